This design comes from an exercise in tuning for small area, a short achievable clock period and few clock cycles per item on the open sky130 flow, not from production work. RTL that was checked went through simulation tests only; none was proved equivalent to the original. The runs stand in the order in which they began. Some may have run side by side, so a run need not build on the results above it, and the first need not be the original design. The series may have gaps, and a smaller design here may also do less where the tests do not look. For runs 1 to 5, 8, 11 to 15, 18, 27 to 30 and 33 to 35, only the layout was checked, not whether the RTL still works. The clock port is modelled as an ideal driver; clocking choices that lean on that would not hold on a real chip.

$ cat flow/design.v
`timescale 1ns/1ps
module booth_fsm
# (parameter DATAWIDTH = 32)
(
  input                        clk,
  input                        rstn,
  input                        en,
  input        [DATAWIDTH-1:0] multiplier,
  input        [DATAWIDTH-1:0] multiplicand,
  output reg                   done,
  output reg [2*DATAWIDTH-1:0] product
);
always @(posedge clk or negedge rstn)
  if (!rstn) done <= 1'b0;
  else       done <= en;
always @(posedge clk)
  product <= $signed(multiplier) * $signed(multiplicand);
endmodule
$ cat flow/config.mk
export PLATFORM = sky130hd
export DESIGN_NAME = booth_fsm
export DESIGN_NICKNAME = booth_fsm
export VERILOG_FILES = /design/flow/design.v
export SDC_FILE = /design/flow/constraint.sdc
export NUM_CORES = 4
export LEC_CHECK = 0
export CAP_MARGIN = 20
export CORE_MARGIN = 2
export CORE_UTILIZATION = 40
export SLEW_MARGIN = 20
$ cat flow/constraint.sdc
create_clock -name core_clock -period 6.0 [get_ports {clk}]
set_input_delay 1.2000 -clock core_clock [delete_from_list [all_inputs] [get_ports {clk}]]
set_output_delay 1.2000 -clock core_clock [all_outputs]
set_load 0.01 [all_outputs]
$ cat flow/run.sh
#!/bin/bash
# synth_recipe.tcl (not shown) runs the flow's synth.tcl, then flattens the netlist and writes it again
# the make line also repeats each setting of config.mk as NAME=value (left out here)
make -C /OpenROAD-flow-scripts/flow DESIGN_CONFIG=/design/flow/config.mk WORK_HOME=/design/flow/orfs CLKGATE_MAP_FILE= SYNTH_SCRIPT=/design/flow/synth_recipe.tcl finish
==> impl_metrics.env, run 1 <==
export IMPL_status="complete, but fails checks"
export IMPL_so_violations="negative setup slack"
export IMPL_finalWirelength_mm=119
export IMPL_ys_top_cells_by_count="1082 x fa_1, 952 x inv_1, 516 x and2_1, 511 x nand2_1, 195 x clkbuf_1"
export IMPL_synthFlopType="dfxtp_1"
export IMPL_start_util_pct=40.5
export IMPL_dp_slack_ps=-3040
export IMPL_setup_ws_ps=-2060
export IMPL_core_um2=91900
export IMPL_async_flop_share_pct=1.54
export IMPL_place_inst=5568
export IMPL_fill_cells=7970
export IMPL_nNetsFinal=5920
export IMPL_avgSynthCellArea_um2=9.59
export IMPL_grt_first_pass_wirelength_mm=184
export IMPL_vias=28807
export IMPL_grt_use_total_pct=25.7
export IMPL_grt_pass1_vias=32185
export IMPL_dr_pass1_iters=7
export IMPL_clock_sinks=65
export IMPL_yosys_warnings=1
export IMPL_grt_overflow=0
export IMPL_multi_input_area_um2=34200
export IMPL_wl_per_cell_um=20.4
export IMPL_dpl_hpwl_mm=91.2
export IMPL_hold_ws_ps=1000
export IMPL_slew_violations=0
export IMPL_path_clk_slew_ps=60
export IMPL_rsz0062_at_grt="yes"
export IMPL_startpoint_type="input port"
export IMPL_area_growth_pct=36.2
export IMPL_ctsHoldBuffers=0
export IMPL_vias_per_cell=4.94
export IMPL_slew_limit_headroom_pct=73.3
export IMPL_critPathRequiredTime_ps=6280
export IMPL_yosysTopAreaCell="fa_1"
export IMPL_pin_count=132
export IMPL_setup_violations=53
export IMPL_fmax_ghz=0.124
export IMPL_stdcell_count=5835
export IMPL_end_kind="register"
export IMPL_antenna_left=0
export IMPL_worst_pin_slew_ps=398
export IMPL_ys_seq_area_share_pct=3.51
export IMPL_die_h_um=309
export IMPL_route_detailed_drc=0
export IMPL_root_buffer="clkbuf_16"
export IMPL_yosysMostFrequentCell="fa_1"
export IMPL_cts_buffers=9
export IMPL_crit_type="input port to register"
export IMPL_synth_edff_count=0
export IMPL_cts_buffer_depth=2
export IMPL_synth_area_top_cells="fa_1 58%, inv_1 9.6%, and2_1 8.7%, ha_1 6.2%, nand2_1 5.1%"
export IMPL_synth_top_area_share_pct=58.1
export IMPL_first_iter_violations=1612
export IMPL_critPathArrivalTime_ps=8340
export IMPL_syn_inst=3885
export IMPL_core_rowCount=111
export IMPL_cts_tree="built"
export IMPL_die_w_um=309
export IMPL_ctsHtreeMaxLevel=3
export IMPL_fp_dieArea_um2=95600
export IMPL_drv_cap=0
export IMPL_register_area_um2=1310
export IMPL_worstHoldPathType="input port to asynchronous set/reset pin"
export IMPL_fin_crit_sh_pct=134
export IMPL_port_buffers=131
export IMPL_crit_fanout=7
export IMPL_synth_cell_type_count=64
export IMPL_syn_area_um2=37300
export IMPL_gp_congestion=0.889
export IMPL_grt_max_degree=23
export IMPL_finalHoldViolCount=0
export IMPL_tns_ps=-75910
export IMPL_synth_seq_cells=65
export IMPL_drive_gt1_share_pct=29.6
export IMPL_antenna_found_initial=3
export IMPL_final_min_clock_period_ps=8060
## area by class of cell
type	count	share of cell area, %
diodes	1	0.00493
repair buffers	891	19.4
inverters	952	7.07
clock buffers	11	0.478
multi-input cells	2668	67.4
flip-flops and latches	65	2.57
clock inverters	4	0.0394
well taps	1243	3.06
## routing by layer
metal	GRT usage, %	share of wire (%)
met1	31.1	37
met2	46.5	53
met3	3.20	5.0
met4	10.3	5.0
met5	0	0.023
## flip-flops by register name, summed over array words and instances, names as in the netlist
| signal | cells |
|---|---|
| done | 1 |
| product | 64 |
## worst max-delay path by stage
stage | from | depth (start not counted) | slack, ps | endpoint
after floorplan | multiplier[31] | 25 | -2180 | product[62]$_DFF_P_
after global placement | multiplicand[11] | 26 | -2910 | product[60]$_DFF_P_
after detailed placement | multiplicand[5] | 25 | -3040 | product[62]$_DFF_P_
after CTS | multiplier[15] | 27 | -2050 | product[62]$_DFF_P_
after global routing | multiplier[15] | 26 | -2200 | product[60]$_DFF_P_
final | multiplicand[18] | 26 | -2060 | product[61]$_DFF_P_
## repair_timing
item                       CTS  global route
buffers inserted           172            63
gates cloned                45             4
pin swaps                  310           313
resized for setup          698           348
setup endpoints to repair   55            54
## logic make-up after synthesis
group	after synthesis	synth area share, %
XOR/XNOR	75	1.76
adder cells (fa/ha/maj)	1266	64.3
buffers and inverters	1152	11.6
flip-flops	65	3.51
AO/OA/AOI/OAI	193	3.46
AND/OR/NAND/NOR	1134	15.4
## worst max-delay path, cell delays in order
cell and delay (ps):
clkdlybuf4s15_1 200, buf_12 160, buf_12 130, buf_4 150, and2_1 150, fa_2 340, fa_1 510, inv_1 50
fa_2 530, fa_1 430, fa_2 540, inv_1 50, fa_2 530, fa_2 500, fa_1 560, ha_4 220
a21oi_1 240, o21ai_4 80, a211oi_2 230, nor2_2 70, buf_4 140, a211oi_4 370, o21ai_4 100, a221o_1 430
a31oi_4 240, xnor2_1 130
## stage by stage
stage	cell area [um^2]	utilization (%)
3_3_place_gp	44900	48.9
6_report	50800	55.2
4_1_cts	49400	53.7
3_5_place_dp	44900	48.9
2_1_floorplan	38500	-
5_1_grt	50800	55.2
## layout by cell type, fill, tap and decap left out, types with 67 or more instances in the layout
master	netlist	final
buf_4	0	503
and2_4	0	80
and2_1	516	436
fa_2	0	118
buf_6	0	123
clkdlybuf4s50_1	0	67
ha_1	184	141
fa_1	1082	964
inv_1	952	883
nand2_1	511	475
buf_12	0	93
Power of run 1 is not shown: default switching activity piles up to over one toggle a cycle in this logic, so the estimate is an artifact.
--- run 2: outline of the changes from run 1 ---
flow/design.v: 18 -> 3128 lines; modules unchanged: 0
  booth_fsm: edited, 17 -> 3119 lines, shown in part
  lookahead_adder_64: new, 7 lines
  code outside the modules changed too, not shown
==> module booth_fsm, changes in run 2, first 128 of 3113 lines <==
@@ -9,9 +9,3111 @@
   output reg                   done,
   output reg [2*DATAWIDTH-1:0] product
 );
+wire [31:0] A = multiplicand;
+wire [31:0] B = multiplier;
+wire neg0;
+wire one0;
+wire two0;
+wire pp0_0;
+wire pp0_1;
+wire pp0_2;
+wire pp0_3;
+wire pp0_4;
+wire pp0_5;
+wire pp0_6;
+wire pp0_7;
+wire pp0_8;
+wire pp0_9;
+wire pp0_10;
+wire pp0_11;
+wire pp0_12;
+wire pp0_13;
+wire pp0_14;
+wire pp0_15;
+wire pp0_16;
+wire pp0_17;
+wire pp0_18;
+wire pp0_19;
+wire pp0_20;
+wire pp0_21;
+wire pp0_22;
+wire pp0_23;
+wire pp0_24;
+wire pp0_25;
+wire pp0_26;
+wire pp0_27;
+wire pp0_28;
+wire pp0_29;
+wire pp0_30;
+wire pp0_31;
+wire pp0_32;
+wire ns0;
+wire neg1;
+wire one1;
+wire two1;
+wire pp1_0;
+wire pp1_1;
+wire pp1_2;
+wire pp1_3;
+wire pp1_4;
+wire pp1_5;
+wire pp1_6;
+wire pp1_7;
+wire pp1_8;
+wire pp1_9;
+wire pp1_10;
+wire pp1_11;
+wire pp1_12;
+wire pp1_13;
+wire pp1_14;
+wire pp1_15;
+wire pp1_16;
+wire pp1_17;
+wire pp1_18;
+wire pp1_19;
+wire pp1_20;
+wire pp1_21;
+wire pp1_22;
+wire pp1_23;
+wire pp1_24;
+wire pp1_25;
+wire pp1_26;
+wire pp1_27;
+wire pp1_28;
+wire pp1_29;
+wire pp1_30;
+wire pp1_31;
+wire pp1_32;
+wire ns1;
+wire neg2;
+wire one2;
+wire two2;
+wire pp2_0;
+wire pp2_1;
+wire pp2_2;
+wire pp2_3;
+wire pp2_4;
+wire pp2_5;
+wire pp2_6;
+wire pp2_7;
+wire pp2_8;
+wire pp2_9;
+wire pp2_10;
+wire pp2_11;
+wire pp2_12;
+wire pp2_13;
+wire pp2_14;
+wire pp2_15;
+wire pp2_16;
+wire pp2_17;
+wire pp2_18;
+wire pp2_19;
+wire pp2_20;
+wire pp2_21;
+wire pp2_22;
+wire pp2_23;
+wire pp2_24;
+wire pp2_25;
+wire pp2_26;
+wire pp2_27;
+wire pp2_28;
+wire pp2_29;
+wire pp2_30;
+wire pp2_31;
+wire pp2_32;
+wire ns2;
+wire neg3;
+wire one3;
+wire two3;
+wire pp3_0;
+wire pp3_1;
+wire pp3_2;
+wire pp3_3;
+wire pp3_4;
+wire pp3_5;
+wire pp3_6;
+wire pp3_7;
==> module lookahead_adder_64 as of run 2 <==
module lookahead_adder_64 (
  input  [63:0] a,
  input  [63:0] b,
  output [63:0] s
);
assign s = a + b;
endmodule
==> impl_metrics.env, run 2 <==
export IMPL_status="complete, but fails checks"
export IMPL_so_violations="negative setup slack"
export IMPL_slowest_delay_ps=540
export IMPL_finalHoldViolCount=0
export IMPL_slew_limit_headroom_pct=49.0
export IMPL_crit_fanout=4
export IMPL_nNetsFinal=4150
export IMPL_syn_inst=2998
export IMPL_critPathBufInv=11
export IMPL_drive_gt1_share_pct=35.5
export IMPL_root_buffer="clkbuf_16"
export IMPL_grt_overflow=0
export IMPL_ctsHoldBuffers=0
export IMPL_grt_max_degree=25
export IMPL_grt_use_total_pct=30.6
export IMPL_met1_usage_pct=43.1
export IMPL_cp_top_family="adder cells"
export IMPL_finalWirelength_mm=104
export IMPL_grt_first_pass_wirelength_mm=158
export IMPL_largestRegisters="product: 64 flops, done: 1 flops"
export IMPL_fp_dieArea_um2=67700
export IMPL_ys_top_cells_by_count="516 x xnor2_1, 498 x inv_1, 466 x a22oi_1, 427 x fa_1, 259 x clkbuf_1"
export IMPL_regMostFlops="product"
export IMPL_syn_area_um2=26200
export IMPL_die_h_um=260
export IMPL_rsz0062_at_grt="yes"
export IMPL_synth_seq_cells=65
export IMPL_synth_top_area_share_pct=32.6
export IMPL_use_met2_pct=46.4
export IMPL_route_detailed_drc=0
export IMPL_grt_use_met3_pct=6.64
export IMPL_fin_crit_sh_pct=120
export IMPL_crit_cells=29
export IMPL_yosysMostFrequentCell="xnor2_1"
export IMPL_area_growth_pct=39.9
export IMPL_crit_type="input port to register"
export IMPL_setup_ws_ps=-1230
export IMPL_dpl_hpwl_mm=81.7
export IMPL_synth_area_top_cells="fa_1 33%, xnor2_1 17%, a22oi_1 13%, inv_1 7.1%, ha_1 6.7%"
export IMPL_die_w_um=260
export IMPL_port_buffers=131
export IMPL_cts_buffer_depth=2
export IMPL_clock_sinks=65
export IMPL_antenna_left=0
export IMPL_fill_cells=5692
export IMPL_startpoint_type="input port"
export IMPL_avgSynthCellArea_um2=8.75
export IMPL_grt_pass1_vias=25722
export IMPL_pin_count=132
export IMPL_setup_violations=45
export IMPL_critPathArrivalTime_ps=7460
export IMPL_worst_pin_slew_ps=758
export IMPL_largest_reg_flops=64
export IMPL_final_common_cell="buf_4"
export IMPL_path_clk_slew_ps=60
export IMPL_end_kind="register"
export IMPL_final_min_clock_period_ps=7230
export IMPL_diodes=0
export IMPL_synth_cell_type_count=70
export IMPL_cts_tree="built"
export IMPL_yosysTopAreaCell="fa_1"
export IMPL_worst_path_max_delay_cell="fa_2"
export IMPL_drv_cap=0
export IMPL_first_iter_violations=2488
export IMPL_start_util_pct=40.6
export IMPL_cts_buffers=9
export IMPL_busiest_layer="met2"
export IMPL_vias=24766
export IMPL_async_flop_share_pct=1.54
export IMPL_hold_ws_ps=991
export IMPL_ctsHtreeMaxLevel=3
export IMPL_yosys_warnings=1
export IMPL_ys_seq_area_share_pct=4.98
export IMPL_wl_per_cell_um=23.8
export IMPL_dr_pass1_iters=6
export IMPL_synth_edff_count=0
export IMPL_fmax_ghz=0.138
export IMPL_core_rowCount=93
export IMPL_vias_per_cell=5.66
export IMPL_core_um2=64700
export IMPL_critPathRequiredTime_ps=6230
export IMPL_slew_violations=0
export IMPL_synthFlopType="dfxtp_1"
export IMPL_worstHoldPathType="input port to asynchronous set/reset pin"
export IMPL_gp_congestion=0.953
export IMPL_antenna_found_initial=0
export IMPL_final_cell_mix="522 x buf_4, 481 x xnor2_1, 419 x inv_1"
[run 2: changes by cell type after synthesis, sizes merged, moves of 43 or more]
| cell | before | now |
|---|---|---|
| xor2 | 22 | 70 |
| ha | 184 | 141 |
| nand2 | 511 | 89 |
| a22oi | 0 | 466 |
| fa | 1082 | 427 |
| clkbuf | 195 | 259 |
| inv | 952 | 506 |
| xnor2 | 53 | 516 |
| and2 | 516 | 6 |
[run 2: per-layer routing]
metal  part of all wire [%]  vias to the layer above
met5                      0                        -
met3                     11                      231
met1                     43                    12327
met4                    3.7                        0
met2                     43                     1399
li1                       -                    10809
[run 2: layout make-up]
class / count / area (um^2) / area share (%)
Clock inverter: 2 / 60.1 / 0.164
Inverter: 512 / 2050 / 5.57
Timing Repair Buffer: 796 / 7390 / 20.1
Sequential cell: 65 / 1310 / 3.56
Tap cell: 855 / 1070 / 2.91
Clock buffer: 13 / 270 / 0.736
Multi-Input combinational cell: 2131 / 24600 / 66.9
[run 2: kinds of logic after synthesis]
| family | share of synthesized area [%] |
|---|---|
| simple gates | 3.81 |
| xor+xnor | 19.6 |
| mux | 0.725 |
| fa+ha+maj | 39.3 |
| flops | 4.98 |
| compound gates | 20.1 |
| buf+inv | 11.6 |
[run 2: what timing repair did]
item,in CTS,in global routing
endpoints found under the setup margin,50,48
resized for setup,506,138
pin swaps,297,110
cloned,8,0
buffers inserted,81,24
[run 2: final timing paths]
kind	from	slack, ps	to
min in group core_clock	en	1290	done$_DFF_PN0_
setup / recovery	multiplier[7]	-1230	product[60]$_DFF_P_
max in group asynchronous	rstn	4910	done$_DFF_PN0_
hold / removal	rstn	990	done$_DFF_PN0_
[run 2: stage by stage]
stage | instances | worst slack, ps | utilization, % | setup TNS (ps) | cell area (um^2)
detailed placement | 4260 | -2140 | 51.3 | -80000 | 33200
floorplan | 2998 | -1210 | - | -31390 | 28100
CTS | 4357 | -1190 | 55.7 | -32990 | 36100
global placement | 4260 | -2050 | 51.3 | -76920 | 33200
global route | 4374 | -1390 | 56.8 | -42310 | 36700
finish | 4374 | -1230 | 56.8 | -34330 | 36700
Power of run 2 is left out for the same reason.
--- run 3: outline of the changes from run 2 ---
flow/design.v: 3128 -> 3175 lines; modules unchanged: 1
  booth_fsm: edited, 3119 -> 3105 lines, shown in part
  mul_fa: new, 10 lines
  mul_ha: new, 9 lines
  mul_cfa: new, 9 lines
  mul_xor: new, 7 lines
  mul_maj: new, 8 lines
  mul_sel: new, 10 lines
  mul_sel0: new, 8 lines
==> module booth_fsm as of run 3, first 61 of 3105 lines <==
module booth_fsm
# (parameter DATAWIDTH = 32)
(
  input                        clk,
  input                        rstn,
  input                        en,
  input        [DATAWIDTH-1:0] multiplier,
  input        [DATAWIDTH-1:0] multiplicand,
  output reg                   done,
  output reg [2*DATAWIDTH-1:0] product
);
wire [31:0] A = multiplicand;
wire [31:0] B = multiplier;
wire pp0_0;
wire pp0_1;
wire pp0_2;
wire pp0_3;
wire pp0_4;
wire pp0_5;
wire pp0_6;
wire pp0_7;
wire pp0_8;
wire pp0_9;
wire pp0_10;
wire pp0_11;
wire pp0_12;
wire pp0_13;
wire pp0_14;
wire pp0_15;
wire pp0_16;
wire pp0_17;
wire pp0_18;
wire pp0_19;
wire pp0_20;
wire pp0_21;
wire pp0_22;
wire pp0_23;
wire pp0_24;
wire pp0_25;
wire pp0_26;
wire pp0_27;
wire pp0_28;
wire pp0_29;
wire pp0_30;
wire pp0_31;
wire pp0_32;
wire pp1_0;
wire pp1_1;
wire pp1_2;
wire pp1_3;
wire pp1_4;
wire pp1_5;
wire pp1_6;
wire pp1_7;
wire pp1_8;
wire pp1_9;
wire pp1_10;
wire pp1_11;
wire pp1_12;
wire pp1_13;
wire pp1_14;
==> module mul_fa as of run 3 <==
module mul_fa (
  input  a,
  input  b,
  input  ci,
  output s,
  output co
);
assign s  = a ^ b ^ ci;
assign co = (a & b) | (ci & (a ^ b));
endmodule
==> module mul_ha as of run 3 <==
module mul_ha (
  input  a,
  input  b,
  output s,
  output co
);
assign s  = a ^ b;
assign co = a & b;
endmodule
==> module mul_cfa as of run 3 <==
module mul_cfa (
  input  a,
  input  b,
  output s,
  output co
);
assign s  = ~(a ^ b);
assign co = a | b;
endmodule
==> module mul_xor as of run 3 <==
module mul_xor (
  input  a,
  input  b,
  output y
);
assign y = a ^ b;
endmodule
==> module mul_maj as of run 3 <==
module mul_maj (
  input  a,
  input  b,
  input  c,
  output y
);
assign y = (a & b) | (c & (a | b));
endmodule
==> module mul_sel as of run 3 <==
module mul_sel (
  input  one,
  input  two,
  input  neg,
  input  x1,
  input  x0,
  output pp
);
assign pp = neg ^ ((one & x1) | (two & x0));
endmodule
==> module mul_sel0 as of run 3 <==
module mul_sel0 (
  input  one,
  input  neg,
  input  x1,
  output pp
);
assign pp = neg ^ (one & x1);
endmodule
--- a/flow/config.mk
+++ b/flow/config.mk
@@ -9,3 +9,4 @@
 export CORE_MARGIN = 2
 export CORE_UTILIZATION = 40
 export SLEW_MARGIN = 20
+export SYNTH_HIERARCHICAL = 1
==> impl_metrics.env, run 3 <==
export IMPL_grt_overflow=0
export IMPL_critPathRequiredTime_ps=6280
export IMPL_cts_buffer_depth=2
export IMPL_synth_top_area_share_pct=23.2
export IMPL_fin_crit_sh_pct=110
export IMPL_antenna_found_initial=1
export IMPL_ys_seq_area_share_pct=4.72
export IMPL_yosysTopAreaCell="a22oi_2"
export IMPL_synth_top_family_by_area="adder cells"
export IMPL_synth_xor_area_share_pct=29.7
export IMPL_setup_ws_ps=-580
export IMPL_dpl_hpwl_mm=85.8
export IMPL_area_growth_pct=48.1
export IMPL_slew_limit_headroom_pct=45.8
export IMPL_drive_gt1_share_pct=57.4
export IMPL_synthFlopType="dfxtp_1"
export IMPL_synth_area_mux_share_pct=0.815
export IMPL_vias=26074
export IMPL_port_buffers=131
export IMPL_worstHoldPathType="input port to asynchronous set/reset pin"
export IMPL_final_cell_mix="741 x buf_4, 512 x a22oi_2, 493 x xnor2_1"
export IMPL_yosysMostFrequentCell="xnor2_1"
export IMPL_route_detailed_drc=0
export IMPL_yosys_area_share_adder_pct=31.8
export IMPL_rsz0062_at_grt="yes"
export IMPL_ys_top_cells_by_count="566 x xnor2_1, 512 x a22oi_2, 372 x xor2_1, 253 x fa_1, 175 x maj3_2"
export IMPL_grt_max_degree=35
export IMPL_drv_cap=0
export IMPL_avgSynthCellArea_um2=10.6
export IMPL_end_kind="register"
export IMPL_syn_area_um2=27600
export IMPL_crit_fanout=8
export IMPL_cts_tree="built"
export IMPL_regMostFlops="product"
export IMPL_finalHoldViolCount=0
export IMPL_ctsHoldBuffers=0
export IMPL_fmax_ghz=0.152
export IMPL_grt_first_pass_wirelength_mm=166
export IMPL_core_um2=68500
export IMPL_grt_use_total_pct=30.6
export IMPL_yosys_warnings=7
export IMPL_path_clk_slew_ps=60
export IMPL_start_util_pct=40.4
export IMPL_die_h_um=267
export IMPL_nNetsFinal=4087
export IMPL_fill_cells=5548
export IMPL_ctsHtreeMaxLevel=3
export IMPL_clock_sinks=65
export IMPL_final_common_cell="buf_4"
export IMPL_grt_pass1_vias=26972
export IMPL_stdcell_count=4513
export IMPL_cts_buffers=9
export IMPL_vias_per_cell=5.78
export IMPL_core_rowCount=96
export IMPL_status="complete, but fails checks"
export IMPL_fp_dieArea_um2=71200
export IMPL_synth_area_top_cells="a22oi_2 23%, fa_1 18%, xnor2_1 18%, xor2_1 12%, maj3_2 7.1%"
export IMPL_hold_ws_ps=981
export IMPL_diodes=0
export IMPL_antenna_left=0
export IMPL_largest_reg_flops=64
export IMPL_setup_violations=31
export IMPL_place_inst=4357
export IMPL_slew_violations=0
export IMPL_critPathArrivalTime_ps=6860
export IMPL_final_min_clock_period_ps=6580
export IMPL_startpoint_type="input port"
export IMPL_finalWirelength_mm=111
export IMPL_wl_per_cell_um=24.6
export IMPL_async_flop_share_pct=1.54
export IMPL_so_violations="negative setup slack"
export IMPL_synth_edff_count=0
export IMPL_crit_type="input port to register"
export IMPL_largestRegisters="product: 64 flops, done: 1 flops"
export IMPL_synth_seq_cells=65
export IMPL_dr_pass1_iters=5
export IMPL_die_w_um=267
export IMPL_pin_count=132
export IMPL_yosys_area_share_simple_pct=3.11
export IMPL_synth_cell_type_count=57
export IMPL_synth_compound_area_share_pct=28.1
export IMPL_root_buffer="clkbuf_16"
export IMPL_syn_inst=2615
export IMPL_worst_pin_slew_ps=813
export IMPL_gp_congestion=0.941
export IMPL_first_iter_violations=1955
==> run 3: cell families after synthesis <==
logic type	after synthesis
flip-flops	65
AND/OR/NAND/NOR	179
multiplexers	15
other	2
buffers and inverters	120
XOR/XNOR	938
AO/OA/AOI/OAI	727
adder cells (fa/ha/maj)	569
==> run 3: repair_timing <==
item | in CTS | in global routing
setup buffers | 89 | 54
gates resized for setup | 424 | 190
pin swaps | 293 | 227
endpoints found under the setup margin | 46 | 35
cloned | 9 | 0
==> run 3: path summary, 6_finish.rpt <==
kind | startpoint | to | slack [ps] | cells after the start
max in group asynchronous | rstn | done$_DFF_PN0_ | 4920 | 1
min | rstn | done$_DFF_PN0_ | 980 | 1
max | multiplier[30] | product[57]$_DFF_P_ | -580 | 27
min in group core_clock | en | done$_DFF_PN0_ | 1290 | 1
==> run 3: modules after synthesis, one instance, submodules excluded <==
| module | flops+latches | times used |
|---|---|---|
| mul_cfa | 0 | 8 |
| lookahead_adder_64 | 0 | 1 |
| mul_ha | 0 | 40 |
| mul_sel | 0 | 512 |
| booth_fsm | 65 | 1 |
| mul_xor | 0 | 350 |
| mul_sel0 | 0 | 16 |
| mul_maj | 0 | 175 |
| mul_fa | 0 | 252 |
==> run 3: metrics by stage <==
| stage | instance area [um^2] | worst slack, ps | TNS, ps | utilization (%) |
|---|---|---|---|---|
| after floorplan | 28100 | -353 | -3580 | - |
| after global placement | 36700 | -1330 | -47770 | 53.6 |
| after detailed placement | 36700 | -1370 | -49970 | 53.6 |
| after CTS | 39500 | -361 | -5170 | 57.6 |
| after global routing | 40900 | -646 | -13480 | 59.8 |
| final | 40900 | -580 | -10710 | 59.8 |
==> run 3: layout make-up <==
type	count	area [um^2]	area share, %
clock buffers	11	243	0.593
inverters	96	378	0.923
well taps	882	1100	2.70
flip-flops and latches	65	1310	3.19
clock inverters	5	31.3	0.0764
multi-input cells	2440	28800	70.3
repair buffers	1014	9080	22.2
==> run 3: per-layer routing <==
metal  up-vias  wire (um)  share of wire (%)  track usage, %
met3       276       7430                6.7            3.59
met1     13221      47300                 43            41.4
met4         0       5780                5.2            13.2
met5         -          0                  0               0
met2      1129      50700                 46            49.0
li1      11448          -                  -               -
==> run 3: worst max-delay path, cell delays in order <==
cell             delay (ps)
clkdlybuf4s50_1         480
inv_1                    50
ha_2                    150
mux2_4                  290
buf_12                  160
a22oi_2                 160
xnor2_2                 150
fa_1                    460
fa_1                    590
buf_4                   140
buf_4                   100
xor2_2                  180
xor2_2                  230
buf_4                   170
xor2_1                  180
xor2_1                  190
ha_1                    320
buf_4                   190
nand2_1                 120
nor2_2                   60
a21oi_1                 160
o21ai_1                 100
a31oi_1                 320
o31ai_2                 150
or2_4                   270
a31oi_4                 160
xnor2_1                 130
Power of run 3 is left out for the same reason.
==> run 4, diff against run 3 <==
--- a/flow/design.v
+++ b/flow/design.v
@@ -12,6 +12,8 @@
 );
 wire [31:0] A = multiplicand;
 wire [31:0] B = multiplier;
+wire one0;
+wire two0;
 wire pp0_0;
 wire pp0_1;
 wire pp0_2;
@@ -45,6 +47,8 @@
 wire pp0_30;
 wire pp0_31;
 wire pp0_32;
+wire one1;
+wire two1;
 wire pp1_0;
 wire pp1_1;
 wire pp1_2;
@@ -78,6 +82,8 @@
 wire pp1_30;
 wire pp1_31;
 wire pp1_32;
+wire one2;
+wire two2;
 wire pp2_0;
 wire pp2_1;
 wire pp2_2;
@@ -111,6 +117,8 @@
 wire pp2_30;
 wire pp2_31;
 wire pp2_32;
+wire one3;
+wire two3;
 wire pp3_0;
 wire pp3_1;
 wire pp3_2;
@@ -144,6 +152,8 @@
 wire pp3_30;
 wire pp3_31;
 wire pp3_32;
+wire one4;
+wire two4;
 wire pp4_0;
 wire pp4_1;
 wire pp4_2;
@@ -177,6 +187,8 @@
 wire pp4_30;
 wire pp4_31;
 wire pp4_32;
+wire one5;
+wire two5;
 wire pp5_0;
 wire pp5_1;
 wire pp5_2;
@@ -210,6 +222,8 @@
 wire pp5_30;
 wire pp5_31;
 wire pp5_32;
+wire one6;
+wire two6;
 wire pp6_0;
 wire pp6_1;
 wire pp6_2;
@@ -243,6 +257,8 @@
 wire pp6_30;
 wire pp6_31;
 wire pp6_32;
+wire one7;
+wire two7;
 wire pp7_0;
 wire pp7_1;
 wire pp7_2;
@@ -276,6 +292,8 @@
 wire pp7_30;
 wire pp7_31;
 wire pp7_32;
+wire one8;
+wire two8;
 wire pp8_0;
 wire pp8_1;
 wire pp8_2;
@@ -309,6 +327,8 @@
 wire pp8_30;
 wire pp8_31;
 wire pp8_32;
+wire one9;
+wire two9;
 wire pp9_0;
 wire pp9_1;
 wire pp9_2;
@@ -342,6 +362,8 @@
 wire pp9_30;
 wire pp9_31;
 wire pp9_32;
+wire one10;
+wire two10;
 wire pp10_0;
 wire pp10_1;
 wire pp10_2;
@@ -375,6 +397,8 @@
 wire pp10_30;
 wire pp10_31;
 wire pp10_32;
+wire one11;
+wire two11;
 wire pp11_0;
 wire pp11_1;
 wire pp11_2;
@@ -408,6 +432,8 @@
 wire pp11_30;
 wire pp11_31;
 wire pp11_32;
+wire one12;
+wire two12;
 wire pp12_0;
 wire pp12_1;
 wire pp12_2;
@@ -441,6 +467,8 @@
 wire pp12_30;
 wire pp12_31;
 wire pp12_32;
+wire one13;
+wire two13;
 wire pp13_0;
 wire pp13_1;
 wire pp13_2;
@@ -474,6 +502,8 @@
 wire pp13_30;
 wire pp13_31;
 wire pp13_32;
+wire one14;
+wire two14;
 wire pp14_0;
 wire pp14_1;
 wire pp14_2;
@@ -507,6 +537,8 @@
 wire pp14_30;
 wire pp14_31;
 wire pp14_32;
+wire one15;
+wire two15;
 wire pp15_0;
 wire pp15_1;
 wire pp15_2;
@@ -1671,8 +1703,7 @@
 wire add465_t;
 wire add466_t;
 wire add468_t;
-wire one0 = B[0];
-wire two0 = B[1] & ~B[0];
+mul_enc u_enc0 (.b2(B[1]), .b1(B[0]), .b0(1'b0), .one(one0), .two(two0));
 wire neg0 = B[1];
 mul_sel0 u_pp0_0 (.one(one0), .neg(neg0), .x1(A[0]), .pp(pp0_0));
 mul_sel u_pp0_1 (.one(one0), .two(two0), .neg(neg0), .x1(A[1]), .x0(A[0]), .pp(pp0_1));
@@ -1708,8 +1739,7 @@
 mul_sel u_pp0_31 (.one(one0), .two(two0), .neg(neg0), .x1(A[31]), .x0(A[30]), .pp(pp0_31));
 mul_sel u_pp0_32 (.one(one0), .two(two0), .neg(neg0), .x1(A[31]), .x0(A[31]), .pp(pp0_32));
 wire ns0 = ~pp0_32;
-wire one1 = B[2] ^ B[1];
-wire two1 = B[3] ? (~B[2] & ~B[1]) : (B[2] & B[1]);
+mul_enc u_enc1 (.b2(B[3]), .b1(B[2]), .b0(B[1]), .one(one1), .two(two1));
 wire neg1 = B[3];
 mul_sel0 u_pp1_0 (.one(one1), .neg(neg1), .x1(A[0]), .pp(pp1_0));
 mul_sel u_pp1_1 (.one(one1), .two(two1), .neg(neg1), .x1(A[1]), .x0(A[0]), .pp(pp1_1));
@@ -1745,8 +1775,7 @@
 mul_sel u_pp1_31 (.one(one1), .two(two1), .neg(neg1), .x1(A[31]), .x0(A[30]), .pp(pp1_31));
 mul_sel u_pp1_32 (.one(one1), .two(two1), .neg(neg1), .x1(A[31]), .x0(A[31]), .pp(pp1_32));
 wire ns1 = ~pp1_32;
-wire one2 = B[4] ^ B[3];
-wire two2 = B[5] ? (~B[4] & ~B[3]) : (B[4] & B[3]);
+mul_enc u_enc2 (.b2(B[5]), .b1(B[4]), .b0(B[3]), .one(one2), .two(two2));
 wire neg2 = B[5];
 mul_sel0 u_pp2_0 (.one(one2), .neg(neg2), .x1(A[0]), .pp(pp2_0));
 mul_sel u_pp2_1 (.one(one2), .two(two2), .neg(neg2), .x1(A[1]), .x0(A[0]), .pp(pp2_1));
@@ -1782,8 +1811,7 @@
 mul_sel u_pp2_31 (.one(one2), .two(two2), .neg(neg2), .x1(A[31]), .x0(A[30]), .pp(pp2_31));
 mul_sel u_pp2_32 (.one(one2), .two(two2), .neg(neg2), .x1(A[31]), .x0(A[31]), .pp(pp2_32));
 wire ns2 = ~pp2_32;
-wire one3 = B[6] ^ B[5];
-wire two3 = B[7] ? (~B[6] & ~B[5]) : (B[6] & B[5]);
+mul_enc u_enc3 (.b2(B[7]), .b1(B[6]), .b0(B[5]), .one(one3), .two(two3));
 wire neg3 = B[7];
 mul_sel0 u_pp3_0 (.one(one3), .neg(neg3), .x1(A[0]), .pp(pp3_0));
 mul_sel u_pp3_1 (.one(one3), .two(two3), .neg(neg3), .x1(A[1]), .x0(A[0]), .pp(pp3_1));
@@ -1819,8 +1847,7 @@
 mul_sel u_pp3_31 (.one(one3), .two(two3), .neg(neg3), .x1(A[31]), .x0(A[30]), .pp(pp3_31));
 mul_sel u_pp3_32 (.one(one3), .two(two3), .neg(neg3), .x1(A[31]), .x0(A[31]), .pp(pp3_32));
 wire ns3 = ~pp3_32;
-wire one4 = B[8] ^ B[7];
-wire two4 = B[9] ? (~B[8] & ~B[7]) : (B[8] & B[7]);
+mul_enc u_enc4 (.b2(B[9]), .b1(B[8]), .b0(B[7]), .one(one4), .two(two4));
 wire neg4 = B[9];
 mul_sel0 u_pp4_0 (.one(one4), .neg(neg4), .x1(A[0]), .pp(pp4_0));
 mul_sel u_pp4_1 (.one(one4), .two(two4), .neg(neg4), .x1(A[1]), .x0(A[0]), .pp(pp4_1));
@@ -1856,8 +1883,7 @@
 mul_sel u_pp4_31 (.one(one4), .two(two4), .neg(neg4), .x1(A[31]), .x0(A[30]), .pp(pp4_31));
 mul_sel u_pp4_32 (.one(one4), .two(two4), .neg(neg4), .x1(A[31]), .x0(A[31]), .pp(pp4_32));
 wire ns4 = ~pp4_32;
-wire one5 = B[10] ^ B[9];
-wire two5 = B[11] ? (~B[10] & ~B[9]) : (B[10] & B[9]);
+mul_enc u_enc5 (.b2(B[11]), .b1(B[10]), .b0(B[9]), .one(one5), .two(two5));
 wire neg5 = B[11];
 mul_sel0 u_pp5_0 (.one(one5), .neg(neg5), .x1(A[0]), .pp(pp5_0));
 mul_sel u_pp5_1 (.one(one5), .two(two5), .neg(neg5), .x1(A[1]), .x0(A[0]), .pp(pp5_1));
@@ -1893,8 +1919,7 @@
 mul_sel u_pp5_31 (.one(one5), .two(two5), .neg(neg5), .x1(A[31]), .x0(A[30]), .pp(pp5_31));
 mul_sel u_pp5_32 (.one(one5), .two(two5), .neg(neg5), .x1(A[31]), .x0(A[31]), .pp(pp5_32));
 wire ns5 = ~pp5_32;
-wire one6 = B[12] ^ B[11];
-wire two6 = B[13] ? (~B[12] & ~B[11]) : (B[12] & B[11]);
+mul_enc u_enc6 (.b2(B[13]), .b1(B[12]), .b0(B[11]), .one(one6), .two(two6));
 wire neg6 = B[13];
 mul_sel0 u_pp6_0 (.one(one6), .neg(neg6), .x1(A[0]), .pp(pp6_0));
 mul_sel u_pp6_1 (.one(one6), .two(two6), .neg(neg6), .x1(A[1]), .x0(A[0]), .pp(pp6_1));
@@ -1930,8 +1955,7 @@
 mul_sel u_pp6_31 (.one(one6), .two(two6), .neg(neg6), .x1(A[31]), .x0(A[30]), .pp(pp6_31));
 mul_sel u_pp6_32 (.one(one6), .two(two6), .neg(neg6), .x1(A[31]), .x0(A[31]), .pp(pp6_32));
 wire ns6 = ~pp6_32;
-wire one7 = B[14] ^ B[13];
-wire two7 = B[15] ? (~B[14] & ~B[13]) : (B[14] & B[13]);
+mul_enc u_enc7 (.b2(B[15]), .b1(B[14]), .b0(B[13]), .one(one7), .two(two7));
 wire neg7 = B[15];
 mul_sel0 u_pp7_0 (.one(one7), .neg(neg7), .x1(A[0]), .pp(pp7_0));
 mul_sel u_pp7_1 (.one(one7), .two(two7), .neg(neg7), .x1(A[1]), .x0(A[0]), .pp(pp7_1));
@@ -1967,8 +1991,7 @@
 mul_sel u_pp7_31 (.one(one7), .two(two7), .neg(neg7), .x1(A[31]), .x0(A[30]), .pp(pp7_31));
 mul_sel u_pp7_32 (.one(one7), .two(two7), .neg(neg7), .x1(A[31]), .x0(A[31]), .pp(pp7_32));
 wire ns7 = ~pp7_32;
-wire one8 = B[16] ^ B[15];
-wire two8 = B[17] ? (~B[16] & ~B[15]) : (B[16] & B[15]);
+mul_enc u_enc8 (.b2(B[17]), .b1(B[16]), .b0(B[15]), .one(one8), .two(two8));
 wire neg8 = B[17];
 mul_sel0 u_pp8_0 (.one(one8), .neg(neg8), .x1(A[0]), .pp(pp8_0));
 mul_sel u_pp8_1 (.one(one8), .two(two8), .neg(neg8), .x1(A[1]), .x0(A[0]), .pp(pp8_1));
@@ -2004,8 +2027,7 @@
 mul_sel u_pp8_31 (.one(one8), .two(two8), .neg(neg8), .x1(A[31]), .x0(A[30]), .pp(pp8_31));
 mul_sel u_pp8_32 (.one(one8), .two(two8), .neg(neg8), .x1(A[31]), .x0(A[31]), .pp(pp8_32));
 wire ns8 = ~pp8_32;
-wire one9 = B[18] ^ B[17];
-wire two9 = B[19] ? (~B[18] & ~B[17]) : (B[18] & B[17]);
+mul_enc u_enc9 (.b2(B[19]), .b1(B[18]), .b0(B[17]), .one(one9), .two(two9));
 wire neg9 = B[19];
 mul_sel0 u_pp9_0 (.one(one9), .neg(neg9), .x1(A[0]), .pp(pp9_0));
 mul_sel u_pp9_1 (.one(one9), .two(two9), .neg(neg9), .x1(A[1]), .x0(A[0]), .pp(pp9_1));
@@ -2041,8 +2063,7 @@
 mul_sel u_pp9_31 (.one(one9), .two(two9), .neg(neg9), .x1(A[31]), .x0(A[30]), .pp(pp9_31));
 mul_sel u_pp9_32 (.one(one9), .two(two9), .neg(neg9), .x1(A[31]), .x0(A[31]), .pp(pp9_32));
 wire ns9 = ~pp9_32;
-wire one10 = B[20] ^ B[19];
-wire two10 = B[21] ? (~B[20] & ~B[19]) : (B[20] & B[19]);
+mul_enc u_enc10 (.b2(B[21]), .b1(B[20]), .b0(B[19]), .one(one10), .two(two10));
 wire neg10 = B[21];
 mul_sel0 u_pp10_0 (.one(one10), .neg(neg10), .x1(A[0]), .pp(pp10_0));
 mul_sel u_pp10_1 (.one(one10), .two(two10), .neg(neg10), .x1(A[1]), .x0(A[0]), .pp(pp10_1));
@@ -2078,8 +2099,7 @@
 mul_sel u_pp10_31 (.one(one10), .two(two10), .neg(neg10), .x1(A[31]), .x0(A[30]), .pp(pp10_31));
 mul_sel u_pp10_32 (.one(one10), .two(two10), .neg(neg10), .x1(A[31]), .x0(A[31]), .pp(pp10_32));
 wire ns10 = ~pp10_32;
-wire one11 = B[22] ^ B[21];
-wire two11 = B[23] ? (~B[22] & ~B[21]) : (B[22] & B[21]);
+mul_enc u_enc11 (.b2(B[23]), .b1(B[22]), .b0(B[21]), .one(one11), .two(two11));
 wire neg11 = B[23];
 mul_sel0 u_pp11_0 (.one(one11), .neg(neg11), .x1(A[0]), .pp(pp11_0));
 mul_sel u_pp11_1 (.one(one11), .two(two11), .neg(neg11), .x1(A[1]), .x0(A[0]), .pp(pp11_1));
@@ -2115,8 +2135,7 @@
 mul_sel u_pp11_31 (.one(one11), .two(two11), .neg(neg11), .x1(A[31]), .x0(A[30]), .pp(pp11_31));
 mul_sel u_pp11_32 (.one(one11), .two(two11), .neg(neg11), .x1(A[31]), .x0(A[31]), .pp(pp11_32));
 wire ns11 = ~pp11_32;
-wire one12 = B[24] ^ B[23];
-wire two12 = B[25] ? (~B[24] & ~B[23]) : (B[24] & B[23]);
+mul_enc u_enc12 (.b2(B[25]), .b1(B[24]), .b0(B[23]), .one(one12), .two(two12));
 wire neg12 = B[25];
 mul_sel0 u_pp12_0 (.one(one12), .neg(neg12), .x1(A[0]), .pp(pp12_0));
 mul_sel u_pp12_1 (.one(one12), .two(two12), .neg(neg12), .x1(A[1]), .x0(A[0]), .pp(pp12_1));
@@ -2152,8 +2171,7 @@
 mul_sel u_pp12_31 (.one(one12), .two(two12), .neg(neg12), .x1(A[31]), .x0(A[30]), .pp(pp12_31));
 mul_sel u_pp12_32 (.one(one12), .two(two12), .neg(neg12), .x1(A[31]), .x0(A[31]), .pp(pp12_32));
 wire ns12 = ~pp12_32;
-wire one13 = B[26] ^ B[25];
-wire two13 = B[27] ? (~B[26] & ~B[25]) : (B[26] & B[25]);
+mul_enc u_enc13 (.b2(B[27]), .b1(B[26]), .b0(B[25]), .one(one13), .two(two13));
 wire neg13 = B[27];
 mul_sel0 u_pp13_0 (.one(one13), .neg(neg13), .x1(A[0]), .pp(pp13_0));
 mul_sel u_pp13_1 (.one(one13), .two(two13), .neg(neg13), .x1(A[1]), .x0(A[0]), .pp(pp13_1));
@@ -2189,8 +2207,7 @@
 mul_sel u_pp13_31 (.one(one13), .two(two13), .neg(neg13), .x1(A[31]), .x0(A[30]), .pp(pp13_31));
 mul_sel u_pp13_32 (.one(one13), .two(two13), .neg(neg13), .x1(A[31]), .x0(A[31]), .pp(pp13_32));
 wire ns13 = ~pp13_32;
-wire one14 = B[28] ^ B[27];
-wire two14 = B[29] ? (~B[28] & ~B[27]) : (B[28] & B[27]);
+mul_enc u_enc14 (.b2(B[29]), .b1(B[28]), .b0(B[27]), .one(one14), .two(two14));
 wire neg14 = B[29];
 mul_sel0 u_pp14_0 (.one(one14), .neg(neg14), .x1(A[0]), .pp(pp14_0));
 mul_sel u_pp14_1 (.one(one14), .two(two14), .neg(neg14), .x1(A[1]), .x0(A[0]), .pp(pp14_1));
@@ -2226,8 +2243,7 @@
 mul_sel u_pp14_31 (.one(one14), .two(two14), .neg(neg14), .x1(A[31]), .x0(A[30]), .pp(pp14_31));
 mul_sel u_pp14_32 (.one(one14), .two(two14), .neg(neg14), .x1(A[31]), .x0(A[31]), .pp(pp14_32));
 wire ns14 = ~pp14_32;
-wire one15 = B[30] ^ B[29];
-wire two15 = B[31] ? (~B[30] & ~B[29]) : (B[30] & B[29]);
+mul_enc u_enc15 (.b2(B[31]), .b1(B[30]), .b0(B[29]), .one(one15), .two(two15));
 wire neg15 = B[31];
 mul_sel0 u_pp15_0 (.one(one15), .neg(neg15), .x1(A[0]), .pp(pp15_0));
 mul_sel u_pp15_1 (.one(one15), .two(two15), .neg(neg15), .x1(A[1]), .x0(A[0]), .pp(pp15_1));
@@ -3155,6 +3171,16 @@
 );
 assign y = (a & b) | (c & (a | b));
 endmodule
+module mul_enc (
+  input  b2,
+  input  b1,
+  input  b0,
+  output one,
+  output two
+);
+assign one = b1 ^ b0;
+assign two = (b2 ^ b1) & ~(b1 ^ b0);
+endmodule
 module mul_sel (
   input  one,
   input  two,
==> impl_metrics.env, run 4 <==
export IMPL_placed_cell_area_um2=37700
export IMPL_crit_type="input port to register"
export IMPL_yosys_warnings=7
export IMPL_root_buffer="clkbuf_16"
export IMPL_final_min_clock_period_ps=6440
export IMPL_clock_sinks=65
export IMPL_core_um2=68500
export IMPL_register_area_um2=1310
export IMPL_slew_violations=0
export IMPL_fin_area_um2=42200
export IMPL_fill_cells=5467
export IMPL_yosys_area_share_adder_pct=30.5
export IMPL_ctsHoldBuffers=0
export IMPL_critPathRequiredTime_ps=6230
export IMPL_synth_seq_cells=65
export IMPL_ctsHtreeMaxLevel=3
export IMPL_nNetsFinal=4145
export IMPL_die_h_um=267
export IMPL_synth_edff_count=0
export IMPL_dpl_hpwl_mm=84.6
export IMPL_worst_path_max_delay_cell="maj3_2"
export IMPL_crit_top_cell="maj3_2"
export IMPL_yosysTopAreaCell="a22oi_2"
export IMPL_worstHoldPathType="input port to asynchronous set/reset pin"
export IMPL_place_inst=4431
export IMPL_synth_cell_type_count=70
export IMPL_multi_input_area_um2=29000
export IMPL_critPathArrivalTime_ps=6670
export IMPL_vias=26354
export IMPL_first_iter_violations=2042
export IMPL_fin_crit_sh_pct=107
export IMPL_avgSynthCellArea_um2=10.5
export IMPL_stdcell_count=4601
export IMPL_gp_congestion=0.943
export IMPL_port_buffers=131
export IMPL_synth_top_area_share_pct=23.2
export IMPL_cts_buffer_depth=2
export IMPL_finalHoldViolCount=0
export IMPL_yosysMostFrequentCell="xnor2_1"
export IMPL_regMostFlops="product"
export IMPL_antenna_found_initial=1
export IMPL_final_cell_mix="777 x buf_4, 512 x a22oi_2, 482 x xnor2_1"
export IMPL_area_growth_pct=52.8
export IMPL_final_common_cell="buf_4"
export IMPL_grt_first_pass_wirelength_mm=165
export IMPL_grt_use_total_pct=30.3
export IMPL_dr_pass1_iters=5
export IMPL_end_kind="register"
export IMPL_synth_xor_area_share_pct=30.3
export IMPL_start_util_pct=40.3
export IMPL_synth_area_mux_share_pct=0
export IMPL_async_flop_share_pct=1.54
export IMPL_yosys_area_share_simple_pct=4.28
export IMPL_drive_gt1_share_pct=57.8
export IMPL_ys_seq_area_share_pct=4.73
export IMPL_die_w_um=267
export IMPL_vias_per_cell=5.73
export IMPL_antenna_left=0
export IMPL_worst_pin_slew_ps=792
export IMPL_synthFlopType="dfxtp_1"
export IMPL_route_detailed_drc=0
export IMPL_syn_inst=2621
export IMPL_dp_slack_ps=-1410
export IMPL_pin_count=132
export IMPL_core_rowCount=96
export IMPL_grt_max_degree=36
export IMPL_synth_top_family_by_area="adder cells"
export IMPL_slew_limit_headroom_pct=47.2
export IMPL_wl_per_cell_um=23.8
export IMPL_status="complete, but fails checks"
export IMPL_finalWirelength_mm=109
export IMPL_setup_violations=31
export IMPL_largest_reg_flops=64
export IMPL_syn_area_um2=27600
export IMPL_synth_compound_area_share_pct=28.9
export IMPL_synth_area_top_cells="a22oi_2 23%, fa_1 18%, xnor2_1 18%, xor2_1 12%, maj3_2 7.1%"
export IMPL_fp_dieArea_um2=71100
export IMPL_path_clk_slew_ps=60
export IMPL_startpoint_type="input port"
export IMPL_drv_cap=0
export IMPL_diodes=0
export IMPL_cts_buffers=9
export IMPL_ys_top_cells_by_count="565 x xnor2_1, 512 x a22oi_2, 389 x xor2_1, 253 x fa_1, 175 x maj3_2"
export IMPL_rsz0062_at_grt="yes"
export IMPL_so_violations="negative setup slack"
export IMPL_setup_ws_ps=-442
export IMPL_utilization_pct=61.6
export IMPL_largestRegisters="product: 64 flops, done: 1 flops"
export IMPL_crit_fanout=6
export IMPL_slowest_delay_ps=370
export IMPL_grt_pass1_vias=27712
export IMPL_grt_overflow=0
export IMPL_cts_tree="built"
export IMPL_fmax_ghz=0.155
run 4: changes by cell type in the layout (fill, tap and decap cells not counted), moves of 10 or more:
| cell | previous run | this run |
|---|---|---|
| ha_4 | 56 | 28 |
| buf_4 | 741 | 777 |
| xnor2_1 | 493 | 482 |
| nand2b_4 | 1 | 12 |
| inv_2 | 17 | 3 |
| xor2_4 | 8 | 21 |
| mux2_4 | 21 | 0 |
| xnor2_2 | 71 | 82 |
| o21ai_4 | 3 | 18 |
| nand3b_1 | 0 | 20 |
| nor2_1 | 22 | 32 |
| buf_12 | 85 | 116 |
run 4: critical path: cells and delay by family:
| kind | cells | cell delay (ps) |
|---|---|---|
| simple gates | 2 | 250 |
| buf+inv | 12 | 1440 |
| fa+ha+maj | 7 | 2340 |
| xor+xnor | 2 | 310 |
| compound gates | 8 | 1160 |
run 4: through the flow:
step	hold WS, ps	setup TNS, ps
after global placement	1350	-44400
final	998	-7170
after floorplan	904	-5520
after detailed placement	1360	-47760
after CTS	989	-5470
after global routing	986	-13520
run 4: final cells by class:
class	instances	share of cell area, %
multi-input cells	2472	68.6
repair buffers	1098	24.3
flip-flops and latches	65	3.10
well taps	882	2.62
inverters	68	0.605
clock buffers	11	0.575
clock inverters	5	0.131
run 4: worst max path at each step:
stage	start	endpoint	slack (ps)	cells past startpoint
final	multiplier[9]	product[56]$_DFF_P_	-440	31
after global routing	multiplier[3]	product[60]$_DFF_P_	-650	27
after CTS	multiplier[9]	product[62]$_DFF_P_	-350	26
after detailed placement	multiplier[18]	product[61]$_DFF_P_	-1410	25
after global placement	multiplier[18]	product[61]$_DFF_P_	-1350	25
after floorplan	multiplier[15]	product[62]$_DFF_P_	-450	20
run 4: modules after synthesis, one instance, submodules excluded, a selection:
| module | flops+latches | cells | cell area [um^2] |
|---|---|---|---|
| booth_fsm | 65 | 89 | 1400 |
| lookahead_adder_64 | 0 | 555 | 3820 |
| mul_cfa | 0 | 5 | 27.5 |
| mul_fa | 0 | 1 | 20.0 |
| mul_ha | 0 | 1 | 12.5 |
| mul_maj | 0 | 1 | 11.3 |
| mul_sel | 0 | 2 | 21.3 |
| mul_sel0 | 0 | 2 | 12.5 |
run 4: per-layer routing:
metal	vias to the layer above	global-route usage, %	routed length [um]
met5	-	0	0
met4	0	13.0	5180
met3	274	4.48	7590
met2	1110	49.0	50300
met1	13300	40.3	46300
li1	11670	-	-
run 4: logic make-up after synthesis:
kind of cell	count (synthesis)
other	2
buffers and inverters	89
adders and majority gates	539
xor gates and xnor gates	954
DFF	65
AOI/OAI and AO/OA	745
and+or+nand+nor	227
run 4: timing repair:
| item | in CTS | in global routing |
|---|---|---|
| pin swaps | 280 | 163 |
| setup buffers | 125 | 37 |
| endpoints found under the setup margin | 51 | 44 |
| gates cloned | 8 | 0 |
| gates resized for setup | 396 | 122 |
Power of run 4 is left out for the same reason.
==> run 5, diff against run 4 <==
--- a/flow/design.v
+++ b/flow/design.v
@@ -3126,7 +3126,13 @@
   input  [63:0] b,
   output [63:0] s
 );
-assign s = a + b;
+wire [63:0] p, g;
+genvar i;
+generate for (i = 0; i < 64; i = i + 1) begin : pg
+  mul_xor u_p (.a(a[i]), .b(b[i]), .y(p[i]));
+  mul_and u_g (.a(a[i]), .b(b[i]), .y(g[i]));
+end endgenerate
+mul_prefix u_prefix (.p(p), .g(g), .s(s));
 endmodule
 module mul_fa (
   input  a,
@@ -3199,3 +3205,659 @@
 );
 assign pp = neg ^ (one & x1);
 endmodule
+module mul_prefix (
+  input  [63:0] p,
+  input  [63:0] g,
+  output [63:0] s
+);
+wire g0_1 = g[1] | (p[1] & g[0]);
+wire g0_2 = g[2] | (p[2] & g[1]);
+wire p0_2 = p[2] & p[1];
+wire g0_3 = g[3] | (p[3] & g[2]);
+wire p0_3 = p[3] & p[2];
+wire g0_4 = g[4] | (p[4] & g[3]);
+wire p0_4 = p[4] & p[3];
+wire g0_5 = g[5] | (p[5] & g[4]);
+wire p0_5 = p[5] & p[4];
+wire g0_6 = g[6] | (p[6] & g[5]);
+wire p0_6 = p[6] & p[5];
+wire g0_7 = g[7] | (p[7] & g[6]);
+wire p0_7 = p[7] & p[6];
+wire g0_8 = g[8] | (p[8] & g[7]);
+wire p0_8 = p[8] & p[7];
+wire g0_9 = g[9] | (p[9] & g[8]);
+wire p0_9 = p[9] & p[8];
+wire g0_10 = g[10] | (p[10] & g[9]);
+wire p0_10 = p[10] & p[9];
+wire g0_11 = g[11] | (p[11] & g[10]);
+wire p0_11 = p[11] & p[10];
+wire g0_12 = g[12] | (p[12] & g[11]);
+wire p0_12 = p[12] & p[11];
+wire g0_13 = g[13] | (p[13] & g[12]);
+wire p0_13 = p[13] & p[12];
+wire g0_14 = g[14] | (p[14] & g[13]);
+wire p0_14 = p[14] & p[13];
+wire g0_15 = g[15] | (p[15] & g[14]);
+wire p0_15 = p[15] & p[14];
+wire g0_16 = g[16] | (p[16] & g[15]);
+wire p0_16 = p[16] & p[15];
+wire g0_17 = g[17] | (p[17] & g[16]);
+wire p0_17 = p[17] & p[16];
+wire g0_18 = g[18] | (p[18] & g[17]);
+wire p0_18 = p[18] & p[17];
+wire g0_19 = g[19] | (p[19] & g[18]);
+wire p0_19 = p[19] & p[18];
+wire g0_20 = g[20] | (p[20] & g[19]);
+wire p0_20 = p[20] & p[19];
+wire g0_21 = g[21] | (p[21] & g[20]);
+wire p0_21 = p[21] & p[20];
+wire g0_22 = g[22] | (p[22] & g[21]);
+wire p0_22 = p[22] & p[21];
+wire g0_23 = g[23] | (p[23] & g[22]);
+wire p0_23 = p[23] & p[22];
+wire g0_24 = g[24] | (p[24] & g[23]);
+wire p0_24 = p[24] & p[23];
+wire g0_25 = g[25] | (p[25] & g[24]);
+wire p0_25 = p[25] & p[24];
+wire g0_26 = g[26] | (p[26] & g[25]);
+wire p0_26 = p[26] & p[25];
+wire g0_27 = g[27] | (p[27] & g[26]);
+wire p0_27 = p[27] & p[26];
+wire g0_28 = g[28] | (p[28] & g[27]);
+wire p0_28 = p[28] & p[27];
+wire g0_29 = g[29] | (p[29] & g[28]);
+wire p0_29 = p[29] & p[28];
+wire g0_30 = g[30] | (p[30] & g[29]);
+wire p0_30 = p[30] & p[29];
+wire g0_31 = g[31] | (p[31] & g[30]);
+wire p0_31 = p[31] & p[30];
+wire g0_32 = g[32] | (p[32] & g[31]);
+wire p0_32 = p[32] & p[31];
+wire g0_33 = g[33] | (p[33] & g[32]);
+wire p0_33 = p[33] & p[32];
+wire g0_34 = g[34] | (p[34] & g[33]);
+wire p0_34 = p[34] & p[33];
+wire g0_35 = g[35] | (p[35] & g[34]);
+wire p0_35 = p[35] & p[34];
+wire g0_36 = g[36] | (p[36] & g[35]);
+wire p0_36 = p[36] & p[35];
+wire g0_37 = g[37] | (p[37] & g[36]);
+wire p0_37 = p[37] & p[36];
+wire g0_38 = g[38] | (p[38] & g[37]);
+wire p0_38 = p[38] & p[37];
+wire g0_39 = g[39] | (p[39] & g[38]);
+wire p0_39 = p[39] & p[38];
+wire g0_40 = g[40] | (p[40] & g[39]);
+wire p0_40 = p[40] & p[39];
+wire g0_41 = g[41] | (p[41] & g[40]);
+wire p0_41 = p[41] & p[40];
+wire g0_42 = g[42] | (p[42] & g[41]);
+wire p0_42 = p[42] & p[41];
+wire g0_43 = g[43] | (p[43] & g[42]);
+wire p0_43 = p[43] & p[42];
+wire g0_44 = g[44] | (p[44] & g[43]);
+wire p0_44 = p[44] & p[43];
+wire g0_45 = g[45] | (p[45] & g[44]);
+wire p0_45 = p[45] & p[44];
+wire g0_46 = g[46] | (p[46] & g[45]);
+wire p0_46 = p[46] & p[45];
+wire g0_47 = g[47] | (p[47] & g[46]);
+wire p0_47 = p[47] & p[46];
+wire g0_48 = g[48] | (p[48] & g[47]);
+wire p0_48 = p[48] & p[47];
+wire g0_49 = g[49] | (p[49] & g[48]);
+wire p0_49 = p[49] & p[48];
+wire g0_50 = g[50] | (p[50] & g[49]);
+wire p0_50 = p[50] & p[49];
+wire g0_51 = g[51] | (p[51] & g[50]);
+wire p0_51 = p[51] & p[50];
+wire g0_52 = g[52] | (p[52] & g[51]);
+wire p0_52 = p[52] & p[51];
+wire g0_53 = g[53] | (p[53] & g[52]);
+wire p0_53 = p[53] & p[52];
+wire g0_54 = g[54] | (p[54] & g[53]);
+wire p0_54 = p[54] & p[53];
+wire g0_55 = g[55] | (p[55] & g[54]);
+wire p0_55 = p[55] & p[54];
+wire g0_56 = g[56] | (p[56] & g[55]);
+wire p0_56 = p[56] & p[55];
+wire g0_57 = g[57] | (p[57] & g[56]);
+wire p0_57 = p[57] & p[56];
+wire g0_58 = g[58] | (p[58] & g[57]);
+wire p0_58 = p[58] & p[57];
+wire g0_59 = g[59] | (p[59] & g[58]);
+wire p0_59 = p[59] & p[58];
+wire g0_60 = g[60] | (p[60] & g[59]);
+wire p0_60 = p[60] & p[59];
+wire g0_61 = g[61] | (p[61] & g[60]);
+wire p0_61 = p[61] & p[60];
+wire g0_62 = g[62] | (p[62] & g[61]);
+wire p0_62 = p[62] & p[61];
+wire g0_63 = g[63] | (p[63] & g[62]);
+wire p0_63 = p[63] & p[62];
+wire g1_2 = g0_2 | (p0_2 & g[0]);
+wire g1_3 = g0_3 | (p0_3 & g0_1);
+wire g1_4 = g0_4 | (p0_4 & g0_2);
+wire p1_4 = p0_4 & p0_2;
+wire g1_5 = g0_5 | (p0_5 & g0_3);
+wire p1_5 = p0_5 & p0_3;
+wire g1_6 = g0_6 | (p0_6 & g0_4);
+wire p1_6 = p0_6 & p0_4;
+wire g1_7 = g0_7 | (p0_7 & g0_5);
+wire p1_7 = p0_7 & p0_5;
+wire g1_8 = g0_8 | (p0_8 & g0_6);
+wire p1_8 = p0_8 & p0_6;
+wire g1_9 = g0_9 | (p0_9 & g0_7);
+wire p1_9 = p0_9 & p0_7;
+wire g1_10 = g0_10 | (p0_10 & g0_8);
+wire p1_10 = p0_10 & p0_8;
+wire g1_11 = g0_11 | (p0_11 & g0_9);
+wire p1_11 = p0_11 & p0_9;
+wire g1_12 = g0_12 | (p0_12 & g0_10);
+wire p1_12 = p0_12 & p0_10;
+wire g1_13 = g0_13 | (p0_13 & g0_11);
+wire p1_13 = p0_13 & p0_11;
+wire g1_14 = g0_14 | (p0_14 & g0_12);
+wire p1_14 = p0_14 & p0_12;
+wire g1_15 = g0_15 | (p0_15 & g0_13);
+wire p1_15 = p0_15 & p0_13;
+wire g1_16 = g0_16 | (p0_16 & g0_14);
+wire p1_16 = p0_16 & p0_14;
+wire g1_17 = g0_17 | (p0_17 & g0_15);
+wire p1_17 = p0_17 & p0_15;
+wire g1_18 = g0_18 | (p0_18 & g0_16);
+wire p1_18 = p0_18 & p0_16;
+wire g1_19 = g0_19 | (p0_19 & g0_17);
+wire p1_19 = p0_19 & p0_17;
+wire g1_20 = g0_20 | (p0_20 & g0_18);
+wire p1_20 = p0_20 & p0_18;
+wire g1_21 = g0_21 | (p0_21 & g0_19);
+wire p1_21 = p0_21 & p0_19;
+wire g1_22 = g0_22 | (p0_22 & g0_20);
+wire p1_22 = p0_22 & p0_20;
+wire g1_23 = g0_23 | (p0_23 & g0_21);
+wire p1_23 = p0_23 & p0_21;
+wire g1_24 = g0_24 | (p0_24 & g0_22);
+wire p1_24 = p0_24 & p0_22;
+wire g1_25 = g0_25 | (p0_25 & g0_23);
+wire p1_25 = p0_25 & p0_23;
+wire g1_26 = g0_26 | (p0_26 & g0_24);
+wire p1_26 = p0_26 & p0_24;
+wire g1_27 = g0_27 | (p0_27 & g0_25);
+wire p1_27 = p0_27 & p0_25;
+wire g1_28 = g0_28 | (p0_28 & g0_26);
+wire p1_28 = p0_28 & p0_26;
+wire g1_29 = g0_29 | (p0_29 & g0_27);
+wire p1_29 = p0_29 & p0_27;
+wire g1_30 = g0_30 | (p0_30 & g0_28);
+wire p1_30 = p0_30 & p0_28;
+wire g1_31 = g0_31 | (p0_31 & g0_29);
+wire p1_31 = p0_31 & p0_29;
+wire g1_32 = g0_32 | (p0_32 & g0_30);
+wire p1_32 = p0_32 & p0_30;
+wire g1_33 = g0_33 | (p0_33 & g0_31);
+wire p1_33 = p0_33 & p0_31;
+wire g1_34 = g0_34 | (p0_34 & g0_32);
+wire p1_34 = p0_34 & p0_32;
+wire g1_35 = g0_35 | (p0_35 & g0_33);
+wire p1_35 = p0_35 & p0_33;
+wire g1_36 = g0_36 | (p0_36 & g0_34);
+wire p1_36 = p0_36 & p0_34;
+wire g1_37 = g0_37 | (p0_37 & g0_35);
+wire p1_37 = p0_37 & p0_35;
+wire g1_38 = g0_38 | (p0_38 & g0_36);
+wire p1_38 = p0_38 & p0_36;
+wire g1_39 = g0_39 | (p0_39 & g0_37);
+wire p1_39 = p0_39 & p0_37;
+wire g1_40 = g0_40 | (p0_40 & g0_38);
+wire p1_40 = p0_40 & p0_38;
+wire g1_41 = g0_41 | (p0_41 & g0_39);
+wire p1_41 = p0_41 & p0_39;
+wire g1_42 = g0_42 | (p0_42 & g0_40);
+wire p1_42 = p0_42 & p0_40;
+wire g1_43 = g0_43 | (p0_43 & g0_41);
+wire p1_43 = p0_43 & p0_41;
+wire g1_44 = g0_44 | (p0_44 & g0_42);
+wire p1_44 = p0_44 & p0_42;
+wire g1_45 = g0_45 | (p0_45 & g0_43);
+wire p1_45 = p0_45 & p0_43;
+wire g1_46 = g0_46 | (p0_46 & g0_44);
+wire p1_46 = p0_46 & p0_44;
+wire g1_47 = g0_47 | (p0_47 & g0_45);
+wire p1_47 = p0_47 & p0_45;
+wire g1_48 = g0_48 | (p0_48 & g0_46);
+wire p1_48 = p0_48 & p0_46;
+wire g1_49 = g0_49 | (p0_49 & g0_47);
+wire p1_49 = p0_49 & p0_47;
+wire g1_50 = g0_50 | (p0_50 & g0_48);
+wire p1_50 = p0_50 & p0_48;
+wire g1_51 = g0_51 | (p0_51 & g0_49);
+wire p1_51 = p0_51 & p0_49;
+wire g1_52 = g0_52 | (p0_52 & g0_50);
+wire p1_52 = p0_52 & p0_50;
+wire g1_53 = g0_53 | (p0_53 & g0_51);
+wire p1_53 = p0_53 & p0_51;
+wire g1_54 = g0_54 | (p0_54 & g0_52);
+wire p1_54 = p0_54 & p0_52;
+wire g1_55 = g0_55 | (p0_55 & g0_53);
+wire p1_55 = p0_55 & p0_53;
+wire g1_56 = g0_56 | (p0_56 & g0_54);
+wire p1_56 = p0_56 & p0_54;
+wire g1_57 = g0_57 | (p0_57 & g0_55);
+wire p1_57 = p0_57 & p0_55;
+wire g1_58 = g0_58 | (p0_58 & g0_56);
+wire p1_58 = p0_58 & p0_56;
+wire g1_59 = g0_59 | (p0_59 & g0_57);
+wire p1_59 = p0_59 & p0_57;
+wire g1_60 = g0_60 | (p0_60 & g0_58);
+wire p1_60 = p0_60 & p0_58;
+wire g1_61 = g0_61 | (p0_61 & g0_59);
+wire p1_61 = p0_61 & p0_59;
+wire g1_62 = g0_62 | (p0_62 & g0_60);
+wire p1_62 = p0_62 & p0_60;
+wire g1_63 = g0_63 | (p0_63 & g0_61);
+wire p1_63 = p0_63 & p0_61;
+wire g2_4 = g1_4 | (p1_4 & g[0]);
+wire g2_5 = g1_5 | (p1_5 & g0_1);
+wire g2_6 = g1_6 | (p1_6 & g1_2);
+wire g2_7 = g1_7 | (p1_7 & g1_3);
+wire g2_8 = g1_8 | (p1_8 & g1_4);
+wire p2_8 = p1_8 & p1_4;
+wire g2_9 = g1_9 | (p1_9 & g1_5);
+wire p2_9 = p1_9 & p1_5;
+wire g2_10 = g1_10 | (p1_10 & g1_6);
+wire p2_10 = p1_10 & p1_6;
+wire g2_11 = g1_11 | (p1_11 & g1_7);
+wire p2_11 = p1_11 & p1_7;
+wire g2_12 = g1_12 | (p1_12 & g1_8);
+wire p2_12 = p1_12 & p1_8;
+wire g2_13 = g1_13 | (p1_13 & g1_9);
+wire p2_13 = p1_13 & p1_9;
+wire g2_14 = g1_14 | (p1_14 & g1_10);
+wire p2_14 = p1_14 & p1_10;
+wire g2_15 = g1_15 | (p1_15 & g1_11);
+wire p2_15 = p1_15 & p1_11;
+wire g2_16 = g1_16 | (p1_16 & g1_12);
+wire p2_16 = p1_16 & p1_12;
+wire g2_17 = g1_17 | (p1_17 & g1_13);
+wire p2_17 = p1_17 & p1_13;
+wire g2_18 = g1_18 | (p1_18 & g1_14);
+wire p2_18 = p1_18 & p1_14;
+wire g2_19 = g1_19 | (p1_19 & g1_15);
+wire p2_19 = p1_19 & p1_15;
+wire g2_20 = g1_20 | (p1_20 & g1_16);
+wire p2_20 = p1_20 & p1_16;
+wire g2_21 = g1_21 | (p1_21 & g1_17);
+wire p2_21 = p1_21 & p1_17;
+wire g2_22 = g1_22 | (p1_22 & g1_18);
+wire p2_22 = p1_22 & p1_18;
+wire g2_23 = g1_23 | (p1_23 & g1_19);
+wire p2_23 = p1_23 & p1_19;
+wire g2_24 = g1_24 | (p1_24 & g1_20);
+wire p2_24 = p1_24 & p1_20;
+wire g2_25 = g1_25 | (p1_25 & g1_21);
+wire p2_25 = p1_25 & p1_21;
+wire g2_26 = g1_26 | (p1_26 & g1_22);
+wire p2_26 = p1_26 & p1_22;
+wire g2_27 = g1_27 | (p1_27 & g1_23);
+wire p2_27 = p1_27 & p1_23;
+wire g2_28 = g1_28 | (p1_28 & g1_24);
+wire p2_28 = p1_28 & p1_24;
+wire g2_29 = g1_29 | (p1_29 & g1_25);
+wire p2_29 = p1_29 & p1_25;
+wire g2_30 = g1_30 | (p1_30 & g1_26);
+wire p2_30 = p1_30 & p1_26;
+wire g2_31 = g1_31 | (p1_31 & g1_27);
+wire p2_31 = p1_31 & p1_27;
+wire g2_32 = g1_32 | (p1_32 & g1_28);
+wire p2_32 = p1_32 & p1_28;
+wire g2_33 = g1_33 | (p1_33 & g1_29);
+wire p2_33 = p1_33 & p1_29;
+wire g2_34 = g1_34 | (p1_34 & g1_30);
+wire p2_34 = p1_34 & p1_30;
+wire g2_35 = g1_35 | (p1_35 & g1_31);
+wire p2_35 = p1_35 & p1_31;
+wire g2_36 = g1_36 | (p1_36 & g1_32);
+wire p2_36 = p1_36 & p1_32;
+wire g2_37 = g1_37 | (p1_37 & g1_33);
+wire p2_37 = p1_37 & p1_33;
+wire g2_38 = g1_38 | (p1_38 & g1_34);
+wire p2_38 = p1_38 & p1_34;
+wire g2_39 = g1_39 | (p1_39 & g1_35);
+wire p2_39 = p1_39 & p1_35;
+wire g2_40 = g1_40 | (p1_40 & g1_36);
+wire p2_40 = p1_40 & p1_36;
+wire g2_41 = g1_41 | (p1_41 & g1_37);
+wire p2_41 = p1_41 & p1_37;
+wire g2_42 = g1_42 | (p1_42 & g1_38);
+wire p2_42 = p1_42 & p1_38;
+wire g2_43 = g1_43 | (p1_43 & g1_39);
+wire p2_43 = p1_43 & p1_39;
+wire g2_44 = g1_44 | (p1_44 & g1_40);
+wire p2_44 = p1_44 & p1_40;
+wire g2_45 = g1_45 | (p1_45 & g1_41);
+wire p2_45 = p1_45 & p1_41;
+wire g2_46 = g1_46 | (p1_46 & g1_42);
+wire p2_46 = p1_46 & p1_42;
+wire g2_47 = g1_47 | (p1_47 & g1_43);
+wire p2_47 = p1_47 & p1_43;
+wire g2_48 = g1_48 | (p1_48 & g1_44);
+wire p2_48 = p1_48 & p1_44;
+wire g2_49 = g1_49 | (p1_49 & g1_45);
+wire p2_49 = p1_49 & p1_45;
+wire g2_50 = g1_50 | (p1_50 & g1_46);
+wire p2_50 = p1_50 & p1_46;
+wire g2_51 = g1_51 | (p1_51 & g1_47);
+wire p2_51 = p1_51 & p1_47;
+wire g2_52 = g1_52 | (p1_52 & g1_48);
+wire p2_52 = p1_52 & p1_48;
+wire g2_53 = g1_53 | (p1_53 & g1_49);
+wire p2_53 = p1_53 & p1_49;
+wire g2_54 = g1_54 | (p1_54 & g1_50);
+wire p2_54 = p1_54 & p1_50;
+wire g2_55 = g1_55 | (p1_55 & g1_51);
+wire p2_55 = p1_55 & p1_51;
+wire g2_56 = g1_56 | (p1_56 & g1_52);
+wire p2_56 = p1_56 & p1_52;
+wire g2_57 = g1_57 | (p1_57 & g1_53);
+wire p2_57 = p1_57 & p1_53;
+wire g2_58 = g1_58 | (p1_58 & g1_54);
+wire p2_58 = p1_58 & p1_54;
+wire g2_59 = g1_59 | (p1_59 & g1_55);
+wire p2_59 = p1_59 & p1_55;
+wire g2_60 = g1_60 | (p1_60 & g1_56);
+wire p2_60 = p1_60 & p1_56;
+wire g2_61 = g1_61 | (p1_61 & g1_57);
+wire p2_61 = p1_61 & p1_57;
+wire g2_62 = g1_62 | (p1_62 & g1_58);
+wire p2_62 = p1_62 & p1_58;
+wire g2_63 = g1_63 | (p1_63 & g1_59);
+wire p2_63 = p1_63 & p1_59;
+wire g3_8 = g2_8 | (p2_8 & g[0]);
+wire g3_9 = g2_9 | (p2_9 & g0_1);
+wire g3_10 = g2_10 | (p2_10 & g1_2);
+wire g3_11 = g2_11 | (p2_11 & g1_3);
+wire g3_12 = g2_12 | (p2_12 & g2_4);
+wire g3_13 = g2_13 | (p2_13 & g2_5);
+wire g3_14 = g2_14 | (p2_14 & g2_6);
+wire g3_15 = g2_15 | (p2_15 & g2_7);
+wire g3_16 = g2_16 | (p2_16 & g2_8);
+wire p3_16 = p2_16 & p2_8;
+wire g3_17 = g2_17 | (p2_17 & g2_9);
+wire p3_17 = p2_17 & p2_9;
+wire g3_18 = g2_18 | (p2_18 & g2_10);
+wire p3_18 = p2_18 & p2_10;
+wire g3_19 = g2_19 | (p2_19 & g2_11);
+wire p3_19 = p2_19 & p2_11;
+wire g3_20 = g2_20 | (p2_20 & g2_12);
+wire p3_20 = p2_20 & p2_12;
+wire g3_21 = g2_21 | (p2_21 & g2_13);
+wire p3_21 = p2_21 & p2_13;
+wire g3_22 = g2_22 | (p2_22 & g2_14);
+wire p3_22 = p2_22 & p2_14;
+wire g3_23 = g2_23 | (p2_23 & g2_15);
+wire p3_23 = p2_23 & p2_15;
+wire g3_24 = g2_24 | (p2_24 & g2_16);
+wire p3_24 = p2_24 & p2_16;
+wire g3_25 = g2_25 | (p2_25 & g2_17);
+wire p3_25 = p2_25 & p2_17;
+wire g3_26 = g2_26 | (p2_26 & g2_18);
+wire p3_26 = p2_26 & p2_18;
+wire g3_27 = g2_27 | (p2_27 & g2_19);
+wire p3_27 = p2_27 & p2_19;
+wire g3_28 = g2_28 | (p2_28 & g2_20);
+wire p3_28 = p2_28 & p2_20;
+wire g3_29 = g2_29 | (p2_29 & g2_21);
+wire p3_29 = p2_29 & p2_21;
+wire g3_30 = g2_30 | (p2_30 & g2_22);
+wire p3_30 = p2_30 & p2_22;
+wire g3_31 = g2_31 | (p2_31 & g2_23);
+wire p3_31 = p2_31 & p2_23;
+wire g3_32 = g2_32 | (p2_32 & g2_24);
+wire p3_32 = p2_32 & p2_24;
+wire g3_33 = g2_33 | (p2_33 & g2_25);
+wire p3_33 = p2_33 & p2_25;
+wire g3_34 = g2_34 | (p2_34 & g2_26);
+wire p3_34 = p2_34 & p2_26;
+wire g3_35 = g2_35 | (p2_35 & g2_27);
+wire p3_35 = p2_35 & p2_27;
+wire g3_36 = g2_36 | (p2_36 & g2_28);
+wire p3_36 = p2_36 & p2_28;
+wire g3_37 = g2_37 | (p2_37 & g2_29);
+wire p3_37 = p2_37 & p2_29;
+wire g3_38 = g2_38 | (p2_38 & g2_30);
+wire p3_38 = p2_38 & p2_30;
+wire g3_39 = g2_39 | (p2_39 & g2_31);
+wire p3_39 = p2_39 & p2_31;
+wire g3_40 = g2_40 | (p2_40 & g2_32);
+wire p3_40 = p2_40 & p2_32;
+wire g3_41 = g2_41 | (p2_41 & g2_33);
+wire p3_41 = p2_41 & p2_33;
+wire g3_42 = g2_42 | (p2_42 & g2_34);
+wire p3_42 = p2_42 & p2_34;
+wire g3_43 = g2_43 | (p2_43 & g2_35);
+wire p3_43 = p2_43 & p2_35;
+wire g3_44 = g2_44 | (p2_44 & g2_36);
+wire p3_44 = p2_44 & p2_36;
+wire g3_45 = g2_45 | (p2_45 & g2_37);
+wire p3_45 = p2_45 & p2_37;
+wire g3_46 = g2_46 | (p2_46 & g2_38);
+wire p3_46 = p2_46 & p2_38;
+wire g3_47 = g2_47 | (p2_47 & g2_39);
+wire p3_47 = p2_47 & p2_39;
+wire g3_48 = g2_48 | (p2_48 & g2_40);
+wire p3_48 = p2_48 & p2_40;
+wire g3_49 = g2_49 | (p2_49 & g2_41);
+wire p3_49 = p2_49 & p2_41;
+wire g3_50 = g2_50 | (p2_50 & g2_42);
+wire p3_50 = p2_50 & p2_42;
+wire g3_51 = g2_51 | (p2_51 & g2_43);
+wire p3_51 = p2_51 & p2_43;
+wire g3_52 = g2_52 | (p2_52 & g2_44);
+wire p3_52 = p2_52 & p2_44;
+wire g3_53 = g2_53 | (p2_53 & g2_45);
+wire p3_53 = p2_53 & p2_45;
+wire g3_54 = g2_54 | (p2_54 & g2_46);
+wire p3_54 = p2_54 & p2_46;
+wire g3_55 = g2_55 | (p2_55 & g2_47);
+wire p3_55 = p2_55 & p2_47;
+wire g3_56 = g2_56 | (p2_56 & g2_48);
+wire p3_56 = p2_56 & p2_48;
+wire g3_57 = g2_57 | (p2_57 & g2_49);
+wire p3_57 = p2_57 & p2_49;
+wire g3_58 = g2_58 | (p2_58 & g2_50);
+wire p3_58 = p2_58 & p2_50;
+wire g3_59 = g2_59 | (p2_59 & g2_51);
+wire p3_59 = p2_59 & p2_51;
+wire g3_60 = g2_60 | (p2_60 & g2_52);
+wire p3_60 = p2_60 & p2_52;
+wire g3_61 = g2_61 | (p2_61 & g2_53);
+wire p3_61 = p2_61 & p2_53;
+wire g3_62 = g2_62 | (p2_62 & g2_54);
+wire p3_62 = p2_62 & p2_54;
+wire g3_63 = g2_63 | (p2_63 & g2_55);
+wire p3_63 = p2_63 & p2_55;
+wire g4_16 = g3_16 | (p3_16 & g[0]);
+wire g4_17 = g3_17 | (p3_17 & g0_1);
+wire g4_18 = g3_18 | (p3_18 & g1_2);
+wire g4_19 = g3_19 | (p3_19 & g1_3);
+wire g4_20 = g3_20 | (p3_20 & g2_4);
+wire g4_21 = g3_21 | (p3_21 & g2_5);
+wire g4_22 = g3_22 | (p3_22 & g2_6);
+wire g4_23 = g3_23 | (p3_23 & g2_7);
+wire g4_24 = g3_24 | (p3_24 & g3_8);
+wire g4_25 = g3_25 | (p3_25 & g3_9);
+wire g4_26 = g3_26 | (p3_26 & g3_10);
+wire g4_27 = g3_27 | (p3_27 & g3_11);
+wire g4_28 = g3_28 | (p3_28 & g3_12);
+wire g4_29 = g3_29 | (p3_29 & g3_13);
+wire g4_30 = g3_30 | (p3_30 & g3_14);
+wire g4_31 = g3_31 | (p3_31 & g3_15);
+wire g4_32 = g3_32 | (p3_32 & g3_16);
+wire p4_32 = p3_32 & p3_16;
+wire g4_33 = g3_33 | (p3_33 & g3_17);
+wire p4_33 = p3_33 & p3_17;
+wire g4_34 = g3_34 | (p3_34 & g3_18);
+wire p4_34 = p3_34 & p3_18;
+wire g4_35 = g3_35 | (p3_35 & g3_19);
+wire p4_35 = p3_35 & p3_19;
+wire g4_36 = g3_36 | (p3_36 & g3_20);
+wire p4_36 = p3_36 & p3_20;
+wire g4_37 = g3_37 | (p3_37 & g3_21);
+wire p4_37 = p3_37 & p3_21;
+wire g4_38 = g3_38 | (p3_38 & g3_22);
+wire p4_38 = p3_38 & p3_22;
+wire g4_39 = g3_39 | (p3_39 & g3_23);
+wire p4_39 = p3_39 & p3_23;
+wire g4_40 = g3_40 | (p3_40 & g3_24);
+wire p4_40 = p3_40 & p3_24;
+wire g4_41 = g3_41 | (p3_41 & g3_25);
+wire p4_41 = p3_41 & p3_25;
+wire g4_42 = g3_42 | (p3_42 & g3_26);
+wire p4_42 = p3_42 & p3_26;
+wire g4_43 = g3_43 | (p3_43 & g3_27);
+wire p4_43 = p3_43 & p3_27;
+wire g4_44 = g3_44 | (p3_44 & g3_28);
+wire p4_44 = p3_44 & p3_28;
+wire g4_45 = g3_45 | (p3_45 & g3_29);
+wire p4_45 = p3_45 & p3_29;
+wire g4_46 = g3_46 | (p3_46 & g3_30);
+wire p4_46 = p3_46 & p3_30;
+wire g4_47 = g3_47 | (p3_47 & g3_31);
+wire p4_47 = p3_47 & p3_31;
+wire g4_48 = g3_48 | (p3_48 & g3_32);
+wire p4_48 = p3_48 & p3_32;
+wire g4_49 = g3_49 | (p3_49 & g3_33);
+wire p4_49 = p3_49 & p3_33;
+wire g4_50 = g3_50 | (p3_50 & g3_34);
+wire p4_50 = p3_50 & p3_34;
+wire g4_51 = g3_51 | (p3_51 & g3_35);
+wire p4_51 = p3_51 & p3_35;
+wire g4_52 = g3_52 | (p3_52 & g3_36);
+wire p4_52 = p3_52 & p3_36;
+wire g4_53 = g3_53 | (p3_53 & g3_37);
+wire p4_53 = p3_53 & p3_37;
+wire g4_54 = g3_54 | (p3_54 & g3_38);
+wire p4_54 = p3_54 & p3_38;
+wire g4_55 = g3_55 | (p3_55 & g3_39);
+wire p4_55 = p3_55 & p3_39;
+wire g4_56 = g3_56 | (p3_56 & g3_40);
+wire p4_56 = p3_56 & p3_40;
+wire g4_57 = g3_57 | (p3_57 & g3_41);
+wire p4_57 = p3_57 & p3_41;
+wire g4_58 = g3_58 | (p3_58 & g3_42);
+wire p4_58 = p3_58 & p3_42;
+wire g4_59 = g3_59 | (p3_59 & g3_43);
+wire p4_59 = p3_59 & p3_43;
+wire g4_60 = g3_60 | (p3_60 & g3_44);
+wire p4_60 = p3_60 & p3_44;
+wire g4_61 = g3_61 | (p3_61 & g3_45);
+wire p4_61 = p3_61 & p3_45;
+wire g4_62 = g3_62 | (p3_62 & g3_46);
+wire p4_62 = p3_62 & p3_46;
+wire g4_63 = g3_63 | (p3_63 & g3_47);
+wire p4_63 = p3_63 & p3_47;
+wire g5_32 = g4_32 | (p4_32 & g[0]);
+wire g5_33 = g4_33 | (p4_33 & g0_1);
+wire g5_34 = g4_34 | (p4_34 & g1_2);
+wire g5_35 = g4_35 | (p4_35 & g1_3);
+wire g5_36 = g4_36 | (p4_36 & g2_4);
+wire g5_37 = g4_37 | (p4_37 & g2_5);
+wire g5_38 = g4_38 | (p4_38 & g2_6);
+wire g5_39 = g4_39 | (p4_39 & g2_7);
+wire g5_40 = g4_40 | (p4_40 & g3_8);
+wire g5_41 = g4_41 | (p4_41 & g3_9);
+wire g5_42 = g4_42 | (p4_42 & g3_10);
+wire g5_43 = g4_43 | (p4_43 & g3_11);
+wire g5_44 = g4_44 | (p4_44 & g3_12);
+wire g5_45 = g4_45 | (p4_45 & g3_13);
+wire g5_46 = g4_46 | (p4_46 & g3_14);
+wire g5_47 = g4_47 | (p4_47 & g3_15);
+wire g5_48 = g4_48 | (p4_48 & g4_16);
+wire g5_49 = g4_49 | (p4_49 & g4_17);
+wire g5_50 = g4_50 | (p4_50 & g4_18);
+wire g5_51 = g4_51 | (p4_51 & g4_19);
+wire g5_52 = g4_52 | (p4_52 & g4_20);
+wire g5_53 = g4_53 | (p4_53 & g4_21);
+wire g5_54 = g4_54 | (p4_54 & g4_22);
+wire g5_55 = g4_55 | (p4_55 & g4_23);
+wire g5_56 = g4_56 | (p4_56 & g4_24);
+wire g5_57 = g4_57 | (p4_57 & g4_25);
+wire g5_58 = g4_58 | (p4_58 & g4_26);
+wire g5_59 = g4_59 | (p4_59 & g4_27);
+wire g5_60 = g4_60 | (p4_60 & g4_28);
+wire g5_61 = g4_61 | (p4_61 & g4_29);
+wire g5_62 = g4_62 | (p4_62 & g4_30);
+wire g5_63 = g4_63 | (p4_63 & g4_31);
+assign s[0] = p[0];
+assign s[1] = p[1] ^ g[0];
+assign s[2] = p[2] ^ g0_1;
+assign s[3] = p[3] ^ g1_2;
+assign s[4] = p[4] ^ g1_3;
+assign s[5] = p[5] ^ g2_4;
+assign s[6] = p[6] ^ g2_5;
+assign s[7] = p[7] ^ g2_6;
+assign s[8] = p[8] ^ g2_7;
+assign s[9] = p[9] ^ g3_8;
+assign s[10] = p[10] ^ g3_9;
+assign s[11] = p[11] ^ g3_10;
+assign s[12] = p[12] ^ g3_11;
+assign s[13] = p[13] ^ g3_12;
+assign s[14] = p[14] ^ g3_13;
+assign s[15] = p[15] ^ g3_14;
+assign s[16] = p[16] ^ g3_15;
+assign s[17] = p[17] ^ g4_16;
+assign s[18] = p[18] ^ g4_17;
+assign s[19] = p[19] ^ g4_18;
+assign s[20] = p[20] ^ g4_19;
+assign s[21] = p[21] ^ g4_20;
+assign s[22] = p[22] ^ g4_21;
+assign s[23] = p[23] ^ g4_22;
+assign s[24] = p[24] ^ g4_23;
+assign s[25] = p[25] ^ g4_24;
+assign s[26] = p[26] ^ g4_25;
+assign s[27] = p[27] ^ g4_26;
+assign s[28] = p[28] ^ g4_27;
+assign s[29] = p[29] ^ g4_28;
+assign s[30] = p[30] ^ g4_29;
+assign s[31] = p[31] ^ g4_30;
+assign s[32] = p[32] ^ g4_31;
+assign s[33] = p[33] ^ g5_32;
+assign s[34] = p[34] ^ g5_33;
+assign s[35] = p[35] ^ g5_34;
+assign s[36] = p[36] ^ g5_35;
+assign s[37] = p[37] ^ g5_36;
+assign s[38] = p[38] ^ g5_37;
+assign s[39] = p[39] ^ g5_38;
+assign s[40] = p[40] ^ g5_39;
+assign s[41] = p[41] ^ g5_40;
+assign s[42] = p[42] ^ g5_41;
+assign s[43] = p[43] ^ g5_42;
+assign s[44] = p[44] ^ g5_43;
+assign s[45] = p[45] ^ g5_44;
+assign s[46] = p[46] ^ g5_45;
+assign s[47] = p[47] ^ g5_46;
+assign s[48] = p[48] ^ g5_47;
+assign s[49] = p[49] ^ g5_48;
+assign s[50] = p[50] ^ g5_49;
+assign s[51] = p[51] ^ g5_50;
+assign s[52] = p[52] ^ g5_51;
+assign s[53] = p[53] ^ g5_52;
+assign s[54] = p[54] ^ g5_53;
+assign s[55] = p[55] ^ g5_54;
+assign s[56] = p[56] ^ g5_55;
+assign s[57] = p[57] ^ g5_56;
+assign s[58] = p[58] ^ g5_57;
+assign s[59] = p[59] ^ g5_58;
+assign s[60] = p[60] ^ g5_59;
+assign s[61] = p[61] ^ g5_60;
+assign s[62] = p[62] ^ g5_61;
+assign s[63] = p[63] ^ g5_62;
+endmodule
+module mul_and (
+  input  a,
+  input  b,
+  output y
+);
+assign y = a & b;
+endmodule
==> impl_metrics.env, run 5 <==
export IMPL_status="complete, but fails checks"
export IMPL_so_violations="negative setup slack"
export IMPL_fp_dieArea_um2=70900
export IMPL_rsz0062_at_grt="yes"
export IMPL_largestRegisters="product: 64 flops, done: 1 flops"
export IMPL_wl_per_cell_um=23.9
export IMPL_core_um2=68300
export IMPL_avgSynthCellArea_um2=10.4
export IMPL_stdcell_count=4611
export IMPL_worst_pin_slew_ps=623
export IMPL_path_clk_slew_ps=60
export IMPL_final_cell_mix="774 x buf_4, 513 x a22oi_2, 469 x xnor2_1"
export IMPL_grt_max_degree=35
export IMPL_setup_violations=34
export IMPL_fin_area_um2=41200
export IMPL_root_buffer="clkbuf_16"
export IMPL_core_rowCount=96
export IMPL_route_detailed_drc=0
export IMPL_ctsHtreeMaxLevel=3
export IMPL_critPathArrivalTime_ps=7000
export IMPL_placed_cell_area_um2=37200
export IMPL_crit_fanout=8
export IMPL_regMostFlops="product"
export IMPL_setup_ws_ps=-727
export IMPL_critPathRequiredTime_ps=6270
export IMPL_syn_area_um2=27500
export IMPL_fmax_ghz=0.149
export IMPL_vias_per_cell=5.67
export IMPL_antenna_found_initial=1
export IMPL_fill_cells=5554
export IMPL_worstHoldPathType="input port to asynchronous set/reset pin"
export IMPL_end_kind="register"
export IMPL_fin_crit_sh_pct=112
export IMPL_drv_cap=0
export IMPL_vias=26156
export IMPL_antenna_left=0
export IMPL_finalHoldViolCount=0
export IMPL_cts_buffer_depth=2
export IMPL_final_common_cell="buf_4"
export IMPL_dr_pass1_iters=5
export IMPL_nNetsFinal=4091
export IMPL_grt_use_total_pct=30.1
export IMPL_startpoint_type="input port"
export IMPL_syn_inst=2655
export IMPL_die_w_um=266
export IMPL_crit_type="input port to register"
export IMPL_drive_gt1_share_pct=56.4
export IMPL_first_iter_violations=1806
export IMPL_port_buffers=131
export IMPL_finalWirelength_mm=110
export IMPL_final_min_clock_period_ps=6730
export IMPL_gp_congestion=0.977
export IMPL_cts_buffers=9
export IMPL_yosys_warnings=7
export IMPL_dpl_hpwl_mm=89.7
export IMPL_grt_overflow=0
export IMPL_die_h_um=266
export IMPL_dp_slack_ps=-1710
export IMPL_grt_first_pass_wirelength_mm=165
export IMPL_start_util_pct=40.3
export IMPL_grt_pass1_vias=27197
export IMPL_place_inst=4462
export IMPL_hold_ws_ps=988
export IMPL_slew_limit_headroom_pct=58.5
export IMPL_largest_reg_flops=64
export IMPL_slew_violations=0
export IMPL_pin_count=132
export IMPL_area_growth_pct=49.5
export IMPL_clock_sinks=65
export IMPL_cts_tree="built"
run 5: what timing repair did:
action	in CTS	in global routing
cloned	0	2
hold buffers	0	0
buffers inserted	69	74
pin swaps	150	257
resized for setup	278	250
setup endpoints to repair	44	39
run 5: cell type report:
class	count	area, um^2	share of cell area (%)
Multi-Input combinational cell	2497	28600	69.4
Clock buffer	11	233	0.565
Timing Repair Buffer	1080	9620	23.4
Inverter	70	263	0.638
Antenna cell	1	2.50	0.00608
Sequential cell	65	1310	3.17
Tap cell	882	1100	2.68
Clock inverter	5	56.3	0.137
run 5: final timing paths:
path,from,to,depth (start not counted)
max in group asynchronous,rstn,done$_DFF_PN0_,1
min in group core_clock,en,done$_DFF_PN0_,1
setup / recovery,multiplier[13],product[60]$_DFF_P_,26
hold / removal,rstn,done$_DFF_PN0_,1
run 5: routing by layer:
layer	GRT usage (%)	share of wire (%)	vias up	wire [um]
li1	-	-	11615	-
met5	0	0	-	0
met2	48.9	46	991	51300
met4	12.9	4.9	0	5390
met1	41.3	43	13310	47600
met3	2.14	5.6	240	6190
run 5: worst max-delay path, stage by stage:
cell	delay [ps]
buf_2	130
buf_6	140
xor2_4	300
buf_4	210
buf_6	160
a22oi_2	100
xnor2_1	400
ha_4	210
xor2_1	190
xor2_1	230
xor2_1	200
xor2_1	300
maj3_2	300
xor2_1	190
xor2_1	280
xor2_1	290
and2_1	270
a21oi_2	70
o21bai_1	280
a21oi_2	140
o221a_1	280
o31a_1	150
o31a_4	310
o41a_1	370
o21ai_2	140
xor2_1	150
run 5: through the flow:
step,setup TNS (ps),utilization [%]
final,-15880,60.2
after global routing,-22020,60.2
after CTS,-12370,57.6
after detailed placement,-53030,54.5
after global placement,-48570,54.5
after floorplan,-10040,-
Power of run 5 is left out for the same reason.
## Run 6: large edit since run 5, in outline
flow/design.v: 3863 -> 3964 lines; modules unchanged: 9
  lookahead_adder_64: edited, 13 -> 716 lines, not shown
  mul_pg0: new, 9 lines
  mul_gpn: new, 11 lines
  mul_gpp: new, 11 lines
  mul_aoi21: new, 8 lines
  mul_oai21: new, 8 lines
  mul_xnor: new, 7 lines
  removed: mul_prefix, mul_and
==> module mul_pg0 as of run 6 <==
module mul_pg0 (
  input  a,
  input  b,
  output gn,
  output pn
);
assign gn = ~(a & b);
assign pn = ~(a | b);
endmodule
==> module mul_gpn as of run 6 <==
module mul_gpn (
  input  gh,
  input  ph,
  input  gl,
  input  pl,
  output g,
  output p
);
assign g = ~(gh | (ph & gl));
assign p = ~(ph & pl);
endmodule
==> module mul_gpp as of run 6 <==
module mul_gpp (
  input  gh,
  input  ph,
  input  gl,
  input  pl,
  output g,
  output p
);
assign g = ~(gh & (ph | gl));
assign p = ~(ph | pl);
endmodule
==> module mul_aoi21 as of run 6 <==
module mul_aoi21 (
  input  gh,
  input  ph,
  input  gl,
  output g
);
assign g = ~(gh | (ph & gl));
endmodule
==> module mul_oai21 as of run 6 <==
module mul_oai21 (
  input  gh,
  input  ph,
  input  gl,
  output g
);
assign g = ~(gh & (ph | gl));
endmodule
==> module mul_xnor as of run 6 <==
module mul_xnor (
  input  a,
  input  b,
  output y
);
assign y = ~(a ^ b);
endmodule
==> impl_metrics.env, run 6 <==
export IMPL_cts_buffer_depth=2
export IMPL_path_clk_slew_ps=70
export IMPL_largestRegisters="product: 64 flops, done: 1 flops"
export IMPL_drv_cap=0
export IMPL_stdcell_count=4584
export IMPL_first_iter_violations=1631
export IMPL_crit_fanout=10
export IMPL_final_min_clock_period_ps=5900
export IMPL_vias_per_cell=5.51
export IMPL_fin_area_um2=40000
export IMPL_setup_violations=0
export IMPL_dpl_hpwl_mm=79.0
export IMPL_wl_per_cell_um=22.2
export IMPL_critPathRequiredTime_ps=6290
export IMPL_critPathBufInv=7
export IMPL_finalWirelength_mm=102
export IMPL_slew_limit_headroom_pct=51.7
export IMPL_area_growth_pct=45.1
export IMPL_crit_top_cell="xor2_1"
export IMPL_core_um2=68500
export IMPL_start_util_pct=40.3
export IMPL_vias=25242
export IMPL_startpoint_type="input port"
export IMPL_fp_dieArea_um2=71000
export IMPL_cts_tree="built"
export IMPL_finalHoldViolCount=0
export IMPL_yosys_warnings=7
export IMPL_fmax_ghz=0.169
export IMPL_cp_top_family="XOR/XNOR gates"
export IMPL_port_buffers=131
export IMPL_diodes=0
export IMPL_avgSynthCellArea_um2=10.3
export IMPL_cts_buffers=9
export IMPL_syn_area_um2=27600
export IMPL_die_w_um=267
export IMPL_final_cell_mix="720 x buf_4, 512 x a22oi_2, 484 x xnor2_1"
export IMPL_core_rowCount=96
export IMPL_antenna_left=0
export IMPL_gp_congestion=0.932
export IMPL_root_buffer="clkbuf_16"
export IMPL_worst_pin_slew_ps=725
export IMPL_grt_use_total_pct=28.1
export IMPL_syn_inst=2686
export IMPL_end_kind="register"
export IMPL_drive_gt1_share_pct=55.1
export IMPL_setup_ws_ps=98.5
export IMPL_clock_sinks=65
export IMPL_place_inst=4440
export IMPL_slowest_delay_ps=500
export IMPL_status="timing/DRC/antenna clean"
export IMPL_grt_first_pass_wirelength_mm=153
export IMPL_fin_crit_sh_pct=98.4
export IMPL_slew_violations=0
export IMPL_crit_type="input port to register"
export IMPL_dp_slack_ps=-755
export IMPL_nNetsFinal=4064
export IMPL_worst_path_max_delay_cell="fa_2"
export IMPL_route_detailed_drc=0
export IMPL_die_h_um=267
export IMPL_hold_ws_ps=929
export IMPL_final_common_cell="buf_4"
export IMPL_grt_overflow=0
export IMPL_rsz0062_at_grt="yes"
export IMPL_dr_pass1_iters=5
export IMPL_ctsHtreeMaxLevel=3
export IMPL_regMostFlops="product"
export IMPL_antenna_found_initial=1
export IMPL_critPathArrivalTime_ps=6190
export IMPL_placed_cell_area_um2=37000
export IMPL_worstHoldPathType="input port to asynchronous set/reset pin"
export IMPL_largest_reg_flops=64
export IMPL_pin_count=132
export IMPL_grt_pass1_vias=26527
export IMPL_grt_max_degree=35
## run 6: through the flow
stage               TNS, ps  util, %
floorplan             -7320        -
global placement     -21760     54.0
detailed placement   -25160     54.0
CTS                   -1130     55.4
global route          -2430     58.4
finish                    0     58.4
## run 6: layout make-up
type / instances / area, um^2
well taps: 882 / 1100
inverters: 111 / 430
repair buffers: 995 / 9150
clock buffers: 9 / 225
fillers: 5766 / 28500
multi-input cells: 2515 / 27700
clock inverters: 7 / 76.3
flip-flops and latches: 65 / 1310
## run 6: layer usage
layer | share of wire [%] | GRT usage (%)
met5 | 0 | 0
met1 | 43 | 37.1
met3 | 5.4 | 3.32
met2 | 48 | 46.9
met4 | 3.9 | 11.1
## run 6: worst paths after layout
path                                        to  slack [ps]            from  cells after the start
max                        product[60]$_DFF_P_         100  multiplier[10]                     26
max in group asynchronous       done$_DFF_PN0_        4970            rstn                      1
min in group core_clock         done$_DFF_PN0_        1240              en                      1
min                             done$_DFF_PN0_         930            rstn                      1
## run 6: what timing repair did
| item | CTS | global route |
|---|---|---|
| resized for setup | 64 | 228 |
| cloned | 2 | 7 |
| endpoints found under the hold margin | 0 | 0 |
| pin swaps | 37 | 209 |
| endpoints found under the setup margin | 32 | 37 |
| buffers inserted | 33 | 90 |
| hold buffers | 0 | 0 |
Testbench counts for the RTL of run 6, summed over its fixed seeds: cycles 2,048, items 2,048.
Power of run 6 is left out for the same reason.
## Run 7: large edit since run 6, in outline
flow/design.v: 3964 -> 4117 lines; modules unchanged: 15
  lookahead_adder_64: edited, 716 -> 869 lines, not shown
removed: flow/run.sh
==> flow/flow/run.sh (new file) <==
#!/bin/bash
# Own layout flow: the standard ORFS flow with two changes.
#  - ports are buffered with a plain buffer (buf_2) instead of the delay
#    buffer buffer_ports picks by default; every port still gets a buffer;
#  - before floorplanning, combinational cells that synthesis upsized are set
#    back to their smallest drive strength (registers are left alone); the
#    resizer then upsizes only what timing needs.
set -euo pipefail
here=$(pwd)
export BUFFER_PORTS_ARGS="-buffer_cell sky130_fd_sc_hd__buf_2"
export PRE_FLOORPLAN_TCL="$here/flow/downsize.tcl"
bash standard.sh > "$here/standard.log" 2>&1
==> flow/flow/downsize.tcl (new file) <==
# Set every combinational cell to the smallest-area cell of the library with
# the same function and pins (registers, clock, tap and tie cells unchanged).
set lib_cells [get_lib_cells */sky130_fd_sc_hd__*]
proc base_name {name} {
  if {[regexp {^(sky130_fd_sc_hd__[a-z0-9]+)_[0-9]+$} $name -> b]} { return $b }
  return ""
}
set area_of [dict create]
set group [dict create]
foreach c $lib_cells {
  set n [get_name $c]
  set b [base_name $n]
  if {$b eq ""} { continue }
  if {[get_property $c dont_use]} { continue }
  dict set area_of $n [get_property $c area]
  dict lappend group $b $n
}
set n_changed 0
foreach inst [get_cells *] {
  set m [get_name [get_lib_cells -of_objects $inst]]
  set b [base_name $m]
  if {$b eq "" || ![dict exists $group $b]} { continue }
  if {[regexp {(df|dl|sdf|edf|clk|conb|tap|fill|decap|buf|inv|probe|lpflow)} $b]} { continue }
  set best $m
  set best_area [dict get $area_of $m]
  foreach cand [dict get $group $b] {
    set a [dict get $area_of $cand]
    if {$a < $best_area || ($a == $best_area && [string match *_1 $cand])} {
      set best $cand
      set best_area $a
    }
  }
  if {$best ne $m} {
    replace_cell $inst $best
    incr n_changed
  }
}
puts "downsize: $n_changed cells set to their smallest drive strength"
==> flow/standard.sh (new file) <==
#!/bin/bash
# synth_recipe.tcl (not shown) runs the flow's synth.tcl, then flattens the netlist and writes it again
# the make line also repeats each setting of config.mk as NAME=value (left out here)
make -C /OpenROAD-flow-scripts/flow DESIGN_CONFIG=/design/flow/config.mk WORK_HOME=/design/flow/orfs CLKGATE_MAP_FILE= SYNTH_SCRIPT=/design/flow/synth_recipe.tcl "${@:-finish}"
--- a/flow/config.mk
+++ b/flow/config.mk
@@ -8,5 +8,6 @@
 export CAP_MARGIN = 20
 export CORE_MARGIN = 2
 export CORE_UTILIZATION = 40
+export GPL_TIMING_DRIVEN = 0
 export SLEW_MARGIN = 20
 export SYNTH_HIERARCHICAL = 1
==> impl_metrics.env, run 7 <==
export IMPL_status="complete, but fails checks"
export IMPL_so_violations="negative setup slack"
export IMPL_utilization_pct=55.1
export IMPL_path_clk_slew_ps=60
export IMPL_vias_per_cell=6.32
export IMPL_ctsHoldBuffers=0
export IMPL_die_w_um=255
export IMPL_rsz0062_at_grt="yes"
export IMPL_drv_cap=0
export IMPL_critPathRequiredTime_ps=6220
export IMPL_wl_per_cell_um=28.2
export IMPL_final_cell_mix="551 x xnor2_1, 503 x a22oi_1, 344 x xor2_1"
export IMPL_port_buffers=131
export IMPL_largestRegisters="product: 64 flops, done: 1 flops"
export IMPL_route_detailed_drc=0
export IMPL_slew_violations=0
export IMPL_cts_buffers=9
export IMPL_fmax_ghz=0.166
export IMPL_drive_gt1_share_pct=29.1
export IMPL_largest_reg_flops=64
export IMPL_avgSynthCellArea_um2=8.65
export IMPL_regMostFlops="product"
export IMPL_final_min_clock_period_ps=6010
export IMPL_cts_buffer_depth=2
export IMPL_finalWirelength_mm=117
export IMPL_fp_dieArea_um2=64800
export IMPL_diodes=0
export IMPL_grt_max_degree=49
export IMPL_worst_pin_slew_ps=1050
export IMPL_first_iter_violations=3206
export IMPL_start_util_pct=40.6
export IMPL_core_um2=61900
export IMPL_ctsHtreeMaxLevel=3
export IMPL_area_growth_pct=35.8
export IMPL_antenna_left=0
export IMPL_finalHoldViolCount=0
export IMPL_clock_sinks=65
export IMPL_grt_pass1_vias=25500
export IMPL_die_h_um=255
export IMPL_crit_type="input port to register"
export IMPL_nNetsFinal=3656
export IMPL_antenna_found_initial=0
export IMPL_grt_overflow=0
export IMPL_final_common_cell="xnor2_1"
export IMPL_worstHoldPathType="input port to asynchronous set/reset pin"
export IMPL_yosys_warnings=7
export IMPL_cts_tree="built"
export IMPL_setup_ws_ps=-13.3
export IMPL_root_buffer="clkbuf_16"
export IMPL_fin_crit_sh_pct=100
export IMPL_grt_use_total_pct=33.1
export IMPL_end_kind="register"
export IMPL_slew_limit_headroom_pct=30.3
export IMPL_grt_first_pass_wirelength_mm=161
export IMPL_crit_fanout=11
export IMPL_dpl_hpwl_mm=73.5
export IMPL_dr_pass1_iters=6
export IMPL_startpoint_type="input port"
export IMPL_vias=26127
export IMPL_setup_violations=1
export IMPL_syn_inst=2903
export IMPL_syn_area_um2=25100
export IMPL_critPathArrivalTime_ps=6230
export IMPL_gp_congestion=1.02
export IMPL_pin_count=132
export IMPL_core_rowCount=91
## run 7: how the worst max path moves through the flow
stage / from / endpoint / slack (ps) / cells after the start
2_1_floorplan: multiplier[0] / product[38]$_DFF_P_ / 150 / 20
6_report: multiplier[0] / product[40]$_DFF_P_ / -10 / 25
3_5_place_dp: multiplier[1] / product[40]$_DFF_P_ / -1880 / 23
3_3_place_gp: multiplier[13] / product[42]$_DFF_P_ / -3290 / 19
4_1_cts: multiplier[9] / product[40]$_DFF_P_ / -130 / 21
5_1_grt: multiplier[0] / product[38]$_DFF_P_ / -140 / 25
## run 7: final cells by class
class                      count  area (um^2)
multi-input combinational   2773        26900
clock buffer                  14          264
inverter                      70          263
timing repair buffer         369         4300
sequential                    65         1310
fill                        5572        27800
tap                          837         1050
clock inverter                 2         60.1
buffer                         1         7.51
## run 7: critical path, cell delays in order
cell       delay, ps
buf_2            180
xor2_4           250
clkbuf_16        230
a22oi_1          130
xnor2_2          330
buf_4            200
xor2_1           180
xor2_1           220
xor2_1           200
xor2_1           110
maj3_2           360
xor2_2           170
xor2_2           190
maj3_2           350
xor2_2           200
xor2_2           230
buf_4            170
nor2_4           180
o21ai_4          100
a21oi_4          180
o21ai_2          100
a21oi_2          180
o21ai_1          110
a21oi_2          290
xnor2_2          170
## run 7: what timing repair did
action | CTS | global route
endpoints found under the hold margin | 0 | 0
pin swaps | 73 | 212
resized for setup | 306 | 464
setup endpoints to repair | 51 | 47
buffers inserted | 103 | 70
gates cloned | 6 | 19
## run 7: per-stage QoR
stage	setup TNS [ps]	setup WS, ps	hold WS [ps]	instance area, um^2	std cells
finish	-13.3	-13.3	614	34100	4131
global route	-2540	-144	607	34100	4131
CTS	-848	-127	598	31200	4043
detailed placement	-70280	-1880	976	28400	3918
global placement	-150690	-3290	974	27000	3877
floorplan	0	146	904	25300	2909
## run 7: layer usage
| metal | vias up | wire length, um | track usage (%) |
|---|---|---|---|
| met5 | - | 42 | 0 |
| met4 | 2 | 5950 | 12.0 |
| met3 | 412 | 13900 | 7.13 |
| met2 | 1835 | 51700 | 53.8 |
| met1 | 12846 | 45000 | 43.3 |
| li1 | 11032 | - | - |
Testbench counts for the RTL of run 7, summed over its fixed seeds: cycles 2,048, items 2,048.
Power of run 7 is left out for the same reason.
## Run 8: large edit since run 7, in outline
flow/design.v: 4117 -> 3928 lines; modules unchanged: 14
  booth_fsm: edited, 3121 -> 3085 lines, not shown
  lookahead_adder_64: edited, 869 -> 716 lines, not shown
--- a/flow/config.mk
+++ b/flow/config.mk
@@ -8,6 +8,5 @@
 export CAP_MARGIN = 20
 export CORE_MARGIN = 2
 export CORE_UTILIZATION = 40
-export GPL_TIMING_DRIVEN = 0
 export SLEW_MARGIN = 20
 export SYNTH_HIERARCHICAL = 1
==> impl_metrics.env, run 8 <==
export IMPL_drive_gt1_share_pct=32.1
export IMPL_end_kind="register"
export IMPL_gp_congestion=0.919
export IMPL_die_h_um=249
export IMPL_syn_inst=2662
export IMPL_start_util_pct=40.6
export IMPL_placed_cell_area_um2=31400
export IMPL_vias_per_cell=5.78
export IMPL_worst_pin_slew_ps=818
export IMPL_final_common_cell="buf_4"
export IMPL_utilization_pct=56.6
export IMPL_grt_first_pass_wirelength_mm=141
export IMPL_fp_dieArea_um2=62100
export IMPL_tns_ps=-47.4
export IMPL_cts_tree="built"
export IMPL_avgSynthCellArea_um2=9.04
export IMPL_critPathRequiredTime_ps=6270
export IMPL_cts_buffers=9
export IMPL_path_clk_slew_ps=70
export IMPL_dr_pass1_iters=7
export IMPL_ctsHoldBuffers=0
export IMPL_setup_violations=3
export IMPL_cts_buffer_depth=2
export IMPL_core_um2=59200
export IMPL_startpoint_type="input port"
export IMPL_route_detailed_drc=0
export IMPL_finalHoldViolCount=0
export IMPL_syn_area_um2=24100
export IMPL_so_violations="negative setup slack"
export IMPL_largest_reg_flops=64
export IMPL_grt_pass1_vias=24370
export IMPL_area_growth_pct=39.3
export IMPL_core_rowCount=89
export IMPL_final_min_clock_period_ps=6040
export IMPL_setup_ws_ps=-36.3
export IMPL_vias=24480
export IMPL_fin_area_um2=33500
export IMPL_antenna_left=0
export IMPL_grt_use_total_pct=29.2
export IMPL_regMostFlops="product"
export IMPL_port_buffers=131
export IMPL_root_buffer="clkbuf_16"
export IMPL_drv_cap=0
export IMPL_slew_limit_headroom_pct=45.5
export IMPL_grt_overflow=0
export IMPL_fin_crit_sh_pct=101
export IMPL_clock_sinks=65
export IMPL_dpl_hpwl_mm=69.5
export IMPL_crit_fanout=8
export IMPL_worstHoldPathType="input port to asynchronous set/reset pin"
export IMPL_rsz0062_at_grt="yes"
export IMPL_critPathArrivalTime_ps=6310
export IMPL_ctsHtreeMaxLevel=3
export IMPL_diodes=0
export IMPL_crit_type="input port to register"
export IMPL_final_cell_mix="566 x buf_4, 552 x xnor2_1, 472 x a22oi_1"
export IMPL_wl_per_cell_um=22.5
export IMPL_nNetsFinal=3834
export IMPL_status="complete, but fails checks"
export IMPL_finalWirelength_mm=95.4
export IMPL_first_iter_violations=2604
export IMPL_pin_count=132
export IMPL_largestRegisters="product: 64 flops, done: 1 flops"
export IMPL_die_w_um=249
export IMPL_antenna_found_initial=1
export IMPL_fmax_ghz=0.166
export IMPL_yosys_warnings=7
export IMPL_grt_max_degree=36
export IMPL_slew_violations=0
run 8: metal layers:
metal	GRT usage (%)	up-vias	part of all wire, %
met5	0	-	0
met1	39.3	12048	42
met4	11.2	0	4.1
met2	46.6	1268	46
li1	-	10930	-
met3	5.04	234	8.6
run 8: critical path: stages:
cell and delay, ps:
buf_12 120, nand2b_4 140, o21ai_4 230, buf_12 160
clkbuf_16 150, a22oi_2 60, xnor2_1 270, xor2_1 220
xor2_1 260, xor2_1 280, xor2_2 260, buf_4 170
xor2_2 60, maj3_2 340, xor2_2 150, xor2_1 220
xor2_1 280, xor2_2 150, buf_4 160, nand2_2 50
o21ai_2 70, a21oi_2 180, o21ai_4 120, a21oi_4 220
clkinvlp_4 290, a21oi_2 240, o21ai_2 70, xor2_1 150
run 8: area by class of cell:
type,count,area [um^2]
tap,773,967
inverter,111,424
sequential,65,1310
clock inverter,7,78.8
timing repair buffer,777,6600
multi-input combinational,2491,23900
fill,5285,25700
clock buffer,9,225
run 8: metrics by stage:
stage / hold slack (ps) / setup slack (ps) / std cells
2_1_floorplan: 904 / -10.4 / 2668
3_3_place_gp: 974 / -548 / 4140
3_5_place_dp: 977 / -525 / 4140
4_1_cts: 533 / 10.6 / 4158
5_1_grt: 551 / -212 / 4233
6_report: 559 / -36.3 / 4233
run 8: worst max-delay path by stage:
stage | cells after the start | endpoint | start
after global placement | 23 | product[51]$_DFF_P_ | multiplier[1]
after detailed placement | 24 | product[51]$_DFF_P_ | multiplier[1]
after CTS | 23 | product[47]$_DFF_P_ | multiplier[1]
final | 28 | product[51]$_DFF_P_ | multiplier[7]
after global routing | 28 | product[51]$_DFF_P_ | multiplier[7]
after floorplan | 20 | product[48]$_DFF_P_ | multiplier[1]
run 8: what timing repair did:
action / in CTS / in global routing
cloned: 0 / 10
resized for setup: 3 / 274
endpoints found under the setup margin: 24 / 32
buffers inserted: 2 / 65
pin swaps: 1 / 204
Power of run 8 is left out for the same reason.
==> run 9, diff against run 8 <==
==> flow/design.v: back to that of run 7 <==
==> impl_metrics.env, run 9 <==
export IMPL_cts_tree="built"
export IMPL_wl_met2_mm=44.0
export IMPL_area_growth_pct=35.6
export IMPL_drv_cap=0
export IMPL_syn_inst=2903
export IMPL_largest_reg_flops=64
export IMPL_final_cell_mix="594 x buf_4, 565 x xnor2_1, 512 x a22oi_1"
export IMPL_regMostFlops="product"
export IMPL_wl_per_cell_um=21.6
export IMPL_ctsHoldBuffers=0
export IMPL_first_iter_violations=2589
export IMPL_antenna_found_initial=6
export IMPL_vias=25780
export IMPL_nNetsFinal=4067
export IMPL_port_buffers=131
export IMPL_rsz0062_at_grt="yes"
export IMPL_pin_count=132
export IMPL_core_rowCount=91
export IMPL_status="timing/DRC/antenna clean"
export IMPL_slew_violations=0
export IMPL_drive_gt1_share_pct=29.1
export IMPL_worstHoldPathType="input port to asynchronous set/reset pin"
export IMPL_grt_max_degree=36
export IMPL_ctsHtreeMaxLevel=3
export IMPL_critPathRequiredTime_ps=6280
export IMPL_cts_buffer_depth=2
export IMPL_grt_use_total_pct=29.9
export IMPL_die_h_um=255
export IMPL_gp_congestion=1.00
export IMPL_crit_fanout=9
export IMPL_cts_buffers=9
export IMPL_die_w_um=255
export IMPL_dr_pass1_iters=6
export IMPL_avgSynthCellArea_um2=8.65
export IMPL_syn_area_um2=25100
export IMPL_largestRegisters="product: 64 flops, done: 1 flops"
export IMPL_stdcell_count=4542
export IMPL_hold_ws_ps=614
export IMPL_utilization_pct=55.0
export IMPL_fmax_ghz=0.169
export IMPL_start_util_pct=40.6
export IMPL_core_um2=61900
export IMPL_dpl_hpwl_mm=82.5
export IMPL_fill_cells=5926
export IMPL_top_layer="met5"
export IMPL_startpoint_type="input port"
export IMPL_finalWirelength_mm=97.9
export IMPL_grt_overflow=0
export IMPL_wl_met3_mm=7.95
export IMPL_antenna_left=0
export IMPL_final_min_clock_period_ps=5900
export IMPL_clock_sinks=65
export IMPL_wl_met1_mm=43.4
export IMPL_vias_per_cell=5.68
export IMPL_route_detailed_drc=0
export IMPL_final_common_cell="buf_4"
export IMPL_root_buffer="clkbuf_16"
export IMPL_grt_pass1_vias=25093
export IMPL_worst_pin_slew_ps=699
export IMPL_diodes=0
export IMPL_grt_first_pass_wirelength_mm=149
export IMPL_slew_limit_headroom_pct=53.4
export IMPL_setup_violations=0
export IMPL_end_kind="register"
export IMPL_critPathArrivalTime_ps=6180
export IMPL_yosys_warnings=7
export IMPL_setup_ws_ps=99.3
export IMPL_crit_type="input port to register"
export IMPL_dp_slack_ps=-526
export IMPL_finalHoldViolCount=0
export IMPL_fp_dieArea_um2=64800
export IMPL_path_clk_slew_ps=60
export IMPL_place_inst=4518
export IMPL_fin_crit_sh_pct=98.3
[run 9: repair_timing]
action	in CTS	in global routing
endpoints found under the setup margin	9	47
setup buffers	1	7
pin swaps	2	62
gates resized for setup	11	283
[run 9: final cells by class]
class / count / area, um^2 / share of cell area, %
clock inverters: 6 / 67.6 / 0.198
clock buffers: 10 / 229 / 0.672
repair buffers: 781 / 6240 / 18.3
well taps: 837 / 1050 / 3.07
flip-flops and latches: 65 / 1310 / 3.83
multi-input cells: 2773 / 24900 / 73.1
inverters: 70 / 263 / 0.771
[run 9: path summary, 6_finish.rpt]
| path | start | endpoint | slack [ps] | depth (start not counted) |
|---|---|---|---|---|
| max in group asynchronous | rstn | done$_DFF_PN0_ | 5300 | 1 |
| min in group core_clock | en | done$_DFF_PN0_ | 960 | 1 |
| min | rstn | done$_DFF_PN0_ | 610 | 1 |
| max | multiplier[18] | product[60]$_DFF_P_ | 100 | 21 |
[run 9: metrics by stage]
step,cell area (um^2),TNS (ps)
after detailed placement,32500,-14610
after global placement,32500,-12160
after floorplan,25300,0
after CTS,32900,0
after global routing,34100,-2670
final,34100,0
[run 9: worst max-delay path, stage by stage]
cell and delay [ps]:
buf_2 260, nand3b_1 170, o21ai_4 140, buf_4 210
buf_4 170, a22oi_1 100, xnor2_1 150, fa_1 440
fa_1 440, fa_1 490, fa_1 480, fa_1 460
nor2_1 200, nor2_1 110, a21oi_1 250, buf_4 150
o21ai_1 120, a21oi_1 200, o21ai_1 80, a21oi_1 170
xnor2_1 160
[run 9: per-layer routing]
layer  global-route usage [%]  vias to the layer above
met5                        0                        -
met1                     42.8                    12616
met2                     47.3                     1173
met3                     3.79                      148
met4                     7.84                        2
li1                         -                    11841
Testbench counts for the RTL of run 9, summed over its fixed seeds: cycles 2,048, items 2,048.
Power of run 9 is left out for the same reason.
==> run 10, diff against run 9 <==
--- a/flow/config.mk
+++ b/flow/config.mk
@@ -5,8 +5,8 @@
 export SDC_FILE = /design/flow/constraint.sdc
 export NUM_CORES = 4
 export LEC_CHECK = 0
-export CAP_MARGIN = 20
+export CAP_MARGIN = 0
 export CORE_MARGIN = 2
 export CORE_UTILIZATION = 40
-export SLEW_MARGIN = 20
+export SLEW_MARGIN = 0
 export SYNTH_HIERARCHICAL = 1
==> impl_metrics.env, run 10 <==
export IMPL_setup_violations=0
export IMPL_cts_buffers=9
export IMPL_wl_met1_mm=43.4
export IMPL_utilization_pct=55.0
export IMPL_cts_tree="built"
export IMPL_worstHoldPathType="input port to asynchronous set/reset pin"
export IMPL_critPathArrivalTime_ps=6180
export IMPL_final_cell_mix="594 x buf_4, 565 x xnor2_1, 512 x a22oi_1"
export IMPL_vias=25780
export IMPL_wl_per_cell_um=21.6
export IMPL_grt_overflow=0
export IMPL_die_h_um=255
export IMPL_first_iter_violations=2589
export IMPL_start_util_pct=40.6
export IMPL_yosys_warnings=7
export IMPL_ctsHtreeMaxLevel=3
export IMPL_tns_ps=0
export IMPL_area_growth_pct=35.6
export IMPL_gp_congestion=1.00
export IMPL_antenna_left=0
export IMPL_rsz0062_at_grt="yes"
export IMPL_slew_limit_headroom_pct=53.4
export IMPL_route_detailed_drc=0
export IMPL_largest_reg_flops=64
export IMPL_antenna_found_initial=6
export IMPL_pin_count=132
export IMPL_fmax_ghz=0.169
export IMPL_critPathRequiredTime_ps=6280
export IMPL_final_common_cell="buf_4"
export IMPL_top_layer="met5"
export IMPL_avgSynthCellArea_um2=8.65
export IMPL_syn_area_um2=25100
export IMPL_port_buffers=131
export IMPL_clock_sinks=65
export IMPL_drive_gt1_share_pct=29.1
export IMPL_core_um2=61900
export IMPL_wl_met3_mm=7.95
export IMPL_crit_type="input port to register"
export IMPL_regMostFlops="product"
export IMPL_slew_violations=0
export IMPL_drv_cap=0
export IMPL_final_min_clock_period_ps=5900
export IMPL_cts_buffer_depth=2
export IMPL_core_rowCount=91
export IMPL_grt_pass1_vias=25093
export IMPL_dpl_hpwl_mm=82.5
export IMPL_largestRegisters="product: 64 flops, done: 1 flops"
export IMPL_crit_fanout=9
export IMPL_status="timing/DRC/antenna clean"
export IMPL_nNetsFinal=4067
export IMPL_die_w_um=255
export IMPL_root_buffer="clkbuf_16"
export IMPL_grt_first_pass_wirelength_mm=149
export IMPL_grt_use_total_pct=29.9
export IMPL_fp_dieArea_um2=64800
export IMPL_wl_met2_mm=44.0
export IMPL_grt_max_degree=36
export IMPL_vias_per_cell=5.68
export IMPL_end_kind="register"
export IMPL_syn_inst=2903
export IMPL_dr_pass1_iters=6
export IMPL_path_clk_slew_ps=60
export IMPL_finalWirelength_mm=97.9
export IMPL_diodes=0
export IMPL_fin_crit_sh_pct=98.3
export IMPL_worst_pin_slew_ps=699
export IMPL_finalHoldViolCount=0
export IMPL_startpoint_type="input port"
-- run 10: through the flow --
step                hold WS, ps  setup WS, ps  area (um^2)  std cells
CTS                         593          1.15        32900       4535
detailed placement          976          -526        32500       4518
floorplan                   904           146        25300       2909
finish                      614          99.3        34100       4542
global placement            974          -463        32500       4518
global route                609          -148        34100       4542
-- run 10: routing by layer --
| layer | vias to the layer above | GRT usage [%] |
|---|---|---|
| met5 | - | 0 |
| met2 | 1173 | 47.3 |
| met4 | 2 | 7.84 |
| li1 | 11841 | - |
| met1 | 12616 | 42.8 |
| met3 | 148 | 3.79 |
-- run 10: worst max-delay path by stage --
stage	from	end	slack (ps)	depth (start not counted)
floorplan	multiplier[0]	product[38]$_DFF_P_	150	20
global placement	multiplier[3]	product[40]$_DFF_P_	-460	23
detailed placement	multiplier[5]	product[40]$_DFF_P_	-530	25
CTS	multiplier[5]	product[40]$_DFF_P_	1	25
global route	multiplier[1]	product[40]$_DFF_P_	-150	26
finish	multiplier[18]	product[60]$_DFF_P_	100	21
-- run 10: area by class of cell --
cell class / instances / area (um^2)
fillers: 5926 / 27900
multi-input cells: 2773 / 24900
repair buffers: 781 / 6240
flip-flops and latches: 65 / 1310
well taps: 837 / 1050
inverters: 70 / 263
clock buffers: 10 / 229
clock inverters: 6 / 67.6
-- run 10: worst max-delay path, stage by stage --
cell and delay [ps]:
buf_2 260, nand3b_1 170, o21ai_4 140, buf_4 210, buf_4 170, a22oi_1 100, xnor2_1 150, fa_1 440
fa_1 440, fa_1 490, fa_1 480, fa_1 460, nor2_1 200, nor2_1 110, a21oi_1 250, buf_4 150
o21ai_1 120, a21oi_1 200, o21ai_1 80, a21oi_1 170, xnor2_1 160
-- run 10: timing repair --
item,in CTS,in global routing
resized for setup,11,283
endpoints found under the hold margin,0,0
hold buffers,0,0
setup buffers,1,7
gates cloned,0,0
setup endpoints to repair,9,47
pin swaps,2,62
Power of run 10 is left out for the same reason.
==> run 11: too many edits to list; what changed since run 10 <==
flow/design.v: 4117 -> 4051 lines; modules unchanged: 14
  booth_fsm: edited, 3121 -> 3208 lines, shown in part
  lookahead_adder_64: edited, 869 -> 716 lines, not shown
==> module booth_fsm, changes in run 11, first 127 of 1788 lines <==
@@ -11,8 +11,10 @@
 );
 wire [31:0] A = multiplicand;
 wire [31:0] B = multiplier;
-wire one0;
-wire two0;
+wire one0_0;
+wire two0_0;
+wire one0_1;
+wire two0_1;
 wire pp0_0;
 wire pp0_1;
 wire pp0_2;
@@ -46,8 +48,10 @@
 wire pp0_30;
 wire pp0_31;
 wire pp0_32;
-wire one1;
-wire two1;
+wire one1_0;
+wire two1_0;
+wire one1_1;
+wire two1_1;
 wire pp1_0;
 wire pp1_1;
 wire pp1_2;
@@ -81,8 +85,10 @@
 wire pp1_30;
 wire pp1_31;
 wire pp1_32;
-wire one2;
-wire two2;
+wire one2_0;
+wire two2_0;
+wire one2_1;
+wire two2_1;
 wire pp2_0;
 wire pp2_1;
 wire pp2_2;
@@ -116,8 +122,10 @@
 wire pp2_30;
 wire pp2_31;
 wire pp2_32;
-wire one3;
-wire two3;
+wire one3_0;
+wire two3_0;
+wire one3_1;
+wire two3_1;
 wire pp3_0;
 wire pp3_1;
 wire pp3_2;
@@ -151,8 +159,10 @@
 wire pp3_30;
 wire pp3_31;
 wire pp3_32;
-wire one4;
-wire two4;
+wire one4_0;
+wire two4_0;
+wire one4_1;
+wire two4_1;
 wire pp4_0;
 wire pp4_1;
 wire pp4_2;
@@ -186,8 +196,10 @@
 wire pp4_30;
 wire pp4_31;
 wire pp4_32;
-wire one5;
-wire two5;
+wire one5_0;
+wire two5_0;
+wire one5_1;
+wire two5_1;
 wire pp5_0;
 wire pp5_1;
 wire pp5_2;
@@ -221,8 +233,10 @@
 wire pp5_30;
 wire pp5_31;
 wire pp5_32;
-wire one6;
-wire two6;
+wire one6_0;
+wire two6_0;
+wire one6_1;
+wire two6_1;
 wire pp6_0;
 wire pp6_1;
 wire pp6_2;
@@ -256,8 +270,10 @@
 wire pp6_30;
 wire pp6_31;
 wire pp6_32;
-wire one7;
-wire two7;
+wire one7_0;
+wire two7_0;
+wire one7_1;
+wire two7_1;
 wire pp7_0;
 wire pp7_1;
 wire pp7_2;
@@ -291,8 +307,10 @@
 wire pp7_30;
 wire pp7_31;
 wire pp7_32;
-wire one8;
-wire two8;
+wire one8_0;
+wire two8_0;
+wire one8_1;
+wire two8_1;
 wire pp8_0;
 wire pp8_1;
 wire pp8_2;
@@ -326,8 +344,10 @@
 wire pp8_30;
 wire pp8_31;
 wire pp8_32;
-wire one9;
-wire two9;
+wire one9_0;
+wire two9_0;
+wire one9_1;
+wire two9_1;
--- a/flow/config.mk
+++ b/flow/config.mk
@@ -5,8 +5,8 @@
 export SDC_FILE = /design/flow/constraint.sdc
 export NUM_CORES = 4
 export LEC_CHECK = 0
-export CAP_MARGIN = 0
+export CAP_MARGIN = 20
 export CORE_MARGIN = 2
 export CORE_UTILIZATION = 40
-export SLEW_MARGIN = 0
+export SLEW_MARGIN = 20
 export SYNTH_HIERARCHICAL = 1
==> impl_metrics.env, run 11 <==
export IMPL_status="timing/DRC/antenna clean"
export IMPL_crit_fanout=16
export IMPL_ctsHtreeMaxLevel=3
export IMPL_worstHoldPathType="input port to asynchronous set/reset pin"
export IMPL_pin_count=132
export IMPL_cts_buffers=9
export IMPL_root_buffer="clkbuf_16"
export IMPL_port_buffers=131
export IMPL_end_kind="register"
export IMPL_clock_sinks=65
export IMPL_startpoint_type="input port"
export IMPL_drv_cap=0
export IMPL_nNetsFinal=3994
export IMPL_finalWirelength_mm=93.9
export IMPL_slew_violations=0
export IMPL_busiest_layer="met2"
export IMPL_finalHoldViolCount=0
export IMPL_wl_per_cell_um=21.2
export IMPL_tns_ps=0
export IMPL_multi_input_area_um2=24200
export IMPL_grt_max_degree=33
export IMPL_first_iter_violations=2147
export IMPL_grt_use_met3_pct=4.98
export IMPL_dpl_hpwl_mm=75.8
export IMPL_gp_congestion=0.951
export IMPL_area_growth_pct=38.4
export IMPL_antenna_left=0
export IMPL_largest_reg_flops=64
export IMPL_setup_ws_ps=120
export IMPL_slew_limit_headroom_pct=37.9
export IMPL_core_um2=61400
export IMPL_setup_violations=0
export IMPL_core_rowCount=91
export IMPL_fmax_ghz=0.170
export IMPL_fill_cells=5464
export IMPL_critPathRequiredTime_ps=6270
export IMPL_register_area_um2=1310
export IMPL_cts_buffer_depth=2
export IMPL_worst_pin_slew_ps=932
export IMPL_fp_dieArea_um2=63700
export IMPL_final_cell_mix="639 x buf_4, 552 x xnor2_1, 509 x a22oi_1"
export IMPL_vias_per_cell=5.69
export IMPL_die_h_um=252
export IMPL_fin_crit_sh_pct=98.0
export IMPL_grt_pass1_vias=25754
export IMPL_rsz0062_at_grt="yes"
export IMPL_antenna_found_initial=7
export IMPL_vias=25242
export IMPL_dr_pass1_iters=6
export IMPL_dp_slack_ps=-621
export IMPL_met1_usage_pct=36.8
export IMPL_final_min_clock_period_ps=5880
export IMPL_drive_gt1_share_pct=30.5
export IMPL_grt_use_total_pct=28.9
export IMPL_critPathArrivalTime_ps=6150
export IMPL_ctsHoldBuffers=0
export IMPL_final_common_cell="buf_4"
export IMPL_cts_tree="built"
export IMPL_syn_area_um2=24700
export IMPL_utilization_pct=55.7
export IMPL_path_clk_slew_ps=70
export IMPL_largestRegisters="product: 64 flops, done: 1 flops"
export IMPL_regMostFlops="product"
export IMPL_route_detailed_drc=0
export IMPL_grt_overflow=0
export IMPL_crit_type="input port to register"
export IMPL_syn_inst=2776
export IMPL_yosys_warnings=7
export IMPL_avgSynthCellArea_um2=8.89
export IMPL_use_met2_pct=48.4
export IMPL_start_util_pct=40.2
export IMPL_die_w_um=252
export IMPL_grt_first_pass_wirelength_mm=144
## run 11: worst paths after layout
path,from,endpoint,slack (ps),cells past startpoint
worst max-delay path,multiplier[11],product[53]$_DFF_P_,120,23
max in group asynchronous,rstn,done$_DFF_PN0_,5350,1
min in group core_clock,en,done$_DFF_PN0_,910,1
worst min-delay path,rstn,done$_DFF_PN0_,560,1
## run 11: timing repair
| action | 4_1_cts | 5_1_grt |
|---|---|---|
| resized for setup | 21 | 254 |
| pin swaps | 8 | 154 |
| setup buffers | 4 | 40 |
| cloned | 0 | 2 |
| setup endpoints to repair | 31 | 41 |
## run 11: worst max-delay path, cell delays in order
cell and delay [ps]:
clkbuf_4 190, buf_4 180, nand2b_1 150, o21ai_2 240, buf_8 170, buf_12 140, a22oi_1 90, xnor2_1 320
fa_1 480, fa_1 440, fa_1 540, fa_1 460, nor2_2 180, o21ai_2 90, a21oi_2 160, buf_4 150
o21ai_2 80, a21oi_2 180, o21ai_4 110, inv_2 80, buf_12 160, o21ai_1 120, xor2_1 170
## run 11: final cells by class
type                            count  area share, %
Multi-Input combinational cell   2608           70.9
Timing Repair Buffer              845           20.1
Sequential cell                    65           3.82
Tap cell                          790           2.89
Inverter                          111           1.26
Clock buffer                       12          0.780
Clock inverter                      4          0.286
Antenna cell                        2         0.0146
## run 11: metal layers
| metal | routed length (um) | vias up | part of all wire (%) |
|---|---|---|---|
| met3 | 7390 | 237 | 7.9 |
| met1 | 37600 | 12432 | 40 |
| met4 | 3650 | 10 | 3.9 |
| met5 | 68 | - | 0.072 |
| met2 | 45200 | 1108 | 48 |
| li1 | - | 11455 | - |
## run 11: stage by stage
step | area [um^2] | hold WS, ps | cells
final | 34200 | 565 | 4437
after global routing | 34200 | 559 | 4436
after CTS | 32700 | 541 | 4393
after detailed placement | 32300 | 976 | 4373
after global placement | 32300 | 974 | 4373
after floorplan | 25000 | 904 | 2785
Power of run 11 is left out for the same reason.
==> run 12: too many edits to list; what changed since run 11 <==
flow/design.v: 4051 -> 4321 lines; modules unchanged: 14
  booth_fsm: edited, 3208 -> 3325 lines, shown in part
  lookahead_adder_64: edited, 716 -> 869 lines, not shown
==> module booth_fsm, changes in run 12, first 127 of 1861 lines <==
@@ -11,10 +11,8 @@
 );
 wire [31:0] A = multiplicand;
 wire [31:0] B = multiplier;
-wire one0_0;
-wire two0_0;
-wire one0_1;
-wire two0_1;
+wire one0;
+wire two0;
 wire pp0_0;
 wire pp0_1;
 wire pp0_2;
@@ -48,10 +46,8 @@
 wire pp0_30;
 wire pp0_31;
 wire pp0_32;
-wire one1_0;
-wire two1_0;
-wire one1_1;
-wire two1_1;
+wire one1;
+wire two1;
 wire pp1_0;
 wire pp1_1;
 wire pp1_2;
@@ -85,10 +81,8 @@
 wire pp1_30;
 wire pp1_31;
 wire pp1_32;
-wire one2_0;
-wire two2_0;
-wire one2_1;
-wire two2_1;
+wire one2;
+wire two2;
 wire pp2_0;
 wire pp2_1;
 wire pp2_2;
@@ -122,10 +116,8 @@
 wire pp2_30;
 wire pp2_31;
 wire pp2_32;
-wire one3_0;
-wire two3_0;
-wire one3_1;
-wire two3_1;
+wire one3;
+wire two3;
 wire pp3_0;
 wire pp3_1;
 wire pp3_2;
@@ -159,10 +151,8 @@
 wire pp3_30;
 wire pp3_31;
 wire pp3_32;
-wire one4_0;
-wire two4_0;
-wire one4_1;
-wire two4_1;
+wire one4;
+wire two4;
 wire pp4_0;
 wire pp4_1;
 wire pp4_2;
@@ -196,10 +186,8 @@
 wire pp4_30;
 wire pp4_31;
 wire pp4_32;
-wire one5_0;
-wire two5_0;
-wire one5_1;
-wire two5_1;
+wire one5;
+wire two5;
 wire pp5_0;
 wire pp5_1;
 wire pp5_2;
@@ -233,10 +221,8 @@
 wire pp5_30;
 wire pp5_31;
 wire pp5_32;
-wire one6_0;
-wire two6_0;
-wire one6_1;
-wire two6_1;
+wire one6;
+wire two6;
 wire pp6_0;
 wire pp6_1;
 wire pp6_2;
@@ -270,10 +256,8 @@
 wire pp6_30;
 wire pp6_31;
 wire pp6_32;
-wire one7_0;
-wire two7_0;
-wire one7_1;
-wire two7_1;
+wire one7;
+wire two7;
 wire pp7_0;
 wire pp7_1;
 wire pp7_2;
@@ -307,10 +291,8 @@
 wire pp7_30;
 wire pp7_31;
 wire pp7_32;
-wire one8_0;
-wire two8_0;
-wire one8_1;
-wire two8_1;
+wire one8;
+wire two8;
 wire pp8_0;
 wire pp8_1;
 wire pp8_2;
@@ -344,10 +326,8 @@
 wire pp8_30;
 wire pp8_31;
 wire pp8_32;
-wire one9_0;
-wire two9_0;
-wire one9_1;
-wire two9_1;
+wire one9;
+wire two9;
==> impl_metrics.env, run 12 <==
export IMPL_status="timing/DRC/antenna clean"
export IMPL_port_buffers=131
export IMPL_setup_violations=0
export IMPL_cts_buffers=9
export IMPL_worst_pin_slew_ps=710
export IMPL_worst_path_max_delay_cell="maj3_1"
export IMPL_startpoint_type="input port"
export IMPL_crit_type="input port to register"
export IMPL_wl_met1_mm=43.2
export IMPL_top_layer="met4"
export IMPL_wl_per_cell_um=20.8
export IMPL_root_buffer="clkbuf_16"
export IMPL_path_clk_slew_ps=70
export IMPL_core_um2=63200
export IMPL_worstHoldPathType="input port to asynchronous set/reset pin"
export IMPL_avgSynthCellArea_um2=8.43
export IMPL_fin_crit_sh_pct=98.2
export IMPL_slowest_delay_ps=410
export IMPL_ctsHoldBuffers=0
export IMPL_regMostFlops="product"
export IMPL_end_kind="register"
export IMPL_vias_per_cell=5.61
export IMPL_fmax_ghz=0.170
export IMPL_grt_overflow=0
export IMPL_utilization_pct=55.6
export IMPL_crit_fanout=5
export IMPL_fp_dieArea_um2=66100
export IMPL_rsz0062_at_grt="yes"
export IMPL_cts_tree="built"
export IMPL_critPathRequiredTime_ps=6300
export IMPL_start_util_pct=40.6
export IMPL_wl_met2_mm=46.0
export IMPL_syn_inst=3039
export IMPL_area_growth_pct=37.0
export IMPL_slew_limit_headroom_pct=52.6
export IMPL_die_w_um=257
export IMPL_final_min_clock_period_ps=5890
export IMPL_clock_sinks=65
export IMPL_largestRegisters="product: 64 flops, done: 1 flops"
export IMPL_grt_use_total_pct=29.4
export IMPL_diodes=0
export IMPL_pin_count=132
export IMPL_fill_cells=5929
export IMPL_largest_reg_flops=64
export IMPL_syn_area_um2=25600
export IMPL_yosys_warnings=7
export IMPL_drv_cap=0
export IMPL_nNetsFinal=4224
export IMPL_die_h_um=257
export IMPL_slew_violations=0
export IMPL_finalHoldViolCount=0
export IMPL_grt_max_degree=35
export IMPL_route_detailed_drc=0
export IMPL_final_common_cell="buf_4"
export IMPL_drive_gt1_share_pct=29.0
export IMPL_antenna_left=0
export IMPL_critPathArrivalTime_ps=6200
export IMPL_antenna_found_initial=0
export IMPL_finalWirelength_mm=99.5
export IMPL_vias=26793
export IMPL_gp_congestion=0.976
export IMPL_cts_buffer_depth=2
export IMPL_final_cell_mix="674 x buf_4, 566 x xnor2_1, 548 x xor2_1"
export IMPL_ctsHtreeMaxLevel=3
export IMPL_first_iter_violations=2528
export IMPL_core_rowCount=92
export IMPL_dpl_hpwl_mm=84.2
export IMPL_dr_pass1_iters=6
export IMPL_grt_first_pass_wirelength_mm=152
export IMPL_grt_pass1_vias=25910
export IMPL_wl_met3_mm=7.37
## run 12: worst max-delay path by stage
stage / to / slack [ps] / startpoint / cells after the start
2_1_floorplan: product[61]$_DFF_P_ / 20 / multiplier[27] / 17
3_3_place_gp: product[40]$_DFF_P_ / -530 / multiplier[0] / 21
3_5_place_dp: product[40]$_DFF_P_ / -620 / multiplier[0] / 21
4_1_cts: product[40]$_DFF_P_ / 20 / multiplier[5] / 26
5_1_grt: product[53]$_DFF_P_ / -150 / multiplier[1] / 27
6_report: product[40]$_DFF_P_ / 110 / multiplier[0] / 25
## run 12: area by class of cell
type | instances | area, um^2 | share of cell area, %
Clock buffer | 9 | 225 | 0.641
Clock inverter | 7 | 78.8 | 0.225
Inverter | 70 | 263 | 0.748
Multi-Input combinational cell | 2909 | 25200 | 71.7
Sequential cell | 65 | 1310 | 3.72
Tap cell | 846 | 1060 | 3.01
Timing Repair Buffer | 870 | 7010 | 20.0
## run 12: per-layer routing
metal	up-vias	GRT usage, %
met4	0	8.04
met5	-	0
met1	12866	40.7
met2	1238	48.5
met3	169	2.90
li1	12520	-
## run 12: critical path: cells and delay by family
family	cells	cell delay, ps
AND/OR/NAND/NOR	1	90
adder cells (fa/ha/maj)	4	1570
AO/OA/AOI/OAI	7	1190
buffers and inverters	6	850
XOR/XNOR	7	1260
## run 12: timing repair
item                                    CTS  global route
setup buffers                             0             9
pin swaps                                 0            52
resized for setup                        11           237
cloned                                    0             1
endpoints found under the setup margin    8            45
## run 12: metrics by stage
stage | setup slack, ps | hold WS (ps) | cells | area [um^2] | setup TNS (ps)
detailed placement | -620 | 975 | 4750 | 33800 | -12880
finish | 106 | 605 | 4776 | 35100 | 0
global route | -154 | 596 | 4776 | 35100 | -1850
floorplan | 23.3 | 904 | 3045 | 25800 | 0
global placement | -532 | 974 | 4750 | 33800 | -11370
CTS | 19.6 | 597 | 4766 | 34100 | 0
Power of run 12 is left out for the same reason.
==> run 13: too many edits to list; what changed since run 12 <==
flow/design.v: 4321 -> 4204 lines; modules unchanged: 15
  booth_fsm: edited, 3325 -> 3208 lines, shown in part
==> module booth_fsm, changes in run 13, first 127 of 1861 lines <==
@@ -11,8 +11,10 @@
 );
 wire [31:0] A = multiplicand;
 wire [31:0] B = multiplier;
-wire one0;
-wire two0;
+wire one0_0;
+wire two0_0;
+wire one0_1;
+wire two0_1;
 wire pp0_0;
 wire pp0_1;
 wire pp0_2;
@@ -46,8 +48,10 @@
 wire pp0_30;
 wire pp0_31;
 wire pp0_32;
-wire one1;
-wire two1;
+wire one1_0;
+wire two1_0;
+wire one1_1;
+wire two1_1;
 wire pp1_0;
 wire pp1_1;
 wire pp1_2;
@@ -81,8 +85,10 @@
 wire pp1_30;
 wire pp1_31;
 wire pp1_32;
-wire one2;
-wire two2;
+wire one2_0;
+wire two2_0;
+wire one2_1;
+wire two2_1;
 wire pp2_0;
 wire pp2_1;
 wire pp2_2;
@@ -116,8 +122,10 @@
 wire pp2_30;
 wire pp2_31;
 wire pp2_32;
-wire one3;
-wire two3;
+wire one3_0;
+wire two3_0;
+wire one3_1;
+wire two3_1;
 wire pp3_0;
 wire pp3_1;
 wire pp3_2;
@@ -151,8 +159,10 @@
 wire pp3_30;
 wire pp3_31;
 wire pp3_32;
-wire one4;
-wire two4;
+wire one4_0;
+wire two4_0;
+wire one4_1;
+wire two4_1;
 wire pp4_0;
 wire pp4_1;
 wire pp4_2;
@@ -186,8 +196,10 @@
 wire pp4_30;
 wire pp4_31;
 wire pp4_32;
-wire one5;
-wire two5;
+wire one5_0;
+wire two5_0;
+wire one5_1;
+wire two5_1;
 wire pp5_0;
 wire pp5_1;
 wire pp5_2;
@@ -221,8 +233,10 @@
 wire pp5_30;
 wire pp5_31;
 wire pp5_32;
-wire one6;
-wire two6;
+wire one6_0;
+wire two6_0;
+wire one6_1;
+wire two6_1;
 wire pp6_0;
 wire pp6_1;
 wire pp6_2;
@@ -256,8 +270,10 @@
 wire pp6_30;
 wire pp6_31;
 wire pp6_32;
-wire one7;
-wire two7;
+wire one7_0;
+wire two7_0;
+wire one7_1;
+wire two7_1;
 wire pp7_0;
 wire pp7_1;
 wire pp7_2;
@@ -291,8 +307,10 @@
 wire pp7_30;
 wire pp7_31;
 wire pp7_32;
-wire one8;
-wire two8;
+wire one8_0;
+wire two8_0;
+wire one8_1;
+wire two8_1;
 wire pp8_0;
 wire pp8_1;
 wire pp8_2;
@@ -326,8 +344,10 @@
 wire pp8_30;
 wire pp8_31;
 wire pp8_32;
-wire one9;
-wire two9;
+wire one9_0;
+wire two9_0;
+wire one9_1;
+wire two9_1;
==> impl_metrics.env, run 13 <==
export IMPL_avgSynthCellArea_um2=8.57
export IMPL_drv_cap=0
export IMPL_place_inst=4691
export IMPL_stdcell_count=4739
export IMPL_fin_crit_sh_pct=97.8
export IMPL_first_iter_violations=2372
export IMPL_port_buffers=131
export IMPL_dpl_hpwl_mm=82.8
export IMPL_cts_buffer_depth=2
export IMPL_worstHoldPathType="input port to asynchronous set/reset pin"
export IMPL_route_detailed_drc=0
export IMPL_cts_tree="built"
export IMPL_vias=26718
export IMPL_largestRegisters="product: 64 flops, done: 1 flops"
export IMPL_setup_violations=0
export IMPL_gp_congestion=0.969
export IMPL_die_h_um=257
export IMPL_clock_sinks=65
export IMPL_ctsHtreeMaxLevel=3
export IMPL_drive_gt1_share_pct=33.0
export IMPL_start_util_pct=40.6
export IMPL_grt_first_pass_wirelength_mm=150
export IMPL_status="timing/DRC/antenna clean"
export IMPL_wl_per_cell_um=21.0
export IMPL_crit_fanout=8
export IMPL_top_layer="met4"
export IMPL_wl_met3_mm=7.33
export IMPL_slew_violations=0
export IMPL_fp_dieArea_um2=66200
export IMPL_ctsHoldBuffers=0
export IMPL_final_cell_mix="692 x buf_4, 563 x xnor2_1, 509 x a22oi_1"
export IMPL_core_rowCount=92
export IMPL_critPathArrivalTime_ps=6110
export IMPL_cts_buffers=9
export IMPL_root_buffer="clkbuf_16"
export IMPL_antenna_left=0
export IMPL_end_kind="register"
export IMPL_slew_limit_headroom_pct=58.9
export IMPL_rsz0062_at_grt="yes"
export IMPL_finalHoldViolCount=0
export IMPL_path_clk_slew_ps=60
export IMPL_die_w_um=257
export IMPL_core_um2=63200
export IMPL_syn_inst=2993
export IMPL_fill_cells=5861
export IMPL_worst_pin_slew_ps=616
export IMPL_syn_area_um2=25700
export IMPL_fmax_ghz=0.170
export IMPL_vias_per_cell=5.64
export IMPL_grt_overflow=0
export IMPL_largest_reg_flops=64
export IMPL_antenna_found_initial=2
export IMPL_final_common_cell="buf_4"
export IMPL_yosys_warnings=7
export IMPL_area_growth_pct=38.9
export IMPL_nNetsFinal=4241
export IMPL_pin_count=132
export IMPL_grt_pass1_vias=26145
export IMPL_grt_use_total_pct=28.8
export IMPL_dr_pass1_iters=5
export IMPL_wl_met2_mm=46.5
export IMPL_grt_max_degree=38
export IMPL_crit_type="input port to register"
export IMPL_final_min_clock_period_ps=5870
export IMPL_finalWirelength_mm=99.3
export IMPL_wl_met1_mm=42.7
export IMPL_startpoint_type="input port"
export IMPL_regMostFlops="product"
export IMPL_critPathRequiredTime_ps=6240
run 13: through the flow:
stage | area (um^2) | TNS, ps | setup slack (ps) | utilization, % | hold WS, ps
floorplan | 25700 | 0 | 266 | - | 904
global placement | 33200 | -26220 | -877 | 52.6 | 975
detailed placement | 33200 | -29380 | -914 | 52.6 | 976
CTS | 33600 | 0 | 0.929 | 53.2 | 600
global route | 35700 | -1520 | -139 | 56.4 | 603
finish | 35700 | 0 | 132 | 56.4 | 612
run 13: layer usage:
metal / track usage, % / vias to the layer above
li1: - / 12372
met1: 39.4 / 13050
met2: 47.3 / 1127
met3: 3.93 / 169
met4: 7.99 / 0
met5: 0 / -
run 13: worst max-delay path, stage by stage:
cell,delay [ps]
buf_2,150
xor2_4,380
buf_4,210
a22oi_1,90
xnor2_1,190
buf_4,150
maj3_1,400
xor2_2,200
xor2_2,240
xor2_1,200
xor2_1,310
buf_4,170
xor2_1,150
xor2_1,260
xor2_1,200
xor2_1,290
buf_4,180
nand2_1,80
o21ai_2,190
a21oi_2,100
o21ai_2,80
buf_4,130
a21oi_1,60
o21ai_1,130
a21oi_1,60
buf_4,170
xnor2_2,120
run 13: layout make-up:
type | count | area [um^2] | share of cell area, %
Antenna cell | 1 | 2.50 | 0.00702
Timing Repair Buffer | 875 | 6810 | 19.1
Sequential cell | 65 | 1310 | 3.66
Tap cell | 846 | 1060 | 2.97
Clock buffer | 10 | 229 | 0.642
Clock inverter | 6 | 67.6 | 0.190
Inverter | 70 | 263 | 0.737
Multi-Input combinational cell | 2866 | 25900 | 72.7
run 13: how the worst max path moves through the flow:
stage,start,end,slack (ps),depth (start not counted)
after floorplan,multiplier[0],product[38]$_DFF_P_,270,20
after global placement,multiplier[0],product[40]$_DFF_P_,-880,22
after detailed placement,multiplier[0],product[40]$_DFF_P_,-910,22
after CTS,multiplier[0],product[54]$_DFF_P_,0.9,25
after global routing,multiplier[5],product[60]$_DFF_P_,-140,27
final,multiplier[0],product[60]$_DFF_P_,130,27
run 13: timing repair:
item,in CTS,in global routing
gates cloned,0,2
setup endpoints to repair,44,48
pin swaps,2,178
resized for setup,19,455
buffers inserted,0,29
Power of run 13 is left out for the same reason.
==> run 14, diff against run 13 <==
==> flow/design.v: back to that of run 11 <==
--- a/flow/config.mk
+++ b/flow/config.mk
@@ -8,5 +8,6 @@
 export CAP_MARGIN = 20
 export CORE_MARGIN = 2
 export CORE_UTILIZATION = 40
+export PLACE_DENSITY = 0.75
 export SLEW_MARGIN = 20
 export SYNTH_HIERARCHICAL = 1
==> impl_metrics.env, run 14 <==
export IMPL_status="complete, but fails checks"
export IMPL_so_violations="negative setup slack"
export IMPL_hold_ws_ps=551
export IMPL_syn_area_um2=24700
export IMPL_dr_pass1_iters=7
export IMPL_drv_cap=0
export IMPL_cts_buffers=9
export IMPL_root_buffer="clkbuf_16"
export IMPL_pin_count=132
export IMPL_clock_sinks=65
export IMPL_crit_type="input port to register"
export IMPL_avgSynthCellArea_um2=8.89
export IMPL_grt_overflow=0
export IMPL_gp_congestion=0.969
export IMPL_finalHoldViolCount=0
export IMPL_yosys_warnings=7
export IMPL_wl_per_cell_um=20.2
export IMPL_startpoint_type="input port"
export IMPL_worst_pin_slew_ps=762
export IMPL_grt_max_degree=30
export IMPL_antenna_found_initial=8
export IMPL_fp_dieArea_um2=63700
export IMPL_drive_gt1_share_pct=31.2
export IMPL_finalWirelength_mm=90.2
export IMPL_core_um2=61400
export IMPL_setup_violations=1
export IMPL_dpl_hpwl_mm=69.9
export IMPL_fin_crit_sh_pct=100
export IMPL_grt_first_pass_wirelength_mm=134
export IMPL_critPathRequiredTime_ps=6290
export IMPL_path_clk_slew_ps=70
export IMPL_grt_use_total_pct=26.4
export IMPL_slew_violations=0
export IMPL_dp_slack_ps=-621
export IMPL_fill_cells=5010
export IMPL_final_min_clock_period_ps=6010
export IMPL_regMostFlops="product"
export IMPL_first_iter_violations=2552
export IMPL_grt_pass1_vias=25137
export IMPL_die_h_um=252
export IMPL_crit_fanout=8
export IMPL_final_cell_mix="675 x buf_4, 549 x xnor2_1, 497 x a22oi_1"
export IMPL_start_util_pct=40.2
export IMPL_vias=25770
export IMPL_route_detailed_drc=0
export IMPL_syn_inst=2776
export IMPL_port_buffers=131
export IMPL_utilization_pct=55.8
export IMPL_antenna_left=0
export IMPL_vias_per_cell=5.78
export IMPL_fmax_ghz=0.166
export IMPL_setup_ws_ps=-7.08
export IMPL_die_w_um=252
export IMPL_end_kind="register"
export IMPL_tns_ps=-7.08
export IMPL_slew_limit_headroom_pct=49.2
export IMPL_area_growth_pct=38.7
export IMPL_ctsHtreeMaxLevel=3
export IMPL_critPathArrivalTime_ps=6290
export IMPL_final_common_cell="buf_4"
export IMPL_largestRegisters="product: 64 flops, done: 1 flops"
export IMPL_largest_reg_flops=64
export IMPL_worstHoldPathType="input port to asynchronous set/reset pin"
export IMPL_cts_tree="built"
export IMPL_rsz0062_at_grt="yes"
export IMPL_core_rowCount=91
export IMPL_cts_buffer_depth=2
export IMPL_nNetsFinal=4014
[run 14: final cells by class]
class	count	area [um^2]	share of cell area, %
multi-input combinational	2608	24300	71.0
timing repair buffer	865	6880	20.1
sequential	65	1310	3.82
tap	790	988	2.89
inverter	111	424	1.24
clock buffer	13	260	0.760
clock inverter	3	40.0	0.117
antenna	6	15.0	0.0439
[run 14: what timing repair did]
| action | CTS | global route |
|---|---|---|
| endpoints found under the setup margin | 23 | 40 |
| setup buffers | 6 | 39 |
| pin swaps | 7 | 179 |
| gates cloned | 0 | 2 |
| hold buffers | 0 | 0 |
| resized for setup | 30 | 259 |
[run 14: per-layer routing]
layer	vias up	wire, um	track usage, %
met5	-	37	0
met4	6	5820	14.6
met3	366	7840	4.77
met2	1358	42400	43.3
met1	12533	34200	32.9
li1	11507	-	-
[run 14: critical path, cell delays in order]
cell        delay (ps)
buf_4              160
buf_12             140
nand3b_1           120
o21ai_4            110
buf_12             160
a22oi_2            210
xnor2_2            140
buf_4              150
maj3_2             340
maj3_1             450
maj3_2             380
xor2_1             180
xor2_1             200
maj3_2             340
buf_4              140
maj3_2             320
nand2_1            100
o21ai_1            120
a21oi_2            200
o21ai_4             90
a21oi_2            150
buf_6              160
clkinvlp_4         230
a21oi_4            220
o21ai_4             80
xor2_1             170
[run 14: worst max path at each step]
stage	startpoint	end	slack [ps]	cells past startpoint
2_1_floorplan	multiplier[7]	product[56]$_DFF_P_	50	19
3_3_place_gp	multiplier[3]	product[53]$_DFF_P_	-470	24
3_5_place_dp	multiplier[3]	product[53]$_DFF_P_	-620	24
4_1_cts	multiplier[3]	product[53]$_DFF_P_	-30	24
5_1_grt	multiplier[5]	product[53]$_DFF_P_	-170	27
6_report	multiplier[1]	product[53]$_DFF_P_	-7	26
[run 14: per-stage QoR]
stage / instances / area (um^2)
after CTS: 4414 / 32800
after detailed placement: 4392 / 32300
after global placement: 4392 / 32300
after floorplan: 2785 / 25000
after global routing: 4460 / 34200
final: 4461 / 34200
Power of run 14 is left out for the same reason.
## Run 15: large edit since run 14, in outline
flow/design.v: 4051 -> 4534 lines; modules unchanged: 14
  booth_fsm: edited, 3208 -> 3550 lines, shown in part
  lookahead_adder_64: edited, 716 -> 857 lines, not shown
==> module booth_fsm, changes in run 15, first 127 of 2434 lines <==
@@ -11,10 +11,8 @@
 );
 wire [31:0] A = multiplicand;
 wire [31:0] B = multiplier;
-wire one0_0;
-wire two0_0;
-wire one0_1;
-wire two0_1;
+wire one0;
+wire two0;
 wire pp0_0;
 wire pp0_1;
 wire pp0_2;
@@ -48,10 +46,8 @@
 wire pp0_30;
 wire pp0_31;
 wire pp0_32;
-wire one1_0;
-wire two1_0;
-wire one1_1;
-wire two1_1;
+wire one1;
+wire two1;
 wire pp1_0;
 wire pp1_1;
 wire pp1_2;
@@ -85,10 +81,8 @@
 wire pp1_30;
 wire pp1_31;
 wire pp1_32;
-wire one2_0;
-wire two2_0;
-wire one2_1;
-wire two2_1;
+wire one2;
+wire two2;
 wire pp2_0;
 wire pp2_1;
 wire pp2_2;
@@ -122,10 +116,8 @@
 wire pp2_30;
 wire pp2_31;
 wire pp2_32;
-wire one3_0;
-wire two3_0;
-wire one3_1;
-wire two3_1;
+wire one3;
+wire two3;
 wire pp3_0;
 wire pp3_1;
 wire pp3_2;
@@ -159,10 +151,8 @@
 wire pp3_30;
 wire pp3_31;
 wire pp3_32;
-wire one4_0;
-wire two4_0;
-wire one4_1;
-wire two4_1;
+wire one4;
+wire two4;
 wire pp4_0;
 wire pp4_1;
 wire pp4_2;
@@ -196,10 +186,8 @@
 wire pp4_30;
 wire pp4_31;
 wire pp4_32;
-wire one5_0;
-wire two5_0;
-wire one5_1;
-wire two5_1;
+wire one5;
+wire two5;
 wire pp5_0;
 wire pp5_1;
 wire pp5_2;
@@ -233,10 +221,8 @@
 wire pp5_30;
 wire pp5_31;
 wire pp5_32;
-wire one6_0;
-wire two6_0;
-wire one6_1;
-wire two6_1;
+wire one6;
+wire two6;
 wire pp6_0;
 wire pp6_1;
 wire pp6_2;
@@ -270,10 +256,8 @@
 wire pp6_30;
 wire pp6_31;
 wire pp6_32;
-wire one7_0;
-wire two7_0;
-wire one7_1;
-wire two7_1;
+wire one7;
+wire two7;
 wire pp7_0;
 wire pp7_1;
 wire pp7_2;
@@ -307,10 +291,8 @@
 wire pp7_30;
 wire pp7_31;
 wire pp7_32;
-wire one8_0;
-wire two8_0;
-wire one8_1;
-wire two8_1;
+wire one8;
+wire two8;
 wire pp8_0;
 wire pp8_1;
 wire pp8_2;
@@ -344,10 +326,8 @@
 wire pp8_30;
 wire pp8_31;
 wire pp8_32;
-wire one9_0;
-wire two9_0;
-wire one9_1;
-wire two9_1;
+wire one9;
+wire two9;
--- a/flow/config.mk
+++ b/flow/config.mk
@@ -8,6 +8,5 @@
 export CAP_MARGIN = 20
 export CORE_MARGIN = 2
 export CORE_UTILIZATION = 40
-export PLACE_DENSITY = 0.75
 export SLEW_MARGIN = 20
 export SYNTH_HIERARCHICAL = 1
==> impl_metrics.env, run 15 <==
export IMPL_status="timing/DRC/antenna clean"
export IMPL_crit_type="input port to register"
export IMPL_wl_met2_mm=47.4
export IMPL_path_clk_slew_ps=60
export IMPL_slowest_delay_ps=440
export IMPL_die_h_um=260
export IMPL_pin_count=132
export IMPL_port_buffers=131
export IMPL_cp_top_family="adder cells"
export IMPL_top_layer="met5"
export IMPL_wl_met3_mm=6.50
export IMPL_final_cell_mix="694 x xor2_1, 650 x buf_4, 569 x xnor2_1"
export IMPL_start_util_pct=40.6
export IMPL_vias=27483
export IMPL_dr_pass1_iters=7
export IMPL_worst_path_max_delay_cell="maj3_1"
export IMPL_grt_max_degree=36
export IMPL_cts_buffers=9
export IMPL_syn_inst=3189
export IMPL_fp_dieArea_um2=67600
export IMPL_die_w_um=260
export IMPL_crit_top_cell="maj3_1"
export IMPL_first_iter_violations=2507
export IMPL_area_growth_pct=34.1
export IMPL_finalHoldViolCount=0
export IMPL_vias_per_cell=5.61
export IMPL_rsz0062_at_grt="yes"
export IMPL_finalWirelength_mm=101
export IMPL_fin_area_um2=35100
export IMPL_slew_limit_headroom_pct=59.9
export IMPL_diodes=0
export IMPL_ctsHoldBuffers=0
export IMPL_ctsHtreeMaxLevel=3
export IMPL_syn_area_um2=26200
export IMPL_gp_congestion=0.950
export IMPL_wl_met1_mm=44.3
export IMPL_root_buffer="clkbuf_16"
export IMPL_avgSynthCellArea_um2=8.21
export IMPL_cts_tree="built"
export IMPL_nNetsFinal=4263
export IMPL_setup_violations=0
export IMPL_route_detailed_drc=0
export IMPL_fmax_ghz=0.169
export IMPL_antenna_found_initial=7
export IMPL_yosys_warnings=7
export IMPL_final_min_clock_period_ps=5910
export IMPL_crit_fanout=8
export IMPL_drv_cap=0
export IMPL_core_rowCount=93
export IMPL_largest_reg_flops=64
export IMPL_slew_violations=0
export IMPL_largestRegisters="product: 64 flops, done: 1 flops"
export IMPL_core_um2=64600
export IMPL_dpl_hpwl_mm=84.5
export IMPL_critPathBufInv=5
export IMPL_worst_pin_slew_ps=597
export IMPL_grt_pass1_vias=26706
export IMPL_critPathRequiredTime_ps=6260
export IMPL_grt_first_pass_wirelength_mm=155
export IMPL_worstHoldPathType="input port to asynchronous set/reset pin"
export IMPL_setup_ws_ps=87.7
export IMPL_antenna_left=0
export IMPL_regMostFlops="product"
export IMPL_path_cells="buf_4 -> nand3b_1 -> o21ai_4 -> buf_4 -> clkbuf_16 -> a22oi_1 -> xnor2_1 -> maj3_1 -> maj3_1 -> maj3_1 -> maj3_1 -> maj3_1 -> xor2_1 -> xor2_1 -> buf_4 -> nor2_2 -> nor2_1 -> buf_4 -> nand2_1 -> nor2_1 -> a21oi_1 -> o21ai_1 -> a21oi_1 -> xnor2_1"
export IMPL_drive_gt1_share_pct=26.3
export IMPL_grt_overflow=0
export IMPL_cts_buffer_depth=2
export IMPL_startpoint_type="input port"
export IMPL_end_kind="register"
export IMPL_final_common_cell="xor2_1"
export IMPL_grt_use_total_pct=29.2
export IMPL_placed_cell_area_um2=33900
export IMPL_dp_slack_ps=-462
export IMPL_critPathArrivalTime_ps=6180
export IMPL_utilization_pct=54.4
export IMPL_fin_crit_sh_pct=98.5
export IMPL_wl_per_cell_um=20.7
export IMPL_clock_sinks=65
## run 15: final cells by class
cell class | count | area (um^2)
timing repair buffer | 834 | 6580
tap | 855 | 1070
sequential | 65 | 1310
fill | 6177 | 29500
clock buffer | 9 | 225
clock inverter | 7 | 100
multi-input combinational | 3059 | 25600
inverter | 70 | 263
## run 15: timing repair
action,in CTS,in global routing
resized for setup,3,202
endpoints found under the setup margin,4,45
gates cloned,0,1
setup buffers,0,17
pin swaps,0,68
## run 15: worst max-delay path by stage
stage | depth (start not counted) | endpoint | start
final | 24 | product[39]$_DFF_P_ | multiplier[5]
after global routing | 26 | product[51]$_DFF_P_ | multiplier[13]
after CTS | 24 | product[44]$_DFF_P_ | multiplier[5]
after detailed placement | 20 | product[50]$_DFF_P_ | multiplier[5]
after global placement | 20 | product[50]$_DFF_P_ | multiplier[5]
after floorplan | 19 | product[61]$_DFF_P_ | multiplier[30]
## run 15: routing by layer
layer | global-route usage, % | vias up
met5 | 0 | -
li1 | - | 12962
met4 | 8.14 | 2
met3 | 2.78 | 203
met1 | 40.1 | 13211
met2 | 48.7 | 1105
## run 15: stage by stage
stage          setup TNS [ps]  instances  hold WS (ps)
4_1_cts                     0       4881           592
3_3_place_gp            -8990       4865           974
3_5_place_dp           -10490       4865           976
6_report                    0       4899           611
5_1_grt                 -2090       4899           604
2_1_floorplan               0       3195           904
Power of run 15 is left out for the same reason.
==> run 16, diff against run 15 <==
==> flow/design.v: back to that of run 7 <==
--- a/flow/config.mk
+++ b/flow/config.mk
@@ -8,5 +8,6 @@
 export CAP_MARGIN = 20
 export CORE_MARGIN = 2
 export CORE_UTILIZATION = 40
+export PLACE_DENSITY = 0.65
 export SLEW_MARGIN = 20
 export SYNTH_HIERARCHICAL = 1
==> impl_metrics.env, run 16 <==
export IMPL_wl_per_cell_um=21.9
export IMPL_cts_buffer_depth=2
export IMPL_crit_fanout=11
export IMPL_so_violations="negative setup slack"
export IMPL_worstHoldPathType="input port to asynchronous set/reset pin"
export IMPL_placed_cell_area_um2=32600
export IMPL_utilization_pct=54.7
export IMPL_first_iter_violations=3190
export IMPL_final_cell_mix="567 x xnor2_1, 562 x buf_4, 511 x a22oi_1"
export IMPL_fin_crit_sh_pct=100
export IMPL_slew_violations=0
export IMPL_drive_gt1_share_pct=27.6
export IMPL_finalWirelength_mm=98.9
export IMPL_rsz0062_at_grt="yes"
export IMPL_status="complete, but fails checks"
export IMPL_grt_first_pass_wirelength_mm=150
export IMPL_end_kind="register"
export IMPL_grt_pass1_vias=25702
export IMPL_port_buffers=131
export IMPL_nNetsFinal=4052
export IMPL_largestRegisters="product: 64 flops, done: 1 flops"
export IMPL_pin_count=132
export IMPL_final_min_clock_period_ps=6010
export IMPL_final_common_cell="xnor2_1"
export IMPL_syn_area_um2=25100
export IMPL_tns_ps=-7.13
export IMPL_worst_pin_slew_ps=668
export IMPL_grt_max_degree=36
export IMPL_grt_use_total_pct=29.8
export IMPL_vias_per_cell=5.80
export IMPL_die_w_um=255
export IMPL_core_rowCount=91
export IMPL_diodes=0
export IMPL_fill_cells=5775
export IMPL_startpoint_type="input port"
export IMPL_fp_dieArea_um2=64800
export IMPL_setup_violations=1
export IMPL_cts_tree="built"
export IMPL_antenna_left=0
export IMPL_setup_ws_ps=-7.13
export IMPL_largest_reg_flops=64
export IMPL_slew_limit_headroom_pct=55.5
export IMPL_start_util_pct=40.6
export IMPL_multi_input_area_um2=24600
export IMPL_register_area_um2=1310
export IMPL_crit_type="input port to register"
export IMPL_fmax_ghz=0.166
export IMPL_drv_cap=0
export IMPL_grt_overflow=0
export IMPL_area_growth_pct=35.0
export IMPL_path_clk_slew_ps=70
export IMPL_regMostFlops="product"
export IMPL_avgSynthCellArea_um2=8.65
export IMPL_core_um2=61900
export IMPL_antenna_found_initial=3
export IMPL_ctsHtreeMaxLevel=3
export IMPL_yosys_warnings=7
export IMPL_critPathArrivalTime_ps=6250
export IMPL_syn_inst=2903
export IMPL_fin_area_um2=33900
export IMPL_dpl_hpwl_mm=80.1
export IMPL_finalHoldViolCount=0
export IMPL_dr_pass1_iters=8
export IMPL_die_h_um=255
export IMPL_cts_buffers=9
export IMPL_clock_sinks=65
export IMPL_vias=26236
export IMPL_route_detailed_drc=0
export IMPL_gp_congestion=1.00
export IMPL_ctsHoldBuffers=0
export IMPL_critPathRequiredTime_ps=6250
export IMPL_root_buffer="clkbuf_16"
-- run 16: cell type report --
cell class / count / area share (%)
multi-input combinational: 2773 / 72.7
tap: 837 / 3.09
clock buffer: 9 / 0.664
sequential: 65 / 3.85
timing repair buffer: 766 / 18.7
clock inverter: 7 / 0.210
inverter: 70 / 0.775
-- run 16: routing by layer --
layer / part of all wire [%] / up-vias / track usage (%) / wire length, um
li1: - / 11828 / - / -
met1: 42 / 12650 / 42.1 / 42000
met2: 45 / 1548 / 46.9 / 44100
met3: 10 / 210 / 4.78 / 9920
met4: 3.0 / 0 / 8.65 / 2940
met5: 0 / - / 0 / 0
-- run 16: through the flow --
| step | setup slack, ps | std cells | hold WS, ps |
|---|---|---|---|
| CTS | 20.2 | 4512 | 600 |
| global route | -184 | 4527 | 608 |
| detailed placement | -550 | 4496 | 976 |
| finish | -7.13 | 4527 | 618 |
| global placement | -490 | 4496 | 974 |
| floorplan | 146 | 2909 | 904 |
-- run 16: what timing repair did --
action	4_1_cts	5_1_grt
endpoints found under the setup margin	1	43
buffers inserted	0	12
gates cloned	0	3
pin swaps	0	23
gates resized for setup	3	226
-- run 16: worst max-delay path, cell delays in order --
cell and delay, ps:
buf_2 140, nand2b_4 150, o21ai_4 300, clkbuf_16 260, a22oi_1 90, xnor2_1 160, fa_1 480, fa_1 440
fa_1 470, fa_1 480, fa_1 490, buf_4 160, nand2_1 70, o21ai_1 80, buf_4 130, a21oi_1 190
o21ai_1 130, buf_4 150, a21oi_1 230, o21ai_1 130, a21oi_2 200, xnor2_1 100
-- run 16: path summary, 6_finish.rpt --
check / startpoint / to / slack [ps] / cells after the start
worst min-delay path: rstn / done$_DFF_PN0_ / 620 / 1
min in group core_clock: en / done$_DFF_PN0_ / 960 / 1
worst max-delay path: multiplier[13] / product[50]$_DFF_P_ / -7 / 22
max in group asynchronous: rstn / done$_DFF_PN0_ / 5300 / 1
Testbench counts for the RTL of run 16, summed over its fixed seeds: cycles 2,048, items 2,048.
Power of run 16 is left out for the same reason.
==> run 17, diff against run 16 <==
--- a/flow/config.mk
+++ b/flow/config.mk
@@ -8,6 +8,6 @@
 export CAP_MARGIN = 20
 export CORE_MARGIN = 2
 export CORE_UTILIZATION = 40
-export PLACE_DENSITY = 0.65
+export PLACE_DENSITY = 0.7
 export SLEW_MARGIN = 20
 export SYNTH_HIERARCHICAL = 1
==> impl_metrics.env, run 17 <==
export IMPL_nNetsFinal=4040
export IMPL_fin_crit_sh_pct=100
export IMPL_grt_first_pass_wirelength_mm=147
export IMPL_clock_sinks=65
export IMPL_status="complete, but fails checks"
export IMPL_final_min_clock_period_ps=6020
export IMPL_critPathRequiredTime_ps=6230
export IMPL_start_util_pct=40.6
export IMPL_setup_ws_ps=-23.1
export IMPL_final_cell_mix="568 x xnor2_1, 554 x buf_4, 511 x a22oi_1"
export IMPL_dr_pass1_iters=6
export IMPL_cts_tree="built"
export IMPL_area_growth_pct=34.4
export IMPL_grt_max_degree=29
export IMPL_stdcell_count=4515
export IMPL_path_clk_slew_ps=60
export IMPL_port_buffers=131
export IMPL_first_iter_violations=3049
export IMPL_setup_violations=1
export IMPL_syn_inst=2903
export IMPL_slew_limit_headroom_pct=61.1
export IMPL_critPathArrivalTime_ps=6250
export IMPL_fill_cells=5745
export IMPL_largest_reg_flops=64
export IMPL_route_detailed_drc=0
export IMPL_finalWirelength_mm=96.7
export IMPL_core_rowCount=91
export IMPL_crit_type="input port to register"
export IMPL_drv_cap=0
export IMPL_avgSynthCellArea_um2=8.65
export IMPL_gp_congestion=0.987
export IMPL_so_violations="negative setup slack"
export IMPL_place_inst=4478
export IMPL_cts_buffer_depth=2
export IMPL_largestRegisters="product: 64 flops, done: 1 flops"
export IMPL_antenna_left=0
export IMPL_rsz0062_at_grt="yes"
export IMPL_vias_per_cell=5.81
export IMPL_wl_per_cell_um=21.4
export IMPL_vias=26218
export IMPL_cts_buffers=9
export IMPL_drive_gt1_share_pct=27.8
export IMPL_yosys_warnings=7
export IMPL_diodes=0
export IMPL_startpoint_type="input port"
export IMPL_dpl_hpwl_mm=80.4
export IMPL_grt_use_total_pct=29.2
export IMPL_grt_pass1_vias=25294
export IMPL_fmax_ghz=0.166
export IMPL_regMostFlops="product"
export IMPL_worst_pin_slew_ps=583
export IMPL_root_buffer="clkbuf_16"
export IMPL_hold_ws_ps=627
export IMPL_ctsHtreeMaxLevel=3
export IMPL_die_h_um=255
export IMPL_die_w_um=255
export IMPL_crit_fanout=16
export IMPL_end_kind="register"
export IMPL_antenna_found_initial=6
export IMPL_fp_dieArea_um2=64800
export IMPL_core_um2=61900
export IMPL_worstHoldPathType="input port to asynchronous set/reset pin"
export IMPL_final_common_cell="xnor2_1"
export IMPL_grt_overflow=0
export IMPL_pin_count=132
export IMPL_finalHoldViolCount=0
export IMPL_slew_violations=0
export IMPL_syn_area_um2=25100
[run 17: per-layer routing]
metal	track usage [%]	part of all wire, %	up-vias
met3	5.91	11	253
met4	7.70	3.0	2
li1	-	-	11816
met5	0	0.013	-
met2	45.7	44	1537
met1	40.7	42	12610
[run 17: worst max-delay path, stage by stage]
cell and delay [ps]:
clkbuf_4 200, nand2b_1 180, o21ai_2 160, buf_12 180, buf_4 140, a22oi_1 70, xnor2_1 150, fa_1 430
fa_1 500, fa_1 440, fa_1 510, buf_4 160, xor2_1 160, buf_4 160, buf_4 130, nand2_1 70
buf_4 110, o21ai_1 70, a21oi_1 220, o21ai_1 180, a21oi_2 240, buf_4 150, o21ai_1 70, a21oi_2 240
xnor2_1 130
[run 17: final cells by class]
class / instances / area (um^2) / share of cell area [%]
sequential: 65 / 1310 / 3.87
multi-input combinational: 2773 / 24600 / 73.0
tap: 837 / 1050 / 3.10
inverter: 70 / 263 / 0.778
clock buffer: 10 / 239 / 0.708
clock inverter: 6 / 90.1 / 0.267
timing repair buffer: 754 / 6190 / 18.3
[run 17: per-stage QoR]
stage	setup slack (ps)	utilization, %	area (um^2)	TNS, ps
final	-23.1	54.5	33800	-23.1
after global routing	-163	54.5	33800	-3100
after CTS	-1.45	52.9	32700	-1.45
after detailed placement	-526	52.3	32400	-10420
after global placement	-528	52.3	32400	-8120
after floorplan	146	-	25300	0
[run 17: what timing repair did]
action	in CTS	in global routing
buffers inserted	0	21
endpoints found under the setup margin	6	44
pin swaps	0	62
gates resized for setup	8	238
hold buffers	0	0
[run 17: final timing paths]
| path | startpoint | endpoint | slack, ps | cells past startpoint |
|---|---|---|---|---|
| worst max-delay path | multiplier[3] | product[42]$_DFF_P_ | -20 | 25 |
| worst min-delay path | rstn | done$_DFF_PN0_ | 630 | 1 |
| max in group asynchronous | rstn | done$_DFF_PN0_ | 5290 | 1 |
| min in group core_clock | en | done$_DFF_PN0_ | 970 | 1 |
Power of run 17 is left out for the same reason.
## Run 18: large edit since run 17, in outline
flow/design.v: 4117 -> 4315 lines; modules unchanged: 14
  booth_fsm: edited, 3121 -> 3288 lines, not shown
  lookahead_adder_64: edited, 869 -> 857 lines, not shown
  mul_mux2i: new, 8 lines
  mul_nor: new, 7 lines
  mul_nand: new, 7 lines
  mul_or: new, 7 lines
  mul_andn: new, 7 lines
  mul_orn: new, 7 lines
==> module mul_mux2i as of run 18 <==
module mul_mux2i (
  input  s,
  input  d0,
  input  d1,
  output y
);
assign y = ~(s ? d1 : d0);
endmodule
==> module mul_nor as of run 18 <==
module mul_nor (
  input  a,
  input  b,
  output y
);
assign y = ~(a | b);
endmodule
==> module mul_nand as of run 18 <==
module mul_nand (
  input  a,
  input  b,
  output y
);
assign y = ~(a & b);
endmodule
==> module mul_or as of run 18 <==
module mul_or (
  input  a,
  input  b,
  output y
);
assign y = a | b;
endmodule
==> module mul_andn as of run 18 <==
module mul_andn (
  input  an,
  input  b,
  output y
);
assign y = ~an & b;
endmodule
==> module mul_orn as of run 18 <==
module mul_orn (
  input  an,
  input  b,
  output y
);
assign y = ~an | b;
endmodule
--- a/flow/config.mk
+++ b/flow/config.mk
@@ -8,6 +8,5 @@
 export CAP_MARGIN = 20
 export CORE_MARGIN = 2
 export CORE_UTILIZATION = 40
-export PLACE_DENSITY = 0.7
 export SLEW_MARGIN = 20
 export SYNTH_HIERARCHICAL = 1
==> impl_metrics.env, run 18 <==
export IMPL_vias_per_cell=5.69
export IMPL_final_common_cell="buf_4"
export IMPL_nNetsFinal=4228
export IMPL_fmax_ghz=0.170
export IMPL_worst_pin_slew_ps=681
export IMPL_fp_dieArea_um2=66400
export IMPL_drv_cap=0
export IMPL_dpl_hpwl_mm=84.5
export IMPL_rsz0062_at_grt="yes"
export IMPL_path_clk_slew_ps=60
export IMPL_avgSynthCellArea_um2=8.54
export IMPL_worst_path_max_delay_cell="fa_1"
export IMPL_gp_congestion=0.995
export IMPL_port_buffers=131
export IMPL_cts_tree="built"
export IMPL_cts_buffers=9
export IMPL_crit_type="input port to register"
export IMPL_antenna_left=0
export IMPL_largest_reg_flops=64
export IMPL_antenna_found_initial=2
export IMPL_critPathArrivalTime_ps=6120
export IMPL_final_cell_mix="678 x buf_4, 569 x xnor2_1, 510 x a22oi_1"
export IMPL_grt_pass1_vias=26439
export IMPL_root_buffer="clkbuf_16"
export IMPL_status="timing/DRC/antenna clean"
export IMPL_ctsHoldBuffers=0
export IMPL_tns_ps=0
export IMPL_clock_sinks=65
export IMPL_stdcell_count=4757
export IMPL_core_um2=63300
export IMPL_pin_count=132
export IMPL_utilization_pct=55.5
export IMPL_ctsHtreeMaxLevel=3
export IMPL_regMostFlops="product"
export IMPL_slowest_delay_ps=520
export IMPL_place_inst=4712
export IMPL_path_cells="clkbuf_4 -> nand2b_1 -> o21ai_1 -> buf_6 -> buf_4 -> a22oi_1 -> xnor2_1 -> buf_4 -> maj3_1 -> fa_1 -> fa_1 -> maj3_1 -> xor2_1 -> xor2_2 -> nor2_4 -> nor2_2 -> nand2_2 -> nor2_2 -> nand2_1 -> o21ai_1 -> a21oi_1 -> xnor2_1"
export IMPL_slew_limit_headroom_pct=54.5
export IMPL_setup_violations=0
export IMPL_startpoint="multiplier[15]"
export IMPL_core_rowCount=92
export IMPL_grt_use_total_pct=29.9
export IMPL_wl_per_cell_um=21.6
export IMPL_finalWirelength_mm=103
export IMPL_largestRegisters="product: 64 flops, done: 1 flops"
export IMPL_slew_violations=0
export IMPL_drive_gt1_share_pct=29.2
export IMPL_finalHoldViolCount=0
export IMPL_start_util_pct=40.6
export IMPL_worstHoldPathType="input port to asynchronous set/reset pin"
export IMPL_crit_fanout=13
export IMPL_yosys_warnings=7
export IMPL_end_kind="register"
export IMPL_final_min_clock_period_ps=5870
export IMPL_dr_pass1_iters=6
export IMPL_die_h_um=258
export IMPL_critPathRequiredTime_ps=6250
export IMPL_cts_buffer_depth=2
export IMPL_grt_overflow=0
export IMPL_syn_inst=3013
export IMPL_route_detailed_drc=0
export IMPL_first_iter_violations=2707
export IMPL_area_growth_pct=36.6
export IMPL_fin_area_um2=35100
export IMPL_grt_first_pass_wirelength_mm=155
export IMPL_vias=27076
export IMPL_syn_area_um2=25700
export IMPL_grt_max_degree=36
export IMPL_fin_crit_sh_pct=97.9
export IMPL_critPathBufInv=4
export IMPL_die_w_um=258
export IMPL_startpoint_type="input port"
export IMPL_placed_cell_area_um2=33500
export IMPL_cp_top_family="adder cells"
==> run 18: repair_timing <==
| action | CTS | global route |
|---|---|---|
| setup buffers | 0 | 25 |
| setup endpoints to repair | 31 | 46 |
| gates resized for setup | 7 | 285 |
| cloned | 0 | 2 |
| pin swaps | 0 | 97 |
==> run 18: path summary, 6_finish.rpt <==
check,slack [ps],cells past startpoint,to
max,130,22,product[63]$_DFF_P_
min in group core_clock,950,1,done$_DFF_PN0_
max in group asynchronous,5310,1,done$_DFF_PN0_
min,610,1,done$_DFF_PN0_
==> run 18: through the flow <==
stage / worst slack, ps / hold WS, ps
after floorplan: 238 / 904
after global placement: -648 / 974
after detailed placement: -678 / 980
after CTS: 13.4 / 598
after global routing: -86.6 / 598
final: 125 / 607
==> run 18: final cells by class <==
cell class,instances,area (um^2)
fillers,6026,28200
multi-input cells,2918,25400
repair buffers,872,6900
flip-flops and latches,65,1310
well taps,846,1060
clock buffers,9,225
inverters,38,143
clock inverters,7,61.3
diodes,2,5.00
==> run 18: per-layer routing <==
metal,share of wire (%),vias up,global-route usage (%)
li1,-,12468,-
met1,42,13104,40.3
met2,46,1261,49.3
met3,7.7,243,3.26
met4,4.3,0,11.1
met5,0,-,0
Power of run 18 is left out for the same reason.
==> run 19, diff against run 18 <==
==> flow/design.v: back to that of run 7 <==
--- a/flow/config.mk
+++ b/flow/config.mk
@@ -8,5 +8,6 @@
 export CAP_MARGIN = 20
 export CORE_MARGIN = 2
 export CORE_UTILIZATION = 40
+export SETUP_SLACK_MARGIN = 0.3
 export SLEW_MARGIN = 20
 export SYNTH_HIERARCHICAL = 1
==> impl_metrics.env, run 19 <==
export IMPL_wl_per_cell_um=22.5
export IMPL_tns_ps=0
export IMPL_finalWirelength_mm=103
export IMPL_vias_per_cell=5.86
export IMPL_area_growth_pct=40.9
export IMPL_slew_limit_headroom_pct=47.9
export IMPL_vias=26790
export IMPL_setup_violations=0
export IMPL_final_cell_mix="617 x buf_4, 563 x xnor2_1, 509 x a22oi_1"
export IMPL_cts_buffer_depth=2
export IMPL_final_min_clock_period_ps=5910
export IMPL_final_common_cell="buf_4"
export IMPL_setup_ws_ps=92.8
export IMPL_largest_reg_flops=64
export IMPL_dpl_hpwl_mm=83.7
export IMPL_pin_count=132
export IMPL_utilization_pct=57.2
export IMPL_critPathArrivalTime_ps=6180
export IMPL_slowest_delay_ps=400
export IMPL_fp_dieArea_um2=64800
export IMPL_crit_top_cell="xor2_1"
export IMPL_startpoint_type="input port"
export IMPL_syn_inst=2903
export IMPL_root_buffer="clkbuf_16"
export IMPL_fmax_ghz=0.169
export IMPL_clock_sinks=65
export IMPL_drive_gt1_share_pct=33.9
export IMPL_worst_pin_slew_ps=782
export IMPL_antenna_found_initial=3
export IMPL_gp_congestion=1.02
export IMPL_worst_path_max_delay_cell="maj3_1"
export IMPL_core_rowCount=91
export IMPL_path_clk_slew_ps=60
export IMPL_start_util_pct=40.6
export IMPL_worstHoldPathType="input port to asynchronous set/reset pin"
export IMPL_slew_violations=0
export IMPL_crit_type="input port to register"
export IMPL_finalHoldViolCount=0
export IMPL_grt_use_total_pct=30.8
export IMPL_rsz0062_at_grt="yes"
export IMPL_largestRegisters="product: 64 flops, done: 1 flops"
export IMPL_grt_first_pass_wirelength_mm=156
export IMPL_cts_tree="built"
export IMPL_dr_pass1_iters=8
export IMPL_nNetsFinal=4092
export IMPL_cts_buffers=9
export IMPL_cp_top_family="XOR/XNOR gates"
export IMPL_drv_cap=0
export IMPL_critPathRequiredTime_ps=6270
export IMPL_grt_overflow=0
export IMPL_ctsHtreeMaxLevel=3
export IMPL_crit_fanout=20
export IMPL_fin_crit_sh_pct=98.5
export IMPL_port_buffers=131
export IMPL_core_um2=61900
export IMPL_critPathBufInv=5
export IMPL_first_iter_violations=3002
export IMPL_die_h_um=255
export IMPL_antenna_left=0
export IMPL_yosys_warnings=7
export IMPL_syn_area_um2=25100
export IMPL_dp_slack_ps=-839
export IMPL_die_w_um=255
export IMPL_status="timing/DRC/antenna clean"
export IMPL_route_detailed_drc=0
export IMPL_grt_pass1_vias=27343
export IMPL_regMostFlops="product"
export IMPL_avgSynthCellArea_um2=8.65
export IMPL_grt_max_degree=36
export IMPL_end_kind="register"
-- run 19: final cells by class --
cell class / instances / area [um^2]
diodes: 3 / 7.51
clock buffers: 9 / 225
clock inverters: 7 / 100
fillers: 5640 / 26500
inverters: 70 / 263
multi-input cells: 2773 / 25900
flip-flops and latches: 65 / 1310
well taps: 837 / 1050
repair buffers: 806 / 6530
-- run 19: how the worst max path moves through the flow --
stage,from,endpoint,slack [ps],depth (start not counted)
2_1_floorplan,multiplier[24],product[63]$_DFF_P_,320,17
3_3_place_gp,multiplier[5],product[40]$_DFF_P_,-790,26
3_5_place_dp,multiplier[14],product[40]$_DFF_P_,-840,22
4_1_cts,multiplier[15],product[40]$_DFF_P_,70,24
5_1_grt,multiplier[5],product[49]$_DFF_P_,-150,28
6_report,multiplier[5],product[56]$_DFF_P_,90,26
-- run 19: metrics by stage --
stage               cells  hold WS (ps)  cell area, um^2
floorplan            2909           904            25600
global placement     4520           975            32800
detailed placement   4520           975            32800
CTS                  4554           598            34000
global route         4567           605            35400
finish               4570           610            35400
-- run 19: metal layers --
metal  global-route usage, %  share of wire (%)  vias to the layer above
li1                        -                  -                    11887
met2                    51.6                 47                     1486
met5                       0                  0                        -
met1                    41.0                 41                    13184
met3                    4.16                8.4                      233
met4                    10.1                3.3                        0
-- run 19: what timing repair did --
action | CTS | global route
endpoints found under the setup margin | 47 | 50
setup buffers | 17 | 12
hold buffers | 0 | 0
gates resized for setup | 210 | 296
pin swaps | 51 | 69
cloned | 1 | 1
Testbench counts for the RTL of run 19, summed over its fixed seeds: cycles 2,048, items 2,048.
Power of run 19 is left out for the same reason.
==> run 20, diff against run 19 <==
--- a/flow/config.mk
+++ b/flow/config.mk
@@ -7,7 +7,6 @@
 export LEC_CHECK = 0
 export CAP_MARGIN = 20
 export CORE_MARGIN = 2
-export CORE_UTILIZATION = 40
-export SETUP_SLACK_MARGIN = 0.3
+export CORE_UTILIZATION = 55
 export SLEW_MARGIN = 20
 export SYNTH_HIERARCHICAL = 1
==> impl_metrics.env, run 20 <==
export IMPL_status="complete, but fails checks"
export IMPL_so_violations="negative setup slack"
export IMPL_ctsHtreeMaxLevel=3
export IMPL_dpl_hpwl_mm=82.4
export IMPL_route_detailed_drc=0
export IMPL_cts_tree="built"
export IMPL_die_w_um=218
export IMPL_grt_overflow=0
export IMPL_gp_congestion=1.05
export IMPL_final_cell_mix="581 x buf_4, 555 x xnor2_1, 510 x a22oi_1"
export IMPL_final_common_cell="buf_4"
export IMPL_finalWirelength_mm=107
export IMPL_start_util_pct=55.6
export IMPL_vias_per_cell=6.45
export IMPL_hold_ws_ps=610
export IMPL_first_iter_violations=3446
export IMPL_critPathRequiredTime_ps=6260
export IMPL_largestRegisters="product: 64 flops, done: 1 flops"
export IMPL_register_area_um2=1310
export IMPL_final_min_clock_period_ps=6050
export IMPL_critPathArrivalTime_ps=6300
export IMPL_pin_count=132
export IMPL_fmax_ghz=0.165
export IMPL_dr_pass1_iters=6
export IMPL_cts_buffers=9
export IMPL_antenna_found_initial=4
export IMPL_worstHoldPathType="input port to asynchronous set/reset pin"
export IMPL_drive_gt1_share_pct=32.2
export IMPL_largest_reg_flops=64
export IMPL_nNetsFinal=4061
export IMPL_syn_inst=2903
export IMPL_root_buffer="clkbuf_16"
export IMPL_rsz0062_at_grt="yes"
export IMPL_grt_pass1_vias=27098
export IMPL_fp_dieArea_um2=47400
export IMPL_yosys_warnings=7
export IMPL_die_h_um=218
export IMPL_antenna_left=0
export IMPL_multi_input_area_um2=25500
export IMPL_grt_max_degree=36
export IMPL_grt_first_pass_wirelength_mm=153
export IMPL_slew_violations=0
export IMPL_grt_use_total_pct=41.8
export IMPL_worst_pin_slew_ps=757
export IMPL_syn_area_um2=25100
export IMPL_core_rowCount=78
export IMPL_ctsHoldBuffers=0
export IMPL_drv_cap=0
export IMPL_slew_limit_headroom_pct=49.5
export IMPL_port_buffers=131
export IMPL_wl_per_cell_um=24.8
export IMPL_setup_violations=6
export IMPL_regMostFlops="product"
export IMPL_avgSynthCellArea_um2=8.65
export IMPL_crit_type="input port to register"
export IMPL_clock_sinks=65
export IMPL_startpoint_type="input port"
export IMPL_fin_crit_sh_pct=101
export IMPL_core_um2=45200
export IMPL_vias=27768
export IMPL_cts_buffer_depth=2
export IMPL_fill_cells=3245
export IMPL_dp_slack_ps=-789
export IMPL_setup_ws_ps=-47.1
export IMPL_path_clk_slew_ps=60
export IMPL_crit_fanout=10
export IMPL_end_kind="register"
export IMPL_area_growth_pct=36.8
export IMPL_finalHoldViolCount=0
run 20: cell count changes in the layout (fill, tap and decap cells not counted), sizes merged:
| cell | before | now |
|---|---|---|
| clkbuf | 11 | 17 |
| clkinv | 2 | 3 |
| clkinvlp | 0 | 1 |
| buf | 804 | 769 |
| inv | 73 | 70 |
| bufinv | 2 | 1 |
run 20: per-layer routing:
layer	up-vias	routed length, um	track usage [%]
met4	2	7030	20.1
met5	-	16	0
met1	13409	39700	54.2
li1	11820	-	-
met2	2023	47400	66.5
met3	514	12600	8.59
run 20: per-stage QoR:
stage / cell area, um^2 / setup TNS [ps] / utilization, % / instances
6_report: 34400 / -146 / 76.1 / 4302
5_1_grt: 34400 / -3460 / 76.1 / 4301
4_1_cts: 32300 / 0 / 71.5 / 4258
3_5_place_dp: 31900 / -15770 / 70.6 / 4240
3_3_place_gp: 31900 / -10200 / 70.6 / 4240
2_1_floorplan: 25300 / 0 / - / 2909
run 20: timing repair:
item / CTS / global route
pin swaps: 10 / 169
gates cloned: 0 / 5
setup buffers: 2 / 36
endpoints found under the setup margin: 21 / 42
gates resized for setup: 28 / 401
hold endpoints to repair: 0 / 0
run 20: path summary, 6_finish.rpt:
path / start / to / slack [ps] / cells after the start
setup / recovery: multiplier[5] / product[45]$_DFF_P_ / -50 / 25
hold / removal: rstn / done$_DFF_PN0_ / 610 / 1
max in group asynchronous: rstn / done$_DFF_PN0_ / 5310 / 1
min in group core_clock: en / done$_DFF_PN0_ / 950 / 1
run 20: final cells by class:
cell class / instances / share of cell area, %
Clock inverter: 5 / 0.164
Inverter: 70 / 0.764
Clock buffer: 11 / 0.677
Antenna cell: 3 / 0.0218
Multi-Input combinational cell: 2773 / 74.1
Timing Repair Buffer: 775 / 18.3
Tap cell: 600 / 2.18
Sequential cell: 65 / 3.80
run 20: critical path: stages:
cell and delay [ps]:
buf_2 150, nand2b_4 160, o21ai_4 190, buf_12 170, a22oi_1 110, xnor2_2 490, xor2_1 220, xor2_1 260
xor2_1 280, xor2_2 300, buf_4 190, xor2_2 80, maj3_2 360, maj3_2 360, xor2_2 160, xor2_1 330
nor2_4 100, nor2_1 130, buf_4 150, nand2_2 110, nor2_2 190, nand2_1 140, nor2_1 150, a21oi_2 100
xnor2_1 210
Power of run 20 is left out for the same reason.
==> run 21, diff against run 20 <==
--- a/flow/flow/run.sh
+++ b/flow/flow/run.sh
@@ -4,9 +4,12 @@
 #    buffer buffer_ports picks by default; every port still gets a buffer;
 #  - before floorplanning, combinational cells that synthesis upsized are set
 #    back to their smallest drive strength (registers are left alone); the
-#    resizer then upsizes only what timing needs.
+#    resizer then upsizes only what timing needs;
+#  - before clock tree synthesis the buffers that timing-driven placement
+#    added are taken out again (flow/rebuffer.tcl).
 set -euo pipefail
 here=$(pwd)
 export BUFFER_PORTS_ARGS="-buffer_cell sky130_fd_sc_hd__buf_2"
 export PRE_FLOORPLAN_TCL="$here/flow/downsize.tcl"
+export PRE_CTS_TCL="$here/flow/rebuffer.tcl"
 bash standard.sh > "$here/standard.log" 2>&1
==> flow/flow/rebuffer.tcl (new file) <==
# Before clock tree synthesis: take out the buffers that timing-driven global
# placement inserted, fix only slew, capacitance and fanout again, and
# legalize; the repair after clock tree synthesis then buffers or sizes only
# the paths that need it.
set bufs [get_cells -quiet place*]
puts "rebuffer: removing [llength $bufs] placement buffers"
if {[llength $bufs] > 0} {
  remove_buffers $bufs
}
estimate_parasitics -placement
repair_design -cap_margin $::env(CAP_MARGIN) -slew_margin $::env(SLEW_MARGIN)
detailed_placement
--- a/flow/config.mk
+++ b/flow/config.mk
@@ -7,6 +7,6 @@
 export LEC_CHECK = 0
 export CAP_MARGIN = 20
 export CORE_MARGIN = 2
-export CORE_UTILIZATION = 55
+export CORE_UTILIZATION = 40
 export SLEW_MARGIN = 20
 export SYNTH_HIERARCHICAL = 1
==> impl_metrics.env, run 21 <==
export IMPL_multi_input_area_um2=24700
export IMPL_grt_first_pass_wirelength_mm=145
export IMPL_die_w_um=255
export IMPL_start_util_pct=40.6
export IMPL_critPathRequiredTime_ps=6230
export IMPL_fin_crit_sh_pct=98.3
export IMPL_cts_buffers=9
export IMPL_dr_pass1_iters=6
export IMPL_final_cell_mix="562 x xnor2_1, 512 x a22oi_1, 408 x xor2_1"
export IMPL_finalWirelength_mm=95.4
export IMPL_largest_reg_flops=64
export IMPL_fmax_ghz=0.170
export IMPL_grt_overflow=0
export IMPL_syn_area_um2=25100
export IMPL_wl_per_cell_um=24.8
export IMPL_setup_violations=0
export IMPL_fin_area_um2=29000
export IMPL_vias_per_cell=6.05
export IMPL_pin_count=132
export IMPL_fill_cells=6246
export IMPL_grt_use_total_pct=29.1
export IMPL_port_buffers=131
export IMPL_grt_pass1_vias=23023
export IMPL_final_common_cell="xnor2_1"
export IMPL_slew_violations=0
export IMPL_route_detailed_drc=0
export IMPL_slew_limit_headroom_pct=37.0
export IMPL_setup_ws_ps=103
export IMPL_syn_inst=2903
export IMPL_core_rowCount=91
export IMPL_worst_pin_slew_ps=945
export IMPL_antenna_found_initial=0
export IMPL_startpoint_type="input port"
export IMPL_dpl_hpwl_mm=82.5
export IMPL_register_area_um2=1310
export IMPL_end_kind="register"
export IMPL_finalHoldViolCount=0
export IMPL_critPathArrivalTime_ps=6120
export IMPL_yosys_warnings=7
export IMPL_die_h_um=255
export IMPL_diodes=0
export IMPL_area_growth_pct=15.3
export IMPL_clock_sinks=65
export IMPL_largestRegisters="product: 64 flops, done: 1 flops"
export IMPL_drive_gt1_share_pct=9.18
export IMPL_regMostFlops="product"
export IMPL_status="timing/DRC/antenna clean"
export IMPL_rsz0062_at_grt="yes"
export IMPL_dp_slack_ps=-526
export IMPL_core_um2=61900
export IMPL_placed_cell_area_um2=32500
export IMPL_crit_type="input port to register"
export IMPL_first_iter_violations=2458
export IMPL_crit_fanout=39
export IMPL_vias=23323
export IMPL_avgSynthCellArea_um2=8.65
export IMPL_final_min_clock_period_ps=5900
export IMPL_drv_cap=0
export IMPL_hold_ws_ps=548
export IMPL_nNetsFinal=3378
export IMPL_cts_tree="built"
export IMPL_worstHoldPathType="input port to asynchronous set/reset pin"
export IMPL_path_clk_slew_ps=50
export IMPL_antenna_left=0
export IMPL_gp_congestion=1.00
export IMPL_fp_dieArea_um2=64800
export IMPL_grt_max_degree=49
## run 21: final cells by class
class | count | area share (%)
Clock inverter | 6 | 0.233
Multi-Input combinational cell | 2775 | 85.2
Inverter | 70 | 0.907
Timing Repair Buffer | 90 | 4.71
Tap cell | 837 | 3.61
Clock buffer | 10 | 0.790
Sequential cell | 65 | 4.51
## run 21: worst max-delay path: stages
cell      delay (ps)
nand2b_1         170
o21ai_4          160
buf_4            140
buf_16           160
a22oi_1          100
xnor2_1          150
fa_1             480
fa_1             460
fa_1             480
fa_1             600
maj3_1           450
nor2_2           210
o21ai_1          190
a21oi_1          230
o21ai_1          190
a21oi_2          210
o21ai_2          130
a21oi_1          250
xnor2_1          130
## run 21: path summary, 6_finish.rpt
| check | cells past startpoint | end | from |
|---|---|---|---|
| max | 19 | product[59]$_DFF_P_ | multiplier[3] |
| min | 0 | done$_DFF_PN0_ | rstn |
| min in group core_clock | 0 | done$_DFF_PN0_ | en |
| max in group asynchronous | 0 | done$_DFF_PN0_ | rstn |
## run 21: per-layer routing
metal	vias to the layer above	GRT usage, %	wire length (um)
li1	10472	-	-
met1	11648	41.4	42000
met2	1110	46.3	43100
met3	93	5.07	8410
met4	0	6.17	1860
met5	-	0	0
## run 21: what timing repair did
item                                    4_1_cts  5_1_grt
endpoints found under the setup margin       32       43
pin swaps                                    12       34
gates resized for setup                      10      136
gates cloned                                  2        0
buffers inserted                             21       39
hold buffers                                  0        0
## run 21: stage by stage
step / util (%) / instances / setup TNS [ps]
floorplan: - / 2909 / 0
CTS: 45.3 / 3814 / -4.01
finish: 46.8 / 3853 / 0
detailed placement: 52.5 / 4518 / -14610
global route: 46.8 / 3853 / -377
global placement: 52.5 / 4518 / -12160
Power of run 21 is left out for the same reason.
==> run 22, diff against run 21 <==
==> flow/flow/rebuffer.tcl (replaced) <==
# Before clock tree synthesis: take out the buffers that timing-driven global
# placement inserted (keeping a buffer on every port), fix only slew, capacitance and fanout again, and
# legalize; the repair after clock tree synthesis then buffers or sizes only
# the paths that need it.
# remove_buffers takes out every buffer, the port buffers too, so the ports
# are buffered again right after, as global placement did.
puts "rebuffer: removing [llength [get_cells -quiet place*]] placement buffers"
remove_buffers
buffer_ports -buffer_cell sky130_fd_sc_hd__buf_2
estimate_parasitics -placement
repair_design -cap_margin $::env(CAP_MARGIN) -slew_margin $::env(SLEW_MARGIN)
detailed_placement
==> impl_metrics.env, run 22 <==
export IMPL_fill_cells=5887
export IMPL_pin_count=132
export IMPL_final_common_cell="xnor2_1"
export IMPL_vias=24571
export IMPL_largest_reg_flops=64
export IMPL_port_buffers=131
export IMPL_grt_max_degree=49
export IMPL_wl_per_cell_um=25.5
export IMPL_vias_per_cell=6.07
export IMPL_final_cell_mix="559 x xnor2_1, 508 x a22oi_1, 347 x xor2_1"
export IMPL_first_iter_violations=2570
export IMPL_fmax_ghz=0.169
export IMPL_worst_pin_slew_ps=907
export IMPL_fp_dieArea_um2=64800
export IMPL_path_clk_slew_ps=50
export IMPL_final_min_clock_period_ps=5910
export IMPL_startpoint_type="input port"
export IMPL_regMostFlops="product"
export IMPL_placed_cell_area_um2=32500
export IMPL_finalWirelength_mm=103
export IMPL_grt_first_pass_wirelength_mm=147
export IMPL_start_util_pct=40.6
export IMPL_clock_sinks=65
export IMPL_fin_crit_sh_pct=98.5
export IMPL_route_detailed_drc=0
export IMPL_antenna_found_initial=1
export IMPL_place_inst=4518
export IMPL_die_w_um=255
export IMPL_antenna_left=0
export IMPL_cts_tree="built"
export IMPL_ctsHoldBuffers=0
export IMPL_gp_congestion=1.00
export IMPL_slew_limit_headroom_pct=39.5
export IMPL_nNetsFinal=3573
export IMPL_slew_violations=0
export IMPL_syn_area_um2=25100
export IMPL_fin_area_um2=32300
export IMPL_cts_buffers=9
export IMPL_setup_violations=0
export IMPL_syn_inst=2903
export IMPL_dr_pass1_iters=7
export IMPL_status="timing/DRC/antenna clean"
export IMPL_area_growth_pct=28.6
export IMPL_drv_cap=0
export IMPL_stdcell_count=4049
export IMPL_core_rowCount=91
export IMPL_critPathRequiredTime_ps=6260
export IMPL_avgSynthCellArea_um2=8.65
export IMPL_crit_type="input port to register"
export IMPL_die_h_um=255
export IMPL_end_kind="register"
export IMPL_drive_gt1_share_pct=23.2
export IMPL_rsz0062_at_grt="yes"
export IMPL_grt_pass1_vias=23683
export IMPL_critPathArrivalTime_ps=6180
export IMPL_yosys_warnings=7
export IMPL_largestRegisters="product: 64 flops, done: 1 flops"
export IMPL_grt_overflow=0
export IMPL_grt_use_total_pct=29.7
export IMPL_dpl_hpwl_mm=82.5
export IMPL_worstHoldPathType="input port to asynchronous set/reset pin"
export IMPL_finalHoldViolCount=0
export IMPL_crit_fanout=20
export IMPL_core_um2=61900
==> run 22: what timing repair did <==
action | CTS | global route
resized for setup | 190 | 395
buffers inserted | 63 | 43
pin swaps | 48 | 140
setup endpoints to repair | 51 | 47
cloned | 4 | 16
hold endpoints to repair | 0 | 0
==> run 22: routing by layer <==
metal | up-vias | part of all wire (%) | track usage, %
li1 | 10846 | - | -
met5 | - | 0 | 0
met1 | 12234 | 43 | 42.7
met3 | 191 | 8.5 | 3.80
met2 | 1300 | 45 | 47.1
met4 | 0 | 3.5 | 6.77
==> run 22: area by class of cell <==
class                           count  area (um^2)  area share, %
Antenna cell                        1         2.50        0.00775
Multi-Input combinational cell   2775        26200           81.1
Clock buffer                       10          229          0.709
Sequential cell                    65         1310           4.04
Inverter                           70          263          0.814
Tap cell                          837         1050           3.24
Clock inverter                      6         67.6          0.209
Timing Repair Buffer              285         3190           9.88
==> run 22: path summary, 6_finish.rpt <==
| path | from | endpoint | slack, ps | depth (start not counted) |
|---|---|---|---|---|
| min in group core_clock | en | done$_DFF_PN0_ | 960 | 1 |
| max in group asynchronous | rstn | done$_DFF_PN0_ | 5300 | 1 |
| setup / recovery | multiplier[5] | product[24]$_DFF_P_ | 90 | 21 |
| hold / removal | rstn | done$_DFF_PN0_ | 620 | 1 |
==> run 22: stage by stage <==
stage / TNS, ps / utilization [%] / hold WS (ps) / setup WS [ps]
global route: -729 / 52.1 / 611 / -80.2
global placement: -12160 / 52.5 / 974 / -463
floorplan: 0 / - / 904 / 146
CTS: -417 / 48.3 / 601 / -53.8
detailed placement: -14610 / 52.5 / 976 / -526
finish: 0 / 52.1 / 616 / 87.7
==> run 22: critical path, stage by stage <==
cell	delay (ps)
buf_16	160
nand2b_1	190
o21ai_4	190
buf_12	160
buf_16	150
a22oi_1	90
xnor2_1	290
fa_2	540
fa_1	400
fa_1	500
maj3_1	440
xor2_2	220
xor2_2	280
nor2_4	110
nor2_4	140
nand2_2	110
nor2_2	210
nand2_1	150
o21ai_4	300
buf_12	150
xor2_2	190
Power of run 22 is left out for the same reason.
==> run 23, diff against run 22 <==
--- a/flow/flow/rebuffer.tcl
+++ b/flow/flow/rebuffer.tcl
@@ -4,9 +4,12 @@
 # the paths that need it.
 # remove_buffers takes out every buffer, the port buffers too, so the ports
 # are buffered again right after, as global placement did.
+set_dont_use $::env(DONT_USE_CELLS)
 puts "rebuffer: removing [llength [get_cells -quiet place*]] placement buffers"
 remove_buffers
 buffer_ports -buffer_cell sky130_fd_sc_hd__buf_2
+# and set the cells placement upsized back to their smallest size
+source [file join [file dirname [info script]] downsize.tcl]
 estimate_parasitics -placement
 repair_design -cap_margin $::env(CAP_MARGIN) -slew_margin $::env(SLEW_MARGIN)
 detailed_placement
==> impl_metrics.env, run 23 <==
export IMPL_start_util_pct=40.6
export IMPL_dpl_hpwl_mm=82.5
export IMPL_avgSynthCellArea_um2=8.65
export IMPL_yosys_warnings=7
export IMPL_core_rowCount=91
export IMPL_stop_error="[ERROR STA-2204] get_property NULL is not an object."
export IMPL_pin_count=132
export IMPL_port_buffers=131
export IMPL_die_h_um=255
export IMPL_haltStage="clock tree synthesis (4_1_cts)"
export IMPL_syn_inst=2903
export IMPL_status="stopped before the end"
export IMPL_die_w_um=255
export IMPL_gp_congestion=1.00
export IMPL_syn_area_um2=25100
-- run 23: worst max-delay path by stage --
stage,to,slack [ps],cells after the start
after floorplan,product[38]$_DFF_P_,150,20
after detailed placement,product[40]$_DFF_P_,-530,25
after global placement,product[40]$_DFF_P_,-460,23
-- run 23: stage by stage --
step	instances	instance area (um^2)	util [%]	setup slack [ps]
2_1_floorplan	2909	25300	-	146
3_3_place_gp	4518	32500	52.5	-463
3_5_place_dp	4518	32500	52.5	-526
==> run 24, diff against run 23 <==
--- a/flow/flow/rebuffer.tcl
+++ b/flow/flow/rebuffer.tcl
@@ -8,8 +8,6 @@
 puts "rebuffer: removing [llength [get_cells -quiet place*]] placement buffers"
 remove_buffers
 buffer_ports -buffer_cell sky130_fd_sc_hd__buf_2
-# and set the cells placement upsized back to their smallest size
-source [file join [file dirname [info script]] downsize.tcl]
 estimate_parasitics -placement
 repair_design -cap_margin $::env(CAP_MARGIN) -slew_margin $::env(SLEW_MARGIN)
 detailed_placement
--- a/flow/config.mk
+++ b/flow/config.mk
@@ -8,5 +8,6 @@
 export CAP_MARGIN = 20
 export CORE_MARGIN = 2
 export CORE_UTILIZATION = 40
+export GPL_TIMING_DRIVEN = 0
 export SLEW_MARGIN = 20
 export SYNTH_HIERARCHICAL = 1
==> impl_metrics.env, run 24 <==
export IMPL_worst_pin_slew_ps=1020
export IMPL_crit_top_cell="xor2_1"
export IMPL_final_cell_mix="545 x xnor2_1, 500 x a22oi_1, 338 x xor2_1"
export IMPL_vias_per_cell=6.33
export IMPL_final_min_clock_period_ps=6090
export IMPL_so_violations="negative setup slack"
export IMPL_setup_violations=5
export IMPL_grt_pass1_vias=25796
export IMPL_status="complete, but fails checks"
export IMPL_die_w_um=255
export IMPL_grt_max_degree=49
export IMPL_syn_inst=2903
export IMPL_antenna_found_initial=3
export IMPL_regMostFlops="product"
export IMPL_cp_endpoint="product[40]$_DFF_P_"
export IMPL_largestRegisters="product: 64 flops, done: 1 flops"
export IMPL_crit_type="input port to register"
export IMPL_tns_ps=-218
export IMPL_startpoint_type="input port"
export IMPL_grt_use_total_pct=34.7
export IMPL_antenna_left=0
export IMPL_syn_area_um2=25100
export IMPL_nNetsFinal=3709
export IMPL_end_kind="register"
export IMPL_port_buffers=131
export IMPL_place_inst=3918
export IMPL_die_h_um=255
export IMPL_stdcell_count=4185
export IMPL_dpl_hpwl_mm=73.5
export IMPL_slowest_delay_ps=390
export IMPL_fp_dieArea_um2=64800
export IMPL_clock_sinks=65
export IMPL_fin_crit_sh_pct=101
export IMPL_critPathArrivalTime_ps=6310
export IMPL_cts_buffers=9
export IMPL_largest_reg_flops=64
export IMPL_first_iter_violations=3037
export IMPL_rsz0062_at_grt="yes"
export IMPL_vias=26489
export IMPL_critPathRequiredTime_ps=6220
export IMPL_pin_count=132
export IMPL_setup_ws_ps=-87.8
export IMPL_avgSynthCellArea_um2=8.65
export IMPL_dp_slack_ps=-1880
export IMPL_startpoint="multiplier[0]"
export IMPL_core_um2=61900
export IMPL_finalWirelength_mm=120
export IMPL_route_detailed_drc=0
export IMPL_start_util_pct=40.6
export IMPL_finalHoldViolCount=0
export IMPL_grt_first_pass_wirelength_mm=167
export IMPL_cts_tree="built"
export IMPL_yosys_warnings=7
export IMPL_gp_congestion=1.02
export IMPL_worstHoldPathType="input port to asynchronous set/reset pin"
export IMPL_ctsHoldBuffers=0
export IMPL_dr_pass1_iters=6
export IMPL_final_common_cell="xnor2_1"
export IMPL_wl_per_cell_um=28.6
export IMPL_path_clk_slew_ps=60
export IMPL_path_cells="buf_2 -> xor2_4 -> buf_16 -> a22oi_2 -> xnor2_2 -> buf_4 -> xor2_1 -> xor2_1 -> xor2_1 -> xor2_1 -> maj3_2 -> maj3_2 -> maj3_2 -> buf_6 -> maj3_4 -> nor2_4 -> o21ai_4 -> a21oi_4 -> o21ai_4 -> a21oi_2 -> o21ai_1 -> a21oi_2 -> xnor2_2"
export IMPL_crit_fanout=21
export IMPL_worst_path_max_delay_cell="maj3_2"
export IMPL_area_growth_pct=39.5
export IMPL_slew_violations=0
export IMPL_drive_gt1_share_pct=32.2
export IMPL_core_rowCount=91
export IMPL_drv_cap=0
export IMPL_fmax_ghz=0.164
export IMPL_grt_overflow=0
export IMPL_slew_limit_headroom_pct=31.8
[run 24: layout make-up]
class	instances	area, um^2
clock buffer	11	253
tap	837	1050
clock inverter	5	30.0
sequential	65	1310
timing repair buffer	420	4880
antenna	1	2.50
inverter	70	263
fill	5440	26900
multi-input combinational	2776	27300
[run 24: repair_timing]
action	CTS	global route
gates cloned	19	12
resized for setup	337	526
pin swaps	125	301
setup endpoints to repair	52	48
buffers inserted	125	102
[run 24: worst max-delay path, delay by kind of cell]
kind,cells,cell delay (ps)
fa+ha+maj,4,1470
simple gates,1,220
compound gates,7,1130
buf+inv,4,710
xor+xnor,7,1540
[run 24: worst min path at each step]
stage / slack (ps) / to / start / depth (start not counted)
after global routing: 610 / done$_DFF_PN0_ / rstn / 1
after floorplan: 900 / done$_DFF_PN0_ / rstn / 0
after detailed placement: 980 / done$_DFF_PN0_ / rstn / 1
after CTS: 600 / done$_DFF_PN0_ / rstn / 1
final: 620 / done$_DFF_PN0_ / rstn / 1
after global placement: 970 / done$_DFF_PN0_ / rstn / 1
[run 24: routing by layer]
metal	up-vias	share of wire (%)	GRT usage, %
li1	11121	-	-
met4	4	6.2	14.1
met3	485	12	8.25
met5	-	0.021	0
met2	1842	44	55.7
met1	13037	38	44.7
[run 24: per-stage QoR]
| stage | cell area (um^2) | util (%) | hold slack (ps) |
|---|---|---|---|
| 5_1_grt | 35000 | 56.6 | 606 |
| 3_3_place_gp | 27000 | 43.6 | 974 |
| 4_1_cts | 31700 | 51.1 | 597 |
| 6_report | 35000 | 56.6 | 619 |
| 3_5_place_dp | 28400 | 45.9 | 976 |
| 2_1_floorplan | 25300 | - | 904 |
Power of run 24 is left out for the same reason.
==> run 25, diff against run 24 <==
==> flow/flow/rebuffer.tcl (replaced) <==
# Before clock tree synthesis: take out the buffers that timing-driven global
# placement inserted inside the design (port buffers stay), fix slew,
# capacitance and fanout again, and legalize; the repair after clock tree
# synthesis then buffers or sizes only the paths that need it.
set_dont_use $::env(DONT_USE_CELLS)
set n 0
set block [ord::get_db_block]
foreach inst [$block getInsts] {
  if {![string match place* [$inst getName]]} { continue }
  set in_it [$inst findITerm A]
  set out_it [$inst findITerm X]
  if {$in_it eq "NULL" || $out_it eq "NULL"} { continue }
  set in_net [$in_it getNet]
  set out_net [$out_it getNet]
  if {[llength [$out_net getBTerms]] > 0} { continue }
  foreach it [$out_net getITerms] {
    if {[$it getInst] eq $inst} { continue }
    $it disconnect
    $it connect $in_net
  }
  $in_it disconnect
  $out_it disconnect
  odb::dbInst_destroy $inst
  odb::dbNet_destroy $out_net
  incr n
}
puts "rebuffer: removed $n placement buffers"
estimate_parasitics -placement
repair_design -cap_margin $::env(CAP_MARGIN) -slew_margin $::env(SLEW_MARGIN)
detailed_placement
--- a/flow/config.mk
+++ b/flow/config.mk
@@ -8,6 +8,5 @@
 export CAP_MARGIN = 20
 export CORE_MARGIN = 2
 export CORE_UTILIZATION = 40
-export GPL_TIMING_DRIVEN = 0
 export SLEW_MARGIN = 20
 export SYNTH_HIERARCHICAL = 1
==> impl_metrics.env, run 25 <==
export IMPL_critPathBufInv=4
export IMPL_critPathRequiredTime_ps=6250
export IMPL_pin_count=132
export IMPL_cts_tree="built"
export IMPL_setup_violations=0
export IMPL_slowest_delay_ps=580
export IMPL_crit_top_cell="fa_1"
export IMPL_stdcell_count=4043
export IMPL_path_clk_slew_ps=60
export IMPL_dpl_hpwl_mm=82.5
export IMPL_grt_overflow=0
export IMPL_worstHoldPathType="input port to asynchronous set/reset pin"
export IMPL_vias=24522
export IMPL_grt_max_degree=49
export IMPL_final_cell_mix="561 x xnor2_1, 512 x a22oi_1, 364 x xor2_1"
export IMPL_cp_top_family="adder cells"
export IMPL_clock_sinks=65
export IMPL_worst_path_max_delay_cell="fa_1"
export IMPL_finalWirelength_mm=102
export IMPL_final_common_cell="xnor2_1"
export IMPL_rsz0062_at_grt="yes"
export IMPL_placed_cell_area_um2=32500
export IMPL_place_inst=4518
export IMPL_fill_cells=5901
export IMPL_fin_area_um2=32200
export IMPL_critPathArrivalTime_ps=6160
export IMPL_path_cells="buf_16 -> nand2b_1 -> o21ai_4 -> buf_4 -> buf_12 -> bufbuf_16 -> a22oi_1 -> xnor2_1 -> fa_1 -> fa_1 -> fa_1 -> fa_1 -> nor2_2 -> nor2_1 -> nand2_1 -> nor2_2 -> nand2_1 -> o21ai_4 -> a21oi_4 -> xnor2_1"
export IMPL_nNetsFinal=3568
export IMPL_syn_area_um2=25100
export IMPL_utilization_pct=52.0
export IMPL_diodes=0
export IMPL_grt_pass1_vias=23649
export IMPL_fmax_ghz=0.169
export IMPL_route_detailed_drc=0
export IMPL_dr_pass1_iters=6
export IMPL_die_w_um=255
export IMPL_yosys_warnings=7
export IMPL_slew_limit_headroom_pct=46.2
export IMPL_area_growth_pct=28.1
export IMPL_finalHoldViolCount=0
export IMPL_crit_fanout=20
export IMPL_first_iter_violations=2756
export IMPL_syn_inst=2903
export IMPL_antenna_left=0
export IMPL_largest_reg_flops=64
export IMPL_regMostFlops="product"
export IMPL_largestRegisters="product: 64 flops, done: 1 flops"
export IMPL_port_buffers=131
export IMPL_tns_ps=0
export IMPL_die_h_um=255
export IMPL_slew_violations=0
export IMPL_worst_pin_slew_ps=807
export IMPL_grt_use_total_pct=29.7
export IMPL_end_kind="register"
export IMPL_startpoint_type="input port"
export IMPL_status="timing/DRC/antenna clean"
export IMPL_ctsHoldBuffers=0
export IMPL_start_util_pct=40.6
export IMPL_fin_crit_sh_pct=98.5
export IMPL_core_rowCount=91
export IMPL_crit_type="input port to register"
export IMPL_grt_first_pass_wirelength_mm=147
export IMPL_wl_per_cell_um=25.3
export IMPL_gp_congestion=1.00
export IMPL_avgSynthCellArea_um2=8.65
export IMPL_drv_cap=0
export IMPL_vias_per_cell=6.07
export IMPL_cts_buffers=9
export IMPL_drive_gt1_share_pct=23.0
export IMPL_fp_dieArea_um2=64800
export IMPL_antenna_found_initial=5
export IMPL_final_min_clock_period_ps=5910
export IMPL_core_um2=61900
## run 25: worst max path at each step
stage / from / endpoint / slack [ps] / cells after the start
finish: multiplier[5] / product[58]$_DFF_P_ / 90 / 20
global route: multiplier[19] / product[35]$_DFF_P_ / -50 / 19
CTS: multiplier[5] / product[56]$_DFF_P_ / -20 / 19
detailed placement: multiplier[5] / product[40]$_DFF_P_ / -530 / 25
global placement: multiplier[3] / product[40]$_DFF_P_ / -460 / 23
floorplan: multiplier[0] / product[38]$_DFF_P_ / 150 / 20
## run 25: repair_timing
| item | CTS | global route |
|---|---|---|
| setup endpoints to repair | 51 | 47 |
| resized for setup | 166 | 422 |
| buffers inserted | 67 | 36 |
| gates cloned | 5 | 13 |
| pin swaps | 49 | 120 |
## run 25: cell type report
class                      instances  area, um^2  share of cell area, %
inverter                          70         263                  0.816
timing repair buffer             280        3120                   9.70
clock inverter                     6        67.6                  0.210
sequential                        65        1310                   4.06
multi-input combinational       2775       26200                   81.3
clock buffer                      10         229                  0.711
tap                              837        1050                   3.25
## run 25: per-layer routing
metal	global-route usage, %	up-vias	share of wire (%)
met1	42.8	12184	43
li1	-	10839	-
met3	4.12	186	9.3
met2	47.1	1313	45
met5	0	-	0
met4	6.47	0	3.5
## run 25: through the flow
stage	setup WS, ps	hold WS, ps
2_1_floorplan	146	904
4_1_cts	-16.7	595
6_report	91.4	616
3_5_place_dp	-526	976
5_1_grt	-54.6	612
3_3_place_gp	-463	974
Power of run 25 is left out for the same reason.
==> run 26, diff against run 25 <==
--- a/flow/flow/rebuffer.tcl
+++ b/flow/flow/rebuffer.tcl
@@ -3,6 +3,9 @@
 # capacitance and fanout again, and legalize; the repair after clock tree
 # synthesis then buffers or sizes only the paths that need it.
 set_dont_use $::env(DONT_USE_CELLS)
+# the repair after clock tree synthesis aims for some slack, as routed
+# wires come out slower than their placement estimates
+set ::env(SETUP_SLACK_MARGIN) 0.3
 set n 0
 set block [ord::get_db_block]
 foreach inst [$block getInsts] {
==> impl_metrics.env, run 26 <==
export IMPL_slowest_delay_ps=610
export IMPL_drive_gt1_share_pct=24.0
export IMPL_worst_path_max_delay_cell="fa_2"
export IMPL_rsz0062_at_grt="yes"
export IMPL_critPathBufInv=4
export IMPL_final_common_cell="xnor2_1"
export IMPL_vias_per_cell=6.08
export IMPL_setup_violations=0
export IMPL_grt_first_pass_wirelength_mm=155
export IMPL_end_kind="register"
export IMPL_vias=24770
export IMPL_wl_per_cell_um=25.4
export IMPL_cp_top_family="adder cells"
export IMPL_yosys_warnings=7
export IMPL_ctsHoldBuffers=0
export IMPL_path_cells="buf_16 -> nand2b_4 -> o21ai_4 -> buf_4 -> buf_6 -> bufbuf_16 -> a22oi_1 -> xnor2_1 -> ha_1 -> xor2_1 -> xor2_1 -> fa_1 -> fa_1 -> fa_2 -> nor2_4 -> nor2_2 -> nand2_1 -> nor2_4 -> nand2_1 -> o21ai_4 -> a21oi_4 -> xnor2_1"
export IMPL_finalHoldViolCount=0
export IMPL_die_h_um=255
export IMPL_fp_dieArea_um2=64800
export IMPL_met1_usage_pct=43.7
export IMPL_pin_count=132
export IMPL_fill_cells=5916
export IMPL_nNetsFinal=3597
export IMPL_final_cell_mix="559 x xnor2_1, 509 x a22oi_1, 371 x xor2_1"
export IMPL_dp_slack_ps=-526
export IMPL_gp_congestion=1.00
export IMPL_grt_pass1_vias=24694
export IMPL_start_util_pct=40.6
export IMPL_fin_crit_sh_pct=97.6
export IMPL_crit_fanout=20
export IMPL_drv_cap=0
export IMPL_antenna_left=0
export IMPL_worst_pin_slew_ps=924
export IMPL_first_iter_violations=2751
export IMPL_startpoint_type="input port"
export IMPL_use_met2_pct=50.1
export IMPL_grt_use_total_pct=31.7
export IMPL_clock_sinks=65
export IMPL_antenna_found_initial=5
export IMPL_status="timing/DRC/antenna clean"
export IMPL_crit_type="input port to register"
export IMPL_slew_limit_headroom_pct=38.4
export IMPL_slew_violations=0
export IMPL_port_buffers=131
export IMPL_core_um2=61900
export IMPL_syn_inst=2903
export IMPL_cts_buffers=9
export IMPL_area_growth_pct=29.2
export IMPL_final_min_clock_period_ps=5850
export IMPL_dpl_hpwl_mm=82.5
export IMPL_busiest_layer="met2"
export IMPL_core_rowCount=91
export IMPL_grt_use_met3_pct=5.55
export IMPL_critPathRequiredTime_ps=6230
export IMPL_fmax_ghz=0.171
export IMPL_die_w_um=255
export IMPL_path_clk_slew_ps=50
export IMPL_largestRegisters="product: 64 flops, done: 1 flops"
export IMPL_grt_overflow=0
export IMPL_cts_tree="built"
export IMPL_avgSynthCellArea_um2=8.65
export IMPL_finalWirelength_mm=103
export IMPL_worstHoldPathType="input port to asynchronous set/reset pin"
export IMPL_dr_pass1_iters=6
export IMPL_largest_reg_flops=64
export IMPL_setup_ws_ps=146
export IMPL_route_detailed_drc=0
export IMPL_critPathArrivalTime_ps=6090
export IMPL_syn_area_um2=25100
export IMPL_regMostFlops="product"
export IMPL_grt_max_degree=49
run 26: changes by cell type in the layout (fill, tap and decap cells not counted), sizes merged:
cell    delta
bufbuf    +15
diode      +1
clkbuf    -29
buf       +43
run 26: what timing repair did:
action / 4_1_cts / 5_1_grt
buffers inserted: 121 / 9
gates cloned: 20 / 0
pin swaps: 167 / 45
resized for setup: 511 / 57
endpoints found under the setup margin: 53 / 32
run 26: through the flow:
stage          hold WS, ps  utilization [%]  setup TNS, ps  area, um^2  instances
2_1_floorplan          904                -              0       25300       2909
5_1_grt                612             52.4           -122       32500       4072
3_5_place_dp           976             52.5         -14610       32500       4518
3_3_place_gp           974             52.5         -12160       32500       4518
4_1_cts                595             51.8              0       32100       4063
6_report               617             52.4              0       32500       4073
run 26: final timing paths:
path                                from  depth (start not counted)  slack, ps                   to
worst min-delay path                rstn                          1        620       done$_DFF_PN0_
worst max-delay path       multiplier[5]                         22        150  product[56]$_DFF_P_
min in group core_clock               en                          1        960       done$_DFF_PN0_
max in group asynchronous           rstn                          1       5300       done$_DFF_PN0_
run 26: area by class of cell:
class | instances | area [um^2] | area share [%]
diodes | 1 | 2.50 | 0.00771
clock buffers | 10 | 229 | 0.705
clock inverters | 6 | 67.6 | 0.208
inverters | 70 | 263 | 0.809
multi-input cells | 2775 | 26000 | 80.1
flip-flops and latches | 65 | 1310 | 4.02
well taps | 837 | 1050 | 3.23
repair buffers | 309 | 3560 | 11.0
run 26: routing by layer:
metal,up-vias,part of all wire [%],routed length [um]
li1,10932,-,-
met1,12331,43,44300
met2,1314,45,46200
met3,193,8.8,9100
met4,0,3.6,3770
met5,-,0,0
Power of run 26 is left out for the same reason.
--- run 27: outline of the changes from run 26 ---
flow/design.v: 4117 -> 4077 lines; modules unchanged: 14
  booth_fsm: edited, 3121 -> 3040 lines, not shown
  lookahead_adder_64: edited, 869 -> 857 lines, not shown
  mul_mux2i: new, 8 lines
  mul_nor: new, 7 lines
  mul_nand: new, 7 lines
  mul_or: new, 7 lines
  mul_andn: new, 7 lines
  mul_orn: new, 7 lines
  mul_seln: new, 10 lines
==> module mul_mux2i as of run 27 <==
module mul_mux2i (
  input  s,
  input  d0,
  input  d1,
  output y
);
assign y = ~(s ? d1 : d0);
endmodule
==> module mul_nor as of run 27 <==
module mul_nor (
  input  a,
  input  b,
  output y
);
assign y = ~(a | b);
endmodule
==> module mul_nand as of run 27 <==
module mul_nand (
  input  a,
  input  b,
  output y
);
assign y = ~(a & b);
endmodule
==> module mul_or as of run 27 <==
module mul_or (
  input  a,
  input  b,
  output y
);
assign y = a | b;
endmodule
==> module mul_andn as of run 27 <==
module mul_andn (
  input  an,
  input  b,
  output y
);
assign y = ~an & b;
endmodule
==> module mul_orn as of run 27 <==
module mul_orn (
  input  an,
  input  b,
  output y
);
assign y = ~an | b;
endmodule
==> module mul_seln as of run 27 <==
module mul_seln (
  input  one,
  input  two,
  input  neg,
  input  x1,
  input  x0,
  output ppn
);
assign ppn = ~(neg ^ ((one & x1) | (two & x0)));
endmodule
==> impl_metrics.env, run 27 <==
export IMPL_fin_crit_sh_pct=98.4
export IMPL_grt_overflow=0
export IMPL_vias_per_cell=6.38
export IMPL_nNetsFinal=3585
export IMPL_regMostFlops="product"
export IMPL_fmax_ghz=0.169
export IMPL_worstHoldPathType="input port to asynchronous set/reset pin"
export IMPL_final_min_clock_period_ps=5900
export IMPL_utilization_pct=53.3
export IMPL_fill_cells=5645
export IMPL_grt_first_pass_wirelength_mm=168
export IMPL_port_buffers=131
export IMPL_placed_cell_area_um2=32200
export IMPL_dr_pass1_iters=8
export IMPL_syn_inst=2811
export IMPL_antenna_left=0
export IMPL_final_cell_mix="553 x xnor2_1, 511 x a22oi_1, 348 x xor2_1"
export IMPL_cts_tree="built"
export IMPL_start_util_pct=40.3
export IMPL_finalHoldViolCount=0
export IMPL_path_cells="buf_16 -> nand2b_1 -> o21ai_4 -> clkbuf_16 -> buf_12 -> a22oi_1 -> xnor2_1 -> fa_1 -> fa_1 -> fa_2 -> xor2_2 -> xor2_2 -> maj3_2 -> nor2_4 -> nor2_4 -> nand2_2 -> o21ai_2 -> a21oi_1 -> o21ai_1 -> a21oi_2 -> xnor2_1"
export IMPL_dpl_hpwl_mm=90.4
export IMPL_path_clk_slew_ps=60
export IMPL_slew_limit_headroom_pct=39.1
export IMPL_grt_use_total_pct=35.1
export IMPL_critPathRequiredTime_ps=6250
export IMPL_slowest_delay_ps=580
export IMPL_cts_buffers=9
export IMPL_tns_ps=0
export IMPL_yosys_warnings=7
export IMPL_largest_reg_flops=64
export IMPL_startpoint_type="input port"
export IMPL_setup_violations=0
export IMPL_register_area_um2=1310
export IMPL_die_w_um=253
export IMPL_largestRegisters="product: 64 flops, done: 1 flops"
export IMPL_syn_area_um2=24800
export IMPL_drive_gt1_share_pct=25.4
export IMPL_critPathArrivalTime_ps=6150
export IMPL_worst_pin_slew_ps=914
export IMPL_core_um2=61500
export IMPL_clock_sinks=65
export IMPL_area_growth_pct=32.4
export IMPL_antenna_found_initial=6
export IMPL_wl_per_cell_um=28.4
export IMPL_avgSynthCellArea_um2=8.81
export IMPL_fp_dieArea_um2=63900
export IMPL_stdcell_count=3996
export IMPL_first_iter_violations=2892
export IMPL_slew_violations=0
export IMPL_end_kind="register"
export IMPL_route_detailed_drc=0
export IMPL_fin_area_um2=32800
export IMPL_final_common_cell="xnor2_1"
export IMPL_core_rowCount=91
export IMPL_place_inst=4375
export IMPL_crit_fanout=20
export IMPL_grt_pass1_vias=26460
export IMPL_drv_cap=0
export IMPL_finalWirelength_mm=113
export IMPL_worst_path_max_delay_cell="fa_2"
export IMPL_rsz0062_at_grt="yes"
export IMPL_pin_count=132
export IMPL_gp_congestion=1.04
export IMPL_multi_input_area_um2=25900
export IMPL_status="timing/DRC/antenna clean"
export IMPL_vias=25500
export IMPL_crit_type="input port to register"
export IMPL_grt_max_degree=51
export IMPL_die_h_um=253
run 27: critical path, delay by kind of cell:
kind / cells / cell delay (ps)
fa+ha+maj: 4 / 1860
compound gates: 6 / 980
buf+inv: 3 / 500
simple gates: 4 / 620
xor+xnor: 4 / 950
run 27: final timing paths:
kind | from | to | slack [ps] | depth (start not counted)
min | rstn | done$_DFF_PN0_ | 610 | 1
min in group core_clock | en | done$_DFF_PN0_ | 950 | 1
max in group asynchronous | rstn | done$_DFF_PN0_ | 5310 | 1
max | multiplier[17] | product[54]$_DFF_P_ | 100 | 21
run 27: cell type report:
cell class / instances / area share (%)
multi-input combinational: 2733 / 78.9
timing repair buffer: 368 / 12.8
sequential: 65 / 3.98
tap: 790 / 3.01
clock buffer: 9 / 0.687
clock inverter: 7 / 0.313
inverter: 22 / 0.252
antenna: 2 / 0.0153
run 27: what timing repair did:
item	4_1_cts	5_1_grt
resized for setup	501	85
buffers inserted	173	14
cloned	25	0
hold buffers	0	0
pin swaps	260	90
endpoints found under the setup margin	52	36
run 27: layer usage:
metal | vias to the layer above | global-route usage [%] | routed length (um)
met3 | 337 | 6.34 | 10600
li1 | 10794 | - | -
met5 | - | 0 | 12
met4 | 2 | 15.9 | 5550
met1 | 12775 | 45.3 | 45200
met2 | 1592 | 57.1 | 52100
run 27: metrics by stage:
stage / hold slack [ps] / worst slack (ps)
5_1_grt: 591 / -73.8
6_report: 606 / 98.9
3_5_place_dp: 975 / -622
4_1_cts: 587 / 267
3_3_place_gp: 975 / -635
2_1_floorplan: 904 / 24.0
Power of run 27 is left out for the same reason.
==> run 28, diff against run 27 <==
--- a/flow/design.v
+++ b/flow/design.v
@@ -1530,11 +1530,6 @@
 wire add480_co;
 wire inv481_y;
 wire add5_t;
-wire add14_t;
-wire add18_t;
-wire add22_t;
-wire add26_t;
-wire add30_t;
 wire add44_t;
 wire add48_t;
 wire add49_t;
@@ -1548,25 +1543,7 @@
 wire add77_t;
 wire add80_t;
 wire add81_t;
-wire add84_t;
-wire add85_t;
-wire add88_t;
-wire add89_t;
-wire add91_t;
-wire add92_t;
-wire add93_t;
-wire add95_t;
-wire add96_t;
-wire add97_t;
-wire add99_t;
-wire add100_t;
-wire add101_t;
-wire add103_t;
-wire add104_t;
-wire add105_t;
-wire add108_t;
-wire add109_t;
-wire add113_t;
+wire add117_t;
 wire add121_t;
 wire pinv1;
 wire add126_t;
@@ -1575,12 +1552,7 @@
 wire add129_t;
 wire add131_t;
 wire add132_t;
-wire add134_t;
 wire add144_t;
-wire add160_t;
-wire add163_t;
-wire add166_t;
-wire add168_t;
 wire add169_t;
 wire add175_t;
 wire add187_t;
@@ -1589,7 +1561,6 @@
 wire add193_t;
 wire add196_t;
 wire add199_t;
-wire add201_t;
 wire add202_t;
 wire add204_t;
 wire add205_t;
@@ -1601,21 +1572,14 @@
 wire add214_t;
 wire add216_t;
 wire add217_t;
-wire add219_t;
 wire add220_t;
 wire add223_t;
 wire add226_t;
-wire add228_t;
-wire add237_t;
 wire add238_t;
-wire add241_t;
 wire pinv2;
-wire add253_t;
 wire add310_t;
-wire add311_t;
 wire add312_t;
 wire add313_t;
-wire add314_t;
 wire add315_t;
 wire add316_t;
 wire add317_t;
@@ -1628,15 +1592,10 @@
 wire add324_t;
 wire add325_t;
 wire add326_t;
-wire add328_t;
 wire add329_t;
-wire add331_t;
-wire add337_t;
 wire pinv3;
 wire add383_t;
 wire add385_t;
-wire add386_t;
-wire add387_t;
 wire add389_t;
 wire add390_t;
 wire add391_t;
@@ -1650,21 +1609,11 @@
 wire add399_t;
 wire add400_t;
 wire add401_t;
-wire add402_t;
-wire add403_t;
 wire add406_t;
 wire add407_t;
-wire add408_t;
 wire pinv4;
-wire add442_t;
-wire add443_t;
 wire add444_t;
 wire add445_t;
-wire add446_t;
-wire add447_t;
-wire add448_t;
-wire add449_t;
-wire add450_t;
 wire add451_t;
 wire add452_t;
 wire add453_t;
@@ -1673,14 +1622,10 @@
 wire add456_t;
 wire add457_t;
 wire add458_t;
-wire add459_t;
 wire add460_t;
 wire add461_t;
-wire add462_t;
-wire add463_t;
 wire add466_t;
 wire add467_t;
-wire add468_t;
 wire pinv5;
 wire pinv6;
 wire neg0 = B[1];
@@ -2259,33 +2204,23 @@
 mul_fa u_add11 (.a(pp3_23), .b(pp4_21), .ci(pp5_19), .s(add11_s), .co(add11_co));
 mul_ha u_ha12 (.a(pp6_17), .b(pp7_15), .s(ha12_s), .co(ha12_co));
 mul_fa u_add13 (.a(neg15), .b(pp0_30), .ci(pp1_28), .s(add13_s), .co(add13_co));
-mul_xor u_add14_x0 (.a(pp2_26), .b(pp3_24), .y(add14_t));
-mul_xor u_add14_x1 (.a(add14_t), .b(pp4_22), .y(add14_s));
-mul_maj u_add14_m (.a(pp2_26), .b(pp3_24), .c(pp4_22), .y(add14_co));
+mul_fa u_add14 (.a(pp2_26), .b(pp3_24), .ci(pp4_22), .s(add14_s), .co(add14_co));
 mul_fa u_add15 (.a(pp5_20), .b(pp6_18), .ci(pp7_16), .s(add15_s), .co(add15_co));
 mul_ha u_ha16 (.a(pp8_14), .b(pp9_12), .s(ha16_s), .co(ha16_co));
 mul_fa u_add17 (.a(pp0_31), .b(pp1_29), .ci(pp2_27), .s(add17_s), .co(add17_co));
-mul_xor u_add18_x0 (.a(pp3_25), .b(pp4_23), .y(add18_t));
-mul_xor u_add18_x1 (.a(add18_t), .b(pp5_21), .y(add18_s));
-mul_maj u_add18_m (.a(pp3_25), .b(pp4_23), .c(pp5_21), .y(add18_co));
+mul_fa u_add18 (.a(pp3_25), .b(pp4_23), .ci(pp5_21), .s(add18_s), .co(add18_co));
 mul_fa u_add19 (.a(pp6_19), .b(pp7_17), .ci(pp8_15), .s(add19_s), .co(add19_co));
 mul_ha u_ha20 (.a(pp9_13), .b(pp10_11), .s(ha20_s), .co(ha20_co));
 mul_fa u_add21 (.a(pp0_32), .b(pp1_30), .ci(pp2_28), .s(add21_s), .co(add21_co));
-mul_xor u_add22_x0 (.a(pp3_26), .b(pp4_24), .y(add22_t));
-mul_xor u_add22_x1 (.a(add22_t), .b(pp5_22), .y(add22_s));
-mul_maj u_add22_m (.a(pp3_26), .b(pp4_24), .c(pp5_22), .y(add22_co));
+mul_fa u_add22 (.a(pp3_26), .b(pp4_24), .ci(pp5_22), .s(add22_s), .co(add22_co));
 mul_fa u_add23 (.a(pp6_20), .b(pp7_18), .ci(pp8_16), .s(add23_s), .co(add23_co));
 mul_ha u_ha24 (.a(pp9_14), .b(pp10_12), .s(ha24_s), .co(ha24_co));
 mul_fa u_add25 (.a(pp0_32), .b(pp1_31), .ci(pp2_29), .s(add25_s), .co(add25_co));
-mul_xor u_add26_x0 (.a(pp3_27), .b(pp4_25), .y(add26_t));
-mul_xor u_add26_x1 (.a(add26_t), .b(pp5_23), .y(add26_s));
-mul_maj u_add26_m (.a(pp3_27), .b(pp4_25), .c(pp5_23), .y(add26_co));
+mul_fa u_add26 (.a(pp3_27), .b(pp4_25), .ci(pp5_23), .s(add26_s), .co(add26_co));
 mul_fa u_add27 (.a(pp6_21), .b(pp7_19), .ci(pp8_17), .s(add27_s), .co(add27_co));
 mul_ha u_ha28 (.a(pp9_15), .b(pp10_13), .s(ha28_s), .co(ha28_co));
 mul_fa u_add29 (.a(ns0), .b(ns1), .ci(pp2_30), .s(add29_s), .co(add29_co));
-mul_xor u_add30_x0 (.a(pp3_28), .b(pp4_26), .y(add30_t));
-mul_xor u_add30_x1 (.a(add30_t), .b(pp5_24), .y(add30_s));
-mul_maj u_add30_m (.a(pp3_28), .b(pp4_26), .c(pp5_24), .y(add30_co));
+mul_fa u_add30 (.a(pp3_28), .b(pp4_26), .ci(pp5_24), .s(add30_s), .co(add30_co));
 mul_fa u_add31 (.a(pp6_22), .b(pp7_20), .ci(pp8_18), .s(add31_s), .co(add31_co));
 mul_ha u_ha32 (.a(pp9_16), .b(pp10_14), .s(ha32_s), .co(ha32_co));
 mul_xnor u_cfa33_x (.a(pp2_31), .b(pp3_29), .y(cfa33_s));
@@ -2366,78 +2301,42 @@
 mul_maj u_add81_m (.a(ha9_s), .b(add5_co), .c(add7_s), .y(add81_co));
 mul_fa u_add82 (.a(pp8_13), .b(pp9_11), .ci(pp10_9), .s(add82_s), .co(add82_co));
 mul_fa u_add83 (.a(pp11_7), .b(pp12_5), .ci(pp13_3), .s(add83_s), .co(add83_co));
-mul_xor u_add84_x0 (.a(pp14_1), .b(ha9_co), .y(add84_t));
-mul_xor u_add84_x1 (.a(add84_t), .b(ha12_s), .y(add84_s));
-mul_maj u_add84_m (.a(pp14_1), .b(ha9_co), .c(ha12_s), .y(add84_co));
-mul_xor u_add85_x0 (.a(add7_co), .b(add8_co), .y(add85_t));
-mul_xor u_add85_x1 (.a(add85_t), .b(add10_s), .y(add85_s));
-mul_maj u_add85_m (.a(add7_co), .b(add8_co), .c(add10_s), .y(add85_co));
+mul_fa u_add84 (.a(pp14_1), .b(ha9_co), .ci(ha12_s), .s(add84_s), .co(add84_co));
+mul_fa u_add85 (.a(add7_co), .b(add8_co), .ci(add10_s), .s(add85_s), .co(add85_co));
 mul_fa u_add86 (.a(pp10_10), .b(pp11_8), .ci(pp12_6), .s(add86_s), .co(add86_co));
 mul_fa u_add87 (.a(pp13_4), .b(pp14_2), .ci(pp15_0), .s(add87_s), .co(add87_co));
-mul_xor u_add88_x0 (.a(ha12_co), .b(ha16_s), .y(add88_t));
-mul_xor u_add88_x1 (.a(add88_t), .b(add10_co), .y(add88_s));
-mul_maj u_add88_m (.a(ha12_co), .b(ha16_s), .c(add10_co), .y(add88_co));
-mul_xor u_add89_x0 (.a(add14_s), .b(add11_co), .y(add89_t));
-mul_xor u_add89_x1 (.a(add89_t), .b(add13_s), .y(add89_s));
-mul_maj u_add89_m (.a(add14_s), .b(add11_co), .c(add13_s), .y(add89_co));
+mul_fa u_add88 (.a(ha12_co), .b(ha16_s), .ci(add10_co), .s(add88_s), .co(add88_co));
+mul_fa u_add89 (.a(add11_co), .b(add13_s), .ci(add14_s), .s(add89_s), .co(add89_co));
 mul_fa u_add90 (.a(pp11_9), .b(pp12_7), .ci(pp13_5), .s(add90_s), .co(add90_co));
-mul_xor u_add91_x0 (.a(pp14_3), .b(pp15_1), .y(add91_t));
-mul_xor u_add91_x1 (.a(add91_t), .b(ha16_co), .y(add91_s));
-mul_maj u_add91_m (.a(pp14_3), .b(pp15_1), .c(ha16_co), .y(add91_co));
-mul_xor u_add92_x0 (.a(ha20_s), .b(add14_co), .y(add92_t));
-mul_xor u_add92_x1 (.a(add92_t), .b(add13_co), .y(add92_s));
-mul_maj u_add92_m (.a(ha20_s), .b(add14_co), .c(add13_co), .y(add92_co));
-mul_xor u_add93_x0 (.a(add18_s), .b(add15_co), .y(add93_t));
-mul_xor u_add93_x1 (.a(add93_t), .b(add17_s), .y(add93_s));
-mul_maj u_add93_m (.a(add18_s), .b(add15_co), .c(add17_s), .y(add93_co));
+mul_fa u_add91 (.a(pp14_3), .b(pp15_1), .ci(ha16_co), .s(add91_s), .co(add91_co));
+mul_fa u_add92 (.a(ha20_s), .b(add13_co), .ci(add14_co), .s(add92_s), .co(add92_co));
+mul_fa u_add93 (.a(add15_co), .b(add17_s), .ci(add18_s), .s(add93_s), .co(add93_co));
 mul_fa u_add94 (.a(pp11_10), .b(pp12_8), .ci(pp13_6), .s(add94_s), .co(add94_co));
-mul_xor u_add95_x0 (.a(pp14_4), .b(pp15_2), .y(add95_t));
-mul_xor u_add95_x1 (.a(add95_t), .b(ha20_co), .y(add95_s));
-mul_maj u_add95_m (.a(pp14_4), .b(pp15_2), .c(ha20_co), .y(add95_co));
-mul_xor u_add96_x0 (.a(ha24_s), .b(add18_co), .y(add96_t));
-mul_xor u_add96_x1 (.a(add96_t), .b(add17_co), .y(add96_s));
-mul_maj u_add96_m (.a(ha24_s), .b(add18_co), .c(add17_co), .y(add96_co));
-mul_xor u_add97_x0 (.a(add22_s), .b(add19_co), .y(add97_t));
-mul_xor u_add97_x1 (.a(add97_t), .b(add21_s), .y(add97_s));
-mul_maj u_add97_m (.a(add22_s), .b(add19_co), .c(add21_s), .y(add97_co));
+mul_fa u_add95 (.a(pp14_4), .b(pp15_2), .ci(ha20_co), .s(add95_s), .co(add95_co));
+mul_fa u_add96 (.a(ha24_s), .b(add17_co), .ci(add18_co), .s(add96_s), .co(add96_co));
+mul_fa u_add97 (.a(add19_co), .b(add21_s), .ci(add22_s), .s(add97_s), .co(add97_co));
 mul_fa u_add98 (.a(pp11_11), .b(pp12_9), .ci(pp13_7), .s(add98_s), .co(add98_co));
-mul_xor u_add99_x0 (.a(pp14_5), .b(pp15_3), .y(add99_t));
-mul_xor u_add99_x1 (.a(add99_t), .b(ha24_co), .y(add99_s));
-mul_maj u_add99_m (.a(pp14_5), .b(pp15_3), .c(ha24_co), .y(add99_co));
-mul_xor u_add100_x0 (.a(ha28_s), .b(add22_co), .y(add100_t));
-mul_xor u_add100_x1 (.a(add100_t), .b(add21_co), .y(add100_s));
-mul_maj u_add100_m (.a(ha28_s), .b(add22_co), .c(add21_co), .y(add100_co));
-mul_xor u_add101_x0 (.a(add26_s), .b(add23_co), .y(add101_t));
-mul_xor u_add101_x1 (.a(add101_t), .b(add25_s), .y(add101_s));
-mul_maj u_add101_m (.a(add26_s), .b(add23_co), .c(add25_s), .y(add101_co));
+mul_fa u_add99 (.a(pp14_5), .b(pp15_3), .ci(ha24_co), .s(add99_s), .co(add99_co));
+mul_fa u_add100 (.a(ha28_s), .b(add21_co), .ci(add22_co), .s(add100_s), .co(add100_co));
+mul_fa u_add101 (.a(add23_co), .b(add25_s), .ci(add26_s), .s(add101_s), .co(add101_co));
 mul_fa u_add102 (.a(pp11_12), .b(pp12_10), .ci(pp13_8), .s(add102_s), .co(add102_co));
-mul_xor u_add103_x0 (.a(pp14_6), .b(pp15_4), .y(add103_t));
-mul_xor u_add103_x1 (.a(add103_t), .b(ha28_co), .y(add103_s));
-mul_maj u_add103_m (.a(pp14_6), .b(pp15_4), .c(ha28_co), .y(add103_co));
-mul_xor u_add104_x0 (.a(ha32_s), .b(add26_co), .y(add104_t));
-mul_xor u_add104_x1 (.a(add104_t), .b(add25_co), .y(add104_s));
-mul_maj u_add104_m (.a(ha32_s), .b(add26_co), .c(add25_co), .y(add104_co));
-mul_xor u_add105_x0 (.a(add30_s), .b(add27_co), .y(add105_t));
-mul_xor u_add105_x1 (.a(add105_t), .b(add29_s), .y(add105_s));
-mul_maj u_add105_m (.a(add30_s), .b(add27_co), .c(add29_s), .y(add105_co));
+mul_fa u_add103 (.a(pp14_6), .b(pp15_4), .ci(ha28_co), .s(add103_s), .co(add103_co));
+mul_fa u_add104 (.a(ha32_s), .b(add25_co), .ci(add26_co), .s(add104_s), .co(add104_co));
+mul_fa u_add105 (.a(add27_co), .b(add29_s), .ci(add30_s), .s(add105_s), .co(add105_co));
 mul_fa u_add106 (.a(pp10_15), .b(pp11_13), .ci(pp12_11), .s(add106_s), .co(add106_co));
 mul_fa u_add107 (.a(pp13_9), .b(pp14_7), .ci(pp15_5), .s(add107_s), .co(add107_co));
-mul_xor u_add108_x0 (.a(ha32_co), .b(cfa33_s), .y(add108_t));
-mul_xor u_add108_x1 (.a(add108_t), .b(add29_co), .y(add108_s));
-mul_maj u_add108_m (.a(ha32_co), .b(cfa33_s), .c(add29_co), .y(add108_co));
-mul_xor u_add109_x0 (.a(add30_co), .b(add31_co), .y(add109_t));
-mul_xor u_add109_x1 (.a(add109_t), .b(add34_s), .y(add109_s));
-mul_maj u_add109_m (.a(add30_co), .b(add31_co), .c(add34_s), .y(add109_co));
+mul_fa u_add108 (.a(ha32_co), .b(cfa33_s), .ci(add29_co), .s(add108_s), .co(add108_co));
+mul_fa u_add109 (.a(add30_co), .b(add31_co), .ci(add34_s), .s(add109_s), .co(add109_co));
 mul_fa u_add110 (.a(pp8_20), .b(pp9_18), .ci(pp10_16), .s(add110_s), .co(add110_co));
 mul_fa u_add111 (.a(pp11_14), .b(pp12_12), .ci(pp13_10), .s(add111_s), .co(add111_co));
 mul_fa u_add112 (.a(pp14_8), .b(pp15_6), .ci(cfa33_co), .s(add112_s), .co(add112_co));
-mul_xor u_add113_x0 (.a(add34_co), .b(add35_co), .y(add113_t));
-mul_xor u_add113_x1 (.a(add113_t), .b(add36_s), .y(add113_s));
-mul_maj u_add113_m (.a(add34_co), .b(add35_co), .c(add36_s), .y(add113_co));
+mul_fa u_add113 (.a(add34_co), .b(add35_co), .ci(add36_s), .s(add113_s), .co(add113_co));
 mul_fa u_add114 (.a(pp7_23), .b(pp8_21), .ci(pp9_19), .s(add114_s), .co(add114_co));
 mul_fa u_add115 (.a(pp10_17), .b(pp11_15), .ci(pp12_13), .s(add115_s), .co(add115_co));
 mul_fa u_add116 (.a(pp13_11), .b(pp14_9), .ci(pp15_7), .s(add116_s), .co(add116_co));
-mul_fa u_add117 (.a(cfa38_s), .b(ha39_s), .ci(add36_co), .s(add117_s), .co(add117_co));
+mul_xor u_add117_x0 (.a(cfa38_s), .b(ha39_s), .y(add117_t));
+mul_xor u_add117_x1 (.a(add117_t), .b(add36_co), .y(add117_s));
+mul_maj u_add117_m (.a(cfa38_s), .b(ha39_s), .c(add36_co), .y(add117_co));
 mul_fa u_add118 (.a(pp6_26), .b(pp7_24), .ci(pp8_22), .s(add118_s), .co(add118_co));
 mul_fa u_add119 (.a(pp9_20), .b(pp10_18), .ci(pp11_16), .s(add119_s), .co(add119_co));
 mul_fa u_add120 (.a(pp12_14), .b(pp13_12), .ci(pp14_10), .s(add120_s), .co(add120_co));
@@ -2470,9 +2369,7 @@
 mul_xor u_add132_x1 (.a(add132_t), .b(pp12_17), .y(add132_s));
 mul_maj u_add132_m (.a(pp10_21), .b(pp11_19), .c(pp12_17), .y(add132_co));
 mul_ha u_ha133 (.a(pp13_15), .b(pp14_13), .s(ha133_s), .co(ha133_co));
-mul_xor u_add134_x0 (.a(ns5), .b(pp6_30), .y(add134_t));
-mul_xor u_add134_x1 (.a(add134_t), .b(pp7_28), .y(add134_s));
-mul_maj u_add134_m (.a(ns5), .b(pp6_30), .c(pp7_28), .y(add134_co));
+mul_fa u_add134 (.a(ns5), .b(pp6_30), .ci(pp7_28), .s(add134_s), .co(add134_co));
 mul_fa u_add135 (.a(pp8_26), .b(pp9_24), .ci(pp10_22), .s(add135_s), .co(add135_co));
 mul_fa u_add136 (.a(pp11_20), .b(pp12_18), .ci(pp13_16), .s(add136_s), .co(add136_co));
 mul_xnor u_cfa137_x (.a(pp6_31), .b(pp7_29), .y(cfa137_s));
@@ -2501,23 +2398,15 @@
 mul_ha u_ha157 (.a(pp6_3), .b(pp7_1), .s(ha157_s), .co(ha157_co));
 mul_fa u_add158 (.a(pp1_14), .b(pp2_12), .ci(pp3_10), .s(add158_s), .co(add158_co));
 mul_fa u_add159 (.a(pp4_8), .b(pp5_6), .ci(pp6_4), .s(add159_s), .co(add159_co));
-mul_xor u_add160_x0 (.a(pp7_2), .b(pp8_0), .y(add160_t));
-mul_xor u_add160_x1 (.a(add160_t), .b(ha42_s), .y(add160_s));
-mul_maj u_add160_m (.a(pp7_2), .b(pp8_0), .c(ha42_s), .y(add160_co));
+mul_fa u_add160 (.a(pp7_2), .b(pp8_0), .ci(ha42_s), .s(add160_s), .co(add160_co));
 mul_fa u_add161 (.a(pp2_13), .b(pp3_11), .ci(pp4_9), .s(add161_s), .co(add161_co));
 mul_fa u_add162 (.a(pp5_7), .b(pp6_5), .ci(pp7_3), .s(add162_s), .co(add162_co));
-mul_xor u_add163_x0 (.a(pp8_1), .b(ha42_co), .y(add163_t));
-mul_xor u_add163_x1 (.a(add163_t), .b(ha43_s), .y(add163_s));
-mul_maj u_add163_m (.a(pp8_1), .b(ha42_co), .c(ha43_s), .y(add163_co));
+mul_fa u_add163 (.a(pp8_1), .b(ha42_co), .ci(ha43_s), .s(add163_s), .co(add163_co));
 mul_fa u_add164 (.a(pp4_10), .b(pp5_8), .ci(pp6_6), .s(add164_s), .co(add164_co));
 mul_fa u_add165 (.a(pp7_4), .b(pp8_2), .ci(pp9_0), .s(add165_s), .co(add165_co));
-mul_xor u_add166_x0 (.a(ha43_co), .b(ha45_s), .y(add166_t));
-mul_xor u_add166_x1 (.a(add166_t), .b(add44_s), .y(add166_s));
-mul_maj u_add166_m (.a(ha43_co), .b(ha45_s), .c(add44_s), .y(add166_co));
+mul_fa u_add166 (.a(ha43_co), .b(ha45_s), .ci(add44_s), .s(add166_s), .co(add166_co));
 mul_fa u_add167 (.a(pp5_9), .b(pp6_7), .ci(pp7_5), .s(add167_s), .co(add167_co));
-mul_xor u_add168_x0 (.a(pp8_3), .b(pp9_1), .y(add168_t));
-mul_xor u_add168_x1 (.a(add168_t), .b(ha45_co), .y(add168_s));
-mul_maj u_add168_m (.a(pp8_3), .b(pp9_1), .c(ha45_co), .y(add168_co));
+mul_fa u_add168 (.a(pp8_3), .b(pp9_1), .ci(ha45_co), .s(add168_s), .co(add168_co));
 mul_xor u_add169_x0 (.a(ha47_s), .b(add44_co), .y(add169_t));
 mul_xor u_add169_x1 (.a(add169_t), .b(add46_s), .y(add169_s));
 mul_maj u_add169_m (.a(ha47_s), .b(add44_co), .c(add46_s), .y(add169_co));
@@ -2562,72 +2451,66 @@
 mul_maj u_add196_m (.a(add80_s), .b(add81_s), .c(add77_co), .y(add196_co));
 mul_fa u_add197 (.a(add78_co), .b(add79_co), .ci(add82_s), .s(add197_s), .co(add197_co));
 mul_fa u_add198 (.a(add83_s), .b(add11_s), .ci(add80_co), .s(add198_s), .co(add198_co));
-mul_xor u_add199_x0 (.a(add84_s), .b(add85_s), .y(add199_t));
-mul_xor u_add199_x1 (.a(add199_t), .b(add81_co), .y(add199_s));
-mul_maj u_add199_m (.a(add84_s), .b(add85_s), .c(add81_co), .y(add199_co));
+mul_xor u_add199_x0 (.a(add84_s), .b(add81_co), .y(add199_t));
+mul_xor u_add199_x1 (.a(add199_t), .b(add85_s), .y(add199_s));
+mul_maj u_add199_m (.a(add84_s), .b(add81_co), .c(add85_s), .y(add199_co));
 mul_fa u_add200 (.a(add82_co), .b(add83_co), .ci(add86_s), .s(add200_s), .co(add200_co));
-mul_xor u_add201_x0 (.a(add87_s), .b(add15_s), .y(add201_t));
-mul_xor u_add201_x1 (.a(add201_t), .b(add84_co), .y(add201_s));
-mul_maj u_add201_m (.a(add87_s), .b(add15_s), .c(add84_co), .y(add201_co));
-mul_xor u_add202_x0 (.a(add88_s), .b(add89_s), .y(add202_t));
-mul_xor u_add202_x1 (.a(add202_t), .b(add85_co), .y(add202_s));
-mul_maj u_add202_m (.a(add88_s), .b(add89_s), .c(add85_co), .y(add202_co));
+mul_fa u_add201 (.a(add87_s), .b(add15_s), .ci(add84_co), .s(add201_s), .co(add201_co));
+mul_xor u_add202_x0 (.a(add88_s), .b(add85_co), .y(add202_t));
+mul_xor u_add202_x1 (.a(add202_t), .b(add89_s), .y(add202_s));
+mul_maj u_add202_m (.a(add88_s), .b(add85_co), .c(add89_s), .y(add202_co));
 mul_fa u_add203 (.a(add86_co), .b(add87_co), .ci(add90_s), .s(add203_s), .co(add203_co));
-mul_xor u_add204_x0 (.a(add91_s), .b(add19_s), .y(add204_t));
+mul_xor u_add204_x0 (.a(add19_s), .b(add91_s), .y(add204_t));
 mul_xor u_add204_x1 (.a(add204_t), .b(add88_co), .y(add204_s));
-mul_maj u_add204_m (.a(add91_s), .b(add19_s), .c(add88_co), .y(add204_co));
-mul_xor u_add205_x0 (.a(add92_s), .b(add93_s), .y(add205_t));
-mul_xor u_add205_x1 (.a(add205_t), .b(add89_co), .y(add205_s));
-mul_maj u_add205_m (.a(add92_s), .b(add93_s), .c(add89_co), .y(add205_co));
+mul_maj u_add204_m (.a(add19_s), .b(add91_s), .c(add88_co), .y(add204_co));
+mul_xor u_add205_x0 (.a(add89_co), .b(add92_s), .y(add205_t));
+mul_xor u_add205_x1 (.a(add205_t), .b(add93_s), .y(add205_s));
+mul_maj u_add205_m (.a(add89_co), .b(add92_s), .c(add93_s), .y(add205_co));
 mul_fa u_add206 (.a(add90_co), .b(add94_s), .ci(add23_s), .s(add206_s), .co(add206_co));
-mul_xor u_add207_x0 (.a(add95_s), .b(add91_co), .y(add207_t));
+mul_xor u_add207_x0 (.a(add91_co), .b(add95_s), .y(add207_t));
 mul_xor u_add207_x1 (.a(add207_t), .b(add92_co), .y(add207_s));
-mul_maj u_add207_m (.a(add95_s), .b(add91_co), .c(add92_co), .y(add207_co));
-mul_xor u_add208_x0 (.a(add96_s), .b(add97_s), .y(add208_t));
-mul_xor u_add208_x1 (.a(add208_t), .b(add93_co), .y(add208_s));
-mul_maj u_add208_m (.a(add96_s), .b(add97_s), .c(add93_co), .y(add208_co));
+mul_maj u_add207_m (.a(add91_co), .b(add95_s), .c(add92_co), .y(add207_co));
+mul_xor u_add208_x0 (.a(add93_co), .b(add96_s), .y(add208_t));
+mul_xor u_add208_x1 (.a(add208_t), .b(add97_s), .y(add208_s));
+mul_maj u_add208_m (.a(add93_co), .b(add96_s), .c(add97_s), .y(add208_co));
 mul_fa u_add209 (.a(add94_co), .b(add98_s), .ci(add27_s), .s(add209_s), .co(add209_co));
-mul_xor u_add210_x0 (.a(add99_s), .b(add95_co), .y(add210_t));
+mul_xor u_add210_x0 (.a(add95_co), .b(add99_s), .y(add210_t));
 mul_xor u_add210_x1 (.a(add210_t), .b(add96_co), .y(add210_s));
-mul_maj u_add210_m (.a(add99_s), .b(add95_co), .c(add96_co), .y(add210_co));
-mul_xor u_add211_x0 (.a(add100_s), .b(add101_s), .y(add211_t));
-mul_xor u_add211_x1 (.a(add211_t), .b(add97_co), .y(add211_s));
-mul_maj u_add211_m (.a(add100_s), .b(add101_s), .c(add97_co), .y(add211_co));
+mul_maj u_add210_m (.a(add95_co), .b(add99_s), .c(add96_co), .y(add210_co));
+mul_xor u_add211_x0 (.a(add97_co), .b(add100_s), .y(add211_t));
+mul_xor u_add211_x1 (.a(add211_t), .b(add101_s), .y(add211_s));
+mul_maj u_add211_m (.a(add97_co), .b(add100_s), .c(add101_s), .y(add211_co));
 mul_fa u_add212 (.a(add98_co), .b(add102_s), .ci(add31_s), .s(add212_s), .co(add212_co));
-mul_xor u_add213_x0 (.a(add103_s), .b(add99_co), .y(add213_t));
+mul_xor u_add213_x0 (.a(add99_co), .b(add103_s), .y(add213_t));
 mul_xor u_add213_x1 (.a(add213_t), .b(add100_co), .y(add213_s));
-mul_maj u_add213_m (.a(add103_s), .b(add99_co), .c(add100_co), .y(add213_co));
-mul_xor u_add214_x0 (.a(add104_s), .b(add105_s), .y(add214_t));
-mul_xor u_add214_x1 (.a(add214_t), .b(add101_co), .y(add214_s));
-mul_maj u_add214_m (.a(add104_s), .b(add105_s), .c(add101_co), .y(add214_co));
+mul_maj u_add213_m (.a(add99_co), .b(add103_s), .c(add100_co), .y(add213_co));
+mul_xor u_add214_x0 (.a(add101_co), .b(add104_s), .y(add214_t));
+mul_xor u_add214_x1 (.a(add214_t), .b(add105_s), .y(add214_s));
+mul_maj u_add214_m (.a(add101_co), .b(add104_s), .c(add105_s), .y(add214_co));
 mul_fa u_add215 (.a(add102_co), .b(add106_s), .ci(add107_s), .s(add215_s), .co(add215_co));
 mul_xor u_add216_x0 (.a(add35_s), .b(add103_co), .y(add216_t));
 mul_xor u_add216_x1 (.a(add216_t), .b(add108_s), .y(add216_s));
 mul_maj u_add216_m (.a(add35_s), .b(add103_co), .c(add108_s), .y(add216_co));
-mul_xor u_add217_x0 (.a(add104_co), .b(add109_s), .y(add217_t));
-mul_xor u_add217_x1 (.a(add217_t), .b(add105_co), .y(add217_s));
-mul_maj u_add217_m (.a(add104_co), .b(add109_s), .c(add105_co), .y(add217_co));
+mul_xor u_add217_x0 (.a(add104_co), .b(add105_co), .y(add217_t));
+mul_xor u_add217_x1 (.a(add217_t), .b(add109_s), .y(add217_s));
+mul_maj u_add217_m (.a(add104_co), .b(add105_co), .c(add109_s), .y(add217_co));
 mul_fa u_add218 (.a(add106_co), .b(add107_co), .ci(add110_s), .s(add218_s), .co(add218_co));
-mul_xor u_add219_x0 (.a(add111_s), .b(add37_s), .y(add219_t));
-mul_xor u_add219_x1 (.a(add219_t), .b(add112_s), .y(add219_s));
-mul_maj u_add219_m (.a(add111_s), .b(add37_s), .c(add112_s), .y(add219_co));
-mul_xor u_add220_x0 (.a(add108_co), .b(add113_s), .y(add220_t));
-mul_xor u_add220_x1 (.a(add220_t), .b(add109_co), .y(add220_s));
-mul_maj u_add220_m (.a(add108_co), .b(add113_s), .c(add109_co), .y(add220_co));
+mul_fa u_add219 (.a(add111_s), .b(add37_s), .ci(add112_s), .s(add219_s), .co(add219_co));
+mul_xor u_add220_x0 (.a(add108_co), .b(add109_co), .y(add220_t));
+mul_xor u_add220_x1 (.a(add220_t), .b(add113_s), .y(add220_s));
+mul_maj u_add220_m (.a(add108_co), .b(add109_co), .c(add113_s), .y(add220_co));
 mul_fa u_add221 (.a(add110_co), .b(add111_co), .ci(add37_co), .s(add221_s), .co(add221_co));
 mul_fa u_add222 (.a(add114_s), .b(add115_s), .ci(add116_s), .s(add222_s), .co(add222_co));
-mul_xor u_add223_x0 (.a(add112_co), .b(add113_co), .y(add223_t));
-mul_xor u_add223_x1 (.a(add223_t), .b(add117_s), .y(add223_s));
-mul_maj u_add223_m (.a(add112_co), .b(add113_co), .c(add117_s), .y(add223_co));
+mul_xor u_add223_x0 (.a(add112_co), .b(add117_s), .y(add223_t));
+mul_xor u_add223_x1 (.a(add223_t), .b(add113_co), .y(add223_s));
+mul_maj u_add223_m (.a(add112_co), .b(add117_s), .c(add113_co), .y(add223_co));
 mul_fa u_add224 (.a(add114_co), .b(add115_co), .ci(add116_co), .s(add224_s), .co(add224_co));
 mul_fa u_add225 (.a(add118_s), .b(add119_s), .ci(add120_s), .s(add225_s), .co(add225_co));
 mul_xor u_add226_x0 (.a(add40_s), .b(add121_s), .y(add226_t));
 mul_xor u_add226_x1 (.a(add226_t), .b(add117_co), .y(add226_s));
 mul_maj u_add226_m (.a(add40_s), .b(add121_s), .c(add117_co), .y(add226_co));
 mul_fa u_add227 (.a(add118_co), .b(add119_co), .ci(add120_co), .s(add227_s), .co(add227_co));
-mul_xor u_add228_x0 (.a(add40_co), .b(add123_s), .y(add228_t));
-mul_xor u_add228_x1 (.a(add228_t), .b(add122_s), .y(add228_s));
-mul_maj u_add228_m (.a(add40_co), .b(add123_s), .c(add122_s), .y(add228_co));
+mul_fa u_add228 (.a(add40_co), .b(add123_s), .ci(add122_s), .s(add228_s), .co(add228_co));
 mul_fa u_add229 (.a(add124_s), .b(add125_s), .ci(add121_co), .s(add229_s), .co(add229_co));
 mul_fa u_add230 (.a(pp15_10), .b(add123_co), .ci(add124_co), .s(add230_s), .co(add230_co));
 mul_fa u_add231 (.a(add126_s), .b(add127_s), .ci(add125_co), .s(add231_s), .co(add231_co));
@@ -2636,17 +2519,13 @@
 mul_fa u_add234 (.a(add126_co), .b(add127_co), .ci(add128_co), .s(add234_s), .co(add234_co));
 mul_fa u_add235 (.a(add129_co), .b(add131_s), .ci(add132_s), .s(add235_s), .co(add235_co));
 mul_fa u_add236 (.a(pp14_14), .b(pp15_12), .ci(ha133_co), .s(add236_s), .co(add236_co));
-mul_xor u_add237_x0 (.a(cfa130_co), .b(add131_co), .y(add237_t));
-mul_xor u_add237_x1 (.a(add237_t), .b(add132_co), .y(add237_s));
-mul_maj u_add237_m (.a(cfa130_co), .b(add131_co), .c(add132_co), .y(add237_co));
+mul_fa u_add237 (.a(cfa130_co), .b(add131_co), .ci(add132_co), .s(add237_s), .co(add237_co));
 mul_xor u_add238_x0 (.a(add134_s), .b(add135_s), .y(add238_t));
 mul_xor u_add238_x1 (.a(add238_t), .b(add136_s), .y(add238_s));
 mul_maj u_add238_m (.a(add134_s), .b(add135_s), .c(add136_s), .y(add238_co));
 mul_fa u_add239 (.a(pp13_17), .b(pp14_15), .ci(pp15_13), .s(add239_s), .co(add239_co));
 mul_fa u_add240 (.a(cfa137_s), .b(ha139_s), .ci(add134_co), .s(add240_s), .co(add240_co));
-mul_xor u_add241_x0 (.a(add135_co), .b(add136_co), .y(add241_t));
-mul_xor u_add241_x1 (.a(add241_t), .b(add138_s), .y(add241_s));
-mul_maj u_add241_m (.a(add135_co), .b(add136_co), .c(add138_s), .y(add241_co));
+mul_fa u_add241 (.a(add135_co), .b(add136_co), .ci(add138_s), .s(add241_s), .co(add241_co));
 mul_fa u_add242 (.a(pp12_20), .b(pp13_18), .ci(pp14_16), .s(add242_s), .co(add242_co));
 mul_fa u_add243 (.a(pp15_14), .b(ha139_co), .ci(cfa137_co), .s(add243_s), .co(add243_co));
 mul_fa u_add244 (.a(add138_co), .b(add140_s), .ci(add141_s), .s(add244_s), .co(add244_co));
@@ -2659,9 +2538,7 @@
 assign pinv2 = ~pp8_31;
 mul_fa u_add251 (.a(pp9_29), .b(pp10_27), .ci(pinv2), .s(add251_s), .co(add251_co));
 mul_fa u_add252 (.a(pp11_25), .b(pp12_23), .ci(pp13_21), .s(add252_s), .co(add252_co));
-mul_xor u_add253_x0 (.a(pp14_19), .b(pp15_17), .y(add253_t));
-mul_xor u_add253_x1 (.a(add253_t), .b(add144_co), .y(add253_s));
-mul_maj u_add253_m (.a(pp14_19), .b(pp15_17), .c(add144_co), .y(add253_co));
+mul_fa u_add253 (.a(pp14_19), .b(pp15_17), .ci(add144_co), .s(add253_s), .co(add253_co));
 mul_fa u_add254 (.a(pp8_31), .b(ns8), .ci(pp9_30), .s(add254_s), .co(add254_co));
 mul_fa u_add255 (.a(pp10_28), .b(pp11_26), .ci(pp12_24), .s(add255_s), .co(add255_co));
 mul_fa u_add256 (.a(pp13_22), .b(pp14_20), .ci(pp15_18), .s(add256_s), .co(add256_co));
@@ -2694,13 +2571,13 @@
 mul_fa u_add282 (.a(ha154_co), .b(ha157_s), .ci(add152_co), .s(add282_s), .co(add282_co));
 mul_fa u_add283 (.a(add153_co), .b(add155_s), .ci(add156_s), .s(add283_s), .co(add283_co));
 mul_fa u_add284 (.a(ha157_co), .b(add155_co), .ci(add156_co), .s(add284_s), .co(add284_co));
-mul_fa u_add285 (.a(add160_s), .b(add158_s), .ci(add159_s), .s(add285_s), .co(add285_co));
+mul_fa u_add285 (.a(add158_s), .b(add159_s), .ci(add160_s), .s(add285_s), .co(add285_co));
 mul_fa u_add286 (.a(add158_co), .b(add159_co), .ci(add161_s), .s(add286_s), .co(add286_co));
-mul_fa u_add287 (.a(add162_s), .b(add163_s), .ci(add160_co), .s(add287_s), .co(add287_co));
+mul_fa u_add287 (.a(add162_s), .b(add160_co), .ci(add163_s), .s(add287_s), .co(add287_co));
 mul_fa u_add288 (.a(add161_co), .b(add162_co), .ci(add164_s), .s(add288_s), .co(add288_co));
 mul_fa u_add289 (.a(add165_s), .b(add163_co), .ci(add166_s), .s(add289_s), .co(add289_co));
 mul_fa u_add290 (.a(add164_co), .b(add165_co), .ci(add167_s), .s(add290_s), .co(add290_co));
-mul_fa u_add291 (.a(add168_s), .b(add166_co), .ci(add169_s), .s(add291_s), .co(add291_co));
+mul_fa u_add291 (.a(add169_s), .b(add168_s), .ci(add166_co), .s(add291_s), .co(add291_co));
 mul_fa u_add292 (.a(add167_co), .b(add170_s), .ci(add168_co), .s(add292_s), .co(add292_co));
 mul_fa u_add293 (.a(add171_s), .b(add169_co), .ci(add172_s), .s(add293_s), .co(add293_co));
 mul_fa u_add294 (.a(add170_co), .b(add173_s), .ci(add171_co), .s(add294_s), .co(add294_co));
@@ -2722,75 +2599,65 @@
 mul_xor u_add310_x0 (.a(add194_co), .b(add195_co), .y(add310_t));
 mul_xor u_add310_x1 (.a(add310_t), .b(add197_s), .y(add310_s));
 mul_maj u_add310_m (.a(add194_co), .b(add195_co), .c(add197_s), .y(add310_co));
-mul_xor u_add311_x0 (.a(add198_s), .b(add196_co), .y(add311_t));
-mul_xor u_add311_x1 (.a(add311_t), .b(add199_s), .y(add311_s));
-mul_maj u_add311_m (.a(add198_s), .b(add196_co), .c(add199_s), .y(add311_co));
-mul_xor u_add312_x0 (.a(add201_s), .b(add197_co), .y(add312_t));
-mul_xor u_add312_x1 (.a(add312_t), .b(add200_s), .y(add312_s));
-mul_maj u_add312_m (.a(add201_s), .b(add197_co), .c(add200_s), .y(add312_co));
+mul_fa u_add311 (.a(add198_s), .b(add196_co), .ci(add199_s), .s(add311_s), .co(add311_co));
+mul_xor u_add312_x0 (.a(add197_co), .b(add200_s), .y(add312_t));
+mul_xor u_add312_x1 (.a(add312_t), .b(add201_s), .y(add312_s));
+mul_maj u_add312_m (.a(add197_co), .b(add200_s), .c(add201_s), .y(add312_co));
 mul_xor u_add313_x0 (.a(add198_co), .b(add202_s), .y(add313_t));
 mul_xor u_add313_x1 (.a(add313_t), .b(add199_co), .y(add313_s));
 mul_maj u_add313_m (.a(add198_co), .b(add202_s), .c(add199_co), .y(add313_co));
-mul_xor u_add314_x0 (.a(add200_co), .b(add204_s), .y(add314_t));
-mul_xor u_add314_x1 (.a(add314_t), .b(add203_s), .y(add314_s));
-mul_maj u_add314_m (.a(add200_co), .b(add204_s), .c(add203_s), .y(add314_co));
+mul_fa u_add314 (.a(add200_co), .b(add203_s), .ci(add204_s), .s(add314_s), .co(add314_co));
 mul_xor u_add315_x0 (.a(add201_co), .b(add205_s), .y(add315_t));
 mul_xor u_add315_x1 (.a(add315_t), .b(add202_co), .y(add315_s));
 mul_maj u_add315_m (.a(add201_co), .b(add205_s), .c(add202_co), .y(add315_co));
-mul_xor u_add316_x0 (.a(add203_co), .b(add207_s), .y(add316_t));
-mul_xor u_add316_x1 (.a(add316_t), .b(add206_s), .y(add316_s));
-mul_maj u_add316_m (.a(add203_co), .b(add207_s), .c(add206_s), .y(add316_co));
+mul_xor u_add316_x0 (.a(add203_co), .b(add206_s), .y(add316_t));
+mul_xor u_add316_x1 (.a(add316_t), .b(add207_s), .y(add316_s));
+mul_maj u_add316_m (.a(add203_co), .b(add206_s), .c(add207_s), .y(add316_co));
 mul_xor u_add317_x0 (.a(add204_co), .b(add208_s), .y(add317_t));
 mul_xor u_add317_x1 (.a(add317_t), .b(add205_co), .y(add317_s));
 mul_maj u_add317_m (.a(add204_co), .b(add208_s), .c(add205_co), .y(add317_co));
-mul_xor u_add318_x0 (.a(add206_co), .b(add210_s), .y(add318_t));
-mul_xor u_add318_x1 (.a(add318_t), .b(add209_s), .y(add318_s));
-mul_maj u_add318_m (.a(add206_co), .b(add210_s), .c(add209_s), .y(add318_co));
+mul_xor u_add318_x0 (.a(add206_co), .b(add209_s), .y(add318_t));
+mul_xor u_add318_x1 (.a(add318_t), .b(add210_s), .y(add318_s));
+mul_maj u_add318_m (.a(add206_co), .b(add209_s), .c(add210_s), .y(add318_co));
 mul_xor u_add319_x0 (.a(add207_co), .b(add211_s), .y(add319_t));
 mul_xor u_add319_x1 (.a(add319_t), .b(add208_co), .y(add319_s));
 mul_maj u_add319_m (.a(add207_co), .b(add211_s), .c(add208_co), .y(add319_co));
-mul_xor u_add320_x0 (.a(add209_co), .b(add213_s), .y(add320_t));
-mul_xor u_add320_x1 (.a(add320_t), .b(add212_s), .y(add320_s));
-mul_maj u_add320_m (.a(add209_co), .b(add213_s), .c(add212_s), .y(add320_co));
+mul_xor u_add320_x0 (.a(add209_co), .b(add212_s), .y(add320_t));
+mul_xor u_add320_x1 (.a(add320_t), .b(add213_s), .y(add320_s));
+mul_maj u_add320_m (.a(add209_co), .b(add212_s), .c(add213_s), .y(add320_co));
 mul_xor u_add321_x0 (.a(add210_co), .b(add214_s), .y(add321_t));
 mul_xor u_add321_x1 (.a(add321_t), .b(add211_co), .y(add321_s));
 mul_maj u_add321_m (.a(add210_co), .b(add214_s), .c(add211_co), .y(add321_co));
-mul_xor u_add322_x0 (.a(add216_s), .b(add212_co), .y(add322_t));
-mul_xor u_add322_x1 (.a(add322_t), .b(add215_s), .y(add322_s));
-mul_maj u_add322_m (.a(add216_s), .b(add212_co), .c(add215_s), .y(add322_co));
+mul_xor u_add322_x0 (.a(add212_co), .b(add215_s), .y(add322_t));
+mul_xor u_add322_x1 (.a(add322_t), .b(add216_s), .y(add322_s));
+mul_maj u_add322_m (.a(add212_co), .b(add215_s), .c(add216_s), .y(add322_co));
 mul_xor u_add323_x0 (.a(add213_co), .b(add217_s), .y(add323_t));
 mul_xor u_add323_x1 (.a(add323_t), .b(add214_co), .y(add323_s));
 mul_maj u_add323_m (.a(add213_co), .b(add217_s), .c(add214_co), .y(add323_co));
-mul_xor u_add324_x0 (.a(add215_co), .b(add219_s), .y(add324_t));
-mul_xor u_add324_x1 (.a(add324_t), .b(add218_s), .y(add324_s));
-mul_maj u_add324_m (.a(add215_co), .b(add219_s), .c(add218_s), .y(add324_co));
+mul_xor u_add324_x0 (.a(add215_co), .b(add218_s), .y(add324_t));
+mul_xor u_add324_x1 (.a(add324_t), .b(add219_s), .y(add324_s));
+mul_maj u_add324_m (.a(add215_co), .b(add218_s), .c(add219_s), .y(add324_co));
 mul_xor u_add325_x0 (.a(add216_co), .b(add220_s), .y(add325_t));
 mul_xor u_add325_x1 (.a(add325_t), .b(add217_co), .y(add325_s));
 mul_maj u_add325_m (.a(add216_co), .b(add220_s), .c(add217_co), .y(add325_co));
 mul_xor u_add326_x0 (.a(add218_co), .b(add221_s), .y(add326_t));
 mul_xor u_add326_x1 (.a(add326_t), .b(add219_co), .y(add326_s));
 mul_maj u_add326_m (.a(add218_co), .b(add221_s), .c(add219_co), .y(add326_co));
-mul_fa u_add327 (.a(add222_s), .b(add220_co), .ci(add223_s), .s(add327_s), .co(add327_co));
-mul_xor u_add328_x0 (.a(add221_co), .b(add222_co), .y(add328_t));
-mul_xor u_add328_x1 (.a(add328_t), .b(add224_s), .y(add328_s));
-mul_maj u_add328_m (.a(add221_co), .b(add222_co), .c(add224_s), .y(add328_co));
+mul_fa u_add327 (.a(add222_s), .b(add223_s), .ci(add220_co), .s(add327_s), .co(add327_co));
+mul_fa u_add328 (.a(add221_co), .b(add222_co), .ci(add224_s), .s(add328_s), .co(add328_co));
 mul_xor u_add329_x0 (.a(add226_s), .b(add225_s), .y(add329_t));
 mul_xor u_add329_x1 (.a(add329_t), .b(add223_co), .y(add329_s));
 mul_maj u_add329_m (.a(add226_s), .b(add225_s), .c(add223_co), .y(add329_co));
 mul_fa u_add330 (.a(add224_co), .b(add225_co), .ci(add227_s), .s(add330_s), .co(add330_co));
-mul_xor u_add331_x0 (.a(add228_s), .b(add229_s), .y(add331_t));
-mul_xor u_add331_x1 (.a(add331_t), .b(add226_co), .y(add331_s));
-mul_maj u_add331_m (.a(add228_s), .b(add229_s), .c(add226_co), .y(add331_co));
-mul_fa u_add332 (.a(add227_co), .b(add228_co), .ci(add230_s), .s(add332_s), .co(add332_co));
+mul_fa u_add331 (.a(add226_co), .b(add229_s), .ci(add228_s), .s(add331_s), .co(add331_co));
+mul_fa u_add332 (.a(add227_co), .b(add230_s), .ci(add228_co), .s(add332_s), .co(add332_co));
 mul_fa u_add333 (.a(add231_s), .b(add229_co), .ci(add232_s), .s(add333_s), .co(add333_co));
 mul_fa u_add334 (.a(add233_s), .b(add230_co), .ci(add231_co), .s(add334_s), .co(add334_co));
 mul_fa u_add335 (.a(add234_s), .b(add232_co), .ci(add235_s), .s(add335_s), .co(add335_co));
 mul_fa u_add336 (.a(add233_co), .b(add236_s), .ci(add234_co), .s(add336_s), .co(add336_co));
-mul_xor u_add337_x0 (.a(add237_s), .b(add235_co), .y(add337_t));
-mul_xor u_add337_x1 (.a(add337_t), .b(add238_s), .y(add337_s));
-mul_maj u_add337_m (.a(add237_s), .b(add235_co), .c(add238_s), .y(add337_co));
+mul_fa u_add337 (.a(add235_co), .b(add237_s), .ci(add238_s), .s(add337_s), .co(add337_co));
 mul_fa u_add338 (.a(add239_s), .b(add236_co), .ci(add237_co), .s(add338_s), .co(add338_co));
-mul_fa u_add339 (.a(add241_s), .b(add240_s), .ci(add238_co), .s(add339_s), .co(add339_co));
+mul_fa u_add339 (.a(add238_co), .b(add240_s), .ci(add241_s), .s(add339_s), .co(add339_co));
 mul_fa u_add340 (.a(add239_co), .b(add242_s), .ci(add243_s), .s(add340_s), .co(add340_co));
 mul_fa u_add341 (.a(add240_co), .b(add241_co), .ci(add244_s), .s(add341_s), .co(add341_co));
 mul_fa u_add342 (.a(add242_co), .b(add245_s), .ci(add246_s), .s(add342_s), .co(add342_co));
@@ -2798,7 +2665,7 @@
 mul_fa u_add344 (.a(add245_co), .b(add248_s), .ci(add249_s), .s(add344_s), .co(add344_co));
 mul_fa u_add345 (.a(add246_co), .b(add247_co), .ci(add250_s), .s(add345_s), .co(add345_co));
 mul_fa u_add346 (.a(add248_co), .b(add249_co), .ci(add251_s), .s(add346_s), .co(add346_co));
-mul_fa u_add347 (.a(add252_s), .b(add253_s), .ci(add250_co), .s(add347_s), .co(add347_co));
+mul_fa u_add347 (.a(add252_s), .b(add250_co), .ci(add253_s), .s(add347_s), .co(add347_co));
 mul_fa u_add348 (.a(add252_co), .b(add254_s), .ci(add255_s), .s(add348_s), .co(add348_co));
 mul_fa u_add349 (.a(add251_co), .b(add256_s), .ci(add253_co), .s(add349_s), .co(add349_co));
 mul_fa u_add350 (.a(cfa257_s), .b(ha259_s), .ci(add254_co), .s(add350_s), .co(add350_co));
@@ -2831,8 +2698,8 @@
 mul_fa u_add376 (.a(add278_co), .b(add280_s), .ci(add279_co), .s(add376_s), .co(add376_co));
 mul_fa u_add377 (.a(add280_co), .b(add282_s), .ci(add281_co), .s(add377_s), .co(add377_co));
 mul_fa u_add378 (.a(add282_co), .b(add283_co), .ci(add284_s), .s(add378_s), .co(add378_co));
-mul_fa u_add379 (.a(add284_co), .b(add285_co), .ci(add286_s), .s(add379_s), .co(add379_co));
-mul_fa u_add380 (.a(add286_co), .b(add287_co), .ci(add288_s), .s(add380_s), .co(add380_co));
+mul_fa u_add379 (.a(add284_co), .b(add286_s), .ci(add285_co), .s(add379_s), .co(add379_co));
+mul_fa u_add380 (.a(add286_co), .b(add288_s), .ci(add287_co), .s(add380_s), .co(add380_co));
 mul_fa u_add381 (.a(add288_co), .b(add290_s), .ci(add289_co), .s(add381_s), .co(add381_co));
 mul_fa u_add382 (.a(add290_co), .b(add292_s), .ci(add291_co), .s(add382_s), .co(add382_co));
 mul_xor u_add383_x0 (.a(add292_co), .b(add294_s), .y(add383_t));
@@ -2842,12 +2709,8 @@
 mul_xor u_add385_x0 (.a(add296_co), .b(add298_s), .y(add385_t));
 mul_xor u_add385_x1 (.a(add385_t), .b(add297_co), .y(add385_s));
 mul_maj u_add385_m (.a(add296_co), .b(add298_s), .c(add297_co), .y(add385_co));
-mul_xor u_add386_x0 (.a(add298_co), .b(add300_s), .y(add386_t));
-mul_xor u_add386_x1 (.a(add386_t), .b(add299_co), .y(add386_s));
-mul_maj u_add386_m (.a(add298_co), .b(add300_s), .c(add299_co), .y(add386_co));
-mul_xor u_add387_x0 (.a(add300_co), .b(add301_co), .y(add387_t));
-mul_xor u_add387_x1 (.a(add387_t), .b(add302_s), .y(add387_s));
-mul_maj u_add387_m (.a(add300_co), .b(add301_co), .c(add302_s), .y(add387_co));
+mul_fa u_add386 (.a(add298_co), .b(add300_s), .ci(add299_co), .s(add386_s), .co(add386_co));
+mul_fa u_add387 (.a(add300_co), .b(add301_co), .ci(add302_s), .s(add387_s), .co(add387_co));
 mul_fa u_add388 (.a(add302_co), .b(add303_co), .ci(add304_s), .s(add388_s), .co(add388_co));
 mul_xor u_add389_x0 (.a(add304_co), .b(add306_s), .y(add389_t));
 mul_xor u_add389_x1 (.a(add389_t), .b(add305_co), .y(add389_s));
@@ -2858,12 +2721,12 @@
 mul_xor u_add391_x0 (.a(add310_s), .b(add308_co), .y(add391_t));
 mul_xor u_add391_x1 (.a(add391_t), .b(add309_co), .y(add391_s));
 mul_maj u_add391_m (.a(add310_s), .b(add308_co), .c(add309_co), .y(add391_co));
-mul_xor u_add392_x0 (.a(add312_s), .b(add310_co), .y(add392_t));
+mul_xor u_add392_x0 (.a(add310_co), .b(add312_s), .y(add392_t));
 mul_xor u_add392_x1 (.a(add392_t), .b(add311_co), .y(add392_s));
-mul_maj u_add392_m (.a(add312_s), .b(add310_co), .c(add311_co), .y(add392_co));
-mul_xor u_add393_x0 (.a(add314_s), .b(add312_co), .y(add393_t));
+mul_maj u_add392_m (.a(add310_co), .b(add312_s), .c(add311_co), .y(add392_co));
+mul_xor u_add393_x0 (.a(add312_co), .b(add314_s), .y(add393_t));
 mul_xor u_add393_x1 (.a(add393_t), .b(add313_co), .y(add393_s));
-mul_maj u_add393_m (.a(add314_s), .b(add312_co), .c(add313_co), .y(add393_co));
+mul_maj u_add393_m (.a(add312_co), .b(add314_s), .c(add313_co), .y(add393_co));
 mul_xor u_add394_x0 (.a(add316_s), .b(add314_co), .y(add394_t));
 mul_xor u_add394_x1 (.a(add394_t), .b(add315_co), .y(add394_s));
 mul_maj u_add394_m (.a(add316_s), .b(add314_co), .c(add315_co), .y(add394_co));
@@ -2876,35 +2739,29 @@
 mul_xor u_add397_x0 (.a(add322_s), .b(add320_co), .y(add397_t));
 mul_xor u_add397_x1 (.a(add397_t), .b(add321_co), .y(add397_s));
 mul_maj u_add397_m (.a(add322_s), .b(add320_co), .c(add321_co), .y(add397_co));
-mul_xor u_add398_x0 (.a(add324_s), .b(add322_co), .y(add398_t));
+mul_xor u_add398_x0 (.a(add322_co), .b(add324_s), .y(add398_t));
 mul_xor u_add398_x1 (.a(add398_t), .b(add323_co), .y(add398_s));
-mul_maj u_add398_m (.a(add324_s), .b(add322_co), .c(add323_co), .y(add398_co));
+mul_maj u_add398_m (.a(add322_co), .b(add324_s), .c(add323_co), .y(add398_co));
 mul_xor u_add399_x0 (.a(add326_s), .b(add324_co), .y(add399_t));
 mul_xor u_add399_x1 (.a(add399_t), .b(add325_co), .y(add399_s));
 mul_maj u_add399_m (.a(add326_s), .b(add324_co), .c(add325_co), .y(add399_co));
-mul_xor u_add400_x0 (.a(add328_s), .b(add326_co), .y(add400_t));
-mul_xor u_add400_x1 (.a(add400_t), .b(add329_s), .y(add400_s));
-mul_maj u_add400_m (.a(add328_s), .b(add326_co), .c(add329_s), .y(add400_co));
+mul_xor u_add400_x0 (.a(add329_s), .b(add328_s), .y(add400_t));
+mul_xor u_add400_x1 (.a(add400_t), .b(add326_co), .y(add400_s));
+mul_maj u_add400_m (.a(add329_s), .b(add328_s), .c(add326_co), .y(add400_co));
 mul_xor u_add401_x0 (.a(add328_co), .b(add330_s), .y(add401_t));
 mul_xor u_add401_x1 (.a(add401_t), .b(add331_s), .y(add401_s));
 mul_maj u_add401_m (.a(add328_co), .b(add330_s), .c(add331_s), .y(add401_co));
-mul_xor u_add402_x0 (.a(add330_co), .b(add332_s), .y(add402_t));
-mul_xor u_add402_x1 (.a(add402_t), .b(add333_s), .y(add402_s));
-mul_maj u_add402_m (.a(add330_co), .b(add332_s), .c(add333_s), .y(add402_co));
-mul_xor u_add403_x0 (.a(add332_co), .b(add334_s), .y(add403_t));
-mul_xor u_add403_x1 (.a(add403_t), .b(add335_s), .y(add403_s));
-mul_maj u_add403_m (.a(add332_co), .b(add334_s), .c(add335_s), .y(add403_co));
+mul_fa u_add402 (.a(add330_co), .b(add332_s), .ci(add333_s), .s(add402_s), .co(add402_co));
+mul_fa u_add403 (.a(add334_s), .b(add332_co), .ci(add335_s), .s(add403_s), .co(add403_co));
 mul_fa u_add404 (.a(add334_co), .b(add336_s), .ci(add335_co), .s(add404_s), .co(add404_co));
 mul_fa u_add405 (.a(add336_co), .b(add338_s), .ci(add337_co), .s(add405_s), .co(add405_co));
-mul_xor u_add406_x0 (.a(add338_co), .b(add339_co), .y(add406_t));
-mul_xor u_add406_x1 (.a(add406_t), .b(add340_s), .y(add406_s));
-mul_maj u_add406_m (.a(add338_co), .b(add339_co), .c(add340_s), .y(add406_co));
+mul_xor u_add406_x0 (.a(add338_co), .b(add340_s), .y(add406_t));
+mul_xor u_add406_x1 (.a(add406_t), .b(add339_co), .y(add406_s));
+mul_maj u_add406_m (.a(add338_co), .b(add340_s), .c(add339_co), .y(add406_co));
 mul_xor u_add407_x0 (.a(add340_co), .b(add342_s), .y(add407_t));
 mul_xor u_add407_x1 (.a(add407_t), .b(add341_co), .y(add407_s));
 mul_maj u_add407_m (.a(add340_co), .b(add342_s), .c(add341_co), .y(add407_co));
-mul_xor u_add408_x0 (.a(add344_s), .b(add342_co), .y(add408_t));
-mul_xor u_add408_x1 (.a(add408_t), .b(add345_s), .y(add408_s));
-mul_maj u_add408_m (.a(add344_s), .b(add342_co), .c(add345_s), .y(add408_co));
+mul_fa u_add408 (.a(add344_s), .b(add342_co), .ci(add345_s), .s(add408_s), .co(add408_co));
 mul_fa u_add409 (.a(add344_co), .b(add346_s), .ci(add347_s), .s(add409_s), .co(add409_co));
 mul_fa u_add410 (.a(add346_co), .b(add348_s), .ci(add349_s), .s(add410_s), .co(add410_co));
 mul_fa u_add411 (.a(add350_s), .b(add348_co), .ci(add351_s), .s(add411_s), .co(add411_co));
@@ -2936,38 +2793,24 @@
 mul_fa u_add437 (.a(add287_s), .b(add378_co), .ci(add379_s), .s(add437_s), .co(add437_co));
 mul_fa u_add438 (.a(add289_s), .b(add379_co), .ci(add380_s), .s(add438_s), .co(add438_co));
 mul_fa u_add439 (.a(add291_s), .b(add380_co), .ci(add381_s), .s(add439_s), .co(add439_co));
-mul_fa u_add440 (.a(add293_s), .b(add381_co), .ci(add382_s), .s(add440_s), .co(add440_co));
-mul_fa u_add441 (.a(add295_s), .b(add382_co), .ci(add383_s), .s(add441_s), .co(add441_co));
-mul_xor u_add442_x0 (.a(add297_s), .b(add383_co), .y(add442_t));
-mul_xor u_add442_x1 (.a(add442_t), .b(add384_s), .y(add442_s));
-mul_maj u_add442_m (.a(add297_s), .b(add383_co), .c(add384_s), .y(add442_co));
-mul_xor u_add443_x0 (.a(add299_s), .b(add385_s), .y(add443_t));
-mul_xor u_add443_x1 (.a(add443_t), .b(add384_co), .y(add443_s));
-mul_maj u_add443_m (.a(add299_s), .b(add385_s), .c(add384_co), .y(add443_co));
+mul_fa u_add440 (.a(add293_s), .b(add382_s), .ci(add381_co), .s(add440_s), .co(add440_co));
+mul_fa u_add441 (.a(add295_s), .b(add383_s), .ci(add382_co), .s(add441_s), .co(add441_co));
+mul_fa u_add442 (.a(add297_s), .b(add383_co), .ci(add384_s), .s(add442_s), .co(add442_co));
+mul_fa u_add443 (.a(add299_s), .b(add385_s), .ci(add384_co), .s(add443_s), .co(add443_co));
 mul_xor u_add444_x0 (.a(add301_s), .b(add385_co), .y(add444_t));
 mul_xor u_add444_x1 (.a(add444_t), .b(add386_s), .y(add444_s));
 mul_maj u_add444_m (.a(add301_s), .b(add385_co), .c(add386_s), .y(add444_co));
-mul_xor u_add445_x0 (.a(add303_s), .b(add387_s), .y(add445_t));
-mul_xor u_add445_x1 (.a(add445_t), .b(add386_co), .y(add445_s));
-mul_maj u_add445_m (.a(add303_s), .b(add387_s), .c(add386_co), .y(add445_co));
-mul_xor u_add446_x0 (.a(add305_s), .b(add387_co), .y(add446_t));
-mul_xor u_add446_x1 (.a(add446_t), .b(add388_s), .y(add446_s));
-mul_maj u_add446_m (.a(add305_s), .b(add387_co), .c(add388_s), .y(add446_co));
-mul_xor u_add447_x0 (.a(add307_s), .b(add388_co), .y(add447_t));
-mul_xor u_add447_x1 (.a(add447_t), .b(add389_s), .y(add447_s));
-mul_maj u_add447_m (.a(add307_s), .b(add388_co), .c(add389_s), .y(add447_co));
-mul_xor u_add448_x0 (.a(add309_s), .b(add389_co), .y(add448_t));
-mul_xor u_add448_x1 (.a(add448_t), .b(add390_s), .y(add448_s));
-mul_maj u_add448_m (.a(add309_s), .b(add389_co), .c(add390_s), .y(add448_co));
-mul_xor u_add449_x0 (.a(add311_s), .b(add391_s), .y(add449_t));
-mul_xor u_add449_x1 (.a(add449_t), .b(add390_co), .y(add449_s));
-mul_maj u_add449_m (.a(add311_s), .b(add391_s), .c(add390_co), .y(add449_co));
-mul_xor u_add450_x0 (.a(add313_s), .b(add392_s), .y(add450_t));
-mul_xor u_add450_x1 (.a(add450_t), .b(add391_co), .y(add450_s));
-mul_maj u_add450_m (.a(add313_s), .b(add392_s), .c(add391_co), .y(add450_co));
-mul_xor u_add451_x0 (.a(add315_s), .b(add393_s), .y(add451_t));
-mul_xor u_add451_x1 (.a(add451_t), .b(add392_co), .y(add451_s));
-mul_maj u_add451_m (.a(add315_s), .b(add393_s), .c(add392_co), .y(add451_co));
+mul_xor u_add445_x0 (.a(add303_s), .b(add386_co), .y(add445_t));
+mul_xor u_add445_x1 (.a(add445_t), .b(add387_s), .y(add445_s));
+mul_maj u_add445_m (.a(add303_s), .b(add386_co), .c(add387_s), .y(add445_co));
+mul_fa u_add446 (.a(add305_s), .b(add387_co), .ci(add388_s), .s(add446_s), .co(add446_co));
+mul_fa u_add447 (.a(add307_s), .b(add388_co), .ci(add389_s), .s(add447_s), .co(add447_co));
+mul_fa u_add448 (.a(add309_s), .b(add389_co), .ci(add390_s), .s(add448_s), .co(add448_co));
+mul_fa u_add449 (.a(add391_s), .b(add311_s), .ci(add390_co), .s(add449_s), .co(add449_co));
+mul_fa u_add450 (.a(add313_s), .b(add392_s), .ci(add391_co), .s(add450_s), .co(add450_co));
+mul_xor u_add451_x0 (.a(add315_s), .b(add392_co), .y(add451_t));
+mul_xor u_add451_x1 (.a(add451_t), .b(add393_s), .y(add451_s));
+mul_maj u_add451_m (.a(add315_s), .b(add392_co), .c(add393_s), .y(add451_co));
 mul_xor u_add452_x0 (.a(add317_s), .b(add394_s), .y(add452_t));
 mul_xor u_add452_x1 (.a(add452_t), .b(add393_co), .y(add452_s));
 mul_maj u_add452_m (.a(add317_s), .b(add394_s), .c(add393_co), .y(add452_co));
@@ -2989,32 +2832,24 @@
 mul_xor u_add458_x0 (.a(add327_co), .b(add400_s), .y(add458_t));
 mul_xor u_add458_x1 (.a(add458_t), .b(add399_co), .y(add458_s));
 mul_maj u_add458_m (.a(add327_co), .b(add400_s), .c(add399_co), .y(add458_co));
-mul_xor u_add459_x0 (.a(add329_co), .b(add400_co), .y(add459_t));
-mul_xor u_add459_x1 (.a(add459_t), .b(add401_s), .y(add459_s));
-mul_maj u_add459_m (.a(add329_co), .b(add400_co), .c(add401_s), .y(add459_co));
+mul_fa u_add459 (.a(add329_co), .b(add401_s), .ci(add400_co), .s(add459_s), .co(add459_co));
 mul_xor u_add460_x0 (.a(add331_co), .b(add401_co), .y(add460_t));
 mul_xor u_add460_x1 (.a(add460_t), .b(add402_s), .y(add460_s));
 mul_maj u_add460_m (.a(add331_co), .b(add401_co), .c(add402_s), .y(add460_co));
-mul_xor u_add461_x0 (.a(add333_co), .b(add403_s), .y(add461_t));
-mul_xor u_add461_x1 (.a(add461_t), .b(add402_co), .y(add461_s));
-mul_maj u_add461_m (.a(add333_co), .b(add403_s), .c(add402_co), .y(add461_co));
-mul_xor u_add462_x0 (.a(add337_s), .b(add403_co), .y(add462_t));
-mul_xor u_add462_x1 (.a(add462_t), .b(add404_s), .y(add462_s));
-mul_maj u_add462_m (.a(add337_s), .b(add403_co), .c(add404_s), .y(add462_co));
-mul_xor u_add463_x0 (.a(add339_s), .b(add404_co), .y(add463_t));
-mul_xor u_add463_x1 (.a(add463_t), .b(add405_s), .y(add463_s));
-mul_maj u_add463_m (.a(add339_s), .b(add404_co), .c(add405_s), .y(add463_co));
-mul_fa u_add464 (.a(add341_s), .b(add405_co), .ci(add406_s), .s(add464_s), .co(add464_co));
-mul_fa u_add465 (.a(add343_s), .b(add406_co), .ci(add407_s), .s(add465_s), .co(add465_co));
-mul_xor u_add466_x0 (.a(add343_co), .b(add408_s), .y(add466_t));
-mul_xor u_add466_x1 (.a(add466_t), .b(add407_co), .y(add466_s));
-mul_maj u_add466_m (.a(add343_co), .b(add408_s), .c(add407_co), .y(add466_co));
+mul_xor u_add461_x0 (.a(add333_co), .b(add402_co), .y(add461_t));
+mul_xor u_add461_x1 (.a(add461_t), .b(add403_s), .y(add461_s));
+mul_maj u_add461_m (.a(add333_co), .b(add402_co), .c(add403_s), .y(add461_co));
+mul_fa u_add462 (.a(add337_s), .b(add403_co), .ci(add404_s), .s(add462_s), .co(add462_co));
+mul_fa u_add463 (.a(add339_s), .b(add404_co), .ci(add405_s), .s(add463_s), .co(add463_co));
+mul_fa u_add464 (.a(add341_s), .b(add406_s), .ci(add405_co), .s(add464_s), .co(add464_co));
+mul_fa u_add465 (.a(add343_s), .b(add407_s), .ci(add406_co), .s(add465_s), .co(add465_co));
+mul_xor u_add466_x0 (.a(add343_co), .b(add407_co), .y(add466_t));
+mul_xor u_add466_x1 (.a(add466_t), .b(add408_s), .y(add466_s));
+mul_maj u_add466_m (.a(add343_co), .b(add407_co), .c(add408_s), .y(add466_co));
 mul_xor u_add467_x0 (.a(add345_co), .b(add408_co), .y(add467_t));
 mul_xor u_add467_x1 (.a(add467_t), .b(add409_s), .y(add467_s));
 mul_maj u_add467_m (.a(add345_co), .b(add408_co), .c(add409_s), .y(add467_co));
-mul_xor u_add468_x0 (.a(add347_co), .b(add410_s), .y(add468_t));
-mul_xor u_add468_x1 (.a(add468_t), .b(add409_co), .y(add468_s));
-mul_maj u_add468_m (.a(add347_co), .b(add410_s), .c(add409_co), .y(add468_co));
+mul_fa u_add468 (.a(add347_co), .b(add410_s), .ci(add409_co), .s(add468_s), .co(add468_co));
 mul_fa u_add469 (.a(add349_co), .b(add411_s), .ci(add410_co), .s(add469_s), .co(add469_co));
 mul_fa u_add470 (.a(add353_s), .b(add411_co), .ci(add412_s), .s(add470_s), .co(add470_co));
 mul_fa u_add471 (.a(add355_s), .b(add412_co), .ci(add413_s), .s(add471_s), .co(add471_co));
==> impl_metrics.env, run 28 <==
export IMPL_drive_gt1_share_pct=30.3
export IMPL_core_um2=60200
export IMPL_fin_area_um2=33800
export IMPL_crit_fanout=20
export IMPL_regMostFlops="product"
export IMPL_path_clk_slew_ps=70
export IMPL_worst_path_max_delay_cell="fa_1"
export IMPL_cp_top_family="adder cells"
export IMPL_dpl_hpwl_mm=86.5
export IMPL_ctsHoldBuffers=0
export IMPL_crit_top_cell="a21oi_2"
export IMPL_grt_use_total_pct=36.6
export IMPL_cts_buffers=9
export IMPL_fin_crit_sh_pct=98.6
export IMPL_placed_cell_area_um2=31400
export IMPL_path_cells="buf_16 -> nand2b_4 -> o21ai_4 -> buf_12 -> buf_6 -> a22oi_1 -> xnor2_1 -> fa_1 -> fa_2 -> maj3_1 -> maj3_2 -> xor2_2 -> buf_4 -> maj3_2 -> nor2_4 -> nor2_4 -> a21oi_2 -> o21ai_2 -> a21oi_2 -> o21ai_1 -> a21oi_2 -> xnor2_2"
export IMPL_slew_violations=0
export IMPL_startpoint_type="input port"
export IMPL_die_h_um=251
export IMPL_route_detailed_drc=0
export IMPL_start_util_pct=40.4
export IMPL_yosys_warnings=7
export IMPL_crit_cells=22
export IMPL_antenna_found_initial=5
export IMPL_core_rowCount=90
export IMPL_tns_ps=0
export IMPL_multi_input_area_um2=26100
export IMPL_status="timing/DRC/antenna clean"
export IMPL_fp_dieArea_um2=62900
export IMPL_critPathArrivalTime_ps=6200
export IMPL_fmax_ghz=0.169
export IMPL_avgSynthCellArea_um2=9.02
export IMPL_worst_pin_slew_ps=746
export IMPL_slowest_delay_ps=520
export IMPL_slew_limit_headroom_pct=50.1
export IMPL_grt_max_degree=51
export IMPL_wl_per_cell_um=29.7
export IMPL_grt_first_pass_wirelength_mm=171
export IMPL_critPathBufInv=4
export IMPL_gp_congestion=0.980
export IMPL_finalWirelength_mm=117
export IMPL_clock_sinks=65
export IMPL_port_buffers=131
export IMPL_setup_ws_ps=83.3
export IMPL_largestRegisters="product: 64 flops, done: 1 flops"
export IMPL_syn_area_um2=24400
export IMPL_finalHoldViolCount=0
export IMPL_cts_tree="built"
export IMPL_grt_pass1_vias=25826
export IMPL_antenna_left=0
export IMPL_rsz0062_at_grt="yes"
export IMPL_area_growth_pct=38.8
export IMPL_place_inst=4196
export IMPL_stdcell_count=3945
export IMPL_syn_inst=2701
export IMPL_largest_reg_flops=64
export IMPL_crit_type="input port to register"
export IMPL_dp_slack_ps=-940
export IMPL_register_area_um2=1310
export IMPL_die_w_um=251
export IMPL_pin_count=132
export IMPL_nNetsFinal=3596
export IMPL_worstHoldPathType="input port to asynchronous set/reset pin"
export IMPL_setup_violations=0
export IMPL_grt_overflow=0
export IMPL_drv_cap=0
export IMPL_final_common_cell="xnor2_1"
export IMPL_final_cell_mix="548 x xnor2_1, 500 x a22oi_1, 276 x fa_1"
export IMPL_fill_cells=5358
export IMPL_vias=25147
export IMPL_vias_per_cell=6.37
export IMPL_dr_pass1_iters=6
export IMPL_end_kind="register"
export IMPL_critPathRequiredTime_ps=6280
export IMPL_first_iter_violations=2925
export IMPL_final_min_clock_period_ps=5920
==> run 28: final cells by class <==
type	count	share of cell area, %
Antenna cell	3	0.0222
Inverter	22	0.244
Sequential cell	65	3.86
Tap cell	782	2.89
Clock inverter	7	0.248
Timing Repair Buffer	428	14.9
Multi-Input combinational cell	2629	77.2
Clock buffer	9	0.666
==> run 28: metrics by stage <==
step	utilization [%]	hold WS, ps
after floorplan	-	904
after global placement	52.0	975
after detailed placement	52.0	975
after CTS	54.5	587
after global routing	56.1	590
final	56.1	601
==> run 28: routing by layer <==
layer | track usage (%) | routed length, um | up-vias
met1 | 47.6 | 45500 | 12697
li1 | - | - | 10554
met3 | 8.02 | 12300 | 314
met2 | 59.0 | 53300 | 1578
met4 | 15.0 | 5910 | 4
met5 | 0 | 23 | -
==> run 28: repair_timing <==
item,in CTS,in global routing
pin swaps,248,148
gates resized for setup,576,162
setup endpoints to repair,53,39
cloned,41,3
buffers inserted,215,27
==> run 28: worst paths after layout <==
kind	start	endpoint	slack [ps]
max in group asynchronous	rstn	done$_DFF_PN0_	5320
min	rstn	done$_DFF_PN0_	600
max	multiplier[7]	product[40]$_DFF_P_	80
min in group core_clock	en	done$_DFF_PN0_	950
Power of run 28 is left out for the same reason.
==> run 29, diff against run 28 <==
==> flow/design.v: back to that of run 11 <==
==> impl_metrics.env, run 29 <==
export IMPL_fp_dieArea_um2=63700
export IMPL_placed_cell_area_um2=32300
export IMPL_pin_count=132
export IMPL_crit_type="input port to register"
export IMPL_worstHoldPathType="input port to asynchronous set/reset pin"
export IMPL_fmax_ghz=0.171
export IMPL_multi_input_area_um2=25000
export IMPL_core_rowCount=91
export IMPL_gp_congestion=0.951
export IMPL_slew_violations=0
export IMPL_vias_per_cell=6.01
export IMPL_register_area_um2=1310
export IMPL_fin_area_um2=32600
export IMPL_clock_sinks=65
export IMPL_fill_cells=5534
export IMPL_rsz0062_at_grt="yes"
export IMPL_critPathRequiredTime_ps=6290
export IMPL_syn_inst=2776
export IMPL_drv_cap=0
export IMPL_end_kind="register"
export IMPL_final_common_cell="xnor2_1"
export IMPL_regMostFlops="product"
export IMPL_fin_crit_sh_pct=97.3
export IMPL_area_growth_pct=32.1
export IMPL_largestRegisters="product: 64 flops, done: 1 flops"
export IMPL_cp_endpoint="product[62]$_DFF_P_"
export IMPL_grt_overflow=0
export IMPL_antenna_left=0
export IMPL_busiest_layer="met2"
export IMPL_die_w_um=252
export IMPL_start_util_pct=40.2
export IMPL_setup_violations=0
export IMPL_route_detailed_drc=0
export IMPL_finalHoldViolCount=0
export IMPL_cts_tree="built"
export IMPL_dpl_hpwl_mm=75.8
export IMPL_final_cell_mix="544 x xnor2_1, 499 x a22oi_1, 428 x xor2_1"
export IMPL_largest_reg_flops=64
export IMPL_syn_area_um2=24700
export IMPL_cts_buffers=9
export IMPL_finalWirelength_mm=96.8
export IMPL_crit_fanout=22
export IMPL_grt_use_total_pct=30.2
export IMPL_worst_pin_slew_ps=841
export IMPL_final_min_clock_period_ps=5840
export IMPL_startpoint="multiplier[5]"
export IMPL_antenna_found_initial=4
export IMPL_die_h_um=252
export IMPL_grt_use_met3_pct=6.35
export IMPL_grt_pass1_vias=25415
export IMPL_path_clk_slew_ps=70
export IMPL_vias=24213
export IMPL_wl_per_cell_um=24.0
export IMPL_avgSynthCellArea_um2=8.89
export IMPL_yosys_warnings=7
export IMPL_met1_usage_pct=36.4
export IMPL_first_iter_violations=2065
export IMPL_core_um2=61400
export IMPL_drive_gt1_share_pct=24.6
export IMPL_nNetsFinal=3588
export IMPL_dr_pass1_iters=6
export IMPL_port_buffers=131
export IMPL_grt_max_degree=49
export IMPL_critPathArrivalTime_ps=6130
export IMPL_startpoint_type="input port"
export IMPL_grt_first_pass_wirelength_mm=148
export IMPL_slew_limit_headroom_pct=44.0
export IMPL_status="timing/DRC/antenna clean"
export IMPL_utilization_pct=53.1
export IMPL_use_met2_pct=50.2
## run 29: changes by cell type in the layout (fill, tap and decap cells not counted), moves of 39 or more
cell / before / now
xor2_1: 243 / 428
inv_1: 22 / 108
maj3_1: 44 / 105
fa_1: 276 / 224
nor2_4: 57 / 11
fa_2: 58 / 15
a21oi_2: 55 / 14
buf_4: 225 / 264
## run 29: repair_timing
item	CTS	global route
pin swaps	216	92
hold buffers	0	0
cloned	19	6
gates resized for setup	369	110
endpoints found under the setup margin	48	29
endpoints found under the hold margin	0	0
setup buffers	249	32
## run 29: worst min-delay path by stage
| stage | end | depth (start not counted) |
|---|---|---|
| 2_1_floorplan | done$_DFF_PN0_ | 0 |
| 3_3_place_gp | done$_DFF_PN0_ | 1 |
| 3_5_place_dp | done$_DFF_PN0_ | 1 |
| 4_1_cts | done$_DFF_PN0_ | 1 |
| 5_1_grt | done$_DFF_PN0_ | 1 |
| 6_report | done$_DFF_PN0_ | 1 |
## run 29: area by class of cell
cell class	count	share of cell area, %
diodes	1	0.00767
clock inverters	4	0.299
inverters	111	1.32
multi-input cells	2608	76.7
repair buffers	439	13.8
flip-flops and latches	65	4.00
clock buffers	12	0.817
well taps	790	3.03
## run 29: per-stage QoR
step | cells | hold slack, ps | worst slack [ps] | TNS (ps)
after floorplan | 2785 | 904 | 45.1 | 0
after global placement | 4373 | 974 | -582 | -15850
after detailed placement | 4373 | 976 | -621 | -20310
after CTS | 3993 | 535 | 300 | 0
after global routing | 4029 | 557 | -63.5 | -631
final | 4030 | 555 | 161 | 0
## run 29: worst max-delay path, stage by stage
cell and delay, ps:
buf_16 160, nand2b_4 170, o21ai_4 230, buf_6 170, a22oi_1 90, xnor2_1 290
xor2_1 230, xor2_1 90, buf_4 160, maj3_2 330, maj3_2 370, xor2_2 170
xor2_2 160, buf_4 140, maj3_2 320, xor2_1 170, xor2_1 160, buf_4 150
nor2_4 120, nor2_4 60, a21oi_4 210, o21ai_4 130, a21oi_4 250, clkinv_4 150
a21oi_1 160, o21ai_1 110, xor2_1 170
## run 29: layer usage
| metal | share of wire [%] | routed length, um |
|---|---|---|
| met1 | 38 | 37200 |
| met2 | 47 | 45900 |
| met4 | 5.6 | 5380 |
| met5 | 0.056 | 54 |
| met3 | 8.5 | 8230 |
Power of run 29 is left out for the same reason.
==> run 30, diff against run 29 <==
==> flow/design.v: back to that of run 13 <==
==> impl_metrics.env, run 30 <==
export IMPL_avgSynthCellArea_um2=8.57
export IMPL_end_kind="register"
export IMPL_register_area_um2=1310
export IMPL_fp_dieArea_um2=66200
export IMPL_crit_fanout=22
export IMPL_yosys_warnings=7
export IMPL_slowest_delay_ps=420
export IMPL_route_detailed_drc=0
export IMPL_crit_top_cell="xor2_2"
export IMPL_start_util_pct=40.6
export IMPL_dr_pass1_iters=7
export IMPL_multi_input_area_um2=26400
export IMPL_final_cell_mix="565 x xnor2_1, 512 x a22oi_1, 415 x xor2_1"
export IMPL_grt_pass1_vias=25168
export IMPL_critPathArrivalTime_ps=6130
export IMPL_grt_overflow=0
export IMPL_setup_violations=0
export IMPL_nNetsFinal=3697
export IMPL_critPathRequiredTime_ps=6240
export IMPL_pin_count=132
export IMPL_rsz0062_at_grt="yes"
export IMPL_first_iter_violations=2565
export IMPL_worst_path_max_delay_cell="maj3_1"
export IMPL_die_w_um=257
export IMPL_status="timing/DRC/antenna clean"
export IMPL_antenna_found_initial=3
export IMPL_grt_use_total_pct=30.1
export IMPL_drv_cap=0
export IMPL_fin_area_um2=32600
export IMPL_slew_violations=0
export IMPL_syn_area_um2=25700
export IMPL_cts_tree="built"
export IMPL_fmax_ghz=0.170
export IMPL_utilization_pct=51.6
export IMPL_antenna_left=0
export IMPL_core_um2=63200
export IMPL_final_common_cell="xnor2_1"
export IMPL_area_growth_pct=27.1
export IMPL_wl_per_cell_um=24.3
export IMPL_port_buffers=131
export IMPL_fin_crit_sh_pct=98.2
export IMPL_vias_per_cell=6.01
export IMPL_vias=25217
export IMPL_slew_limit_headroom_pct=42.6
export IMPL_startpoint_type="input port"
export IMPL_regMostFlops="product"
export IMPL_fill_cells=6018
export IMPL_worst_pin_slew_ps=860
export IMPL_die_h_um=257
export IMPL_final_min_clock_period_ps=5890
export IMPL_placed_cell_area_um2=33200
export IMPL_clock_sinks=65
export IMPL_crit_type="input port to register"
export IMPL_finalWirelength_mm=102
export IMPL_dpl_hpwl_mm=82.8
export IMPL_worstHoldPathType="input port to asynchronous set/reset pin"
export IMPL_grt_first_pass_wirelength_mm=154
export IMPL_largest_reg_flops=64
export IMPL_core_rowCount=92
export IMPL_cts_buffers=9
export IMPL_path_clk_slew_ps=70
export IMPL_ctsHoldBuffers=0
export IMPL_syn_inst=2993
export IMPL_finalHoldViolCount=0
export IMPL_largestRegisters="product: 64 flops, done: 1 flops"
export IMPL_grt_max_degree=49
export IMPL_gp_congestion=0.969
export IMPL_drive_gt1_share_pct=22.0
## run 30: layout make-up
type                    instances  share of cell area, %
diodes                          3                 0.0230
clock buffers                  10                  0.702
clock inverters                 6                  0.207
inverters                      70                  0.806
multi-input cells            2866                   81.0
flip-flops and latches         65                   4.01
well taps                     846                   3.25
repair buffers                331                   9.98
## run 30: per-layer routing
metal / global-route usage, % / up-vias / share of wire [%]
met3: 3.81 / 170 / 7.7
met1: 40.8 / 12550 / 42
met5: 0 / - / 0
met4: 8.49 / 0 / 2.7
met2: 50.2 / 1218 / 47
li1: - / 11279 / -
## run 30: worst max-delay path by stage
stage | start | to | cells after the start
finish | multiplier[9] | product[40]$_DFF_P_ | 25
global route | multiplier[9] | product[60]$_DFF_P_ | 25
CTS | multiplier[3] | product[38]$_DFF_P_ | 23
detailed placement | multiplier[0] | product[40]$_DFF_P_ | 22
global placement | multiplier[0] | product[40]$_DFF_P_ | 22
floorplan | multiplier[0] | product[38]$_DFF_P_ | 20
## run 30: metrics by stage
step	setup WS, ps	setup TNS (ps)	instances	hold slack, ps
4_1_cts	268	0	4181	599
6_report	110	0	4197	611
2_1_floorplan	266	0	3002	904
3_5_place_dp	-914	-29380	4691	976
5_1_grt	-75.0	-602	4194	604
3_3_place_gp	-877	-26220	4691	975
## run 30: timing repair
action / CTS / global route
pin swaps: 129 / 51
resized for setup: 444 / 86
gates cloned: 15 / 1
setup endpoints to repair: 52 / 39
setup buffers: 154 / 12
## run 30: critical path: cells and delay by family
| kind | cells | cell delay (ps) |
|---|---|---|
| adders and majority gates | 3 | 1170 |
| and+or+nand+nor | 3 | 450 |
| xor gates and xnor gates | 8 | 1540 |
| AOI/OAI and AO/OA | 7 | 1130 |
| buffers and inverters | 4 | 580 |
Power of run 30 is left out for the same reason.
==> run 31, diff against run 30 <==
==> flow/design.v: back to that of run 7 <==
==> flow/flow/run.sh (replaced) <==
#!/bin/bash
# Own layout flow: the standard ORFS flow with three changes.
#  - ports are buffered with a plain buffer (buf_2) instead of the delay
#    buffer buffer_ports picks by default; every port still gets a buffer;
#  - before floorplanning, combinational cells that synthesis upsized are set
#    back to their smallest drive strength (registers are left alone); the
#    resizer then upsizes only what timing needs;
#  - before clock tree synthesis the buffers that timing-driven placement
#    added inside the design are taken out again and only slew, capacitance
#    and fanout are repaired (flow/rebuffer.tcl); the usual timing repair
#    after clock tree synthesis and global routing then does the rest.
# Each ORFS step writes its full log under orfs/logs/; make's output goes to
# standard.log here.
set -euo pipefail
here=$(pwd)
export BUFFER_PORTS_ARGS="-buffer_cell sky130_fd_sc_hd__buf_2"
export PRE_FLOORPLAN_TCL="$here/flow/downsize.tcl"
export PRE_CTS_TCL="$here/flow/rebuffer.tcl"
bash standard.sh > "$here/standard.log" 2>&1
--- a/flow/flow/rebuffer.tcl
+++ b/flow/flow/rebuffer.tcl
@@ -3,9 +3,6 @@
 # capacitance and fanout again, and legalize; the repair after clock tree
 # synthesis then buffers or sizes only the paths that need it.
 set_dont_use $::env(DONT_USE_CELLS)
-# the repair after clock tree synthesis aims for some slack, as routed
-# wires come out slower than their placement estimates
-set ::env(SETUP_SLACK_MARGIN) 0.3
 set n 0
 set block [ord::get_db_block]
 foreach inst [$block getInsts] {
==> impl_metrics.env, run 31 <==
export IMPL_final_common_cell="xnor2_1"
export IMPL_first_iter_violations=2756
export IMPL_crit_type="input port to register"
export IMPL_vias=24522
export IMPL_clock_sinks=65
export IMPL_core_um2=61900
export IMPL_dp_slack_ps=-526
export IMPL_setup_ws_ps=91.4
export IMPL_fp_dieArea_um2=64800
export IMPL_rsz0062_at_grt="yes"
export IMPL_largestRegisters="product: 64 flops, done: 1 flops"
export IMPL_yosys_warnings=7
export IMPL_grt_pass1_vias=23649
export IMPL_finalWirelength_mm=102
export IMPL_fill_cells=5901
export IMPL_end_kind="register"
export IMPL_slew_limit_headroom_pct=46.2
export IMPL_antenna_found_initial=5
export IMPL_core_rowCount=91
export IMPL_pin_count=132
export IMPL_cts_tree="built"
export IMPL_syn_inst=2903
export IMPL_syn_area_um2=25100
export IMPL_cts_buffers=9
export IMPL_diodes=0
export IMPL_gp_congestion=1.00
export IMPL_grt_use_total_pct=29.7
export IMPL_dr_pass1_iters=6
export IMPL_port_buffers=131
export IMPL_drv_cap=0
export IMPL_register_area_um2=1310
export IMPL_die_h_um=255
export IMPL_worst_pin_slew_ps=807
export IMPL_slew_violations=0
export IMPL_regMostFlops="product"
export IMPL_crit_fanout=20
export IMPL_antenna_left=0
export IMPL_route_detailed_drc=0
export IMPL_grt_overflow=0
export IMPL_nNetsFinal=3568
export IMPL_die_w_um=255
export IMPL_final_cell_mix="561 x xnor2_1, 512 x a22oi_1, 364 x xor2_1"
export IMPL_grt_first_pass_wirelength_mm=147
export IMPL_area_growth_pct=28.1
export IMPL_path_clk_slew_ps=60
export IMPL_fin_crit_sh_pct=98.5
export IMPL_grt_max_degree=49
export IMPL_critPathRequiredTime_ps=6250
export IMPL_dpl_hpwl_mm=82.5
export IMPL_wl_per_cell_um=25.3
export IMPL_multi_input_area_um2=26200
export IMPL_avgSynthCellArea_um2=8.65
export IMPL_critPathArrivalTime_ps=6160
export IMPL_status="timing/DRC/antenna clean"
export IMPL_setup_violations=0
export IMPL_drive_gt1_share_pct=23.0
export IMPL_start_util_pct=40.6
export IMPL_vias_per_cell=6.07
export IMPL_largest_reg_flops=64
export IMPL_final_min_clock_period_ps=5910
export IMPL_fmax_ghz=0.169
export IMPL_tns_ps=0
export IMPL_startpoint="multiplier[5]"
export IMPL_worstHoldPathType="input port to asynchronous set/reset pin"
export IMPL_finalHoldViolCount=0
export IMPL_startpoint_type="input port"
## run 31: critical path, cell delays in order
cell       delay [ps]
buf_16            160
nand2b_1          190
o21ai_4           250
buf_4             180
buf_12            110
bufbuf_16         270
a22oi_1            80
xnor2_1           210
fa_1              460
fa_1              510
fa_1              440
fa_1              580
nor2_2             90
nor2_1            250
nand2_1           160
nor2_2            230
nand2_1           190
o21ai_4           320
a21oi_4           120
xnor2_1           130
## run 31: path summary, 6_finish.rpt
kind / end / slack [ps]
max in group asynchronous: done$_DFF_PN0_ / 5300
min in group core_clock: done$_DFF_PN0_ / 960
min: done$_DFF_PN0_ / 620
max: product[58]$_DFF_P_ / 90
## run 31: layout make-up
class | count | area share (%)
clock buffer | 10 | 0.711
clock inverter | 6 | 0.210
inverter | 70 | 0.816
multi-input combinational | 2775 | 81.3
sequential | 65 | 4.06
tap | 837 | 3.25
timing repair buffer | 280 | 9.70
## run 31: timing repair
action                     4_1_cts  5_1_grt
cloned                           5       13
resized for setup              166      422
pin swaps                       49      120
hold buffers                     0        0
setup endpoints to repair       51       47
buffers inserted                67       36
## run 31: through the flow
step / util, % / area [um^2] / hold slack (ps) / instances
final: 52.0 / 32200 / 616 / 4043
after global routing: 52.0 / 32200 / 612 / 4043
after floorplan: - / 25300 / 904 / 2909
after detailed placement: 52.5 / 32500 / 976 / 4518
after global placement: 52.5 / 32500 / 974 / 4518
after CTS: 48.2 / 29900 / 595 / 3994
## run 31: metal layers
| layer | track usage, % | wire (um) |
|---|---|---|
| met1 | 42.8 | 43600 |
| met2 | 47.1 | 45600 |
| met3 | 4.12 | 9500 |
| met4 | 6.47 | 3580 |
| met5 | 0 | 0 |
Testbench counts for the RTL of run 31, summed over its fixed seeds: cycles 2,048, items 2,048.
Power of run 31 is left out for the same reason.
==> run 32, diff against run 31 <==
==> flow/flow/run.sh (replaced) <==
#!/bin/bash
# Own layout flow: the standard ORFS flow with two changes.
#  - ports are buffered with a plain buffer (buf_2) instead of the delay
#    buffer buffer_ports picks by default; every port still gets a buffer;
#  - before floorplanning, combinational cells that synthesis upsized are set
#    back to their smallest drive strength (registers are left alone); the
#    resizer then upsizes only what timing needs;
#  - before clock tree synthesis the buffers that timing-driven placement
#    added are taken out again (flow/rebuffer.tcl).
set -euo pipefail
here=$(pwd)
export BUFFER_PORTS_ARGS="-buffer_cell sky130_fd_sc_hd__buf_2"
export PRE_FLOORPLAN_TCL="$here/flow/downsize.tcl"
export PRE_CTS_TCL="$here/flow/rebuffer.tcl"
bash standard.sh > "$here/standard.log" 2>&1
--- a/flow/flow/rebuffer.tcl
+++ b/flow/flow/rebuffer.tcl
@@ -3,6 +3,9 @@
 # capacitance and fanout again, and legalize; the repair after clock tree
 # synthesis then buffers or sizes only the paths that need it.
 set_dont_use $::env(DONT_USE_CELLS)
+# the repair after clock tree synthesis aims for some slack, as routed
+# wires come out slower than their placement estimates
+set ::env(SETUP_SLACK_MARGIN) 0.45
 set n 0
 set block [ord::get_db_block]
 foreach inst [$block getInsts] {
==> impl_metrics.env, run 32 <==
export IMPL_critPathArrivalTime_ps=6010
export IMPL_finalHoldViolCount=0
export IMPL_start_util_pct=40.6
export IMPL_use_met2_pct=51.6
export IMPL_slew_violations=0
export IMPL_final_min_clock_period_ps=5770
export IMPL_die_w_um=255
export IMPL_end_kind="register"
export IMPL_yosys_warnings=7
export IMPL_ctsHoldBuffers=0
export IMPL_critPathRequiredTime_ps=6240
export IMPL_grt_max_degree=49
export IMPL_regMostFlops="product"
export IMPL_place_inst=4518
export IMPL_slowest_delay_ps=610
export IMPL_fp_dieArea_um2=64800
export IMPL_grt_overflow=0
export IMPL_drive_gt1_share_pct=27.0
export IMPL_busiest_layer="met2"
export IMPL_path_cells="buf_16 -> nand2b_1 -> o21ai_4 -> buf_12 -> buf_16 -> a22oi_1 -> xnor2_1 -> ha_1 -> fa_1 -> fa_1 -> fa_1 -> fa_2 -> nor2_4 -> nor2_2 -> nand2_2 -> nor2_4 -> nand2_2 -> o21ai_4 -> a21oi_2 -> xnor2_1"
export IMPL_avgSynthCellArea_um2=8.65
export IMPL_grt_pass1_vias=25198
export IMPL_fin_crit_sh_pct=96.1
export IMPL_cts_tree="built"
export IMPL_status="timing/DRC/antenna clean"
export IMPL_worst_pin_slew_ps=833
export IMPL_port_buffers=131
export IMPL_largestRegisters="product: 64 flops, done: 1 flops"
export IMPL_crit_type="input port to register"
export IMPL_final_cell_mix="560 x xnor2_1, 508 x a22oi_1, 362 x xor2_1"
export IMPL_wl_per_cell_um=25.8
export IMPL_setup_violations=0
export IMPL_rsz0062_at_grt="no"
export IMPL_syn_area_um2=25100
export IMPL_vias=25049
export IMPL_fmax_ghz=0.173
export IMPL_route_detailed_drc=0
export IMPL_core_rowCount=91
export IMPL_syn_inst=2903
export IMPL_vias_per_cell=6.09
export IMPL_startpoint_type="input port"
export IMPL_crit_top_cell="fa_1"
export IMPL_drv_cap=0
export IMPL_met1_usage_pct=44.3
export IMPL_nNetsFinal=3638
export IMPL_cts_buffers=9
export IMPL_grt_use_met3_pct=5.71
export IMPL_antenna_left=0
export IMPL_grt_first_pass_wirelength_mm=159
export IMPL_dpl_hpwl_mm=82.5
export IMPL_gp_congestion=1.00
export IMPL_grt_use_total_pct=32.5
export IMPL_slew_limit_headroom_pct=44.4
export IMPL_final_common_cell="xnor2_1"
export IMPL_worst_path_max_delay_cell="fa_2"
export IMPL_crit_fanout=20
export IMPL_largest_reg_flops=64
export IMPL_stdcell_count=4116
export IMPL_dr_pass1_iters=7
export IMPL_first_iter_violations=2807
export IMPL_die_h_um=255
export IMPL_worstHoldPathType="input port to asynchronous set/reset pin"
export IMPL_clock_sinks=65
export IMPL_core_um2=61900
export IMPL_pin_count=132
export IMPL_antenna_found_initial=6
export IMPL_path_clk_slew_ps=60
export IMPL_area_growth_pct=33.0
export IMPL_finalWirelength_mm=106
-- run 32: worst paths after layout --
check,from,to,slack (ps)
max in group asynchronous,rstn,done$_DFF_PN0_,5300
hold / removal,rstn,done$_DFF_PN0_,620
min in group core_clock,en,done$_DFF_PN0_,960
setup / recovery,multiplier[1],product[58]$_DFF_P_,230
-- run 32: area by class of cell --
type | count | area [um^2]
Clock buffer | 10 | 229
Tap cell | 837 | 1050
Clock inverter | 6 | 67.6
Inverter | 70 | 263
Multi-Input combinational cell | 2775 | 26300
Sequential cell | 65 | 1310
Timing Repair Buffer | 350 | 4170
Antenna cell | 3 | 7.51
Fill cell | 5806 | 28500
-- run 32: stage by stage --
stage | setup TNS (ps) | cell area [um^2] | setup slack, ps | utilization (%) | hold slack [ps]
3_3_place_gp | -12160 | 32500 | -463 | 52.5 | 974
4_1_cts | 0 | 33300 | 367 | 53.8 | 595
5_1_grt | 0 | 33400 | 3.29 | 53.9 | 612
6_report | 0 | 33400 | 234 | 53.9 | 617
2_1_floorplan | 0 | 25300 | 146 | - | 904
3_5_place_dp | -14610 | 32500 | -526 | 52.5 | 976
-- run 32: routing by layer --
layer	routed length [um]	vias to the layer above
met4	4450	2
met2	47200	1376
met1	44600	12424
li1	-	11016
met5	8	-
met3	9820	231
-- run 32: critical path: cells and delay by family --
kind,cells,cell delay (ps)
buffers and inverters,3,450
AO/OA/AOI/OAI,4,730
adder cells (fa/ha/maj),5,2330
AND/OR/NAND/NOR,6,850
XOR/XNOR,2,430
-- run 32: what timing repair did --
item                                    CTS  global route
pin swaps                               252             6
gates cloned                             31             0
resized for setup                       661             9
endpoints found under the setup margin   55             6
setup buffers                           157             3
Power of run 32 is left out for the same reason.
--- run 33: outline of the changes from run 32 ---
flow/design.v: 4117 -> 3816 lines; modules unchanged: 15
  lookahead_adder_64: edited, 869 -> 568 lines, not shown
==> flow/flow/run.sh (replaced) <==
#!/bin/bash
# Own layout flow: the standard ORFS flow with three changes.
#  - ports are buffered with a plain buffer (buf_2) instead of the delay
#    buffer buffer_ports picks by default; every port still gets a buffer;
#  - before floorplanning, combinational cells that synthesis upsized are set
#    back to their smallest drive strength (registers are left alone); the
#    resizer then upsizes only what timing needs;
#  - before clock tree synthesis the buffers that timing-driven placement
#    added inside the design are taken out again and only slew, capacitance
#    and fanout are repaired (flow/rebuffer.tcl); the usual timing repair
#    after clock tree synthesis and global routing then does the rest.
# Each ORFS step writes its full log under orfs/logs/; make's output goes to
# standard.log here.
set -euo pipefail
here=$(pwd)
export BUFFER_PORTS_ARGS="-buffer_cell sky130_fd_sc_hd__buf_2"
export PRE_FLOORPLAN_TCL="$here/flow/downsize.tcl"
export PRE_CTS_TCL="$here/flow/rebuffer.tcl"
bash standard.sh > "$here/standard.log" 2>&1
--- a/flow/flow/rebuffer.tcl
+++ b/flow/flow/rebuffer.tcl
@@ -3,9 +3,6 @@
 # capacitance and fanout again, and legalize; the repair after clock tree
 # synthesis then buffers or sizes only the paths that need it.
 set_dont_use $::env(DONT_USE_CELLS)
-# the repair after clock tree synthesis aims for some slack, as routed
-# wires come out slower than their placement estimates
-set ::env(SETUP_SLACK_MARGIN) 0.45
 set n 0
 set block [ord::get_db_block]
 foreach inst [$block getInsts] {
==> impl_metrics.env, run 33 <==
export IMPL_path_clk_slew_ps=60
export IMPL_so_violations="negative setup slack"
export IMPL_antenna_found_initial=2
export IMPL_final_cell_mix="551 x xnor2_1, 481 x a22oi_1, 365 x xor2_1"
export IMPL_final_min_clock_period_ps=6040
export IMPL_end_kind="register"
export IMPL_slew_limit_headroom_pct=35.9
export IMPL_grt_first_pass_wirelength_mm=157
export IMPL_syn_area_um2=23800
export IMPL_worst_path_max_delay_cell="fa_1"
export IMPL_largestRegisters="product: 64 flops, done: 1 flops"
export IMPL_fp_dieArea_um2=61500
export IMPL_yosys_warnings=7
export IMPL_utilization_pct=56.4
export IMPL_area_growth_pct=39.5
export IMPL_status="complete, but fails checks"
export IMPL_rsz0062_at_grt="yes"
export IMPL_drv_cap=0
export IMPL_cts_tree="built"
export IMPL_startpoint="multiplier[13]"
export IMPL_setup_violations=6
export IMPL_core_rowCount=89
export IMPL_core_um2=58900
export IMPL_slew_violations=0
export IMPL_finalHoldViolCount=0
export IMPL_gp_congestion=1.01
export IMPL_grt_use_total_pct=34.8
export IMPL_path_cells="buf_16 -> nand2b_4 -> o21ai_4 -> buf_4 -> buf_4 -> a22oi_1 -> xnor2_1 -> fa_1 -> maj3_1 -> fa_1 -> xor2_2 -> xor2_2 -> maj3_2 -> nor2_4 -> o21ai_2 -> a21oi_4 -> buf_12 -> buf_4 -> o21ai_4 -> a21oi_2 -> o21ai_1 -> a21oi_2 -> o21ai_2 -> xor2_2"
export IMPL_port_buffers=131
export IMPL_critPathArrivalTime_ps=6330
export IMPL_cts_buffers=9
export IMPL_drive_gt1_share_pct=31.7
export IMPL_dpl_hpwl_mm=79.4
export IMPL_wl_per_cell_um=28.6
export IMPL_start_util_pct=40.4
export IMPL_crit_fanout=10
export IMPL_fin_area_um2=33200
export IMPL_dp_slack_ps=-1120
export IMPL_stdcell_count=3892
export IMPL_route_detailed_drc=0
export IMPL_crit_type="input port to register"
export IMPL_syn_inst=2607
export IMPL_vias_per_cell=6.27
export IMPL_placed_cell_area_um2=31800
export IMPL_largest_reg_flops=64
export IMPL_multi_input_area_um2=25100
export IMPL_avgSynthCellArea_um2=9.13
export IMPL_worstHoldPathType="input port to asynchronous set/reset pin"
export IMPL_fmax_ghz=0.166
export IMPL_fin_crit_sh_pct=101
export IMPL_slowest_delay_ps=500
export IMPL_worst_pin_slew_ps=961
export IMPL_pin_count=132
export IMPL_final_common_cell="xnor2_1"
export IMPL_grt_pass1_vias=24268
export IMPL_vias=24384
export IMPL_clock_sinks=65
export IMPL_first_iter_violations=2896
export IMPL_antenna_left=0
export IMPL_grt_overflow=0
export IMPL_nNetsFinal=3480
export IMPL_dr_pass1_iters=9
export IMPL_grt_max_degree=49
export IMPL_startpoint_type="input port"
export IMPL_critPathRequiredTime_ps=6290
export IMPL_regMostFlops="product"
export IMPL_fill_cells=5105
export IMPL_setup_ws_ps=-38.5
export IMPL_die_w_um=248
export IMPL_register_area_um2=1310
export IMPL_place_inst=4210
export IMPL_die_h_um=248
export IMPL_finalWirelength_mm=111
run 33: final timing paths:
check	end	slack, ps	cells past startpoint
min	done$_DFF_PN0_	580	1
min in group core_clock	done$_DFF_PN0_	920	1
max	product[41]$_DFF_P_	-40	24
max in group asynchronous	done$_DFF_PN0_	5340	1
run 33: final cells by class:
class	instances	share of cell area, %
diodes	1	0.00754
inverters	100	1.14
clock inverters	6	0.203
repair buffers	473	15.6
well taps	773	2.91
flip-flops and latches	65	3.93
multi-input cells	2464	75.4
clock buffers	10	0.720
run 33: stage by stage:
step           hold slack [ps]  TNS [ps]
4_1_cts                    563         0
3_5_place_dp               977    -35730
5_1_grt                    565     -2030
2_1_floorplan              904         0
3_3_place_gp               975    -36190
6_report                   578      -105
run 33: critical path: cells and delay by family:
family / cells / cell delay (ps)
xor gates and xnor gates: 4 / 1150
buffers and inverters: 5 / 690
AOI/OAI and AO/OA: 9 / 1310
adders and majority gates: 4 / 1720
and+or+nand+nor: 2 / 240
run 33: metal layers:
layer  vias up  part of all wire (%)  track usage, %
li1      10204                     -               -
met1     12139                    38            44.9
met2      1631                    44            54.4
met3       408                    12            9.26
met4         2                   5.8            16.0
met5         -                 0.012               0
run 33: repair_timing:
| action | 4_1_cts | 5_1_grt |
|---|---|---|
| buffers inserted | 214 | 86 |
| setup endpoints to repair | 52 | 42 |
| cloned | 33 | 10 |
| hold buffers | 0 | 0 |
| pin swaps | 125 | 245 |
| gates resized for setup | 299 | 393 |
Power of run 33 is left out for the same reason.
==> run 34, diff against run 33 <==
--- a/flow/design.v
+++ b/flow/design.v
@@ -3323,371 +3323,399 @@
 mul_gpp u_g1_61 (.gh(gn0_61), .ph(pn0_61), .gl(gn0_60), .pl(pn0_60), .g(g1_61), .p(p1_61));
 wire g2_3;
 mul_aoi21 u_g2_3 (.gh(g1_3), .ph(p1_3), .gl(g1_1), .g(g2_3));
+wire g2_5, p2_5;
+mul_gpn u_g2_5 (.gh(g1_5), .ph(p1_5), .gl(g1_3), .pl(p1_3), .g(g2_5), .p(p2_5));
 wire g2_7, p2_7;
 mul_gpn u_g2_7 (.gh(g1_7), .ph(p1_7), .gl(g1_5), .pl(p1_5), .g(g2_7), .p(p2_7));
+wire g2_9, p2_9;
+mul_gpn u_g2_9 (.gh(g1_9), .ph(p1_9), .gl(g1_7), .pl(p1_7), .g(g2_9), .p(p2_9));
 wire g2_11, p2_11;
 mul_gpn u_g2_11 (.gh(g1_11), .ph(p1_11), .gl(g1_9), .pl(p1_9), .g(g2_11), .p(p2_11));
+wire g2_13, p2_13;
+mul_gpn u_g2_13 (.gh(g1_13), .ph(p1_13), .gl(g1_11), .pl(p1_11), .g(g2_13), .p(p2_13));
 wire g2_15, p2_15;
 mul_gpn u_g2_15 (.gh(g1_15), .ph(p1_15), .gl(g1_13), .pl(p1_13), .g(g2_15), .p(p2_15));
+wire g2_17, p2_17;
+mul_gpn u_g2_17 (.gh(g1_17), .ph(p1_17), .gl(g1_15), .pl(p1_15), .g(g2_17), .p(p2_17));
 wire g2_19, p2_19;
 mul_gpn u_g2_19 (.gh(g1_19), .ph(p1_19), .gl(g1_17), .pl(p1_17), .g(g2_19), .p(p2_19));
+wire g2_21, p2_21;
+mul_gpn u_g2_21 (.gh(g1_21), .ph(p1_21), .gl(g1_19), .pl(p1_19), .g(g2_21), .p(p2_21));
 wire g2_23, p2_23;
 mul_gpn u_g2_23 (.gh(g1_23), .ph(p1_23), .gl(g1_21), .pl(p1_21), .g(g2_23), .p(p2_23));
+wire g2_25, p2_25;
+mul_gpn u_g2_25 (.gh(g1_25), .ph(p1_25), .gl(g1_23), .pl(p1_23), .g(g2_25), .p(p2_25));
 wire g2_27, p2_27;
 mul_gpn u_g2_27 (.gh(g1_27), .ph(p1_27), .gl(g1_25), .pl(p1_25), .g(g2_27), .p(p2_27));
+wire g2_29, p2_29;
+mul_gpn u_g2_29 (.gh(g1_29), .ph(p1_29), .gl(g1_27), .pl(p1_27), .g(g2_29), .p(p2_29));
 wire g2_31, p2_31;
 mul_gpn u_g2_31 (.gh(g1_31), .ph(p1_31), .gl(g1_29), .pl(p1_29), .g(g2_31), .p(p2_31));
+wire g2_33, p2_33;
+mul_gpn u_g2_33 (.gh(g1_33), .ph(p1_33), .gl(g1_31), .pl(p1_31), .g(g2_33), .p(p2_33));
 wire g2_35, p2_35;
 mul_gpn u_g2_35 (.gh(g1_35), .ph(p1_35), .gl(g1_33), .pl(p1_33), .g(g2_35), .p(p2_35));
+wire g2_37, p2_37;
+mul_gpn u_g2_37 (.gh(g1_37), .ph(p1_37), .gl(g1_35), .pl(p1_35), .g(g2_37), .p(p2_37));
 wire g2_39, p2_39;
 mul_gpn u_g2_39 (.gh(g1_39), .ph(p1_39), .gl(g1_37), .pl(p1_37), .g(g2_39), .p(p2_39));
+wire g2_41, p2_41;
+mul_gpn u_g2_41 (.gh(g1_41), .ph(p1_41), .gl(g1_39), .pl(p1_39), .g(g2_41), .p(p2_41));
 wire g2_43, p2_43;
 mul_gpn u_g2_43 (.gh(g1_43), .ph(p1_43), .gl(g1_41), .pl(p1_41), .g(g2_43), .p(p2_43));
+wire g2_45, p2_45;
+mul_gpn u_g2_45 (.gh(g1_45), .ph(p1_45), .gl(g1_43), .pl(p1_43), .g(g2_45), .p(p2_45));
 wire g2_47, p2_47;
 mul_gpn u_g2_47 (.gh(g1_47), .ph(p1_47), .gl(g1_45), .pl(p1_45), .g(g2_47), .p(p2_47));
+wire g2_49, p2_49;
+mul_gpn u_g2_49 (.gh(g1_49), .ph(p1_49), .gl(g1_47), .pl(p1_47), .g(g2_49), .p(p2_49));
 wire g2_51, p2_51;
 mul_gpn u_g2_51 (.gh(g1_51), .ph(p1_51), .gl(g1_49), .pl(p1_49), .g(g2_51), .p(p2_51));
+wire g2_53, p2_53;
+mul_gpn u_g2_53 (.gh(g1_53), .ph(p1_53), .gl(g1_51), .pl(p1_51), .g(g2_53), .p(p2_53));
 wire g2_55, p2_55;
 mul_gpn u_g2_55 (.gh(g1_55), .ph(p1_55), .gl(g1_53), .pl(p1_53), .g(g2_55), .p(p2_55));
+wire g2_57, p2_57;
+mul_gpn u_g2_57 (.gh(g1_57), .ph(p1_57), .gl(g1_55), .pl(p1_55), .g(g2_57), .p(p2_57));
 wire g2_59, p2_59;
 mul_gpn u_g2_59 (.gh(g1_59), .ph(p1_59), .gl(g1_57), .pl(p1_57), .g(g2_59), .p(p2_59));
+wire g2_61, p2_61;
+mul_gpn u_g2_61 (.gh(g1_61), .ph(p1_61), .gl(g1_59), .pl(p1_59), .g(g2_61), .p(p2_61));
 wire ig1 = ~g1_1;
-wire g2_2;
-mul_oai21 u_g2_2 (.gh(gn0_2), .ph(pn0_2), .gl(ig1), .g(g2_2));
-wire ig2 = ~g1_5;
-wire ip2 = ~p1_5;
-wire g2_6, p2_6;
-mul_gpp u_g2_6 (.gh(gn0_6), .ph(pn0_6), .gl(ig2), .pl(ip2), .g(g2_6), .p(p2_6));
-wire ig3 = ~g1_9;
-wire ip3 = ~p1_9;
-wire g2_10, p2_10;
-mul_gpp u_g2_10 (.gh(gn0_10), .ph(pn0_10), .gl(ig3), .pl(ip3), .g(g2_10), .p(p2_10));
-wire ig4 = ~g1_13;
-wire ip4 = ~p1_13;
-wire g2_14, p2_14;
-mul_gpp u_g2_14 (.gh(gn0_14), .ph(pn0_14), .gl(ig4), .pl(ip4), .g(g2_14), .p(p2_14));
-wire ig5 = ~g1_17;
-wire ip5 = ~p1_17;
-wire g2_18, p2_18;
-mul_gpp u_g2_18 (.gh(gn0_18), .ph(pn0_18), .gl(ig5), .pl(ip5), .g(g2_18), .p(p2_18));
-wire ig6 = ~g1_21;
-wire ip6 = ~p1_21;
-wire g2_22, p2_22;
-mul_gpp u_g2_22 (.gh(gn0_22), .ph(pn0_22), .gl(ig6), .pl(ip6), .g(g2_22), .p(p2_22));
-wire ig7 = ~g1_25;
-wire ip7 = ~p1_25;
-wire g2_26, p2_26;
-mul_gpp u_g2_26 (.gh(gn0_26), .ph(pn0_26), .gl(ig7), .pl(ip7), .g(g2_26), .p(p2_26));
-wire ig8 = ~g1_29;
-wire ip8 = ~p1_29;
-wire g2_30, p2_30;
-mul_gpp u_g2_30 (.gh(gn0_30), .ph(pn0_30), .gl(ig8), .pl(ip8), .g(g2_30), .p(p2_30));
-wire ig9 = ~g1_33;
-wire ip9 = ~p1_33;
-wire g2_34, p2_34;
-mul_gpp u_g2_34 (.gh(gn0_34), .ph(pn0_34), .gl(ig9), .pl(ip9), .g(g2_34), .p(p2_34));
-wire ig10 = ~g1_37;
-wire ip10 = ~p1_37;
-wire g2_38, p2_38;
-mul_gpp u_g2_38 (.gh(gn0_38), .ph(pn0_38), .gl(ig10), .pl(ip10), .g(g2_38), .p(p2_38));
-wire ig11 = ~g1_41;
-wire ip11 = ~p1_41;
-wire g2_42, p2_42;
-mul_gpp u_g2_42 (.gh(gn0_42), .ph(pn0_42), .gl(ig11), .pl(ip11), .g(g2_42), .p(p2_42));
-wire ig12 = ~g1_45;
-wire ip12 = ~p1_45;
-wire g2_46, p2_46;
-mul_gpp u_g2_46 (.gh(gn0_46), .ph(pn0_46), .gl(ig12), .pl(ip12), .g(g2_46), .p(p2_46));
-wire ig13 = ~g1_49;
-wire ip13 = ~p1_49;
-wire g2_50, p2_50;
-mul_gpp u_g2_50 (.gh(gn0_50), .ph(pn0_50), .gl(ig13), .pl(ip13), .g(g2_50), .p(p2_50));
-wire ig14 = ~g1_53;
-wire ip14 = ~p1_53;
-wire g2_54, p2_54;
-mul_gpp u_g2_54 (.gh(gn0_54), .ph(pn0_54), .gl(ig14), .pl(ip14), .g(g2_54), .p(p2_54));
-wire ig15 = ~g1_57;
-wire ip15 = ~p1_57;
-wire g2_58, p2_58;
-mul_gpp u_g2_58 (.gh(gn0_58), .ph(pn0_58), .gl(ig15), .pl(ip15), .g(g2_58), .p(p2_58));
-wire ig16 = ~g1_61;
-wire ip16 = ~p1_61;
-wire g2_62, p2_62;
-mul_gpp u_g2_62 (.gh(gn0_62), .ph(pn0_62), .gl(ig16), .pl(ip16), .g(g2_62), .p(p2_62));
+wire g3_5;
+mul_oai21 u_g3_5 (.gh(g2_5), .ph(p2_5), .gl(ig1), .g(g3_5));
 wire g3_7;
 mul_oai21 u_g3_7 (.gh(g2_7), .ph(p2_7), .gl(g2_3), .g(g3_7));
+wire g3_9, p3_9;
+mul_gpp u_g3_9 (.gh(g2_9), .ph(p2_9), .gl(g2_5), .pl(p2_5), .g(g3_9), .p(p3_9));
 wire g3_11, p3_11;
 mul_gpp u_g3_11 (.gh(g2_11), .ph(p2_11), .gl(g2_7), .pl(p2_7), .g(g3_11), .p(p3_11));
+wire g3_13, p3_13;
+mul_gpp u_g3_13 (.gh(g2_13), .ph(p2_13), .gl(g2_9), .pl(p2_9), .g(g3_13), .p(p3_13));
 wire g3_15, p3_15;
 mul_gpp u_g3_15 (.gh(g2_15), .ph(p2_15), .gl(g2_11), .pl(p2_11), .g(g3_15), .p(p3_15));
+wire g3_17, p3_17;
+mul_gpp u_g3_17 (.gh(g2_17), .ph(p2_17), .gl(g2_13), .pl(p2_13), .g(g3_17), .p(p3_17));
 wire g3_19, p3_19;
 mul_gpp u_g3_19 (.gh(g2_19), .ph(p2_19), .gl(g2_15), .pl(p2_15), .g(g3_19), .p(p3_19));
+wire g3_21, p3_21;
+mul_gpp u_g3_21 (.gh(g2_21), .ph(p2_21), .gl(g2_17), .pl(p2_17), .g(g3_21), .p(p3_21));
 wire g3_23, p3_23;
 mul_gpp u_g3_23 (.gh(g2_23), .ph(p2_23), .gl(g2_19), .pl(p2_19), .g(g3_23), .p(p3_23));
+wire g3_25, p3_25;
+mul_gpp u_g3_25 (.gh(g2_25), .ph(p2_25), .gl(g2_21), .pl(p2_21), .g(g3_25), .p(p3_25));
 wire g3_27, p3_27;
 mul_gpp u_g3_27 (.gh(g2_27), .ph(p2_27), .gl(g2_23), .pl(p2_23), .g(g3_27), .p(p3_27));
+wire g3_29, p3_29;
+mul_gpp u_g3_29 (.gh(g2_29), .ph(p2_29), .gl(g2_25), .pl(p2_25), .g(g3_29), .p(p3_29));
 wire g3_31, p3_31;
 mul_gpp u_g3_31 (.gh(g2_31), .ph(p2_31), .gl(g2_27), .pl(p2_27), .g(g3_31), .p(p3_31));
+wire g3_33, p3_33;
+mul_gpp u_g3_33 (.gh(g2_33), .ph(p2_33), .gl(g2_29), .pl(p2_29), .g(g3_33), .p(p3_33));
 wire g3_35, p3_35;
 mul_gpp u_g3_35 (.gh(g2_35), .ph(p2_35), .gl(g2_31), .pl(p2_31), .g(g3_35), .p(p3_35));
+wire g3_37, p3_37;
+mul_gpp u_g3_37 (.gh(g2_37), .ph(p2_37), .gl(g2_33), .pl(p2_33), .g(g3_37), .p(p3_37));
 wire g3_39, p3_39;
 mul_gpp u_g3_39 (.gh(g2_39), .ph(p2_39), .gl(g2_35), .pl(p2_35), .g(g3_39), .p(p3_39));
+wire g3_41, p3_41;
+mul_gpp u_g3_41 (.gh(g2_41), .ph(p2_41), .gl(g2_37), .pl(p2_37), .g(g3_41), .p(p3_41));
 wire g3_43, p3_43;
 mul_gpp u_g3_43 (.gh(g2_43), .ph(p2_43), .gl(g2_39), .pl(p2_39), .g(g3_43), .p(p3_43));
+wire g3_45, p3_45;
+mul_gpp u_g3_45 (.gh(g2_45), .ph(p2_45), .gl(g2_41), .pl(p2_41), .g(g3_45), .p(p3_45));
 wire g3_47, p3_47;
 mul_gpp u_g3_47 (.gh(g2_47), .ph(p2_47), .gl(g2_43), .pl(p2_43), .g(g3_47), .p(p3_47));
+wire g3_49, p3_49;
+mul_gpp u_g3_49 (.gh(g2_49), .ph(p2_49), .gl(g2_45), .pl(p2_45), .g(g3_49), .p(p3_49));
 wire g3_51, p3_51;
 mul_gpp u_g3_51 (.gh(g2_51), .ph(p2_51), .gl(g2_47), .pl(p2_47), .g(g3_51), .p(p3_51));
+wire g3_53, p3_53;
+mul_gpp u_g3_53 (.gh(g2_53), .ph(p2_53), .gl(g2_49), .pl(p2_49), .g(g3_53), .p(p3_53));
 wire g3_55, p3_55;
 mul_gpp u_g3_55 (.gh(g2_55), .ph(p2_55), .gl(g2_51), .pl(p2_51), .g(g3_55), .p(p3_55));
+wire g3_57, p3_57;
+mul_gpp u_g3_57 (.gh(g2_57), .ph(p2_57), .gl(g2_53), .pl(p2_53), .g(g3_57), .p(p3_57));
 wire g3_59, p3_59;
 mul_gpp u_g3_59 (.gh(g2_59), .ph(p2_59), .gl(g2_55), .pl(p2_55), .g(g3_59), .p(p3_59));
-wire ig17 = ~g2_3;
+wire g3_61, p3_61;
+mul_gpp u_g3_61 (.gh(g2_61), .ph(p2_61), .gl(g2_57), .pl(p2_57), .g(g3_61), .p(p3_61));
+wire g4_9;
+mul_aoi21 u_g4_9 (.gh(g3_9), .ph(p3_9), .gl(g1_1), .g(g4_9));
+wire ig2 = ~g2_3;
 wire g4_11;
-mul_aoi21 u_g4_11 (.gh(g3_11), .ph(p3_11), .gl(ig17), .g(g4_11));
+mul_aoi21 u_g4_11 (.gh(g3_11), .ph(p3_11), .gl(ig2), .g(g4_11));
+wire g4_13;
+mul_aoi21 u_g4_13 (.gh(g3_13), .ph(p3_13), .gl(g3_5), .g(g4_13));
 wire g4_15;
 mul_aoi21 u_g4_15 (.gh(g3_15), .ph(p3_15), .gl(g3_7), .g(g4_15));
+wire g4_17, p4_17;
+mul_gpn u_g4_17 (.gh(g3_17), .ph(p3_17), .gl(g3_9), .pl(p3_9), .g(g4_17), .p(p4_17));
 wire g4_19, p4_19;
 mul_gpn u_g4_19 (.gh(g3_19), .ph(p3_19), .gl(g3_11), .pl(p3_11), .g(g4_19), .p(p4_19));
+wire g4_21, p4_21;
+mul_gpn u_g4_21 (.gh(g3_21), .ph(p3_21), .gl(g3_13), .pl(p3_13), .g(g4_21), .p(p4_21));
 wire g4_23, p4_23;
 mul_gpn u_g4_23 (.gh(g3_23), .ph(p3_23), .gl(g3_15), .pl(p3_15), .g(g4_23), .p(p4_23));
+wire g4_25, p4_25;
+mul_gpn u_g4_25 (.gh(g3_25), .ph(p3_25), .gl(g3_17), .pl(p3_17), .g(g4_25), .p(p4_25));
 wire g4_27, p4_27;
 mul_gpn u_g4_27 (.gh(g3_27), .ph(p3_27), .gl(g3_19), .pl(p3_19), .g(g4_27), .p(p4_27));
+wire g4_29, p4_29;
+mul_gpn u_g4_29 (.gh(g3_29), .ph(p3_29), .gl(g3_21), .pl(p3_21), .g(g4_29), .p(p4_29));
 wire g4_31, p4_31;
 mul_gpn u_g4_31 (.gh(g3_31), .ph(p3_31), .gl(g3_23), .pl(p3_23), .g(g4_31), .p(p4_31));
+wire g4_33, p4_33;
+mul_gpn u_g4_33 (.gh(g3_33), .ph(p3_33), .gl(g3_25), .pl(p3_25), .g(g4_33), .p(p4_33));
 wire g4_35, p4_35;
 mul_gpn u_g4_35 (.gh(g3_35), .ph(p3_35), .gl(g3_27), .pl(p3_27), .g(g4_35), .p(p4_35));
+wire g4_37, p4_37;
+mul_gpn u_g4_37 (.gh(g3_37), .ph(p3_37), .gl(g3_29), .pl(p3_29), .g(g4_37), .p(p4_37));
 wire g4_39, p4_39;
 mul_gpn u_g4_39 (.gh(g3_39), .ph(p3_39), .gl(g3_31), .pl(p3_31), .g(g4_39), .p(p4_39));
+wire g4_41, p4_41;
+mul_gpn u_g4_41 (.gh(g3_41), .ph(p3_41), .gl(g3_33), .pl(p3_33), .g(g4_41), .p(p4_41));
 wire g4_43, p4_43;
 mul_gpn u_g4_43 (.gh(g3_43), .ph(p3_43), .gl(g3_35), .pl(p3_35), .g(g4_43), .p(p4_43));
+wire g4_45, p4_45;
+mul_gpn u_g4_45 (.gh(g3_45), .ph(p3_45), .gl(g3_37), .pl(p3_37), .g(g4_45), .p(p4_45));
 wire g4_47, p4_47;
 mul_gpn u_g4_47 (.gh(g3_47), .ph(p3_47), .gl(g3_39), .pl(p3_39), .g(g4_47), .p(p4_47));
+wire g4_49, p4_49;
+mul_gpn u_g4_49 (.gh(g3_49), .ph(p3_49), .gl(g3_41), .pl(p3_41), .g(g4_49), .p(p4_49));
 wire g4_51, p4_51;
 mul_gpn u_g4_51 (.gh(g3_51), .ph(p3_51), .gl(g3_43), .pl(p3_43), .g(g4_51), .p(p4_51));
+wire g4_53, p4_53;
+mul_gpn u_g4_53 (.gh(g3_53), .ph(p3_53), .gl(g3_45), .pl(p3_45), .g(g4_53), .p(p4_53));
 wire g4_55, p4_55;
 mul_gpn u_g4_55 (.gh(g3_55), .ph(p3_55), .gl(g3_47), .pl(p3_47), .g(g4_55), .p(p4_55));
+wire g4_57, p4_57;
+mul_gpn u_g4_57 (.gh(g3_57), .ph(p3_57), .gl(g3_49), .pl(p3_49), .g(g4_57), .p(p4_57));
 wire g4_59, p4_59;
 mul_gpn u_g4_59 (.gh(g3_59), .ph(p3_59), .gl(g3_51), .pl(p3_51), .g(g4_59), .p(p4_59));
+wire g4_61, p4_61;
+mul_gpn u_g4_61 (.gh(g3_61), .ph(p3_61), .gl(g3_53), .pl(p3_53), .g(g4_61), .p(p4_61));
+wire ig3 = ~g1_1;
+wire g5_17;
+mul_oai21 u_g5_17 (.gh(g4_17), .ph(p4_17), .gl(ig3), .g(g5_17));
 wire g5_19;
 mul_oai21 u_g5_19 (.gh(g4_19), .ph(p4_19), .gl(g2_3), .g(g5_19));
-wire ig18 = ~g3_7;
+wire ig4 = ~g3_5;
+wire g5_21;
+mul_oai21 u_g5_21 (.gh(g4_21), .ph(p4_21), .gl(ig4), .g(g5_21));
+wire ig5 = ~g3_7;
 wire g5_23;
-mul_oai21 u_g5_23 (.gh(g4_23), .ph(p4_23), .gl(ig18), .g(g5_23));
+mul_oai21 u_g5_23 (.gh(g4_23), .ph(p4_23), .gl(ig5), .g(g5_23));
+wire g5_25;
+mul_oai21 u_g5_25 (.gh(g4_25), .ph(p4_25), .gl(g4_9), .g(g5_25));
 wire g5_27;
 mul_oai21 u_g5_27 (.gh(g4_27), .ph(p4_27), .gl(g4_11), .g(g5_27));
+wire g5_29;
+mul_oai21 u_g5_29 (.gh(g4_29), .ph(p4_29), .gl(g4_13), .g(g5_29));
 wire g5_31;
 mul_oai21 u_g5_31 (.gh(g4_31), .ph(p4_31), .gl(g4_15), .g(g5_31));
+wire g5_33, p5_33;
+mul_gpp u_g5_33 (.gh(g4_33), .ph(p4_33), .gl(g4_17), .pl(p4_17), .g(g5_33), .p(p5_33));
 wire g5_35, p5_35;
 mul_gpp u_g5_35 (.gh(g4_35), .ph(p4_35), .gl(g4_19), .pl(p4_19), .g(g5_35), .p(p5_35));
+wire g5_37, p5_37;
+mul_gpp u_g5_37 (.gh(g4_37), .ph(p4_37), .gl(g4_21), .pl(p4_21), .g(g5_37), .p(p5_37));
 wire g5_39, p5_39;
 mul_gpp u_g5_39 (.gh(g4_39), .ph(p4_39), .gl(g4_23), .pl(p4_23), .g(g5_39), .p(p5_39));
+wire g5_41, p5_41;
+mul_gpp u_g5_41 (.gh(g4_41), .ph(p4_41), .gl(g4_25), .pl(p4_25), .g(g5_41), .p(p5_41));
 wire g5_43, p5_43;
 mul_gpp u_g5_43 (.gh(g4_43), .ph(p4_43), .gl(g4_27), .pl(p4_27), .g(g5_43), .p(p5_43));
+wire g5_45, p5_45;
+mul_gpp u_g5_45 (.gh(g4_45), .ph(p4_45), .gl(g4_29), .pl(p4_29), .g(g5_45), .p(p5_45));
 wire g5_47, p5_47;
 mul_gpp u_g5_47 (.gh(g4_47), .ph(p4_47), .gl(g4_31), .pl(p4_31), .g(g5_47), .p(p5_47));
+wire g5_49, p5_49;
+mul_gpp u_g5_49 (.gh(g4_49), .ph(p4_49), .gl(g4_33), .pl(p4_33), .g(g5_49), .p(p5_49));
 wire g5_51, p5_51;
 mul_gpp u_g5_51 (.gh(g4_51), .ph(p4_51), .gl(g4_35), .pl(p4_35), .g(g5_51), .p(p5_51));
+wire g5_53, p5_53;
+mul_gpp u_g5_53 (.gh(g4_53), .ph(p4_53), .gl(g4_37), .pl(p4_37), .g(g5_53), .p(p5_53));
 wire g5_55, p5_55;
 mul_gpp u_g5_55 (.gh(g4_55), .ph(p4_55), .gl(g4_39), .pl(p4_39), .g(g5_55), .p(p5_55));
+wire g5_57, p5_57;
+mul_gpp u_g5_57 (.gh(g4_57), .ph(p4_57), .gl(g4_41), .pl(p4_41), .g(g5_57), .p(p5_57));
 wire g5_59, p5_59;
 mul_gpp u_g5_59 (.gh(g4_59), .ph(p4_59), .gl(g4_43), .pl(p4_43), .g(g5_59), .p(p5_59));
-wire ig19 = ~g2_3;
+wire g5_61, p5_61;
+mul_gpp u_g5_61 (.gh(g4_61), .ph(p4_61), .gl(g4_45), .pl(p4_45), .g(g5_61), .p(p5_61));
+wire g6_33;
+mul_aoi21 u_g6_33 (.gh(g5_33), .ph(p5_33), .gl(g1_1), .g(g6_33));
+wire ig6 = ~g2_3;
 wire g6_35;
-mul_aoi21 u_g6_35 (.gh(g5_35), .ph(p5_35), .gl(ig19), .g(g6_35));
+mul_aoi21 u_g6_35 (.gh(g5_35), .ph(p5_35), .gl(ig6), .g(g6_35));
+wire g6_37;
+mul_aoi21 u_g6_37 (.gh(g5_37), .ph(p5_37), .gl(g3_5), .g(g6_37));
 wire g6_39;
 mul_aoi21 u_g6_39 (.gh(g5_39), .ph(p5_39), .gl(g3_7), .g(g6_39));
-wire ig20 = ~g4_11;
+wire ig7 = ~g4_9;
+wire g6_41;
+mul_aoi21 u_g6_41 (.gh(g5_41), .ph(p5_41), .gl(ig7), .g(g6_41));
+wire ig8 = ~g4_11;
 wire g6_43;
-mul_aoi21 u_g6_43 (.gh(g5_43), .ph(p5_43), .gl(ig20), .g(g6_43));
-wire ig21 = ~g4_15;
+mul_aoi21 u_g6_43 (.gh(g5_43), .ph(p5_43), .gl(ig8), .g(g6_43));
+wire ig9 = ~g4_13;
+wire g6_45;
+mul_aoi21 u_g6_45 (.gh(g5_45), .ph(p5_45), .gl(ig9), .g(g6_45));
+wire ig10 = ~g4_15;
 wire g6_47;
-mul_aoi21 u_g6_47 (.gh(g5_47), .ph(p5_47), .gl(ig21), .g(g6_47));
+mul_aoi21 u_g6_47 (.gh(g5_47), .ph(p5_47), .gl(ig10), .g(g6_47));
+wire g6_49;
+mul_aoi21 u_g6_49 (.gh(g5_49), .ph(p5_49), .gl(g5_17), .g(g6_49));
 wire g6_51;
 mul_aoi21 u_g6_51 (.gh(g5_51), .ph(p5_51), .gl(g5_19), .g(g6_51));
+wire g6_53;
+mul_aoi21 u_g6_53 (.gh(g5_53), .ph(p5_53), .gl(g5_21), .g(g6_53));
 wire g6_55;
 mul_aoi21 u_g6_55 (.gh(g5_55), .ph(p5_55), .gl(g5_23), .g(g6_55));
+wire g6_57;
+mul_aoi21 u_g6_57 (.gh(g5_57), .ph(p5_57), .gl(g5_25), .g(g6_57));
 wire g6_59;
 mul_aoi21 u_g6_59 (.gh(g5_59), .ph(p5_59), .gl(g5_27), .g(g6_59));
+wire g6_61;
+mul_aoi21 u_g6_61 (.gh(g5_61), .ph(p5_61), .gl(g5_29), .g(g6_61));
+wire ig11 = ~g1_1;
+wire g7_2;
+mul_oai21 u_g7_2 (.gh(gn0_2), .ph(pn0_2), .gl(ig11), .g(g7_2));
 wire g7_4;
 mul_oai21 u_g7_4 (.gh(gn0_4), .ph(pn0_4), .gl(g2_3), .g(g7_4));
-wire ig22 = ~g2_3;
-wire g7_5;
-mul_aoi21 u_g7_5 (.gh(g1_5), .ph(p1_5), .gl(ig22), .g(g7_5));
-wire ig23 = ~g2_3;
+wire ig12 = ~g3_5;
 wire g7_6;
-mul_aoi21 u_g7_6 (.gh(g2_6), .ph(p2_6), .gl(ig23), .g(g7_6));
-wire ig24 = ~g3_7;
+mul_oai21 u_g7_6 (.gh(gn0_6), .ph(pn0_6), .gl(ig12), .g(g7_6));
+wire ig13 = ~g3_7;
 wire g7_8;
-mul_oai21 u_g7_8 (.gh(gn0_8), .ph(pn0_8), .gl(ig24), .g(g7_8));
-wire g7_9;
-mul_aoi21 u_g7_9 (.gh(g1_9), .ph(p1_9), .gl(g3_7), .g(g7_9));
+mul_oai21 u_g7_8 (.gh(gn0_8), .ph(pn0_8), .gl(ig13), .g(g7_8));
 wire g7_10;
-mul_aoi21 u_g7_10 (.gh(g2_10), .ph(p2_10), .gl(g3_7), .g(g7_10));
+mul_oai21 u_g7_10 (.gh(gn0_10), .ph(pn0_10), .gl(g4_9), .g(g7_10));
 wire g7_12;
 mul_oai21 u_g7_12 (.gh(gn0_12), .ph(pn0_12), .gl(g4_11), .g(g7_12));
-wire ig25 = ~g4_11;
-wire g7_13;
-mul_aoi21 u_g7_13 (.gh(g1_13), .ph(p1_13), .gl(ig25), .g(g7_13));
-wire ig26 = ~g4_11;
 wire g7_14;
-mul_aoi21 u_g7_14 (.gh(g2_14), .ph(p2_14), .gl(ig26), .g(g7_14));
+mul_oai21 u_g7_14 (.gh(gn0_14), .ph(pn0_14), .gl(g4_13), .g(g7_14));
 wire g7_16;
 mul_oai21 u_g7_16 (.gh(gn0_16), .ph(pn0_16), .gl(g4_15), .g(g7_16));
-wire ig27 = ~g4_15;
-wire g7_17;
-mul_aoi21 u_g7_17 (.gh(g1_17), .ph(p1_17), .gl(ig27), .g(g7_17));
-wire ig28 = ~g4_15;
+wire ig14 = ~g5_17;
 wire g7_18;
-mul_aoi21 u_g7_18 (.gh(g2_18), .ph(p2_18), .gl(ig28), .g(g7_18));
-wire ig29 = ~g5_19;
+mul_oai21 u_g7_18 (.gh(gn0_18), .ph(pn0_18), .gl(ig14), .g(g7_18));
+wire ig15 = ~g5_19;
 wire g7_20;
-mul_oai21 u_g7_20 (.gh(gn0_20), .ph(pn0_20), .gl(ig29), .g(g7_20));
-wire g7_21;
-mul_aoi21 u_g7_21 (.gh(g1_21), .ph(p1_21), .gl(g5_19), .g(g7_21));
+mul_oai21 u_g7_20 (.gh(gn0_20), .ph(pn0_20), .gl(ig15), .g(g7_20));
+wire ig16 = ~g5_21;
 wire g7_22;
-mul_aoi21 u_g7_22 (.gh(g2_22), .ph(p2_22), .gl(g5_19), .g(g7_22));
-wire ig30 = ~g5_23;
+mul_oai21 u_g7_22 (.gh(gn0_22), .ph(pn0_22), .gl(ig16), .g(g7_22));
+wire ig17 = ~g5_23;
 wire g7_24;
-mul_oai21 u_g7_24 (.gh(gn0_24), .ph(pn0_24), .gl(ig30), .g(g7_24));
-wire g7_25;
-mul_aoi21 u_g7_25 (.gh(g1_25), .ph(p1_25), .gl(g5_23), .g(g7_25));
+mul_oai21 u_g7_24 (.gh(gn0_24), .ph(pn0_24), .gl(ig17), .g(g7_24));
+wire ig18 = ~g5_25;
 wire g7_26;
-mul_aoi21 u_g7_26 (.gh(g2_26), .ph(p2_26), .gl(g5_23), .g(g7_26));
-wire ig31 = ~g5_27;
+mul_oai21 u_g7_26 (.gh(gn0_26), .ph(pn0_26), .gl(ig18), .g(g7_26));
+wire ig19 = ~g5_27;
 wire g7_28;
-mul_oai21 u_g7_28 (.gh(gn0_28), .ph(pn0_28), .gl(ig31), .g(g7_28));
-wire g7_29;
-mul_aoi21 u_g7_29 (.gh(g1_29), .ph(p1_29), .gl(g5_27), .g(g7_29));
+mul_oai21 u_g7_28 (.gh(gn0_28), .ph(pn0_28), .gl(ig19), .g(g7_28));
+wire ig20 = ~g5_29;
 wire g7_30;
-mul_aoi21 u_g7_30 (.gh(g2_30), .ph(p2_30), .gl(g5_27), .g(g7_30));
-wire ig32 = ~g5_31;
+mul_oai21 u_g7_30 (.gh(gn0_30), .ph(pn0_30), .gl(ig20), .g(g7_30));
+wire ig21 = ~g5_31;
 wire g7_32;
-mul_oai21 u_g7_32 (.gh(gn0_32), .ph(pn0_32), .gl(ig32), .g(g7_32));
-wire g7_33;
-mul_aoi21 u_g7_33 (.gh(g1_33), .ph(p1_33), .gl(g5_31), .g(g7_33));
+mul_oai21 u_g7_32 (.gh(gn0_32), .ph(pn0_32), .gl(ig21), .g(g7_32));
 wire g7_34;
-mul_aoi21 u_g7_34 (.gh(g2_34), .ph(p2_34), .gl(g5_31), .g(g7_34));
+mul_oai21 u_g7_34 (.gh(gn0_34), .ph(pn0_34), .gl(g6_33), .g(g7_34));
 wire g7_36;
 mul_oai21 u_g7_36 (.gh(gn0_36), .ph(pn0_36), .gl(g6_35), .g(g7_36));
-wire ig33 = ~g6_35;
-wire g7_37;
-mul_aoi21 u_g7_37 (.gh(g1_37), .ph(p1_37), .gl(ig33), .g(g7_37));
-wire ig34 = ~g6_35;
 wire g7_38;
-mul_aoi21 u_g7_38 (.gh(g2_38), .ph(p2_38), .gl(ig34), .g(g7_38));
+mul_oai21 u_g7_38 (.gh(gn0_38), .ph(pn0_38), .gl(g6_37), .g(g7_38));
 wire g7_40;
 mul_oai21 u_g7_40 (.gh(gn0_40), .ph(pn0_40), .gl(g6_39), .g(g7_40));
-wire ig35 = ~g6_39;
-wire g7_41;
-mul_aoi21 u_g7_41 (.gh(g1_41), .ph(p1_41), .gl(ig35), .g(g7_41));
-wire ig36 = ~g6_39;
 wire g7_42;
-mul_aoi21 u_g7_42 (.gh(g2_42), .ph(p2_42), .gl(ig36), .g(g7_42));
+mul_oai21 u_g7_42 (.gh(gn0_42), .ph(pn0_42), .gl(g6_41), .g(g7_42));
 wire g7_44;
 mul_oai21 u_g7_44 (.gh(gn0_44), .ph(pn0_44), .gl(g6_43), .g(g7_44));
-wire ig37 = ~g6_43;
-wire g7_45;
-mul_aoi21 u_g7_45 (.gh(g1_45), .ph(p1_45), .gl(ig37), .g(g7_45));
-wire ig38 = ~g6_43;
 wire g7_46;
-mul_aoi21 u_g7_46 (.gh(g2_46), .ph(p2_46), .gl(ig38), .g(g7_46));
+mul_oai21 u_g7_46 (.gh(gn0_46), .ph(pn0_46), .gl(g6_45), .g(g7_46));
 wire g7_48;
 mul_oai21 u_g7_48 (.gh(gn0_48), .ph(pn0_48), .gl(g6_47), .g(g7_48));
-wire ig39 = ~g6_47;
-wire g7_49;
-mul_aoi21 u_g7_49 (.gh(g1_49), .ph(p1_49), .gl(ig39), .g(g7_49));
-wire ig40 = ~g6_47;
 wire g7_50;
-mul_aoi21 u_g7_50 (.gh(g2_50), .ph(p2_50), .gl(ig40), .g(g7_50));
+mul_oai21 u_g7_50 (.gh(gn0_50), .ph(pn0_50), .gl(g6_49), .g(g7_50));
 wire g7_52;
 mul_oai21 u_g7_52 (.gh(gn0_52), .ph(pn0_52), .gl(g6_51), .g(g7_52));
-wire ig41 = ~g6_51;
-wire g7_53;
-mul_aoi21 u_g7_53 (.gh(g1_53), .ph(p1_53), .gl(ig41), .g(g7_53));
-wire ig42 = ~g6_51;
 wire g7_54;
-mul_aoi21 u_g7_54 (.gh(g2_54), .ph(p2_54), .gl(ig42), .g(g7_54));
+mul_oai21 u_g7_54 (.gh(gn0_54), .ph(pn0_54), .gl(g6_53), .g(g7_54));
 wire g7_56;
 mul_oai21 u_g7_56 (.gh(gn0_56), .ph(pn0_56), .gl(g6_55), .g(g7_56));
-wire ig43 = ~g6_55;
-wire g7_57;
-mul_aoi21 u_g7_57 (.gh(g1_57), .ph(p1_57), .gl(ig43), .g(g7_57));
-wire ig44 = ~g6_55;
 wire g7_58;
-mul_aoi21 u_g7_58 (.gh(g2_58), .ph(p2_58), .gl(ig44), .g(g7_58));
+mul_oai21 u_g7_58 (.gh(gn0_58), .ph(pn0_58), .gl(g6_57), .g(g7_58));
 wire g7_60;
 mul_oai21 u_g7_60 (.gh(gn0_60), .ph(pn0_60), .gl(g6_59), .g(g7_60));
-wire ig45 = ~g6_59;
-wire g7_61;
-mul_aoi21 u_g7_61 (.gh(g1_61), .ph(p1_61), .gl(ig45), .g(g7_61));
-wire ig46 = ~g6_59;
 wire g7_62;
-mul_aoi21 u_g7_62 (.gh(g2_62), .ph(p2_62), .gl(ig46), .g(g7_62));
+mul_oai21 u_g7_62 (.gh(gn0_62), .ph(pn0_62), .gl(g6_61), .g(g7_62));
 assign s[0] = x[0];
 mul_xnor u_s1 (.a(x[1]), .b(gn0_0), .y(s[1]));
 mul_xor u_s2 (.a(x[2]), .b(g1_1), .y(s[2]));
-mul_xor u_s3 (.a(x[3]), .b(g2_2), .y(s[3]));
+mul_xor u_s3 (.a(x[3]), .b(g7_2), .y(s[3]));
 mul_xnor u_s4 (.a(x[4]), .b(g2_3), .y(s[4]));
 mul_xor u_s5 (.a(x[5]), .b(g7_4), .y(s[5]));
-mul_xnor u_s6 (.a(x[6]), .b(g7_5), .y(s[6]));
-mul_xnor u_s7 (.a(x[7]), .b(g7_6), .y(s[7]));
+mul_xor u_s6 (.a(x[6]), .b(g3_5), .y(s[6]));
+mul_xor u_s7 (.a(x[7]), .b(g7_6), .y(s[7]));
 mul_xor u_s8 (.a(x[8]), .b(g3_7), .y(s[8]));
 mul_xor u_s9 (.a(x[9]), .b(g7_8), .y(s[9]));
-mul_xnor u_s10 (.a(x[10]), .b(g7_9), .y(s[10]));
-mul_xnor u_s11 (.a(x[11]), .b(g7_10), .y(s[11]));
+mul_xnor u_s10 (.a(x[10]), .b(g4_9), .y(s[10]));
+mul_xor u_s11 (.a(x[11]), .b(g7_10), .y(s[11]));
 mul_xnor u_s12 (.a(x[12]), .b(g4_11), .y(s[12]));
 mul_xor u_s13 (.a(x[13]), .b(g7_12), .y(s[13]));
-mul_xnor u_s14 (.a(x[14]), .b(g7_13), .y(s[14]));
-mul_xnor u_s15 (.a(x[15]), .b(g7_14), .y(s[15]));
+mul_xnor u_s14 (.a(x[14]), .b(g4_13), .y(s[14]));
+mul_xor u_s15 (.a(x[15]), .b(g7_14), .y(s[15]));
 mul_xnor u_s16 (.a(x[16]), .b(g4_15), .y(s[16]));
 mul_xor u_s17 (.a(x[17]), .b(g7_16), .y(s[17]));
-mul_xnor u_s18 (.a(x[18]), .b(g7_17), .y(s[18]));
-mul_xnor u_s19 (.a(x[19]), .b(g7_18), .y(s[19]));
+mul_xor u_s18 (.a(x[18]), .b(g5_17), .y(s[18]));
+mul_xor u_s19 (.a(x[19]), .b(g7_18), .y(s[19]));
 mul_xor u_s20 (.a(x[20]), .b(g5_19), .y(s[20]));
 mul_xor u_s21 (.a(x[21]), .b(g7_20), .y(s[21]));
-mul_xnor u_s22 (.a(x[22]), .b(g7_21), .y(s[22]));
-mul_xnor u_s23 (.a(x[23]), .b(g7_22), .y(s[23]));
+mul_xor u_s22 (.a(x[22]), .b(g5_21), .y(s[22]));
+mul_xor u_s23 (.a(x[23]), .b(g7_22), .y(s[23]));
 mul_xor u_s24 (.a(x[24]), .b(g5_23), .y(s[24]));
 mul_xor u_s25 (.a(x[25]), .b(g7_24), .y(s[25]));
-mul_xnor u_s26 (.a(x[26]), .b(g7_25), .y(s[26]));
-mul_xnor u_s27 (.a(x[27]), .b(g7_26), .y(s[27]));
+mul_xor u_s26 (.a(x[26]), .b(g5_25), .y(s[26]));
+mul_xor u_s27 (.a(x[27]), .b(g7_26), .y(s[27]));
 mul_xor u_s28 (.a(x[28]), .b(g5_27), .y(s[28]));
 mul_xor u_s29 (.a(x[29]), .b(g7_28), .y(s[29]));
-mul_xnor u_s30 (.a(x[30]), .b(g7_29), .y(s[30]));
-mul_xnor u_s31 (.a(x[31]), .b(g7_30), .y(s[31]));
+mul_xor u_s30 (.a(x[30]), .b(g5_29), .y(s[30]));
+mul_xor u_s31 (.a(x[31]), .b(g7_30), .y(s[31]));
 mul_xor u_s32 (.a(x[32]), .b(g5_31), .y(s[32]));
 mul_xor u_s33 (.a(x[33]), .b(g7_32), .y(s[33]));
-mul_xnor u_s34 (.a(x[34]), .b(g7_33), .y(s[34]));
-mul_xnor u_s35 (.a(x[35]), .b(g7_34), .y(s[35]));
+mul_xnor u_s34 (.a(x[34]), .b(g6_33), .y(s[34]));
+mul_xor u_s35 (.a(x[35]), .b(g7_34), .y(s[35]));
 mul_xnor u_s36 (.a(x[36]), .b(g6_35), .y(s[36]));
 mul_xor u_s37 (.a(x[37]), .b(g7_36), .y(s[37]));
-mul_xnor u_s38 (.a(x[38]), .b(g7_37), .y(s[38]));
-mul_xnor u_s39 (.a(x[39]), .b(g7_38), .y(s[39]));
+mul_xnor u_s38 (.a(x[38]), .b(g6_37), .y(s[38]));
+mul_xor u_s39 (.a(x[39]), .b(g7_38), .y(s[39]));
 mul_xnor u_s40 (.a(x[40]), .b(g6_39), .y(s[40]));
 mul_xor u_s41 (.a(x[41]), .b(g7_40), .y(s[41]));
-mul_xnor u_s42 (.a(x[42]), .b(g7_41), .y(s[42]));
-mul_xnor u_s43 (.a(x[43]), .b(g7_42), .y(s[43]));
+mul_xnor u_s42 (.a(x[42]), .b(g6_41), .y(s[42]));
+mul_xor u_s43 (.a(x[43]), .b(g7_42), .y(s[43]));
 mul_xnor u_s44 (.a(x[44]), .b(g6_43), .y(s[44]));
 mul_xor u_s45 (.a(x[45]), .b(g7_44), .y(s[45]));
-mul_xnor u_s46 (.a(x[46]), .b(g7_45), .y(s[46]));
-mul_xnor u_s47 (.a(x[47]), .b(g7_46), .y(s[47]));
+mul_xnor u_s46 (.a(x[46]), .b(g6_45), .y(s[46]));
+mul_xor u_s47 (.a(x[47]), .b(g7_46), .y(s[47]));
 mul_xnor u_s48 (.a(x[48]), .b(g6_47), .y(s[48]));
 mul_xor u_s49 (.a(x[49]), .b(g7_48), .y(s[49]));
-mul_xnor u_s50 (.a(x[50]), .b(g7_49), .y(s[50]));
-mul_xnor u_s51 (.a(x[51]), .b(g7_50), .y(s[51]));
+mul_xnor u_s50 (.a(x[50]), .b(g6_49), .y(s[50]));
+mul_xor u_s51 (.a(x[51]), .b(g7_50), .y(s[51]));
 mul_xnor u_s52 (.a(x[52]), .b(g6_51), .y(s[52]));
 mul_xor u_s53 (.a(x[53]), .b(g7_52), .y(s[53]));
-mul_xnor u_s54 (.a(x[54]), .b(g7_53), .y(s[54]));
-mul_xnor u_s55 (.a(x[55]), .b(g7_54), .y(s[55]));
+mul_xnor u_s54 (.a(x[54]), .b(g6_53), .y(s[54]));
+mul_xor u_s55 (.a(x[55]), .b(g7_54), .y(s[55]));
 mul_xnor u_s56 (.a(x[56]), .b(g6_55), .y(s[56]));
 mul_xor u_s57 (.a(x[57]), .b(g7_56), .y(s[57]));
-mul_xnor u_s58 (.a(x[58]), .b(g7_57), .y(s[58]));
-mul_xnor u_s59 (.a(x[59]), .b(g7_58), .y(s[59]));
+mul_xnor u_s58 (.a(x[58]), .b(g6_57), .y(s[58]));
+mul_xor u_s59 (.a(x[59]), .b(g7_58), .y(s[59]));
 mul_xnor u_s60 (.a(x[60]), .b(g6_59), .y(s[60]));
 mul_xor u_s61 (.a(x[61]), .b(g7_60), .y(s[61]));
-mul_xnor u_s62 (.a(x[62]), .b(g7_61), .y(s[62]));
-mul_xnor u_s63 (.a(x[63]), .b(g7_62), .y(s[63]));
+mul_xnor u_s62 (.a(x[62]), .b(g6_61), .y(s[62]));
+mul_xor u_s63 (.a(x[63]), .b(g7_62), .y(s[63]));
 endmodule
 module mul_fa (
   input  a,
==> impl_metrics.env, run 34 <==
export IMPL_status="complete, but fails checks"
export IMPL_so_violations="negative setup slack"
export IMPL_grt_pass1_vias=23860
export IMPL_fin_area_um2=31500
export IMPL_first_iter_violations=2432
export IMPL_final_cell_mix="541 x xnor2_1, 509 x a22oi_1, 397 x xor2_1"
export IMPL_syn_area_um2=24000
export IMPL_path_clk_slew_ps=60
export IMPL_antenna_left=0
export IMPL_utilization_pct=53.2
export IMPL_finalHoldViolCount=0
export IMPL_die_w_um=249
export IMPL_syn_inst=2645
export IMPL_core_um2=59100
export IMPL_crit_type="input port to register"
export IMPL_dr_pass1_iters=23
export IMPL_grt_first_pass_wirelength_mm=151
export IMPL_final_common_cell="xnor2_1"
export IMPL_vias_per_cell=6.24
export IMPL_setup_violations=4
export IMPL_cts_buffers=9
export IMPL_clock_sinks=65
export IMPL_regMostFlops="product"
export IMPL_area_growth_pct=31.1
export IMPL_die_h_um=249
export IMPL_startpoint_type="input port"
export IMPL_end_kind="register"
export IMPL_drv_cap=0
export IMPL_dpl_hpwl_mm=82.8
export IMPL_final_min_clock_period_ps=6060
export IMPL_fp_dieArea_um2=62000
export IMPL_antenna_found_initial=3
export IMPL_gp_congestion=1.04
export IMPL_placed_cell_area_um2=31200
export IMPL_vias=23607
export IMPL_nNetsFinal=3369
export IMPL_setup_ws_ps=-57.1
export IMPL_start_util_pct=40.6
export IMPL_largest_reg_flops=64
export IMPL_core_rowCount=89
export IMPL_cts_tree="built"
export IMPL_worstHoldPathType="input port to asynchronous set/reset pin"
export IMPL_largestRegisters="product: 64 flops, done: 1 flops"
export IMPL_yosys_warnings=7
export IMPL_critPathArrivalTime_ps=6320
export IMPL_rsz0062_at_grt="yes"
export IMPL_dp_slack_ps=-915
export IMPL_wl_per_cell_um=27.3
export IMPL_worst_pin_slew_ps=956
export IMPL_grt_max_degree=49
export IMPL_route_detailed_drc=0
export IMPL_avgSynthCellArea_um2=9.07
export IMPL_slew_violations=0
export IMPL_critPathRequiredTime_ps=6260
export IMPL_startpoint="multiplier[9]"
export IMPL_slew_limit_headroom_pct=36.3
export IMPL_grt_use_total_pct=32.2
export IMPL_pin_count=132
export IMPL_port_buffers=131
export IMPL_finalWirelength_mm=103
export IMPL_fmax_ghz=0.165
export IMPL_fin_crit_sh_pct=101
export IMPL_drive_gt1_share_pct=23.6
export IMPL_ctsHoldBuffers=0
export IMPL_crit_fanout=20
export IMPL_grt_overflow=0
run 34: metal layers:
metal  GRT usage, %  wire, um
met4           16.5      5440
met1           41.4     41200
met2           50.1     46200
met3           7.97     10600
met5              0        13
run 34: cell type report:
| type | instances | area [um^2] |
|---|---|---|
| fillers | 5374 | 27700 |
| multi-input cells | 2516 | 24600 |
| repair buffers | 340 | 4000 |
| flip-flops and latches | 65 | 1310 |
| well taps | 773 | 967 |
| inverters | 70 | 263 |
| clock buffers | 10 | 229 |
| clock inverters | 6 | 92.6 |
| diodes | 2 | 5.00 |
run 34: what timing repair did:
item | CTS | global route
resized for setup | 220 | 265
setup endpoints to repair | 51 | 42
pin swaps | 71 | 138
gates cloned | 17 | 3
setup buffers | 113 | 46
run 34: through the flow:
step	hold WS (ps)	setup TNS, ps	cells
floorplan	904	0	2651
global placement	975	-25570	4193
detailed placement	977	-27440	4193
CTS	552	-189	3731
global route	568	-3580	3781
finish	585	-82.1	3782
run 34: worst max-delay path: stages:
cell and delay [ps]:
buf_16 160, nand2b_4 170, o21ai_4 180, buf_12 160, buf_16 150, a22oi_1 90, xnor2_1 220, buf_4 160
maj3_2 380, maj3_2 370, maj3_1 380, maj3_1 390, maj3_1 380, xor2_1 180, xor2_1 200, buf_4 170
nand2_1 60, o21ai_2 90, a21oi_4 170, buf_4 160, o21ai_4 70, a21oi_2 150, o21ai_1 100, a21oi_2 250
o21ai_1 130, xor2_1 180
run 34: final timing paths:
check | endpoint | slack, ps | depth (start not counted)
setup / recovery | product[41]$_DFF_P_ | -60 | 26
hold / removal | done$_DFF_PN0_ | 590 | 1
max in group asynchronous | done$_DFF_PN0_ | 5330 | 1
min in group core_clock | done$_DFF_PN0_ | 930 | 1
Power of run 34 is left out for the same reason.
==> run 35, diff against run 34 <==
==> flow/design.v: back to that of run 13 <==
==> impl_metrics.env, run 35 <==
export IMPL_drv_cap=0
export IMPL_hold_ws_ps=607
export IMPL_path_cells="buf_16 -> nand2b_1 -> o21ai_4 -> buf_4 -> a22oi_1 -> xnor2_1 -> fa_1 -> fa_1 -> fa_1 -> maj3_1 -> xor2_2 -> xor2_2 -> buf_4 -> nand2_1 -> o21ai_1 -> a21oi_2 -> o21ai_1 -> a21oi_2 -> o21ai_4 -> buf_12 -> xor2_2"
export IMPL_drive_gt1_share_pct=21.8
export IMPL_grt_max_degree=49
export IMPL_antenna_left=0
export IMPL_critPathBufInv=4
export IMPL_cp_top_family="adder cells"
export IMPL_worstHoldPathType="input port to asynchronous set/reset pin"
export IMPL_syn_inst=2993
export IMPL_status="timing/DRC/antenna clean"
export IMPL_grt_overflow=0
export IMPL_grt_first_pass_wirelength_mm=148
export IMPL_crit_fanout=22
export IMPL_syn_area_um2=25700
export IMPL_die_h_um=257
export IMPL_vias=24920
export IMPL_fp_dieArea_um2=66200
export IMPL_gp_congestion=0.969
export IMPL_first_iter_violations=2258
export IMPL_fin_crit_sh_pct=97.8
export IMPL_core_rowCount=92
export IMPL_finalHoldViolCount=0
export IMPL_cts_tree="built"
export IMPL_worst_pin_slew_ps=855
export IMPL_cts_buffers=9
export IMPL_largestRegisters="product: 64 flops, done: 1 flops"
export IMPL_dr_pass1_iters=6
export IMPL_start_util_pct=40.6
export IMPL_route_detailed_drc=0
export IMPL_end_kind="register"
export IMPL_startpoint_type="input port"
export IMPL_critPathArrivalTime_ps=6100
export IMPL_pin_count=132
export IMPL_nNetsFinal=3665
export IMPL_stdcell_count=4163
export IMPL_crit_cells=21
export IMPL_antenna_found_initial=1
export IMPL_avgSynthCellArea_um2=8.57
export IMPL_setup_violations=0
export IMPL_critPathRequiredTime_ps=6230
export IMPL_final_min_clock_period_ps=5870
export IMPL_area_growth_pct=26.6
export IMPL_grt_pass1_vias=24505
export IMPL_wl_per_cell_um=24.2
export IMPL_rsz0062_at_grt="yes"
export IMPL_largest_reg_flops=64
export IMPL_fin_area_um2=32500
export IMPL_crit_type="input port to register"
export IMPL_fmax_ghz=0.170
export IMPL_grt_use_total_pct=28.6
export IMPL_final_common_cell="xnor2_1"
export IMPL_slew_limit_headroom_pct=43.0
export IMPL_regMostFlops="product"
export IMPL_slew_violations=0
export IMPL_final_cell_mix="563 x xnor2_1, 510 x a22oi_1, 393 x xor2_1"
export IMPL_utilization_pct=51.4
export IMPL_worst_path_max_delay_cell="fa_1"
export IMPL_yosys_warnings=7
export IMPL_slowest_delay_ps=510
export IMPL_placed_cell_area_um2=33200
export IMPL_port_buffers=131
export IMPL_path_clk_slew_ps=60
export IMPL_die_w_um=257
export IMPL_vias_per_cell=5.99
export IMPL_finalWirelength_mm=101
export IMPL_dpl_hpwl_mm=82.8
export IMPL_ctsHoldBuffers=0
export IMPL_place_inst=4691
export IMPL_clock_sinks=65
export IMPL_core_um2=63200
[run 35: cell types whose count changed in the layout (fill, tap and decap cells not counted), moves of 31 or more]
cell / change
nor2_1: +54
o21ai_1: +44
a21oi_1: +50
nand2_1: +53
buf_16: -31
maj3_1: +36
[run 35: per-layer routing]
| metal | vias up | global-route usage (%) | wire length [um] |
|---|---|---|---|
| li1 | 11203 | - | - |
| met1 | 12404 | 39.9 | 43200 |
| met2 | 1158 | 47.1 | 47400 |
| met3 | 155 | 3.21 | 7240 |
| met4 | 0 | 7.40 | 2750 |
| met5 | - | 0 | 0 |
[run 35: what timing repair did]
| action | CTS | global route |
|---|---|---|
| pin swaps | 41 | 118 |
| gates resized for setup | 170 | 394 |
| setup endpoints to repair | 49 | 49 |
| cloned | 5 | 8 |
| buffers inserted | 84 | 53 |
[run 35: final timing paths]
path,start,to,slack (ps)
max,multiplier[13],product[26]$_DFF_P_,130
min,rstn,done$_DFF_PN0_,610
max in group asynchronous,rstn,done$_DFF_PN0_,5310
min in group core_clock,en,done$_DFF_PN0_,950
[run 35: through the flow]
| step | setup slack [ps] | setup TNS (ps) |
|---|---|---|
| floorplan | 266 | 0 |
| global placement | -877 | -26220 |
| detailed placement | -914 | -29380 |
| CTS | -18.5 | -18.5 |
| global route | -68.4 | -616 |
| finish | 132 | 0 |
[run 35: layout make-up]
class / instances / area [um^2]
clock inverter: 6 / 67.6
clock buffer: 10 / 229
timing repair buffer: 299 / 2860
antenna: 1 / 2.50
fill: 6058 / 30700
tap: 846 / 1060
sequential: 65 / 1310
multi-input combinational: 2866 / 26700
inverter: 70 / 263
Power of run 35 is left out for the same reason.

-- re-timing with driven ports --
No port has a modelled driver above. Below, the same layouts with a new extraction and two added sets of constraints. Step 1 assumes that a clkbuf_16 drives the clock port and a buf_2 every other input. Step 2 times the ports against the registers' clock, not the clock port: input delays grow and output delays shrink by t, the midpoint of the rising clock arrivals with the driver on. Three values: no drivers, after step 1, after step 2; two values: the first two.
| run | t (ns) | setup slack, ns | hold slack, ns | worst register clock-pin slew, ns | cell pins on the clock port's net |
|---|---|---|---|---|---|
| run 1 | 0.394 | -2.060 / -2.041 / -2.434 | 1.002 / 0.980 / 1.374 | 0.06 / 0.06 | 1 |
| run 2 | 0.394 | -1.230 / -1.245 / -1.638 | 0.991 / 0.965 / 1.358 | 0.06 / 0.06 | 1 |
| run 3 | 0.402 | -0.580 / -0.560 / -0.963 | 0.981 / 0.957 / 1.360 | 0.07 / 0.07 | 1 |
| run 4 | 0.387 | -0.442 / -0.449 / -0.835 | 0.998 / 0.983 / 1.370 | 0.06 / 0.06 | 1 |
| run 5 | 0.389 | -0.727 / -0.712 / -1.100 | 0.988 / 0.970 / 1.359 | 0.06 / 0.06 | 1 |
| run 6 | 0.472 | 0.099 / 0.137 / -0.334 | 0.929 / 0.890 / 1.361 | 0.08 / 0.08 | 1 |
| run 7 | 0.398 | -0.013 / -0.220 / -0.618 | 0.614 / 0.593 / 0.990 | 0.06 / 0.06 | 1 |
| run 8 | 0.456 | -0.036 / -0.030 / -0.486 | 0.559 / 0.522 / 0.978 | 0.08 / 0.08 | 1 |
| run 9 | 0.398 | 0.099 / -0.035 / -0.433 | 0.614 / 0.595 / 0.994 | 0.07 / 0.07 | 1 |
| run 10 | 0.398 | 0.099 / -0.035 / -0.433 | 0.614 / 0.595 / 0.994 | 0.07 / 0.07 | 1 |
| run 11 | 0.449 | 0.120 / 0.120 / -0.329 | 0.565 / 0.527 / 0.976 | 0.07 / 0.07 | 1 |
| run 12 | 0.407 | 0.106 / 0.123 / -0.284 | 0.605 / 0.588 / 0.995 | 0.07 / 0.07 | 1 |
| run 13 | 0.392 | 0.132 / 0.138 / -0.254 | 0.612 / 0.594 / 0.986 | 0.07 / 0.07 | 1 |
| run 14 | 0.457 | -0.007 / 0.022 / -0.435 | 0.551 / 0.520 / 0.977 | 0.07 / 0.07 | 1 |
| run 15 | 0.394 | 0.088 / 0.018 / -0.376 | 0.611 / 0.590 / 0.984 | 0.07 / 0.07 | 1 |
| run 16 | 0.395 | -0.007 / 0.017 / -0.378 | 0.618 / 0.598 / 0.992 | 0.07 / 0.07 | 1 |
| run 17 | 0.384 | -0.023 / -0.012 / -0.395 | 0.627 / 0.617 / 1.000 | 0.07 / 0.07 | 1 |
| run 18 | 0.400 | 0.125 / 0.058 / -0.342 | 0.607 / 0.593 / 0.993 | 0.07 / 0.07 | 1 |
| run 19 | 0.394 | 0.093 / 0.022 / -0.372 | 0.610 / 0.592 / 0.985 | 0.07 / 0.07 | 1 |
| run 20 | 0.399 | -0.047 / -0.026 / -0.426 | 0.610 / 0.589 / 0.989 | 0.08 / 0.08 | 1 |
| run 21 | 0.395 | 0.103 / -1.039 / -1.434 | 0.548 / 0.518 / 0.913 | 0.07 / 0.07 | 1 |
| run 22 | 0.397 | 0.088 / -0.116 / -0.513 | 0.616 / 0.599 / 0.996 | 0.07 / 0.07 | 1 |
| run 24 | 0.395 | -0.088 / -0.283 / -0.677 | 0.619 / 0.600 / 0.994 | 0.06 / 0.06 | 1 |
| run 25 | 0.396 | 0.091 / -0.131 / -0.527 | 0.616 / 0.598 / 0.994 | 0.07 / 0.07 | 1 |
| run 26 | 0.396 | 0.146 / -0.029 / -0.425 | 0.617 / 0.599 / 0.995 | 0.07 / 0.07 | 1 |
| run 27 | 0.402 | 0.099 / -0.056 / -0.459 | 0.606 / 0.588 / 0.990 | 0.07 / 0.07 | 1 |
| run 28 | 0.413 | 0.083 / -0.090 / -0.503 | 0.601 / 0.573 / 0.986 | 0.07 / 0.07 | 1 |
| run 29 | 0.463 | 0.161 / 0.016 / -0.447 | 0.555 / 0.514 / 0.977 | 0.08 / 0.08 | 1 |
| run 30 | 0.390 | 0.110 / -0.122 / -0.512 | 0.611 / 0.595 / 0.985 | 0.07 / 0.07 | 1 |
| run 31 | 0.396 | 0.091 / -0.131 / -0.527 | 0.616 / 0.598 / 0.994 | 0.07 / 0.07 | 1 |
| run 32 | 0.397 | 0.234 / -0.003 / -0.400 | 0.617 / 0.598 / 0.995 | 0.07 / 0.07 | 1 |
| run 33 | 0.460 | -0.039 / -0.183 / -0.643 | 0.578 / 0.532 / 0.992 | 0.08 / 0.08 | 1 |
| run 34 | 0.428 | -0.057 / -0.231 / -0.659 | 0.585 / 0.561 / 0.989 | 0.07 / 0.07 | 1 |
| run 35 | 0.394 | 0.132 / -0.092 / -0.486 | 0.607 / 0.590 / 0.984 | 0.07 / 0.07 | 1 |
Met with ideal ports but missed after step 2: setup timing in 20 of these runs. For run 21, which loses most, drivers alone change the setup slack by -1.142 ns; drivers and shift together by -1.537 ns.
